Background: an optimization exercise with open tools, aiming at a short achievable clock period and few clock cycles. Do not read the settings as production practice.
Only simulation tests tie the RTL to the original design; equivalence was not proved.
Order is by start time. A run may have started before the one above it ended, and the first run may already hold edits.
Not every run is shown, and edits may drop behaviour that the tests do not exercise.

## design/flow/run.sh

```bash
#!/bin/bash
# synth_recipe.tcl (not shown) runs the flow's synth.tcl, then flattens the netlist and writes it again
# the make line also repeats each setting of config.mk as NAME=value (left out here)
make -C /OpenROAD-flow-scripts/flow DESIGN_CONFIG=/design/flow/config.mk WORK_HOME=/design/flow/orfs CLKGATE_MAP_FILE= SYNTH_SCRIPT=/design/flow/synth_recipe.tcl finish
```

## design/flow/config.mk

```make
export PLATFORM = sky130hd
export DESIGN_NAME = mp4
export DESIGN_NICKNAME = mp4
export VERILOG_FILES = /design/flow/design.v
export SDC_FILE = /design/flow/constraint.sdc
export NUM_CORES = 4
export LEC_CHECK = 0
export CAP_MARGIN = 35
export CORE_MARGIN = 2
export CORE_UTILIZATION = 35
export SLEW_MARGIN = 20
```

## design/flow/constraint.sdc

```tcl
create_clock -name core_clock -period 12.0 [get_ports {clk}]
set_input_delay 2.4000 -clock core_clock [delete_from_list [all_inputs] [get_ports {clk}]]
set_output_delay 2.4000 -clock core_clock [all_outputs]
set_load 0.01 [all_outputs]
```

## design/flow/design.v

```verilog
package pcmux;
typedef enum bit [1:0] {
    pc_plus4  = 2'b00
    ,alu_out  = 2'b01
    ,alu_mod2 = 2'b10
    ,br       = 2'b11
} pcmux_sel_t;
endpackage
package marmux;
typedef enum bit {
    pc_out = 1'b0
    ,alu_out = 1'b1
} marmux_sel_t;
endpackage
package cmpmux;
typedef enum bit {
    rs2_out = 1'b0
    ,i_imm = 1'b1
} cmpmux_sel_t;
endpackage
package alumux;
typedef enum bit {
    rs1_out = 1'b0
    ,pc_out = 1'b1
} alumux1_sel_t;
typedef enum bit [2:0] {
    i_imm    = 3'b000
    ,u_imm   = 3'b001
    ,b_imm   = 3'b010
    ,s_imm   = 3'b011
    ,j_imm   = 3'b100
    ,rs2_out = 3'b101
} alumux2_sel_t;
endpackage
package regfilemux;
typedef enum bit [3:0] {
    alu_out   = 4'b0000
    ,br_en    = 4'b0001
    ,u_imm    = 4'b0010
    ,lw       = 4'b0011
    ,pc_plus4 = 4'b0100
    ,lb        = 4'b0101
    ,lbu       = 4'b0110   
    ,lh        = 4'b0111
    ,lhu       = 4'b1000   
} regfilemux_sel_t;
endpackage
package forwardmux;
typedef enum bit [2:0] {
    regfile_out    = 3'b000
    ,alu_out   = 3'b001
    ,cmp_out   = 3'b010
    ,idex_umm_out   = 3'b011
    ,idex_pc_out_plus4   = 3'b100
    ,exmem_regfilemux_out = 3'b101
    ,memwb_regmuxout_out = 3'b110
    ,m_out = 3'b111
} forwardmux_sel_t;
endpackage
package exemux;
typedef enum bit [1:0] {
    aluout      = 2'b00,
    mulout      = 2'b01,
    divout_q    = 2'b10,
    divout_r    = 2'b11
} exemux_sel_t;
endpackage
typedef logic [31:0] rv32i_word;
typedef logic [4:0] rv32i_reg;
typedef logic [3:0] rv32i_mem_wmask;
typedef enum bit [6:0] {
    op_lui   = 7'b0110111,  
    op_auipc = 7'b0010111,  
    op_jal   = 7'b1101111,  
    op_jalr  = 7'b1100111,  
    op_br    = 7'b1100011,  
    op_load  = 7'b0000011,  
    op_store = 7'b0100011,  
    op_imm   = 7'b0010011,  
    op_reg   = 7'b0110011,  
    op_csr   = 7'b1110011,   
    op_zeros = 7'b0000000
} rv32i_opcode;
typedef enum bit [2:0] {
    beq  = 3'b000,
    bne  = 3'b001,
    blt  = 3'b100,
    bge  = 3'b101,
    bltu = 3'b110,
    bgeu = 3'b111
} branch_funct3_t;
typedef enum bit [2:0] {
    lb  = 3'b000,
    lh  = 3'b001,
    lw  = 3'b010,
    lbu = 3'b100,
    lhu = 3'b101
} load_funct3_t;
typedef enum bit [2:0] {
    sb = 3'b000,
    sh = 3'b001,
    sw = 3'b010
} store_funct3_t;
typedef enum bit [2:0] {
    add  = 3'b000,  
    sll  = 3'b001,
    slt  = 3'b010,
    sltu = 3'b011,
    axor = 3'b100,
    sr   = 3'b101,  
    aor  = 3'b110,
    aand = 3'b111
} arith_funct3_t;
typedef enum bit [2:0] {
    mul     = 3'b000, 
    mulh    = 3'b001,
    mulhsu  = 3'b010,
    mulhu   = 3'b011,
    div     = 3'b100,
    divu    = 3'b101,
    rem     = 3'b110,
    remu    = 3'b111
} m_funct3_t;
typedef enum bit [2:0] {
    alu_add = 3'b000,
    alu_sll = 3'b001,
    alu_sra = 3'b010,
    alu_sub = 3'b011,
    alu_xor = 3'b100,
    alu_srl = 3'b101,
    alu_or  = 3'b110,
    alu_and = 3'b111
} alu_ops;
typedef struct packed {
    logic [1:0] pcmux_sel;
    logic alumux1_sel;
    logic [2:0] alumux2_sel;
    logic [3:0] regfilemux_sel;
    logic cmpmux_sel;
    alu_ops aluop;
    branch_funct3_t cmpop;
    logic [3:0] dmem_wmask;
    logic [4:0] rd;
    logic dmem_read;
    logic dmem_write;
    rv32i_opcode opcode;
    logic [4:0] rs1;
    logic [4:0] rs2;
    logic [1:0]  exemux_sel;
    logic         mul_en;
    logic         div_en;
    logic         div_signed_en;
    m_funct3_t    mul_funct3;
} control_word_t;
typedef enum logic [1:0] {
    sn,
    wn,
    wt,
    st
} state_t;
typedef struct packed {
    logic [1:0] bhrt_index;
    logic [1:0] bhr;
    state_t state;
} state_word_t;
module register
#(parameter REG_WIDTH=32)(clk, rst, load, reg_in, reg_out);
    input logic clk;
    input logic rst;
    input logic load;
    input logic [REG_WIDTH-1:0] reg_in;
    output logic [REG_WIDTH-1:0] reg_out;
    logic [REG_WIDTH-1:0] data;
    always_ff @(posedge clk) begin
        if (rst) begin 
            data <= '0;
        end
        else if (load) begin
            data <= reg_in;
        end
    end
    assign reg_out = data;
endmodule
module ir
(
    input clk,
    input rst,
    input load,
    input [31:0] in,
    output [2:0] funct3,
    output [6:0] funct7,
    output rv32i_opcode opcode,
    output [31:0] i_imm,
    output [31:0] s_imm,
    output [31:0] b_imm,
    output [31:0] u_imm,
    output [31:0] j_imm,
    output [4:0] rs1,
    output [4:0] rs2,
    output [4:0] rd
);
logic [31:0] data;
assign funct3 = data[14:12];
assign funct7 = data[31:25];
assign opcode = rv32i_opcode'(data[6:0]);
assign i_imm = {{21{data[31]}}, data[30:20]};
assign s_imm = {{21{data[31]}}, data[30:25], data[11:7]};
assign b_imm = {{20{data[31]}}, data[7], data[30:25], data[11:8], 1'b0};
assign u_imm = {data[31:12], 12'h000};
assign j_imm = {{12{data[31]}}, data[19:12], data[20], data[30:21], 1'b0};
assign rs1 = data[19:15];
assign rs2 = data[24:20];
assign rd = data[11:7];
always_ff @(posedge clk)
begin
    if (rst)
    begin
        data <= '0;
    end
    else if (load == 1)
    begin
        data <= in;
    end
    else
    begin
        data <= data;
    end
end
endmodule
module state_register
(
    input clk,
    input rst,
    input load,
    input state_word_t struct_in,
    output state_word_t struct_out
);
    state_word_t data;
    always_ff @(posedge clk) begin
        if (rst) begin 
            data.bhrt_index <= '0;
            data.bhr <= '0;
            data.state <= wn;
        end
        else if (load) begin
            data <= struct_in;
        end
    end
    assign struct_out = data;
endmodule
module control_register
(
    input clk,
    input rst,
    input load,
    input control_word_t struct_in,
    output control_word_t struct_out
);
    control_word_t data;
    always_ff @(posedge clk) begin
        if (rst) begin 
            data.pcmux_sel <= pcmux::pc_plus4;  
            data.cmpmux_sel <= cmpmux::rs2_out;
            data.alumux1_sel <= alumux::rs1_out;
            data.alumux2_sel <= alumux::i_imm;
            data.regfilemux_sel <= regfilemux::alu_out;
            data.aluop <= alu_add;
            data.cmpop <= beq;
            data.dmem_read <= 1'b0;
            data.dmem_write <= 1'b0;
            data.dmem_wmask <= 4'b0000;
            data.rd <= '0;
            data.opcode <= op_zeros;
            data.rs1 <= '0;
            data.rs2 <= '0;
            data.exemux_sel <= exemux::aluout;
            data.mul_en <= '0;
            data.div_en <= '0;
            data.div_signed_en <= '0;
            data.mul_funct3 <= m_funct3_t'(3'b000);
        end
        else if (load) begin
            data <= struct_in;
        end
    end
    assign struct_out = data;
endmodule
module full_adder (
    input logic A,
    input logic B,
    input logic Cin,
    output logic S,
    output logic Cout
);
assign S = A ^ B ^ Cin;
assign Cout = (A & B) | (B & Cin) | (A & Cin);
endmodule
module half_adder(
    input logic A,
    input logic B,
    output logic S,
    output logic Cout
);
assign S = A ^ B;      
assign Cout = A & B;     
endmodule
module alu
(
    input alu_ops aluop,
    input [31:0] a, b,
    output logic [31:0] f
);
always_comb
begin
    unique case (aluop)
        alu_add:  f = a + b;
        alu_sll:  f = a << b[4:0];
        alu_sra:  f = $unsigned($signed(a) >>> b[4:0]);
        alu_sub:  f = a - b;
        alu_xor:  f = a ^ b;
        alu_srl:  f = a >> b[4:0];
        alu_or:   f = a | b;
        alu_and:  f = a & b;
        default:;
    endcase
end
endmodule
module cmp
(
    input branch_funct3_t cmpop,
    input logic [31:0] rs1_out, cmpmux_out,
    output logic br_en
);
logic cmp_out;
always_comb
begin
    unique case(cmpop)
        beq: cmp_out = (rs1_out == cmpmux_out);
        bne: cmp_out = (rs1_out != cmpmux_out);
        blt: cmp_out = (signed'(rs1_out) < signed'(cmpmux_out));
        bge: cmp_out = (signed'(rs1_out) >= signed'(cmpmux_out));
        bltu: cmp_out = (rs1_out < cmpmux_out);
        bgeu: cmp_out = (rs1_out >= cmpmux_out);
        default: cmp_out = '0;
    endcase
end
assign br_en = cmp_out;
endmodule
module control_op
(
    input rv32i_opcode opcode,
    input logic [2:0] funct3,
    input logic [6:0] funct7,
    input logic [4:0] rd,  
    input logic [4:0] rs1,
    input logic [4:0] rs2,
    output control_word_t control_word,
    input [1:0] byte_pos
);
branch_funct3_t branch_funct3;
store_funct3_t store_funct3;
load_funct3_t load_funct3;
arith_funct3_t arith_funct3;
m_funct3_t mul_funct3;
assign arith_funct3 = arith_funct3_t'(funct3);
assign branch_funct3 = branch_funct3_t'(funct3);
assign load_funct3 = load_funct3_t'(funct3);
assign store_funct3 = store_funct3_t'(funct3);
assign mul_funct3 = m_funct3_t'(funct3);
function void set_defaults();    
    control_word.pcmux_sel = pcmux::pc_plus4;  
    control_word.cmpmux_sel = cmpmux::rs2_out;
    control_word.alumux1_sel = alumux::rs1_out;
    control_word.alumux2_sel = alumux::i_imm;
    control_word.regfilemux_sel = regfilemux::alu_out;
    control_word.aluop = alu_add;
    control_word.cmpop = beq;
    control_word.dmem_read = 1'b0;
    control_word.dmem_write = 1'b0;
    control_word.dmem_wmask = 4'b0000;  
    control_word.rd = '0;
    control_word.opcode = opcode;
    control_word.rs1 = '0;
    control_word.rs2 = '0;
    control_word.exemux_sel = exemux::aluout;
    control_word.mul_en = '0;
    control_word.div_en = '0;
    control_word.div_signed_en = '0;
    control_word.mul_funct3 = m_funct3_t'(3'b000);
endfunction
function void loadPC(logic [1:0] sel);
    control_word.pcmux_sel = sel;
endfunction
function void loadRegfile(logic [4:0] rd_val, logic [3:0] sel);
    control_word.regfilemux_sel = sel;
    control_word.rd = rd_val;
endfunction
function void setALU(logic sel1, logic [2:0] sel2, logic setop, alu_ops op);
    control_word.alumux1_sel = sel1;
    control_word.alumux2_sel = sel2;
    if (setop) control_word.aluop = op;  
    control_word.exemux_sel = exemux::aluout;
endfunction
function automatic void setCMP(logic sel, branch_funct3_t op);
    control_word.cmpop = op;
    control_word.cmpmux_sel = sel;
endfunction
function void setMUL();
    control_word.mul_en = 1'b1;
    control_word.exemux_sel = exemux::mulout;
    control_word.mul_funct3 = mul_funct3;
    control_word.alumux1_sel = alumux::rs1_out;
    control_word.alumux2_sel = alumux::rs2_out;
endfunction
function void setDIV(logic signed_en, logic [1:0] sel);
    control_word.div_en = 1'b1;
    control_word.div_signed_en = signed_en;
    control_word.exemux_sel = sel;
    control_word.alumux1_sel = alumux::rs1_out;
    control_word.alumux2_sel = alumux::rs2_out;
endfunction
always_comb begin : opcode_action
    set_defaults();
    case (opcode)
        op_lui: begin            
            loadRegfile(rd, regfilemux::u_imm);
        end
        op_auipc: begin
            setALU(alumux::pc_out, alumux::u_imm, 1'b1, alu_add);
            loadRegfile(rd, regfilemux::alu_out);
        end
        op_jal: begin 
            loadRegfile(rd, regfilemux::pc_plus4);
            setALU(alumux::pc_out, alumux::j_imm, 1'b1, alu_add);
            loadPC(pcmux::alu_out);
        end
        op_jalr: begin
            loadRegfile(rd, regfilemux::pc_plus4);
            setALU(alumux::rs1_out, alumux::i_imm, 1'b1, alu_add);
            loadPC(pcmux::alu_mod2);
            control_word.rs1 = rs1;       
        end
        op_br: begin
            setCMP(cmpmux::rs2_out, branch_funct3);
            setALU(alumux::pc_out, alumux::b_imm, 1'b1, alu_add);
            loadPC(pcmux::br);
            control_word.rs1 = rs1;
            control_word.rs2 = rs2;   
        end 
        op_load: begin
            setALU(alumux::rs1_out, alumux::i_imm, 1'b1, alu_add);
            control_word.dmem_read = 1'b1;           
            case(load_funct3)
                lw: loadRegfile(rd, regfilemux::lw);
                lb: loadRegfile(rd, regfilemux::lb);
                lbu: loadRegfile(rd, regfilemux::lbu);
                lh: loadRegfile(rd, regfilemux::lh);
                lhu: loadRegfile(rd, regfilemux::lhu);                                         
                default: loadRegfile(rd, regfilemux::lw);  
            endcase
            control_word.rs1 = rs1;
        end
        op_store: begin
            setALU(alumux::rs1_out, alumux::s_imm, 1'b1, alu_add);
            control_word.dmem_write = 1'b1;
            case (store_funct3)
                sw: control_word.dmem_wmask = 4'b1111;
                sh: control_word.dmem_wmask = 4'b0011 << byte_pos;   
                sb: control_word.dmem_wmask = 4'b0001 << byte_pos;   
                default: ;
            endcase
            control_word.rs1 = rs1;
            control_word.rs2 = rs2;       
        end
        op_imm: begin  
            case (arith_funct3)
                add:begin
                    setALU(alumux::rs1_out, alumux::i_imm, 1'b1, alu_add);
                    loadRegfile(rd, regfilemux::alu_out);
                    loadPC(pcmux::pc_plus4);
                end
                slt:begin  
                    setCMP(cmpmux::i_imm, blt);
                    loadRegfile(rd, regfilemux::br_en);
                    loadPC(pcmux::pc_plus4);
                end
                sltu:begin  
                    setCMP(cmpmux::i_imm, bltu);
                    loadRegfile(rd, regfilemux::br_en);
                    loadPC(pcmux::pc_plus4);
                end
                axor:begin
                    setALU(alumux::rs1_out, alumux::i_imm, 1'b1, alu_xor);
                    loadRegfile(rd, regfilemux::alu_out);
                    loadPC(pcmux::pc_plus4);
                end
                aor:begin
                    setALU(alumux::rs1_out, alumux::i_imm, 1'b1, alu_or);
                    loadRegfile(rd, regfilemux::alu_out);
                    loadPC(pcmux::pc_plus4);
                end
                aand:begin
                    setALU(alumux::rs1_out, alumux::i_imm, 1'b1, alu_and);
                    loadRegfile(rd, regfilemux::alu_out);
                    loadPC(pcmux::pc_plus4);
                end
                sll:begin
                    setALU(alumux::rs1_out, alumux::i_imm, 1'b1, alu_sll);
                    loadRegfile(rd, regfilemux::alu_out);
                    loadPC(pcmux::pc_plus4);
                end
                sr:begin  
                    if(funct7 == 7'b0100000) begin  
                        setALU(alumux::rs1_out, alumux::i_imm, 1'b1, alu_sra);
                    end
                    else begin   
                        setALU(alumux::rs1_out, alumux::i_imm, 1'b1, alu_srl);
                    end
                    loadRegfile(rd, regfilemux::alu_out);
                    loadPC(pcmux::pc_plus4);
                    end
                default: begin
                end
            endcase
            control_word.rs1 = rs1;
        end 
        op_reg: begin  
            if (!funct7[0]) begin    
                case (arith_funct3)
                    add:begin
                        if (funct7 == 7'b0100000) begin  
                            setALU(alumux::rs1_out, alumux::rs2_out, 1'b1, alu_sub);
                        end else begin  
                            setALU(alumux::rs1_out, alumux::rs2_out, 1'b1, alu_add);                    
                        end
                        loadRegfile(rd, regfilemux::alu_out);
                        loadPC(pcmux::pc_plus4);
                    end
                    slt:begin  
                        setCMP(cmpmux::rs2_out, blt);
                        loadRegfile(rd, regfilemux::br_en);
                        loadPC(pcmux::pc_plus4);
                    end
                    sltu:begin  
                        setCMP(cmpmux::rs2_out, bltu);
                        loadRegfile(rd, regfilemux::br_en);
                        loadPC(pcmux::pc_plus4);
                    end
                    axor:begin
                        setALU(alumux::rs1_out, alumux::rs2_out, 1'b1, alu_xor);
                        loadRegfile(rd, regfilemux::alu_out);
                        loadPC(pcmux::pc_plus4);
                    end
                    aor:begin
                        setALU(alumux::rs1_out, alumux::rs2_out, 1'b1, alu_or);
                        loadRegfile(rd, regfilemux::alu_out);
                        loadPC(pcmux::pc_plus4);
                    end
                    aand:begin
                        setALU(alumux::rs1_out, alumux::rs2_out, 1'b1, alu_and);
                        loadRegfile(rd, regfilemux::alu_out);
                        loadPC(pcmux::pc_plus4);
                    end
                    sll:begin
                        setALU(alumux::rs1_out, alumux::rs2_out, 1'b1, alu_sll);
                        loadRegfile(rd, regfilemux::alu_out);
                        loadPC(pcmux::pc_plus4);
                    end
                    sr:begin  
                        if(funct7 == 7'b0100000) begin  
                            setALU(alumux::rs1_out, alumux::rs2_out, 1'b1, alu_sra);
                        end
                        else begin   
                            setALU(alumux::rs1_out, alumux::rs2_out, 1'b1, alu_srl);
                        end
                        loadRegfile(rd, regfilemux::alu_out);
                        loadPC(pcmux::pc_plus4);
                    end
                    default: begin
                    end
                endcase
            end
            else begin       
                case (arith_funct3)
                    mul, mulh, mulhsu, mulhu: setMUL();
                    div: setDIV(1'b1, exemux::divout_q);
                    divu: setDIV(1'b0, exemux::divout_q);
                    rem: setDIV(1'b1, exemux::divout_r);
                    remu: setDIV(1'b0, exemux::divout_r);
                    default: ;
                endcase
                loadRegfile(rd, regfilemux::alu_out);
            end
            control_word.rs1 = rs1;
            control_word.rs2 = rs2;
        end 
        op_csr: begin
        end 
        op_zeros: begin
        end
        default: ;
    endcase
end
endmodule
module hdu
(
    input pc_brjl_load,
    input control_word_t ifid_control_out,
    input control_word_t idex_control_out,
    input control_word_t exmem_control_out,
    input control_word_t memwb_control_out,
    input logic all_ready,
    output logic ifid_flush,
    output logic idex_flush,
    output logic exmem_flush,
    output logic memwb_flush,
    output logic ifid_stall,
    output logic [2:0] forwardmux1_sel,
    output logic [2:0] forwardmux2_sel
);
always_comb begin
    ifid_flush = 1'b0;
    idex_flush = 1'b0; 
    exmem_flush = 1'b0;
    memwb_flush = 1'b0;
    ifid_stall = 1'b0;
    forwardmux1_sel = forwardmux::regfile_out;
    forwardmux2_sel = forwardmux::regfile_out;
    if (pc_brjl_load) begin
        if (all_ready) begin
            ifid_flush = 1'b1;
            idex_flush = 1'b1;
            exmem_flush = 1'b1;
        end
    end
    if (ifid_control_out.rs1) begin
        if (ifid_control_out.rs1 == idex_control_out.rd) begin
            unique case(idex_control_out.regfilemux_sel)
                regfilemux::alu_out:  begin
                    if(idex_control_out.mul_en || idex_control_out.div_en) begin
                        forwardmux1_sel = forwardmux::m_out;
                        if (all_ready) begin
                            ifid_stall = 1'b1;
                            idex_flush = 1'b1;
                        end
                    end
                    else 
                        forwardmux1_sel = forwardmux::alu_out;
                end
                regfilemux::br_en:  forwardmux1_sel = forwardmux::cmp_out;
                regfilemux::u_imm:  forwardmux1_sel = forwardmux::idex_umm_out;
                regfilemux::pc_plus4: forwardmux1_sel = forwardmux::idex_pc_out_plus4;
                regfilemux::lw, regfilemux::lb, regfilemux::lbu, regfilemux::lh,regfilemux::lhu: begin
                    if (all_ready) begin
                        ifid_stall = 1'b1;
                        idex_flush = 1'b1;
                    end
                end
                default: ;
            endcase     
        end
        else if (ifid_control_out.rs1 == exmem_control_out.rd) begin
            unique case(exmem_control_out.regfilemux_sel)
                regfilemux::lw, regfilemux::lb, regfilemux::lbu, regfilemux::lh,regfilemux::lhu: begin
                    if (all_ready) begin
                        ifid_stall = 1'b1;
                        idex_flush = 1'b1;
                    end
                end
                default: forwardmux1_sel = forwardmux::exmem_regfilemux_out;
            endcase     
        end
        else if (ifid_control_out.rs1 == memwb_control_out.rd) begin
            forwardmux1_sel = forwardmux::memwb_regmuxout_out;
        end
    end
    if (ifid_control_out.rs2) begin
        if (ifid_control_out.rs2 == idex_control_out.rd) begin
            unique case(idex_control_out.regfilemux_sel)
                regfilemux::alu_out:  begin
                    if(idex_control_out.mul_en || idex_control_out.div_en) begin
                        forwardmux2_sel = forwardmux::m_out;
                        if (all_ready) begin
                            ifid_stall = 1'b1;
                            idex_flush = 1'b1;
                        end
                    end
                    else 
                        forwardmux2_sel = forwardmux::alu_out;
                end
                regfilemux::br_en:  forwardmux2_sel = forwardmux::cmp_out;
                regfilemux::u_imm:  forwardmux2_sel = forwardmux::idex_umm_out;
                regfilemux::pc_plus4: forwardmux2_sel = forwardmux::idex_pc_out_plus4;
                regfilemux::lw, regfilemux::lb, regfilemux::lbu, regfilemux::lh,regfilemux::lhu: begin
                    if (all_ready) begin
                        ifid_stall = 1'b1;
                        idex_flush = 1'b1;
                    end
                end
                default: ;
            endcase     
        end
        else if (ifid_control_out.rs2 == exmem_control_out.rd) begin
            unique case(exmem_control_out.regfilemux_sel)
                regfilemux::lw, regfilemux::lb, regfilemux::lbu, regfilemux::lh,regfilemux::lhu: begin
                    if (all_ready) begin
                        ifid_stall = 1'b1;
                        idex_flush = 1'b1;
                    end
                end
                default: forwardmux2_sel = forwardmux::exmem_regfilemux_out;
            endcase
        end
        else if (ifid_control_out.rs2 == memwb_control_out.rd) begin
            forwardmux2_sel = forwardmux::memwb_regmuxout_out;
        end
    end
end
endmodule
module gbht
(   
    input clk,
    input rst,
    input update,
    input br_mem,
    input rv32i_word imem_address,
    input state_word_t ifid_state_out,
    input state_word_t idex_state_out,
    input state_word_t exmem_state_out,
    output state_word_t state_out,
    output logic mispredicted,
    output logic br_predicted 
);
state_t pht [16];
logic [1:0] ghr;
state_t updated_state;
logic [1:0] updated_ghr;
logic [3:0] pht_index;
assign br_predicted = (state_out.state == st || state_out.state == wt);
assign pht_index = {state_out.bhr, state_out.bhrt_index};
always_comb begin
    state_out.bhrt_index = imem_address[3:2];
    state_out.bhr = ghr;
    state_out.state = pht[pht_index];
end
always_comb begin
    updated_state = exmem_state_out.state;
    mispredicted = '0;
    if (update) begin
        unique case (exmem_state_out.state)
            sn: begin
                if (br_mem) begin
                    updated_state = wn;
                    mispredicted = '1;
                end
                else begin
                    updated_state = sn;
                end
            end
            wn: begin
                if (br_mem) begin
                    updated_state = wt;
                    mispredicted = '1;
                end
                else begin
                    updated_state = sn;
                end
            end
            wt: begin
                if (!br_mem) begin
                    updated_state = wn;
                    mispredicted = '1;
                end
                else begin
                    updated_state = st;
                end
            end
            st: begin
                if (!br_mem) begin
                    updated_state = wt;
                    mispredicted = '1;
                end
                else begin
                    updated_state = st;
                end
            end
            default: ;
        endcase
    end
end
always_ff @(posedge clk) begin
    if (rst) begin
        for (int i = 0; i < 16; i = i + 1) begin
            pht[i] <= wn;
        end
        ghr <= '0;
    end
    else if (update) begin
        ghr <= {ghr[0], br_mem};
        pht[{{exmem_state_out.bhr, exmem_state_out.bhrt_index}}] <= updated_state;
    end
end
endmodule
module pc_reg
(
    input clk,
    input rst,
    input load,
    input [31:0] pc_in,
    output logic [31:0] pc_out);
    logic [31:0] data;
    always_ff @(posedge clk) begin
        if (rst) begin 
            data <= 32'h40000000;
        end
        else if (load) begin
            data <= pc_in;
        end
    end
    assign pc_out = data;
endmodule
module regfile
(
    input clk,
    input rst,
    input load,
    input [31:0] in,
    input [4:0] src_a, src_b, dest,
    output logic [31:0] reg_a, reg_b
);
logic [31:0] data [32];
always_ff @(posedge clk)
begin
    if (rst)
    begin
        for (int i=0; i<32; i=i+1) begin
            data[i] <= '0;
        end
    end
    else if (load && dest)
    begin
        data[dest] <= in;
    end
end
always_comb
begin
    reg_a = src_a ? data[src_a] : 0;
    reg_b = src_b ? data[src_b] : 0;
end
endmodule
module IFID_latch
(
    input   clk,
    input   rst,
    input   load,
    input   rv32i_word pc_in,
    input   rv32i_word mem_rdata_i,
    output  [2:0] funct3,
    output  [6:0] funct7_,
    output  rv32i_opcode opcode,
    output  rv32i_word i_imm,
    output  rv32i_word s_imm,
    output  rv32i_word b_imm,
    output  rv32i_word u_imm,
    output  rv32i_word j_imm,
    output  [4:0] rs1,
    output  [4:0] rs2,
    output  [4:0] rd ,
    output  rv32i_word pc_id_out,
    input   state_word_t state_in,
    output  state_word_t state_out
);
    register IFID_PC_REG(
        .clk(clk),
        .rst(rst),
        .load(load),
        .reg_in(pc_in),
        .reg_out(pc_id_out)
    );
    ir IFID_INST_REG(
        .clk(clk),
        .rst(rst),
        .load(load),
        .in(mem_rdata_i),
        .funct3(funct3),
        .funct7(funct7_),
        .opcode(opcode),
        .i_imm(i_imm),
        .s_imm(s_imm),
        .b_imm(b_imm),
        .u_imm(u_imm),
        .j_imm(j_imm),
        .rs1(rs1),
        .rs2(rs2),
        .rd(rd)
    );
    state_register IFID_STATE_REG(
        .clk(clk),
        .rst(rst),
        .load(load),
        .struct_in(state_in),
        .struct_out(state_out)
    );
endmodule
module IDEX_latch
(
    input       clk,
    input       rst,
    input       load,
    input       rv32i_word pc_in,
    output      rv32i_word pc_out,
    input       rv32i_word u_imm_in,
    output      rv32i_word u_imm_out,
    input       rv32i_word rs2_in,
    output      rv32i_word rs2_out,
    input       rv32i_word alumux1_in,
    output      rv32i_word alumux1_out,
    input       rv32i_word alumux2_in,
    output      rv32i_word alumux2_out,
    input       rv32i_word cmp1_in,
    output      rv32i_word cmp1_out,
    input       rv32i_word cmp2_in,
    output      rv32i_word cmp2_out,
    input       control_word_t control_in,
    output      control_word_t control_out,
    input       logic [2:0] ifid_funct3_out,
    output      logic [2:0] idex_funct3_out,
    input       state_word_t state_in,
    output      state_word_t state_out
);
register IDEX_PC_REG(
    .clk(clk),
    .rst(rst),
    .load(load),
    .reg_in(pc_in),
    .reg_out(pc_out)
);
register #(3) IDEX_FUNCT3_REG(
    .clk(clk),
    .rst(rst),
    .load(load),
    .reg_in(ifid_funct3_out),
    .reg_out(idex_funct3_out)
);
register IDEX_UIMM_REG(
    .clk(clk),
    .rst(rst),
    .load(load),
    .reg_in(u_imm_in),
    .reg_out(u_imm_out)
);
register IDEX_RS2OUT_REG(
    .clk(clk),
    .rst(rst),
    .load(load),
    .reg_in(rs2_in),
    .reg_out(rs2_out)
);
register IDEX_ALU1_REG(
    .clk(clk),
    .rst(rst),
    .load(load),
    .reg_in(alumux1_in),
    .reg_out(alumux1_out)
);
register IDEX_ALU2_REG(
    .clk(clk),
    .rst(rst),
    .load(load),
    .reg_in(alumux2_in),
    .reg_out(alumux2_out)
);
register IDEX_CMP1_REG(
    .clk(clk),
    .rst(rst),
    .load(load),
    .reg_in(cmp1_in),
    .reg_out(cmp1_out)
);
register IDEX_CMP2_REG(
    .clk(clk),
    .rst(rst),
    .load(load),
    .reg_in(cmp2_in),
    .reg_out(cmp2_out)
);
control_register IDEX_CONTROL_REG(
    .clk(clk),
    .rst(rst),
    .load(load),
    .struct_in(control_in),
    .struct_out(control_out)
);
state_register IDEX_STATE_REG(
        .clk(clk),
        .rst(rst),
        .load(load),
        .struct_in(state_in),
        .struct_out(state_out)
    );
endmodule
module EXMEM_latch
(
    input       clk,
    input       rst,
    input       load,
    input       rv32i_word pc_in,
    output      rv32i_word pc_out,
    input       rv32i_word u_imm_in,
    output      rv32i_word u_imm_out,
    input       rv32i_word rs2_in,
    output      rv32i_word rs2_out,
    input       rv32i_word aluout_in,
    output      rv32i_word aluout_out,
    input       rv32i_word cmpout_in,
    output      rv32i_word cmpout_out,
    input       control_word_t control_in,
    output      control_word_t control_out,
    input       logic[1:0] byte_pos_in,
    output      logic[1:0] byte_pos_out,
    input       logic [2:0] idex_funct3_out,
    output      logic [2:0] exmem_funct3_out,
    input       state_word_t state_in,
    output      state_word_t state_out
);
register EXMEM_PC_REG(
    .clk(clk),
    .rst(rst),
    .load(load),
    .reg_in(pc_in),
    .reg_out(pc_out)
);
register EXMEM_UIMM_REG(
    .clk(clk),
    .rst(rst),
    .load(load),
    .reg_in(u_imm_in),
    .reg_out(u_imm_out)
);
register EXMEM_RS2OUT_REG(
    .clk(clk),
    .rst(rst),
    .load(load),
    .reg_in(rs2_in),
    .reg_out(rs2_out)
);
register EXMEM_ALUOUT_REG(
    .clk(clk),
    .rst(rst),
    .load(load),
    .reg_in(aluout_in),
    .reg_out(aluout_out)
);
register EXMEM_CMPOUT_REG(
    .clk(clk),
    .rst(rst),
    .load(load),
    .reg_in(cmpout_in),
    .reg_out(cmpout_out)
);
control_register EXEMEM_CONTROL_REG(
    .clk(clk),
    .rst(rst),
    .load(load),
    .struct_in(control_in),
    .struct_out(control_out)
);
register #(3) IDEX_FUNCT3_REG(
    .clk(clk),
    .rst(rst),
    .load(load),
    .reg_in(idex_funct3_out),
    .reg_out(exmem_funct3_out)
);
register #(2) EXMEM_BYTE_POS_REG(
    .clk(clk),
    .rst(rst),
    .load(load),
    .reg_in(byte_pos_in),
    .reg_out(byte_pos_out)
);
state_register EXMEM_STATE_REG(
    .clk(clk),
    .rst(rst),
    .load(load),
    .struct_in(state_in),
    .struct_out(state_out)
);
endmodule
module MEMWB_latch
(
    input   clk,
    input   rst,
    input   load,
    input   control_word_t control_in,
    output  control_word_t control_out,
    input   rv32i_word regmuxout_in,
    output  rv32i_word regmuxout_out
);
register MEMWB_REGMUXOUT_REG(
    .clk(clk),
    .rst(rst),
    .load(load),
    .reg_in(regmuxout_in),
    .reg_out(regmuxout_out)
);
control_register MEMWB_CONTROL_REG(
    .clk(clk),
    .rst(rst),
    .load(load),
    .struct_in(control_in),
    .struct_out(control_out)
);
endmodule
module Multiplier
(
    input clk,
    input rst,
    input logic mul_en,
    input logic [31:0] multiplier,
    input logic [31:0] multiplicand,
    input m_funct3_t mul_funct3,
    output logic [31:0] mul_out,
    output logic resp
);
logic [31:0] A, B;
logic [63:0] pre_result, pre_result_in;
logic [63:0] result;
logic sign, sign_in; 
enum int unsigned {IDLE, PREPARE, REDUCTION} state, next_state;
always_ff @(posedge clk) begin
    if(rst) begin
        state <= IDLE;
        pre_result <= '0;
        sign <= 1'b0;
    end
    else begin
        state <= next_state;
        pre_result <= pre_result_in;
        sign <= sign_in;
    end
end
always_comb begin
    next_state = state;
    unique case (state)
        IDLE: begin
            if(mul_en)
                next_state = PREPARE;
            else 
                next_state = IDLE;
        end
        PREPARE: next_state = REDUCTION;
        REDUCTION: next_state = IDLE;
        default:;
    endcase
end
always_comb begin
    mul_out = 32'd0;
    resp = 1'b0;
    mul_out = '0;
    result = '0;
    sign_in = 1'b0;
    A = '0;
    B = '0;
    unique case (state)
        IDLE: begin 
            sign_in = 1'b0;
        end
        PREPARE:begin
            case (mul_funct3)
                mul, mulh: begin
                    if (multiplier[31] && !multiplicand[31]) begin       
                        sign_in = 1'b1;
                        A = ~multiplier + 1;
                        B = multiplicand;
                    end
                    else if(!multiplier[31] && multiplicand[31]) begin   
                        sign_in = 1'b1;
                        A = multiplier;
                        B = ~multiplicand + 1;
                    end
                    else if (multiplier[31] && multiplicand[31])begin    
                        sign_in = 1'b0;
                        A = ~multiplier + 1;
                        B = ~multiplicand + 1;
                    end
                    else begin                                           
                        sign_in = 1'b0;
                        A = multiplier;
                        B = multiplicand;
                    end
                end
                mulhsu: begin
                    if (multiplier[31]) begin       
                        sign_in = 1'b1;
                        A = ~multiplier + 1;
                        B = multiplicand;
                    end
                    else begin
                        sign_in = 1'b0;
                        A = multiplier;
                        B = multiplicand;
                    end
                end
                mulhu: begin
                    sign_in = 1'b0;
                    A = multiplier;
                    B = multiplicand;
                end
                default: begin
                    sign_in = 1'b0;
                    A = multiplier;
                    B = multiplicand;
                end
            endcase
        end
        REDUCTION: begin
            case (sign) 
                1'b0: result = pre_result;
                1'b1: result = ~pre_result + 1;
                default: result = '0;
            endcase
            case (mul_funct3) 
                mul: begin
                    mul_out = result[31:0];
                end
                default: begin
                    mul_out = result[63:32];
                end
            endcase
            resp = 1'b1;
        end
        default: begin
            sign_in = 1'b0;
            resp = 1'b0;
            mul_out = '0;
            result = '0;
            A = '0;
            B = '0;
        end
    endcase
end
logic ps_00, ps_11, ps_10, ps_22, ps_21, ps_20, ps_33, ps_32, ps_31, ps_30, ps_44, ps_43, ps_42, ps_41, ps_40, ps_55, ps_54, ps_53, ps_52, ps_51, ps_50, ps_66, ps_65, ps_64, ps_63, ps_62, ps_61, ps_60, ps_77, ps_76, ps_75, ps_74, ps_73, ps_72, ps_71, ps_70, ps_88, ps_87, ps_86, ps_85, ps_84, ps_83, ps_82, ps_81, ps_80, ps_99, ps_98, ps_97, ps_96, ps_95, ps_94, ps_93, ps_92, ps_91, ps_90, ps_1010, ps_109, ps_108, ps_107, ps_106, ps_105, ps_104, ps_103, ps_102, ps_101, ps_100, ps_1111, ps_1110, ps_119, ps_118, ps_117, ps_116, ps_115, ps_114, ps_113, ps_112, ps_111, ps_110, ps_1212, ps_1211, ps_1210, ps_129, ps_128, ps_127, ps_126, ps_125, ps_124, ps_123, ps_122, ps_121, ps_120, ps_1313, ps_1312, ps_1311, ps_1310, ps_139, ps_138, ps_137, ps_136, ps_135, ps_134, ps_133, ps_132, ps_131, ps_130, ps_1414, ps_1413, ps_1412, ps_1411, ps_1410, ps_149, ps_148, ps_147, ps_146, ps_145, ps_144, ps_143, ps_142, ps_141, ps_140, ps_1515, ps_1514, ps_1513, ps_1512, ps_1511, ps_1510, ps_159, ps_158, ps_157, ps_156, ps_155, ps_154, ps_153, ps_152, ps_151, ps_150, ps_1616, ps_1615, ps_1614, ps_1613, ps_1612, ps_1611, ps_1610, ps_169, ps_168, ps_167, ps_166, ps_165, ps_164, ps_163, ps_162, ps_161, ps_160, ps_1717, ps_1716, ps_1715, ps_1714, ps_1713, ps_1712, ps_1711, ps_1710, ps_179, ps_178, ps_177, ps_176, ps_175, ps_174, ps_173, ps_172, ps_171, ps_170, ps_1818, ps_1817, ps_1816, ps_1815, ps_1814, ps_1813, ps_1812, ps_1811, ps_1810, ps_189, ps_188, ps_187, ps_186, ps_185, ps_184, ps_183, ps_182, ps_181, ps_180, ps_1919, ps_1918, ps_1917, ps_1916, ps_1915, ps_1914, ps_1913, ps_1912, ps_1911, ps_1910, ps_199, ps_198, ps_197, ps_196, ps_195, ps_194, ps_193, ps_192, ps_191, ps_190, ps_2020, ps_2019, ps_2018, ps_2017, ps_2016, ps_2015, ps_2014, ps_2013, ps_2012, ps_2011, ps_2010, ps_209, ps_208, ps_207, ps_206, ps_205, ps_204, ps_203, ps_202, ps_201, ps_200, ps_2121, ps_2120, ps_2119, ps_2118, ps_2117, ps_2116, ps_2115, ps_2114, ps_2113, ps_2112, ps_2111, ps_2110, ps_219, ps_218, ps_217, ps_216, ps_215, ps_214, ps_213, ps_212, ps_211, ps_210, ps_2222, ps_2221, ps_2220, ps_2219, ps_2218, ps_2217, ps_2216, ps_2215, ps_2214, ps_2213, ps_2212, ps_2211, ps_2210, ps_229, ps_228, ps_227, ps_226, ps_225, ps_224, ps_223, ps_222, ps_221, ps_220, ps_2323, ps_2322, ps_2321, ps_2320, ps_2319, ps_2318, ps_2317, ps_2316, ps_2315, ps_2314, ps_2313, ps_2312, ps_2311, ps_2310, ps_239, ps_238, ps_237, ps_236, ps_235, ps_234, ps_233, ps_232, ps_231, ps_230, ps_2424, ps_2423, ps_2422, ps_2421, ps_2420, ps_2419, ps_2418, ps_2417, ps_2416, ps_2415, ps_2414, ps_2413, ps_2412, ps_2411, ps_2410, ps_249, ps_248, ps_247, ps_246, ps_245, ps_244, ps_243, ps_242, ps_241, ps_240, ps_2525, ps_2524, ps_2523, ps_2522, ps_2521, ps_2520, ps_2519, ps_2518, ps_2517, ps_2516, ps_2515, ps_2514, ps_2513, ps_2512, ps_2511, ps_2510, ps_259, ps_258, ps_257, ps_256, ps_255, ps_254, ps_253, ps_252, ps_251, ps_250, ps_2626, ps_2625, ps_2624, ps_2623, ps_2622, ps_2621, ps_2620, ps_2619, ps_2618, ps_2617, ps_2616, ps_2615, ps_2614, ps_2613, ps_2612, ps_2611, ps_2610, ps_269, ps_268, ps_267, ps_266, ps_265, ps_264, ps_263, ps_262, ps_261, ps_260, ps_2727, ps_2726, ps_2725, ps_2724, ps_2723, ps_2722, ps_2721, ps_2720, ps_2719, ps_2718, ps_2717, ps_2716, ps_2715, ps_2714, ps_2713, ps_2712, ps_2711, ps_2710, ps_279, ps_278, ps_277, ps_276, ps_275, ps_274, ps_273, ps_272, ps_271, ps_270, ps_2828, ps_2827, ps_2826, ps_2825, ps_2824, ps_2823, ps_2822, ps_2821, ps_2820, ps_2819, ps_2818, ps_2817, ps_2816, ps_2815, ps_2814, ps_2813, ps_2812, ps_2811, ps_2810, ps_289, ps_288, ps_287, ps_286, ps_285, ps_284, ps_283, ps_282, ps_281, ps_280, ps_2929, ps_2928, ps_2927, ps_2926, ps_2925, ps_2924, ps_2923, ps_2922, ps_2921, ps_2920, ps_2919, ps_2918, ps_2917, ps_2916, ps_2915, ps_2914, ps_2913, ps_2912, ps_2911, ps_2910, ps_299, ps_298, ps_297, ps_296, ps_295, ps_294, ps_293, ps_292, ps_291, ps_290, ps_3030, ps_3029, ps_3028, ps_3027, ps_3026, ps_3025, ps_3024, ps_3023, ps_3022, ps_3021, ps_3020, ps_3019, ps_3018, ps_3017, ps_3016, ps_3015, ps_3014, ps_3013, ps_3012, ps_3011, ps_3010, ps_309, ps_308, ps_307, ps_306, ps_305, ps_304, ps_303, ps_302, ps_301, ps_300, ps_3131, ps_3130, ps_3129, ps_3128, ps_3127, ps_3126, ps_3125, ps_3124, ps_3123, ps_3122, ps_3121, ps_3120, ps_3119, ps_3118, ps_3117, ps_3116, ps_3115, ps_3114, ps_3113, ps_3112, ps_3111, ps_3110, ps_319, ps_318, ps_317, ps_316, ps_315, ps_314, ps_313, ps_312, ps_311, ps_310, ps_3231, ps_3230, ps_3229, ps_3228, ps_3227, ps_3226, ps_3225, ps_3224, ps_3223, ps_3222, ps_3221, ps_3220, ps_3219, ps_3218, ps_3217, ps_3216, ps_3215, ps_3214, ps_3213, ps_3212, ps_3211, ps_3210, ps_329, ps_328, ps_327, ps_326, ps_325, ps_324, ps_323, ps_322, ps_321, ps_3331, ps_3330, ps_3329, ps_3328, ps_3327, ps_3326, ps_3325, ps_3324, ps_3323, ps_3322, ps_3321, ps_3320, ps_3319, ps_3318, ps_3317, ps_3316, ps_3315, ps_3314, ps_3313, ps_3312, ps_3311, ps_3310, ps_339, ps_338, ps_337, ps_336, ps_335, ps_334, ps_333, ps_332, ps_3431, ps_3430, ps_3429, ps_3428, ps_3427, ps_3426, ps_3425, ps_3424, ps_3423, ps_3422, ps_3421, ps_3420, ps_3419, ps_3418, ps_3417, ps_3416, ps_3415, ps_3414, ps_3413, ps_3412, ps_3411, ps_3410, ps_349, ps_348, ps_347, ps_346, ps_345, ps_344, ps_343, ps_3531, ps_3530, ps_3529, ps_3528, ps_3527, ps_3526, ps_3525, ps_3524, ps_3523, ps_3522, ps_3521, ps_3520, ps_3519, ps_3518, ps_3517, ps_3516, ps_3515, ps_3514, ps_3513, ps_3512, ps_3511, ps_3510, ps_359, ps_358, ps_357, ps_356, ps_355, ps_354, ps_3631, ps_3630, ps_3629, ps_3628, ps_3627, ps_3626, ps_3625, ps_3624, ps_3623, ps_3622, ps_3621, ps_3620, ps_3619, ps_3618, ps_3617, ps_3616, ps_3615, ps_3614, ps_3613, ps_3612, ps_3611, ps_3610, ps_369, ps_368, ps_367, ps_366, ps_365, ps_3731, ps_3730, ps_3729, ps_3728, ps_3727, ps_3726, ps_3725, ps_3724, ps_3723, ps_3722, ps_3721, ps_3720, ps_3719, ps_3718, ps_3717, ps_3716, ps_3715, ps_3714, ps_3713, ps_3712, ps_3711, ps_3710, ps_379, ps_378, ps_377, ps_376, ps_3831, ps_3830, ps_3829, ps_3828, ps_3827, ps_3826, ps_3825, ps_3824, ps_3823, ps_3822, ps_3821, ps_3820, ps_3819, ps_3818, ps_3817, ps_3816, ps_3815, ps_3814, ps_3813, ps_3812, ps_3811, ps_3810, ps_389, ps_388, ps_387, ps_3931, ps_3930, ps_3929, ps_3928, ps_3927, ps_3926, ps_3925, ps_3924, ps_3923, ps_3922, ps_3921, ps_3920, ps_3919, ps_3918, ps_3917, ps_3916, ps_3915, ps_3914, ps_3913, ps_3912, ps_3911, ps_3910, ps_399, ps_398, ps_4031, ps_4030, ps_4029, ps_4028, ps_4027, ps_4026, ps_4025, ps_4024, ps_4023, ps_4022, ps_4021, ps_4020, ps_4019, ps_4018, ps_4017, ps_4016, ps_4015, ps_4014, ps_4013, ps_4012, ps_4011, ps_4010, ps_409, ps_4131, ps_4130, ps_4129, ps_4128, ps_4127, ps_4126, ps_4125, ps_4124, ps_4123, ps_4122, ps_4121, ps_4120, ps_4119, ps_4118, ps_4117, ps_4116, ps_4115, ps_4114, ps_4113, ps_4112, ps_4111, ps_4110, ps_4231, ps_4230, ps_4229, ps_4228, ps_4227, ps_4226, ps_4225, ps_4224, ps_4223, ps_4222, ps_4221, ps_4220, ps_4219, ps_4218, ps_4217, ps_4216, ps_4215, ps_4214, ps_4213, ps_4212, ps_4211, ps_4331, ps_4330, ps_4329, ps_4328, ps_4327, ps_4326, ps_4325, ps_4324, ps_4323, ps_4322, ps_4321, ps_4320, ps_4319, ps_4318, ps_4317, ps_4316, ps_4315, ps_4314, ps_4313, ps_4312, ps_4431, ps_4430, ps_4429, ps_4428, ps_4427, ps_4426, ps_4425, ps_4424, ps_4423, ps_4422, ps_4421, ps_4420, ps_4419, ps_4418, ps_4417, ps_4416, ps_4415, ps_4414, ps_4413, ps_4531, ps_4530, ps_4529, ps_4528, ps_4527, ps_4526, ps_4525, ps_4524, ps_4523, ps_4522, ps_4521, ps_4520, ps_4519, ps_4518, ps_4517, ps_4516, ps_4515, ps_4514, ps_4631, ps_4630, ps_4629, ps_4628, ps_4627, ps_4626, ps_4625, ps_4624, ps_4623, ps_4622, ps_4621, ps_4620, ps_4619, ps_4618, ps_4617, ps_4616, ps_4615, ps_4731, ps_4730, ps_4729, ps_4728, ps_4727, ps_4726, ps_4725, ps_4724, ps_4723, ps_4722, ps_4721, ps_4720, ps_4719, ps_4718, ps_4717, ps_4716, ps_4831, ps_4830, ps_4829, ps_4828, ps_4827, ps_4826, ps_4825, ps_4824, ps_4823, ps_4822, ps_4821, ps_4820, ps_4819, ps_4818, ps_4817, ps_4931, ps_4930, ps_4929, ps_4928, ps_4927, ps_4926, ps_4925, ps_4924, ps_4923, ps_4922, ps_4921, ps_4920, ps_4919, ps_4918, ps_5031, ps_5030, ps_5029, ps_5028, ps_5027, ps_5026, ps_5025, ps_5024, ps_5023, ps_5022, ps_5021, ps_5020, ps_5019, ps_5131, ps_5130, ps_5129, ps_5128, ps_5127, ps_5126, ps_5125, ps_5124, ps_5123, ps_5122, ps_5121, ps_5120, ps_5231, ps_5230, ps_5229, ps_5228, ps_5227, ps_5226, ps_5225, ps_5224, ps_5223, ps_5222, ps_5221, ps_5331, ps_5330, ps_5329, ps_5328, ps_5327, ps_5326, ps_5325, ps_5324, ps_5323, ps_5322, ps_5431, ps_5430, ps_5429, ps_5428, ps_5427, ps_5426, ps_5425, ps_5424, ps_5423, ps_5531, ps_5530, ps_5529, ps_5528, ps_5527, ps_5526, ps_5525, ps_5524, ps_5631, ps_5630, ps_5629, ps_5628, ps_5627, ps_5626, ps_5625, ps_5731, ps_5730, ps_5729, ps_5728, ps_5727, ps_5726, ps_5831, ps_5830, ps_5829, ps_5828, ps_5827, ps_5931, ps_5930, ps_5929, ps_5928, ps_6031, ps_6030, ps_6029, ps_6131, ps_6130, ps_6231;
assign ps_00 = A[0] & B[0]; 
assign ps_11 = A[1] & B[0]; 
assign ps_10 = A[0] & B[1]; 
assign ps_22 = A[2] & B[0]; 
assign ps_21 = A[1] & B[1]; 
assign ps_20 = A[0] & B[2]; 
assign ps_33 = A[3] & B[0]; 
assign ps_32 = A[2] & B[1]; 
assign ps_31 = A[1] & B[2]; 
assign ps_30 = A[0] & B[3]; 
assign ps_44 = A[4] & B[0]; 
assign ps_43 = A[3] & B[1]; 
assign ps_42 = A[2] & B[2]; 
assign ps_41 = A[1] & B[3]; 
assign ps_40 = A[0] & B[4]; 
assign ps_55 = A[5] & B[0]; 
assign ps_54 = A[4] & B[1]; 
assign ps_53 = A[3] & B[2]; 
assign ps_52 = A[2] & B[3]; 
assign ps_51 = A[1] & B[4]; 
assign ps_50 = A[0] & B[5]; 
assign ps_66 = A[6] & B[0]; 
assign ps_65 = A[5] & B[1]; 
assign ps_64 = A[4] & B[2]; 
assign ps_63 = A[3] & B[3]; 
assign ps_62 = A[2] & B[4]; 
assign ps_61 = A[1] & B[5]; 
assign ps_60 = A[0] & B[6]; 
assign ps_77 = A[7] & B[0]; 
assign ps_76 = A[6] & B[1]; 
assign ps_75 = A[5] & B[2]; 
assign ps_74 = A[4] & B[3]; 
assign ps_73 = A[3] & B[4]; 
assign ps_72 = A[2] & B[5]; 
assign ps_71 = A[1] & B[6]; 
assign ps_70 = A[0] & B[7]; 
assign ps_88 = A[8] & B[0]; 
assign ps_87 = A[7] & B[1]; 
assign ps_86 = A[6] & B[2]; 
assign ps_85 = A[5] & B[3]; 
assign ps_84 = A[4] & B[4]; 
assign ps_83 = A[3] & B[5]; 
assign ps_82 = A[2] & B[6]; 
assign ps_81 = A[1] & B[7]; 
assign ps_80 = A[0] & B[8]; 
assign ps_99 = A[9] & B[0]; 
assign ps_98 = A[8] & B[1]; 
assign ps_97 = A[7] & B[2]; 
assign ps_96 = A[6] & B[3]; 
assign ps_95 = A[5] & B[4]; 
assign ps_94 = A[4] & B[5]; 
assign ps_93 = A[3] & B[6]; 
assign ps_92 = A[2] & B[7]; 
assign ps_91 = A[1] & B[8]; 
assign ps_90 = A[0] & B[9]; 
assign ps_1010 = A[10] & B[0]; 
assign ps_109 = A[9] & B[1]; 
assign ps_108 = A[8] & B[2]; 
assign ps_107 = A[7] & B[3]; 
assign ps_106 = A[6] & B[4]; 
assign ps_105 = A[5] & B[5]; 
assign ps_104 = A[4] & B[6]; 
assign ps_103 = A[3] & B[7]; 
assign ps_102 = A[2] & B[8]; 
assign ps_101 = A[1] & B[9]; 
assign ps_100 = A[0] & B[10]; 
assign ps_1111 = A[11] & B[0]; 
assign ps_1110 = A[10] & B[1]; 
assign ps_119 = A[9] & B[2]; 
assign ps_118 = A[8] & B[3]; 
assign ps_117 = A[7] & B[4]; 
assign ps_116 = A[6] & B[5]; 
assign ps_115 = A[5] & B[6]; 
assign ps_114 = A[4] & B[7]; 
assign ps_113 = A[3] & B[8]; 
assign ps_112 = A[2] & B[9]; 
assign ps_111 = A[1] & B[10]; 
assign ps_110 = A[0] & B[11]; 
assign ps_1212 = A[12] & B[0]; 
assign ps_1211 = A[11] & B[1]; 
assign ps_1210 = A[10] & B[2]; 
assign ps_129 = A[9] & B[3]; 
assign ps_128 = A[8] & B[4]; 
assign ps_127 = A[7] & B[5]; 
assign ps_126 = A[6] & B[6]; 
assign ps_125 = A[5] & B[7]; 
assign ps_124 = A[4] & B[8]; 
assign ps_123 = A[3] & B[9]; 
assign ps_122 = A[2] & B[10]; 
assign ps_121 = A[1] & B[11]; 
assign ps_120 = A[0] & B[12]; 
assign ps_1313 = A[13] & B[0]; 
assign ps_1312 = A[12] & B[1]; 
assign ps_1311 = A[11] & B[2]; 
assign ps_1310 = A[10] & B[3]; 
assign ps_139 = A[9] & B[4]; 
assign ps_138 = A[8] & B[5]; 
assign ps_137 = A[7] & B[6]; 
assign ps_136 = A[6] & B[7]; 
assign ps_135 = A[5] & B[8]; 
assign ps_134 = A[4] & B[9]; 
assign ps_133 = A[3] & B[10]; 
assign ps_132 = A[2] & B[11]; 
assign ps_131 = A[1] & B[12]; 
assign ps_130 = A[0] & B[13]; 
assign ps_1414 = A[14] & B[0]; 
assign ps_1413 = A[13] & B[1]; 
assign ps_1412 = A[12] & B[2]; 
assign ps_1411 = A[11] & B[3]; 
assign ps_1410 = A[10] & B[4]; 
assign ps_149 = A[9] & B[5]; 
assign ps_148 = A[8] & B[6]; 
assign ps_147 = A[7] & B[7]; 
assign ps_146 = A[6] & B[8]; 
assign ps_145 = A[5] & B[9]; 
assign ps_144 = A[4] & B[10]; 
assign ps_143 = A[3] & B[11]; 
assign ps_142 = A[2] & B[12]; 
assign ps_141 = A[1] & B[13]; 
assign ps_140 = A[0] & B[14]; 
assign ps_1515 = A[15] & B[0]; 
assign ps_1514 = A[14] & B[1]; 
assign ps_1513 = A[13] & B[2]; 
assign ps_1512 = A[12] & B[3]; 
assign ps_1511 = A[11] & B[4]; 
assign ps_1510 = A[10] & B[5]; 
assign ps_159 = A[9] & B[6]; 
assign ps_158 = A[8] & B[7]; 
assign ps_157 = A[7] & B[8]; 
assign ps_156 = A[6] & B[9]; 
assign ps_155 = A[5] & B[10]; 
assign ps_154 = A[4] & B[11]; 
assign ps_153 = A[3] & B[12]; 
assign ps_152 = A[2] & B[13]; 
assign ps_151 = A[1] & B[14]; 
assign ps_150 = A[0] & B[15]; 
assign ps_1616 = A[16] & B[0]; 
assign ps_1615 = A[15] & B[1]; 
assign ps_1614 = A[14] & B[2]; 
assign ps_1613 = A[13] & B[3]; 
assign ps_1612 = A[12] & B[4]; 
assign ps_1611 = A[11] & B[5]; 
assign ps_1610 = A[10] & B[6]; 
assign ps_169 = A[9] & B[7]; 
assign ps_168 = A[8] & B[8]; 
assign ps_167 = A[7] & B[9]; 
assign ps_166 = A[6] & B[10]; 
assign ps_165 = A[5] & B[11]; 
assign ps_164 = A[4] & B[12]; 
assign ps_163 = A[3] & B[13]; 
assign ps_162 = A[2] & B[14]; 
assign ps_161 = A[1] & B[15]; 
assign ps_160 = A[0] & B[16]; 
assign ps_1717 = A[17] & B[0]; 
assign ps_1716 = A[16] & B[1]; 
assign ps_1715 = A[15] & B[2]; 
assign ps_1714 = A[14] & B[3]; 
assign ps_1713 = A[13] & B[4]; 
assign ps_1712 = A[12] & B[5]; 
assign ps_1711 = A[11] & B[6]; 
assign ps_1710 = A[10] & B[7]; 
assign ps_179 = A[9] & B[8]; 
assign ps_178 = A[8] & B[9]; 
assign ps_177 = A[7] & B[10]; 
assign ps_176 = A[6] & B[11]; 
assign ps_175 = A[5] & B[12]; 
assign ps_174 = A[4] & B[13]; 
assign ps_173 = A[3] & B[14]; 
assign ps_172 = A[2] & B[15]; 
assign ps_171 = A[1] & B[16]; 
assign ps_170 = A[0] & B[17]; 
assign ps_1818 = A[18] & B[0]; 
assign ps_1817 = A[17] & B[1]; 
assign ps_1816 = A[16] & B[2]; 
assign ps_1815 = A[15] & B[3]; 
assign ps_1814 = A[14] & B[4]; 
assign ps_1813 = A[13] & B[5]; 
assign ps_1812 = A[12] & B[6]; 
assign ps_1811 = A[11] & B[7]; 
assign ps_1810 = A[10] & B[8]; 
assign ps_189 = A[9] & B[9]; 
assign ps_188 = A[8] & B[10]; 
assign ps_187 = A[7] & B[11]; 
assign ps_186 = A[6] & B[12]; 
assign ps_185 = A[5] & B[13]; 
assign ps_184 = A[4] & B[14]; 
assign ps_183 = A[3] & B[15]; 
assign ps_182 = A[2] & B[16]; 
assign ps_181 = A[1] & B[17]; 
assign ps_180 = A[0] & B[18]; 
assign ps_1919 = A[19] & B[0]; 
assign ps_1918 = A[18] & B[1]; 
assign ps_1917 = A[17] & B[2]; 
assign ps_1916 = A[16] & B[3]; 
assign ps_1915 = A[15] & B[4]; 
assign ps_1914 = A[14] & B[5]; 
assign ps_1913 = A[13] & B[6]; 
assign ps_1912 = A[12] & B[7]; 
assign ps_1911 = A[11] & B[8]; 
assign ps_1910 = A[10] & B[9]; 
assign ps_199 = A[9] & B[10]; 
assign ps_198 = A[8] & B[11]; 
assign ps_197 = A[7] & B[12]; 
assign ps_196 = A[6] & B[13]; 
assign ps_195 = A[5] & B[14]; 
assign ps_194 = A[4] & B[15]; 
assign ps_193 = A[3] & B[16]; 
assign ps_192 = A[2] & B[17]; 
assign ps_191 = A[1] & B[18]; 
assign ps_190 = A[0] & B[19]; 
assign ps_2020 = A[20] & B[0]; 
assign ps_2019 = A[19] & B[1]; 
assign ps_2018 = A[18] & B[2]; 
assign ps_2017 = A[17] & B[3]; 
assign ps_2016 = A[16] & B[4]; 
assign ps_2015 = A[15] & B[5]; 
assign ps_2014 = A[14] & B[6]; 
assign ps_2013 = A[13] & B[7]; 
assign ps_2012 = A[12] & B[8]; 
assign ps_2011 = A[11] & B[9]; 
assign ps_2010 = A[10] & B[10]; 
assign ps_209 = A[9] & B[11]; 
assign ps_208 = A[8] & B[12]; 
assign ps_207 = A[7] & B[13]; 
assign ps_206 = A[6] & B[14]; 
assign ps_205 = A[5] & B[15]; 
assign ps_204 = A[4] & B[16]; 
assign ps_203 = A[3] & B[17]; 
assign ps_202 = A[2] & B[18]; 
assign ps_201 = A[1] & B[19]; 
assign ps_200 = A[0] & B[20]; 
assign ps_2121 = A[21] & B[0]; 
assign ps_2120 = A[20] & B[1]; 
assign ps_2119 = A[19] & B[2]; 
assign ps_2118 = A[18] & B[3]; 
assign ps_2117 = A[17] & B[4]; 
assign ps_2116 = A[16] & B[5]; 
assign ps_2115 = A[15] & B[6]; 
assign ps_2114 = A[14] & B[7]; 
assign ps_2113 = A[13] & B[8]; 
assign ps_2112 = A[12] & B[9]; 
assign ps_2111 = A[11] & B[10]; 
assign ps_2110 = A[10] & B[11]; 
assign ps_219 = A[9] & B[12]; 
assign ps_218 = A[8] & B[13]; 
assign ps_217 = A[7] & B[14]; 
assign ps_216 = A[6] & B[15]; 
assign ps_215 = A[5] & B[16]; 
assign ps_214 = A[4] & B[17]; 
assign ps_213 = A[3] & B[18]; 
assign ps_212 = A[2] & B[19]; 
assign ps_211 = A[1] & B[20]; 
assign ps_210 = A[0] & B[21]; 
assign ps_2222 = A[22] & B[0]; 
assign ps_2221 = A[21] & B[1]; 
assign ps_2220 = A[20] & B[2]; 
assign ps_2219 = A[19] & B[3]; 
assign ps_2218 = A[18] & B[4]; 
assign ps_2217 = A[17] & B[5]; 
assign ps_2216 = A[16] & B[6]; 
assign ps_2215 = A[15] & B[7]; 
assign ps_2214 = A[14] & B[8]; 
assign ps_2213 = A[13] & B[9]; 
assign ps_2212 = A[12] & B[10]; 
assign ps_2211 = A[11] & B[11]; 
assign ps_2210 = A[10] & B[12]; 
assign ps_229 = A[9] & B[13]; 
assign ps_228 = A[8] & B[14]; 
assign ps_227 = A[7] & B[15]; 
assign ps_226 = A[6] & B[16]; 
assign ps_225 = A[5] & B[17]; 
assign ps_224 = A[4] & B[18]; 
assign ps_223 = A[3] & B[19]; 
assign ps_222 = A[2] & B[20]; 
assign ps_221 = A[1] & B[21]; 
assign ps_220 = A[0] & B[22]; 
assign ps_2323 = A[23] & B[0]; 
assign ps_2322 = A[22] & B[1]; 
assign ps_2321 = A[21] & B[2]; 
assign ps_2320 = A[20] & B[3]; 
assign ps_2319 = A[19] & B[4]; 
assign ps_2318 = A[18] & B[5]; 
assign ps_2317 = A[17] & B[6]; 
assign ps_2316 = A[16] & B[7]; 
assign ps_2315 = A[15] & B[8]; 
assign ps_2314 = A[14] & B[9]; 
assign ps_2313 = A[13] & B[10]; 
assign ps_2312 = A[12] & B[11]; 
assign ps_2311 = A[11] & B[12]; 
assign ps_2310 = A[10] & B[13]; 
assign ps_239 = A[9] & B[14]; 
assign ps_238 = A[8] & B[15]; 
assign ps_237 = A[7] & B[16]; 
assign ps_236 = A[6] & B[17]; 
assign ps_235 = A[5] & B[18]; 
assign ps_234 = A[4] & B[19]; 
assign ps_233 = A[3] & B[20]; 
assign ps_232 = A[2] & B[21]; 
assign ps_231 = A[1] & B[22]; 
assign ps_230 = A[0] & B[23]; 
assign ps_2424 = A[24] & B[0]; 
assign ps_2423 = A[23] & B[1]; 
assign ps_2422 = A[22] & B[2]; 
assign ps_2421 = A[21] & B[3]; 
assign ps_2420 = A[20] & B[4]; 
assign ps_2419 = A[19] & B[5]; 
assign ps_2418 = A[18] & B[6]; 
assign ps_2417 = A[17] & B[7]; 
assign ps_2416 = A[16] & B[8]; 
assign ps_2415 = A[15] & B[9]; 
assign ps_2414 = A[14] & B[10]; 
assign ps_2413 = A[13] & B[11]; 
assign ps_2412 = A[12] & B[12]; 
assign ps_2411 = A[11] & B[13]; 
assign ps_2410 = A[10] & B[14]; 
assign ps_249 = A[9] & B[15]; 
assign ps_248 = A[8] & B[16]; 
assign ps_247 = A[7] & B[17]; 
assign ps_246 = A[6] & B[18]; 
assign ps_245 = A[5] & B[19]; 
assign ps_244 = A[4] & B[20]; 
assign ps_243 = A[3] & B[21]; 
assign ps_242 = A[2] & B[22]; 
assign ps_241 = A[1] & B[23]; 
assign ps_240 = A[0] & B[24]; 
assign ps_2525 = A[25] & B[0]; 
assign ps_2524 = A[24] & B[1]; 
assign ps_2523 = A[23] & B[2]; 
assign ps_2522 = A[22] & B[3]; 
assign ps_2521 = A[21] & B[4]; 
assign ps_2520 = A[20] & B[5]; 
assign ps_2519 = A[19] & B[6]; 
assign ps_2518 = A[18] & B[7]; 
assign ps_2517 = A[17] & B[8]; 
assign ps_2516 = A[16] & B[9]; 
assign ps_2515 = A[15] & B[10]; 
assign ps_2514 = A[14] & B[11]; 
assign ps_2513 = A[13] & B[12]; 
assign ps_2512 = A[12] & B[13]; 
assign ps_2511 = A[11] & B[14]; 
assign ps_2510 = A[10] & B[15]; 
assign ps_259 = A[9] & B[16]; 
assign ps_258 = A[8] & B[17]; 
assign ps_257 = A[7] & B[18]; 
assign ps_256 = A[6] & B[19]; 
assign ps_255 = A[5] & B[20]; 
assign ps_254 = A[4] & B[21]; 
assign ps_253 = A[3] & B[22]; 
assign ps_252 = A[2] & B[23]; 
assign ps_251 = A[1] & B[24]; 
assign ps_250 = A[0] & B[25]; 
assign ps_2626 = A[26] & B[0]; 
assign ps_2625 = A[25] & B[1]; 
assign ps_2624 = A[24] & B[2]; 
assign ps_2623 = A[23] & B[3]; 
assign ps_2622 = A[22] & B[4]; 
assign ps_2621 = A[21] & B[5]; 
assign ps_2620 = A[20] & B[6]; 
assign ps_2619 = A[19] & B[7]; 
assign ps_2618 = A[18] & B[8]; 
assign ps_2617 = A[17] & B[9]; 
assign ps_2616 = A[16] & B[10]; 
assign ps_2615 = A[15] & B[11]; 
assign ps_2614 = A[14] & B[12]; 
assign ps_2613 = A[13] & B[13]; 
assign ps_2612 = A[12] & B[14]; 
assign ps_2611 = A[11] & B[15]; 
assign ps_2610 = A[10] & B[16]; 
assign ps_269 = A[9] & B[17]; 
assign ps_268 = A[8] & B[18]; 
assign ps_267 = A[7] & B[19]; 
assign ps_266 = A[6] & B[20]; 
assign ps_265 = A[5] & B[21]; 
assign ps_264 = A[4] & B[22]; 
assign ps_263 = A[3] & B[23]; 
assign ps_262 = A[2] & B[24]; 
assign ps_261 = A[1] & B[25]; 
assign ps_260 = A[0] & B[26]; 
assign ps_2727 = A[27] & B[0]; 
assign ps_2726 = A[26] & B[1]; 
assign ps_2725 = A[25] & B[2]; 
assign ps_2724 = A[24] & B[3]; 
assign ps_2723 = A[23] & B[4]; 
assign ps_2722 = A[22] & B[5]; 
assign ps_2721 = A[21] & B[6]; 
assign ps_2720 = A[20] & B[7]; 
assign ps_2719 = A[19] & B[8]; 
assign ps_2718 = A[18] & B[9]; 
assign ps_2717 = A[17] & B[10]; 
assign ps_2716 = A[16] & B[11]; 
assign ps_2715 = A[15] & B[12]; 
assign ps_2714 = A[14] & B[13]; 
assign ps_2713 = A[13] & B[14]; 
assign ps_2712 = A[12] & B[15]; 
assign ps_2711 = A[11] & B[16]; 
assign ps_2710 = A[10] & B[17]; 
assign ps_279 = A[9] & B[18]; 
assign ps_278 = A[8] & B[19]; 
assign ps_277 = A[7] & B[20]; 
assign ps_276 = A[6] & B[21]; 
assign ps_275 = A[5] & B[22]; 
assign ps_274 = A[4] & B[23]; 
assign ps_273 = A[3] & B[24]; 
assign ps_272 = A[2] & B[25]; 
assign ps_271 = A[1] & B[26]; 
assign ps_270 = A[0] & B[27]; 
assign ps_2828 = A[28] & B[0]; 
assign ps_2827 = A[27] & B[1]; 
assign ps_2826 = A[26] & B[2]; 
assign ps_2825 = A[25] & B[3]; 
assign ps_2824 = A[24] & B[4]; 
assign ps_2823 = A[23] & B[5]; 
assign ps_2822 = A[22] & B[6]; 
assign ps_2821 = A[21] & B[7]; 
assign ps_2820 = A[20] & B[8]; 
assign ps_2819 = A[19] & B[9]; 
assign ps_2818 = A[18] & B[10]; 
assign ps_2817 = A[17] & B[11]; 
assign ps_2816 = A[16] & B[12]; 
assign ps_2815 = A[15] & B[13]; 
assign ps_2814 = A[14] & B[14]; 
assign ps_2813 = A[13] & B[15]; 
assign ps_2812 = A[12] & B[16]; 
assign ps_2811 = A[11] & B[17]; 
assign ps_2810 = A[10] & B[18]; 
assign ps_289 = A[9] & B[19]; 
assign ps_288 = A[8] & B[20]; 
assign ps_287 = A[7] & B[21]; 
assign ps_286 = A[6] & B[22]; 
assign ps_285 = A[5] & B[23]; 
assign ps_284 = A[4] & B[24]; 
assign ps_283 = A[3] & B[25]; 
assign ps_282 = A[2] & B[26]; 
assign ps_281 = A[1] & B[27]; 
assign ps_280 = A[0] & B[28]; 
assign ps_2929 = A[29] & B[0]; 
assign ps_2928 = A[28] & B[1]; 
assign ps_2927 = A[27] & B[2]; 
assign ps_2926 = A[26] & B[3]; 
assign ps_2925 = A[25] & B[4]; 
assign ps_2924 = A[24] & B[5]; 
assign ps_2923 = A[23] & B[6]; 
assign ps_2922 = A[22] & B[7]; 
assign ps_2921 = A[21] & B[8]; 
assign ps_2920 = A[20] & B[9]; 
assign ps_2919 = A[19] & B[10]; 
assign ps_2918 = A[18] & B[11]; 
assign ps_2917 = A[17] & B[12]; 
assign ps_2916 = A[16] & B[13]; 
assign ps_2915 = A[15] & B[14]; 
assign ps_2914 = A[14] & B[15]; 
assign ps_2913 = A[13] & B[16]; 
assign ps_2912 = A[12] & B[17]; 
assign ps_2911 = A[11] & B[18]; 
assign ps_2910 = A[10] & B[19]; 
assign ps_299 = A[9] & B[20]; 
assign ps_298 = A[8] & B[21]; 
assign ps_297 = A[7] & B[22]; 
assign ps_296 = A[6] & B[23]; 
assign ps_295 = A[5] & B[24]; 
assign ps_294 = A[4] & B[25]; 
assign ps_293 = A[3] & B[26]; 
assign ps_292 = A[2] & B[27]; 
assign ps_291 = A[1] & B[28]; 
assign ps_290 = A[0] & B[29]; 
assign ps_3030 = A[30] & B[0]; 
assign ps_3029 = A[29] & B[1]; 
assign ps_3028 = A[28] & B[2]; 
assign ps_3027 = A[27] & B[3]; 
assign ps_3026 = A[26] & B[4]; 
assign ps_3025 = A[25] & B[5]; 
assign ps_3024 = A[24] & B[6]; 
assign ps_3023 = A[23] & B[7]; 
assign ps_3022 = A[22] & B[8]; 
assign ps_3021 = A[21] & B[9]; 
assign ps_3020 = A[20] & B[10]; 
assign ps_3019 = A[19] & B[11]; 
assign ps_3018 = A[18] & B[12]; 
assign ps_3017 = A[17] & B[13]; 
assign ps_3016 = A[16] & B[14]; 
assign ps_3015 = A[15] & B[15]; 
assign ps_3014 = A[14] & B[16]; 
assign ps_3013 = A[13] & B[17]; 
assign ps_3012 = A[12] & B[18]; 
assign ps_3011 = A[11] & B[19]; 
assign ps_3010 = A[10] & B[20]; 
assign ps_309 = A[9] & B[21]; 
assign ps_308 = A[8] & B[22]; 
assign ps_307 = A[7] & B[23]; 
assign ps_306 = A[6] & B[24]; 
assign ps_305 = A[5] & B[25]; 
assign ps_304 = A[4] & B[26]; 
assign ps_303 = A[3] & B[27]; 
assign ps_302 = A[2] & B[28]; 
assign ps_301 = A[1] & B[29]; 
assign ps_300 = A[0] & B[30]; 
assign ps_3131 = A[31] & B[0]; 
assign ps_3130 = A[30] & B[1]; 
assign ps_3129 = A[29] & B[2]; 
assign ps_3128 = A[28] & B[3]; 
assign ps_3127 = A[27] & B[4]; 
assign ps_3126 = A[26] & B[5]; 
assign ps_3125 = A[25] & B[6]; 
assign ps_3124 = A[24] & B[7]; 
assign ps_3123 = A[23] & B[8]; 
assign ps_3122 = A[22] & B[9]; 
assign ps_3121 = A[21] & B[10]; 
assign ps_3120 = A[20] & B[11]; 
assign ps_3119 = A[19] & B[12]; 
assign ps_3118 = A[18] & B[13]; 
assign ps_3117 = A[17] & B[14]; 
assign ps_3116 = A[16] & B[15]; 
assign ps_3115 = A[15] & B[16]; 
assign ps_3114 = A[14] & B[17]; 
assign ps_3113 = A[13] & B[18]; 
assign ps_3112 = A[12] & B[19]; 
assign ps_3111 = A[11] & B[20]; 
assign ps_3110 = A[10] & B[21]; 
assign ps_319 = A[9] & B[22]; 
assign ps_318 = A[8] & B[23]; 
assign ps_317 = A[7] & B[24]; 
assign ps_316 = A[6] & B[25]; 
assign ps_315 = A[5] & B[26]; 
assign ps_314 = A[4] & B[27]; 
assign ps_313 = A[3] & B[28]; 
assign ps_312 = A[2] & B[29]; 
assign ps_311 = A[1] & B[30]; 
assign ps_310 = A[0] & B[31]; 
assign ps_3231 = A[31] & B[1]; 
assign ps_3230 = A[30] & B[2]; 
assign ps_3229 = A[29] & B[3]; 
assign ps_3228 = A[28] & B[4]; 
assign ps_3227 = A[27] & B[5]; 
assign ps_3226 = A[26] & B[6]; 
assign ps_3225 = A[25] & B[7]; 
assign ps_3224 = A[24] & B[8]; 
assign ps_3223 = A[23] & B[9]; 
assign ps_3222 = A[22] & B[10]; 
assign ps_3221 = A[21] & B[11]; 
assign ps_3220 = A[20] & B[12]; 
assign ps_3219 = A[19] & B[13]; 
assign ps_3218 = A[18] & B[14]; 
assign ps_3217 = A[17] & B[15]; 
assign ps_3216 = A[16] & B[16]; 
assign ps_3215 = A[15] & B[17]; 
assign ps_3214 = A[14] & B[18]; 
assign ps_3213 = A[13] & B[19]; 
assign ps_3212 = A[12] & B[20]; 
assign ps_3211 = A[11] & B[21]; 
assign ps_3210 = A[10] & B[22]; 
assign ps_329 = A[9] & B[23]; 
assign ps_328 = A[8] & B[24]; 
assign ps_327 = A[7] & B[25]; 
assign ps_326 = A[6] & B[26]; 
assign ps_325 = A[5] & B[27]; 
assign ps_324 = A[4] & B[28]; 
assign ps_323 = A[3] & B[29]; 
assign ps_322 = A[2] & B[30]; 
assign ps_321 = A[1] & B[31]; 
assign ps_3331 = A[31] & B[2]; 
assign ps_3330 = A[30] & B[3]; 
assign ps_3329 = A[29] & B[4]; 
assign ps_3328 = A[28] & B[5]; 
assign ps_3327 = A[27] & B[6]; 
assign ps_3326 = A[26] & B[7]; 
assign ps_3325 = A[25] & B[8]; 
assign ps_3324 = A[24] & B[9]; 
assign ps_3323 = A[23] & B[10]; 
assign ps_3322 = A[22] & B[11]; 
assign ps_3321 = A[21] & B[12]; 
assign ps_3320 = A[20] & B[13]; 
assign ps_3319 = A[19] & B[14]; 
assign ps_3318 = A[18] & B[15]; 
assign ps_3317 = A[17] & B[16]; 
assign ps_3316 = A[16] & B[17]; 
assign ps_3315 = A[15] & B[18]; 
assign ps_3314 = A[14] & B[19]; 
assign ps_3313 = A[13] & B[20]; 
assign ps_3312 = A[12] & B[21]; 
assign ps_3311 = A[11] & B[22]; 
assign ps_3310 = A[10] & B[23]; 
assign ps_339 = A[9] & B[24]; 
assign ps_338 = A[8] & B[25]; 
assign ps_337 = A[7] & B[26]; 
assign ps_336 = A[6] & B[27]; 
assign ps_335 = A[5] & B[28]; 
assign ps_334 = A[4] & B[29]; 
assign ps_333 = A[3] & B[30]; 
assign ps_332 = A[2] & B[31]; 
assign ps_3431 = A[31] & B[3]; 
assign ps_3430 = A[30] & B[4]; 
assign ps_3429 = A[29] & B[5]; 
assign ps_3428 = A[28] & B[6]; 
assign ps_3427 = A[27] & B[7]; 
assign ps_3426 = A[26] & B[8]; 
assign ps_3425 = A[25] & B[9]; 
assign ps_3424 = A[24] & B[10]; 
assign ps_3423 = A[23] & B[11]; 
assign ps_3422 = A[22] & B[12]; 
assign ps_3421 = A[21] & B[13]; 
assign ps_3420 = A[20] & B[14]; 
assign ps_3419 = A[19] & B[15]; 
assign ps_3418 = A[18] & B[16]; 
assign ps_3417 = A[17] & B[17]; 
assign ps_3416 = A[16] & B[18]; 
assign ps_3415 = A[15] & B[19]; 
assign ps_3414 = A[14] & B[20]; 
assign ps_3413 = A[13] & B[21]; 
assign ps_3412 = A[12] & B[22]; 
assign ps_3411 = A[11] & B[23]; 
assign ps_3410 = A[10] & B[24]; 
assign ps_349 = A[9] & B[25]; 
assign ps_348 = A[8] & B[26]; 
assign ps_347 = A[7] & B[27]; 
assign ps_346 = A[6] & B[28]; 
assign ps_345 = A[5] & B[29]; 
assign ps_344 = A[4] & B[30]; 
assign ps_343 = A[3] & B[31]; 
assign ps_3531 = A[31] & B[4]; 
assign ps_3530 = A[30] & B[5]; 
assign ps_3529 = A[29] & B[6]; 
assign ps_3528 = A[28] & B[7]; 
assign ps_3527 = A[27] & B[8]; 
assign ps_3526 = A[26] & B[9]; 
assign ps_3525 = A[25] & B[10]; 
assign ps_3524 = A[24] & B[11]; 
assign ps_3523 = A[23] & B[12]; 
assign ps_3522 = A[22] & B[13]; 
assign ps_3521 = A[21] & B[14]; 
assign ps_3520 = A[20] & B[15]; 
assign ps_3519 = A[19] & B[16]; 
assign ps_3518 = A[18] & B[17]; 
assign ps_3517 = A[17] & B[18]; 
assign ps_3516 = A[16] & B[19]; 
assign ps_3515 = A[15] & B[20]; 
assign ps_3514 = A[14] & B[21]; 
assign ps_3513 = A[13] & B[22]; 
assign ps_3512 = A[12] & B[23]; 
assign ps_3511 = A[11] & B[24]; 
assign ps_3510 = A[10] & B[25]; 
assign ps_359 = A[9] & B[26]; 
assign ps_358 = A[8] & B[27]; 
assign ps_357 = A[7] & B[28]; 
assign ps_356 = A[6] & B[29]; 
assign ps_355 = A[5] & B[30]; 
assign ps_354 = A[4] & B[31]; 
assign ps_3631 = A[31] & B[5]; 
assign ps_3630 = A[30] & B[6]; 
assign ps_3629 = A[29] & B[7]; 
assign ps_3628 = A[28] & B[8]; 
assign ps_3627 = A[27] & B[9]; 
assign ps_3626 = A[26] & B[10]; 
assign ps_3625 = A[25] & B[11]; 
assign ps_3624 = A[24] & B[12]; 
assign ps_3623 = A[23] & B[13]; 
assign ps_3622 = A[22] & B[14]; 
assign ps_3621 = A[21] & B[15]; 
assign ps_3620 = A[20] & B[16]; 
assign ps_3619 = A[19] & B[17]; 
assign ps_3618 = A[18] & B[18]; 
assign ps_3617 = A[17] & B[19]; 
assign ps_3616 = A[16] & B[20]; 
assign ps_3615 = A[15] & B[21]; 
assign ps_3614 = A[14] & B[22]; 
assign ps_3613 = A[13] & B[23]; 
assign ps_3612 = A[12] & B[24]; 
assign ps_3611 = A[11] & B[25]; 
assign ps_3610 = A[10] & B[26]; 
assign ps_369 = A[9] & B[27]; 
assign ps_368 = A[8] & B[28]; 
assign ps_367 = A[7] & B[29]; 
assign ps_366 = A[6] & B[30]; 
assign ps_365 = A[5] & B[31]; 
assign ps_3731 = A[31] & B[6]; 
assign ps_3730 = A[30] & B[7]; 
assign ps_3729 = A[29] & B[8]; 
assign ps_3728 = A[28] & B[9]; 
assign ps_3727 = A[27] & B[10]; 
assign ps_3726 = A[26] & B[11]; 
assign ps_3725 = A[25] & B[12]; 
assign ps_3724 = A[24] & B[13]; 
assign ps_3723 = A[23] & B[14]; 
assign ps_3722 = A[22] & B[15]; 
assign ps_3721 = A[21] & B[16]; 
assign ps_3720 = A[20] & B[17]; 
assign ps_3719 = A[19] & B[18]; 
assign ps_3718 = A[18] & B[19]; 
assign ps_3717 = A[17] & B[20]; 
assign ps_3716 = A[16] & B[21]; 
assign ps_3715 = A[15] & B[22]; 
assign ps_3714 = A[14] & B[23]; 
assign ps_3713 = A[13] & B[24]; 
assign ps_3712 = A[12] & B[25]; 
assign ps_3711 = A[11] & B[26]; 
assign ps_3710 = A[10] & B[27]; 
assign ps_379 = A[9] & B[28]; 
assign ps_378 = A[8] & B[29]; 
assign ps_377 = A[7] & B[30]; 
assign ps_376 = A[6] & B[31]; 
assign ps_3831 = A[31] & B[7]; 
assign ps_3830 = A[30] & B[8]; 
assign ps_3829 = A[29] & B[9]; 
assign ps_3828 = A[28] & B[10]; 
assign ps_3827 = A[27] & B[11]; 
assign ps_3826 = A[26] & B[12]; 
assign ps_3825 = A[25] & B[13]; 
assign ps_3824 = A[24] & B[14]; 
assign ps_3823 = A[23] & B[15]; 
assign ps_3822 = A[22] & B[16]; 
assign ps_3821 = A[21] & B[17]; 
assign ps_3820 = A[20] & B[18]; 
assign ps_3819 = A[19] & B[19]; 
assign ps_3818 = A[18] & B[20]; 
assign ps_3817 = A[17] & B[21]; 
assign ps_3816 = A[16] & B[22]; 
assign ps_3815 = A[15] & B[23]; 
assign ps_3814 = A[14] & B[24]; 
assign ps_3813 = A[13] & B[25]; 
assign ps_3812 = A[12] & B[26]; 
assign ps_3811 = A[11] & B[27]; 
assign ps_3810 = A[10] & B[28]; 
assign ps_389 = A[9] & B[29]; 
assign ps_388 = A[8] & B[30]; 
assign ps_387 = A[7] & B[31]; 
assign ps_3931 = A[31] & B[8]; 
assign ps_3930 = A[30] & B[9]; 
assign ps_3929 = A[29] & B[10]; 
assign ps_3928 = A[28] & B[11]; 
assign ps_3927 = A[27] & B[12]; 
assign ps_3926 = A[26] & B[13]; 
assign ps_3925 = A[25] & B[14]; 
assign ps_3924 = A[24] & B[15]; 
assign ps_3923 = A[23] & B[16]; 
assign ps_3922 = A[22] & B[17]; 
assign ps_3921 = A[21] & B[18]; 
assign ps_3920 = A[20] & B[19]; 
assign ps_3919 = A[19] & B[20]; 
assign ps_3918 = A[18] & B[21]; 
assign ps_3917 = A[17] & B[22]; 
assign ps_3916 = A[16] & B[23]; 
assign ps_3915 = A[15] & B[24]; 
assign ps_3914 = A[14] & B[25]; 
assign ps_3913 = A[13] & B[26]; 
assign ps_3912 = A[12] & B[27]; 
assign ps_3911 = A[11] & B[28]; 
assign ps_3910 = A[10] & B[29]; 
assign ps_399 = A[9] & B[30]; 
assign ps_398 = A[8] & B[31]; 
assign ps_4031 = A[31] & B[9]; 
assign ps_4030 = A[30] & B[10]; 
assign ps_4029 = A[29] & B[11]; 
assign ps_4028 = A[28] & B[12]; 
assign ps_4027 = A[27] & B[13]; 
assign ps_4026 = A[26] & B[14]; 
assign ps_4025 = A[25] & B[15]; 
assign ps_4024 = A[24] & B[16]; 
assign ps_4023 = A[23] & B[17]; 
assign ps_4022 = A[22] & B[18]; 
assign ps_4021 = A[21] & B[19]; 
assign ps_4020 = A[20] & B[20]; 
assign ps_4019 = A[19] & B[21]; 
assign ps_4018 = A[18] & B[22]; 
assign ps_4017 = A[17] & B[23]; 
assign ps_4016 = A[16] & B[24]; 
assign ps_4015 = A[15] & B[25]; 
assign ps_4014 = A[14] & B[26]; 
assign ps_4013 = A[13] & B[27]; 
assign ps_4012 = A[12] & B[28]; 
assign ps_4011 = A[11] & B[29]; 
assign ps_4010 = A[10] & B[30]; 
assign ps_409 = A[9] & B[31]; 
assign ps_4131 = A[31] & B[10]; 
assign ps_4130 = A[30] & B[11]; 
assign ps_4129 = A[29] & B[12]; 
assign ps_4128 = A[28] & B[13]; 
assign ps_4127 = A[27] & B[14]; 
assign ps_4126 = A[26] & B[15]; 
assign ps_4125 = A[25] & B[16]; 
assign ps_4124 = A[24] & B[17]; 
assign ps_4123 = A[23] & B[18]; 
assign ps_4122 = A[22] & B[19]; 
assign ps_4121 = A[21] & B[20]; 
assign ps_4120 = A[20] & B[21]; 
assign ps_4119 = A[19] & B[22]; 
assign ps_4118 = A[18] & B[23]; 
assign ps_4117 = A[17] & B[24]; 
assign ps_4116 = A[16] & B[25]; 
assign ps_4115 = A[15] & B[26]; 
assign ps_4114 = A[14] & B[27]; 
assign ps_4113 = A[13] & B[28]; 
assign ps_4112 = A[12] & B[29]; 
assign ps_4111 = A[11] & B[30]; 
assign ps_4110 = A[10] & B[31]; 
assign ps_4231 = A[31] & B[11]; 
assign ps_4230 = A[30] & B[12]; 
assign ps_4229 = A[29] & B[13]; 
assign ps_4228 = A[28] & B[14]; 
assign ps_4227 = A[27] & B[15]; 
assign ps_4226 = A[26] & B[16]; 
assign ps_4225 = A[25] & B[17]; 
assign ps_4224 = A[24] & B[18]; 
assign ps_4223 = A[23] & B[19]; 
assign ps_4222 = A[22] & B[20]; 
assign ps_4221 = A[21] & B[21]; 
assign ps_4220 = A[20] & B[22]; 
assign ps_4219 = A[19] & B[23]; 
assign ps_4218 = A[18] & B[24]; 
assign ps_4217 = A[17] & B[25]; 
assign ps_4216 = A[16] & B[26]; 
assign ps_4215 = A[15] & B[27]; 
assign ps_4214 = A[14] & B[28]; 
assign ps_4213 = A[13] & B[29]; 
assign ps_4212 = A[12] & B[30]; 
assign ps_4211 = A[11] & B[31]; 
assign ps_4331 = A[31] & B[12]; 
assign ps_4330 = A[30] & B[13]; 
assign ps_4329 = A[29] & B[14]; 
assign ps_4328 = A[28] & B[15]; 
assign ps_4327 = A[27] & B[16]; 
assign ps_4326 = A[26] & B[17]; 
assign ps_4325 = A[25] & B[18]; 
assign ps_4324 = A[24] & B[19]; 
assign ps_4323 = A[23] & B[20]; 
assign ps_4322 = A[22] & B[21]; 
assign ps_4321 = A[21] & B[22]; 
assign ps_4320 = A[20] & B[23]; 
assign ps_4319 = A[19] & B[24]; 
assign ps_4318 = A[18] & B[25]; 
assign ps_4317 = A[17] & B[26]; 
assign ps_4316 = A[16] & B[27]; 
assign ps_4315 = A[15] & B[28]; 
assign ps_4314 = A[14] & B[29]; 
assign ps_4313 = A[13] & B[30]; 
assign ps_4312 = A[12] & B[31]; 
assign ps_4431 = A[31] & B[13]; 
assign ps_4430 = A[30] & B[14]; 
assign ps_4429 = A[29] & B[15]; 
assign ps_4428 = A[28] & B[16]; 
assign ps_4427 = A[27] & B[17]; 
assign ps_4426 = A[26] & B[18]; 
assign ps_4425 = A[25] & B[19]; 
assign ps_4424 = A[24] & B[20]; 
assign ps_4423 = A[23] & B[21]; 
assign ps_4422 = A[22] & B[22]; 
assign ps_4421 = A[21] & B[23]; 
assign ps_4420 = A[20] & B[24]; 
assign ps_4419 = A[19] & B[25]; 
assign ps_4418 = A[18] & B[26]; 
assign ps_4417 = A[17] & B[27]; 
assign ps_4416 = A[16] & B[28]; 
assign ps_4415 = A[15] & B[29]; 
assign ps_4414 = A[14] & B[30]; 
assign ps_4413 = A[13] & B[31]; 
assign ps_4531 = A[31] & B[14]; 
assign ps_4530 = A[30] & B[15]; 
assign ps_4529 = A[29] & B[16]; 
assign ps_4528 = A[28] & B[17]; 
assign ps_4527 = A[27] & B[18]; 
assign ps_4526 = A[26] & B[19]; 
assign ps_4525 = A[25] & B[20]; 
assign ps_4524 = A[24] & B[21]; 
assign ps_4523 = A[23] & B[22]; 
assign ps_4522 = A[22] & B[23]; 
assign ps_4521 = A[21] & B[24]; 
assign ps_4520 = A[20] & B[25]; 
assign ps_4519 = A[19] & B[26]; 
assign ps_4518 = A[18] & B[27]; 
assign ps_4517 = A[17] & B[28]; 
assign ps_4516 = A[16] & B[29]; 
assign ps_4515 = A[15] & B[30]; 
assign ps_4514 = A[14] & B[31]; 
assign ps_4631 = A[31] & B[15]; 
assign ps_4630 = A[30] & B[16]; 
assign ps_4629 = A[29] & B[17]; 
assign ps_4628 = A[28] & B[18]; 
assign ps_4627 = A[27] & B[19]; 
assign ps_4626 = A[26] & B[20]; 
assign ps_4625 = A[25] & B[21]; 
assign ps_4624 = A[24] & B[22]; 
assign ps_4623 = A[23] & B[23]; 
assign ps_4622 = A[22] & B[24]; 
assign ps_4621 = A[21] & B[25]; 
assign ps_4620 = A[20] & B[26]; 
assign ps_4619 = A[19] & B[27]; 
assign ps_4618 = A[18] & B[28]; 
assign ps_4617 = A[17] & B[29]; 
assign ps_4616 = A[16] & B[30]; 
assign ps_4615 = A[15] & B[31]; 
assign ps_4731 = A[31] & B[16]; 
assign ps_4730 = A[30] & B[17]; 
assign ps_4729 = A[29] & B[18]; 
assign ps_4728 = A[28] & B[19]; 
assign ps_4727 = A[27] & B[20]; 
assign ps_4726 = A[26] & B[21]; 
assign ps_4725 = A[25] & B[22]; 
assign ps_4724 = A[24] & B[23]; 
assign ps_4723 = A[23] & B[24]; 
assign ps_4722 = A[22] & B[25]; 
assign ps_4721 = A[21] & B[26]; 
assign ps_4720 = A[20] & B[27]; 
assign ps_4719 = A[19] & B[28]; 
assign ps_4718 = A[18] & B[29]; 
assign ps_4717 = A[17] & B[30]; 
assign ps_4716 = A[16] & B[31]; 
assign ps_4831 = A[31] & B[17]; 
assign ps_4830 = A[30] & B[18]; 
assign ps_4829 = A[29] & B[19]; 
assign ps_4828 = A[28] & B[20]; 
assign ps_4827 = A[27] & B[21]; 
assign ps_4826 = A[26] & B[22]; 
assign ps_4825 = A[25] & B[23]; 
assign ps_4824 = A[24] & B[24]; 
assign ps_4823 = A[23] & B[25]; 
assign ps_4822 = A[22] & B[26]; 
assign ps_4821 = A[21] & B[27]; 
assign ps_4820 = A[20] & B[28]; 
assign ps_4819 = A[19] & B[29]; 
assign ps_4818 = A[18] & B[30]; 
assign ps_4817 = A[17] & B[31]; 
assign ps_4931 = A[31] & B[18]; 
assign ps_4930 = A[30] & B[19]; 
assign ps_4929 = A[29] & B[20]; 
assign ps_4928 = A[28] & B[21]; 
assign ps_4927 = A[27] & B[22]; 
assign ps_4926 = A[26] & B[23]; 
assign ps_4925 = A[25] & B[24]; 
assign ps_4924 = A[24] & B[25]; 
assign ps_4923 = A[23] & B[26]; 
assign ps_4922 = A[22] & B[27]; 
assign ps_4921 = A[21] & B[28]; 
assign ps_4920 = A[20] & B[29]; 
assign ps_4919 = A[19] & B[30]; 
assign ps_4918 = A[18] & B[31]; 
assign ps_5031 = A[31] & B[19]; 
assign ps_5030 = A[30] & B[20]; 
assign ps_5029 = A[29] & B[21]; 
assign ps_5028 = A[28] & B[22]; 
assign ps_5027 = A[27] & B[23]; 
assign ps_5026 = A[26] & B[24]; 
assign ps_5025 = A[25] & B[25]; 
assign ps_5024 = A[24] & B[26]; 
assign ps_5023 = A[23] & B[27]; 
assign ps_5022 = A[22] & B[28]; 
assign ps_5021 = A[21] & B[29]; 
assign ps_5020 = A[20] & B[30]; 
assign ps_5019 = A[19] & B[31]; 
assign ps_5131 = A[31] & B[20]; 
assign ps_5130 = A[30] & B[21]; 
assign ps_5129 = A[29] & B[22]; 
assign ps_5128 = A[28] & B[23]; 
assign ps_5127 = A[27] & B[24]; 
assign ps_5126 = A[26] & B[25]; 
assign ps_5125 = A[25] & B[26]; 
assign ps_5124 = A[24] & B[27]; 
assign ps_5123 = A[23] & B[28]; 
assign ps_5122 = A[22] & B[29]; 
assign ps_5121 = A[21] & B[30]; 
assign ps_5120 = A[20] & B[31]; 
assign ps_5231 = A[31] & B[21]; 
assign ps_5230 = A[30] & B[22]; 
assign ps_5229 = A[29] & B[23]; 
assign ps_5228 = A[28] & B[24]; 
assign ps_5227 = A[27] & B[25]; 
assign ps_5226 = A[26] & B[26]; 
assign ps_5225 = A[25] & B[27]; 
assign ps_5224 = A[24] & B[28]; 
assign ps_5223 = A[23] & B[29]; 
assign ps_5222 = A[22] & B[30]; 
assign ps_5221 = A[21] & B[31]; 
assign ps_5331 = A[31] & B[22]; 
assign ps_5330 = A[30] & B[23]; 
assign ps_5329 = A[29] & B[24]; 
assign ps_5328 = A[28] & B[25]; 
assign ps_5327 = A[27] & B[26]; 
assign ps_5326 = A[26] & B[27]; 
assign ps_5325 = A[25] & B[28]; 
assign ps_5324 = A[24] & B[29]; 
assign ps_5323 = A[23] & B[30]; 
assign ps_5322 = A[22] & B[31]; 
assign ps_5431 = A[31] & B[23]; 
assign ps_5430 = A[30] & B[24]; 
assign ps_5429 = A[29] & B[25]; 
assign ps_5428 = A[28] & B[26]; 
assign ps_5427 = A[27] & B[27]; 
assign ps_5426 = A[26] & B[28]; 
assign ps_5425 = A[25] & B[29]; 
assign ps_5424 = A[24] & B[30]; 
assign ps_5423 = A[23] & B[31]; 
assign ps_5531 = A[31] & B[24]; 
assign ps_5530 = A[30] & B[25]; 
assign ps_5529 = A[29] & B[26]; 
assign ps_5528 = A[28] & B[27]; 
assign ps_5527 = A[27] & B[28]; 
assign ps_5526 = A[26] & B[29]; 
assign ps_5525 = A[25] & B[30]; 
assign ps_5524 = A[24] & B[31]; 
assign ps_5631 = A[31] & B[25]; 
assign ps_5630 = A[30] & B[26]; 
assign ps_5629 = A[29] & B[27]; 
assign ps_5628 = A[28] & B[28]; 
assign ps_5627 = A[27] & B[29]; 
assign ps_5626 = A[26] & B[30]; 
assign ps_5625 = A[25] & B[31]; 
assign ps_5731 = A[31] & B[26]; 
assign ps_5730 = A[30] & B[27]; 
assign ps_5729 = A[29] & B[28]; 
assign ps_5728 = A[28] & B[29]; 
assign ps_5727 = A[27] & B[30]; 
assign ps_5726 = A[26] & B[31]; 
assign ps_5831 = A[31] & B[27]; 
assign ps_5830 = A[30] & B[28]; 
assign ps_5829 = A[29] & B[29]; 
assign ps_5828 = A[28] & B[30]; 
assign ps_5827 = A[27] & B[31]; 
assign ps_5931 = A[31] & B[28]; 
assign ps_5930 = A[30] & B[29]; 
assign ps_5929 = A[29] & B[30]; 
assign ps_5928 = A[28] & B[31]; 
assign ps_6031 = A[31] & B[29]; 
assign ps_6030 = A[30] & B[30]; 
assign ps_6029 = A[29] & B[31]; 
assign ps_6131 = A[31] & B[30]; 
assign ps_6130 = A[30] & B[31]; 
assign ps_6231 = A[31] & B[31]; 
logic s1_280_hacout, s1_280_has, s1_290_facout, s1_290_fas, s1_290_hacout, s1_290_has, s1_300_facout, s1_300_fas, s1_301_facout, s1_301_fas, s1_300_hacout, s1_300_has, s1_310_facout, s1_310_fas, s1_311_facout, s1_311_fas, s1_312_facout, s1_312_fas, s1_310_hacout, s1_310_has, s1_320_facout, s1_320_fas, s1_321_facout, s1_321_fas, s1_322_facout, s1_322_fas, s1_320_hacout, s1_320_has, s1_330_facout, s1_330_fas, s1_331_facout, s1_331_fas, s1_332_facout, s1_332_fas, s1_340_facout, s1_340_fas, s1_341_facout, s1_341_fas, s1_350_facout, s1_350_fas;
half_adder s1_28ha0 ( .A(ps_2828), .B(ps_2827), .S(s1_280_has), .Cout(s1_280_hacout));
full_adder s1_29fa0 ( .A(ps_2929), .B(ps_2928), .Cin(ps_2927), .S(s1_290_fas), .Cout(s1_290_facout));
half_adder s1_29ha0 ( .A(ps_2926), .B(ps_2925), .S(s1_290_has), .Cout(s1_290_hacout));
full_adder s1_30fa0 ( .A(ps_3030), .B(ps_3029), .Cin(ps_3028), .S(s1_300_fas), .Cout(s1_300_facout));
full_adder s1_30fa1 ( .A(ps_3027), .B(ps_3026), .Cin(ps_3025), .S(s1_301_fas), .Cout(s1_301_facout));
half_adder s1_30ha0 ( .A(ps_3024), .B(ps_3023), .S(s1_300_has), .Cout(s1_300_hacout));
full_adder s1_31fa0 ( .A(ps_3131), .B(ps_3130), .Cin(ps_3129), .S(s1_310_fas), .Cout(s1_310_facout));
full_adder s1_31fa1 ( .A(ps_3128), .B(ps_3127), .Cin(ps_3126), .S(s1_311_fas), .Cout(s1_311_facout));
full_adder s1_31fa2 ( .A(ps_3125), .B(ps_3124), .Cin(ps_3123), .S(s1_312_fas), .Cout(s1_312_facout));
half_adder s1_31ha0 ( .A(ps_3122), .B(ps_3121), .S(s1_310_has), .Cout(s1_310_hacout));
full_adder s1_32fa0 ( .A(ps_3231), .B(ps_3230), .Cin(ps_3229), .S(s1_320_fas), .Cout(s1_320_facout));
full_adder s1_32fa1 ( .A(ps_3228), .B(ps_3227), .Cin(ps_3226), .S(s1_321_fas), .Cout(s1_321_facout));
full_adder s1_32fa2 ( .A(ps_3225), .B(ps_3224), .Cin(ps_3223), .S(s1_322_fas), .Cout(s1_322_facout));
half_adder s1_32ha0 ( .A(ps_3222), .B(ps_3221), .S(s1_320_has), .Cout(s1_320_hacout));
full_adder s1_33fa0 ( .A(ps_3331), .B(ps_3330), .Cin(ps_3329), .S(s1_330_fas), .Cout(s1_330_facout));
full_adder s1_33fa1 ( .A(ps_3328), .B(ps_3327), .Cin(ps_3326), .S(s1_331_fas), .Cout(s1_331_facout));
full_adder s1_33fa2 ( .A(ps_3325), .B(ps_3324), .Cin(ps_3323), .S(s1_332_fas), .Cout(s1_332_facout));
full_adder s1_34fa0 ( .A(ps_3431), .B(ps_3430), .Cin(ps_3429), .S(s1_340_fas), .Cout(s1_340_facout));
full_adder s1_34fa1 ( .A(ps_3428), .B(ps_3427), .Cin(ps_3426), .S(s1_341_fas), .Cout(s1_341_facout));
full_adder s1_35fa0 ( .A(ps_3531), .B(ps_3530), .Cin(ps_3529), .S(s1_350_fas), .Cout(s1_350_facout));
logic s2_190_hacout, s2_190_has, s2_200_facout, s2_200_fas, s2_200_hacout, s2_200_has, s2_210_facout, s2_210_fas, s2_211_facout, s2_211_fas, s2_210_hacout, s2_210_has, s2_220_facout, s2_220_fas, s2_221_facout, s2_221_fas, s2_222_facout, s2_222_fas, s2_220_hacout, s2_220_has, s2_230_facout, s2_230_fas, s2_231_facout, s2_231_fas, s2_232_facout, s2_232_fas, s2_233_facout, s2_233_fas, s2_230_hacout, s2_230_has, s2_240_facout, s2_240_fas, s2_241_facout, s2_241_fas, s2_242_facout, s2_242_fas, s2_243_facout, s2_243_fas, s2_244_facout, s2_244_fas, s2_240_hacout, s2_240_has, s2_250_facout, s2_250_fas, s2_251_facout, s2_251_fas, s2_252_facout, s2_252_fas, s2_253_facout, s2_253_fas, s2_254_facout, s2_254_fas, s2_255_facout, s2_255_fas, s2_250_hacout, s2_250_has, s2_260_facout, s2_260_fas, s2_261_facout, s2_261_fas, s2_262_facout, s2_262_fas, s2_263_facout, s2_263_fas, s2_264_facout, s2_264_fas, s2_265_facout, s2_265_fas, s2_266_facout, s2_266_fas, s2_260_hacout, s2_260_has, s2_270_facout, s2_270_fas, s2_271_facout, s2_271_fas, s2_272_facout, s2_272_fas, s2_273_facout, s2_273_fas, s2_274_facout, s2_274_fas, s2_275_facout, s2_275_fas, s2_276_facout, s2_276_fas, s2_277_facout, s2_277_fas, s2_270_hacout, s2_270_has, s2_280_facout, s2_280_fas, s2_281_facout, s2_281_fas, s2_282_facout, s2_282_fas, s2_283_facout, s2_283_fas, s2_284_facout, s2_284_fas, s2_285_facout, s2_285_fas, s2_286_facout, s2_286_fas, s2_287_facout, s2_287_fas, s2_288_facout, s2_288_fas, s2_290_facout, s2_290_fas, s2_291_facout, s2_291_fas, s2_292_facout, s2_292_fas, s2_293_facout, s2_293_fas, s2_294_facout, s2_294_fas, s2_295_facout, s2_295_fas, s2_296_facout, s2_296_fas, s2_297_facout, s2_297_fas, s2_298_facout, s2_298_fas, s2_300_facout, s2_300_fas, s2_301_facout, s2_301_fas, s2_302_facout, s2_302_fas, s2_303_facout, s2_303_fas, s2_304_facout, s2_304_fas, s2_305_facout, s2_305_fas, s2_306_facout, s2_306_fas, s2_307_facout, s2_307_fas, s2_308_facout, s2_308_fas, s2_310_facout, s2_310_fas, s2_311_facout, s2_311_fas, s2_312_facout, s2_312_fas, s2_313_facout, s2_313_fas, s2_314_facout, s2_314_fas, s2_315_facout, s2_315_fas, s2_316_facout, s2_316_fas, s2_317_facout, s2_317_fas, s2_318_facout, s2_318_fas, s2_320_facout, s2_320_fas, s2_321_facout, s2_321_fas, s2_322_facout, s2_322_fas, s2_323_facout, s2_323_fas, s2_324_facout, s2_324_fas, s2_325_facout, s2_325_fas, s2_326_facout, s2_326_fas, s2_327_facout, s2_327_fas, s2_328_facout, s2_328_fas, s2_330_facout, s2_330_fas, s2_331_facout, s2_331_fas, s2_332_facout, s2_332_fas, s2_333_facout, s2_333_fas, s2_334_facout, s2_334_fas, s2_335_facout, s2_335_fas, s2_336_facout, s2_336_fas, s2_337_facout, s2_337_fas, s2_338_facout, s2_338_fas, s2_340_facout, s2_340_fas, s2_341_facout, s2_341_fas, s2_342_facout, s2_342_fas, s2_343_facout, s2_343_fas, s2_344_facout, s2_344_fas, s2_345_facout, s2_345_fas, s2_346_facout, s2_346_fas, s2_347_facout, s2_347_fas, s2_348_facout, s2_348_fas, s2_350_facout, s2_350_fas, s2_351_facout, s2_351_fas, s2_352_facout, s2_352_fas, s2_353_facout, s2_353_fas, s2_354_facout, s2_354_fas, s2_355_facout, s2_355_fas, s2_356_facout, s2_356_fas, s2_357_facout, s2_357_fas, s2_358_facout, s2_358_fas, s2_360_facout, s2_360_fas, s2_361_facout, s2_361_fas, s2_362_facout, s2_362_fas, s2_363_facout, s2_363_fas, s2_364_facout, s2_364_fas, s2_365_facout, s2_365_fas, s2_366_facout, s2_366_fas, s2_367_facout, s2_367_fas, s2_368_facout, s2_368_fas, s2_370_facout, s2_370_fas, s2_371_facout, s2_371_fas, s2_372_facout, s2_372_fas, s2_373_facout, s2_373_fas, s2_374_facout, s2_374_fas, s2_375_facout, s2_375_fas, s2_376_facout, s2_376_fas, s2_377_facout, s2_377_fas, s2_380_facout, s2_380_fas, s2_381_facout, s2_381_fas, s2_382_facout, s2_382_fas, s2_383_facout, s2_383_fas, s2_384_facout, s2_384_fas, s2_385_facout, s2_385_fas, s2_386_facout, s2_386_fas, s2_390_facout, s2_390_fas, s2_391_facout, s2_391_fas, s2_392_facout, s2_392_fas, s2_393_facout, s2_393_fas, s2_394_facout, s2_394_fas, s2_395_facout, s2_395_fas, s2_400_facout, s2_400_fas, s2_401_facout, s2_401_fas, s2_402_facout, s2_402_fas, s2_403_facout, s2_403_fas, s2_404_facout, s2_404_fas, s2_410_facout, s2_410_fas, s2_411_facout, s2_411_fas, s2_412_facout, s2_412_fas, s2_413_facout, s2_413_fas, s2_420_facout, s2_420_fas, s2_421_facout, s2_421_fas, s2_422_facout, s2_422_fas, s2_430_facout, s2_430_fas, s2_431_facout, s2_431_fas, s2_440_facout, s2_440_fas;
half_adder s2_19ha0 ( .A(ps_1919), .B(ps_1918), .S(s2_190_has), .Cout(s2_190_hacout));
full_adder s2_20fa0 ( .A(ps_2020), .B(ps_2019), .Cin(ps_2018), .S(s2_200_fas), .Cout(s2_200_facout));
half_adder s2_20ha0 ( .A(ps_2017), .B(ps_2016), .S(s2_200_has), .Cout(s2_200_hacout));
full_adder s2_21fa0 ( .A(ps_2121), .B(ps_2120), .Cin(ps_2119), .S(s2_210_fas), .Cout(s2_210_facout));
full_adder s2_21fa1 ( .A(ps_2118), .B(ps_2117), .Cin(ps_2116), .S(s2_211_fas), .Cout(s2_211_facout));
half_adder s2_21ha0 ( .A(ps_2115), .B(ps_2114), .S(s2_210_has), .Cout(s2_210_hacout));
full_adder s2_22fa0 ( .A(ps_2222), .B(ps_2221), .Cin(ps_2220), .S(s2_220_fas), .Cout(s2_220_facout));
full_adder s2_22fa1 ( .A(ps_2219), .B(ps_2218), .Cin(ps_2217), .S(s2_221_fas), .Cout(s2_221_facout));
full_adder s2_22fa2 ( .A(ps_2216), .B(ps_2215), .Cin(ps_2214), .S(s2_222_fas), .Cout(s2_222_facout));
half_adder s2_22ha0 ( .A(ps_2213), .B(ps_2212), .S(s2_220_has), .Cout(s2_220_hacout));
full_adder s2_23fa0 ( .A(ps_2323), .B(ps_2322), .Cin(ps_2321), .S(s2_230_fas), .Cout(s2_230_facout));
full_adder s2_23fa1 ( .A(ps_2320), .B(ps_2319), .Cin(ps_2318), .S(s2_231_fas), .Cout(s2_231_facout));
full_adder s2_23fa2 ( .A(ps_2317), .B(ps_2316), .Cin(ps_2315), .S(s2_232_fas), .Cout(s2_232_facout));
full_adder s2_23fa3 ( .A(ps_2314), .B(ps_2313), .Cin(ps_2312), .S(s2_233_fas), .Cout(s2_233_facout));
half_adder s2_23ha0 ( .A(ps_2311), .B(ps_2310), .S(s2_230_has), .Cout(s2_230_hacout));
full_adder s2_24fa0 ( .A(ps_2424), .B(ps_2423), .Cin(ps_2422), .S(s2_240_fas), .Cout(s2_240_facout));
full_adder s2_24fa1 ( .A(ps_2421), .B(ps_2420), .Cin(ps_2419), .S(s2_241_fas), .Cout(s2_241_facout));
full_adder s2_24fa2 ( .A(ps_2418), .B(ps_2417), .Cin(ps_2416), .S(s2_242_fas), .Cout(s2_242_facout));
full_adder s2_24fa3 ( .A(ps_2415), .B(ps_2414), .Cin(ps_2413), .S(s2_243_fas), .Cout(s2_243_facout));
full_adder s2_24fa4 ( .A(ps_2412), .B(ps_2411), .Cin(ps_2410), .S(s2_244_fas), .Cout(s2_244_facout));
half_adder s2_24ha0 ( .A(ps_249), .B(ps_248), .S(s2_240_has), .Cout(s2_240_hacout));
full_adder s2_25fa0 ( .A(ps_2525), .B(ps_2524), .Cin(ps_2523), .S(s2_250_fas), .Cout(s2_250_facout));
full_adder s2_25fa1 ( .A(ps_2522), .B(ps_2521), .Cin(ps_2520), .S(s2_251_fas), .Cout(s2_251_facout));
full_adder s2_25fa2 ( .A(ps_2519), .B(ps_2518), .Cin(ps_2517), .S(s2_252_fas), .Cout(s2_252_facout));
full_adder s2_25fa3 ( .A(ps_2516), .B(ps_2515), .Cin(ps_2514), .S(s2_253_fas), .Cout(s2_253_facout));
full_adder s2_25fa4 ( .A(ps_2513), .B(ps_2512), .Cin(ps_2511), .S(s2_254_fas), .Cout(s2_254_facout));
full_adder s2_25fa5 ( .A(ps_2510), .B(ps_259), .Cin(ps_258), .S(s2_255_fas), .Cout(s2_255_facout));
half_adder s2_25ha0 ( .A(ps_257), .B(ps_256), .S(s2_250_has), .Cout(s2_250_hacout));
full_adder s2_26fa0 ( .A(ps_2626), .B(ps_2625), .Cin(ps_2624), .S(s2_260_fas), .Cout(s2_260_facout));
full_adder s2_26fa1 ( .A(ps_2623), .B(ps_2622), .Cin(ps_2621), .S(s2_261_fas), .Cout(s2_261_facout));
full_adder s2_26fa2 ( .A(ps_2620), .B(ps_2619), .Cin(ps_2618), .S(s2_262_fas), .Cout(s2_262_facout));
full_adder s2_26fa3 ( .A(ps_2617), .B(ps_2616), .Cin(ps_2615), .S(s2_263_fas), .Cout(s2_263_facout));
full_adder s2_26fa4 ( .A(ps_2614), .B(ps_2613), .Cin(ps_2612), .S(s2_264_fas), .Cout(s2_264_facout));
full_adder s2_26fa5 ( .A(ps_2611), .B(ps_2610), .Cin(ps_269), .S(s2_265_fas), .Cout(s2_265_facout));
full_adder s2_26fa6 ( .A(ps_268), .B(ps_267), .Cin(ps_266), .S(s2_266_fas), .Cout(s2_266_facout));
half_adder s2_26ha0 ( .A(ps_265), .B(ps_264), .S(s2_260_has), .Cout(s2_260_hacout));
full_adder s2_27fa0 ( .A(ps_2727), .B(ps_2726), .Cin(ps_2725), .S(s2_270_fas), .Cout(s2_270_facout));
full_adder s2_27fa1 ( .A(ps_2724), .B(ps_2723), .Cin(ps_2722), .S(s2_271_fas), .Cout(s2_271_facout));
full_adder s2_27fa2 ( .A(ps_2721), .B(ps_2720), .Cin(ps_2719), .S(s2_272_fas), .Cout(s2_272_facout));
full_adder s2_27fa3 ( .A(ps_2718), .B(ps_2717), .Cin(ps_2716), .S(s2_273_fas), .Cout(s2_273_facout));
full_adder s2_27fa4 ( .A(ps_2715), .B(ps_2714), .Cin(ps_2713), .S(s2_274_fas), .Cout(s2_274_facout));
full_adder s2_27fa5 ( .A(ps_2712), .B(ps_2711), .Cin(ps_2710), .S(s2_275_fas), .Cout(s2_275_facout));
full_adder s2_27fa6 ( .A(ps_279), .B(ps_278), .Cin(ps_277), .S(s2_276_fas), .Cout(s2_276_facout));
full_adder s2_27fa7 ( .A(ps_276), .B(ps_275), .Cin(ps_274), .S(s2_277_fas), .Cout(s2_277_facout));
half_adder s2_27ha0 ( .A(ps_273), .B(ps_272), .S(s2_270_has), .Cout(s2_270_hacout));
full_adder s2_28fa0 ( .A(ps_2826), .B(ps_2825), .Cin(ps_2824), .S(s2_280_fas), .Cout(s2_280_facout));
full_adder s2_28fa1 ( .A(ps_2823), .B(ps_2822), .Cin(ps_2821), .S(s2_281_fas), .Cout(s2_281_facout));
full_adder s2_28fa2 ( .A(ps_2820), .B(ps_2819), .Cin(ps_2818), .S(s2_282_fas), .Cout(s2_282_facout));
full_adder s2_28fa3 ( .A(ps_2817), .B(ps_2816), .Cin(ps_2815), .S(s2_283_fas), .Cout(s2_283_facout));
full_adder s2_28fa4 ( .A(ps_2814), .B(ps_2813), .Cin(ps_2812), .S(s2_284_fas), .Cout(s2_284_facout));
full_adder s2_28fa5 ( .A(ps_2811), .B(ps_2810), .Cin(ps_289), .S(s2_285_fas), .Cout(s2_285_facout));
full_adder s2_28fa6 ( .A(ps_288), .B(ps_287), .Cin(ps_286), .S(s2_286_fas), .Cout(s2_286_facout));
full_adder s2_28fa7 ( .A(ps_285), .B(ps_284), .Cin(ps_283), .S(s2_287_fas), .Cout(s2_287_facout));
full_adder s2_28fa8 ( .A(ps_282), .B(ps_281), .Cin(ps_280), .S(s2_288_fas), .Cout(s2_288_facout));
full_adder s2_29fa0 ( .A(ps_2924), .B(ps_2923), .Cin(ps_2922), .S(s2_290_fas), .Cout(s2_290_facout));
full_adder s2_29fa1 ( .A(ps_2921), .B(ps_2920), .Cin(ps_2919), .S(s2_291_fas), .Cout(s2_291_facout));
full_adder s2_29fa2 ( .A(ps_2918), .B(ps_2917), .Cin(ps_2916), .S(s2_292_fas), .Cout(s2_292_facout));
full_adder s2_29fa3 ( .A(ps_2915), .B(ps_2914), .Cin(ps_2913), .S(s2_293_fas), .Cout(s2_293_facout));
full_adder s2_29fa4 ( .A(ps_2912), .B(ps_2911), .Cin(ps_2910), .S(s2_294_fas), .Cout(s2_294_facout));
full_adder s2_29fa5 ( .A(ps_299), .B(ps_298), .Cin(ps_297), .S(s2_295_fas), .Cout(s2_295_facout));
full_adder s2_29fa6 ( .A(ps_296), .B(ps_295), .Cin(ps_294), .S(s2_296_fas), .Cout(s2_296_facout));
full_adder s2_29fa7 ( .A(ps_293), .B(ps_292), .Cin(ps_291), .S(s2_297_fas), .Cout(s2_297_facout));
full_adder s2_29fa8 ( .A(ps_290), .B(s1_280_hacout), .Cin(s1_290_fas), .S(s2_298_fas), .Cout(s2_298_facout));
full_adder s2_30fa0 ( .A(ps_3022), .B(ps_3021), .Cin(ps_3020), .S(s2_300_fas), .Cout(s2_300_facout));
full_adder s2_30fa1 ( .A(ps_3019), .B(ps_3018), .Cin(ps_3017), .S(s2_301_fas), .Cout(s2_301_facout));
full_adder s2_30fa2 ( .A(ps_3016), .B(ps_3015), .Cin(ps_3014), .S(s2_302_fas), .Cout(s2_302_facout));
full_adder s2_30fa3 ( .A(ps_3013), .B(ps_3012), .Cin(ps_3011), .S(s2_303_fas), .Cout(s2_303_facout));
full_adder s2_30fa4 ( .A(ps_3010), .B(ps_309), .Cin(ps_308), .S(s2_304_fas), .Cout(s2_304_facout));
full_adder s2_30fa5 ( .A(ps_307), .B(ps_306), .Cin(ps_305), .S(s2_305_fas), .Cout(s2_305_facout));
full_adder s2_30fa6 ( .A(ps_304), .B(ps_303), .Cin(ps_302), .S(s2_306_fas), .Cout(s2_306_facout));
full_adder s2_30fa7 ( .A(ps_301), .B(ps_300), .Cin(s1_290_facout), .S(s2_307_fas), .Cout(s2_307_facout));
full_adder s2_30fa8 ( .A(s1_290_hacout), .B(s1_300_fas), .Cin(s1_301_fas), .S(s2_308_fas), .Cout(s2_308_facout));
full_adder s2_31fa0 ( .A(ps_3120), .B(ps_3119), .Cin(ps_3118), .S(s2_310_fas), .Cout(s2_310_facout));
full_adder s2_31fa1 ( .A(ps_3117), .B(ps_3116), .Cin(ps_3115), .S(s2_311_fas), .Cout(s2_311_facout));
full_adder s2_31fa2 ( .A(ps_3114), .B(ps_3113), .Cin(ps_3112), .S(s2_312_fas), .Cout(s2_312_facout));
full_adder s2_31fa3 ( .A(ps_3111), .B(ps_3110), .Cin(ps_319), .S(s2_313_fas), .Cout(s2_313_facout));
full_adder s2_31fa4 ( .A(ps_318), .B(ps_317), .Cin(ps_316), .S(s2_314_fas), .Cout(s2_314_facout));
full_adder s2_31fa5 ( .A(ps_315), .B(ps_314), .Cin(ps_313), .S(s2_315_fas), .Cout(s2_315_facout));
full_adder s2_31fa6 ( .A(ps_312), .B(ps_311), .Cin(ps_310), .S(s2_316_fas), .Cout(s2_316_facout));
full_adder s2_31fa7 ( .A(s1_300_facout), .B(s1_301_facout), .Cin(s1_300_hacout), .S(s2_317_fas), .Cout(s2_317_facout));
full_adder s2_31fa8 ( .A(s1_310_fas), .B(s1_311_fas), .Cin(s1_312_fas), .S(s2_318_fas), .Cout(s2_318_facout));
full_adder s2_32fa0 ( .A(ps_3220), .B(ps_3219), .Cin(ps_3218), .S(s2_320_fas), .Cout(s2_320_facout));
full_adder s2_32fa1 ( .A(ps_3217), .B(ps_3216), .Cin(ps_3215), .S(s2_321_fas), .Cout(s2_321_facout));
full_adder s2_32fa2 ( .A(ps_3214), .B(ps_3213), .Cin(ps_3212), .S(s2_322_fas), .Cout(s2_322_facout));
full_adder s2_32fa3 ( .A(ps_3211), .B(ps_3210), .Cin(ps_329), .S(s2_323_fas), .Cout(s2_323_facout));
full_adder s2_32fa4 ( .A(ps_328), .B(ps_327), .Cin(ps_326), .S(s2_324_fas), .Cout(s2_324_facout));
full_adder s2_32fa5 ( .A(ps_325), .B(ps_324), .Cin(ps_323), .S(s2_325_fas), .Cout(s2_325_facout));
full_adder s2_32fa6 ( .A(ps_322), .B(ps_321), .Cin(s1_310_facout), .S(s2_326_fas), .Cout(s2_326_facout));
full_adder s2_32fa7 ( .A(s1_311_facout), .B(s1_312_facout), .Cin(s1_310_hacout), .S(s2_327_fas), .Cout(s2_327_facout));
full_adder s2_32fa8 ( .A(s1_320_fas), .B(s1_321_fas), .Cin(s1_322_fas), .S(s2_328_fas), .Cout(s2_328_facout));
full_adder s2_33fa0 ( .A(ps_3322), .B(ps_3321), .Cin(ps_3320), .S(s2_330_fas), .Cout(s2_330_facout));
full_adder s2_33fa1 ( .A(ps_3319), .B(ps_3318), .Cin(ps_3317), .S(s2_331_fas), .Cout(s2_331_facout));
full_adder s2_33fa2 ( .A(ps_3316), .B(ps_3315), .Cin(ps_3314), .S(s2_332_fas), .Cout(s2_332_facout));
full_adder s2_33fa3 ( .A(ps_3313), .B(ps_3312), .Cin(ps_3311), .S(s2_333_fas), .Cout(s2_333_facout));
full_adder s2_33fa4 ( .A(ps_3310), .B(ps_339), .Cin(ps_338), .S(s2_334_fas), .Cout(s2_334_facout));
full_adder s2_33fa5 ( .A(ps_337), .B(ps_336), .Cin(ps_335), .S(s2_335_fas), .Cout(s2_335_facout));
full_adder s2_33fa6 ( .A(ps_334), .B(ps_333), .Cin(ps_332), .S(s2_336_fas), .Cout(s2_336_facout));
full_adder s2_33fa7 ( .A(s1_320_facout), .B(s1_321_facout), .Cin(s1_322_facout), .S(s2_337_fas), .Cout(s2_337_facout));
full_adder s2_33fa8 ( .A(s1_320_hacout), .B(s1_330_fas), .Cin(s1_331_fas), .S(s2_338_fas), .Cout(s2_338_facout));
full_adder s2_34fa0 ( .A(ps_3425), .B(ps_3424), .Cin(ps_3423), .S(s2_340_fas), .Cout(s2_340_facout));
full_adder s2_34fa1 ( .A(ps_3422), .B(ps_3421), .Cin(ps_3420), .S(s2_341_fas), .Cout(s2_341_facout));
full_adder s2_34fa2 ( .A(ps_3419), .B(ps_3418), .Cin(ps_3417), .S(s2_342_fas), .Cout(s2_342_facout));
full_adder s2_34fa3 ( .A(ps_3416), .B(ps_3415), .Cin(ps_3414), .S(s2_343_fas), .Cout(s2_343_facout));
full_adder s2_34fa4 ( .A(ps_3413), .B(ps_3412), .Cin(ps_3411), .S(s2_344_fas), .Cout(s2_344_facout));
full_adder s2_34fa5 ( .A(ps_3410), .B(ps_349), .Cin(ps_348), .S(s2_345_fas), .Cout(s2_345_facout));
full_adder s2_34fa6 ( .A(ps_347), .B(ps_346), .Cin(ps_345), .S(s2_346_fas), .Cout(s2_346_facout));
full_adder s2_34fa7 ( .A(ps_344), .B(ps_343), .Cin(s1_330_facout), .S(s2_347_fas), .Cout(s2_347_facout));
full_adder s2_34fa8 ( .A(s1_331_facout), .B(s1_332_facout), .Cin(s1_340_fas), .S(s2_348_fas), .Cout(s2_348_facout));
full_adder s2_35fa0 ( .A(ps_3528), .B(ps_3527), .Cin(ps_3526), .S(s2_350_fas), .Cout(s2_350_facout));
full_adder s2_35fa1 ( .A(ps_3525), .B(ps_3524), .Cin(ps_3523), .S(s2_351_fas), .Cout(s2_351_facout));
full_adder s2_35fa2 ( .A(ps_3522), .B(ps_3521), .Cin(ps_3520), .S(s2_352_fas), .Cout(s2_352_facout));
full_adder s2_35fa3 ( .A(ps_3519), .B(ps_3518), .Cin(ps_3517), .S(s2_353_fas), .Cout(s2_353_facout));
full_adder s2_35fa4 ( .A(ps_3516), .B(ps_3515), .Cin(ps_3514), .S(s2_354_fas), .Cout(s2_354_facout));
full_adder s2_35fa5 ( .A(ps_3513), .B(ps_3512), .Cin(ps_3511), .S(s2_355_fas), .Cout(s2_355_facout));
full_adder s2_35fa6 ( .A(ps_3510), .B(ps_359), .Cin(ps_358), .S(s2_356_fas), .Cout(s2_356_facout));
full_adder s2_35fa7 ( .A(ps_357), .B(ps_356), .Cin(ps_355), .S(s2_357_fas), .Cout(s2_357_facout));
full_adder s2_35fa8 ( .A(ps_354), .B(s1_340_facout), .Cin(s1_341_facout), .S(s2_358_fas), .Cout(s2_358_facout));
full_adder s2_36fa0 ( .A(ps_3631), .B(ps_3630), .Cin(ps_3629), .S(s2_360_fas), .Cout(s2_360_facout));
full_adder s2_36fa1 ( .A(ps_3628), .B(ps_3627), .Cin(ps_3626), .S(s2_361_fas), .Cout(s2_361_facout));
full_adder s2_36fa2 ( .A(ps_3625), .B(ps_3624), .Cin(ps_3623), .S(s2_362_fas), .Cout(s2_362_facout));
full_adder s2_36fa3 ( .A(ps_3622), .B(ps_3621), .Cin(ps_3620), .S(s2_363_fas), .Cout(s2_363_facout));
full_adder s2_36fa4 ( .A(ps_3619), .B(ps_3618), .Cin(ps_3617), .S(s2_364_fas), .Cout(s2_364_facout));
full_adder s2_36fa5 ( .A(ps_3616), .B(ps_3615), .Cin(ps_3614), .S(s2_365_fas), .Cout(s2_365_facout));
full_adder s2_36fa6 ( .A(ps_3613), .B(ps_3612), .Cin(ps_3611), .S(s2_366_fas), .Cout(s2_366_facout));
full_adder s2_36fa7 ( .A(ps_3610), .B(ps_369), .Cin(ps_368), .S(s2_367_fas), .Cout(s2_367_facout));
full_adder s2_36fa8 ( .A(ps_367), .B(ps_366), .Cin(ps_365), .S(s2_368_fas), .Cout(s2_368_facout));
full_adder s2_37fa0 ( .A(ps_3731), .B(ps_3730), .Cin(ps_3729), .S(s2_370_fas), .Cout(s2_370_facout));
full_adder s2_37fa1 ( .A(ps_3728), .B(ps_3727), .Cin(ps_3726), .S(s2_371_fas), .Cout(s2_371_facout));
full_adder s2_37fa2 ( .A(ps_3725), .B(ps_3724), .Cin(ps_3723), .S(s2_372_fas), .Cout(s2_372_facout));
full_adder s2_37fa3 ( .A(ps_3722), .B(ps_3721), .Cin(ps_3720), .S(s2_373_fas), .Cout(s2_373_facout));
full_adder s2_37fa4 ( .A(ps_3719), .B(ps_3718), .Cin(ps_3717), .S(s2_374_fas), .Cout(s2_374_facout));
full_adder s2_37fa5 ( .A(ps_3716), .B(ps_3715), .Cin(ps_3714), .S(s2_375_fas), .Cout(s2_375_facout));
full_adder s2_37fa6 ( .A(ps_3713), .B(ps_3712), .Cin(ps_3711), .S(s2_376_fas), .Cout(s2_376_facout));
full_adder s2_37fa7 ( .A(ps_3710), .B(ps_379), .Cin(ps_378), .S(s2_377_fas), .Cout(s2_377_facout));
full_adder s2_38fa0 ( .A(ps_3831), .B(ps_3830), .Cin(ps_3829), .S(s2_380_fas), .Cout(s2_380_facout));
full_adder s2_38fa1 ( .A(ps_3828), .B(ps_3827), .Cin(ps_3826), .S(s2_381_fas), .Cout(s2_381_facout));
full_adder s2_38fa2 ( .A(ps_3825), .B(ps_3824), .Cin(ps_3823), .S(s2_382_fas), .Cout(s2_382_facout));
full_adder s2_38fa3 ( .A(ps_3822), .B(ps_3821), .Cin(ps_3820), .S(s2_383_fas), .Cout(s2_383_facout));
full_adder s2_38fa4 ( .A(ps_3819), .B(ps_3818), .Cin(ps_3817), .S(s2_384_fas), .Cout(s2_384_facout));
full_adder s2_38fa5 ( .A(ps_3816), .B(ps_3815), .Cin(ps_3814), .S(s2_385_fas), .Cout(s2_385_facout));
full_adder s2_38fa6 ( .A(ps_3813), .B(ps_3812), .Cin(ps_3811), .S(s2_386_fas), .Cout(s2_386_facout));
full_adder s2_39fa0 ( .A(ps_3931), .B(ps_3930), .Cin(ps_3929), .S(s2_390_fas), .Cout(s2_390_facout));
full_adder s2_39fa1 ( .A(ps_3928), .B(ps_3927), .Cin(ps_3926), .S(s2_391_fas), .Cout(s2_391_facout));
full_adder s2_39fa2 ( .A(ps_3925), .B(ps_3924), .Cin(ps_3923), .S(s2_392_fas), .Cout(s2_392_facout));
full_adder s2_39fa3 ( .A(ps_3922), .B(ps_3921), .Cin(ps_3920), .S(s2_393_fas), .Cout(s2_393_facout));
full_adder s2_39fa4 ( .A(ps_3919), .B(ps_3918), .Cin(ps_3917), .S(s2_394_fas), .Cout(s2_394_facout));
full_adder s2_39fa5 ( .A(ps_3916), .B(ps_3915), .Cin(ps_3914), .S(s2_395_fas), .Cout(s2_395_facout));
full_adder s2_40fa0 ( .A(ps_4031), .B(ps_4030), .Cin(ps_4029), .S(s2_400_fas), .Cout(s2_400_facout));
full_adder s2_40fa1 ( .A(ps_4028), .B(ps_4027), .Cin(ps_4026), .S(s2_401_fas), .Cout(s2_401_facout));
full_adder s2_40fa2 ( .A(ps_4025), .B(ps_4024), .Cin(ps_4023), .S(s2_402_fas), .Cout(s2_402_facout));
full_adder s2_40fa3 ( .A(ps_4022), .B(ps_4021), .Cin(ps_4020), .S(s2_403_fas), .Cout(s2_403_facout));
full_adder s2_40fa4 ( .A(ps_4019), .B(ps_4018), .Cin(ps_4017), .S(s2_404_fas), .Cout(s2_404_facout));
full_adder s2_41fa0 ( .A(ps_4131), .B(ps_4130), .Cin(ps_4129), .S(s2_410_fas), .Cout(s2_410_facout));
full_adder s2_41fa1 ( .A(ps_4128), .B(ps_4127), .Cin(ps_4126), .S(s2_411_fas), .Cout(s2_411_facout));
full_adder s2_41fa2 ( .A(ps_4125), .B(ps_4124), .Cin(ps_4123), .S(s2_412_fas), .Cout(s2_412_facout));
full_adder s2_41fa3 ( .A(ps_4122), .B(ps_4121), .Cin(ps_4120), .S(s2_413_fas), .Cout(s2_413_facout));
full_adder s2_42fa0 ( .A(ps_4231), .B(ps_4230), .Cin(ps_4229), .S(s2_420_fas), .Cout(s2_420_facout));
full_adder s2_42fa1 ( .A(ps_4228), .B(ps_4227), .Cin(ps_4226), .S(s2_421_fas), .Cout(s2_421_facout));
full_adder s2_42fa2 ( .A(ps_4225), .B(ps_4224), .Cin(ps_4223), .S(s2_422_fas), .Cout(s2_422_facout));
full_adder s2_43fa0 ( .A(ps_4331), .B(ps_4330), .Cin(ps_4329), .S(s2_430_fas), .Cout(s2_430_facout));
full_adder s2_43fa1 ( .A(ps_4328), .B(ps_4327), .Cin(ps_4326), .S(s2_431_fas), .Cout(s2_431_facout));
full_adder s2_44fa0 ( .A(ps_4431), .B(ps_4430), .Cin(ps_4429), .S(s2_440_fas), .Cout(s2_440_facout));
logic s3_130_hacout, s3_130_has, s3_140_facout, s3_140_fas, s3_140_hacout, s3_140_has, s3_150_facout, s3_150_fas, s3_151_facout, s3_151_fas, s3_150_hacout, s3_150_has, s3_160_facout, s3_160_fas, s3_161_facout, s3_161_fas, s3_162_facout, s3_162_fas, s3_160_hacout, s3_160_has, s3_170_facout, s3_170_fas, s3_171_facout, s3_171_fas, s3_172_facout, s3_172_fas, s3_173_facout, s3_173_fas, s3_170_hacout, s3_170_has, s3_180_facout, s3_180_fas, s3_181_facout, s3_181_fas, s3_182_facout, s3_182_fas, s3_183_facout, s3_183_fas, s3_184_facout, s3_184_fas, s3_180_hacout, s3_180_has, s3_190_facout, s3_190_fas, s3_191_facout, s3_191_fas, s3_192_facout, s3_192_fas, s3_193_facout, s3_193_fas, s3_194_facout, s3_194_fas, s3_195_facout, s3_195_fas, s3_200_facout, s3_200_fas, s3_201_facout, s3_201_fas, s3_202_facout, s3_202_fas, s3_203_facout, s3_203_fas, s3_204_facout, s3_204_fas, s3_205_facout, s3_205_fas, s3_210_facout, s3_210_fas, s3_211_facout, s3_211_fas, s3_212_facout, s3_212_fas, s3_213_facout, s3_213_fas, s3_214_facout, s3_214_fas, s3_215_facout, s3_215_fas, s3_220_facout, s3_220_fas, s3_221_facout, s3_221_fas, s3_222_facout, s3_222_fas, s3_223_facout, s3_223_fas, s3_224_facout, s3_224_fas, s3_225_facout, s3_225_fas, s3_230_facout, s3_230_fas, s3_231_facout, s3_231_fas, s3_232_facout, s3_232_fas, s3_233_facout, s3_233_fas, s3_234_facout, s3_234_fas, s3_235_facout, s3_235_fas, s3_240_facout, s3_240_fas, s3_241_facout, s3_241_fas, s3_242_facout, s3_242_fas, s3_243_facout, s3_243_fas, s3_244_facout, s3_244_fas, s3_245_facout, s3_245_fas, s3_250_facout, s3_250_fas, s3_251_facout, s3_251_fas, s3_252_facout, s3_252_fas, s3_253_facout, s3_253_fas, s3_254_facout, s3_254_fas, s3_255_facout, s3_255_fas, s3_260_facout, s3_260_fas, s3_261_facout, s3_261_fas, s3_262_facout, s3_262_fas, s3_263_facout, s3_263_fas, s3_264_facout, s3_264_fas, s3_265_facout, s3_265_fas, s3_270_facout, s3_270_fas, s3_271_facout, s3_271_fas, s3_272_facout, s3_272_fas, s3_273_facout, s3_273_fas, s3_274_facout, s3_274_fas, s3_275_facout, s3_275_fas, s3_280_facout, s3_280_fas, s3_281_facout, s3_281_fas, s3_282_facout, s3_282_fas, s3_283_facout, s3_283_fas, s3_284_facout, s3_284_fas, s3_285_facout, s3_285_fas, s3_290_facout, s3_290_fas, s3_291_facout, s3_291_fas, s3_292_facout, s3_292_fas, s3_293_facout, s3_293_fas, s3_294_facout, s3_294_fas, s3_295_facout, s3_295_fas, s3_300_facout, s3_300_fas, s3_301_facout, s3_301_fas, s3_302_facout, s3_302_fas, s3_303_facout, s3_303_fas, s3_304_facout, s3_304_fas, s3_305_facout, s3_305_fas, s3_310_facout, s3_310_fas, s3_311_facout, s3_311_fas, s3_312_facout, s3_312_fas, s3_313_facout, s3_313_fas, s3_314_facout, s3_314_fas, s3_315_facout, s3_315_fas, s3_320_facout, s3_320_fas, s3_321_facout, s3_321_fas, s3_322_facout, s3_322_fas, s3_323_facout, s3_323_fas, s3_324_facout, s3_324_fas, s3_325_facout, s3_325_fas, s3_330_facout, s3_330_fas, s3_331_facout, s3_331_fas, s3_332_facout, s3_332_fas, s3_333_facout, s3_333_fas, s3_334_facout, s3_334_fas, s3_335_facout, s3_335_fas, s3_340_facout, s3_340_fas, s3_341_facout, s3_341_fas, s3_342_facout, s3_342_fas, s3_343_facout, s3_343_fas, s3_344_facout, s3_344_fas, s3_345_facout, s3_345_fas, s3_350_facout, s3_350_fas, s3_351_facout, s3_351_fas, s3_352_facout, s3_352_fas, s3_353_facout, s3_353_fas, s3_354_facout, s3_354_fas, s3_355_facout, s3_355_fas, s3_360_facout, s3_360_fas, s3_361_facout, s3_361_fas, s3_362_facout, s3_362_fas, s3_363_facout, s3_363_fas, s3_364_facout, s3_364_fas, s3_365_facout, s3_365_fas, s3_370_facout, s3_370_fas, s3_371_facout, s3_371_fas, s3_372_facout, s3_372_fas, s3_373_facout, s3_373_fas, s3_374_facout, s3_374_fas, s3_375_facout, s3_375_fas, s3_380_facout, s3_380_fas, s3_381_facout, s3_381_fas, s3_382_facout, s3_382_fas, s3_383_facout, s3_383_fas, s3_384_facout, s3_384_fas, s3_385_facout, s3_385_fas, s3_390_facout, s3_390_fas, s3_391_facout, s3_391_fas, s3_392_facout, s3_392_fas, s3_393_facout, s3_393_fas, s3_394_facout, s3_394_fas, s3_395_facout, s3_395_fas, s3_400_facout, s3_400_fas, s3_401_facout, s3_401_fas, s3_402_facout, s3_402_fas, s3_403_facout, s3_403_fas, s3_404_facout, s3_404_fas, s3_405_facout, s3_405_fas, s3_410_facout, s3_410_fas, s3_411_facout, s3_411_fas, s3_412_facout, s3_412_fas, s3_413_facout, s3_413_fas, s3_414_facout, s3_414_fas, s3_415_facout, s3_415_fas, s3_420_facout, s3_420_fas, s3_421_facout, s3_421_fas, s3_422_facout, s3_422_fas, s3_423_facout, s3_423_fas, s3_424_facout, s3_424_fas, s3_425_facout, s3_425_fas, s3_430_facout, s3_430_fas, s3_431_facout, s3_431_fas, s3_432_facout, s3_432_fas, s3_433_facout, s3_433_fas, s3_434_facout, s3_434_fas, s3_435_facout, s3_435_fas, s3_440_facout, s3_440_fas, s3_441_facout, s3_441_fas, s3_442_facout, s3_442_fas, s3_443_facout, s3_443_fas, s3_444_facout, s3_444_fas, s3_445_facout, s3_445_fas, s3_450_facout, s3_450_fas, s3_451_facout, s3_451_fas, s3_452_facout, s3_452_fas, s3_453_facout, s3_453_fas, s3_454_facout, s3_454_fas, s3_455_facout, s3_455_fas, s3_460_facout, s3_460_fas, s3_461_facout, s3_461_fas, s3_462_facout, s3_462_fas, s3_463_facout, s3_463_fas, s3_464_facout, s3_464_fas, s3_470_facout, s3_470_fas, s3_471_facout, s3_471_fas, s3_472_facout, s3_472_fas, s3_473_facout, s3_473_fas, s3_480_facout, s3_480_fas, s3_481_facout, s3_481_fas, s3_482_facout, s3_482_fas, s3_490_facout, s3_490_fas, s3_491_facout, s3_491_fas, s3_500_facout, s3_500_fas;
half_adder s3_13ha0 ( .A(ps_1313), .B(ps_1312), .S(s3_130_has), .Cout(s3_130_hacout));
full_adder s3_14fa0 ( .A(ps_1414), .B(ps_1413), .Cin(ps_1412), .S(s3_140_fas), .Cout(s3_140_facout));
half_adder s3_14ha0 ( .A(ps_1411), .B(ps_1410), .S(s3_140_has), .Cout(s3_140_hacout));
full_adder s3_15fa0 ( .A(ps_1515), .B(ps_1514), .Cin(ps_1513), .S(s3_150_fas), .Cout(s3_150_facout));
full_adder s3_15fa1 ( .A(ps_1512), .B(ps_1511), .Cin(ps_1510), .S(s3_151_fas), .Cout(s3_151_facout));
half_adder s3_15ha0 ( .A(ps_159), .B(ps_158), .S(s3_150_has), .Cout(s3_150_hacout));
full_adder s3_16fa0 ( .A(ps_1616), .B(ps_1615), .Cin(ps_1614), .S(s3_160_fas), .Cout(s3_160_facout));
full_adder s3_16fa1 ( .A(ps_1613), .B(ps_1612), .Cin(ps_1611), .S(s3_161_fas), .Cout(s3_161_facout));
full_adder s3_16fa2 ( .A(ps_1610), .B(ps_169), .Cin(ps_168), .S(s3_162_fas), .Cout(s3_162_facout));
half_adder s3_16ha0 ( .A(ps_167), .B(ps_166), .S(s3_160_has), .Cout(s3_160_hacout));
full_adder s3_17fa0 ( .A(ps_1717), .B(ps_1716), .Cin(ps_1715), .S(s3_170_fas), .Cout(s3_170_facout));
full_adder s3_17fa1 ( .A(ps_1714), .B(ps_1713), .Cin(ps_1712), .S(s3_171_fas), .Cout(s3_171_facout));
full_adder s3_17fa2 ( .A(ps_1711), .B(ps_1710), .Cin(ps_179), .S(s3_172_fas), .Cout(s3_172_facout));
full_adder s3_17fa3 ( .A(ps_178), .B(ps_177), .Cin(ps_176), .S(s3_173_fas), .Cout(s3_173_facout));
half_adder s3_17ha0 ( .A(ps_175), .B(ps_174), .S(s3_170_has), .Cout(s3_170_hacout));
full_adder s3_18fa0 ( .A(ps_1818), .B(ps_1817), .Cin(ps_1816), .S(s3_180_fas), .Cout(s3_180_facout));
full_adder s3_18fa1 ( .A(ps_1815), .B(ps_1814), .Cin(ps_1813), .S(s3_181_fas), .Cout(s3_181_facout));
full_adder s3_18fa2 ( .A(ps_1812), .B(ps_1811), .Cin(ps_1810), .S(s3_182_fas), .Cout(s3_182_facout));
full_adder s3_18fa3 ( .A(ps_189), .B(ps_188), .Cin(ps_187), .S(s3_183_fas), .Cout(s3_183_facout));
full_adder s3_18fa4 ( .A(ps_186), .B(ps_185), .Cin(ps_184), .S(s3_184_fas), .Cout(s3_184_facout));
half_adder s3_18ha0 ( .A(ps_183), .B(ps_182), .S(s3_180_has), .Cout(s3_180_hacout));
full_adder s3_19fa0 ( .A(ps_1917), .B(ps_1916), .Cin(ps_1915), .S(s3_190_fas), .Cout(s3_190_facout));
full_adder s3_19fa1 ( .A(ps_1914), .B(ps_1913), .Cin(ps_1912), .S(s3_191_fas), .Cout(s3_191_facout));
full_adder s3_19fa2 ( .A(ps_1911), .B(ps_1910), .Cin(ps_199), .S(s3_192_fas), .Cout(s3_192_facout));
full_adder s3_19fa3 ( .A(ps_198), .B(ps_197), .Cin(ps_196), .S(s3_193_fas), .Cout(s3_193_facout));
full_adder s3_19fa4 ( .A(ps_195), .B(ps_194), .Cin(ps_193), .S(s3_194_fas), .Cout(s3_194_facout));
full_adder s3_19fa5 ( .A(ps_192), .B(ps_191), .Cin(ps_190), .S(s3_195_fas), .Cout(s3_195_facout));
full_adder s3_20fa0 ( .A(ps_2015), .B(ps_2014), .Cin(ps_2013), .S(s3_200_fas), .Cout(s3_200_facout));
full_adder s3_20fa1 ( .A(ps_2012), .B(ps_2011), .Cin(ps_2010), .S(s3_201_fas), .Cout(s3_201_facout));
full_adder s3_20fa2 ( .A(ps_209), .B(ps_208), .Cin(ps_207), .S(s3_202_fas), .Cout(s3_202_facout));
full_adder s3_20fa3 ( .A(ps_206), .B(ps_205), .Cin(ps_204), .S(s3_203_fas), .Cout(s3_203_facout));
full_adder s3_20fa4 ( .A(ps_203), .B(ps_202), .Cin(ps_201), .S(s3_204_fas), .Cout(s3_204_facout));
full_adder s3_20fa5 ( .A(ps_200), .B(s2_190_hacout), .Cin(s2_200_fas), .S(s3_205_fas), .Cout(s3_205_facout));
full_adder s3_21fa0 ( .A(ps_2113), .B(ps_2112), .Cin(ps_2111), .S(s3_210_fas), .Cout(s3_210_facout));
full_adder s3_21fa1 ( .A(ps_2110), .B(ps_219), .Cin(ps_218), .S(s3_211_fas), .Cout(s3_211_facout));
full_adder s3_21fa2 ( .A(ps_217), .B(ps_216), .Cin(ps_215), .S(s3_212_fas), .Cout(s3_212_facout));
full_adder s3_21fa3 ( .A(ps_214), .B(ps_213), .Cin(ps_212), .S(s3_213_fas), .Cout(s3_213_facout));
full_adder s3_21fa4 ( .A(ps_211), .B(ps_210), .Cin(s2_200_facout), .S(s3_214_fas), .Cout(s3_214_facout));
full_adder s3_21fa5 ( .A(s2_200_hacout), .B(s2_210_fas), .Cin(s2_211_fas), .S(s3_215_fas), .Cout(s3_215_facout));
full_adder s3_22fa0 ( .A(ps_2211), .B(ps_2210), .Cin(ps_229), .S(s3_220_fas), .Cout(s3_220_facout));
full_adder s3_22fa1 ( .A(ps_228), .B(ps_227), .Cin(ps_226), .S(s3_221_fas), .Cout(s3_221_facout));
full_adder s3_22fa2 ( .A(ps_225), .B(ps_224), .Cin(ps_223), .S(s3_222_fas), .Cout(s3_222_facout));
full_adder s3_22fa3 ( .A(ps_222), .B(ps_221), .Cin(ps_220), .S(s3_223_fas), .Cout(s3_223_facout));
full_adder s3_22fa4 ( .A(s2_210_facout), .B(s2_211_facout), .Cin(s2_210_hacout), .S(s3_224_fas), .Cout(s3_224_facout));
full_adder s3_22fa5 ( .A(s2_220_fas), .B(s2_221_fas), .Cin(s2_222_fas), .S(s3_225_fas), .Cout(s3_225_facout));
full_adder s3_23fa0 ( .A(ps_239), .B(ps_238), .Cin(ps_237), .S(s3_230_fas), .Cout(s3_230_facout));
full_adder s3_23fa1 ( .A(ps_236), .B(ps_235), .Cin(ps_234), .S(s3_231_fas), .Cout(s3_231_facout));
full_adder s3_23fa2 ( .A(ps_233), .B(ps_232), .Cin(ps_231), .S(s3_232_fas), .Cout(s3_232_facout));
full_adder s3_23fa3 ( .A(ps_230), .B(s2_220_facout), .Cin(s2_221_facout), .S(s3_233_fas), .Cout(s3_233_facout));
full_adder s3_23fa4 ( .A(s2_222_facout), .B(s2_220_hacout), .Cin(s2_230_fas), .S(s3_234_fas), .Cout(s3_234_facout));
full_adder s3_23fa5 ( .A(s2_231_fas), .B(s2_232_fas), .Cin(s2_233_fas), .S(s3_235_fas), .Cout(s3_235_facout));
full_adder s3_24fa0 ( .A(ps_247), .B(ps_246), .Cin(ps_245), .S(s3_240_fas), .Cout(s3_240_facout));
full_adder s3_24fa1 ( .A(ps_244), .B(ps_243), .Cin(ps_242), .S(s3_241_fas), .Cout(s3_241_facout));
full_adder s3_24fa2 ( .A(ps_241), .B(ps_240), .Cin(s2_230_facout), .S(s3_242_fas), .Cout(s3_242_facout));
full_adder s3_24fa3 ( .A(s2_231_facout), .B(s2_232_facout), .Cin(s2_233_facout), .S(s3_243_fas), .Cout(s3_243_facout));
full_adder s3_24fa4 ( .A(s2_230_hacout), .B(s2_240_fas), .Cin(s2_241_fas), .S(s3_244_fas), .Cout(s3_244_facout));
full_adder s3_24fa5 ( .A(s2_242_fas), .B(s2_243_fas), .Cin(s2_244_fas), .S(s3_245_fas), .Cout(s3_245_facout));
full_adder s3_25fa0 ( .A(ps_255), .B(ps_254), .Cin(ps_253), .S(s3_250_fas), .Cout(s3_250_facout));
full_adder s3_25fa1 ( .A(ps_252), .B(ps_251), .Cin(ps_250), .S(s3_251_fas), .Cout(s3_251_facout));
full_adder s3_25fa2 ( .A(s2_240_facout), .B(s2_241_facout), .Cin(s2_242_facout), .S(s3_252_fas), .Cout(s3_252_facout));
full_adder s3_25fa3 ( .A(s2_243_facout), .B(s2_244_facout), .Cin(s2_240_hacout), .S(s3_253_fas), .Cout(s3_253_facout));
full_adder s3_25fa4 ( .A(s2_250_fas), .B(s2_251_fas), .Cin(s2_252_fas), .S(s3_254_fas), .Cout(s3_254_facout));
full_adder s3_25fa5 ( .A(s2_253_fas), .B(s2_254_fas), .Cin(s2_255_fas), .S(s3_255_fas), .Cout(s3_255_facout));
full_adder s3_26fa0 ( .A(ps_263), .B(ps_262), .Cin(ps_261), .S(s3_260_fas), .Cout(s3_260_facout));
full_adder s3_26fa1 ( .A(ps_260), .B(s2_250_facout), .Cin(s2_251_facout), .S(s3_261_fas), .Cout(s3_261_facout));
full_adder s3_26fa2 ( .A(s2_252_facout), .B(s2_253_facout), .Cin(s2_254_facout), .S(s3_262_fas), .Cout(s3_262_facout));
full_adder s3_26fa3 ( .A(s2_255_facout), .B(s2_250_hacout), .Cin(s2_260_fas), .S(s3_263_fas), .Cout(s3_263_facout));
full_adder s3_26fa4 ( .A(s2_261_fas), .B(s2_262_fas), .Cin(s2_263_fas), .S(s3_264_fas), .Cout(s3_264_facout));
full_adder s3_26fa5 ( .A(s2_264_fas), .B(s2_265_fas), .Cin(s2_266_fas), .S(s3_265_fas), .Cout(s3_265_facout));
full_adder s3_27fa0 ( .A(ps_271), .B(ps_270), .Cin(s2_260_facout), .S(s3_270_fas), .Cout(s3_270_facout));
full_adder s3_27fa1 ( .A(s2_261_facout), .B(s2_262_facout), .Cin(s2_263_facout), .S(s3_271_fas), .Cout(s3_271_facout));
full_adder s3_27fa2 ( .A(s2_264_facout), .B(s2_265_facout), .Cin(s2_266_facout), .S(s3_272_fas), .Cout(s3_272_facout));
full_adder s3_27fa3 ( .A(s2_260_hacout), .B(s2_270_fas), .Cin(s2_271_fas), .S(s3_273_fas), .Cout(s3_273_facout));
full_adder s3_27fa4 ( .A(s2_272_fas), .B(s2_273_fas), .Cin(s2_274_fas), .S(s3_274_fas), .Cout(s3_274_facout));
full_adder s3_27fa5 ( .A(s2_275_fas), .B(s2_276_fas), .Cin(s2_277_fas), .S(s3_275_fas), .Cout(s3_275_facout));
full_adder s3_28fa0 ( .A(s1_280_has), .B(s2_270_facout), .Cin(s2_271_facout), .S(s3_280_fas), .Cout(s3_280_facout));
full_adder s3_28fa1 ( .A(s2_272_facout), .B(s2_273_facout), .Cin(s2_274_facout), .S(s3_281_fas), .Cout(s3_281_facout));
full_adder s3_28fa2 ( .A(s2_275_facout), .B(s2_276_facout), .Cin(s2_277_facout), .S(s3_282_fas), .Cout(s3_282_facout));
full_adder s3_28fa3 ( .A(s2_270_hacout), .B(s2_280_fas), .Cin(s2_281_fas), .S(s3_283_fas), .Cout(s3_283_facout));
full_adder s3_28fa4 ( .A(s2_282_fas), .B(s2_283_fas), .Cin(s2_284_fas), .S(s3_284_fas), .Cout(s3_284_facout));
full_adder s3_28fa5 ( .A(s2_285_fas), .B(s2_286_fas), .Cin(s2_287_fas), .S(s3_285_fas), .Cout(s3_285_facout));
full_adder s3_29fa0 ( .A(s1_290_has), .B(s2_280_facout), .Cin(s2_281_facout), .S(s3_290_fas), .Cout(s3_290_facout));
full_adder s3_29fa1 ( .A(s2_282_facout), .B(s2_283_facout), .Cin(s2_284_facout), .S(s3_291_fas), .Cout(s3_291_facout));
full_adder s3_29fa2 ( .A(s2_285_facout), .B(s2_286_facout), .Cin(s2_287_facout), .S(s3_292_fas), .Cout(s3_292_facout));
full_adder s3_29fa3 ( .A(s2_288_facout), .B(s2_290_fas), .Cin(s2_291_fas), .S(s3_293_fas), .Cout(s3_293_facout));
full_adder s3_29fa4 ( .A(s2_292_fas), .B(s2_293_fas), .Cin(s2_294_fas), .S(s3_294_fas), .Cout(s3_294_facout));
full_adder s3_29fa5 ( .A(s2_295_fas), .B(s2_296_fas), .Cin(s2_297_fas), .S(s3_295_fas), .Cout(s3_295_facout));
full_adder s3_30fa0 ( .A(s1_300_has), .B(s2_290_facout), .Cin(s2_291_facout), .S(s3_300_fas), .Cout(s3_300_facout));
full_adder s3_30fa1 ( .A(s2_292_facout), .B(s2_293_facout), .Cin(s2_294_facout), .S(s3_301_fas), .Cout(s3_301_facout));
full_adder s3_30fa2 ( .A(s2_295_facout), .B(s2_296_facout), .Cin(s2_297_facout), .S(s3_302_fas), .Cout(s3_302_facout));
full_adder s3_30fa3 ( .A(s2_298_facout), .B(s2_300_fas), .Cin(s2_301_fas), .S(s3_303_fas), .Cout(s3_303_facout));
full_adder s3_30fa4 ( .A(s2_302_fas), .B(s2_303_fas), .Cin(s2_304_fas), .S(s3_304_fas), .Cout(s3_304_facout));
full_adder s3_30fa5 ( .A(s2_305_fas), .B(s2_306_fas), .Cin(s2_307_fas), .S(s3_305_fas), .Cout(s3_305_facout));
full_adder s3_31fa0 ( .A(s1_310_has), .B(s2_300_facout), .Cin(s2_301_facout), .S(s3_310_fas), .Cout(s3_310_facout));
full_adder s3_31fa1 ( .A(s2_302_facout), .B(s2_303_facout), .Cin(s2_304_facout), .S(s3_311_fas), .Cout(s3_311_facout));
full_adder s3_31fa2 ( .A(s2_305_facout), .B(s2_306_facout), .Cin(s2_307_facout), .S(s3_312_fas), .Cout(s3_312_facout));
full_adder s3_31fa3 ( .A(s2_308_facout), .B(s2_310_fas), .Cin(s2_311_fas), .S(s3_313_fas), .Cout(s3_313_facout));
full_adder s3_31fa4 ( .A(s2_312_fas), .B(s2_313_fas), .Cin(s2_314_fas), .S(s3_314_fas), .Cout(s3_314_facout));
full_adder s3_31fa5 ( .A(s2_315_fas), .B(s2_316_fas), .Cin(s2_317_fas), .S(s3_315_fas), .Cout(s3_315_facout));
full_adder s3_32fa0 ( .A(s1_320_has), .B(s2_310_facout), .Cin(s2_311_facout), .S(s3_320_fas), .Cout(s3_320_facout));
full_adder s3_32fa1 ( .A(s2_312_facout), .B(s2_313_facout), .Cin(s2_314_facout), .S(s3_321_fas), .Cout(s3_321_facout));
full_adder s3_32fa2 ( .A(s2_315_facout), .B(s2_316_facout), .Cin(s2_317_facout), .S(s3_322_fas), .Cout(s3_322_facout));
full_adder s3_32fa3 ( .A(s2_318_facout), .B(s2_320_fas), .Cin(s2_321_fas), .S(s3_323_fas), .Cout(s3_323_facout));
full_adder s3_32fa4 ( .A(s2_322_fas), .B(s2_323_fas), .Cin(s2_324_fas), .S(s3_324_fas), .Cout(s3_324_facout));
full_adder s3_32fa5 ( .A(s2_325_fas), .B(s2_326_fas), .Cin(s2_327_fas), .S(s3_325_fas), .Cout(s3_325_facout));
full_adder s3_33fa0 ( .A(s1_332_fas), .B(s2_320_facout), .Cin(s2_321_facout), .S(s3_330_fas), .Cout(s3_330_facout));
full_adder s3_33fa1 ( .A(s2_322_facout), .B(s2_323_facout), .Cin(s2_324_facout), .S(s3_331_fas), .Cout(s3_331_facout));
full_adder s3_33fa2 ( .A(s2_325_facout), .B(s2_326_facout), .Cin(s2_327_facout), .S(s3_332_fas), .Cout(s3_332_facout));
full_adder s3_33fa3 ( .A(s2_328_facout), .B(s2_330_fas), .Cin(s2_331_fas), .S(s3_333_fas), .Cout(s3_333_facout));
full_adder s3_33fa4 ( .A(s2_332_fas), .B(s2_333_fas), .Cin(s2_334_fas), .S(s3_334_fas), .Cout(s3_334_facout));
full_adder s3_33fa5 ( .A(s2_335_fas), .B(s2_336_fas), .Cin(s2_337_fas), .S(s3_335_fas), .Cout(s3_335_facout));
full_adder s3_34fa0 ( .A(s1_341_fas), .B(s2_330_facout), .Cin(s2_331_facout), .S(s3_340_fas), .Cout(s3_340_facout));
full_adder s3_34fa1 ( .A(s2_332_facout), .B(s2_333_facout), .Cin(s2_334_facout), .S(s3_341_fas), .Cout(s3_341_facout));
full_adder s3_34fa2 ( .A(s2_335_facout), .B(s2_336_facout), .Cin(s2_337_facout), .S(s3_342_fas), .Cout(s3_342_facout));
full_adder s3_34fa3 ( .A(s2_338_facout), .B(s2_340_fas), .Cin(s2_341_fas), .S(s3_343_fas), .Cout(s3_343_facout));
full_adder s3_34fa4 ( .A(s2_342_fas), .B(s2_343_fas), .Cin(s2_344_fas), .S(s3_344_fas), .Cout(s3_344_facout));
full_adder s3_34fa5 ( .A(s2_345_fas), .B(s2_346_fas), .Cin(s2_347_fas), .S(s3_345_fas), .Cout(s3_345_facout));
full_adder s3_35fa0 ( .A(s1_350_fas), .B(s2_340_facout), .Cin(s2_341_facout), .S(s3_350_fas), .Cout(s3_350_facout));
full_adder s3_35fa1 ( .A(s2_342_facout), .B(s2_343_facout), .Cin(s2_344_facout), .S(s3_351_fas), .Cout(s3_351_facout));
full_adder s3_35fa2 ( .A(s2_345_facout), .B(s2_346_facout), .Cin(s2_347_facout), .S(s3_352_fas), .Cout(s3_352_facout));
full_adder s3_35fa3 ( .A(s2_348_facout), .B(s2_350_fas), .Cin(s2_351_fas), .S(s3_353_fas), .Cout(s3_353_facout));
full_adder s3_35fa4 ( .A(s2_352_fas), .B(s2_353_fas), .Cin(s2_354_fas), .S(s3_354_fas), .Cout(s3_354_facout));
full_adder s3_35fa5 ( .A(s2_355_fas), .B(s2_356_fas), .Cin(s2_357_fas), .S(s3_355_fas), .Cout(s3_355_facout));
full_adder s3_36fa0 ( .A(s1_350_facout), .B(s2_350_facout), .Cin(s2_351_facout), .S(s3_360_fas), .Cout(s3_360_facout));
full_adder s3_36fa1 ( .A(s2_352_facout), .B(s2_353_facout), .Cin(s2_354_facout), .S(s3_361_fas), .Cout(s3_361_facout));
full_adder s3_36fa2 ( .A(s2_355_facout), .B(s2_356_facout), .Cin(s2_357_facout), .S(s3_362_fas), .Cout(s3_362_facout));
full_adder s3_36fa3 ( .A(s2_358_facout), .B(s2_360_fas), .Cin(s2_361_fas), .S(s3_363_fas), .Cout(s3_363_facout));
full_adder s3_36fa4 ( .A(s2_362_fas), .B(s2_363_fas), .Cin(s2_364_fas), .S(s3_364_fas), .Cout(s3_364_facout));
full_adder s3_36fa5 ( .A(s2_365_fas), .B(s2_366_fas), .Cin(s2_367_fas), .S(s3_365_fas), .Cout(s3_365_facout));
full_adder s3_37fa0 ( .A(ps_377), .B(ps_376), .Cin(s2_360_facout), .S(s3_370_fas), .Cout(s3_370_facout));
full_adder s3_37fa1 ( .A(s2_361_facout), .B(s2_362_facout), .Cin(s2_363_facout), .S(s3_371_fas), .Cout(s3_371_facout));
full_adder s3_37fa2 ( .A(s2_364_facout), .B(s2_365_facout), .Cin(s2_366_facout), .S(s3_372_fas), .Cout(s3_372_facout));
full_adder s3_37fa3 ( .A(s2_367_facout), .B(s2_368_facout), .Cin(s2_370_fas), .S(s3_373_fas), .Cout(s3_373_facout));
full_adder s3_37fa4 ( .A(s2_371_fas), .B(s2_372_fas), .Cin(s2_373_fas), .S(s3_374_fas), .Cout(s3_374_facout));
full_adder s3_37fa5 ( .A(s2_374_fas), .B(s2_375_fas), .Cin(s2_376_fas), .S(s3_375_fas), .Cout(s3_375_facout));
full_adder s3_38fa0 ( .A(ps_3810), .B(ps_389), .Cin(ps_388), .S(s3_380_fas), .Cout(s3_380_facout));
full_adder s3_38fa1 ( .A(ps_387), .B(s2_370_facout), .Cin(s2_371_facout), .S(s3_381_fas), .Cout(s3_381_facout));
full_adder s3_38fa2 ( .A(s2_372_facout), .B(s2_373_facout), .Cin(s2_374_facout), .S(s3_382_fas), .Cout(s3_382_facout));
full_adder s3_38fa3 ( .A(s2_375_facout), .B(s2_376_facout), .Cin(s2_377_facout), .S(s3_383_fas), .Cout(s3_383_facout));
full_adder s3_38fa4 ( .A(s2_380_fas), .B(s2_381_fas), .Cin(s2_382_fas), .S(s3_384_fas), .Cout(s3_384_facout));
full_adder s3_38fa5 ( .A(s2_383_fas), .B(s2_384_fas), .Cin(s2_385_fas), .S(s3_385_fas), .Cout(s3_385_facout));
full_adder s3_39fa0 ( .A(ps_3913), .B(ps_3912), .Cin(ps_3911), .S(s3_390_fas), .Cout(s3_390_facout));
full_adder s3_39fa1 ( .A(ps_3910), .B(ps_399), .Cin(ps_398), .S(s3_391_fas), .Cout(s3_391_facout));
full_adder s3_39fa2 ( .A(s2_380_facout), .B(s2_381_facout), .Cin(s2_382_facout), .S(s3_392_fas), .Cout(s3_392_facout));
full_adder s3_39fa3 ( .A(s2_383_facout), .B(s2_384_facout), .Cin(s2_385_facout), .S(s3_393_fas), .Cout(s3_393_facout));
full_adder s3_39fa4 ( .A(s2_386_facout), .B(s2_390_fas), .Cin(s2_391_fas), .S(s3_394_fas), .Cout(s3_394_facout));
full_adder s3_39fa5 ( .A(s2_392_fas), .B(s2_393_fas), .Cin(s2_394_fas), .S(s3_395_fas), .Cout(s3_395_facout));
full_adder s3_40fa0 ( .A(ps_4016), .B(ps_4015), .Cin(ps_4014), .S(s3_400_fas), .Cout(s3_400_facout));
full_adder s3_40fa1 ( .A(ps_4013), .B(ps_4012), .Cin(ps_4011), .S(s3_401_fas), .Cout(s3_401_facout));
full_adder s3_40fa2 ( .A(ps_4010), .B(ps_409), .Cin(s2_390_facout), .S(s3_402_fas), .Cout(s3_402_facout));
full_adder s3_40fa3 ( .A(s2_391_facout), .B(s2_392_facout), .Cin(s2_393_facout), .S(s3_403_fas), .Cout(s3_403_facout));
full_adder s3_40fa4 ( .A(s2_394_facout), .B(s2_395_facout), .Cin(s2_400_fas), .S(s3_404_fas), .Cout(s3_404_facout));
full_adder s3_40fa5 ( .A(s2_401_fas), .B(s2_402_fas), .Cin(s2_403_fas), .S(s3_405_fas), .Cout(s3_405_facout));
full_adder s3_41fa0 ( .A(ps_4119), .B(ps_4118), .Cin(ps_4117), .S(s3_410_fas), .Cout(s3_410_facout));
full_adder s3_41fa1 ( .A(ps_4116), .B(ps_4115), .Cin(ps_4114), .S(s3_411_fas), .Cout(s3_411_facout));
full_adder s3_41fa2 ( .A(ps_4113), .B(ps_4112), .Cin(ps_4111), .S(s3_412_fas), .Cout(s3_412_facout));
full_adder s3_41fa3 ( .A(ps_4110), .B(s2_400_facout), .Cin(s2_401_facout), .S(s3_413_fas), .Cout(s3_413_facout));
full_adder s3_41fa4 ( .A(s2_402_facout), .B(s2_403_facout), .Cin(s2_404_facout), .S(s3_414_fas), .Cout(s3_414_facout));
full_adder s3_41fa5 ( .A(s2_410_fas), .B(s2_411_fas), .Cin(s2_412_fas), .S(s3_415_fas), .Cout(s3_415_facout));
full_adder s3_42fa0 ( .A(ps_4222), .B(ps_4221), .Cin(ps_4220), .S(s3_420_fas), .Cout(s3_420_facout));
full_adder s3_42fa1 ( .A(ps_4219), .B(ps_4218), .Cin(ps_4217), .S(s3_421_fas), .Cout(s3_421_facout));
full_adder s3_42fa2 ( .A(ps_4216), .B(ps_4215), .Cin(ps_4214), .S(s3_422_fas), .Cout(s3_422_facout));
full_adder s3_42fa3 ( .A(ps_4213), .B(ps_4212), .Cin(ps_4211), .S(s3_423_fas), .Cout(s3_423_facout));
full_adder s3_42fa4 ( .A(s2_410_facout), .B(s2_411_facout), .Cin(s2_412_facout), .S(s3_424_fas), .Cout(s3_424_facout));
full_adder s3_42fa5 ( .A(s2_413_facout), .B(s2_420_fas), .Cin(s2_421_fas), .S(s3_425_fas), .Cout(s3_425_facout));
full_adder s3_43fa0 ( .A(ps_4325), .B(ps_4324), .Cin(ps_4323), .S(s3_430_fas), .Cout(s3_430_facout));
full_adder s3_43fa1 ( .A(ps_4322), .B(ps_4321), .Cin(ps_4320), .S(s3_431_fas), .Cout(s3_431_facout));
full_adder s3_43fa2 ( .A(ps_4319), .B(ps_4318), .Cin(ps_4317), .S(s3_432_fas), .Cout(s3_432_facout));
full_adder s3_43fa3 ( .A(ps_4316), .B(ps_4315), .Cin(ps_4314), .S(s3_433_fas), .Cout(s3_433_facout));
full_adder s3_43fa4 ( .A(ps_4313), .B(ps_4312), .Cin(s2_420_facout), .S(s3_434_fas), .Cout(s3_434_facout));
full_adder s3_43fa5 ( .A(s2_421_facout), .B(s2_422_facout), .Cin(s2_430_fas), .S(s3_435_fas), .Cout(s3_435_facout));
full_adder s3_44fa0 ( .A(ps_4428), .B(ps_4427), .Cin(ps_4426), .S(s3_440_fas), .Cout(s3_440_facout));
full_adder s3_44fa1 ( .A(ps_4425), .B(ps_4424), .Cin(ps_4423), .S(s3_441_fas), .Cout(s3_441_facout));
full_adder s3_44fa2 ( .A(ps_4422), .B(ps_4421), .Cin(ps_4420), .S(s3_442_fas), .Cout(s3_442_facout));
full_adder s3_44fa3 ( .A(ps_4419), .B(ps_4418), .Cin(ps_4417), .S(s3_443_fas), .Cout(s3_443_facout));
full_adder s3_44fa4 ( .A(ps_4416), .B(ps_4415), .Cin(ps_4414), .S(s3_444_fas), .Cout(s3_444_facout));
full_adder s3_44fa5 ( .A(ps_4413), .B(s2_430_facout), .Cin(s2_431_facout), .S(s3_445_fas), .Cout(s3_445_facout));
full_adder s3_45fa0 ( .A(ps_4531), .B(ps_4530), .Cin(ps_4529), .S(s3_450_fas), .Cout(s3_450_facout));
full_adder s3_45fa1 ( .A(ps_4528), .B(ps_4527), .Cin(ps_4526), .S(s3_451_fas), .Cout(s3_451_facout));
full_adder s3_45fa2 ( .A(ps_4525), .B(ps_4524), .Cin(ps_4523), .S(s3_452_fas), .Cout(s3_452_facout));
full_adder s3_45fa3 ( .A(ps_4522), .B(ps_4521), .Cin(ps_4520), .S(s3_453_fas), .Cout(s3_453_facout));
full_adder s3_45fa4 ( .A(ps_4519), .B(ps_4518), .Cin(ps_4517), .S(s3_454_fas), .Cout(s3_454_facout));
full_adder s3_45fa5 ( .A(ps_4516), .B(ps_4515), .Cin(ps_4514), .S(s3_455_fas), .Cout(s3_455_facout));
full_adder s3_46fa0 ( .A(ps_4631), .B(ps_4630), .Cin(ps_4629), .S(s3_460_fas), .Cout(s3_460_facout));
full_adder s3_46fa1 ( .A(ps_4628), .B(ps_4627), .Cin(ps_4626), .S(s3_461_fas), .Cout(s3_461_facout));
full_adder s3_46fa2 ( .A(ps_4625), .B(ps_4624), .Cin(ps_4623), .S(s3_462_fas), .Cout(s3_462_facout));
full_adder s3_46fa3 ( .A(ps_4622), .B(ps_4621), .Cin(ps_4620), .S(s3_463_fas), .Cout(s3_463_facout));
full_adder s3_46fa4 ( .A(ps_4619), .B(ps_4618), .Cin(ps_4617), .S(s3_464_fas), .Cout(s3_464_facout));
full_adder s3_47fa0 ( .A(ps_4731), .B(ps_4730), .Cin(ps_4729), .S(s3_470_fas), .Cout(s3_470_facout));
full_adder s3_47fa1 ( .A(ps_4728), .B(ps_4727), .Cin(ps_4726), .S(s3_471_fas), .Cout(s3_471_facout));
full_adder s3_47fa2 ( .A(ps_4725), .B(ps_4724), .Cin(ps_4723), .S(s3_472_fas), .Cout(s3_472_facout));
full_adder s3_47fa3 ( .A(ps_4722), .B(ps_4721), .Cin(ps_4720), .S(s3_473_fas), .Cout(s3_473_facout));
full_adder s3_48fa0 ( .A(ps_4831), .B(ps_4830), .Cin(ps_4829), .S(s3_480_fas), .Cout(s3_480_facout));
full_adder s3_48fa1 ( .A(ps_4828), .B(ps_4827), .Cin(ps_4826), .S(s3_481_fas), .Cout(s3_481_facout));
full_adder s3_48fa2 ( .A(ps_4825), .B(ps_4824), .Cin(ps_4823), .S(s3_482_fas), .Cout(s3_482_facout));
full_adder s3_49fa0 ( .A(ps_4931), .B(ps_4930), .Cin(ps_4929), .S(s3_490_fas), .Cout(s3_490_facout));
full_adder s3_49fa1 ( .A(ps_4928), .B(ps_4927), .Cin(ps_4926), .S(s3_491_fas), .Cout(s3_491_facout));
full_adder s3_50fa0 ( .A(ps_5031), .B(ps_5030), .Cin(ps_5029), .S(s3_500_fas), .Cout(s3_500_facout));
logic s4_90_hacout, s4_90_has, s4_100_facout, s4_100_fas, s4_100_hacout, s4_100_has, s4_110_facout, s4_110_fas, s4_111_facout, s4_111_fas, s4_110_hacout, s4_110_has, s4_120_facout, s4_120_fas, s4_121_facout, s4_121_fas, s4_122_facout, s4_122_fas, s4_120_hacout, s4_120_has, s4_130_facout, s4_130_fas, s4_131_facout, s4_131_fas, s4_132_facout, s4_132_fas, s4_133_facout, s4_133_fas, s4_140_facout, s4_140_fas, s4_141_facout, s4_141_fas, s4_142_facout, s4_142_fas, s4_143_facout, s4_143_fas, s4_150_facout, s4_150_fas, s4_151_facout, s4_151_fas, s4_152_facout, s4_152_fas, s4_153_facout, s4_153_fas, s4_160_facout, s4_160_fas, s4_161_facout, s4_161_fas, s4_162_facout, s4_162_fas, s4_163_facout, s4_163_fas, s4_170_facout, s4_170_fas, s4_171_facout, s4_171_fas, s4_172_facout, s4_172_fas, s4_173_facout, s4_173_fas, s4_180_facout, s4_180_fas, s4_181_facout, s4_181_fas, s4_182_facout, s4_182_fas, s4_183_facout, s4_183_fas, s4_190_facout, s4_190_fas, s4_191_facout, s4_191_fas, s4_192_facout, s4_192_fas, s4_193_facout, s4_193_fas, s4_200_facout, s4_200_fas, s4_201_facout, s4_201_fas, s4_202_facout, s4_202_fas, s4_203_facout, s4_203_fas, s4_210_facout, s4_210_fas, s4_211_facout, s4_211_fas, s4_212_facout, s4_212_fas, s4_213_facout, s4_213_fas, s4_220_facout, s4_220_fas, s4_221_facout, s4_221_fas, s4_222_facout, s4_222_fas, s4_223_facout, s4_223_fas, s4_230_facout, s4_230_fas, s4_231_facout, s4_231_fas, s4_232_facout, s4_232_fas, s4_233_facout, s4_233_fas, s4_240_facout, s4_240_fas, s4_241_facout, s4_241_fas, s4_242_facout, s4_242_fas, s4_243_facout, s4_243_fas, s4_250_facout, s4_250_fas, s4_251_facout, s4_251_fas, s4_252_facout, s4_252_fas, s4_253_facout, s4_253_fas, s4_260_facout, s4_260_fas, s4_261_facout, s4_261_fas, s4_262_facout, s4_262_fas, s4_263_facout, s4_263_fas, s4_270_facout, s4_270_fas, s4_271_facout, s4_271_fas, s4_272_facout, s4_272_fas, s4_273_facout, s4_273_fas, s4_280_facout, s4_280_fas, s4_281_facout, s4_281_fas, s4_282_facout, s4_282_fas, s4_283_facout, s4_283_fas, s4_290_facout, s4_290_fas, s4_291_facout, s4_291_fas, s4_292_facout, s4_292_fas, s4_293_facout, s4_293_fas, s4_300_facout, s4_300_fas, s4_301_facout, s4_301_fas, s4_302_facout, s4_302_fas, s4_303_facout, s4_303_fas, s4_310_facout, s4_310_fas, s4_311_facout, s4_311_fas, s4_312_facout, s4_312_fas, s4_313_facout, s4_313_fas, s4_320_facout, s4_320_fas, s4_321_facout, s4_321_fas, s4_322_facout, s4_322_fas, s4_323_facout, s4_323_fas, s4_330_facout, s4_330_fas, s4_331_facout, s4_331_fas, s4_332_facout, s4_332_fas, s4_333_facout, s4_333_fas, s4_340_facout, s4_340_fas, s4_341_facout, s4_341_fas, s4_342_facout, s4_342_fas, s4_343_facout, s4_343_fas, s4_350_facout, s4_350_fas, s4_351_facout, s4_351_fas, s4_352_facout, s4_352_fas, s4_353_facout, s4_353_fas, s4_360_facout, s4_360_fas, s4_361_facout, s4_361_fas, s4_362_facout, s4_362_fas, s4_363_facout, s4_363_fas, s4_370_facout, s4_370_fas, s4_371_facout, s4_371_fas, s4_372_facout, s4_372_fas, s4_373_facout, s4_373_fas, s4_380_facout, s4_380_fas, s4_381_facout, s4_381_fas, s4_382_facout, s4_382_fas, s4_383_facout, s4_383_fas, s4_390_facout, s4_390_fas, s4_391_facout, s4_391_fas, s4_392_facout, s4_392_fas, s4_393_facout, s4_393_fas, s4_400_facout, s4_400_fas, s4_401_facout, s4_401_fas, s4_402_facout, s4_402_fas, s4_403_facout, s4_403_fas, s4_410_facout, s4_410_fas, s4_411_facout, s4_411_fas, s4_412_facout, s4_412_fas, s4_413_facout, s4_413_fas, s4_420_facout, s4_420_fas, s4_421_facout, s4_421_fas, s4_422_facout, s4_422_fas, s4_423_facout, s4_423_fas, s4_430_facout, s4_430_fas, s4_431_facout, s4_431_fas, s4_432_facout, s4_432_fas, s4_433_facout, s4_433_fas, s4_440_facout, s4_440_fas, s4_441_facout, s4_441_fas, s4_442_facout, s4_442_fas, s4_443_facout, s4_443_fas, s4_450_facout, s4_450_fas, s4_451_facout, s4_451_fas, s4_452_facout, s4_452_fas, s4_453_facout, s4_453_fas, s4_460_facout, s4_460_fas, s4_461_facout, s4_461_fas, s4_462_facout, s4_462_fas, s4_463_facout, s4_463_fas, s4_470_facout, s4_470_fas, s4_471_facout, s4_471_fas, s4_472_facout, s4_472_fas, s4_473_facout, s4_473_fas, s4_480_facout, s4_480_fas, s4_481_facout, s4_481_fas, s4_482_facout, s4_482_fas, s4_483_facout, s4_483_fas, s4_490_facout, s4_490_fas, s4_491_facout, s4_491_fas, s4_492_facout, s4_492_fas, s4_493_facout, s4_493_fas, s4_500_facout, s4_500_fas, s4_501_facout, s4_501_fas, s4_502_facout, s4_502_fas, s4_503_facout, s4_503_fas, s4_510_facout, s4_510_fas, s4_511_facout, s4_511_fas, s4_512_facout, s4_512_fas, s4_513_facout, s4_513_fas, s4_520_facout, s4_520_fas, s4_521_facout, s4_521_fas, s4_522_facout, s4_522_fas, s4_530_facout, s4_530_fas, s4_531_facout, s4_531_fas, s4_540_facout, s4_540_fas;
half_adder s4_9ha0 ( .A(ps_99), .B(ps_98), .S(s4_90_has), .Cout(s4_90_hacout));
full_adder s4_10fa0 ( .A(ps_1010), .B(ps_109), .Cin(ps_108), .S(s4_100_fas), .Cout(s4_100_facout));
half_adder s4_10ha0 ( .A(ps_107), .B(ps_106), .S(s4_100_has), .Cout(s4_100_hacout));
full_adder s4_11fa0 ( .A(ps_1111), .B(ps_1110), .Cin(ps_119), .S(s4_110_fas), .Cout(s4_110_facout));
full_adder s4_11fa1 ( .A(ps_118), .B(ps_117), .Cin(ps_116), .S(s4_111_fas), .Cout(s4_111_facout));
half_adder s4_11ha0 ( .A(ps_115), .B(ps_114), .S(s4_110_has), .Cout(s4_110_hacout));
full_adder s4_12fa0 ( .A(ps_1212), .B(ps_1211), .Cin(ps_1210), .S(s4_120_fas), .Cout(s4_120_facout));
full_adder s4_12fa1 ( .A(ps_129), .B(ps_128), .Cin(ps_127), .S(s4_121_fas), .Cout(s4_121_facout));
full_adder s4_12fa2 ( .A(ps_126), .B(ps_125), .Cin(ps_124), .S(s4_122_fas), .Cout(s4_122_facout));
half_adder s4_12ha0 ( .A(ps_123), .B(ps_122), .S(s4_120_has), .Cout(s4_120_hacout));
full_adder s4_13fa0 ( .A(ps_1311), .B(ps_1310), .Cin(ps_139), .S(s4_130_fas), .Cout(s4_130_facout));
full_adder s4_13fa1 ( .A(ps_138), .B(ps_137), .Cin(ps_136), .S(s4_131_fas), .Cout(s4_131_facout));
full_adder s4_13fa2 ( .A(ps_135), .B(ps_134), .Cin(ps_133), .S(s4_132_fas), .Cout(s4_132_facout));
full_adder s4_13fa3 ( .A(ps_132), .B(ps_131), .Cin(ps_130), .S(s4_133_fas), .Cout(s4_133_facout));
full_adder s4_14fa0 ( .A(ps_149), .B(ps_148), .Cin(ps_147), .S(s4_140_fas), .Cout(s4_140_facout));
full_adder s4_14fa1 ( .A(ps_146), .B(ps_145), .Cin(ps_144), .S(s4_141_fas), .Cout(s4_141_facout));
full_adder s4_14fa2 ( .A(ps_143), .B(ps_142), .Cin(ps_141), .S(s4_142_fas), .Cout(s4_142_facout));
full_adder s4_14fa3 ( .A(ps_140), .B(s3_130_hacout), .Cin(s3_140_fas), .S(s4_143_fas), .Cout(s4_143_facout));
full_adder s4_15fa0 ( .A(ps_157), .B(ps_156), .Cin(ps_155), .S(s4_150_fas), .Cout(s4_150_facout));
full_adder s4_15fa1 ( .A(ps_154), .B(ps_153), .Cin(ps_152), .S(s4_151_fas), .Cout(s4_151_facout));
full_adder s4_15fa2 ( .A(ps_151), .B(ps_150), .Cin(s3_140_facout), .S(s4_152_fas), .Cout(s4_152_facout));
full_adder s4_15fa3 ( .A(s3_140_hacout), .B(s3_150_fas), .Cin(s3_151_fas), .S(s4_153_fas), .Cout(s4_153_facout));
full_adder s4_16fa0 ( .A(ps_165), .B(ps_164), .Cin(ps_163), .S(s4_160_fas), .Cout(s4_160_facout));
full_adder s4_16fa1 ( .A(ps_162), .B(ps_161), .Cin(ps_160), .S(s4_161_fas), .Cout(s4_161_facout));
full_adder s4_16fa2 ( .A(s3_150_facout), .B(s3_151_facout), .Cin(s3_150_hacout), .S(s4_162_fas), .Cout(s4_162_facout));
full_adder s4_16fa3 ( .A(s3_160_fas), .B(s3_161_fas), .Cin(s3_162_fas), .S(s4_163_fas), .Cout(s4_163_facout));
full_adder s4_17fa0 ( .A(ps_173), .B(ps_172), .Cin(ps_171), .S(s4_170_fas), .Cout(s4_170_facout));
full_adder s4_17fa1 ( .A(ps_170), .B(s3_160_facout), .Cin(s3_161_facout), .S(s4_171_fas), .Cout(s4_171_facout));
full_adder s4_17fa2 ( .A(s3_162_facout), .B(s3_160_hacout), .Cin(s3_170_fas), .S(s4_172_fas), .Cout(s4_172_facout));
full_adder s4_17fa3 ( .A(s3_171_fas), .B(s3_172_fas), .Cin(s3_173_fas), .S(s4_173_fas), .Cout(s4_173_facout));
full_adder s4_18fa0 ( .A(ps_181), .B(ps_180), .Cin(s3_170_facout), .S(s4_180_fas), .Cout(s4_180_facout));
full_adder s4_18fa1 ( .A(s3_171_facout), .B(s3_172_facout), .Cin(s3_173_facout), .S(s4_181_fas), .Cout(s4_181_facout));
full_adder s4_18fa2 ( .A(s3_170_hacout), .B(s3_180_fas), .Cin(s3_181_fas), .S(s4_182_fas), .Cout(s4_182_facout));
full_adder s4_18fa3 ( .A(s3_182_fas), .B(s3_183_fas), .Cin(s3_184_fas), .S(s4_183_fas), .Cout(s4_183_facout));
full_adder s4_19fa0 ( .A(s2_190_has), .B(s3_180_facout), .Cin(s3_181_facout), .S(s4_190_fas), .Cout(s4_190_facout));
full_adder s4_19fa1 ( .A(s3_182_facout), .B(s3_183_facout), .Cin(s3_184_facout), .S(s4_191_fas), .Cout(s4_191_facout));
full_adder s4_19fa2 ( .A(s3_180_hacout), .B(s3_190_fas), .Cin(s3_191_fas), .S(s4_192_fas), .Cout(s4_192_facout));
full_adder s4_19fa3 ( .A(s3_192_fas), .B(s3_193_fas), .Cin(s3_194_fas), .S(s4_193_fas), .Cout(s4_193_facout));
full_adder s4_20fa0 ( .A(s2_200_has), .B(s3_190_facout), .Cin(s3_191_facout), .S(s4_200_fas), .Cout(s4_200_facout));
full_adder s4_20fa1 ( .A(s3_192_facout), .B(s3_193_facout), .Cin(s3_194_facout), .S(s4_201_fas), .Cout(s4_201_facout));
full_adder s4_20fa2 ( .A(s3_195_facout), .B(s3_200_fas), .Cin(s3_201_fas), .S(s4_202_fas), .Cout(s4_202_facout));
full_adder s4_20fa3 ( .A(s3_202_fas), .B(s3_203_fas), .Cin(s3_204_fas), .S(s4_203_fas), .Cout(s4_203_facout));
full_adder s4_21fa0 ( .A(s2_210_has), .B(s3_200_facout), .Cin(s3_201_facout), .S(s4_210_fas), .Cout(s4_210_facout));
full_adder s4_21fa1 ( .A(s3_202_facout), .B(s3_203_facout), .Cin(s3_204_facout), .S(s4_211_fas), .Cout(s4_211_facout));
full_adder s4_21fa2 ( .A(s3_205_facout), .B(s3_210_fas), .Cin(s3_211_fas), .S(s4_212_fas), .Cout(s4_212_facout));
full_adder s4_21fa3 ( .A(s3_212_fas), .B(s3_213_fas), .Cin(s3_214_fas), .S(s4_213_fas), .Cout(s4_213_facout));
full_adder s4_22fa0 ( .A(s2_220_has), .B(s3_210_facout), .Cin(s3_211_facout), .S(s4_220_fas), .Cout(s4_220_facout));
full_adder s4_22fa1 ( .A(s3_212_facout), .B(s3_213_facout), .Cin(s3_214_facout), .S(s4_221_fas), .Cout(s4_221_facout));
full_adder s4_22fa2 ( .A(s3_215_facout), .B(s3_220_fas), .Cin(s3_221_fas), .S(s4_222_fas), .Cout(s4_222_facout));
full_adder s4_22fa3 ( .A(s3_222_fas), .B(s3_223_fas), .Cin(s3_224_fas), .S(s4_223_fas), .Cout(s4_223_facout));
full_adder s4_23fa0 ( .A(s2_230_has), .B(s3_220_facout), .Cin(s3_221_facout), .S(s4_230_fas), .Cout(s4_230_facout));
full_adder s4_23fa1 ( .A(s3_222_facout), .B(s3_223_facout), .Cin(s3_224_facout), .S(s4_231_fas), .Cout(s4_231_facout));
full_adder s4_23fa2 ( .A(s3_225_facout), .B(s3_230_fas), .Cin(s3_231_fas), .S(s4_232_fas), .Cout(s4_232_facout));
full_adder s4_23fa3 ( .A(s3_232_fas), .B(s3_233_fas), .Cin(s3_234_fas), .S(s4_233_fas), .Cout(s4_233_facout));
full_adder s4_24fa0 ( .A(s2_240_has), .B(s3_230_facout), .Cin(s3_231_facout), .S(s4_240_fas), .Cout(s4_240_facout));
full_adder s4_24fa1 ( .A(s3_232_facout), .B(s3_233_facout), .Cin(s3_234_facout), .S(s4_241_fas), .Cout(s4_241_facout));
full_adder s4_24fa2 ( .A(s3_235_facout), .B(s3_240_fas), .Cin(s3_241_fas), .S(s4_242_fas), .Cout(s4_242_facout));
full_adder s4_24fa3 ( .A(s3_242_fas), .B(s3_243_fas), .Cin(s3_244_fas), .S(s4_243_fas), .Cout(s4_243_facout));
full_adder s4_25fa0 ( .A(s2_250_has), .B(s3_240_facout), .Cin(s3_241_facout), .S(s4_250_fas), .Cout(s4_250_facout));
full_adder s4_25fa1 ( .A(s3_242_facout), .B(s3_243_facout), .Cin(s3_244_facout), .S(s4_251_fas), .Cout(s4_251_facout));
full_adder s4_25fa2 ( .A(s3_245_facout), .B(s3_250_fas), .Cin(s3_251_fas), .S(s4_252_fas), .Cout(s4_252_facout));
full_adder s4_25fa3 ( .A(s3_252_fas), .B(s3_253_fas), .Cin(s3_254_fas), .S(s4_253_fas), .Cout(s4_253_facout));
full_adder s4_26fa0 ( .A(s2_260_has), .B(s3_250_facout), .Cin(s3_251_facout), .S(s4_260_fas), .Cout(s4_260_facout));
full_adder s4_26fa1 ( .A(s3_252_facout), .B(s3_253_facout), .Cin(s3_254_facout), .S(s4_261_fas), .Cout(s4_261_facout));
full_adder s4_26fa2 ( .A(s3_255_facout), .B(s3_260_fas), .Cin(s3_261_fas), .S(s4_262_fas), .Cout(s4_262_facout));
full_adder s4_26fa3 ( .A(s3_262_fas), .B(s3_263_fas), .Cin(s3_264_fas), .S(s4_263_fas), .Cout(s4_263_facout));
full_adder s4_27fa0 ( .A(s2_270_has), .B(s3_260_facout), .Cin(s3_261_facout), .S(s4_270_fas), .Cout(s4_270_facout));
full_adder s4_27fa1 ( .A(s3_262_facout), .B(s3_263_facout), .Cin(s3_264_facout), .S(s4_271_fas), .Cout(s4_271_facout));
full_adder s4_27fa2 ( .A(s3_265_facout), .B(s3_270_fas), .Cin(s3_271_fas), .S(s4_272_fas), .Cout(s4_272_facout));
full_adder s4_27fa3 ( .A(s3_272_fas), .B(s3_273_fas), .Cin(s3_274_fas), .S(s4_273_fas), .Cout(s4_273_facout));
full_adder s4_28fa0 ( .A(s2_288_fas), .B(s3_270_facout), .Cin(s3_271_facout), .S(s4_280_fas), .Cout(s4_280_facout));
full_adder s4_28fa1 ( .A(s3_272_facout), .B(s3_273_facout), .Cin(s3_274_facout), .S(s4_281_fas), .Cout(s4_281_facout));
full_adder s4_28fa2 ( .A(s3_275_facout), .B(s3_280_fas), .Cin(s3_281_fas), .S(s4_282_fas), .Cout(s4_282_facout));
full_adder s4_28fa3 ( .A(s3_282_fas), .B(s3_283_fas), .Cin(s3_284_fas), .S(s4_283_fas), .Cout(s4_283_facout));
full_adder s4_29fa0 ( .A(s2_298_fas), .B(s3_280_facout), .Cin(s3_281_facout), .S(s4_290_fas), .Cout(s4_290_facout));
full_adder s4_29fa1 ( .A(s3_282_facout), .B(s3_283_facout), .Cin(s3_284_facout), .S(s4_291_fas), .Cout(s4_291_facout));
full_adder s4_29fa2 ( .A(s3_285_facout), .B(s3_290_fas), .Cin(s3_291_fas), .S(s4_292_fas), .Cout(s4_292_facout));
full_adder s4_29fa3 ( .A(s3_292_fas), .B(s3_293_fas), .Cin(s3_294_fas), .S(s4_293_fas), .Cout(s4_293_facout));
full_adder s4_30fa0 ( .A(s2_308_fas), .B(s3_290_facout), .Cin(s3_291_facout), .S(s4_300_fas), .Cout(s4_300_facout));
full_adder s4_30fa1 ( .A(s3_292_facout), .B(s3_293_facout), .Cin(s3_294_facout), .S(s4_301_fas), .Cout(s4_301_facout));
full_adder s4_30fa2 ( .A(s3_295_facout), .B(s3_300_fas), .Cin(s3_301_fas), .S(s4_302_fas), .Cout(s4_302_facout));
full_adder s4_30fa3 ( .A(s3_302_fas), .B(s3_303_fas), .Cin(s3_304_fas), .S(s4_303_fas), .Cout(s4_303_facout));
full_adder s4_31fa0 ( .A(s2_318_fas), .B(s3_300_facout), .Cin(s3_301_facout), .S(s4_310_fas), .Cout(s4_310_facout));
full_adder s4_31fa1 ( .A(s3_302_facout), .B(s3_303_facout), .Cin(s3_304_facout), .S(s4_311_fas), .Cout(s4_311_facout));
full_adder s4_31fa2 ( .A(s3_305_facout), .B(s3_310_fas), .Cin(s3_311_fas), .S(s4_312_fas), .Cout(s4_312_facout));
full_adder s4_31fa3 ( .A(s3_312_fas), .B(s3_313_fas), .Cin(s3_314_fas), .S(s4_313_fas), .Cout(s4_313_facout));
full_adder s4_32fa0 ( .A(s2_328_fas), .B(s3_310_facout), .Cin(s3_311_facout), .S(s4_320_fas), .Cout(s4_320_facout));
full_adder s4_32fa1 ( .A(s3_312_facout), .B(s3_313_facout), .Cin(s3_314_facout), .S(s4_321_fas), .Cout(s4_321_facout));
full_adder s4_32fa2 ( .A(s3_315_facout), .B(s3_320_fas), .Cin(s3_321_fas), .S(s4_322_fas), .Cout(s4_322_facout));
full_adder s4_32fa3 ( .A(s3_322_fas), .B(s3_323_fas), .Cin(s3_324_fas), .S(s4_323_fas), .Cout(s4_323_facout));
full_adder s4_33fa0 ( .A(s2_338_fas), .B(s3_320_facout), .Cin(s3_321_facout), .S(s4_330_fas), .Cout(s4_330_facout));
full_adder s4_33fa1 ( .A(s3_322_facout), .B(s3_323_facout), .Cin(s3_324_facout), .S(s4_331_fas), .Cout(s4_331_facout));
full_adder s4_33fa2 ( .A(s3_325_facout), .B(s3_330_fas), .Cin(s3_331_fas), .S(s4_332_fas), .Cout(s4_332_facout));
full_adder s4_33fa3 ( .A(s3_332_fas), .B(s3_333_fas), .Cin(s3_334_fas), .S(s4_333_fas), .Cout(s4_333_facout));
full_adder s4_34fa0 ( .A(s2_348_fas), .B(s3_330_facout), .Cin(s3_331_facout), .S(s4_340_fas), .Cout(s4_340_facout));
full_adder s4_34fa1 ( .A(s3_332_facout), .B(s3_333_facout), .Cin(s3_334_facout), .S(s4_341_fas), .Cout(s4_341_facout));
full_adder s4_34fa2 ( .A(s3_335_facout), .B(s3_340_fas), .Cin(s3_341_fas), .S(s4_342_fas), .Cout(s4_342_facout));
full_adder s4_34fa3 ( .A(s3_342_fas), .B(s3_343_fas), .Cin(s3_344_fas), .S(s4_343_fas), .Cout(s4_343_facout));
full_adder s4_35fa0 ( .A(s2_358_fas), .B(s3_340_facout), .Cin(s3_341_facout), .S(s4_350_fas), .Cout(s4_350_facout));
full_adder s4_35fa1 ( .A(s3_342_facout), .B(s3_343_facout), .Cin(s3_344_facout), .S(s4_351_fas), .Cout(s4_351_facout));
full_adder s4_35fa2 ( .A(s3_345_facout), .B(s3_350_fas), .Cin(s3_351_fas), .S(s4_352_fas), .Cout(s4_352_facout));
full_adder s4_35fa3 ( .A(s3_352_fas), .B(s3_353_fas), .Cin(s3_354_fas), .S(s4_353_fas), .Cout(s4_353_facout));
full_adder s4_36fa0 ( .A(s2_368_fas), .B(s3_350_facout), .Cin(s3_351_facout), .S(s4_360_fas), .Cout(s4_360_facout));
full_adder s4_36fa1 ( .A(s3_352_facout), .B(s3_353_facout), .Cin(s3_354_facout), .S(s4_361_fas), .Cout(s4_361_facout));
full_adder s4_36fa2 ( .A(s3_355_facout), .B(s3_360_fas), .Cin(s3_361_fas), .S(s4_362_fas), .Cout(s4_362_facout));
full_adder s4_36fa3 ( .A(s3_362_fas), .B(s3_363_fas), .Cin(s3_364_fas), .S(s4_363_fas), .Cout(s4_363_facout));
full_adder s4_37fa0 ( .A(s2_377_fas), .B(s3_360_facout), .Cin(s3_361_facout), .S(s4_370_fas), .Cout(s4_370_facout));
full_adder s4_37fa1 ( .A(s3_362_facout), .B(s3_363_facout), .Cin(s3_364_facout), .S(s4_371_fas), .Cout(s4_371_facout));
full_adder s4_37fa2 ( .A(s3_365_facout), .B(s3_370_fas), .Cin(s3_371_fas), .S(s4_372_fas), .Cout(s4_372_facout));
full_adder s4_37fa3 ( .A(s3_372_fas), .B(s3_373_fas), .Cin(s3_374_fas), .S(s4_373_fas), .Cout(s4_373_facout));
full_adder s4_38fa0 ( .A(s2_386_fas), .B(s3_370_facout), .Cin(s3_371_facout), .S(s4_380_fas), .Cout(s4_380_facout));
full_adder s4_38fa1 ( .A(s3_372_facout), .B(s3_373_facout), .Cin(s3_374_facout), .S(s4_381_fas), .Cout(s4_381_facout));
full_adder s4_38fa2 ( .A(s3_375_facout), .B(s3_380_fas), .Cin(s3_381_fas), .S(s4_382_fas), .Cout(s4_382_facout));
full_adder s4_38fa3 ( .A(s3_382_fas), .B(s3_383_fas), .Cin(s3_384_fas), .S(s4_383_fas), .Cout(s4_383_facout));
full_adder s4_39fa0 ( .A(s2_395_fas), .B(s3_380_facout), .Cin(s3_381_facout), .S(s4_390_fas), .Cout(s4_390_facout));
full_adder s4_39fa1 ( .A(s3_382_facout), .B(s3_383_facout), .Cin(s3_384_facout), .S(s4_391_fas), .Cout(s4_391_facout));
full_adder s4_39fa2 ( .A(s3_385_facout), .B(s3_390_fas), .Cin(s3_391_fas), .S(s4_392_fas), .Cout(s4_392_facout));
full_adder s4_39fa3 ( .A(s3_392_fas), .B(s3_393_fas), .Cin(s3_394_fas), .S(s4_393_fas), .Cout(s4_393_facout));
full_adder s4_40fa0 ( .A(s2_404_fas), .B(s3_390_facout), .Cin(s3_391_facout), .S(s4_400_fas), .Cout(s4_400_facout));
full_adder s4_40fa1 ( .A(s3_392_facout), .B(s3_393_facout), .Cin(s3_394_facout), .S(s4_401_fas), .Cout(s4_401_facout));
full_adder s4_40fa2 ( .A(s3_395_facout), .B(s3_400_fas), .Cin(s3_401_fas), .S(s4_402_fas), .Cout(s4_402_facout));
full_adder s4_40fa3 ( .A(s3_402_fas), .B(s3_403_fas), .Cin(s3_404_fas), .S(s4_403_fas), .Cout(s4_403_facout));
full_adder s4_41fa0 ( .A(s2_413_fas), .B(s3_400_facout), .Cin(s3_401_facout), .S(s4_410_fas), .Cout(s4_410_facout));
full_adder s4_41fa1 ( .A(s3_402_facout), .B(s3_403_facout), .Cin(s3_404_facout), .S(s4_411_fas), .Cout(s4_411_facout));
full_adder s4_41fa2 ( .A(s3_405_facout), .B(s3_410_fas), .Cin(s3_411_fas), .S(s4_412_fas), .Cout(s4_412_facout));
full_adder s4_41fa3 ( .A(s3_412_fas), .B(s3_413_fas), .Cin(s3_414_fas), .S(s4_413_fas), .Cout(s4_413_facout));
full_adder s4_42fa0 ( .A(s2_422_fas), .B(s3_410_facout), .Cin(s3_411_facout), .S(s4_420_fas), .Cout(s4_420_facout));
full_adder s4_42fa1 ( .A(s3_412_facout), .B(s3_413_facout), .Cin(s3_414_facout), .S(s4_421_fas), .Cout(s4_421_facout));
full_adder s4_42fa2 ( .A(s3_415_facout), .B(s3_420_fas), .Cin(s3_421_fas), .S(s4_422_fas), .Cout(s4_422_facout));
full_adder s4_42fa3 ( .A(s3_422_fas), .B(s3_423_fas), .Cin(s3_424_fas), .S(s4_423_fas), .Cout(s4_423_facout));
full_adder s4_43fa0 ( .A(s2_431_fas), .B(s3_420_facout), .Cin(s3_421_facout), .S(s4_430_fas), .Cout(s4_430_facout));
full_adder s4_43fa1 ( .A(s3_422_facout), .B(s3_423_facout), .Cin(s3_424_facout), .S(s4_431_fas), .Cout(s4_431_facout));
full_adder s4_43fa2 ( .A(s3_425_facout), .B(s3_430_fas), .Cin(s3_431_fas), .S(s4_432_fas), .Cout(s4_432_facout));
full_adder s4_43fa3 ( .A(s3_432_fas), .B(s3_433_fas), .Cin(s3_434_fas), .S(s4_433_fas), .Cout(s4_433_facout));
full_adder s4_44fa0 ( .A(s2_440_fas), .B(s3_430_facout), .Cin(s3_431_facout), .S(s4_440_fas), .Cout(s4_440_facout));
full_adder s4_44fa1 ( .A(s3_432_facout), .B(s3_433_facout), .Cin(s3_434_facout), .S(s4_441_fas), .Cout(s4_441_facout));
full_adder s4_44fa2 ( .A(s3_435_facout), .B(s3_440_fas), .Cin(s3_441_fas), .S(s4_442_fas), .Cout(s4_442_facout));
full_adder s4_44fa3 ( .A(s3_442_fas), .B(s3_443_fas), .Cin(s3_444_fas), .S(s4_443_fas), .Cout(s4_443_facout));
full_adder s4_45fa0 ( .A(s2_440_facout), .B(s3_440_facout), .Cin(s3_441_facout), .S(s4_450_fas), .Cout(s4_450_facout));
full_adder s4_45fa1 ( .A(s3_442_facout), .B(s3_443_facout), .Cin(s3_444_facout), .S(s4_451_fas), .Cout(s4_451_facout));
full_adder s4_45fa2 ( .A(s3_445_facout), .B(s3_450_fas), .Cin(s3_451_fas), .S(s4_452_fas), .Cout(s4_452_facout));
full_adder s4_45fa3 ( .A(s3_452_fas), .B(s3_453_fas), .Cin(s3_454_fas), .S(s4_453_fas), .Cout(s4_453_facout));
full_adder s4_46fa0 ( .A(ps_4616), .B(ps_4615), .Cin(s3_450_facout), .S(s4_460_fas), .Cout(s4_460_facout));
full_adder s4_46fa1 ( .A(s3_451_facout), .B(s3_452_facout), .Cin(s3_453_facout), .S(s4_461_fas), .Cout(s4_461_facout));
full_adder s4_46fa2 ( .A(s3_454_facout), .B(s3_455_facout), .Cin(s3_460_fas), .S(s4_462_fas), .Cout(s4_462_facout));
full_adder s4_46fa3 ( .A(s3_461_fas), .B(s3_462_fas), .Cin(s3_463_fas), .S(s4_463_fas), .Cout(s4_463_facout));
full_adder s4_47fa0 ( .A(ps_4719), .B(ps_4718), .Cin(ps_4717), .S(s4_470_fas), .Cout(s4_470_facout));
full_adder s4_47fa1 ( .A(ps_4716), .B(s3_460_facout), .Cin(s3_461_facout), .S(s4_471_fas), .Cout(s4_471_facout));
full_adder s4_47fa2 ( .A(s3_462_facout), .B(s3_463_facout), .Cin(s3_464_facout), .S(s4_472_fas), .Cout(s4_472_facout));
full_adder s4_47fa3 ( .A(s3_470_fas), .B(s3_471_fas), .Cin(s3_472_fas), .S(s4_473_fas), .Cout(s4_473_facout));
full_adder s4_48fa0 ( .A(ps_4822), .B(ps_4821), .Cin(ps_4820), .S(s4_480_fas), .Cout(s4_480_facout));
full_adder s4_48fa1 ( .A(ps_4819), .B(ps_4818), .Cin(ps_4817), .S(s4_481_fas), .Cout(s4_481_facout));
full_adder s4_48fa2 ( .A(s3_470_facout), .B(s3_471_facout), .Cin(s3_472_facout), .S(s4_482_fas), .Cout(s4_482_facout));
full_adder s4_48fa3 ( .A(s3_473_facout), .B(s3_480_fas), .Cin(s3_481_fas), .S(s4_483_fas), .Cout(s4_483_facout));
full_adder s4_49fa0 ( .A(ps_4925), .B(ps_4924), .Cin(ps_4923), .S(s4_490_fas), .Cout(s4_490_facout));
full_adder s4_49fa1 ( .A(ps_4922), .B(ps_4921), .Cin(ps_4920), .S(s4_491_fas), .Cout(s4_491_facout));
full_adder s4_49fa2 ( .A(ps_4919), .B(ps_4918), .Cin(s3_480_facout), .S(s4_492_fas), .Cout(s4_492_facout));
full_adder s4_49fa3 ( .A(s3_481_facout), .B(s3_482_facout), .Cin(s3_490_fas), .S(s4_493_fas), .Cout(s4_493_facout));
full_adder s4_50fa0 ( .A(ps_5028), .B(ps_5027), .Cin(ps_5026), .S(s4_500_fas), .Cout(s4_500_facout));
full_adder s4_50fa1 ( .A(ps_5025), .B(ps_5024), .Cin(ps_5023), .S(s4_501_fas), .Cout(s4_501_facout));
full_adder s4_50fa2 ( .A(ps_5022), .B(ps_5021), .Cin(ps_5020), .S(s4_502_fas), .Cout(s4_502_facout));
full_adder s4_50fa3 ( .A(ps_5019), .B(s3_490_facout), .Cin(s3_491_facout), .S(s4_503_fas), .Cout(s4_503_facout));
full_adder s4_51fa0 ( .A(ps_5131), .B(ps_5130), .Cin(ps_5129), .S(s4_510_fas), .Cout(s4_510_facout));
full_adder s4_51fa1 ( .A(ps_5128), .B(ps_5127), .Cin(ps_5126), .S(s4_511_fas), .Cout(s4_511_facout));
full_adder s4_51fa2 ( .A(ps_5125), .B(ps_5124), .Cin(ps_5123), .S(s4_512_fas), .Cout(s4_512_facout));
full_adder s4_51fa3 ( .A(ps_5122), .B(ps_5121), .Cin(ps_5120), .S(s4_513_fas), .Cout(s4_513_facout));
full_adder s4_52fa0 ( .A(ps_5231), .B(ps_5230), .Cin(ps_5229), .S(s4_520_fas), .Cout(s4_520_facout));
full_adder s4_52fa1 ( .A(ps_5228), .B(ps_5227), .Cin(ps_5226), .S(s4_521_fas), .Cout(s4_521_facout));
full_adder s4_52fa2 ( .A(ps_5225), .B(ps_5224), .Cin(ps_5223), .S(s4_522_fas), .Cout(s4_522_facout));
full_adder s4_53fa0 ( .A(ps_5331), .B(ps_5330), .Cin(ps_5329), .S(s4_530_fas), .Cout(s4_530_facout));
full_adder s4_53fa1 ( .A(ps_5328), .B(ps_5327), .Cin(ps_5326), .S(s4_531_fas), .Cout(s4_531_facout));
full_adder s4_54fa0 ( .A(ps_5431), .B(ps_5430), .Cin(ps_5429), .S(s4_540_fas), .Cout(s4_540_facout));
logic s5_60_hacout, s5_60_has, s5_70_facout, s5_70_fas, s5_70_hacout, s5_70_has, s5_80_facout, s5_80_fas, s5_81_facout, s5_81_fas, s5_80_hacout, s5_80_has, s5_90_facout, s5_90_fas, s5_91_facout, s5_91_fas, s5_92_facout, s5_92_fas, s5_100_facout, s5_100_fas, s5_101_facout, s5_101_fas, s5_102_facout, s5_102_fas, s5_110_facout, s5_110_fas, s5_111_facout, s5_111_fas, s5_112_facout, s5_112_fas, s5_120_facout, s5_120_fas, s5_121_facout, s5_121_fas, s5_122_facout, s5_122_fas, s5_130_facout, s5_130_fas, s5_131_facout, s5_131_fas, s5_132_facout, s5_132_fas, s5_140_facout, s5_140_fas, s5_141_facout, s5_141_fas, s5_142_facout, s5_142_fas, s5_150_facout, s5_150_fas, s5_151_facout, s5_151_fas, s5_152_facout, s5_152_fas, s5_160_facout, s5_160_fas, s5_161_facout, s5_161_fas, s5_162_facout, s5_162_fas, s5_170_facout, s5_170_fas, s5_171_facout, s5_171_fas, s5_172_facout, s5_172_fas, s5_180_facout, s5_180_fas, s5_181_facout, s5_181_fas, s5_182_facout, s5_182_fas, s5_190_facout, s5_190_fas, s5_191_facout, s5_191_fas, s5_192_facout, s5_192_fas, s5_200_facout, s5_200_fas, s5_201_facout, s5_201_fas, s5_202_facout, s5_202_fas, s5_210_facout, s5_210_fas, s5_211_facout, s5_211_fas, s5_212_facout, s5_212_fas, s5_220_facout, s5_220_fas, s5_221_facout, s5_221_fas, s5_222_facout, s5_222_fas, s5_230_facout, s5_230_fas, s5_231_facout, s5_231_fas, s5_232_facout, s5_232_fas, s5_240_facout, s5_240_fas, s5_241_facout, s5_241_fas, s5_242_facout, s5_242_fas, s5_250_facout, s5_250_fas, s5_251_facout, s5_251_fas, s5_252_facout, s5_252_fas, s5_260_facout, s5_260_fas, s5_261_facout, s5_261_fas, s5_262_facout, s5_262_fas, s5_270_facout, s5_270_fas, s5_271_facout, s5_271_fas, s5_272_facout, s5_272_fas, s5_280_facout, s5_280_fas, s5_281_facout, s5_281_fas, s5_282_facout, s5_282_fas, s5_290_facout, s5_290_fas, s5_291_facout, s5_291_fas, s5_292_facout, s5_292_fas, s5_300_facout, s5_300_fas, s5_301_facout, s5_301_fas, s5_302_facout, s5_302_fas, s5_310_facout, s5_310_fas, s5_311_facout, s5_311_fas, s5_312_facout, s5_312_fas, s5_320_facout, s5_320_fas, s5_321_facout, s5_321_fas, s5_322_facout, s5_322_fas, s5_330_facout, s5_330_fas, s5_331_facout, s5_331_fas, s5_332_facout, s5_332_fas, s5_340_facout, s5_340_fas, s5_341_facout, s5_341_fas, s5_342_facout, s5_342_fas, s5_350_facout, s5_350_fas, s5_351_facout, s5_351_fas, s5_352_facout, s5_352_fas, s5_360_facout, s5_360_fas, s5_361_facout, s5_361_fas, s5_362_facout, s5_362_fas, s5_370_facout, s5_370_fas, s5_371_facout, s5_371_fas, s5_372_facout, s5_372_fas, s5_380_facout, s5_380_fas, s5_381_facout, s5_381_fas, s5_382_facout, s5_382_fas, s5_390_facout, s5_390_fas, s5_391_facout, s5_391_fas, s5_392_facout, s5_392_fas, s5_400_facout, s5_400_fas, s5_401_facout, s5_401_fas, s5_402_facout, s5_402_fas, s5_410_facout, s5_410_fas, s5_411_facout, s5_411_fas, s5_412_facout, s5_412_fas, s5_420_facout, s5_420_fas, s5_421_facout, s5_421_fas, s5_422_facout, s5_422_fas, s5_430_facout, s5_430_fas, s5_431_facout, s5_431_fas, s5_432_facout, s5_432_fas, s5_440_facout, s5_440_fas, s5_441_facout, s5_441_fas, s5_442_facout, s5_442_fas, s5_450_facout, s5_450_fas, s5_451_facout, s5_451_fas, s5_452_facout, s5_452_fas, s5_460_facout, s5_460_fas, s5_461_facout, s5_461_fas, s5_462_facout, s5_462_fas, s5_470_facout, s5_470_fas, s5_471_facout, s5_471_fas, s5_472_facout, s5_472_fas, s5_480_facout, s5_480_fas, s5_481_facout, s5_481_fas, s5_482_facout, s5_482_fas, s5_490_facout, s5_490_fas, s5_491_facout, s5_491_fas, s5_492_facout, s5_492_fas, s5_500_facout, s5_500_fas, s5_501_facout, s5_501_fas, s5_502_facout, s5_502_fas, s5_510_facout, s5_510_fas, s5_511_facout, s5_511_fas, s5_512_facout, s5_512_fas, s5_520_facout, s5_520_fas, s5_521_facout, s5_521_fas, s5_522_facout, s5_522_fas, s5_530_facout, s5_530_fas, s5_531_facout, s5_531_fas, s5_532_facout, s5_532_fas, s5_540_facout, s5_540_fas, s5_541_facout, s5_541_fas, s5_542_facout, s5_542_fas, s5_550_facout, s5_550_fas, s5_551_facout, s5_551_fas, s5_552_facout, s5_552_fas, s5_560_facout, s5_560_fas, s5_561_facout, s5_561_fas, s5_570_facout, s5_570_fas;
half_adder s5_6ha0 ( .A(ps_66), .B(ps_65), .S(s5_60_has), .Cout(s5_60_hacout));
full_adder s5_7fa0 ( .A(ps_77), .B(ps_76), .Cin(ps_75), .S(s5_70_fas), .Cout(s5_70_facout));
half_adder s5_7ha0 ( .A(ps_74), .B(ps_73), .S(s5_70_has), .Cout(s5_70_hacout));
full_adder s5_8fa0 ( .A(ps_88), .B(ps_87), .Cin(ps_86), .S(s5_80_fas), .Cout(s5_80_facout));
full_adder s5_8fa1 ( .A(ps_85), .B(ps_84), .Cin(ps_83), .S(s5_81_fas), .Cout(s5_81_facout));
half_adder s5_8ha0 ( .A(ps_82), .B(ps_81), .S(s5_80_has), .Cout(s5_80_hacout));
full_adder s5_9fa0 ( .A(ps_97), .B(ps_96), .Cin(ps_95), .S(s5_90_fas), .Cout(s5_90_facout));
full_adder s5_9fa1 ( .A(ps_94), .B(ps_93), .Cin(ps_92), .S(s5_91_fas), .Cout(s5_91_facout));
full_adder s5_9fa2 ( .A(ps_91), .B(ps_90), .Cin(s4_90_has), .S(s5_92_fas), .Cout(s5_92_facout));
full_adder s5_10fa0 ( .A(ps_105), .B(ps_104), .Cin(ps_103), .S(s5_100_fas), .Cout(s5_100_facout));
full_adder s5_10fa1 ( .A(ps_102), .B(ps_101), .Cin(ps_100), .S(s5_101_fas), .Cout(s5_101_facout));
full_adder s5_10fa2 ( .A(s4_90_hacout), .B(s4_100_fas), .Cin(s4_100_has), .S(s5_102_fas), .Cout(s5_102_facout));
full_adder s5_11fa0 ( .A(ps_113), .B(ps_112), .Cin(ps_111), .S(s5_110_fas), .Cout(s5_110_facout));
full_adder s5_11fa1 ( .A(ps_110), .B(s4_100_facout), .Cin(s4_100_hacout), .S(s5_111_fas), .Cout(s5_111_facout));
full_adder s5_11fa2 ( .A(s4_110_fas), .B(s4_111_fas), .Cin(s4_110_has), .S(s5_112_fas), .Cout(s5_112_facout));
full_adder s5_12fa0 ( .A(ps_121), .B(ps_120), .Cin(s4_110_facout), .S(s5_120_fas), .Cout(s5_120_facout));
full_adder s5_12fa1 ( .A(s4_111_facout), .B(s4_110_hacout), .Cin(s4_120_fas), .S(s5_121_fas), .Cout(s5_121_facout));
full_adder s5_12fa2 ( .A(s4_121_fas), .B(s4_122_fas), .Cin(s4_120_has), .S(s5_122_fas), .Cout(s5_122_facout));
full_adder s5_13fa0 ( .A(s3_130_has), .B(s4_120_facout), .Cin(s4_121_facout), .S(s5_130_fas), .Cout(s5_130_facout));
full_adder s5_13fa1 ( .A(s4_122_facout), .B(s4_120_hacout), .Cin(s4_130_fas), .S(s5_131_fas), .Cout(s5_131_facout));
full_adder s5_13fa2 ( .A(s4_131_fas), .B(s4_132_fas), .Cin(s4_133_fas), .S(s5_132_fas), .Cout(s5_132_facout));
full_adder s5_14fa0 ( .A(s3_140_has), .B(s4_130_facout), .Cin(s4_131_facout), .S(s5_140_fas), .Cout(s5_140_facout));
full_adder s5_14fa1 ( .A(s4_132_facout), .B(s4_133_facout), .Cin(s4_140_fas), .S(s5_141_fas), .Cout(s5_141_facout));
full_adder s5_14fa2 ( .A(s4_141_fas), .B(s4_142_fas), .Cin(s4_143_fas), .S(s5_142_fas), .Cout(s5_142_facout));
full_adder s5_15fa0 ( .A(s3_150_has), .B(s4_140_facout), .Cin(s4_141_facout), .S(s5_150_fas), .Cout(s5_150_facout));
full_adder s5_15fa1 ( .A(s4_142_facout), .B(s4_143_facout), .Cin(s4_150_fas), .S(s5_151_fas), .Cout(s5_151_facout));
full_adder s5_15fa2 ( .A(s4_151_fas), .B(s4_152_fas), .Cin(s4_153_fas), .S(s5_152_fas), .Cout(s5_152_facout));
full_adder s5_16fa0 ( .A(s3_160_has), .B(s4_150_facout), .Cin(s4_151_facout), .S(s5_160_fas), .Cout(s5_160_facout));
full_adder s5_16fa1 ( .A(s4_152_facout), .B(s4_153_facout), .Cin(s4_160_fas), .S(s5_161_fas), .Cout(s5_161_facout));
full_adder s5_16fa2 ( .A(s4_161_fas), .B(s4_162_fas), .Cin(s4_163_fas), .S(s5_162_fas), .Cout(s5_162_facout));
full_adder s5_17fa0 ( .A(s3_170_has), .B(s4_160_facout), .Cin(s4_161_facout), .S(s5_170_fas), .Cout(s5_170_facout));
full_adder s5_17fa1 ( .A(s4_162_facout), .B(s4_163_facout), .Cin(s4_170_fas), .S(s5_171_fas), .Cout(s5_171_facout));
full_adder s5_17fa2 ( .A(s4_171_fas), .B(s4_172_fas), .Cin(s4_173_fas), .S(s5_172_fas), .Cout(s5_172_facout));
full_adder s5_18fa0 ( .A(s3_180_has), .B(s4_170_facout), .Cin(s4_171_facout), .S(s5_180_fas), .Cout(s5_180_facout));
full_adder s5_18fa1 ( .A(s4_172_facout), .B(s4_173_facout), .Cin(s4_180_fas), .S(s5_181_fas), .Cout(s5_181_facout));
full_adder s5_18fa2 ( .A(s4_181_fas), .B(s4_182_fas), .Cin(s4_183_fas), .S(s5_182_fas), .Cout(s5_182_facout));
full_adder s5_19fa0 ( .A(s3_195_fas), .B(s4_180_facout), .Cin(s4_181_facout), .S(s5_190_fas), .Cout(s5_190_facout));
full_adder s5_19fa1 ( .A(s4_182_facout), .B(s4_183_facout), .Cin(s4_190_fas), .S(s5_191_fas), .Cout(s5_191_facout));
full_adder s5_19fa2 ( .A(s4_191_fas), .B(s4_192_fas), .Cin(s4_193_fas), .S(s5_192_fas), .Cout(s5_192_facout));
full_adder s5_20fa0 ( .A(s3_205_fas), .B(s4_190_facout), .Cin(s4_191_facout), .S(s5_200_fas), .Cout(s5_200_facout));
full_adder s5_20fa1 ( .A(s4_192_facout), .B(s4_193_facout), .Cin(s4_200_fas), .S(s5_201_fas), .Cout(s5_201_facout));
full_adder s5_20fa2 ( .A(s4_201_fas), .B(s4_202_fas), .Cin(s4_203_fas), .S(s5_202_fas), .Cout(s5_202_facout));
full_adder s5_21fa0 ( .A(s3_215_fas), .B(s4_200_facout), .Cin(s4_201_facout), .S(s5_210_fas), .Cout(s5_210_facout));
full_adder s5_21fa1 ( .A(s4_202_facout), .B(s4_203_facout), .Cin(s4_210_fas), .S(s5_211_fas), .Cout(s5_211_facout));
full_adder s5_21fa2 ( .A(s4_211_fas), .B(s4_212_fas), .Cin(s4_213_fas), .S(s5_212_fas), .Cout(s5_212_facout));
full_adder s5_22fa0 ( .A(s3_225_fas), .B(s4_210_facout), .Cin(s4_211_facout), .S(s5_220_fas), .Cout(s5_220_facout));
full_adder s5_22fa1 ( .A(s4_212_facout), .B(s4_213_facout), .Cin(s4_220_fas), .S(s5_221_fas), .Cout(s5_221_facout));
full_adder s5_22fa2 ( .A(s4_221_fas), .B(s4_222_fas), .Cin(s4_223_fas), .S(s5_222_fas), .Cout(s5_222_facout));
full_adder s5_23fa0 ( .A(s3_235_fas), .B(s4_220_facout), .Cin(s4_221_facout), .S(s5_230_fas), .Cout(s5_230_facout));
full_adder s5_23fa1 ( .A(s4_222_facout), .B(s4_223_facout), .Cin(s4_230_fas), .S(s5_231_fas), .Cout(s5_231_facout));
full_adder s5_23fa2 ( .A(s4_231_fas), .B(s4_232_fas), .Cin(s4_233_fas), .S(s5_232_fas), .Cout(s5_232_facout));
full_adder s5_24fa0 ( .A(s3_245_fas), .B(s4_230_facout), .Cin(s4_231_facout), .S(s5_240_fas), .Cout(s5_240_facout));
full_adder s5_24fa1 ( .A(s4_232_facout), .B(s4_233_facout), .Cin(s4_240_fas), .S(s5_241_fas), .Cout(s5_241_facout));
full_adder s5_24fa2 ( .A(s4_241_fas), .B(s4_242_fas), .Cin(s4_243_fas), .S(s5_242_fas), .Cout(s5_242_facout));
full_adder s5_25fa0 ( .A(s3_255_fas), .B(s4_240_facout), .Cin(s4_241_facout), .S(s5_250_fas), .Cout(s5_250_facout));
full_adder s5_25fa1 ( .A(s4_242_facout), .B(s4_243_facout), .Cin(s4_250_fas), .S(s5_251_fas), .Cout(s5_251_facout));
full_adder s5_25fa2 ( .A(s4_251_fas), .B(s4_252_fas), .Cin(s4_253_fas), .S(s5_252_fas), .Cout(s5_252_facout));
full_adder s5_26fa0 ( .A(s3_265_fas), .B(s4_250_facout), .Cin(s4_251_facout), .S(s5_260_fas), .Cout(s5_260_facout));
full_adder s5_26fa1 ( .A(s4_252_facout), .B(s4_253_facout), .Cin(s4_260_fas), .S(s5_261_fas), .Cout(s5_261_facout));
full_adder s5_26fa2 ( .A(s4_261_fas), .B(s4_262_fas), .Cin(s4_263_fas), .S(s5_262_fas), .Cout(s5_262_facout));
full_adder s5_27fa0 ( .A(s3_275_fas), .B(s4_260_facout), .Cin(s4_261_facout), .S(s5_270_fas), .Cout(s5_270_facout));
full_adder s5_27fa1 ( .A(s4_262_facout), .B(s4_263_facout), .Cin(s4_270_fas), .S(s5_271_fas), .Cout(s5_271_facout));
full_adder s5_27fa2 ( .A(s4_271_fas), .B(s4_272_fas), .Cin(s4_273_fas), .S(s5_272_fas), .Cout(s5_272_facout));
full_adder s5_28fa0 ( .A(s3_285_fas), .B(s4_270_facout), .Cin(s4_271_facout), .S(s5_280_fas), .Cout(s5_280_facout));
full_adder s5_28fa1 ( .A(s4_272_facout), .B(s4_273_facout), .Cin(s4_280_fas), .S(s5_281_fas), .Cout(s5_281_facout));
full_adder s5_28fa2 ( .A(s4_281_fas), .B(s4_282_fas), .Cin(s4_283_fas), .S(s5_282_fas), .Cout(s5_282_facout));
full_adder s5_29fa0 ( .A(s3_295_fas), .B(s4_280_facout), .Cin(s4_281_facout), .S(s5_290_fas), .Cout(s5_290_facout));
full_adder s5_29fa1 ( .A(s4_282_facout), .B(s4_283_facout), .Cin(s4_290_fas), .S(s5_291_fas), .Cout(s5_291_facout));
full_adder s5_29fa2 ( .A(s4_291_fas), .B(s4_292_fas), .Cin(s4_293_fas), .S(s5_292_fas), .Cout(s5_292_facout));
full_adder s5_30fa0 ( .A(s3_305_fas), .B(s4_290_facout), .Cin(s4_291_facout), .S(s5_300_fas), .Cout(s5_300_facout));
full_adder s5_30fa1 ( .A(s4_292_facout), .B(s4_293_facout), .Cin(s4_300_fas), .S(s5_301_fas), .Cout(s5_301_facout));
full_adder s5_30fa2 ( .A(s4_301_fas), .B(s4_302_fas), .Cin(s4_303_fas), .S(s5_302_fas), .Cout(s5_302_facout));
full_adder s5_31fa0 ( .A(s3_315_fas), .B(s4_300_facout), .Cin(s4_301_facout), .S(s5_310_fas), .Cout(s5_310_facout));
full_adder s5_31fa1 ( .A(s4_302_facout), .B(s4_303_facout), .Cin(s4_310_fas), .S(s5_311_fas), .Cout(s5_311_facout));
full_adder s5_31fa2 ( .A(s4_311_fas), .B(s4_312_fas), .Cin(s4_313_fas), .S(s5_312_fas), .Cout(s5_312_facout));
full_adder s5_32fa0 ( .A(s3_325_fas), .B(s4_310_facout), .Cin(s4_311_facout), .S(s5_320_fas), .Cout(s5_320_facout));
full_adder s5_32fa1 ( .A(s4_312_facout), .B(s4_313_facout), .Cin(s4_320_fas), .S(s5_321_fas), .Cout(s5_321_facout));
full_adder s5_32fa2 ( .A(s4_321_fas), .B(s4_322_fas), .Cin(s4_323_fas), .S(s5_322_fas), .Cout(s5_322_facout));
full_adder s5_33fa0 ( .A(s3_335_fas), .B(s4_320_facout), .Cin(s4_321_facout), .S(s5_330_fas), .Cout(s5_330_facout));
full_adder s5_33fa1 ( .A(s4_322_facout), .B(s4_323_facout), .Cin(s4_330_fas), .S(s5_331_fas), .Cout(s5_331_facout));
full_adder s5_33fa2 ( .A(s4_331_fas), .B(s4_332_fas), .Cin(s4_333_fas), .S(s5_332_fas), .Cout(s5_332_facout));
full_adder s5_34fa0 ( .A(s3_345_fas), .B(s4_330_facout), .Cin(s4_331_facout), .S(s5_340_fas), .Cout(s5_340_facout));
full_adder s5_34fa1 ( .A(s4_332_facout), .B(s4_333_facout), .Cin(s4_340_fas), .S(s5_341_fas), .Cout(s5_341_facout));
full_adder s5_34fa2 ( .A(s4_341_fas), .B(s4_342_fas), .Cin(s4_343_fas), .S(s5_342_fas), .Cout(s5_342_facout));
full_adder s5_35fa0 ( .A(s3_355_fas), .B(s4_340_facout), .Cin(s4_341_facout), .S(s5_350_fas), .Cout(s5_350_facout));
full_adder s5_35fa1 ( .A(s4_342_facout), .B(s4_343_facout), .Cin(s4_350_fas), .S(s5_351_fas), .Cout(s5_351_facout));
full_adder s5_35fa2 ( .A(s4_351_fas), .B(s4_352_fas), .Cin(s4_353_fas), .S(s5_352_fas), .Cout(s5_352_facout));
full_adder s5_36fa0 ( .A(s3_365_fas), .B(s4_350_facout), .Cin(s4_351_facout), .S(s5_360_fas), .Cout(s5_360_facout));
full_adder s5_36fa1 ( .A(s4_352_facout), .B(s4_353_facout), .Cin(s4_360_fas), .S(s5_361_fas), .Cout(s5_361_facout));
full_adder s5_36fa2 ( .A(s4_361_fas), .B(s4_362_fas), .Cin(s4_363_fas), .S(s5_362_fas), .Cout(s5_362_facout));
full_adder s5_37fa0 ( .A(s3_375_fas), .B(s4_360_facout), .Cin(s4_361_facout), .S(s5_370_fas), .Cout(s5_370_facout));
full_adder s5_37fa1 ( .A(s4_362_facout), .B(s4_363_facout), .Cin(s4_370_fas), .S(s5_371_fas), .Cout(s5_371_facout));
full_adder s5_37fa2 ( .A(s4_371_fas), .B(s4_372_fas), .Cin(s4_373_fas), .S(s5_372_fas), .Cout(s5_372_facout));
full_adder s5_38fa0 ( .A(s3_385_fas), .B(s4_370_facout), .Cin(s4_371_facout), .S(s5_380_fas), .Cout(s5_380_facout));
full_adder s5_38fa1 ( .A(s4_372_facout), .B(s4_373_facout), .Cin(s4_380_fas), .S(s5_381_fas), .Cout(s5_381_facout));
full_adder s5_38fa2 ( .A(s4_381_fas), .B(s4_382_fas), .Cin(s4_383_fas), .S(s5_382_fas), .Cout(s5_382_facout));
full_adder s5_39fa0 ( .A(s3_395_fas), .B(s4_380_facout), .Cin(s4_381_facout), .S(s5_390_fas), .Cout(s5_390_facout));
full_adder s5_39fa1 ( .A(s4_382_facout), .B(s4_383_facout), .Cin(s4_390_fas), .S(s5_391_fas), .Cout(s5_391_facout));
full_adder s5_39fa2 ( .A(s4_391_fas), .B(s4_392_fas), .Cin(s4_393_fas), .S(s5_392_fas), .Cout(s5_392_facout));
full_adder s5_40fa0 ( .A(s3_405_fas), .B(s4_390_facout), .Cin(s4_391_facout), .S(s5_400_fas), .Cout(s5_400_facout));
full_adder s5_40fa1 ( .A(s4_392_facout), .B(s4_393_facout), .Cin(s4_400_fas), .S(s5_401_fas), .Cout(s5_401_facout));
full_adder s5_40fa2 ( .A(s4_401_fas), .B(s4_402_fas), .Cin(s4_403_fas), .S(s5_402_fas), .Cout(s5_402_facout));
full_adder s5_41fa0 ( .A(s3_415_fas), .B(s4_400_facout), .Cin(s4_401_facout), .S(s5_410_fas), .Cout(s5_410_facout));
full_adder s5_41fa1 ( .A(s4_402_facout), .B(s4_403_facout), .Cin(s4_410_fas), .S(s5_411_fas), .Cout(s5_411_facout));
full_adder s5_41fa2 ( .A(s4_411_fas), .B(s4_412_fas), .Cin(s4_413_fas), .S(s5_412_fas), .Cout(s5_412_facout));
full_adder s5_42fa0 ( .A(s3_425_fas), .B(s4_410_facout), .Cin(s4_411_facout), .S(s5_420_fas), .Cout(s5_420_facout));
full_adder s5_42fa1 ( .A(s4_412_facout), .B(s4_413_facout), .Cin(s4_420_fas), .S(s5_421_fas), .Cout(s5_421_facout));
full_adder s5_42fa2 ( .A(s4_421_fas), .B(s4_422_fas), .Cin(s4_423_fas), .S(s5_422_fas), .Cout(s5_422_facout));
full_adder s5_43fa0 ( .A(s3_435_fas), .B(s4_420_facout), .Cin(s4_421_facout), .S(s5_430_fas), .Cout(s5_430_facout));
full_adder s5_43fa1 ( .A(s4_422_facout), .B(s4_423_facout), .Cin(s4_430_fas), .S(s5_431_fas), .Cout(s5_431_facout));
full_adder s5_43fa2 ( .A(s4_431_fas), .B(s4_432_fas), .Cin(s4_433_fas), .S(s5_432_fas), .Cout(s5_432_facout));
full_adder s5_44fa0 ( .A(s3_445_fas), .B(s4_430_facout), .Cin(s4_431_facout), .S(s5_440_fas), .Cout(s5_440_facout));
full_adder s5_44fa1 ( .A(s4_432_facout), .B(s4_433_facout), .Cin(s4_440_fas), .S(s5_441_fas), .Cout(s5_441_facout));
full_adder s5_44fa2 ( .A(s4_441_fas), .B(s4_442_fas), .Cin(s4_443_fas), .S(s5_442_fas), .Cout(s5_442_facout));
full_adder s5_45fa0 ( .A(s3_455_fas), .B(s4_440_facout), .Cin(s4_441_facout), .S(s5_450_fas), .Cout(s5_450_facout));
full_adder s5_45fa1 ( .A(s4_442_facout), .B(s4_443_facout), .Cin(s4_450_fas), .S(s5_451_fas), .Cout(s5_451_facout));
full_adder s5_45fa2 ( .A(s4_451_fas), .B(s4_452_fas), .Cin(s4_453_fas), .S(s5_452_fas), .Cout(s5_452_facout));
full_adder s5_46fa0 ( .A(s3_464_fas), .B(s4_450_facout), .Cin(s4_451_facout), .S(s5_460_fas), .Cout(s5_460_facout));
full_adder s5_46fa1 ( .A(s4_452_facout), .B(s4_453_facout), .Cin(s4_460_fas), .S(s5_461_fas), .Cout(s5_461_facout));
full_adder s5_46fa2 ( .A(s4_461_fas), .B(s4_462_fas), .Cin(s4_463_fas), .S(s5_462_fas), .Cout(s5_462_facout));
full_adder s5_47fa0 ( .A(s3_473_fas), .B(s4_460_facout), .Cin(s4_461_facout), .S(s5_470_fas), .Cout(s5_470_facout));
full_adder s5_47fa1 ( .A(s4_462_facout), .B(s4_463_facout), .Cin(s4_470_fas), .S(s5_471_fas), .Cout(s5_471_facout));
full_adder s5_47fa2 ( .A(s4_471_fas), .B(s4_472_fas), .Cin(s4_473_fas), .S(s5_472_fas), .Cout(s5_472_facout));
full_adder s5_48fa0 ( .A(s3_482_fas), .B(s4_470_facout), .Cin(s4_471_facout), .S(s5_480_fas), .Cout(s5_480_facout));
full_adder s5_48fa1 ( .A(s4_472_facout), .B(s4_473_facout), .Cin(s4_480_fas), .S(s5_481_fas), .Cout(s5_481_facout));
full_adder s5_48fa2 ( .A(s4_481_fas), .B(s4_482_fas), .Cin(s4_483_fas), .S(s5_482_fas), .Cout(s5_482_facout));
full_adder s5_49fa0 ( .A(s3_491_fas), .B(s4_480_facout), .Cin(s4_481_facout), .S(s5_490_fas), .Cout(s5_490_facout));
full_adder s5_49fa1 ( .A(s4_482_facout), .B(s4_483_facout), .Cin(s4_490_fas), .S(s5_491_fas), .Cout(s5_491_facout));
full_adder s5_49fa2 ( .A(s4_491_fas), .B(s4_492_fas), .Cin(s4_493_fas), .S(s5_492_fas), .Cout(s5_492_facout));
full_adder s5_50fa0 ( .A(s3_500_fas), .B(s4_490_facout), .Cin(s4_491_facout), .S(s5_500_fas), .Cout(s5_500_facout));
full_adder s5_50fa1 ( .A(s4_492_facout), .B(s4_493_facout), .Cin(s4_500_fas), .S(s5_501_fas), .Cout(s5_501_facout));
full_adder s5_50fa2 ( .A(s4_501_fas), .B(s4_502_fas), .Cin(s4_503_fas), .S(s5_502_fas), .Cout(s5_502_facout));
full_adder s5_51fa0 ( .A(s3_500_facout), .B(s4_500_facout), .Cin(s4_501_facout), .S(s5_510_fas), .Cout(s5_510_facout));
full_adder s5_51fa1 ( .A(s4_502_facout), .B(s4_503_facout), .Cin(s4_510_fas), .S(s5_511_fas), .Cout(s5_511_facout));
full_adder s5_51fa2 ( .A(s4_511_fas), .B(s4_512_fas), .Cin(s4_513_fas), .S(s5_512_fas), .Cout(s5_512_facout));
full_adder s5_52fa0 ( .A(ps_5222), .B(ps_5221), .Cin(s4_510_facout), .S(s5_520_fas), .Cout(s5_520_facout));
full_adder s5_52fa1 ( .A(s4_511_facout), .B(s4_512_facout), .Cin(s4_513_facout), .S(s5_521_fas), .Cout(s5_521_facout));
full_adder s5_52fa2 ( .A(s4_520_fas), .B(s4_521_fas), .Cin(s4_522_fas), .S(s5_522_fas), .Cout(s5_522_facout));
full_adder s5_53fa0 ( .A(ps_5325), .B(ps_5324), .Cin(ps_5323), .S(s5_530_fas), .Cout(s5_530_facout));
full_adder s5_53fa1 ( .A(ps_5322), .B(s4_520_facout), .Cin(s4_521_facout), .S(s5_531_fas), .Cout(s5_531_facout));
full_adder s5_53fa2 ( .A(s4_522_facout), .B(s4_530_fas), .Cin(s4_531_fas), .S(s5_532_fas), .Cout(s5_532_facout));
full_adder s5_54fa0 ( .A(ps_5428), .B(ps_5427), .Cin(ps_5426), .S(s5_540_fas), .Cout(s5_540_facout));
full_adder s5_54fa1 ( .A(ps_5425), .B(ps_5424), .Cin(ps_5423), .S(s5_541_fas), .Cout(s5_541_facout));
full_adder s5_54fa2 ( .A(s4_530_facout), .B(s4_531_facout), .Cin(s4_540_fas), .S(s5_542_fas), .Cout(s5_542_facout));
full_adder s5_55fa0 ( .A(ps_5531), .B(ps_5530), .Cin(ps_5529), .S(s5_550_fas), .Cout(s5_550_facout));
full_adder s5_55fa1 ( .A(ps_5528), .B(ps_5527), .Cin(ps_5526), .S(s5_551_fas), .Cout(s5_551_facout));
full_adder s5_55fa2 ( .A(ps_5525), .B(ps_5524), .Cin(s4_540_facout), .S(s5_552_fas), .Cout(s5_552_facout));
full_adder s5_56fa0 ( .A(ps_5631), .B(ps_5630), .Cin(ps_5629), .S(s5_560_fas), .Cout(s5_560_facout));
full_adder s5_56fa1 ( .A(ps_5628), .B(ps_5627), .Cin(ps_5626), .S(s5_561_fas), .Cout(s5_561_facout));
full_adder s5_57fa0 ( .A(ps_5731), .B(ps_5730), .Cin(ps_5729), .S(s5_570_fas), .Cout(s5_570_facout));
logic s6_40_hacout, s6_40_has, s6_50_facout, s6_50_fas, s6_50_hacout, s6_50_has, s6_60_facout, s6_60_fas, s6_61_facout, s6_61_fas, s6_70_facout, s6_70_fas, s6_71_facout, s6_71_fas, s6_80_facout, s6_80_fas, s6_81_facout, s6_81_fas, s6_90_facout, s6_90_fas, s6_91_facout, s6_91_fas, s6_100_facout, s6_100_fas, s6_101_facout, s6_101_fas, s6_110_facout, s6_110_fas, s6_111_facout, s6_111_fas, s6_120_facout, s6_120_fas, s6_121_facout, s6_121_fas, s6_130_facout, s6_130_fas, s6_131_facout, s6_131_fas, s6_140_facout, s6_140_fas, s6_141_facout, s6_141_fas, s6_150_facout, s6_150_fas, s6_151_facout, s6_151_fas, s6_160_facout, s6_160_fas, s6_161_facout, s6_161_fas, s6_170_facout, s6_170_fas, s6_171_facout, s6_171_fas, s6_180_facout, s6_180_fas, s6_181_facout, s6_181_fas, s6_190_facout, s6_190_fas, s6_191_facout, s6_191_fas, s6_200_facout, s6_200_fas, s6_201_facout, s6_201_fas, s6_210_facout, s6_210_fas, s6_211_facout, s6_211_fas, s6_220_facout, s6_220_fas, s6_221_facout, s6_221_fas, s6_230_facout, s6_230_fas, s6_231_facout, s6_231_fas, s6_240_facout, s6_240_fas, s6_241_facout, s6_241_fas, s6_250_facout, s6_250_fas, s6_251_facout, s6_251_fas, s6_260_facout, s6_260_fas, s6_261_facout, s6_261_fas, s6_270_facout, s6_270_fas, s6_271_facout, s6_271_fas, s6_280_facout, s6_280_fas, s6_281_facout, s6_281_fas, s6_290_facout, s6_290_fas, s6_291_facout, s6_291_fas, s6_300_facout, s6_300_fas, s6_301_facout, s6_301_fas, s6_310_facout, s6_310_fas, s6_311_facout, s6_311_fas, s6_320_facout, s6_320_fas, s6_321_facout, s6_321_fas, s6_330_facout, s6_330_fas, s6_331_facout, s6_331_fas, s6_340_facout, s6_340_fas, s6_341_facout, s6_341_fas, s6_350_facout, s6_350_fas, s6_351_facout, s6_351_fas, s6_360_facout, s6_360_fas, s6_361_facout, s6_361_fas, s6_370_facout, s6_370_fas, s6_371_facout, s6_371_fas, s6_380_facout, s6_380_fas, s6_381_facout, s6_381_fas, s6_390_facout, s6_390_fas, s6_391_facout, s6_391_fas, s6_400_facout, s6_400_fas, s6_401_facout, s6_401_fas, s6_410_facout, s6_410_fas, s6_411_facout, s6_411_fas, s6_420_facout, s6_420_fas, s6_421_facout, s6_421_fas, s6_430_facout, s6_430_fas, s6_431_facout, s6_431_fas, s6_440_facout, s6_440_fas, s6_441_facout, s6_441_fas, s6_450_facout, s6_450_fas, s6_451_facout, s6_451_fas, s6_460_facout, s6_460_fas, s6_461_facout, s6_461_fas, s6_470_facout, s6_470_fas, s6_471_facout, s6_471_fas, s6_480_facout, s6_480_fas, s6_481_facout, s6_481_fas, s6_490_facout, s6_490_fas, s6_491_facout, s6_491_fas, s6_500_facout, s6_500_fas, s6_501_facout, s6_501_fas, s6_510_facout, s6_510_fas, s6_511_facout, s6_511_fas, s6_520_facout, s6_520_fas, s6_521_facout, s6_521_fas, s6_530_facout, s6_530_fas, s6_531_facout, s6_531_fas, s6_540_facout, s6_540_fas, s6_541_facout, s6_541_fas, s6_550_facout, s6_550_fas, s6_551_facout, s6_551_fas, s6_560_facout, s6_560_fas, s6_561_facout, s6_561_fas, s6_570_facout, s6_570_fas, s6_571_facout, s6_571_fas, s6_580_facout, s6_580_fas, s6_581_facout, s6_581_fas, s6_590_facout, s6_590_fas;
half_adder s6_4ha0 ( .A(ps_44), .B(ps_43), .S(s6_40_has), .Cout(s6_40_hacout));
full_adder s6_5fa0 ( .A(ps_55), .B(ps_54), .Cin(ps_53), .S(s6_50_fas), .Cout(s6_50_facout));
half_adder s6_5ha0 ( .A(ps_52), .B(ps_51), .S(s6_50_has), .Cout(s6_50_hacout));
full_adder s6_6fa0 ( .A(ps_64), .B(ps_63), .Cin(ps_62), .S(s6_60_fas), .Cout(s6_60_facout));
full_adder s6_6fa1 ( .A(ps_61), .B(ps_60), .Cin(s5_60_has), .S(s6_61_fas), .Cout(s6_61_facout));
full_adder s6_7fa0 ( .A(ps_72), .B(ps_71), .Cin(ps_70), .S(s6_70_fas), .Cout(s6_70_facout));
full_adder s6_7fa1 ( .A(s5_60_hacout), .B(s5_70_fas), .Cin(s5_70_has), .S(s6_71_fas), .Cout(s6_71_facout));
full_adder s6_8fa0 ( .A(ps_80), .B(s5_70_facout), .Cin(s5_70_hacout), .S(s6_80_fas), .Cout(s6_80_facout));
full_adder s6_8fa1 ( .A(s5_80_fas), .B(s5_81_fas), .Cin(s5_80_has), .S(s6_81_fas), .Cout(s6_81_facout));
full_adder s6_9fa0 ( .A(s5_80_facout), .B(s5_81_facout), .Cin(s5_80_hacout), .S(s6_90_fas), .Cout(s6_90_facout));
full_adder s6_9fa1 ( .A(s5_90_fas), .B(s5_91_fas), .Cin(s5_92_fas), .S(s6_91_fas), .Cout(s6_91_facout));
full_adder s6_10fa0 ( .A(s5_90_facout), .B(s5_91_facout), .Cin(s5_92_facout), .S(s6_100_fas), .Cout(s6_100_facout));
full_adder s6_10fa1 ( .A(s5_100_fas), .B(s5_101_fas), .Cin(s5_102_fas), .S(s6_101_fas), .Cout(s6_101_facout));
full_adder s6_11fa0 ( .A(s5_100_facout), .B(s5_101_facout), .Cin(s5_102_facout), .S(s6_110_fas), .Cout(s6_110_facout));
full_adder s6_11fa1 ( .A(s5_110_fas), .B(s5_111_fas), .Cin(s5_112_fas), .S(s6_111_fas), .Cout(s6_111_facout));
full_adder s6_12fa0 ( .A(s5_110_facout), .B(s5_111_facout), .Cin(s5_112_facout), .S(s6_120_fas), .Cout(s6_120_facout));
full_adder s6_12fa1 ( .A(s5_120_fas), .B(s5_121_fas), .Cin(s5_122_fas), .S(s6_121_fas), .Cout(s6_121_facout));
full_adder s6_13fa0 ( .A(s5_120_facout), .B(s5_121_facout), .Cin(s5_122_facout), .S(s6_130_fas), .Cout(s6_130_facout));
full_adder s6_13fa1 ( .A(s5_130_fas), .B(s5_131_fas), .Cin(s5_132_fas), .S(s6_131_fas), .Cout(s6_131_facout));
full_adder s6_14fa0 ( .A(s5_130_facout), .B(s5_131_facout), .Cin(s5_132_facout), .S(s6_140_fas), .Cout(s6_140_facout));
full_adder s6_14fa1 ( .A(s5_140_fas), .B(s5_141_fas), .Cin(s5_142_fas), .S(s6_141_fas), .Cout(s6_141_facout));
full_adder s6_15fa0 ( .A(s5_140_facout), .B(s5_141_facout), .Cin(s5_142_facout), .S(s6_150_fas), .Cout(s6_150_facout));
full_adder s6_15fa1 ( .A(s5_150_fas), .B(s5_151_fas), .Cin(s5_152_fas), .S(s6_151_fas), .Cout(s6_151_facout));
full_adder s6_16fa0 ( .A(s5_150_facout), .B(s5_151_facout), .Cin(s5_152_facout), .S(s6_160_fas), .Cout(s6_160_facout));
full_adder s6_16fa1 ( .A(s5_160_fas), .B(s5_161_fas), .Cin(s5_162_fas), .S(s6_161_fas), .Cout(s6_161_facout));
full_adder s6_17fa0 ( .A(s5_160_facout), .B(s5_161_facout), .Cin(s5_162_facout), .S(s6_170_fas), .Cout(s6_170_facout));
full_adder s6_17fa1 ( .A(s5_170_fas), .B(s5_171_fas), .Cin(s5_172_fas), .S(s6_171_fas), .Cout(s6_171_facout));
full_adder s6_18fa0 ( .A(s5_170_facout), .B(s5_171_facout), .Cin(s5_172_facout), .S(s6_180_fas), .Cout(s6_180_facout));
full_adder s6_18fa1 ( .A(s5_180_fas), .B(s5_181_fas), .Cin(s5_182_fas), .S(s6_181_fas), .Cout(s6_181_facout));
full_adder s6_19fa0 ( .A(s5_180_facout), .B(s5_181_facout), .Cin(s5_182_facout), .S(s6_190_fas), .Cout(s6_190_facout));
full_adder s6_19fa1 ( .A(s5_190_fas), .B(s5_191_fas), .Cin(s5_192_fas), .S(s6_191_fas), .Cout(s6_191_facout));
full_adder s6_20fa0 ( .A(s5_190_facout), .B(s5_191_facout), .Cin(s5_192_facout), .S(s6_200_fas), .Cout(s6_200_facout));
full_adder s6_20fa1 ( .A(s5_200_fas), .B(s5_201_fas), .Cin(s5_202_fas), .S(s6_201_fas), .Cout(s6_201_facout));
full_adder s6_21fa0 ( .A(s5_200_facout), .B(s5_201_facout), .Cin(s5_202_facout), .S(s6_210_fas), .Cout(s6_210_facout));
full_adder s6_21fa1 ( .A(s5_210_fas), .B(s5_211_fas), .Cin(s5_212_fas), .S(s6_211_fas), .Cout(s6_211_facout));
full_adder s6_22fa0 ( .A(s5_210_facout), .B(s5_211_facout), .Cin(s5_212_facout), .S(s6_220_fas), .Cout(s6_220_facout));
full_adder s6_22fa1 ( .A(s5_220_fas), .B(s5_221_fas), .Cin(s5_222_fas), .S(s6_221_fas), .Cout(s6_221_facout));
full_adder s6_23fa0 ( .A(s5_220_facout), .B(s5_221_facout), .Cin(s5_222_facout), .S(s6_230_fas), .Cout(s6_230_facout));
full_adder s6_23fa1 ( .A(s5_230_fas), .B(s5_231_fas), .Cin(s5_232_fas), .S(s6_231_fas), .Cout(s6_231_facout));
full_adder s6_24fa0 ( .A(s5_230_facout), .B(s5_231_facout), .Cin(s5_232_facout), .S(s6_240_fas), .Cout(s6_240_facout));
full_adder s6_24fa1 ( .A(s5_240_fas), .B(s5_241_fas), .Cin(s5_242_fas), .S(s6_241_fas), .Cout(s6_241_facout));
full_adder s6_25fa0 ( .A(s5_240_facout), .B(s5_241_facout), .Cin(s5_242_facout), .S(s6_250_fas), .Cout(s6_250_facout));
full_adder s6_25fa1 ( .A(s5_250_fas), .B(s5_251_fas), .Cin(s5_252_fas), .S(s6_251_fas), .Cout(s6_251_facout));
full_adder s6_26fa0 ( .A(s5_250_facout), .B(s5_251_facout), .Cin(s5_252_facout), .S(s6_260_fas), .Cout(s6_260_facout));
full_adder s6_26fa1 ( .A(s5_260_fas), .B(s5_261_fas), .Cin(s5_262_fas), .S(s6_261_fas), .Cout(s6_261_facout));
full_adder s6_27fa0 ( .A(s5_260_facout), .B(s5_261_facout), .Cin(s5_262_facout), .S(s6_270_fas), .Cout(s6_270_facout));
full_adder s6_27fa1 ( .A(s5_270_fas), .B(s5_271_fas), .Cin(s5_272_fas), .S(s6_271_fas), .Cout(s6_271_facout));
full_adder s6_28fa0 ( .A(s5_270_facout), .B(s5_271_facout), .Cin(s5_272_facout), .S(s6_280_fas), .Cout(s6_280_facout));
full_adder s6_28fa1 ( .A(s5_280_fas), .B(s5_281_fas), .Cin(s5_282_fas), .S(s6_281_fas), .Cout(s6_281_facout));
full_adder s6_29fa0 ( .A(s5_280_facout), .B(s5_281_facout), .Cin(s5_282_facout), .S(s6_290_fas), .Cout(s6_290_facout));
full_adder s6_29fa1 ( .A(s5_290_fas), .B(s5_291_fas), .Cin(s5_292_fas), .S(s6_291_fas), .Cout(s6_291_facout));
full_adder s6_30fa0 ( .A(s5_290_facout), .B(s5_291_facout), .Cin(s5_292_facout), .S(s6_300_fas), .Cout(s6_300_facout));
full_adder s6_30fa1 ( .A(s5_300_fas), .B(s5_301_fas), .Cin(s5_302_fas), .S(s6_301_fas), .Cout(s6_301_facout));
full_adder s6_31fa0 ( .A(s5_300_facout), .B(s5_301_facout), .Cin(s5_302_facout), .S(s6_310_fas), .Cout(s6_310_facout));
full_adder s6_31fa1 ( .A(s5_310_fas), .B(s5_311_fas), .Cin(s5_312_fas), .S(s6_311_fas), .Cout(s6_311_facout));
full_adder s6_32fa0 ( .A(s5_310_facout), .B(s5_311_facout), .Cin(s5_312_facout), .S(s6_320_fas), .Cout(s6_320_facout));
full_adder s6_32fa1 ( .A(s5_320_fas), .B(s5_321_fas), .Cin(s5_322_fas), .S(s6_321_fas), .Cout(s6_321_facout));
full_adder s6_33fa0 ( .A(s5_320_facout), .B(s5_321_facout), .Cin(s5_322_facout), .S(s6_330_fas), .Cout(s6_330_facout));
full_adder s6_33fa1 ( .A(s5_330_fas), .B(s5_331_fas), .Cin(s5_332_fas), .S(s6_331_fas), .Cout(s6_331_facout));
full_adder s6_34fa0 ( .A(s5_330_facout), .B(s5_331_facout), .Cin(s5_332_facout), .S(s6_340_fas), .Cout(s6_340_facout));
full_adder s6_34fa1 ( .A(s5_340_fas), .B(s5_341_fas), .Cin(s5_342_fas), .S(s6_341_fas), .Cout(s6_341_facout));
full_adder s6_35fa0 ( .A(s5_340_facout), .B(s5_341_facout), .Cin(s5_342_facout), .S(s6_350_fas), .Cout(s6_350_facout));
full_adder s6_35fa1 ( .A(s5_350_fas), .B(s5_351_fas), .Cin(s5_352_fas), .S(s6_351_fas), .Cout(s6_351_facout));
full_adder s6_36fa0 ( .A(s5_350_facout), .B(s5_351_facout), .Cin(s5_352_facout), .S(s6_360_fas), .Cout(s6_360_facout));
full_adder s6_36fa1 ( .A(s5_360_fas), .B(s5_361_fas), .Cin(s5_362_fas), .S(s6_361_fas), .Cout(s6_361_facout));
full_adder s6_37fa0 ( .A(s5_360_facout), .B(s5_361_facout), .Cin(s5_362_facout), .S(s6_370_fas), .Cout(s6_370_facout));
full_adder s6_37fa1 ( .A(s5_370_fas), .B(s5_371_fas), .Cin(s5_372_fas), .S(s6_371_fas), .Cout(s6_371_facout));
full_adder s6_38fa0 ( .A(s5_370_facout), .B(s5_371_facout), .Cin(s5_372_facout), .S(s6_380_fas), .Cout(s6_380_facout));
full_adder s6_38fa1 ( .A(s5_380_fas), .B(s5_381_fas), .Cin(s5_382_fas), .S(s6_381_fas), .Cout(s6_381_facout));
full_adder s6_39fa0 ( .A(s5_380_facout), .B(s5_381_facout), .Cin(s5_382_facout), .S(s6_390_fas), .Cout(s6_390_facout));
full_adder s6_39fa1 ( .A(s5_390_fas), .B(s5_391_fas), .Cin(s5_392_fas), .S(s6_391_fas), .Cout(s6_391_facout));
full_adder s6_40fa0 ( .A(s5_390_facout), .B(s5_391_facout), .Cin(s5_392_facout), .S(s6_400_fas), .Cout(s6_400_facout));
full_adder s6_40fa1 ( .A(s5_400_fas), .B(s5_401_fas), .Cin(s5_402_fas), .S(s6_401_fas), .Cout(s6_401_facout));
full_adder s6_41fa0 ( .A(s5_400_facout), .B(s5_401_facout), .Cin(s5_402_facout), .S(s6_410_fas), .Cout(s6_410_facout));
full_adder s6_41fa1 ( .A(s5_410_fas), .B(s5_411_fas), .Cin(s5_412_fas), .S(s6_411_fas), .Cout(s6_411_facout));
full_adder s6_42fa0 ( .A(s5_410_facout), .B(s5_411_facout), .Cin(s5_412_facout), .S(s6_420_fas), .Cout(s6_420_facout));
full_adder s6_42fa1 ( .A(s5_420_fas), .B(s5_421_fas), .Cin(s5_422_fas), .S(s6_421_fas), .Cout(s6_421_facout));
full_adder s6_43fa0 ( .A(s5_420_facout), .B(s5_421_facout), .Cin(s5_422_facout), .S(s6_430_fas), .Cout(s6_430_facout));
full_adder s6_43fa1 ( .A(s5_430_fas), .B(s5_431_fas), .Cin(s5_432_fas), .S(s6_431_fas), .Cout(s6_431_facout));
full_adder s6_44fa0 ( .A(s5_430_facout), .B(s5_431_facout), .Cin(s5_432_facout), .S(s6_440_fas), .Cout(s6_440_facout));
full_adder s6_44fa1 ( .A(s5_440_fas), .B(s5_441_fas), .Cin(s5_442_fas), .S(s6_441_fas), .Cout(s6_441_facout));
full_adder s6_45fa0 ( .A(s5_440_facout), .B(s5_441_facout), .Cin(s5_442_facout), .S(s6_450_fas), .Cout(s6_450_facout));
full_adder s6_45fa1 ( .A(s5_450_fas), .B(s5_451_fas), .Cin(s5_452_fas), .S(s6_451_fas), .Cout(s6_451_facout));
full_adder s6_46fa0 ( .A(s5_450_facout), .B(s5_451_facout), .Cin(s5_452_facout), .S(s6_460_fas), .Cout(s6_460_facout));
full_adder s6_46fa1 ( .A(s5_460_fas), .B(s5_461_fas), .Cin(s5_462_fas), .S(s6_461_fas), .Cout(s6_461_facout));
full_adder s6_47fa0 ( .A(s5_460_facout), .B(s5_461_facout), .Cin(s5_462_facout), .S(s6_470_fas), .Cout(s6_470_facout));
full_adder s6_47fa1 ( .A(s5_470_fas), .B(s5_471_fas), .Cin(s5_472_fas), .S(s6_471_fas), .Cout(s6_471_facout));
full_adder s6_48fa0 ( .A(s5_470_facout), .B(s5_471_facout), .Cin(s5_472_facout), .S(s6_480_fas), .Cout(s6_480_facout));
full_adder s6_48fa1 ( .A(s5_480_fas), .B(s5_481_fas), .Cin(s5_482_fas), .S(s6_481_fas), .Cout(s6_481_facout));
full_adder s6_49fa0 ( .A(s5_480_facout), .B(s5_481_facout), .Cin(s5_482_facout), .S(s6_490_fas), .Cout(s6_490_facout));
full_adder s6_49fa1 ( .A(s5_490_fas), .B(s5_491_fas), .Cin(s5_492_fas), .S(s6_491_fas), .Cout(s6_491_facout));
full_adder s6_50fa0 ( .A(s5_490_facout), .B(s5_491_facout), .Cin(s5_492_facout), .S(s6_500_fas), .Cout(s6_500_facout));
full_adder s6_50fa1 ( .A(s5_500_fas), .B(s5_501_fas), .Cin(s5_502_fas), .S(s6_501_fas), .Cout(s6_501_facout));
full_adder s6_51fa0 ( .A(s5_500_facout), .B(s5_501_facout), .Cin(s5_502_facout), .S(s6_510_fas), .Cout(s6_510_facout));
full_adder s6_51fa1 ( .A(s5_510_fas), .B(s5_511_fas), .Cin(s5_512_fas), .S(s6_511_fas), .Cout(s6_511_facout));
full_adder s6_52fa0 ( .A(s5_510_facout), .B(s5_511_facout), .Cin(s5_512_facout), .S(s6_520_fas), .Cout(s6_520_facout));
full_adder s6_52fa1 ( .A(s5_520_fas), .B(s5_521_fas), .Cin(s5_522_fas), .S(s6_521_fas), .Cout(s6_521_facout));
full_adder s6_53fa0 ( .A(s5_520_facout), .B(s5_521_facout), .Cin(s5_522_facout), .S(s6_530_fas), .Cout(s6_530_facout));
full_adder s6_53fa1 ( .A(s5_530_fas), .B(s5_531_fas), .Cin(s5_532_fas), .S(s6_531_fas), .Cout(s6_531_facout));
full_adder s6_54fa0 ( .A(s5_530_facout), .B(s5_531_facout), .Cin(s5_532_facout), .S(s6_540_fas), .Cout(s6_540_facout));
full_adder s6_54fa1 ( .A(s5_540_fas), .B(s5_541_fas), .Cin(s5_542_fas), .S(s6_541_fas), .Cout(s6_541_facout));
full_adder s6_55fa0 ( .A(s5_540_facout), .B(s5_541_facout), .Cin(s5_542_facout), .S(s6_550_fas), .Cout(s6_550_facout));
full_adder s6_55fa1 ( .A(s5_550_fas), .B(s5_551_fas), .Cin(s5_552_fas), .S(s6_551_fas), .Cout(s6_551_facout));
full_adder s6_56fa0 ( .A(ps_5625), .B(s5_550_facout), .Cin(s5_551_facout), .S(s6_560_fas), .Cout(s6_560_facout));
full_adder s6_56fa1 ( .A(s5_552_facout), .B(s5_560_fas), .Cin(s5_561_fas), .S(s6_561_fas), .Cout(s6_561_facout));
full_adder s6_57fa0 ( .A(ps_5728), .B(ps_5727), .Cin(ps_5726), .S(s6_570_fas), .Cout(s6_570_facout));
full_adder s6_57fa1 ( .A(s5_560_facout), .B(s5_561_facout), .Cin(s5_570_fas), .S(s6_571_fas), .Cout(s6_571_facout));
full_adder s6_58fa0 ( .A(ps_5831), .B(ps_5830), .Cin(ps_5829), .S(s6_580_fas), .Cout(s6_580_facout));
full_adder s6_58fa1 ( .A(ps_5828), .B(ps_5827), .Cin(s5_570_facout), .S(s6_581_fas), .Cout(s6_581_facout));
full_adder s6_59fa0 ( .A(ps_5931), .B(ps_5930), .Cin(ps_5929), .S(s6_590_fas), .Cout(s6_590_facout));
logic s7_30_hacout, s7_30_has, s7_40_facout, s7_40_fas, s7_50_facout, s7_50_fas, s7_60_facout, s7_60_fas, s7_70_facout, s7_70_fas, s7_80_facout, s7_80_fas, s7_90_facout, s7_90_fas, s7_100_facout, s7_100_fas, s7_110_facout, s7_110_fas, s7_120_facout, s7_120_fas, s7_130_facout, s7_130_fas, s7_140_facout, s7_140_fas, s7_150_facout, s7_150_fas, s7_160_facout, s7_160_fas, s7_170_facout, s7_170_fas, s7_180_facout, s7_180_fas, s7_190_facout, s7_190_fas, s7_200_facout, s7_200_fas, s7_210_facout, s7_210_fas, s7_220_facout, s7_220_fas, s7_230_facout, s7_230_fas, s7_240_facout, s7_240_fas, s7_250_facout, s7_250_fas, s7_260_facout, s7_260_fas, s7_270_facout, s7_270_fas, s7_280_facout, s7_280_fas, s7_290_facout, s7_290_fas, s7_300_facout, s7_300_fas, s7_310_facout, s7_310_fas, s7_320_facout, s7_320_fas, s7_330_facout, s7_330_fas, s7_340_facout, s7_340_fas, s7_350_facout, s7_350_fas, s7_360_facout, s7_360_fas, s7_370_facout, s7_370_fas, s7_380_facout, s7_380_fas, s7_390_facout, s7_390_fas, s7_400_facout, s7_400_fas, s7_410_facout, s7_410_fas, s7_420_facout, s7_420_fas, s7_430_facout, s7_430_fas, s7_440_facout, s7_440_fas, s7_450_facout, s7_450_fas, s7_460_facout, s7_460_fas, s7_470_facout, s7_470_fas, s7_480_facout, s7_480_fas, s7_490_facout, s7_490_fas, s7_500_facout, s7_500_fas, s7_510_facout, s7_510_fas, s7_520_facout, s7_520_fas, s7_530_facout, s7_530_fas, s7_540_facout, s7_540_fas, s7_550_facout, s7_550_fas, s7_560_facout, s7_560_fas, s7_570_facout, s7_570_fas, s7_580_facout, s7_580_fas, s7_590_facout, s7_590_fas, s7_600_facout, s7_600_fas;
half_adder s7_3ha0 ( .A(ps_33), .B(ps_32), .S(s7_30_has), .Cout(s7_30_hacout));
full_adder s7_4fa0 ( .A(ps_42), .B(ps_41), .Cin(ps_40), .S(s7_40_fas), .Cout(s7_40_facout));
full_adder s7_5fa0 ( .A(ps_50), .B(s6_40_hacout), .Cin(s6_50_fas), .S(s7_50_fas), .Cout(s7_50_facout));
full_adder s7_6fa0 ( .A(s6_50_facout), .B(s6_50_hacout), .Cin(s6_60_fas), .S(s7_60_fas), .Cout(s7_60_facout));
full_adder s7_7fa0 ( .A(s6_60_facout), .B(s6_61_facout), .Cin(s6_70_fas), .S(s7_70_fas), .Cout(s7_70_facout));
full_adder s7_8fa0 ( .A(s6_70_facout), .B(s6_71_facout), .Cin(s6_80_fas), .S(s7_80_fas), .Cout(s7_80_facout));
full_adder s7_9fa0 ( .A(s6_80_facout), .B(s6_81_facout), .Cin(s6_90_fas), .S(s7_90_fas), .Cout(s7_90_facout));
full_adder s7_10fa0 ( .A(s6_90_facout), .B(s6_91_facout), .Cin(s6_100_fas), .S(s7_100_fas), .Cout(s7_100_facout));
full_adder s7_11fa0 ( .A(s6_100_facout), .B(s6_101_facout), .Cin(s6_110_fas), .S(s7_110_fas), .Cout(s7_110_facout));
full_adder s7_12fa0 ( .A(s6_110_facout), .B(s6_111_facout), .Cin(s6_120_fas), .S(s7_120_fas), .Cout(s7_120_facout));
full_adder s7_13fa0 ( .A(s6_120_facout), .B(s6_121_facout), .Cin(s6_130_fas), .S(s7_130_fas), .Cout(s7_130_facout));
full_adder s7_14fa0 ( .A(s6_130_facout), .B(s6_131_facout), .Cin(s6_140_fas), .S(s7_140_fas), .Cout(s7_140_facout));
full_adder s7_15fa0 ( .A(s6_140_facout), .B(s6_141_facout), .Cin(s6_150_fas), .S(s7_150_fas), .Cout(s7_150_facout));
full_adder s7_16fa0 ( .A(s6_150_facout), .B(s6_151_facout), .Cin(s6_160_fas), .S(s7_160_fas), .Cout(s7_160_facout));
full_adder s7_17fa0 ( .A(s6_160_facout), .B(s6_161_facout), .Cin(s6_170_fas), .S(s7_170_fas), .Cout(s7_170_facout));
full_adder s7_18fa0 ( .A(s6_170_facout), .B(s6_171_facout), .Cin(s6_180_fas), .S(s7_180_fas), .Cout(s7_180_facout));
full_adder s7_19fa0 ( .A(s6_180_facout), .B(s6_181_facout), .Cin(s6_190_fas), .S(s7_190_fas), .Cout(s7_190_facout));
full_adder s7_20fa0 ( .A(s6_190_facout), .B(s6_191_facout), .Cin(s6_200_fas), .S(s7_200_fas), .Cout(s7_200_facout));
full_adder s7_21fa0 ( .A(s6_200_facout), .B(s6_201_facout), .Cin(s6_210_fas), .S(s7_210_fas), .Cout(s7_210_facout));
full_adder s7_22fa0 ( .A(s6_210_facout), .B(s6_211_facout), .Cin(s6_220_fas), .S(s7_220_fas), .Cout(s7_220_facout));
full_adder s7_23fa0 ( .A(s6_220_facout), .B(s6_221_facout), .Cin(s6_230_fas), .S(s7_230_fas), .Cout(s7_230_facout));
full_adder s7_24fa0 ( .A(s6_230_facout), .B(s6_231_facout), .Cin(s6_240_fas), .S(s7_240_fas), .Cout(s7_240_facout));
full_adder s7_25fa0 ( .A(s6_240_facout), .B(s6_241_facout), .Cin(s6_250_fas), .S(s7_250_fas), .Cout(s7_250_facout));
full_adder s7_26fa0 ( .A(s6_250_facout), .B(s6_251_facout), .Cin(s6_260_fas), .S(s7_260_fas), .Cout(s7_260_facout));
full_adder s7_27fa0 ( .A(s6_260_facout), .B(s6_261_facout), .Cin(s6_270_fas), .S(s7_270_fas), .Cout(s7_270_facout));
full_adder s7_28fa0 ( .A(s6_270_facout), .B(s6_271_facout), .Cin(s6_280_fas), .S(s7_280_fas), .Cout(s7_280_facout));
full_adder s7_29fa0 ( .A(s6_280_facout), .B(s6_281_facout), .Cin(s6_290_fas), .S(s7_290_fas), .Cout(s7_290_facout));
full_adder s7_30fa0 ( .A(s6_290_facout), .B(s6_291_facout), .Cin(s6_300_fas), .S(s7_300_fas), .Cout(s7_300_facout));
full_adder s7_31fa0 ( .A(s6_300_facout), .B(s6_301_facout), .Cin(s6_310_fas), .S(s7_310_fas), .Cout(s7_310_facout));
full_adder s7_32fa0 ( .A(s6_310_facout), .B(s6_311_facout), .Cin(s6_320_fas), .S(s7_320_fas), .Cout(s7_320_facout));
full_adder s7_33fa0 ( .A(s6_320_facout), .B(s6_321_facout), .Cin(s6_330_fas), .S(s7_330_fas), .Cout(s7_330_facout));
full_adder s7_34fa0 ( .A(s6_330_facout), .B(s6_331_facout), .Cin(s6_340_fas), .S(s7_340_fas), .Cout(s7_340_facout));
full_adder s7_35fa0 ( .A(s6_340_facout), .B(s6_341_facout), .Cin(s6_350_fas), .S(s7_350_fas), .Cout(s7_350_facout));
full_adder s7_36fa0 ( .A(s6_350_facout), .B(s6_351_facout), .Cin(s6_360_fas), .S(s7_360_fas), .Cout(s7_360_facout));
full_adder s7_37fa0 ( .A(s6_360_facout), .B(s6_361_facout), .Cin(s6_370_fas), .S(s7_370_fas), .Cout(s7_370_facout));
full_adder s7_38fa0 ( .A(s6_370_facout), .B(s6_371_facout), .Cin(s6_380_fas), .S(s7_380_fas), .Cout(s7_380_facout));
full_adder s7_39fa0 ( .A(s6_380_facout), .B(s6_381_facout), .Cin(s6_390_fas), .S(s7_390_fas), .Cout(s7_390_facout));
full_adder s7_40fa0 ( .A(s6_390_facout), .B(s6_391_facout), .Cin(s6_400_fas), .S(s7_400_fas), .Cout(s7_400_facout));
full_adder s7_41fa0 ( .A(s6_400_facout), .B(s6_401_facout), .Cin(s6_410_fas), .S(s7_410_fas), .Cout(s7_410_facout));
full_adder s7_42fa0 ( .A(s6_410_facout), .B(s6_411_facout), .Cin(s6_420_fas), .S(s7_420_fas), .Cout(s7_420_facout));
full_adder s7_43fa0 ( .A(s6_420_facout), .B(s6_421_facout), .Cin(s6_430_fas), .S(s7_430_fas), .Cout(s7_430_facout));
full_adder s7_44fa0 ( .A(s6_430_facout), .B(s6_431_facout), .Cin(s6_440_fas), .S(s7_440_fas), .Cout(s7_440_facout));
full_adder s7_45fa0 ( .A(s6_440_facout), .B(s6_441_facout), .Cin(s6_450_fas), .S(s7_450_fas), .Cout(s7_450_facout));
full_adder s7_46fa0 ( .A(s6_450_facout), .B(s6_451_facout), .Cin(s6_460_fas), .S(s7_460_fas), .Cout(s7_460_facout));
full_adder s7_47fa0 ( .A(s6_460_facout), .B(s6_461_facout), .Cin(s6_470_fas), .S(s7_470_fas), .Cout(s7_470_facout));
full_adder s7_48fa0 ( .A(s6_470_facout), .B(s6_471_facout), .Cin(s6_480_fas), .S(s7_480_fas), .Cout(s7_480_facout));
full_adder s7_49fa0 ( .A(s6_480_facout), .B(s6_481_facout), .Cin(s6_490_fas), .S(s7_490_fas), .Cout(s7_490_facout));
full_adder s7_50fa0 ( .A(s6_490_facout), .B(s6_491_facout), .Cin(s6_500_fas), .S(s7_500_fas), .Cout(s7_500_facout));
full_adder s7_51fa0 ( .A(s6_500_facout), .B(s6_501_facout), .Cin(s6_510_fas), .S(s7_510_fas), .Cout(s7_510_facout));
full_adder s7_52fa0 ( .A(s6_510_facout), .B(s6_511_facout), .Cin(s6_520_fas), .S(s7_520_fas), .Cout(s7_520_facout));
full_adder s7_53fa0 ( .A(s6_520_facout), .B(s6_521_facout), .Cin(s6_530_fas), .S(s7_530_fas), .Cout(s7_530_facout));
full_adder s7_54fa0 ( .A(s6_530_facout), .B(s6_531_facout), .Cin(s6_540_fas), .S(s7_540_fas), .Cout(s7_540_facout));
full_adder s7_55fa0 ( .A(s6_540_facout), .B(s6_541_facout), .Cin(s6_550_fas), .S(s7_550_fas), .Cout(s7_550_facout));
full_adder s7_56fa0 ( .A(s6_550_facout), .B(s6_551_facout), .Cin(s6_560_fas), .S(s7_560_fas), .Cout(s7_560_facout));
full_adder s7_57fa0 ( .A(s6_560_facout), .B(s6_561_facout), .Cin(s6_570_fas), .S(s7_570_fas), .Cout(s7_570_facout));
full_adder s7_58fa0 ( .A(s6_570_facout), .B(s6_571_facout), .Cin(s6_580_fas), .S(s7_580_fas), .Cout(s7_580_facout));
full_adder s7_59fa0 ( .A(ps_5928), .B(s6_580_facout), .Cin(s6_581_facout), .S(s7_590_fas), .Cout(s7_590_facout));
full_adder s7_60fa0 ( .A(ps_6031), .B(ps_6030), .Cin(ps_6029), .S(s7_600_fas), .Cout(s7_600_facout));
logic s8_20_hacout, s8_20_has, s8_30_facout, s8_30_fas, s8_40_facout, s8_40_fas, s8_50_facout, s8_50_fas, s8_60_facout, s8_60_fas, s8_70_facout, s8_70_fas, s8_80_facout, s8_80_fas, s8_90_facout, s8_90_fas, s8_100_facout, s8_100_fas, s8_110_facout, s8_110_fas, s8_120_facout, s8_120_fas, s8_130_facout, s8_130_fas, s8_140_facout, s8_140_fas, s8_150_facout, s8_150_fas, s8_160_facout, s8_160_fas, s8_170_facout, s8_170_fas, s8_180_facout, s8_180_fas, s8_190_facout, s8_190_fas, s8_200_facout, s8_200_fas, s8_210_facout, s8_210_fas, s8_220_facout, s8_220_fas, s8_230_facout, s8_230_fas, s8_240_facout, s8_240_fas, s8_250_facout, s8_250_fas, s8_260_facout, s8_260_fas, s8_270_facout, s8_270_fas, s8_280_facout, s8_280_fas, s8_290_facout, s8_290_fas, s8_300_facout, s8_300_fas, s8_310_facout, s8_310_fas, s8_320_facout, s8_320_fas, s8_330_facout, s8_330_fas, s8_340_facout, s8_340_fas, s8_350_facout, s8_350_fas, s8_360_facout, s8_360_fas, s8_370_facout, s8_370_fas, s8_380_facout, s8_380_fas, s8_390_facout, s8_390_fas, s8_400_facout, s8_400_fas, s8_410_facout, s8_410_fas, s8_420_facout, s8_420_fas, s8_430_facout, s8_430_fas, s8_440_facout, s8_440_fas, s8_450_facout, s8_450_fas, s8_460_facout, s8_460_fas, s8_470_facout, s8_470_fas, s8_480_facout, s8_480_fas, s8_490_facout, s8_490_fas, s8_500_facout, s8_500_fas, s8_510_facout, s8_510_fas, s8_520_facout, s8_520_fas, s8_530_facout, s8_530_fas, s8_540_facout, s8_540_fas, s8_550_facout, s8_550_fas, s8_560_facout, s8_560_fas, s8_570_facout, s8_570_fas, s8_580_facout, s8_580_fas, s8_590_facout, s8_590_fas, s8_600_facout, s8_600_fas, s8_610_facout, s8_610_fas;
half_adder s8_2ha0 ( .A(ps_22), .B(ps_21), .S(s8_20_has), .Cout(s8_20_hacout));
full_adder s8_3fa0 ( .A(ps_31), .B(ps_30), .Cin(s7_30_has), .S(s8_30_fas), .Cout(s8_30_facout));
full_adder s8_4fa0 ( .A(s6_40_has), .B(s7_30_hacout), .Cin(s7_40_fas), .S(s8_40_fas), .Cout(s8_40_facout));
full_adder s8_5fa0 ( .A(s6_50_has), .B(s7_40_facout), .Cin(s7_50_fas), .S(s8_50_fas), .Cout(s8_50_facout));
full_adder s8_6fa0 ( .A(s6_61_fas), .B(s7_50_facout), .Cin(s7_60_fas), .S(s8_60_fas), .Cout(s8_60_facout));
full_adder s8_7fa0 ( .A(s6_71_fas), .B(s7_60_facout), .Cin(s7_70_fas), .S(s8_70_fas), .Cout(s8_70_facout));
full_adder s8_8fa0 ( .A(s6_81_fas), .B(s7_70_facout), .Cin(s7_80_fas), .S(s8_80_fas), .Cout(s8_80_facout));
full_adder s8_9fa0 ( .A(s6_91_fas), .B(s7_80_facout), .Cin(s7_90_fas), .S(s8_90_fas), .Cout(s8_90_facout));
full_adder s8_10fa0 ( .A(s6_101_fas), .B(s7_90_facout), .Cin(s7_100_fas), .S(s8_100_fas), .Cout(s8_100_facout));
full_adder s8_11fa0 ( .A(s6_111_fas), .B(s7_100_facout), .Cin(s7_110_fas), .S(s8_110_fas), .Cout(s8_110_facout));
full_adder s8_12fa0 ( .A(s6_121_fas), .B(s7_110_facout), .Cin(s7_120_fas), .S(s8_120_fas), .Cout(s8_120_facout));
full_adder s8_13fa0 ( .A(s6_131_fas), .B(s7_120_facout), .Cin(s7_130_fas), .S(s8_130_fas), .Cout(s8_130_facout));
full_adder s8_14fa0 ( .A(s6_141_fas), .B(s7_130_facout), .Cin(s7_140_fas), .S(s8_140_fas), .Cout(s8_140_facout));
full_adder s8_15fa0 ( .A(s6_151_fas), .B(s7_140_facout), .Cin(s7_150_fas), .S(s8_150_fas), .Cout(s8_150_facout));
full_adder s8_16fa0 ( .A(s6_161_fas), .B(s7_150_facout), .Cin(s7_160_fas), .S(s8_160_fas), .Cout(s8_160_facout));
full_adder s8_17fa0 ( .A(s6_171_fas), .B(s7_160_facout), .Cin(s7_170_fas), .S(s8_170_fas), .Cout(s8_170_facout));
full_adder s8_18fa0 ( .A(s6_181_fas), .B(s7_170_facout), .Cin(s7_180_fas), .S(s8_180_fas), .Cout(s8_180_facout));
full_adder s8_19fa0 ( .A(s6_191_fas), .B(s7_180_facout), .Cin(s7_190_fas), .S(s8_190_fas), .Cout(s8_190_facout));
full_adder s8_20fa0 ( .A(s6_201_fas), .B(s7_190_facout), .Cin(s7_200_fas), .S(s8_200_fas), .Cout(s8_200_facout));
full_adder s8_21fa0 ( .A(s6_211_fas), .B(s7_200_facout), .Cin(s7_210_fas), .S(s8_210_fas), .Cout(s8_210_facout));
full_adder s8_22fa0 ( .A(s6_221_fas), .B(s7_210_facout), .Cin(s7_220_fas), .S(s8_220_fas), .Cout(s8_220_facout));
full_adder s8_23fa0 ( .A(s6_231_fas), .B(s7_220_facout), .Cin(s7_230_fas), .S(s8_230_fas), .Cout(s8_230_facout));
full_adder s8_24fa0 ( .A(s6_241_fas), .B(s7_230_facout), .Cin(s7_240_fas), .S(s8_240_fas), .Cout(s8_240_facout));
full_adder s8_25fa0 ( .A(s6_251_fas), .B(s7_240_facout), .Cin(s7_250_fas), .S(s8_250_fas), .Cout(s8_250_facout));
full_adder s8_26fa0 ( .A(s6_261_fas), .B(s7_250_facout), .Cin(s7_260_fas), .S(s8_260_fas), .Cout(s8_260_facout));
full_adder s8_27fa0 ( .A(s6_271_fas), .B(s7_260_facout), .Cin(s7_270_fas), .S(s8_270_fas), .Cout(s8_270_facout));
full_adder s8_28fa0 ( .A(s6_281_fas), .B(s7_270_facout), .Cin(s7_280_fas), .S(s8_280_fas), .Cout(s8_280_facout));
full_adder s8_29fa0 ( .A(s6_291_fas), .B(s7_280_facout), .Cin(s7_290_fas), .S(s8_290_fas), .Cout(s8_290_facout));
full_adder s8_30fa0 ( .A(s6_301_fas), .B(s7_290_facout), .Cin(s7_300_fas), .S(s8_300_fas), .Cout(s8_300_facout));
full_adder s8_31fa0 ( .A(s6_311_fas), .B(s7_300_facout), .Cin(s7_310_fas), .S(s8_310_fas), .Cout(s8_310_facout));
full_adder s8_32fa0 ( .A(s6_321_fas), .B(s7_310_facout), .Cin(s7_320_fas), .S(s8_320_fas), .Cout(s8_320_facout));
full_adder s8_33fa0 ( .A(s6_331_fas), .B(s7_320_facout), .Cin(s7_330_fas), .S(s8_330_fas), .Cout(s8_330_facout));
full_adder s8_34fa0 ( .A(s6_341_fas), .B(s7_330_facout), .Cin(s7_340_fas), .S(s8_340_fas), .Cout(s8_340_facout));
full_adder s8_35fa0 ( .A(s6_351_fas), .B(s7_340_facout), .Cin(s7_350_fas), .S(s8_350_fas), .Cout(s8_350_facout));
full_adder s8_36fa0 ( .A(s6_361_fas), .B(s7_350_facout), .Cin(s7_360_fas), .S(s8_360_fas), .Cout(s8_360_facout));
full_adder s8_37fa0 ( .A(s6_371_fas), .B(s7_360_facout), .Cin(s7_370_fas), .S(s8_370_fas), .Cout(s8_370_facout));
full_adder s8_38fa0 ( .A(s6_381_fas), .B(s7_370_facout), .Cin(s7_380_fas), .S(s8_380_fas), .Cout(s8_380_facout));
full_adder s8_39fa0 ( .A(s6_391_fas), .B(s7_380_facout), .Cin(s7_390_fas), .S(s8_390_fas), .Cout(s8_390_facout));
full_adder s8_40fa0 ( .A(s6_401_fas), .B(s7_390_facout), .Cin(s7_400_fas), .S(s8_400_fas), .Cout(s8_400_facout));
full_adder s8_41fa0 ( .A(s6_411_fas), .B(s7_400_facout), .Cin(s7_410_fas), .S(s8_410_fas), .Cout(s8_410_facout));
full_adder s8_42fa0 ( .A(s6_421_fas), .B(s7_410_facout), .Cin(s7_420_fas), .S(s8_420_fas), .Cout(s8_420_facout));
full_adder s8_43fa0 ( .A(s6_431_fas), .B(s7_420_facout), .Cin(s7_430_fas), .S(s8_430_fas), .Cout(s8_430_facout));
full_adder s8_44fa0 ( .A(s6_441_fas), .B(s7_430_facout), .Cin(s7_440_fas), .S(s8_440_fas), .Cout(s8_440_facout));
full_adder s8_45fa0 ( .A(s6_451_fas), .B(s7_440_facout), .Cin(s7_450_fas), .S(s8_450_fas), .Cout(s8_450_facout));
full_adder s8_46fa0 ( .A(s6_461_fas), .B(s7_450_facout), .Cin(s7_460_fas), .S(s8_460_fas), .Cout(s8_460_facout));
full_adder s8_47fa0 ( .A(s6_471_fas), .B(s7_460_facout), .Cin(s7_470_fas), .S(s8_470_fas), .Cout(s8_470_facout));
full_adder s8_48fa0 ( .A(s6_481_fas), .B(s7_470_facout), .Cin(s7_480_fas), .S(s8_480_fas), .Cout(s8_480_facout));
full_adder s8_49fa0 ( .A(s6_491_fas), .B(s7_480_facout), .Cin(s7_490_fas), .S(s8_490_fas), .Cout(s8_490_facout));
full_adder s8_50fa0 ( .A(s6_501_fas), .B(s7_490_facout), .Cin(s7_500_fas), .S(s8_500_fas), .Cout(s8_500_facout));
full_adder s8_51fa0 ( .A(s6_511_fas), .B(s7_500_facout), .Cin(s7_510_fas), .S(s8_510_fas), .Cout(s8_510_facout));
full_adder s8_52fa0 ( .A(s6_521_fas), .B(s7_510_facout), .Cin(s7_520_fas), .S(s8_520_fas), .Cout(s8_520_facout));
full_adder s8_53fa0 ( .A(s6_531_fas), .B(s7_520_facout), .Cin(s7_530_fas), .S(s8_530_fas), .Cout(s8_530_facout));
full_adder s8_54fa0 ( .A(s6_541_fas), .B(s7_530_facout), .Cin(s7_540_fas), .S(s8_540_fas), .Cout(s8_540_facout));
full_adder s8_55fa0 ( .A(s6_551_fas), .B(s7_540_facout), .Cin(s7_550_fas), .S(s8_550_fas), .Cout(s8_550_facout));
full_adder s8_56fa0 ( .A(s6_561_fas), .B(s7_550_facout), .Cin(s7_560_fas), .S(s8_560_fas), .Cout(s8_560_facout));
full_adder s8_57fa0 ( .A(s6_571_fas), .B(s7_560_facout), .Cin(s7_570_fas), .S(s8_570_fas), .Cout(s8_570_facout));
full_adder s8_58fa0 ( .A(s6_581_fas), .B(s7_570_facout), .Cin(s7_580_fas), .S(s8_580_fas), .Cout(s8_580_facout));
full_adder s8_59fa0 ( .A(s6_590_fas), .B(s7_580_facout), .Cin(s7_590_fas), .S(s8_590_fas), .Cout(s8_590_facout));
full_adder s8_60fa0 ( .A(s6_590_facout), .B(s7_590_facout), .Cin(s7_600_fas), .S(s8_600_fas), .Cout(s8_600_facout));
full_adder s8_61fa0 ( .A(ps_6131), .B(ps_6130), .Cin(s7_600_facout), .S(s8_610_fas), .Cout(s8_610_facout));
logic [63:0] op1, op2;
assign op1[0] = ps_00;
assign op2[0] = '0;
assign op1[1] = ps_11;
assign op2[1] = ps_10;
assign op1[2] = ps_20;
assign op2[2] = s8_20_has;
assign op1[3] = s8_20_hacout;
assign op2[3] = s8_30_fas;
assign op1[4] = s8_30_facout;
assign op2[4] = s8_40_fas;
assign op1[5] = s8_40_facout;
assign op2[5] = s8_50_fas;
assign op1[6] = s8_50_facout;
assign op2[6] = s8_60_fas;
assign op1[7] = s8_60_facout;
assign op2[7] = s8_70_fas;
assign op1[8] = s8_70_facout;
assign op2[8] = s8_80_fas;
assign op1[9] = s8_80_facout;
assign op2[9] = s8_90_fas;
assign op1[10] = s8_90_facout;
assign op2[10] = s8_100_fas;
assign op1[11] = s8_100_facout;
assign op2[11] = s8_110_fas;
assign op1[12] = s8_110_facout;
assign op2[12] = s8_120_fas;
assign op1[13] = s8_120_facout;
assign op2[13] = s8_130_fas;
assign op1[14] = s8_130_facout;
assign op2[14] = s8_140_fas;
assign op1[15] = s8_140_facout;
assign op2[15] = s8_150_fas;
assign op1[16] = s8_150_facout;
assign op2[16] = s8_160_fas;
assign op1[17] = s8_160_facout;
assign op2[17] = s8_170_fas;
assign op1[18] = s8_170_facout;
assign op2[18] = s8_180_fas;
assign op1[19] = s8_180_facout;
assign op2[19] = s8_190_fas;
assign op1[20] = s8_190_facout;
assign op2[20] = s8_200_fas;
assign op1[21] = s8_200_facout;
assign op2[21] = s8_210_fas;
assign op1[22] = s8_210_facout;
assign op2[22] = s8_220_fas;
assign op1[23] = s8_220_facout;
assign op2[23] = s8_230_fas;
assign op1[24] = s8_230_facout;
assign op2[24] = s8_240_fas;
assign op1[25] = s8_240_facout;
assign op2[25] = s8_250_fas;
assign op1[26] = s8_250_facout;
assign op2[26] = s8_260_fas;
assign op1[27] = s8_260_facout;
assign op2[27] = s8_270_fas;
assign op1[28] = s8_270_facout;
assign op2[28] = s8_280_fas;
assign op1[29] = s8_280_facout;
assign op2[29] = s8_290_fas;
assign op1[30] = s8_290_facout;
assign op2[30] = s8_300_fas;
assign op1[31] = s8_300_facout;
assign op2[31] = s8_310_fas;
assign op1[32] = s8_310_facout;
assign op2[32] = s8_320_fas;
assign op1[33] = s8_320_facout;
assign op2[33] = s8_330_fas;
assign op1[34] = s8_330_facout;
assign op2[34] = s8_340_fas;
assign op1[35] = s8_340_facout;
assign op2[35] = s8_350_fas;
assign op1[36] = s8_350_facout;
assign op2[36] = s8_360_fas;
assign op1[37] = s8_360_facout;
assign op2[37] = s8_370_fas;
assign op1[38] = s8_370_facout;
assign op2[38] = s8_380_fas;
assign op1[39] = s8_380_facout;
assign op2[39] = s8_390_fas;
assign op1[40] = s8_390_facout;
assign op2[40] = s8_400_fas;
assign op1[41] = s8_400_facout;
assign op2[41] = s8_410_fas;
assign op1[42] = s8_410_facout;
assign op2[42] = s8_420_fas;
assign op1[43] = s8_420_facout;
assign op2[43] = s8_430_fas;
assign op1[44] = s8_430_facout;
assign op2[44] = s8_440_fas;
assign op1[45] = s8_440_facout;
assign op2[45] = s8_450_fas;
assign op1[46] = s8_450_facout;
assign op2[46] = s8_460_fas;
assign op1[47] = s8_460_facout;
assign op2[47] = s8_470_fas;
assign op1[48] = s8_470_facout;
assign op2[48] = s8_480_fas;
assign op1[49] = s8_480_facout;
assign op2[49] = s8_490_fas;
assign op1[50] = s8_490_facout;
assign op2[50] = s8_500_fas;
assign op1[51] = s8_500_facout;
assign op2[51] = s8_510_fas;
assign op1[52] = s8_510_facout;
assign op2[52] = s8_520_fas;
assign op1[53] = s8_520_facout;
assign op2[53] = s8_530_fas;
assign op1[54] = s8_530_facout;
assign op2[54] = s8_540_fas;
assign op1[55] = s8_540_facout;
assign op2[55] = s8_550_fas;
assign op1[56] = s8_550_facout;
assign op2[56] = s8_560_fas;
assign op1[57] = s8_560_facout;
assign op2[57] = s8_570_fas;
assign op1[58] = s8_570_facout;
assign op2[58] = s8_580_fas;
assign op1[59] = s8_580_facout;
assign op2[59] = s8_590_fas;
assign op1[60] = s8_590_facout;
assign op2[60] = s8_600_fas;
assign op1[61] = s8_600_facout;
assign op2[61] = s8_610_fas;
assign op1[62] = ps_6231;
assign op2[62] = s8_610_facout;
assign op1[63] = '0;
assign op2[63] = '0;
assign pre_result_in = op1 + op2;
endmodule
module Divider
(
  input clk,
  input rst,
  input logic div_en,
  input logic [31:0] dividend,
  input logic [31:0] divisor,
  input logic signed_en,
  output logic [31:0] quotient,
  output logic [31:0] remainder,
  output logic resp
);
    enum logic [1:0] {IDLE, PREPARE, DIV, DONE} state;
    logic [31:0] divisor_temp, quotient_temp;
    logic [32:0] remainder_temp;
    logic [4:0]  count;
    logic [32:0] trial;
    assign trial = {remainder_temp[31:0], quotient_temp[31]} - {1'b0, divisor_temp};
    always_ff @(posedge clk) begin
        if (rst) begin
            state <= IDLE;
            divisor_temp <= '0;
            quotient_temp <= '0;
            remainder_temp <= '0;
            count <= '0;
        end
        else begin
            unique case (state)
                IDLE: begin
                    if (div_en) begin
                        state <= PREPARE;
                        quotient_temp <= (dividend[31] & signed_en) ? ~dividend + 1 : dividend;
                        divisor_temp <= (divisor[31] & signed_en) ? ~divisor + 1 : divisor;
                        remainder_temp <= '0;
                        count <= '0;
                    end
                end
                PREPARE: state <= DIV;
                DIV: begin
                    if (trial[32]) begin
                        remainder_temp <= {remainder_temp[31:0], quotient_temp[31]};
                        quotient_temp <= {quotient_temp[30:0], 1'b0};
                    end
                    else begin
                        remainder_temp <= trial;
                        quotient_temp <= {quotient_temp[30:0], 1'b1};
                    end
                    count <= count + 5'd1;
                    if (count == 5'd31) state <= DONE;
                end
                DONE: state <= IDLE;
                default: state <= IDLE;
            endcase
        end
    end
    always_comb begin
        resp = '0;
        quotient = '0;
        remainder = '0;
        if (state == DONE) begin
            resp = '1;
            if (divisor == 32'd0) begin
                quotient = 32'hffffffff;
                remainder = dividend;
            end
            else begin
                quotient = ((dividend[31] ^ divisor[31]) & signed_en) ? ~quotient_temp + 1 : quotient_temp;
                remainder = (dividend[31] & signed_en) ? ~remainder_temp[31:0] + 1 : remainder_temp[31:0];
            end
        end
    end
endmodule
module datapath
(
    input    logic                           clk,
    input    logic                           rst,
    output   logic                           imem_read,
    output   logic [31:0]                    imem_address,
    input    logic [31:0]                    imem_rdata,
    output   logic                           dmem_read,
    output   logic                           dmem_write,
    output   logic [3:0]                     dmem_wmask,
    output   logic [31:0]                    dmem_address,
    input    logic [31:0]                    dmem_rdata,
    output   logic [31:0]                    dmem_wdata,
    input    control_word_t                  control,
    output   rv32i_opcode                    opcode,
    output   logic [2:0]                     funct3,
    output   logic [6:0]                     funct7,
    output   logic [4:0]                     rd,
    output   logic [4:0]                     rs1,
    output   logic [4:0]                     rs2,
    input    logic                           imem_resp,
    input    logic                           dmem_resp,
    output   logic [1:0]                     byte_pos,
    output   logic                           pc_brjl_load,
    output   control_word_t                  ifid_control_out,
    output   control_word_t                  idex_control_out,
    output   control_word_t                  exmem_control_out,
    output   control_word_t                  memwb_control_out,
    input    logic                           ifid_flush,
    input    logic                           idex_flush,
    input    logic                           exmem_flush,
    input    logic                           memwb_flush,
    input    logic                           ifid_stall,
    input    logic [2:0]    forwardmux1_sel,
    input    logic [2:0]    forwardmux2_sel,
    output   logic                           all_ready,
    input    logic                           br_predicted,
    input    logic                           mispredicted,
    input    state_word_t                    state_out,
    output   state_word_t                    ifid_state_out,
    output   state_word_t                    idex_state_out,
    output   state_word_t                    exmem_state_out,
    output   logic                           br_mem,
    output   logic                           update
);
rv32i_word pcmux_out;
rv32i_word pc_in;
rv32i_word alumux1_out;
rv32i_word alumux2_out;
rv32i_word regfilemux_out;
rv32i_word cmpmux_out;
logic [4:0] ifid_rs1_out, rs1_addr;
logic [4:0] ifid_rs2_out, rs2_addr;
assign rs1_addr = ifid_rs1_out;
assign rs2_addr = ifid_rs2_out;
logic [4:0] ifid_rd_out;
logic [2:0] ifid_funct3_out;
logic [6:0] ifid_funct7_out;
logic [2:0] idex_funct3_out;
logic [2:0] exmem_funct3_out;
rv32i_opcode ifid_opcode_out;
rv32i_word ifid_i_imm_out, ifid_s_imm_out, ifid_b_imm_out, ifid_u_imm_out, ifid_j_imm_out, ifid_pc_out;
rv32i_word idex_pc_out, idex_umm_out, idex_alumux1_out, idex_alumux2_out, idex_cmp1_out, idex_cmp2_out;
rv32i_word idex_rs2_out;
logic load_ifid, load_idex, load_exmem, load_memwb;
rv32i_word exmem_pc_out, exmem_umm_out, exmem_rs2_out, exmem_aluout, exmem_cmpout;
rv32i_word memwb_regmuxout_out; 
logic load_pc;
logic [31:0] pc_out, pc_prev;
logic [31:0] i_imm, s_imm, b_imm, u_imm, j_imm;
logic [31:0] rs1_out, rs2_out, updated_rs1_out, updated_rs2_out;
logic br_en;
logic [31:0] alu_out, mul_out, div_q_out, div_r_out, exe_out;
logic [31:0] cmp_out;
logic [4:0] ready_mask;
logic [31:0] shifted_val;
logic [3:0] dmem_rmask;
logic [1:0] byte_pos_out;
logic mul_resp, div_resp;
logic br_if;
rv32i_word target_predicted;
assign update = (exmem_control_out.pcmux_sel == pcmux::br && all_ready);
assign br_mem = (exmem_cmpout == 32'b1);
assign br_if = imem_rdata[6:0] == op_br;
assign target_predicted = pc_out + {{20{imem_rdata[31]}}, imem_rdata[7], imem_rdata[30:25], imem_rdata[11:8], 1'b0};
assign pc_brjl_load = ((exmem_control_out.pcmux_sel == pcmux::br && mispredicted) || (exmem_control_out.pcmux_sel == pcmux::alu_out) || (exmem_control_out.pcmux_sel == pcmux::alu_mod2)) && all_ready;
assign ifid_control_out = control;
assign cmp_out = {31'd0, br_en};
assign rs1 = ifid_rs1_out;
assign rs2 = ifid_rs2_out;
assign ready_mask = {(!imem_read || imem_resp), 1'b1, 
(!idex_control_out.mul_en || (idex_control_out.mul_en && mul_resp)) && (!idex_control_out.div_en || (idex_control_out.div_en && div_resp)), 
((!exmem_control_out.dmem_read && !exmem_control_out.dmem_write) || dmem_resp), 1'b1};
assign all_ready = (ready_mask == 5'b11111);
assign load_ifid = all_ready && (~ifid_stall);
assign load_idex = all_ready;
assign load_exmem = all_ready;
assign load_memwb = all_ready;
assign load_pc = load_ifid|| pc_brjl_load;
assign imem_address = pc_out;
assign imem_read = '1;
assign dmem_read = exmem_control_out.dmem_read;
assign dmem_write = exmem_control_out.dmem_write;
assign opcode = ifid_opcode_out;
assign funct3 = ifid_funct3_out;
assign funct7 = ifid_funct7_out;
assign rd = ifid_rd_out;
pc_reg PC_REG(
    .clk(clk),
    .rst(rst),
    .load(load_pc),
    .pc_in(pcmux_out),
    .pc_out(pc_out)
);
IFID_latch ifid_latch(
    .clk(clk),
    .rst(rst || ifid_flush),
    .load(load_ifid),
    .pc_in(pc_out),
    .mem_rdata_i(imem_rdata),
    .funct3(ifid_funct3_out),
    .funct7_(ifid_funct7_out),
    .opcode(ifid_opcode_out),
    .i_imm(ifid_i_imm_out),
    .s_imm(ifid_s_imm_out),
    .b_imm(ifid_b_imm_out),
    .u_imm(ifid_u_imm_out),
    .j_imm(ifid_j_imm_out),
    .rs1(ifid_rs1_out),
    .rs2(ifid_rs2_out),
    .rd (ifid_rd_out),
    .pc_id_out(ifid_pc_out),
    .state_in(state_out),
    .state_out(ifid_state_out)
);
regfile regfile(
    .clk(clk),
    .rst(rst),
    .load(load_memwb),
    .in(memwb_regmuxout_out),
    .src_a(ifid_rs1_out),
    .src_b(ifid_rs2_out),
    .dest(memwb_control_out.rd),
    .reg_a(rs1_out),
    .reg_b(rs2_out)
);
IDEX_latch idex_latch(
    .clk(clk),
    .rst(rst || idex_flush),
    .load(load_idex),
    .pc_in(ifid_pc_out),
    .pc_out(idex_pc_out),
    .u_imm_in(ifid_u_imm_out),
    .u_imm_out(idex_umm_out),
    .rs2_in(updated_rs2_out),
    .rs2_out(idex_rs2_out),
    .alumux1_in(alumux1_out),
    .alumux1_out(idex_alumux1_out),
    .alumux2_in(alumux2_out),
    .alumux2_out(idex_alumux2_out),
    .cmp1_in(updated_rs1_out),
    .cmp1_out(idex_cmp1_out),
    .cmp2_in(cmpmux_out),
    .cmp2_out(idex_cmp2_out),
    .control_in(control),
    .control_out(idex_control_out),
    .ifid_funct3_out(ifid_funct3_out),
    .idex_funct3_out(idex_funct3_out),
    .state_in(ifid_state_out),
    .state_out(idex_state_out)
);
alu ALU(
    .aluop(idex_control_out.aluop), 
    .a(idex_alumux1_out), 
    .b(idex_alumux2_out), 
    .f(alu_out)
);
Multiplier multuplier(
    .clk(clk),
    .rst(rst),
    .mul_en(idex_control_out.mul_en),
    .multiplier(idex_alumux1_out),
    .multiplicand(idex_alumux2_out),
    .mul_funct3(idex_control_out.mul_funct3),
    .mul_out(mul_out),
    .resp(mul_resp)
);
Divider divider(
    .clk(clk),
    .rst(rst),
    .div_en(idex_control_out.div_en),
    .dividend(idex_alumux1_out),
    .divisor(idex_alumux2_out),
    .signed_en(idex_control_out.div_signed_en),
    .quotient(div_q_out),
    .remainder(div_r_out),
    .resp(div_resp)
);
cmp CMP(
    .cmpop(idex_control_out.cmpop),
    .rs1_out(idex_cmp1_out),
    .cmpmux_out(idex_cmp2_out),
    .br_en(br_en)
);
EXMEM_latch exmem_latch(
    .clk(clk),
    .rst(rst || exmem_flush),
    .load(load_exmem),
    .pc_in(idex_pc_out),
    .pc_out(exmem_pc_out),
    .u_imm_in(idex_umm_out),
    .u_imm_out(exmem_umm_out),
    .rs2_in(idex_rs2_out),
    .rs2_out(exmem_rs2_out),
    .aluout_in(exe_out),
    .aluout_out(exmem_aluout),
    .cmpout_in(cmp_out),
    .cmpout_out(exmem_cmpout),
    .control_in(idex_control_out),
    .control_out(exmem_control_out),
    .byte_pos_in(byte_pos),
    .byte_pos_out(byte_pos_out),
    .idex_funct3_out(idex_funct3_out),
    .exmem_funct3_out(exmem_funct3_out),
    .state_in(idex_state_out),
    .state_out(exmem_state_out)
);
assign dmem_address = {exmem_aluout[31:2], 2'b00};
assign byte_pos = exmem_aluout[1:0];
MEMWB_latch memwb_latch(
    .clk(clk),
    .rst(rst || memwb_flush),
    .load(load_memwb),
    .regmuxout_in(regfilemux_out),
    .regmuxout_out(memwb_regmuxout_out),
    .control_in(exmem_control_out),
    .control_out(memwb_control_out)
);
always_comb begin : assign_mask
    if(dmem_write) begin
        case (exmem_funct3_out)
            sw: begin 
                dmem_wdata = exmem_rs2_out;
                dmem_wmask = 4'b1111;
            end
            sh: begin 
                dmem_wdata = exmem_rs2_out  << (8 * byte_pos);
                dmem_wmask = 4'b0011 << byte_pos;   
            end
            sb: begin
                dmem_wdata = exmem_rs2_out  << (8 * byte_pos);
                dmem_wmask = 4'b0001 << byte_pos;   
            end
            default: begin
                dmem_wmask = 4'b0000;
                dmem_wdata = '0;
            end
        endcase
    end
    else begin 
        dmem_wmask = 4'b0000;
        dmem_wdata = '0;
    end
end
always_comb begin : MUXES
    shifted_val = '0;
    unique case (exmem_control_out.regfilemux_sel)
        regfilemux::alu_out:   begin 
            regfilemux_out = exmem_aluout;
            dmem_rmask = '0;
        end
        regfilemux::br_en:     begin 
            regfilemux_out = exmem_cmpout;
            dmem_rmask = '0;
        end
        regfilemux::u_imm:     begin 
            regfilemux_out = exmem_umm_out;
            dmem_rmask = '0;
        end
        regfilemux::pc_plus4:  begin 
            regfilemux_out = exmem_pc_out + 4;
            dmem_rmask = '0;
        end
        regfilemux::lw: begin
            regfilemux_out = dmem_rdata;
            dmem_rmask = 4'b1111;
        end
        regfilemux::lb: begin
            shifted_val = (dmem_rdata >> (8 * byte_pos));
            regfilemux_out = {{24{shifted_val[7]}}, shifted_val[7:0]};
            dmem_rmask = 4'b0001 << byte_pos;
        end
        regfilemux::lbu: begin
            shifted_val = (dmem_rdata >> (8 * byte_pos));
            regfilemux_out = {24'b0, shifted_val[7:0]};
            dmem_rmask = 4'b0001 << byte_pos;
        end
        regfilemux::lh: begin
            shifted_val = (dmem_rdata >> (8 * byte_pos));
            regfilemux_out = {{16{shifted_val[15]}}, shifted_val[15:0]};
            dmem_rmask = 4'b0011 << byte_pos;
        end
        regfilemux::lhu: begin
            shifted_val = (dmem_rdata >> (8 * byte_pos));
            regfilemux_out = {16'b0, shifted_val[15:0]};
            dmem_rmask = 4'b0011 << byte_pos;
        end
        default: begin
            shifted_val = '0;
            regfilemux_out = '0;
            dmem_rmask = '0;
        end
    endcase
    unique case (exmem_control_out.pcmux_sel)
        pcmux::pc_plus4: pcmux_out = (br_if && br_predicted) ? target_predicted : pc_out + 4;
        pcmux::alu_out: pcmux_out = exmem_aluout;
        pcmux::alu_mod2: pcmux_out = {exmem_aluout[31:1], 1'b0};
        pcmux::br: pcmux_out = mispredicted ? ((exmem_cmpout == 32'b1) ? exmem_aluout : exmem_pc_out + 4) : ((br_if && br_predicted) ? target_predicted : pc_out + 4);
    endcase
    unique case (forwardmux1_sel)
        forwardmux::regfile_out: updated_rs1_out = rs1_out;
        forwardmux::alu_out: updated_rs1_out = alu_out;
        forwardmux::cmp_out: updated_rs1_out = cmp_out;
        forwardmux::idex_umm_out: updated_rs1_out = idex_umm_out;
        forwardmux::idex_pc_out_plus4: updated_rs1_out = idex_pc_out + 4;
        forwardmux::exmem_regfilemux_out: updated_rs1_out = regfilemux_out;
        forwardmux::memwb_regmuxout_out: updated_rs1_out = memwb_regmuxout_out;
        forwardmux::m_out: updated_rs1_out = exmem_aluout;
        default: updated_rs1_out = '0;
    endcase
    unique case (forwardmux2_sel)
        forwardmux::regfile_out: updated_rs2_out = rs2_out;
        forwardmux::alu_out: updated_rs2_out = alu_out;
        forwardmux::cmp_out: updated_rs2_out = cmp_out;
        forwardmux::idex_umm_out: updated_rs2_out = idex_umm_out;
        forwardmux::idex_pc_out_plus4: updated_rs2_out = idex_pc_out + 4;
        forwardmux::exmem_regfilemux_out: updated_rs2_out = regfilemux_out;
        forwardmux::memwb_regmuxout_out: updated_rs2_out = memwb_regmuxout_out;
        forwardmux::m_out: updated_rs2_out = exmem_aluout;
        default: updated_rs2_out = '0;
    endcase
    unique case (control.alumux1_sel)
        alumux::rs1_out: alumux1_out = updated_rs1_out;
        alumux::pc_out: alumux1_out = ifid_pc_out;
    endcase
    unique case (control.alumux2_sel)
        alumux::i_imm: alumux2_out = ifid_i_imm_out;
        alumux::u_imm: alumux2_out = ifid_u_imm_out;
        alumux::b_imm: alumux2_out = ifid_b_imm_out;
        alumux::s_imm: alumux2_out = ifid_s_imm_out;
        alumux::j_imm: alumux2_out = ifid_j_imm_out;
        alumux::rs2_out: alumux2_out = updated_rs2_out;
        default: alumux2_out = '0;
    endcase
    unique case (control.cmpmux_sel)
        cmpmux::rs2_out: cmpmux_out = updated_rs2_out;
        cmpmux::i_imm: cmpmux_out = ifid_i_imm_out;
    endcase
    unique case (idex_control_out.exemux_sel) 
        exemux::aluout:     exe_out = alu_out;
        exemux::mulout:     exe_out = mul_out;
        exemux::divout_q:   exe_out = div_q_out;
        exemux::divout_r:   exe_out = div_r_out;
        default: exe_out = alu_out;
    endcase
end
endmodule
module mp4
(
    input   logic           clk,
    input   logic           rst,
    output  logic   [31:0]  imem_address,
    output  logic           imem_read,
    input   logic   [31:0]  imem_rdata,
    input   logic           imem_resp,
    output  logic   [31:0]  dmem_address,
    output  logic           dmem_read,
    output  logic           dmem_write,
    output  logic   [3:0]   dmem_wmask,
    input   logic   [31:0]  dmem_rdata,
    output  logic   [31:0]  dmem_wdata,
    input   logic           dmem_resp
);
    rv32i_opcode opcode;
    logic [2:0] funct3;
    logic [6:0] funct7;
    logic [4:0] rd;
    logic [4:0] rs1;
    logic [4:0] rs2;
    logic [4:0] rs1_addr;
    logic [4:0] rs2_addr;
    control_word_t control_word;
    logic [1:0] byte_pos;
    logic pc_brjl_load;
    control_word_t ifid_control_out;
    control_word_t idex_control_out;
    control_word_t exmem_control_out;
    control_word_t memwb_control_out;
    logic ifid_flush;
    logic idex_flush;
    logic exmem_flush;
    logic memwb_flush;
    logic ifid_stall;
    logic [2:0] forwardmux1_sel;
    logic [2:0] forwardmux2_sel;
    logic all_ready;
    state_word_t state_out;
    state_word_t ifid_state_out;
    state_word_t idex_state_out;
    state_word_t exmem_state_out;
    logic        br_mem;
    logic mispredicted;
    logic br_predicted; 
    logic update;
    control_op control_op(
        .opcode(opcode),
        .funct3(funct3),
        .funct7(funct7),
        .rd(rd),
        .control_word(control_word),
        .byte_pos(byte_pos),
        .rs1(rs1),
        .rs2(rs2)
    );
    hdu hazard_detection_unit(
        .pc_brjl_load(pc_brjl_load),
        .ifid_control_out(ifid_control_out),
        .idex_control_out(idex_control_out),
        .exmem_control_out(exmem_control_out),
        .memwb_control_out(memwb_control_out),
        .ifid_flush(ifid_flush),
        .idex_flush(idex_flush),
        .exmem_flush(exmem_flush),
        .memwb_flush(memwb_flush),
        .ifid_stall(ifid_stall),
        .forwardmux1_sel(forwardmux1_sel),
        .forwardmux2_sel(forwardmux2_sel),
        .all_ready(all_ready)
    );
    gbht global_branch_history_table(
        .clk(clk),
        .rst(rst),
        .br_mem(br_mem),
        .imem_address(imem_address),
        .ifid_state_out(ifid_state_out),
        .idex_state_out(idex_state_out),
        .exmem_state_out(exmem_state_out),
        .state_out(state_out),
        .mispredicted(mispredicted),
        .br_predicted(br_predicted),
        .update(update)
    );
    datapath datapath(
        .clk(clk),
        .rst(rst),
        .imem_read(imem_read),
        .imem_address(imem_address),
        .imem_rdata(imem_rdata),
        .dmem_read(dmem_read),
        .dmem_write(dmem_write),
        .dmem_wmask(dmem_wmask),
        .dmem_address(dmem_address),
        .dmem_rdata(dmem_rdata),
        .dmem_wdata(dmem_wdata),
        .control(control_word),
        .opcode(opcode),
        .funct3(funct3),
        .funct7(funct7),
        .rd(rd),
        .imem_resp(imem_resp),
        .dmem_resp(dmem_resp),
        .byte_pos(byte_pos),
        .pc_brjl_load(pc_brjl_load),
        .ifid_control_out(ifid_control_out),
        .idex_control_out(idex_control_out),
        .exmem_control_out(exmem_control_out),
        .memwb_control_out(memwb_control_out),
        .ifid_flush(ifid_flush),
        .idex_flush(idex_flush),
        .exmem_flush(exmem_flush),
        .memwb_flush(memwb_flush),
        .ifid_stall(ifid_stall),
        .forwardmux1_sel(forwardmux1_sel),
        .forwardmux2_sel(forwardmux2_sel),
        .rs1(rs1),
        .rs2(rs2),
        .all_ready(all_ready),
        .br_mem(br_mem),
        .ifid_state_out(ifid_state_out),
        .idex_state_out(idex_state_out),
        .exmem_state_out(exmem_state_out),
        .state_out(state_out),
        .mispredicted(mispredicted),
        .br_predicted(br_predicted),
        .update(update)
    );
endmodule
```

==> results of run 1 <==
==> worst min path at each step <==
stage                                                            start                                              to  slack [ns]
after floorplan           datapath.idex_latch.IDEX_RS2OUT_REG.data[16]  datapath.exmem_latch.EXMEM_RS2OUT_REG.data[16]        0.43
after global placement      datapath.ifid_latch.IFID_STATE_REG.data[1]      datapath.idex_latch.IDEX_STATE_REG.data[1]        0.44
after detailed placement  datapath.idex_latch.IDEX_RS2OUT_REG.data[26]  datapath.exmem_latch.EXMEM_RS2OUT_REG.data[26]        0.44
after CTS                  datapath.idex_latch.IDEX_RS2OUT_REG.data[9]   datapath.exmem_latch.EXMEM_RS2OUT_REG.data[9]        0.41
after global routing       datapath.idex_latch.IDEX_RS2OUT_REG.data[9]   datapath.exmem_latch.EXMEM_RS2OUT_REG.data[9]        0.43
final                      datapath.idex_latch.IDEX_RS2OUT_REG.data[9]   datapath.exmem_latch.EXMEM_RS2OUT_REG.data[9]        0.40
==> layout make-up <==
type | count | area (sq um) | share of cell area [%]
diodes | 43 | 108 | 0.0692
clock buffers | 239 | 5240 | 3.37
clock inverters | 97 | 1150 | 0.740
inverters | 1209 | 4540 | 2.92
multi-input cells | 10200 | 85400 | 55.0
flip-flops and latches | 1751 | 45700 | 29.4
well taps | 5242 | 6560 | 4.22
repair buffers | 794 | 6770 | 4.35
==> cell families (layout without fill, tap and decap cells) <==
kind of cell,after synthesis,after routing,synth area share (%)
compound gates,2502,2502,11.5
xor+xnor,464,464,2.92
fa+ha+maj,1218,1218,15.8
buf+inv,2393,2339,6.66
flops,1751,1751,32.8
mux,935,935,13.2
other cells,2,78,0.00540
simple gates,5079,5079,17.0
==> cells in the final DEF, fill, tap and decap left out, types with 166 or more instances in the layout <==
master,count
buf_4,555
nor2_1,1233
xnor2_1,285
inv_1,1189
fa_1,903
and2_1,1054
mux4_2,716
edfxtp_1,1056
nand2_1,1902
clkdlybuf4s50_1,166
clkbuf_16,196
ha_1,312
a211oi_1,189
dfxtp_1,675
a21oi_1,795
o21ai_0,576
==> metal layers <==
layer  up-vias  share of wire, %  track usage (%)
li1      49100                 -                -
met1     59800                38             41.2
met2      8425                41             44.7
met3      1916                14             10.9
met4        48               7.0             19.0
met5         -             0.060                0
==> stage by stage <==
step           hold slack [ns]  util, %  cell area (sq um)  worst slack, ns
2_1_floorplan            0.429        -             139000             1.59
3_3_place_gp             0.438     37.4             148000            0.830
3_5_place_dp             0.443     37.5             149000            0.911
4_1_cts                  0.407     39.2             155000            0.879
5_1_grt                  0.434     39.3             155000            0.216
6_report                 0.401     39.3             155000            0.555
==> worst max-delay path: cells and delay by family (launching register included) <==
kind,cells,cell delay [ns]
AO/OA/AOI/OAI,5,1.12
XOR/XNOR,1,0.19
adder cells (fa/ha/maj),9,4.35
buffers and inverters,5,1.21
flip-flops,1,0.49
AND/OR/NAND/NOR,12,3.93
==> metrics.cfg, run 1 <==
[layout]
nets=15500
fill_cells=38900
area_growth_pct=11.8
drive_gt1_share_pct=13.6
largest_reg_flops=1024
top_register=datapath.regfile.data
instances_no_fill=19600
reg_top3=datapath.regfile.data: 1024 flops, datapath.multuplier.pre_result: 64 flops

[clocking]
root_buffer=clkbuf_16
cts_sinks=1751
numCtsBuffers=192
h-tree-depth=4
cts_hold_buf=0
cts_setup_buffers=0
cts_buffer_depth=4
cts.reportedPaths.clkPinSlew_ns=0.06
post_cts_resized=0
clock_latency_ns=0.93
cts_tree=yes

[min_path]
min_path_type=reg2reg
hold_depth=2

[detailed_routing]
routedWlPerCell_um=33.1
vias=119000
dr.pass1.iters=7
antenna_left=0
wirelength_um=650000
drc=0
drt_iter0_markers=18200
vias_per_cell=6.08

[global_route]
grt_max_degree=187
overflow=0
grt_pass1_vias=113000
grtUsageTotal_pct=31.5
antenna_found_initial=71
grt_pass1_wl_um=894000

[setup_path]
endpoint_kind=flop
crit_type=reg2reg
crit_end=datapath.multuplier.pre_result[63]
critPathRequiredTime_ns=12.73
cp_max_fo=33
rrSetupSlack_ns=0.56
startpoint=datapath.idex_latch.IDEX_ALU2_REG.data[1]
r2r-end=datapath.multuplier.pre_result[63]
rr_startpoint=datapath.idex_latch.IDEX_ALU2_REG.data[1]
cpPeakStageDelay_ns=0.68
slowest_stage=nor3_1
r2r_cells=32
arrival_ns=12.17
critPathMostFrequentCell=fa_1
cp-start-kind=flop

[yosys]
ys_seq_elements=1751
async_reset_ff_share_pct=0
avgSynthCellArea_sq_um=9.69
synth_top_area_cell=edfxtp_1
yosys-top-cells-area=edfxtp_1, fa_1, mux4_2
yosys_warnings=16
synth_edf_count=1056
synth_cell_types=120
synth-seq-area-share_pct=32.8
syn_area_sq_mm=0.139
syn_inst=14300
synth.most_common_cell=nand2_1
synth_common_cells=nand2_1, nor2_1, inv_1
netlist.area_leader.share_pct=22.8
synth_flop_cell=edfxtp_1

[sta]
fmax_mhz=87.4
relSlewSlack_pct=19.6
period_needed_ns=11.44
rsz0062_at_grt=false
finalSetupViolations=0
post-route-period-util_pct=95.4
finalHoldViolations=0
worst_clock_skew_ns=0.116
drv_slew=0
fin_setup_tns_ns=0
max_slew.worst_pin.slew_ns=1.21

[die]
die_w_um=634
core_sq_mm=0.396
die_y_um=634
start_util_pct=35.1
rows=231
dieArea_sq_mm=0.402
io-pin-count=171

[flow_run]
drv_cap=0

[placed_design]
placed_cells=19200
gp_congestion=1.06
port_buffers=167
dpl.hpwl_um=464000

[outcome]
outcome=timing/DRC/antenna clean

Testbench counts, summed over its fixed seeds: cycles 951,074.
Power of run 1 is not shown: the default activity estimate is doubtful for this run.
## Run 2: large edit since run 1, in outline
design/flow/design.v: 3905 -> 3686 lines; modules unchanged: 0
  mul_tree: new, 3203 lines, shown in part
  muldiv: new, 108 lines
  mp4: edited, 130 -> 375 lines
  removed: register, ir, state_register, control_register, full_adder, half_adder, alu, cmp, control_op, hdu, gbht, pc_reg, regfile, IFID_latch, IDEX_latch, EXMEM_latch, MEMWB_latch, Multiplier, Divider, datapath
  code outside the modules changed too, not shown
==> module mul_tree as of run 2, first 57 of 3203 lines <==
module mul_tree (input logic [32:0] a, input logic [32:0] b, output logic [63:0] s, output logic [63:0] c);
    wire t0 = (a[0] & b[0]);
    wire t1 = (a[0] & b[1]);
    wire t2 = (a[1] & b[0]);
    wire t3 = (a[0] & b[2]);
    wire t4 = (a[1] & b[1]);
    wire t5 = (a[2] & b[0]);
    wire t6 = (a[0] & b[3]);
    wire t7 = (a[1] & b[2]);
    wire t8 = (a[2] & b[1]);
    wire t9 = (a[3] & b[0]);
    wire t10 = (a[0] & b[4]);
    wire t11 = (a[1] & b[3]);
    wire t12 = (a[2] & b[2]);
    wire t13 = (a[3] & b[1]);
    wire t14 = (a[4] & b[0]);
    wire t15 = (a[0] & b[5]);
    wire t16 = (a[1] & b[4]);
    wire t17 = (a[2] & b[3]);
    wire t18 = (a[3] & b[2]);
    wire t19 = (a[4] & b[1]);
    wire t20 = (a[5] & b[0]);
    wire t21 = (a[0] & b[6]);
    wire t22 = (a[1] & b[5]);
    wire t23 = (a[2] & b[4]);
    wire t24 = (a[3] & b[3]);
    wire t25 = (a[4] & b[2]);
    wire t26 = (a[5] & b[1]);
    wire t27 = (a[6] & b[0]);
    wire t28 = (a[0] & b[7]);
    wire t29 = (a[1] & b[6]);
    wire t30 = (a[2] & b[5]);
    wire t31 = (a[3] & b[4]);
    wire t32 = (a[4] & b[3]);
    wire t33 = (a[5] & b[2]);
    wire t34 = (a[6] & b[1]);
    wire t35 = (a[7] & b[0]);
    wire t36 = (a[0] & b[8]);
    wire t37 = (a[1] & b[7]);
    wire t38 = (a[2] & b[6]);
    wire t39 = (a[3] & b[5]);
    wire t40 = (a[4] & b[4]);
    wire t41 = (a[5] & b[3]);
    wire t42 = (a[6] & b[2]);
    wire t43 = (a[7] & b[1]);
    wire t44 = (a[8] & b[0]);
    wire t45 = (a[0] & b[9]);
    wire t46 = (a[1] & b[8]);
    wire t47 = (a[2] & b[7]);
    wire t48 = (a[3] & b[6]);
    wire t49 = (a[4] & b[5]);
    wire t50 = (a[5] & b[4]);
    wire t51 = (a[6] & b[3]);
    wire t52 = (a[7] & b[2]);
    wire t53 = (a[8] & b[1]);
    wire t54 = (a[9] & b[0]);
    wire t55 = (a[0] & b[10]);
==> module muldiv as of run 2 <==
module muldiv
(
    input  logic        clk,
    input  logic        rst,
    input  logic        start_mul,
    input  logic        start_div,
    input  logic [2:0]  f3,
    input  logic [31:0] a,
    input  logic [31:0] b,
    input  logic        adv,
    output logic        done,
    output logic [31:0] res
);
    typedef enum logic [2:0] {S_IDLE, S_M1, S_M2, S_DNORM, S_DITER, S_DDONE} st_t;
    st_t state;
    logic [32:0] ma, mb;
    logic        mhi;
    logic [63:0] ts, tc, ms, mc, mprod;
    mul_tree u_tree (.a(ma), .b(mb), .s(ts), .c(tc));
    assign mprod = ms + mc;
    logic [31:0] n_abs, d_abs, a_raw, dq, dr, dd;
    logic        neg_q, neg_r, dz, drem;
    logic [4:0]  cnt;
    logic [5:0]  cn, cd;
    logic [32:0] diff;
    function automatic logic [5:0] clz32(input logic [31:0] v);
        logic [5:0] r;
        r = 6'd32;
        for (int i = 0; i < 32; i++) if (v[i]) r = 31 - i;
        clz32 = r;
    endfunction
    logic [5:0] kdiff;
    assign cn   = clz32(n_abs);
    assign kdiff = cd - cn;
    assign cd   = clz32(d_abs);
    assign diff = {1'b0, dr} - {1'b0, dd};
    always_ff @(posedge clk) begin
        if (rst) begin
            state <= S_IDLE;
        end else begin
            case (state)
                S_IDLE: begin
                    if (start_mul) state <= S_M1;
                    else if (start_div) state <= S_DNORM;
                end
                S_M1: state <= S_M2;
                S_M2: if (adv) state <= S_IDLE;
                S_DNORM: begin
                    if (dz || cd < cn) state <= S_DDONE;
                    else state <= S_DITER;
                end
                S_DITER: if (cnt == 5'd0) state <= S_DDONE;
                S_DDONE: if (adv) state <= S_IDLE;
                default: state <= S_IDLE;
            endcase
        end
    end
    always_ff @(posedge clk) begin
        case (state)
            S_IDLE: begin
                ma    <= {(f3[1:0] == 2'd1 || f3[1:0] == 2'd2) & a[31], a};
                mb    <= {(f3[1:0] == 2'd1) & b[31], b};
                mhi   <= (f3[1:0] != 2'd0);
                n_abs <= (!f3[0] && a[31]) ? (32'd0 - a) : a;
                d_abs <= (!f3[0] && b[31]) ? (32'd0 - b) : b;
                a_raw <= a;
                neg_q <= !f3[0] && (a[31] ^ b[31]);
                neg_r <= !f3[0] && a[31];
                dz    <= (b == 32'd0);
                drem  <= f3[1];
            end
            S_M1: begin
                ms <= ts;
                mc <= tc;
            end
            S_DNORM: begin
                dq  <= 32'd0;
                dr  <= n_abs;
                dd  <= d_abs << kdiff[4:0];
                cnt <= kdiff[4:0];
            end
            S_DITER: begin
                if (!diff[32]) begin
                    dr <= diff[31:0];
                    dq <= {dq[30:0], 1'b1};
                end else begin
                    dq <= {dq[30:0], 1'b0};
                end
                dd  <= dd >> 1;
                cnt <= cnt - 5'd1;
            end
            default: ;
        endcase
    end
    always_comb begin
        done = 1'b0;
        res  = 32'd0;
        if (state == S_M2) begin
            done = 1'b1;
            res  = mhi ? mprod[63:32] : mprod[31:0];
        end else if (state == S_DDONE) begin
            done = 1'b1;
            if (dz)        res = drem ? a_raw : 32'hffffffff;
            else if (drem) res = neg_r ? (32'd0 - dr) : dr;
            else           res = neg_q ? (32'd0 - dq) : dq;
        end
    end
endmodule
==> module mp4 as of run 2 <==
module mp4
(
    input   logic           clk,
    input   logic           rst,
    output  logic   [31:0]  imem_address,
    output  logic           imem_read,
    input   logic   [31:0]  imem_rdata,
    input   logic           imem_resp,
    output  logic   [31:0]  dmem_address,
    output  logic           dmem_read,
    output  logic           dmem_write,
    output  logic   [3:0]   dmem_wmask,
    input   logic   [31:0]  dmem_rdata,
    output  logic   [31:0]  dmem_wdata,
    input   logic           dmem_resp
);
    logic stall_m, stall_x, load_use, hold_d, redirect;
    logic [31:0] redirect_pc;
    logic [31:0] pc_f;
    logic        btb_v   [16];
    logic [9:0]  btb_tag [16];
    logic [31:0] btb_tgt [16];
    logic        btb_j   [16];
    logic [1:0]  pht [256];
    logic [7:0]  ghr;
    logic [3:0]  btb_idx_f;
    logic        btb_hit_f, pred_taken_f;
    logic [7:0]  pht_idx_f;
    logic [31:0] pred_tgt_f;
    assign btb_idx_f    = pc_f[5:2];
    assign btb_hit_f    = btb_v[btb_idx_f] && (btb_tag[btb_idx_f] == pc_f[15:6]);
    assign pht_idx_f    = pc_f[9:2] ^ ghr;
    assign pred_taken_f = btb_hit_f && (btb_j[btb_idx_f] || pht[pht_idx_f][1]);
    assign pred_tgt_f   = btb_tgt[btb_idx_f];
    assign imem_address = pc_f;
    assign imem_read    = 1'b1;
    logic        valid_d;
    logic [31:0] instr_d, pc_d, pred_tgt_d;
    logic        pred_taken_d;
    logic [7:0]  pht_idx_d;
    always_ff @(posedge clk) begin
        if (rst) begin
            pc_f <= 32'h40000000;
        end else if (redirect) begin
            pc_f <= redirect_pc;
        end else if (!hold_d && imem_resp) begin
            pc_f <= pred_taken_f ? pred_tgt_f : pc_f + 32'd4;
        end
    end
    always_ff @(posedge clk) begin
        if (rst || redirect) valid_d <= 1'b0;
        else if (!hold_d)    valid_d <= imem_resp;
    end
    always_ff @(posedge clk) begin
        if (!hold_d) begin
            instr_d      <= imem_rdata;
            pc_d         <= pc_f;
            pred_taken_d <= pred_taken_f;
            pred_tgt_d   <= pred_tgt_f;
            pht_idx_d    <= pht_idx_f;
        end
    end
    logic [6:0] opc_d;
    logic [4:0] rd_d, rs1_d, rs2_d;
    logic [2:0] f3_d;
    logic [6:0] f7_d;
    assign opc_d = instr_d[6:0];
    assign rd_d  = instr_d[11:7];
    assign f3_d  = instr_d[14:12];
    assign rs1_d = instr_d[19:15];
    assign rs2_d = instr_d[24:20];
    assign f7_d  = instr_d[31:25];
    logic is_lui_d, is_auipc_d, is_jal_d, is_jalr_d, is_br_d, is_load_d, is_store_d, is_opimm_d, is_op_d;
    logic is_md_d, is_mul_d, is_div_d;
    assign is_lui_d   = opc_d == 7'b0110111;
    assign is_auipc_d = opc_d == 7'b0010111;
    assign is_jal_d   = opc_d == 7'b1101111;
    assign is_jalr_d  = opc_d == 7'b1100111;
    assign is_br_d    = opc_d == 7'b1100011;
    assign is_load_d  = opc_d == 7'b0000011;
    assign is_store_d = opc_d == 7'b0100011;
    assign is_opimm_d = opc_d == 7'b0010011;
    assign is_op_d    = opc_d == 7'b0110011;
    assign is_md_d    = is_op_d && (f7_d == 7'b0000001);
    assign is_mul_d   = is_md_d && !f3_d[2];
    assign is_div_d   = is_md_d &&  f3_d[2];
    logic uses_rs1_d, uses_rs2_d, wen_d;
    assign uses_rs1_d = (is_jalr_d || is_br_d || is_load_d || is_store_d || is_opimm_d || is_op_d) && (rs1_d != 5'd0);
    assign uses_rs2_d = (is_br_d || is_store_d || is_op_d) && (rs2_d != 5'd0);
    assign wen_d      = (is_lui_d || is_auipc_d || is_jal_d || is_jalr_d || is_load_d || is_opimm_d || is_op_d) && (rd_d != 5'd0);
    logic [31:0] imm_i_d, imm_s_d, imm_b_d, imm_u_d, imm_j_d;
    assign imm_i_d = {{20{instr_d[31]}}, instr_d[31:20]};
    assign imm_s_d = {{20{instr_d[31]}}, instr_d[31:25], instr_d[11:7]};
    assign imm_b_d = {{19{instr_d[31]}}, instr_d[31], instr_d[7], instr_d[30:25], instr_d[11:8], 1'b0};
    assign imm_u_d = {instr_d[31:12], 12'b0};
    assign imm_j_d = {{11{instr_d[31]}}, instr_d[31], instr_d[19:12], instr_d[20], instr_d[30:21], 1'b0};
    logic [31:0] rf [1:31];
    logic        wen_w;
    logic [4:0]  rd_w;
    logic [31:0] wdata_w;
    logic [31:0] rs1_val_d, rs2_val_d;
    always_comb begin
        if (rs1_d == 5'd0)                    rs1_val_d = 32'd0;
        else if (wen_w && rd_w == rs1_d)      rs1_val_d = wdata_w;
        else                                  rs1_val_d = rf[rs1_d];
        if (rs2_d == 5'd0)                    rs2_val_d = 32'd0;
        else if (wen_w && rd_w == rs2_d)      rs2_val_d = wdata_w;
        else                                  rs2_val_d = rf[rs2_d];
    end
    logic [31:0] op1_d, op2_d;
    logic        op2_is_rs2_d;
    assign op2_is_rs2_d = is_op_d || is_br_d;
    always_comb begin
        if (is_auipc_d)    op1_d = pc_d;
        else if (is_lui_d) op1_d = 32'd0;
        else               op1_d = rs1_val_d;
        if (op2_is_rs2_d)                   op2_d = rs2_val_d;
        else if (is_store_d)                op2_d = imm_s_d;
        else if (is_lui_d || is_auipc_d)    op2_d = imm_u_d;
        else                                op2_d = imm_i_d;
    end
    logic [9:0] aluop_d;
    always_comb begin
        aluop_d = 10'b1;
        if ((is_op_d && !is_md_d) || is_opimm_d) begin
            case (f3_d)
                3'd0: aluop_d = (is_op_d && f7_d[5]) ? 10'd2 : 10'd1;
                3'd1: aluop_d = 10'd4;
                3'd2: aluop_d = 10'd8;
                3'd3: aluop_d = 10'd16;
                3'd4: aluop_d = 10'd32;
                3'd5: aluop_d = f7_d[5] ? 10'd128 : 10'd64;
                3'd6: aluop_d = 10'd256;
                3'd7: aluop_d = 10'd512;
            endcase
        end
    end
    logic [31:0] target_d, pc4_d;
    assign target_d = pc_d + (is_jal_d ? imm_j_d : imm_b_d);
    assign pc4_d    = pc_d + 32'd4;
    logic        valid_x;
    logic [31:0] pc_x, pc4_x, target_x, pred_tgt_x, op1_x, op2_x, rs2v_x;
    logic        pred_taken_x;
    logic [7:0]  pht_idx_x;
    logic [4:0]  rd_x;
    logic        wen_x;
    logic [2:0]  f3_x;
    logic [9:0]  aluop_x;
    logic        is_jal_x, is_jalr_x, is_br_x, is_load_x, is_store_x, is_mul_x, is_div_x, is_link_x;
    logic        f1m_x, f1w_x, f2m_x, f2w_x, fsm_x, fsw_x;
    logic        f1m_d, f1w_d, f2m_d, f2w_d, fsm_d, fsw_d;
    logic [4:0]  rd_m;
    logic        wen_m, valid_m;
    assign f1m_d = uses_rs1_d && valid_x && wen_x && (rd_x == rs1_d);
    assign f1w_d = uses_rs1_d && valid_m && wen_m && (rd_m == rs1_d);
    assign fsm_d = uses_rs2_d && valid_x && wen_x && (rd_x == rs2_d);
    assign fsw_d = uses_rs2_d && valid_m && wen_m && (rd_m == rs2_d);
    assign f2m_d = op2_is_rs2_d && fsm_d;
    assign f2w_d = op2_is_rs2_d && fsw_d;
    assign load_use = valid_d && valid_x && is_load_x && wen_x &&
                      ((uses_rs1_d && rd_x == rs1_d) || (uses_rs2_d && rd_x == rs2_d));
    assign hold_d   = stall_m || stall_x || load_use;
    always_ff @(posedge clk) begin
        if (rst || redirect)            valid_x <= 1'b0;
        else if (stall_m || stall_x)    valid_x <= valid_x;
        else if (load_use)              valid_x <= 1'b0;
        else                            valid_x <= valid_d;
    end
    always_ff @(posedge clk) begin
        if (!(stall_m || stall_x)) begin
            pc_x         <= pc_d;
            pc4_x        <= pc4_d;
            target_x     <= target_d;
            pred_tgt_x   <= pred_tgt_d;
            pred_taken_x <= pred_taken_d;
            pht_idx_x    <= pht_idx_d;
            op1_x        <= op1_d;
            op2_x        <= op2_d;
            rs2v_x       <= rs2_val_d;
            rd_x         <= rd_d;
            wen_x        <= wen_d;
            f3_x         <= f3_d;
            aluop_x      <= aluop_d;
            is_jal_x     <= is_jal_d;
            is_jalr_x    <= is_jalr_d;
            is_br_x      <= is_br_d;
            is_load_x    <= is_load_d;
            is_store_x   <= is_store_d;
            is_mul_x     <= is_mul_d;
            is_div_x     <= is_div_d;
            is_link_x    <= is_jal_d || is_jalr_d;
            f1m_x        <= f1m_d;
            f1w_x        <= f1w_d;
            f2m_x        <= f2m_d;
            f2w_x        <= f2w_d;
            fsm_x        <= fsm_d;
            fsw_x        <= fsw_d;
        end
    end
    logic [31:0] res_m;
    logic [31:0] a_x, b_x, sd_x;
    assign a_x  = f1m_x ? res_m : (f1w_x ? wdata_w : op1_x);
    assign b_x  = f2m_x ? res_m : (f2w_x ? wdata_w : op2_x);
    assign sd_x = fsm_x ? res_m : (fsw_x ? wdata_w : rs2v_x);
    logic eq_x, lt_x, ltu_x;
    assign eq_x  = (a_x == b_x);
    assign lt_x  = ($signed(a_x) < $signed(b_x));
    assign ltu_x = (a_x < b_x);
    logic [31:0] sum_x, alu_x;
    assign sum_x = aluop_x[1] ? (a_x - b_x) : (a_x + b_x);
    always_comb begin
        alu_x = 32'd0;
        case (1'b1)
            aluop_x[0]: alu_x = sum_x;
            aluop_x[1]: alu_x = sum_x;
            aluop_x[2]: alu_x = a_x << b_x[4:0];
            aluop_x[3]: alu_x = {31'd0, lt_x};
            aluop_x[4]: alu_x = {31'd0, ltu_x};
            aluop_x[5]: alu_x = a_x ^ b_x;
            aluop_x[6]: alu_x = a_x >> b_x[4:0];
            aluop_x[7]: alu_x = $unsigned($signed(a_x) >>> b_x[4:0]);
            aluop_x[8]: alu_x = a_x | b_x;
            aluop_x[9]: alu_x = a_x & b_x;
            default:    alu_x = sum_x;
        endcase
    end
    logic br_cond_x, taken_x, mispred_x;
    always_comb begin
        case (f3_x)
            3'd0: br_cond_x = eq_x;
            3'd1: br_cond_x = !eq_x;
            3'd4: br_cond_x = lt_x;
            3'd5: br_cond_x = !lt_x;
            3'd6: br_cond_x = ltu_x;
            3'd7: br_cond_x = !ltu_x;
            default: br_cond_x = 1'b0;
        endcase
    end
    assign taken_x   = is_jal_x || (is_br_x && br_cond_x);
    assign mispred_x = is_jalr_x || (taken_x != pred_taken_x) || (taken_x && (target_x != pred_tgt_x));
    assign redirect  = valid_x && mispred_x && !stall_m && !stall_x;
    always_comb begin
        if (is_jalr_x)    redirect_pc = {sum_x[31:1], 1'b0};
        else if (taken_x) redirect_pc = target_x;
        else              redirect_pc = pc4_x;
    end
    logic        md_done;
    logic [31:0] md_res;
    logic        x_adv;
    assign x_adv = !stall_m;
    muldiv u_md (
        .clk(clk), .rst(rst),
        .start_mul(valid_x && is_mul_x), .start_div(valid_x && is_div_x),
        .f3(f3_x), .a(a_x), .b(b_x), .adv(x_adv),
        .done(md_done), .res(md_res)
    );
    assign stall_x = valid_x && (is_mul_x || is_div_x) && !md_done;
    logic [31:0] res_x;
    assign res_x = is_link_x ? pc4_x : ((is_mul_x || is_div_x) ? md_res : alu_x);
    logic [31:0] wdata_x;
    logic [3:0]  wmask_x;
    always_comb begin
        case (f3_x[1:0])
            2'd0: begin wdata_x = {4{sd_x[7:0]}};  wmask_x = 4'b0001 << sum_x[1:0]; end
            2'd1: begin wdata_x = {2{sd_x[15:0]}}; wmask_x = sum_x[1] ? 4'b1100 : 4'b0011; end
            default: begin wdata_x = sd_x;         wmask_x = 4'b1111; end
        endcase
    end
    logic        upd_br, upd_taken, upd_set, upd_clr, upd_j;
    logic [7:0]  upd_pidx;
    logic [3:0]  upd_bidx;
    logic [9:0]  upd_tag;
    logic [31:0] upd_tgt;
    always_ff @(posedge clk) begin
        if (rst) begin
            upd_br  <= 1'b0;
            upd_set <= 1'b0;
            upd_clr <= 1'b0;
        end else begin
            upd_br  <= valid_x && !stall_m && !stall_x && is_br_x;
            upd_set <= valid_x && !stall_m && !stall_x && taken_x;
            upd_clr <= valid_x && !stall_m && !stall_x && !taken_x && pred_taken_x && !is_br_x;
        end
    end
    always_ff @(posedge clk) begin
        upd_taken <= br_cond_x;
        upd_pidx  <= pht_idx_x;
        upd_bidx  <= pc_x[5:2];
        upd_tag   <= pc_x[15:6];
        upd_tgt   <= target_x;
        upd_j     <= is_jal_x;
    end
    always_ff @(posedge clk) begin
        if (rst) begin
            ghr <= 8'd0;
            for (int i = 0; i < 256; i++) pht[i] <= 2'b01;
            for (int i = 0; i < 16; i++) btb_v[i] <= 1'b0;
        end else begin
            if (upd_br) begin
                ghr <= {ghr[6:0], upd_taken};
                if (upd_taken) pht[upd_pidx] <= (pht[upd_pidx] == 2'b11) ? 2'b11 : pht[upd_pidx] + 2'b01;
                else           pht[upd_pidx] <= (pht[upd_pidx] == 2'b00) ? 2'b00 : pht[upd_pidx] - 2'b01;
            end
            if (upd_set)      btb_v[upd_bidx] <= 1'b1;
            else if (upd_clr) btb_v[upd_bidx] <= 1'b0;
        end
    end
    always_ff @(posedge clk) begin
        if (upd_set) begin
            btb_tag[upd_bidx] <= upd_tag;
            btb_tgt[upd_bidx] <= upd_tgt;
            btb_j[upd_bidx]   <= upd_j;
        end
    end
    logic        is_load_m, is_store_m;
    logic [2:0]  f3_m;
    logic [31:0] wdata_m;
    logic [3:0]  wmask_m;
    always_ff @(posedge clk) begin
        if (rst)            valid_m <= 1'b0;
        else if (stall_m)   valid_m <= valid_m;
        else if (stall_x)   valid_m <= 1'b0;
        else                valid_m <= valid_x;
    end
    always_ff @(posedge clk) begin
        if (!stall_m) begin
            res_m      <= res_x;
            rd_m       <= rd_x;
            wen_m      <= wen_x;
            is_load_m  <= is_load_x;
            is_store_m <= is_store_x;
            f3_m       <= f3_x;
            wdata_m    <= wdata_x;
            wmask_m    <= wmask_x;
        end
    end
    assign dmem_address = {res_m[31:2], 2'b00};
    assign dmem_read    = valid_m && is_load_m;
    assign dmem_write   = valid_m && is_store_m;
    assign dmem_wdata   = wdata_m;
    assign dmem_wmask   = wmask_m;
    assign stall_m      = valid_m && (is_load_m || is_store_m) && !dmem_resp;
    logic [31:0] ld_m, wb_m;
    logic [15:0] ld_h;
    logic [7:0]  ld_b;
    always_comb begin
        ld_h = res_m[1] ? dmem_rdata[31:16] : dmem_rdata[15:0];
        ld_b = res_m[0] ? ld_h[15:8] : ld_h[7:0];
        case (f3_m)
            3'd0: ld_m = {{24{ld_b[7]}}, ld_b};
            3'd1: ld_m = {{16{ld_h[15]}}, ld_h};
            3'd4: ld_m = {24'd0, ld_b};
            3'd5: ld_m = {16'd0, ld_h};
            default: ld_m = dmem_rdata;
        endcase
    end
    assign wb_m = is_load_m ? ld_m : res_m;
    always_ff @(posedge clk) begin
        if (rst)            wen_w <= 1'b0;
        else if (!stall_m)  wen_w <= valid_m && wen_m;
    end
    always_ff @(posedge clk) begin
        if (!stall_m) begin
            rd_w    <= rd_m;
            wdata_w <= wb_m;
        end
    end
    always_ff @(posedge clk) begin
        if (rst) begin
            for (int i = 1; i < 32; i++) rf[i] <= 32'd0;
        end else if (wen_w) begin
            rf[rd_w] <= wdata_w;
        end
    end
endmodule
--- a/design/flow/config.mk
+++ b/design/flow/config.mk
@@ -7,2 +7,3 @@
 export LEC_CHECK = 0
+export ABC_CLOCK_PERIOD_IN_PS = 4000
 export CAP_MARGIN = 35
@@ -10,2 +11,3 @@
 export CORE_UTILIZATION = 35
+export SETUP_SLACK_MARGIN = 5
 export SLEW_MARGIN = 20
==> run 2 against run 1 <==
Net effect:
- still clean
- register-to-register slack better by 4.7 ns
- clock skew up 0.041 ns
- flip-flop and latch count up 1438
- first-iteration DRC count up 0.19%
- cell area up 42%
- worst hold slack worse by 0.13 ns
- fmax up 70%
- setup slack better by 4.7 ns
- area after synthesis up 43%
- highest routed layer unchanged
==> metrics.cfg, run 2 <==
[outcome]
outcome=timing/DRC/antenna clean  ; unchanged

[detailed_routing]
dr_wl_met3_um=76500  ; was 88500 um
vias=137000  ; was 119000
drt_iter0_markers=18300  ; was 18200
wirelength_um=733000  ; was 650000 um
antenna_left=0  ; unchanged
drc=0  ; unchanged
vias_per_cell=5.87  ; was 6.08
routedWlPerCell_um=31.4  ; was 33.1 um
dr_wl_met2_um=333000  ; was 269000 um
dr.pass1.iters=8  ; was 7
detail_route.wirelength.met1_um=279000  ; was 247000 um
highest_layer=met5  ; unchanged

[die]
start_util_pct=35.1  ; about the same
rows=276  ; was 231
core_sq_mm=0.565  ; was 0.396 sq mm
dieArea_sq_mm=0.573  ; was 0.402 sq mm
die_w_um=757  ; was 634 um
io-pin-count=171  ; unchanged
die_y_um=757  ; was 634 um

[setup_path]
crit_type=reg2reg  ; unchanged
endpoint_kind=flop  ; unchanged
critPathBufInv=5  ; unchanged
path_depth=19  ; was 32
cp_max_fo=48  ; was 33
worst_path_dominant_cell_family=compound AO/OA/AOI/OAI gates  ; was adder cells
rr_startpoint=f2w_x  ; was datapath.idex_latch.IDEX_ALU2_REG.data[1]
slowest_stage=a2111oi_0  ; was nor3_1
cp-start-kind=flop  ; unchanged
crit_chain=buf_6 -> mux2i_1 -> o21a_2 -> buf_4 -> buf_6 -> inv_1 -> buf_4 -> ha_1 -> a2111oi_0 -> o21ai_0 -> a311o_1 -> a311o_1 -> o21ai_0 -> o311ai_0 -> a21oi_1 -> xnor2_1 -> o221ai_1 -> a32o_1 -> nand3_1
r2r-end=res_m[24]  ; was datapath.multuplier.pre_result[63]
cpPeakStageDelay_ns=0.57  ; was 0.68 ns
arrival_ns=7.53  ; was 12.17 ns
critPathRequiredTime_ns=12.78  ; was 12.73 ns
startpoint=f2w_x  ; was datapath.idex_latch.IDEX_ALU2_REG.data[1]
rrSetupSlack_ns=5.26  ; was 0.56 ns
r2r_cells=19  ; was 32
crit_end=res_m[24]  ; was datapath.multuplier.pre_result[63]

[layout]
final_cell_mix=edfxtp_1, and2_1, inv_1  ; was nand2_1, nor2_1, inv_1
reg_top3=rf: 1024 flops, btb_tgt: 512 flops, pht: 512 flops  ; was datapath.regfile.data: 1024 flops, datapath.multuplier.pre_result: 64 flops
area_growth_pct=11.5  ; was 11.8%
largest_reg_flops=1024  ; unchanged
nets=16800  ; was 15500
drive_gt1_share_pct=15.2  ; was 13.6%
top_register=rf  ; was datapath.regfile.data
layout_commonest_cell=edfxtp_1  ; was nand2_1

[clocking]
cts_tree=yes  ; unchanged
numCtsBuffers=347  ; was 192
cts_sinks=3189  ; was 1751
cts.reportedPaths.clkPinSlew_ns=0.07  ; was 0.06 ns
root_buffer=clkbuf_16  ; unchanged
clock_latency_ns=1.06  ; was 0.93 ns
h-tree-depth=5  ; was 4
cts_buffer_depth=4  ; unchanged

[yosys]
synth_edf_count=3069  ; was 1056
synth_common_cells=edfxtp_1, and2_1, inv_1  ; was nand2_1, nor2_1, inv_1
async_reset_ff_share_pct=0  ; unchanged
avgSynthCellArea_sq_um=12.5  ; was 9.69 sq um
syn_area_sq_mm=0.198  ; was 0.139 sq mm
netlist.area_leader.share_pct=46.5  ; was 22.8%
synth_cell_types=97  ; was 120
ys_seq_elements=3189  ; was 1751
yosys-top-cells-area=edfxtp_1, mux4_2, fa_1  ; was edfxtp_1, fa_1, mux4_2
synth.most_common_cell=edfxtp_1  ; was nand2_1
synth_top_area_cell=edfxtp_1  ; unchanged
synth-seq-area-share_pct=47.7  ; was 32.8%
synth_flop_cell=edfxtp_1  ; unchanged
syn_inst=15900  ; was 14300
yosys_warnings=2  ; was 16

[placed_design]
port_buffers=167  ; unchanged
gp_congestion=1.09  ; was 1.06
dpl.hpwl_um=486000  ; was 464000 um

[global_route]
grtUsageTotal_pct=25.1  ; was 31.5%
grt_pass1_vias=136000  ; was 113000
overflow=0  ; unchanged
antenna_found_initial=73  ; was 71
grt_pass1_wl_um=1030000  ; was 894000 um
grt_max_degree=191  ; was 187

[sta]
fin_setup_tns_ns=0  ; unchanged
rsz0062_at_grt=false  ; unchanged
post-route-period-util_pct=56.2  ; was 95.4%
max_slew.worst_pin.slew_ns=1.20  ; was 1.21 ns
finalSetupViolations=0  ; unchanged
relSlewSlack_pct=20.3  ; was 19.6%
worst_clock_skew_ns=0.157  ; was 0.116 ns
finalHoldViolations=0  ; unchanged
period_needed_ns=6.74  ; was 11.44 ns
fmax_mhz=148  ; was 87.4 MHz
drv_slew=0  ; unchanged

[min_path]
min_path_type=reg2reg  ; unchanged

[flow_run]
drv_cap=0  ; unchanged

-- run 2: cell types whose count changed in the layout (fill, tap and decap cells not counted), moves of 73 or more --
cell and delta:
edfxtp_1 +2013, a21oi_1 -286, mux4_2 +383, inv_1 +164, a211oi_1 -73, dfxtp_1 -573, buf_4 -147, nand2_1 -888
and2_1 +786, nor3_1 +179, clkbuf_16 +153, nand3_1 +238, mux2i_1 +292, nor2_1 -644
-- run 2: layer usage --
layer | vias to the layer above | track usage [%]
met5 | - | 0
met4 | 22 | 12.8
met3 | 1747 | 5.89
met2 | 8045 | 39.1
met1 | 71100 | 32.7
li1 | 56300 | -
-- run 2: cell type report --
class	count	area [sq um]
tap	7506	9390
sequential	3189	94600
timing repair buffer	669	6130
antenna	29	72.6
clock buffer	437	9180
inverter	1367	5150
clock inverter	207	2250
fill	53100	344000
multi-input combinational	9970	94300
-- run 2: repair_timing --
action | 4_1_cts | 5_1_grt
resized for setup | 1 | 8
pin swaps | 1 | 0
hold buffers | 0 | 0
endpoints found under the setup margin | 24 | 37
buffers inserted | 2 | 0
-- run 2: worst register-to-register path, delay by kind of cell, from the launching register on --
family | cells | cell delay [ns]
adders and majority gates | 1 | 0.33
xor gates and xnor gates | 1 | 0.27
DFF | 1 | 0.34
and+or+nand+nor | 1 | 0.07
buffers and inverters | 5 | 1.50
AOI/OAI and AO/OA | 10 | 3.67
muxes | 1 | 0.32
-- run 2: how the worst min path moves through the flow --
stage | startpoint | endpoint | slack [ns] | cells past startpoint
6_report | pred_tgt_d[13] | pred_tgt_x[13] | 0.27 | 0
2_1_floorplan | pc_x[2] | upd_bidx[0] | 0.32 | 0
3_5_place_dp | pc_x[8] | upd_tag[2] | 0.33 | 0
3_3_place_gp | pc_x[10] | upd_tag[4] | 0.32 | 0
4_1_cts | pc_x[10] | upd_tag[4] | 0.26 | 0
5_1_grt | pc_x[10] | upd_tag[4] | 0.28 | 0
-- run 2: stage by stage --
step	hold slack, ns	utilization, %	worst slack [ns]	instances	instance area (sq um)
after floorplan	0.323	-	4.84	15900	198000
after global placement	0.325	36.9	4.75	22600	208000
after detailed placement	0.329	37.0	4.85	22700	209000
after CTS	0.263	39.1	5.15	23300	221000
after global routing	0.281	39.1	5.01	23300	221000
final	0.273	39.2	5.26	23400	221000
-- run 2: kinds of logic (layout without fill, tap and decap cells) --
family	Yosys count	count (layout)	synth area share (%)
simple gates	4667	4667	12.2
other cells	2	32	0.00379
xor+xnor	365	365	1.62
compound gates	2078	2078	6.55
buf+inv	2697	2680	5.33
mux	1619	1619	15.1
flops	3189	3189	47.7
fa+ha+maj	1238	1238	11.5
Testbench counts for the RTL of run 2, summed over its fixed seeds: cycles 799,748.
Power of run 2 is not shown: the default activity estimate is doubtful for this run.
## Run 3: large edit since run 2, in outline
design/flow/design.v: 3686 -> 4122 lines; modules unchanged: 0
  mul_tree1: new, 2987 lines, shown in part
  mul_tree2: new, 640 lines, not shown
  muldiv: edited, 108 -> 117 lines
  mp4: edited, 375 -> 378 lines
  removed: mul_tree
==> module mul_tree1 as of run 3, first 54 of 2987 lines <==
module mul_tree1 (input logic [32:0] a, input logic [32:0] b, output logic [63:0] r0, output logic [63:0] r1, output logic [63:0] r2, output logic [63:0] r3, output logic [63:0] r4, output logic [63:0] r5);
    wire t0 = (a[0] & b[0]);
    wire t1 = (a[0] & b[1]);
    wire t2 = (a[1] & b[0]);
    wire t3 = (a[0] & b[2]);
    wire t4 = (a[1] & b[1]);
    wire t5 = (a[2] & b[0]);
    wire t6 = (a[0] & b[3]);
    wire t7 = (a[1] & b[2]);
    wire t8 = (a[2] & b[1]);
    wire t9 = (a[3] & b[0]);
    wire t10 = (a[0] & b[4]);
    wire t11 = (a[1] & b[3]);
    wire t12 = (a[2] & b[2]);
    wire t13 = (a[3] & b[1]);
    wire t14 = (a[4] & b[0]);
    wire t15 = (a[0] & b[5]);
    wire t16 = (a[1] & b[4]);
    wire t17 = (a[2] & b[3]);
    wire t18 = (a[3] & b[2]);
    wire t19 = (a[4] & b[1]);
    wire t20 = (a[5] & b[0]);
    wire t21 = (a[0] & b[6]);
    wire t22 = (a[1] & b[5]);
    wire t23 = (a[2] & b[4]);
    wire t24 = (a[3] & b[3]);
    wire t25 = (a[4] & b[2]);
    wire t26 = (a[5] & b[1]);
    wire t27 = (a[6] & b[0]);
    wire t28 = (a[0] & b[7]);
    wire t29 = (a[1] & b[6]);
    wire t30 = (a[2] & b[5]);
    wire t31 = (a[3] & b[4]);
    wire t32 = (a[4] & b[3]);
    wire t33 = (a[5] & b[2]);
    wire t34 = (a[6] & b[1]);
    wire t35 = (a[7] & b[0]);
    wire t36 = (a[0] & b[8]);
    wire t37 = (a[1] & b[7]);
    wire t38 = (a[2] & b[6]);
    wire t39 = (a[3] & b[5]);
    wire t40 = (a[4] & b[4]);
    wire t41 = (a[5] & b[3]);
    wire t42 = (a[6] & b[2]);
    wire t43 = (a[7] & b[1]);
    wire t44 = (a[8] & b[0]);
    wire t45 = (a[0] & b[9]);
    wire t46 = (a[1] & b[8]);
    wire t47 = (a[2] & b[7]);
    wire t48 = (a[3] & b[6]);
    wire t49 = (a[4] & b[5]);
    wire t50 = (a[5] & b[4]);
    wire t51 = (a[6] & b[3]);
    wire t52 = (a[7] & b[2]);
==> module muldiv, changes in run 3 <==
@@ -17,6 +17,10 @@
     logic        mhi;
-    logic [63:0] ts, tc, ms, mc, mprod;
-    mul_tree u_tree (.a(ma), .b(mb), .s(ts), .c(tc));
+    logic [63:0] q0, q1, q2, q3, q4, q5, r0, r1, r2, r3, r4, r5, ms, mc, mprod;
+    mul_tree1 u_tree1 (.a(ma), .b(mb), .r0(q0), .r1(q1), .r2(q2), .r3(q3), .r4(q4), .r5(q5));
+    mul_tree2 u_tree2 (.r0(r0), .r1(r1), .r2(r2), .r3(r3), .r4(r4), .r5(r5), .s(ms), .c(mc));
     assign mprod = ms + mc;
     logic [31:0] n_abs, d_abs, a_raw, dq, dr, dd;
+    logic [34:0] t1, t2, t3;
+    logic [33:0] d3, dd3;
+    logic [1:0]  qd;
     logic        neg_q, neg_r, dz, drem;
@@ -24,3 +28,2 @@
     logic [5:0]  cn, cd;
-    logic [32:0] diff;
     function automatic logic [5:0] clz32(input logic [31:0] v);
@@ -35,3 +38,7 @@
     assign cd   = clz32(d_abs);
-    assign diff = {1'b0, dr} - {1'b0, dd};
+    assign t1 = {3'b0, dr} - {3'b0, dd};
+    assign t2 = {3'b0, dr} - {2'b0, dd, 1'b0};
+    assign t3 = {3'b0, dr} - {1'b0, dd3};
+    assign d3 = {2'b0, d_abs} + {1'b0, d_abs, 1'b0};
+    assign qd = !t3[34] ? 2'd3 : !t2[34] ? 2'd2 : !t1[34] ? 2'd1 : 2'd0;
     always_ff @(posedge clk) begin
@@ -72,4 +79,3 @@
             S_M1: begin
-                ms <= ts;
-                mc <= tc;
+                r0 <= q0; r1 <= q1; r2 <= q2; r3 <= q3; r4 <= q4; r5 <= q5;
             end
@@ -78,13 +84,16 @@
                 dr  <= n_abs;
-                dd  <= d_abs << kdiff[4:0];
-                cnt <= kdiff[4:0];
+                dd  <= d_abs << {kdiff[4:1], 1'b0};
+                dd3 <= d3 << {kdiff[4:1], 1'b0};
+                cnt <= {1'b0, kdiff[4:1]};
             end
             S_DITER: begin
-                if (!diff[32]) begin
-                    dr <= diff[31:0];
-                    dq <= {dq[30:0], 1'b1};
-                end else begin
-                    dq <= {dq[30:0], 1'b0};
-                end
-                dd  <= dd >> 1;
+                case (qd)
+                    2'd3: dr <= t3[31:0];
+                    2'd2: dr <= t2[31:0];
+                    2'd1: dr <= t1[31:0];
+                    default: ;
+                endcase
+                dq  <= {dq[29:0], qd};
+                dd  <= dd >> 2;
+                dd3 <= dd3 >> 2;
                 cnt <= cnt - 5'd1;
==> module mp4, changes in run 3 <==
@@ -16,4 +16,4 @@
 );
-    logic stall_m, stall_x, load_use, hold_d, redirect;
-    logic [31:0] redirect_pc;
+    logic stall_m, stall_x, load_use, hold_d, mis_x, redir_q;
+    logic [31:0] redirect_pc, redir_pc_q;
     logic [31:0] pc_f;
@@ -43,4 +43,4 @@
             pc_f <= 32'h40000000;
-        end else if (redirect) begin
-            pc_f <= redirect_pc;
+        end else if (redir_q) begin
+            pc_f <= redir_pc_q;
         end else if (!hold_d && imem_resp) begin
@@ -50,3 +50,3 @@
     always_ff @(posedge clk) begin
-        if (rst || redirect) valid_d <= 1'b0;
+        if (rst || redir_q)  valid_d <= 1'b0;
         else if (!hold_d)    valid_d <= imem_resp;
@@ -100,10 +100,15 @@
     logic [31:0] wdata_w;
+    logic [4:0]  rd_m;
+    logic        wen_m, valid_m;
+    logic [31:0] wb_m;
     logic [31:0] rs1_val_d, rs2_val_d;
     always_comb begin
-        if (rs1_d == 5'd0)                    rs1_val_d = 32'd0;
-        else if (wen_w && rd_w == rs1_d)      rs1_val_d = wdata_w;
-        else                                  rs1_val_d = rf[rs1_d];
-        if (rs2_d == 5'd0)                    rs2_val_d = 32'd0;
-        else if (wen_w && rd_w == rs2_d)      rs2_val_d = wdata_w;
-        else                                  rs2_val_d = rf[rs2_d];
+        if (rs1_d == 5'd0)                          rs1_val_d = 32'd0;
+        else if (valid_m && wen_m && rd_m == rs1_d) rs1_val_d = wb_m;
+        else if (wen_w && rd_w == rs1_d)            rs1_val_d = wdata_w;
+        else                                        rs1_val_d = rf[rs1_d];
+        if (rs2_d == 5'd0)                          rs2_val_d = 32'd0;
+        else if (valid_m && wen_m && rd_m == rs2_d) rs2_val_d = wb_m;
+        else if (wen_w && rd_w == rs2_d)            rs2_val_d = wdata_w;
+        else                                        rs2_val_d = rf[rs2_d];
     end
@@ -140,3 +145,4 @@
     assign pc4_d    = pc_d + 32'd4;
-    logic        valid_x;
+    logic        valid_x, valid_xr;
+    assign valid_x = valid_xr && !redir_q;
     logic [31:0] pc_x, pc4_x, target_x, pred_tgt_x, op1_x, op2_x, rs2v_x;
@@ -149,12 +155,7 @@
     logic        is_jal_x, is_jalr_x, is_br_x, is_load_x, is_store_x, is_mul_x, is_div_x, is_link_x;
-    logic        f1m_x, f1w_x, f2m_x, f2w_x, fsm_x, fsw_x;
-    logic        f1m_d, f1w_d, f2m_d, f2w_d, fsm_d, fsw_d;
-    logic [4:0]  rd_m;
-    logic        wen_m, valid_m;
+    logic        f1m_x, f2m_x, fsm_x;
+    logic        f1m_d, f2m_d, fsm_d;
     assign f1m_d = uses_rs1_d && valid_x && wen_x && (rd_x == rs1_d);
-    assign f1w_d = uses_rs1_d && valid_m && wen_m && (rd_m == rs1_d);
     assign fsm_d = uses_rs2_d && valid_x && wen_x && (rd_x == rs2_d);
-    assign fsw_d = uses_rs2_d && valid_m && wen_m && (rd_m == rs2_d);
     assign f2m_d = op2_is_rs2_d && fsm_d;
-    assign f2w_d = op2_is_rs2_d && fsw_d;
     assign load_use = valid_d && valid_x && is_load_x && wen_x &&
@@ -163,6 +164,6 @@
     always_ff @(posedge clk) begin
-        if (rst || redirect)            valid_x <= 1'b0;
-        else if (stall_m || stall_x)    valid_x <= valid_x;
-        else if (load_use)              valid_x <= 1'b0;
-        else                            valid_x <= valid_d;
+        if (rst || redir_q)             valid_xr <= 1'b0;
+        else if (stall_m || stall_x)    valid_xr <= valid_xr;
+        else if (load_use)              valid_xr <= 1'b0;
+        else                            valid_xr <= valid_d;
     end
@@ -192,7 +193,4 @@
             f1m_x        <= f1m_d;
-            f1w_x        <= f1w_d;
             f2m_x        <= f2m_d;
-            f2w_x        <= f2w_d;
             fsm_x        <= fsm_d;
-            fsw_x        <= fsw_d;
         end
@@ -201,5 +199,5 @@
     logic [31:0] a_x, b_x, sd_x;
-    assign a_x  = f1m_x ? res_m : (f1w_x ? wdata_w : op1_x);
-    assign b_x  = f2m_x ? res_m : (f2w_x ? wdata_w : op2_x);
-    assign sd_x = fsm_x ? res_m : (fsw_x ? wdata_w : rs2v_x);
+    assign a_x  = f1m_x ? res_m : op1_x;
+    assign b_x  = f2m_x ? res_m : op2_x;
+    assign sd_x = fsm_x ? res_m : rs2v_x;
     logic eq_x, lt_x, ltu_x;
@@ -240,3 +238,8 @@
     assign mispred_x = is_jalr_x || (taken_x != pred_taken_x) || (taken_x && (target_x != pred_tgt_x));
-    assign redirect  = valid_x && mispred_x && !stall_m && !stall_x;
+    assign mis_x     = valid_x && mispred_x && !stall_m && !stall_x;
+    always_ff @(posedge clk) begin
+        if (rst) redir_q <= 1'b0;
+        else     redir_q <= mis_x;
+        redir_pc_q <= redirect_pc;
+    end
     always_comb begin
@@ -342,3 +345,3 @@
     assign stall_m      = valid_m && (is_load_m || is_store_m) && !dmem_resp;
-    logic [31:0] ld_m, wb_m;
+    logic [31:0] ld_m;
     logic [15:0] ld_h;
removed: design/flow/run.sh
==> design/flow/flow/run.sh (new file) <==
#!/bin/bash
set -euo pipefail
MARGIN=$(cat flow/margin.txt)
bash standard.sh SETUP_SLACK_MARGIN=$MARGIN finish > standard_flow.log 2>&1
==> design/flow/flow/margin.txt (new file) <==
7
==> design/flow/standard.sh (new file) <==
#!/bin/bash
# synth_recipe.tcl (not shown) runs the flow's synth.tcl, then flattens the netlist and writes it again
# the make line also repeats each setting of config.mk as NAME=value (left out here)
make -C /OpenROAD-flow-scripts/flow DESIGN_CONFIG=/design/flow/config.mk WORK_HOME=/design/flow/orfs CLKGATE_MAP_FILE= SYNTH_SCRIPT=/design/flow/synth_recipe.tcl "${@:-finish}"
--- a/design/flow/config.mk
+++ b/design/flow/config.mk
@@ -11,3 +11,2 @@
 export CORE_UTILIZATION = 35
-export SETUP_SLACK_MARGIN = 5
 export SLEW_MARGIN = 20
==> run 3 against run 2 <==
Net effect:
- still clean on timing, DRC and antenna
- register-to-register slack better by 1.4 ns
- setup slack better by 1.4 ns
- via count increased by 8.7%
- flip-flop and latch count grew 297
- fmax rose by 27%
- count of clock-buffer cells in the layout rose by 86
- first-iteration DRC count rose by 12%
- critical path type unchanged
- critical endpoint is now res_m[22]
==> metrics.cfg, run 3 <==
[sta]
finalSetupViolations=0  ; unchanged
max_slew.worst_pin.slew_ns=1.03  ; was 1.20 ns
rsz0062_at_grt=true  ; was false
fmax_mhz=188  ; was 148 MHz
post-route-period-util_pct=44.3  ; was 56.2%
finalHoldViolations=0  ; unchanged
relSlewSlack_pct=30.5  ; was 20.3%
fin_setup_tns_ns=0  ; unchanged
drv_slew=0  ; unchanged
period_needed_ns=5.31  ; was 6.74 ns
worst_clock_skew_ns=0.138  ; was 0.157 ns

[yosys]
synth_common_cells=edfxtp_1, and2_1, inv_1  ; unchanged
ys_seq_elements=3486  ; was 3189
synth.most_common_cell=edfxtp_1  ; unchanged
async_reset_ff_share_pct=0  ; unchanged
yosys_warnings=2  ; unchanged
synth_cell_types=105  ; was 97
syn_area_sq_mm=0.212  ; was 0.198 sq mm
synth-seq-area-share_pct=48.6  ; was 47.7%
synth_top_area_cell=edfxtp_1  ; unchanged
synth_edf_count=3333  ; was 3069
netlist.area_leader.share_pct=47.1  ; was 46.5%
synth_flop_cell=edfxtp_1  ; unchanged
avgSynthCellArea_sq_um=12.6  ; was 12.5 sq um
syn_inst=16800  ; was 15900
yosys-top-cells-area=edfxtp_1, mux4_2, fa_1  ; unchanged

[detailed_routing]
detail_route.wirelength.met1_um=298000  ; was 279000 um
vias_per_cell=5.92  ; was 5.87
wirelength_um=798000  ; was 733000 um
dr.pass1.iters=9  ; was 8
drt_iter0_markers=20500  ; was 18300
vias=149000  ; was 137000
antenna_left=0  ; unchanged
dr_wl_met2_um=358000  ; was 333000 um
dr_wl_met3_um=88200  ; was 76500 um
drc=0  ; unchanged
routedWlPerCell_um=31.7  ; was 31.4 um
highest_layer=met5  ; unchanged

[layout]
multi_input_area_sq_mm=0.102  ; was 0.0943 sq mm
top_register=rf  ; unchanged
nets=18200  ; was 16800
largest_reg_flops=1024  ; unchanged
utilization_pct=39.9  ; was 39.2%
layout_commonest_cell=edfxtp_1  ; unchanged
drive_gt1_share_pct=17.3  ; was 15.2%
area_growth_pct=13.8  ; was 11.5%
fill_cells=56500  ; was 53100
instances_no_fill=25200  ; was 23400
postLayoutCellArea_sq_mm=0.242  ; was 0.221 sq mm
final_cell_mix=edfxtp_1, and2_1, inv_1  ; unchanged
reg_top3=rf: 1024 flops, btb_tgt: 512 flops, pht: 512 flops  ; unchanged
regArea_sq_mm=0.103  ; was 0.0946 sq mm

[setup_path]
worst_path_dominant_cell_family=compound AO/OA/AOI/OAI gates  ; unchanged
arrival_ns=5.99  ; was 7.53 ns
crit_chain=fa_1 -> ha_1 -> fa_1 -> ha_4 -> inv_2 -> fa_2 -> nor2b_4 -> o31a_1 -> o2111ai_4 -> buf_4 -> a21oi_4 -> o21ba_4 -> o21ai_2 -> a211oi_2 -> mux2i_2 -> a221oi_4 -> o211ai_1  ; was buf_6 -> mux2i_1 -> o21a_2 -> buf_4 -> buf_6 -> inv_1 -> buf_4 -> ha_1 -> a2111oi_0 -> o21ai_0 -> a311o_1 -> a311o_1 -> o21ai_0 -> o311ai_0 -> a21oi_1 -> xnor2_1 -> o221ai_1 -> a32o_1 -> nand3_1
cp_max_fo=4  ; was 48
endpoint_kind=flop  ; unchanged
cp-start-kind=flop  ; unchanged
critPathBufInv=2  ; was 5
critPathMostFrequentCell=fa_1
critPathRequiredTime_ns=12.68  ; was 12.78 ns
cpPeakStageDelay_ns=0.56  ; was 0.57 ns
crit_type=reg2reg  ; unchanged
slowest_stage=o211ai_1  ; was a2111oi_0

[die]
io-pin-count=171  ; unchanged
start_util_pct=35.1  ; about the same
rows=286  ; was 276
core_sq_mm=0.605  ; was 0.565 sq mm
die_w_um=783  ; was 757 um
dieArea_sq_mm=0.613  ; was 0.573 sq mm
die_y_um=783  ; was 757 um

[clocking]
root_buffer=clkbuf_16  ; unchanged
cts_buffer_depth=4  ; unchanged
h-tree-depth=5  ; unchanged
numCtsBuffers=388  ; was 347
cts_hold_buf=0  ; unchanged
cts.reportedPaths.clkPinSlew_ns=0.06  ; was 0.07 ns
cts_tree=yes  ; unchanged
clock_latency_ns=1.06  ; about the same
cts_sinks=3486  ; was 3189

[min_path]
min_path_type=reg2reg  ; unchanged

[placed_design]
dpl_cell_area_sq_mm=0.225  ; was 0.209 sq mm
port_buffers=167  ; unchanged
dpl.hpwl_um=525000  ; was 486000 um
placed_cells=24200  ; was 22700
gp_congestion=1.04  ; was 1.09

[global_route]
grt_pass1_vias=146000  ; was 136000
antenna_found_initial=76  ; was 73
grt_pass1_wl_um=1120000  ; was 1030000 um
grt_max_degree=156  ; was 191
grtUsageTotal_pct=25.3  ; was 25.1%
overflow=0  ; unchanged

[flow_run]
drv_cap=0  ; unchanged

[outcome]
outcome=timing/DRC/antenna clean  ; unchanged

run 3: cell type report:
type	count	area share, %
clock inverter	194	0.850
sequential	3486	42.7
multi-input combinational	10700	42.2
timing repair buffer	884	3.71
antenna	36	0.0373
tap	8064	4.18
inverter	1259	1.98
timing repair inverter	2	0.00414
clock buffer	523	4.35
run 3: per-layer routing:
layer,vias up,global-route usage (%)
met5,-,0
met2,9479,39.2
li1,61000,-
met1,76600,33.0
met3,1998,5.64
met4,18,14.1
run 3: cells by family after synthesis:
family,after synthesis,share of synthesized area [%]
compound gates,2470,7.38
xor+xnor,435,1.80
buf+inv,2573,4.86
simple gates,4861,11.9
other cells,2,0.00354
mux,1624,14.2
flops,3486,48.6
fa+ha+maj,1340,11.3
run 3: path summary, 6_finish.rpt:
| kind | end | from | slack, ns | cells past startpoint |
|---|---|---|---|---|
| worst max-delay path | res_m[22] | u_md.r0[4] | 6.69 | 17 |
| worst min-delay path | upd_pidx[1] | pht_idx_x[1] | 0.26 | 0 |
| worst min register to register | upd_pidx[1] | pht_idx_x[1] | 0.26 | 0 |
| worst max register to register | res_m[22] | u_md.r0[4] | 6.69 | 17 |
run 3: worst register-to-register path: stages, from the launching register on:
cell and delay (ns):
edfxtp_1 0.41, fa_1 0.50, ha_1 0.32, fa_1 0.52, ha_4 0.15, inv_2 0.04, fa_2 0.41, nor2b_4 0.13
o31a_1 0.27, o2111ai_4 0.23, buf_4 0.21, a21oi_4 0.17, o21ba_4 0.19, o21ai_2 0.08, a211oi_2 0.32, mux2i_2 0.37
a221oi_4 0.14, o211ai_1 0.57
run 3: metrics by stage:
stage,hold WS (ns),setup WS (ns)
after CTS,0.247,6.87
after detailed placement,0.328,5.02
final,0.259,6.69
after floorplan,0.323,1.95
after global routing,0.266,6.75
after global placement,0.327,5.07
run 3: repair_timing:
action / 4_1_cts / 5_1_grt
endpoints found under the setup margin: 981 / 458
gates cloned: 10 / 8
buffers inserted: 75 / 68
gates resized for setup: 285 / 215
pin swaps: 60 / 87
Testbench counts for the RTL of run 3, summed over its fixed seeds: cycles 795,538.
Power of run 3 is not shown: the default activity estimate is doubtful for this run.
==> run 4: too many edits to list; what changed since run 3 <==
design/flow/design.v: 4122 -> 3939 lines; modules unchanged: 0
  mul_tree1: edited, 2987 -> 3143 lines, shown in part
  mul_tree2: edited, 640 -> 258 lines
  muldiv: edited, 117 -> 131 lines
  mp4: edited, 378 -> 407 lines
==> module mul_tree1, changes in run 4, first 32 of 921 lines <==
@@ -1,2 +1,2 @@
-module mul_tree1 (input logic [32:0] a, input logic [32:0] b, output logic [63:0] r0, output logic [63:0] r1, output logic [63:0] r2, output logic [63:0] r3, output logic [63:0] r4, output logic [63:0] r5);
+module mul_tree1 (input logic [32:0] a, input logic [32:0] b, output logic [63:0] r0, output logic [63:0] r1, output logic [63:0] r2);
     wire t0 = (a[0] & b[0]);
@@ -2602,2 +2602,350 @@
     wire t2600 = (t1069 & t1070) | (t1069 & t1071) | (t1070 & t1071);
+    wire t2601 = t10 ^ t11;
+    wire t2602 = t10 & t11;
+    wire t2603 = t15 ^ t16 ^ t17;
+    wire t2604 = (t15 & t16) | (t15 & t17) | (t16 & t17);
+    wire t2605 = t18 ^ t19;
+    wire t2606 = t18 & t19;
+    wire t2607 = t2289 ^ t23 ^ t24;
+    wire t2608 = (t2289 & t23) | (t2289 & t24) | (t23 & t24);
+    wire t2609 = t25 ^ t26 ^ t27;
+    wire t2610 = (t25 & t26) | (t25 & t27) | (t26 & t27);
+    wire t2611 = t2290 ^ t2291 ^ t2293;
+    wire t2612 = (t2290 & t2291) | (t2290 & t2293) | (t2291 & t2293);
+    wire t2613 = t33 ^ t34 ^ t35;
+    wire t2614 = (t33 & t34) | (t33 & t35) | (t34 & t35);
+    wire t2615 = t2292 ^ t2294 ^ t2295;
+    wire t2616 = (t2292 & t2294) | (t2292 & t2295) | (t2294 & t2295);
+    wire t2617 = t2297 ^ t2299 ^ t44;
+    wire t2618 = (t2297 & t2299) | (t2297 & t44) | (t2299 & t44);
+    wire t2619 = t2296 ^ t2298 ^ t2300;
+    wire t2620 = (t2296 & t2298) | (t2296 & t2300) | (t2298 & t2300);
+    wire t2621 = t2301 ^ t2303 ^ t2305;
+    wire t2622 = (t2301 & t2303) | (t2301 & t2305) | (t2303 & t2305);
+    wire t2623 = t2302 ^ t2304 ^ t2306;
+    wire t2624 = (t2302 & t2304) | (t2302 & t2306) | (t2304 & t2306);
+    wire t2625 = t2307 ^ t2309 ^ t2311;
+    wire t2626 = (t2307 & t2309) | (t2307 & t2311) | (t2309 & t2311);
==> module mul_tree2 as of run 4 <==
module mul_tree2 (input logic [63:0] r0, input logic [63:0] r1, input logic [63:0] r2, output logic [63:0] s, output logic [63:0] c);
    wire t2949 = r0[0] ^ r1[0];
    wire t2950 = r0[0] & r1[0];
    wire t2951 = r0[1] ^ r1[1] ^ r2[1];
    wire t2952 = (r0[1] & r1[1]) | (r0[1] & r2[1]) | (r1[1] & r2[1]);
    wire t2953 = r0[2] ^ r1[2] ^ r2[2];
    wire t2954 = (r0[2] & r1[2]) | (r0[2] & r2[2]) | (r1[2] & r2[2]);
    wire t2955 = r0[3] ^ r1[3] ^ r2[3];
    wire t2956 = (r0[3] & r1[3]) | (r0[3] & r2[3]) | (r1[3] & r2[3]);
    wire t2957 = r0[4] ^ r1[4] ^ r2[4];
    wire t2958 = (r0[4] & r1[4]) | (r0[4] & r2[4]) | (r1[4] & r2[4]);
    wire t2959 = r0[5] ^ r1[5] ^ r2[5];
    wire t2960 = (r0[5] & r1[5]) | (r0[5] & r2[5]) | (r1[5] & r2[5]);
    wire t2961 = r0[6] ^ r1[6] ^ r2[6];
    wire t2962 = (r0[6] & r1[6]) | (r0[6] & r2[6]) | (r1[6] & r2[6]);
    wire t2963 = r0[7] ^ r1[7] ^ r2[7];
    wire t2964 = (r0[7] & r1[7]) | (r0[7] & r2[7]) | (r1[7] & r2[7]);
    wire t2965 = r0[8] ^ r1[8] ^ r2[8];
    wire t2966 = (r0[8] & r1[8]) | (r0[8] & r2[8]) | (r1[8] & r2[8]);
    wire t2967 = r0[9] ^ r1[9] ^ r2[9];
    wire t2968 = (r0[9] & r1[9]) | (r0[9] & r2[9]) | (r1[9] & r2[9]);
    wire t2969 = r0[10] ^ r1[10] ^ r2[10];
    wire t2970 = (r0[10] & r1[10]) | (r0[10] & r2[10]) | (r1[10] & r2[10]);
    wire t2971 = r0[11] ^ r1[11] ^ r2[11];
    wire t2972 = (r0[11] & r1[11]) | (r0[11] & r2[11]) | (r1[11] & r2[11]);
    wire t2973 = r0[12] ^ r1[12] ^ r2[12];
    wire t2974 = (r0[12] & r1[12]) | (r0[12] & r2[12]) | (r1[12] & r2[12]);
    wire t2975 = r0[13] ^ r1[13] ^ r2[13];
    wire t2976 = (r0[13] & r1[13]) | (r0[13] & r2[13]) | (r1[13] & r2[13]);
    wire t2977 = r0[14] ^ r1[14] ^ r2[14];
    wire t2978 = (r0[14] & r1[14]) | (r0[14] & r2[14]) | (r1[14] & r2[14]);
    wire t2979 = r0[15] ^ r1[15] ^ r2[15];
    wire t2980 = (r0[15] & r1[15]) | (r0[15] & r2[15]) | (r1[15] & r2[15]);
    wire t2981 = r0[16] ^ r1[16] ^ r2[16];
    wire t2982 = (r0[16] & r1[16]) | (r0[16] & r2[16]) | (r1[16] & r2[16]);
    wire t2983 = r0[17] ^ r1[17] ^ r2[17];
    wire t2984 = (r0[17] & r1[17]) | (r0[17] & r2[17]) | (r1[17] & r2[17]);
    wire t2985 = r0[18] ^ r1[18] ^ r2[18];
    wire t2986 = (r0[18] & r1[18]) | (r0[18] & r2[18]) | (r1[18] & r2[18]);
    wire t2987 = r0[19] ^ r1[19] ^ r2[19];
    wire t2988 = (r0[19] & r1[19]) | (r0[19] & r2[19]) | (r1[19] & r2[19]);
    wire t2989 = r0[20] ^ r1[20] ^ r2[20];
    wire t2990 = (r0[20] & r1[20]) | (r0[20] & r2[20]) | (r1[20] & r2[20]);
    wire t2991 = r0[21] ^ r1[21] ^ r2[21];
    wire t2992 = (r0[21] & r1[21]) | (r0[21] & r2[21]) | (r1[21] & r2[21]);
    wire t2993 = r0[22] ^ r1[22] ^ r2[22];
    wire t2994 = (r0[22] & r1[22]) | (r0[22] & r2[22]) | (r1[22] & r2[22]);
    wire t2995 = r0[23] ^ r1[23] ^ r2[23];
    wire t2996 = (r0[23] & r1[23]) | (r0[23] & r2[23]) | (r1[23] & r2[23]);
    wire t2997 = r0[24] ^ r1[24] ^ r2[24];
    wire t2998 = (r0[24] & r1[24]) | (r0[24] & r2[24]) | (r1[24] & r2[24]);
    wire t2999 = r0[25] ^ r1[25] ^ r2[25];
    wire t3000 = (r0[25] & r1[25]) | (r0[25] & r2[25]) | (r1[25] & r2[25]);
    wire t3001 = r0[26] ^ r1[26] ^ r2[26];
    wire t3002 = (r0[26] & r1[26]) | (r0[26] & r2[26]) | (r1[26] & r2[26]);
    wire t3003 = r0[27] ^ r1[27] ^ r2[27];
    wire t3004 = (r0[27] & r1[27]) | (r0[27] & r2[27]) | (r1[27] & r2[27]);
    wire t3005 = r0[28] ^ r1[28] ^ r2[28];
    wire t3006 = (r0[28] & r1[28]) | (r0[28] & r2[28]) | (r1[28] & r2[28]);
    wire t3007 = r0[29] ^ r1[29] ^ r2[29];
    wire t3008 = (r0[29] & r1[29]) | (r0[29] & r2[29]) | (r1[29] & r2[29]);
    wire t3009 = r0[30] ^ r1[30] ^ r2[30];
    wire t3010 = (r0[30] & r1[30]) | (r0[30] & r2[30]) | (r1[30] & r2[30]);
    wire t3011 = r0[31] ^ r1[31] ^ r2[31];
    wire t3012 = (r0[31] & r1[31]) | (r0[31] & r2[31]) | (r1[31] & r2[31]);
    wire t3013 = r0[32] ^ r1[32] ^ r2[32];
    wire t3014 = (r0[32] & r1[32]) | (r0[32] & r2[32]) | (r1[32] & r2[32]);
    wire t3015 = r0[33] ^ r1[33] ^ r2[33];
    wire t3016 = (r0[33] & r1[33]) | (r0[33] & r2[33]) | (r1[33] & r2[33]);
    wire t3017 = r0[34] ^ r1[34] ^ r2[34];
    wire t3018 = (r0[34] & r1[34]) | (r0[34] & r2[34]) | (r1[34] & r2[34]);
    wire t3019 = r0[35] ^ r1[35] ^ r2[35];
    wire t3020 = (r0[35] & r1[35]) | (r0[35] & r2[35]) | (r1[35] & r2[35]);
    wire t3021 = r0[36] ^ r1[36] ^ r2[36];
    wire t3022 = (r0[36] & r1[36]) | (r0[36] & r2[36]) | (r1[36] & r2[36]);
    wire t3023 = r0[37] ^ r1[37] ^ r2[37];
    wire t3024 = (r0[37] & r1[37]) | (r0[37] & r2[37]) | (r1[37] & r2[37]);
    wire t3025 = r0[38] ^ r1[38] ^ r2[38];
    wire t3026 = (r0[38] & r1[38]) | (r0[38] & r2[38]) | (r1[38] & r2[38]);
    wire t3027 = r0[39] ^ r1[39] ^ r2[39];
    wire t3028 = (r0[39] & r1[39]) | (r0[39] & r2[39]) | (r1[39] & r2[39]);
    wire t3029 = r0[40] ^ r1[40] ^ r2[40];
    wire t3030 = (r0[40] & r1[40]) | (r0[40] & r2[40]) | (r1[40] & r2[40]);
    wire t3031 = r0[41] ^ r1[41] ^ r2[41];
    wire t3032 = (r0[41] & r1[41]) | (r0[41] & r2[41]) | (r1[41] & r2[41]);
    wire t3033 = r0[42] ^ r1[42] ^ r2[42];
    wire t3034 = (r0[42] & r1[42]) | (r0[42] & r2[42]) | (r1[42] & r2[42]);
    wire t3035 = r0[43] ^ r1[43] ^ r2[43];
    wire t3036 = (r0[43] & r1[43]) | (r0[43] & r2[43]) | (r1[43] & r2[43]);
    wire t3037 = r0[44] ^ r1[44] ^ r2[44];
    wire t3038 = (r0[44] & r1[44]) | (r0[44] & r2[44]) | (r1[44] & r2[44]);
    wire t3039 = r0[45] ^ r1[45] ^ r2[45];
    wire t3040 = (r0[45] & r1[45]) | (r0[45] & r2[45]) | (r1[45] & r2[45]);
    wire t3041 = r0[46] ^ r1[46] ^ r2[46];
    wire t3042 = (r0[46] & r1[46]) | (r0[46] & r2[46]) | (r1[46] & r2[46]);
    wire t3043 = r0[47] ^ r1[47] ^ r2[47];
    wire t3044 = (r0[47] & r1[47]) | (r0[47] & r2[47]) | (r1[47] & r2[47]);
    wire t3045 = r0[48] ^ r1[48] ^ r2[48];
    wire t3046 = (r0[48] & r1[48]) | (r0[48] & r2[48]) | (r1[48] & r2[48]);
    wire t3047 = r0[49] ^ r1[49] ^ r2[49];
    wire t3048 = (r0[49] & r1[49]) | (r0[49] & r2[49]) | (r1[49] & r2[49]);
    wire t3049 = r0[50] ^ r1[50] ^ r2[50];
    wire t3050 = (r0[50] & r1[50]) | (r0[50] & r2[50]) | (r1[50] & r2[50]);
    wire t3051 = r0[51] ^ r1[51] ^ r2[51];
    wire t3052 = (r0[51] & r1[51]) | (r0[51] & r2[51]) | (r1[51] & r2[51]);
    wire t3053 = r0[52] ^ r1[52] ^ r2[52];
    wire t3054 = (r0[52] & r1[52]) | (r0[52] & r2[52]) | (r1[52] & r2[52]);
    wire t3055 = r0[53] ^ r1[53] ^ r2[53];
    wire t3056 = (r0[53] & r1[53]) | (r0[53] & r2[53]) | (r1[53] & r2[53]);
    wire t3057 = r0[54] ^ r1[54] ^ r2[54];
    wire t3058 = (r0[54] & r1[54]) | (r0[54] & r2[54]) | (r1[54] & r2[54]);
    wire t3059 = r0[55] ^ r1[55] ^ r2[55];
    wire t3060 = (r0[55] & r1[55]) | (r0[55] & r2[55]) | (r1[55] & r2[55]);
    wire t3061 = r0[56] ^ r1[56] ^ r2[56];
    wire t3062 = (r0[56] & r1[56]) | (r0[56] & r2[56]) | (r1[56] & r2[56]);
    wire t3063 = r0[57] ^ r1[57] ^ r2[57];
    wire t3064 = (r0[57] & r1[57]) | (r0[57] & r2[57]) | (r1[57] & r2[57]);
    wire t3065 = r0[58] ^ r1[58] ^ r2[58];
    wire t3066 = (r0[58] & r1[58]) | (r0[58] & r2[58]) | (r1[58] & r2[58]);
    wire t3067 = r0[59] ^ r1[59] ^ r2[59];
    wire t3068 = (r0[59] & r1[59]) | (r0[59] & r2[59]) | (r1[59] & r2[59]);
    wire t3069 = r0[60] ^ r1[60] ^ r2[60];
    wire t3070 = (r0[60] & r1[60]) | (r0[60] & r2[60]) | (r1[60] & r2[60]);
    wire t3071 = r0[61] ^ r1[61] ^ r2[61];
    wire t3072 = (r0[61] & r1[61]) | (r0[61] & r2[61]) | (r1[61] & r2[61]);
    wire t3073 = r0[62] ^ r1[62] ^ r2[62];
    wire t3074 = (r0[62] & r1[62]) | (r0[62] & r2[62]) | (r1[62] & r2[62]);
    wire t3075 = r0[63] ^ r1[63] ^ r2[63];
    wire t3076 = (r0[63] & r1[63]) | (r0[63] & r2[63]) | (r1[63] & r2[63]);
    assign s[0] = t2949;
    assign c[0] = r2[0];
    assign s[1] = t2950;
    assign c[1] = t2951;
    assign s[2] = t2952;
    assign c[2] = t2953;
    assign s[3] = t2954;
    assign c[3] = t2955;
    assign s[4] = t2956;
    assign c[4] = t2957;
    assign s[5] = t2958;
    assign c[5] = t2959;
    assign s[6] = t2960;
    assign c[6] = t2961;
    assign s[7] = t2962;
    assign c[7] = t2963;
    assign s[8] = t2964;
    assign c[8] = t2965;
    assign s[9] = t2966;
    assign c[9] = t2967;
    assign s[10] = t2968;
    assign c[10] = t2969;
    assign s[11] = t2970;
    assign c[11] = t2971;
    assign s[12] = t2972;
    assign c[12] = t2973;
    assign s[13] = t2974;
    assign c[13] = t2975;
    assign s[14] = t2976;
    assign c[14] = t2977;
    assign s[15] = t2978;
    assign c[15] = t2979;
    assign s[16] = t2980;
    assign c[16] = t2981;
    assign s[17] = t2982;
    assign c[17] = t2983;
    assign s[18] = t2984;
    assign c[18] = t2985;
    assign s[19] = t2986;
    assign c[19] = t2987;
    assign s[20] = t2988;
    assign c[20] = t2989;
    assign s[21] = t2990;
    assign c[21] = t2991;
    assign s[22] = t2992;
    assign c[22] = t2993;
    assign s[23] = t2994;
    assign c[23] = t2995;
    assign s[24] = t2996;
    assign c[24] = t2997;
    assign s[25] = t2998;
    assign c[25] = t2999;
    assign s[26] = t3000;
    assign c[26] = t3001;
    assign s[27] = t3002;
    assign c[27] = t3003;
    assign s[28] = t3004;
    assign c[28] = t3005;
    assign s[29] = t3006;
    assign c[29] = t3007;
    assign s[30] = t3008;
    assign c[30] = t3009;
    assign s[31] = t3010;
    assign c[31] = t3011;
    assign s[32] = t3012;
    assign c[32] = t3013;
    assign s[33] = t3014;
    assign c[33] = t3015;
    assign s[34] = t3016;
    assign c[34] = t3017;
    assign s[35] = t3018;
    assign c[35] = t3019;
    assign s[36] = t3020;
    assign c[36] = t3021;
    assign s[37] = t3022;
    assign c[37] = t3023;
    assign s[38] = t3024;
    assign c[38] = t3025;
    assign s[39] = t3026;
    assign c[39] = t3027;
    assign s[40] = t3028;
    assign c[40] = t3029;
    assign s[41] = t3030;
    assign c[41] = t3031;
    assign s[42] = t3032;
    assign c[42] = t3033;
    assign s[43] = t3034;
    assign c[43] = t3035;
    assign s[44] = t3036;
    assign c[44] = t3037;
    assign s[45] = t3038;
    assign c[45] = t3039;
    assign s[46] = t3040;
    assign c[46] = t3041;
    assign s[47] = t3042;
    assign c[47] = t3043;
    assign s[48] = t3044;
    assign c[48] = t3045;
    assign s[49] = t3046;
    assign c[49] = t3047;
    assign s[50] = t3048;
    assign c[50] = t3049;
    assign s[51] = t3050;
    assign c[51] = t3051;
    assign s[52] = t3052;
    assign c[52] = t3053;
    assign s[53] = t3054;
    assign c[53] = t3055;
    assign s[54] = t3056;
    assign c[54] = t3057;
    assign s[55] = t3058;
    assign c[55] = t3059;
    assign s[56] = t3060;
    assign c[56] = t3061;
    assign s[57] = t3062;
    assign c[57] = t3063;
    assign s[58] = t3064;
    assign c[58] = t3065;
    assign s[59] = t3066;
    assign c[59] = t3067;
    assign s[60] = t3068;
    assign c[60] = t3069;
    assign s[61] = t3070;
    assign c[61] = t3071;
    assign s[62] = t3072;
    assign c[62] = t3073;
    assign s[63] = t3074;
    assign c[63] = t3075;
endmodule
==> module muldiv, changes in run 4 <==
@@ -17,5 +17,5 @@
     logic        mhi;
-    logic [63:0] q0, q1, q2, q3, q4, q5, r0, r1, r2, r3, r4, r5, ms, mc, mprod;
-    mul_tree1 u_tree1 (.a(ma), .b(mb), .r0(q0), .r1(q1), .r2(q2), .r3(q3), .r4(q4), .r5(q5));
-    mul_tree2 u_tree2 (.r0(r0), .r1(r1), .r2(r2), .r3(r3), .r4(r4), .r5(r5), .s(ms), .c(mc));
+    logic [63:0] q0, q1, q2, r0, r1, r2, ms, mc, mprod;
+    mul_tree1 u_tree1 (.a(ma), .b(mb), .r0(q0), .r1(q1), .r2(q2));
+    mul_tree2 u_tree2 (.r0(r0), .r1(r1), .r2(r2), .s(ms), .c(mc));
     assign mprod = ms + mc;
@@ -28,7 +28,21 @@
     logic [5:0]  cn, cd;
+    function automatic logic [2:0] clz8(input logic [7:0] v);
+        logic [2:0] r;
+        r = 3'd7;
+        for (int i = 0; i < 8; i++) if (v[i]) r = 7 - i;
+        clz8 = r;
+    endfunction
     function automatic logic [5:0] clz32(input logic [31:0] v);
-        logic [5:0] r;
-        r = 6'd32;
-        for (int i = 0; i < 32; i++) if (v[i]) r = 31 - i;
-        clz32 = r;
+        logic [3:0] nz;
+        logic [2:0] c3, c2, c1, c0;
+        nz = {|v[31:24], |v[23:16], |v[15:8], |v[7:0]};
+        c3 = clz8(v[31:24]);
+        c2 = clz8(v[23:16]);
+        c1 = clz8(v[15:8]);
+        c0 = clz8(v[7:0]);
+        if (nz[3])      clz32 = {3'd0, c3};
+        else if (nz[2]) clz32 = {3'd1, c2};
+        else if (nz[1]) clz32 = {3'd2, c1};
+        else if (nz[0]) clz32 = {3'd3, c0};
+        else            clz32 = 6'd32;
     endfunction
@@ -79,3 +93,3 @@
             S_M1: begin
-                r0 <= q0; r1 <= q1; r2 <= q2; r3 <= q3; r4 <= q4; r5 <= q5;
+                r0 <= q0; r1 <= q1; r2 <= q2;
             end
==> module mp4, changes in run 4 <==
@@ -28,3 +28,4 @@
     logic [7:0]  pht_idx_f;
-    logic [31:0] pred_tgt_f;
+    logic [31:0] pred_tgt_f, pc4_f, target_f;
+    logic [1:0]  pht_val_f;
     assign btb_idx_f    = pc_f[5:2];
@@ -32,4 +33,11 @@
     assign pht_idx_f    = pc_f[9:2] ^ ghr;
-    assign pred_taken_f = btb_hit_f && (btb_j[btb_idx_f] || pht[pht_idx_f][1]);
+    assign pred_taken_f = btb_hit_f && (btb_j[btb_idx_f] || pht_val_f[1]);
     assign pred_tgt_f   = btb_tgt[btb_idx_f];
+    logic        rst_q;
+    always_ff @(posedge clk) rst_q <= rst;
+    assign pht_val_f    = rst_q ? 2'b01 : pht[pht_idx_f];
+    assign pc4_f        = pc_f + 32'd4;
+    assign target_f     = pc_f + ((imem_rdata[6:0] == 7'b1101111) ?
+                          {{11{imem_rdata[31]}}, imem_rdata[31], imem_rdata[19:12], imem_rdata[20], imem_rdata[30:21], 1'b0} :
+                          {{19{imem_rdata[31]}}, imem_rdata[31], imem_rdata[7], imem_rdata[30:25], imem_rdata[11:8], 1'b0});
     assign imem_address = pc_f;
@@ -37,3 +45,4 @@
     logic        valid_d;
-    logic [31:0] instr_d, pc_d, pred_tgt_d;
+    logic [31:0] instr_d, pc_d, pred_tgt_d, target_d, pc4_d;
+    logic [1:0]  pht_val_d;
     logic        pred_taken_d;
@@ -46,3 +55,3 @@
         end else if (!hold_d && imem_resp) begin
-            pc_f <= pred_taken_f ? pred_tgt_f : pc_f + 32'd4;
+            pc_f <= pred_taken_f ? pred_tgt_f : pc4_f;
         end
@@ -60,2 +69,5 @@
             pht_idx_d    <= pht_idx_f;
+            pht_val_d    <= pht_val_f;
+            target_d     <= target_f;
+            pc4_d        <= pc4_f;
         end
@@ -142,5 +154,2 @@
     end
-    logic [31:0] target_d, pc4_d;
-    assign target_d = pc_d + (is_jal_d ? imm_j_d : imm_b_d);
-    assign pc4_d    = pc_d + 32'd4;
     logic        valid_x, valid_xr;
@@ -148,2 +157,3 @@
     logic [31:0] pc_x, pc4_x, target_x, pred_tgt_x, op1_x, op2_x, rs2v_x;
+    logic [1:0]  pht_val_x;
     logic        pred_taken_x;
@@ -175,2 +185,3 @@
             pred_tgt_x   <= pred_tgt_d;
+            pht_val_x    <= pht_val_d;
             pred_taken_x <= pred_taken_d;
@@ -273,2 +284,3 @@
     logic [7:0]  upd_pidx;
+    logic [1:0]  upd_pval;
     logic [3:0]  upd_bidx;
@@ -290,2 +302,3 @@
         upd_pidx  <= pht_idx_x;
+        upd_pval  <= pht_val_x;
         upd_bidx  <= pc_x[5:2];
@@ -296,5 +309,12 @@
     always_ff @(posedge clk) begin
+        if (rst_q) begin
+            for (int i = 0; i < 256; i++) pht[i] <= 2'b01;
+        end else if (upd_br) begin
+            if (upd_taken) pht[upd_pidx] <= (upd_pval == 2'b11) ? 2'b11 : upd_pval + 2'b01;
+            else           pht[upd_pidx] <= (upd_pval == 2'b00) ? 2'b00 : upd_pval - 2'b01;
+        end
+    end
+    always_ff @(posedge clk) begin
         if (rst) begin
             ghr <= 8'd0;
-            for (int i = 0; i < 256; i++) pht[i] <= 2'b01;
             for (int i = 0; i < 16; i++) btb_v[i] <= 1'b0;
@@ -303,4 +323,2 @@
                 ghr <= {ghr[6:0], upd_taken};
-                if (upd_taken) pht[upd_pidx] <= (pht[upd_pidx] == 2'b11) ? 2'b11 : pht[upd_pidx] + 2'b01;
-                else           pht[upd_pidx] <= (pht[upd_pidx] == 2'b00) ? 2'b00 : pht[upd_pidx] - 2'b01;
             end
@@ -317,3 +335,3 @@
     end
-    logic        is_load_m, is_store_m;
+    logic        is_load_m, is_store_m, rdreq_m, wrreq_m;
     logic [2:0]  f3_m;
@@ -322,6 +340,19 @@
     always_ff @(posedge clk) begin
-        if (rst)            valid_m <= 1'b0;
-        else if (stall_m)   valid_m <= valid_m;
-        else if (stall_x)   valid_m <= 1'b0;
-        else                valid_m <= valid_x;
+        if (rst) begin
+            valid_m <= 1'b0;
+            rdreq_m <= 1'b0;
+            wrreq_m <= 1'b0;
+        end else if (stall_m) begin
+            valid_m <= valid_m;
+            rdreq_m <= rdreq_m;
+            wrreq_m <= wrreq_m;
+        end else if (stall_x) begin
+            valid_m <= 1'b0;
+            rdreq_m <= 1'b0;
+            wrreq_m <= 1'b0;
+        end else begin
+            valid_m <= valid_x;
+            rdreq_m <= valid_x && is_load_x;
+            wrreq_m <= valid_x && is_store_x;
+        end
     end
@@ -340,7 +371,7 @@
     assign dmem_address = {res_m[31:2], 2'b00};
-    assign dmem_read    = valid_m && is_load_m;
-    assign dmem_write   = valid_m && is_store_m;
+    assign dmem_read    = rdreq_m;
+    assign dmem_write   = wrreq_m;
     assign dmem_wdata   = wdata_m;
     assign dmem_wmask   = wmask_m;
-    assign stall_m      = valid_m && (is_load_m || is_store_m) && !dmem_resp;
+    assign stall_m      = (rdreq_m || wrreq_m) && !dmem_resp;
     logic [31:0] ld_m;
@@ -361,13 +392,11 @@
     always_ff @(posedge clk) begin
-        if (rst)            wen_w <= 1'b0;
-        else if (!stall_m)  wen_w <= valid_m && wen_m;
+        if (rst) wen_w <= 1'b0;
+        else     wen_w <= valid_m && wen_m && !stall_m;
     end
     always_ff @(posedge clk) begin
-        if (!stall_m) begin
-            rd_w    <= rd_m;
-            wdata_w <= wb_m;
-        end
+        rd_w    <= rd_m;
+        wdata_w <= wb_m;
     end
     always_ff @(posedge clk) begin
-        if (rst) begin
+        if (rst_q) begin
             for (int i = 1; i < 32; i++) rf[i] <= 32'd0;
==> design/flow/flow/margin.txt (replaced) <==
7.5
--- a/design/flow/config.mk
+++ b/design/flow/config.mk
@@ -10,3 +10,3 @@
 export CORE_MARGIN = 2
-export CORE_UTILIZATION = 35
+export CORE_UTILIZATION = 45
 export SLEW_MARGIN = 20
==> run 4 against run 3 <==
Net effect:
- still clean
- via count fell by 0.56%
- synthesized cell count fell by 1.6%
- non-clock buffer count rose by 277
- cell area fell by 1.1%
- final cell count fell by 7.8%
- wire length rose by 0.68%
- clock skew fell by 0.040 ns
- fmax rose by 7.0%
- die area fell by 24%
- largest cell class is now multi-input gates
==> metrics.cfg, run 4 <==
[sta]
finalHoldViolations=0  ; unchanged
fmax_mhz=201  ; was 188 MHz
fin_setup_tns_ns=0  ; unchanged
rsz0062_at_grt=true  ; unchanged
finalSetupViolations=0  ; unchanged
period_needed_ns=4.96  ; was 5.31 ns
relSlewSlack_pct=3.75  ; was 30.5%
fin_ws_ns=7.04  ; was 6.69 ns
worst_clock_skew_ns=0.0976  ; was 0.138 ns
hold_ws_ns=0.340  ; was 0.259 ns
max_slew.worst_pin.slew_ns=1.44  ; was 1.03 ns
post-route-period-util_pct=41.4  ; was 44.3%
drv_slew=0  ; unchanged

[layout]
drive_gt1_share_pct=20.9  ; was 17.3%
final_cell_mix=edfxtp_1, and2_1, inv_1  ; unchanged
area_growth_pct=15.5  ; was 13.8%
nets=18200  ; about the same
layout_commonest_cell=edfxtp_1  ; unchanged
top_register=rf  ; unchanged
largest_reg_flops=1024  ; unchanged
reg_top3=rf: 1024 flops, btb_tgt: 512 flops, pht: 512 flops  ; unchanged

[placed_design]
port_buffers=167  ; unchanged
dpl.hpwl_um=509000  ; was 525000 um
pre_cts_slack_ns=4.49  ; was 5.02 ns
gp_congestion=1.03  ; was 1.04

[clocking]
clock_latency_ns=1.03  ; was 1.06 ns
cts.reportedPaths.clkPinSlew_ns=0.07  ; was 0.06 ns
cts_buffer_depth=4  ; unchanged
cts_sinks=3384  ; was 3486
root_buffer=clkbuf_16  ; unchanged
numCtsBuffers=370  ; was 388
cts_tree=yes  ; unchanged
h-tree-depth=5  ; unchanged

[die]
die_y_um=682  ; was 783 um
die_w_um=682  ; was 783 um
start_util_pct=45.3  ; was 35.1%
core_sq_mm=0.457  ; was 0.605 sq mm
dieArea_sq_mm=0.465  ; was 0.613 sq mm
io-pin-count=171  ; unchanged
rows=248  ; was 286

[yosys]
synth_cell_types=95  ; was 105
synth_edf_count=3189  ; was 3333
netlist.area_leader.share_pct=46.3  ; was 47.1%
synth_flop_cell=edfxtp_1  ; unchanged
synth.most_common_cell=edfxtp_1  ; unchanged
synth_top_area_cell=edfxtp_1  ; unchanged
syn_inst=16500  ; was 16800
yosys-top-cells-area=edfxtp_1, mux4_2, fa_1  ; unchanged
synth_common_cells=edfxtp_1, and2_1, inv_1  ; unchanged
async_reset_ff_share_pct=0  ; unchanged
avgSynthCellArea_sq_um=12.5  ; was 12.6 sq um
synth-seq-area-share_pct=48.2  ; was 48.6%
syn_area_sq_mm=0.207  ; was 0.212 sq mm
ys_seq_elements=3384  ; was 3486
yosys_warnings=2  ; unchanged

[flow_run]
drv_cap=0  ; unchanged

[setup_path]
crit_chain=buf_6 -> nand4_1 -> nor3_4 -> buf_6 -> mux2_4 -> ha_4 -> a21o_1 -> a21oi_2 -> o21ai_2 -> a21o_1 -> a2111oi_4 -> nor3_2 -> o31a_1 -> o211ai_1 -> buf_4 -> a21boi_2 -> a31oi_1 -> xnor2_1  ; was fa_1 -> ha_1 -> fa_1 -> ha_4 -> inv_2 -> fa_2 -> nor2b_4 -> o31a_1 -> o2111ai_4 -> buf_4 -> a21oi_4 -> o21ba_4 -> o21ai_2 -> a211oi_2 -> mux2i_2 -> a221oi_4 -> o211ai_1
slowest_stage=a2111oi_4  ; was o211ai_1
cp-start-kind=input pin  ; was flop
critPathBufInv=3  ; was 2
rr_startpoint=u_md.dr[0]  ; was u_md.r0[4]
arrival_ns=5.75  ; was 5.99 ns
crit_type=in2reg  ; was reg2reg
critPathRequiredTime_ns=12.78  ; was 12.68 ns
endpoint_kind=flop  ; unchanged
rrSetupSlack_ns=7.24  ; was 6.69 ns
worst_path_dominant_cell_family=compound AO/OA/AOI/OAI gates  ; unchanged
cp_max_fo=4  ; unchanged
r2r_cells=19  ; was 17
r2r-end=u_md.dr[28]  ; was res_m[22]
cpPeakStageDelay_ns=0.38  ; was 0.56 ns

[detailed_routing]
routedWlPerCell_um=34.6  ; was 31.7 um
drt_iter0_markers=21300  ; was 20500
dr.pass1.iters=9  ; unchanged
vias_per_cell=6.39  ; was 5.92
drc=0  ; unchanged
wirelength_um=804000  ; was 798000 um
vias=148000  ; was 149000
antenna_left=0  ; unchanged

[outcome]
outcome=timing/DRC/antenna clean  ; unchanged

[min_path]
holdPathEnd=upd_pval[0]  ; was upd_pidx[1]
min_path_type=reg2reg  ; unchanged
worstHoldStart=pht_val_x[0]  ; was pht_idx_x[1]
hold_depth=0  ; unchanged

[global_route]
grt_pass1_wl_um=1110000  ; was 1120000 um
grtUsageTotal_pct=33.8  ; was 25.3%
antenna_found_initial=83  ; was 76
grt_max_degree=154  ; was 156
overflow=0  ; unchanged
grt_pass1_vias=144000  ; was 146000

[run 4: logic make-up (layout without fill, tap and decap cells)]
logic type      Yosys count  in the layout  share of synthesized area, %
compound gates         2506           2506                          7.99
buf+inv                2552           3088                          4.75
xor+xnor                437            437                          1.86
mux                    1459           1459                          13.2
flops                  3384           3384                          48.2
other cells               2             35                       0.00363
fa+ha+maj              1365           1365                          11.8
simple gates           4820           4820                          12.2
[run 4: per-layer routing]
metal	up-vias	part of all wire, %	global-route usage (%)
met3	2118	12	8.56
li1	60500	-	-
met5	-	0.017	0
met2	9560	44	50.5
met4	24	7.5	20.4
met1	76100	37	44.6
[run 4: how the worst max path moves through the flow]
stage	depth (start not counted)	endpoint	from	slack (ns)
5_1_grt	18	target_d[30]	imem_rdata[0]	6.90
4_1_cts	18	target_d[30]	imem_rdata[2]	7.01
6_report	18	target_d[30]	imem_rdata[0]	7.04
3_5_place_dp	17	target_d[31]	imem_rdata[0]	4.49
3_3_place_gp	17	target_d[31]	imem_rdata[2]	4.43
2_1_floorplan	4	aluop_x[0]	dmem_resp	3.95
[run 4: layout make-up]
type,instances,area [sq um]
fillers,38800,218000
multi-input cells,10600,102000
flip-flops and latches,3384,99800
repair buffers,1161,12600
clock buffers,476,9990
well taps,6125,7660
inverters,1251,4850
clock inverters,197,1960
diodes,32,80.1
repair inverters,3,27.5
[run 4: repair_timing]
item,in CTS,in global routing
hold buffers,0,0
pin swaps,157,271
endpoints found under the setup margin,590,300
gates resized for setup,850,567
cloned,34,29
buffers inserted,228,171
[run 4: per-stage QoR]
step	cell area (sq um)	utilization, %	cells
2_1_floorplan	207000	-	16500
3_3_place_gp	216000	47.2	22000
3_5_place_dp	216000	47.4	22000
4_1_cts	234000	51.2	23000
5_1_grt	239000	52.3	23200
6_report	239000	52.3	23200
Testbench counts for the RTL of run 4, summed over its fixed seeds: cycles 795,538.
Power of run 4 is not shown: the default activity estimate is doubtful for this run.
## Run 5: large edit since run 4, in outline
design/flow/design.v: 3939 -> 2621 lines; modules unchanged: 0
  mul_tree1: edited, 3143 -> 1829 lines, shown in part
  mul_tree2: edited, 258 -> 258 lines
  muldiv: edited, 131 -> 122 lines
  mp4: edited, 407 -> 412 lines
==> module mul_tree1 as of run 5, first 43 of 1829 lines <==
module mul_tree1 (input logic [32:0] a, input logic [32:0] b, output logic [63:0] r0, output logic [63:0] r1, output logic [63:0] r2);
    wire t0 = b[0] ^ 1'b0;
    wire t1 = (b[1] & ~b[0] & ~1'b0) | (~b[1] & b[0] & 1'b0);
    wire t2 = b[1];
    wire t3 = b[2] ^ b[1];
    wire t4 = (b[3] & ~b[2] & ~b[1]) | (~b[3] & b[2] & b[1]);
    wire t5 = b[3];
    wire t6 = b[4] ^ b[3];
    wire t7 = (b[5] & ~b[4] & ~b[3]) | (~b[5] & b[4] & b[3]);
    wire t8 = b[5];
    wire t9 = b[6] ^ b[5];
    wire t10 = (b[7] & ~b[6] & ~b[5]) | (~b[7] & b[6] & b[5]);
    wire t11 = b[7];
    wire t12 = b[8] ^ b[7];
    wire t13 = (b[9] & ~b[8] & ~b[7]) | (~b[9] & b[8] & b[7]);
    wire t14 = b[9];
    wire t15 = b[10] ^ b[9];
    wire t16 = (b[11] & ~b[10] & ~b[9]) | (~b[11] & b[10] & b[9]);
    wire t17 = b[11];
    wire t18 = b[12] ^ b[11];
    wire t19 = (b[13] & ~b[12] & ~b[11]) | (~b[13] & b[12] & b[11]);
    wire t20 = b[13];
    wire t21 = b[14] ^ b[13];
    wire t22 = (b[15] & ~b[14] & ~b[13]) | (~b[15] & b[14] & b[13]);
    wire t23 = b[15];
    wire t24 = b[16] ^ b[15];
    wire t25 = (b[17] & ~b[16] & ~b[15]) | (~b[17] & b[16] & b[15]);
    wire t26 = b[17];
    wire t27 = b[18] ^ b[17];
    wire t28 = (b[19] & ~b[18] & ~b[17]) | (~b[19] & b[18] & b[17]);
    wire t29 = b[19];
    wire t30 = b[20] ^ b[19];
    wire t31 = (b[21] & ~b[20] & ~b[19]) | (~b[21] & b[20] & b[19]);
    wire t32 = b[21];
    wire t33 = b[22] ^ b[21];
    wire t34 = (b[23] & ~b[22] & ~b[21]) | (~b[23] & b[22] & b[21]);
    wire t35 = b[23];
    wire t36 = b[24] ^ b[23];
    wire t37 = (b[25] & ~b[24] & ~b[23]) | (~b[25] & b[24] & b[23]);
    wire t38 = b[25];
    wire t39 = b[26] ^ b[25];
    wire t40 = (b[27] & ~b[26] & ~b[25]) | (~b[27] & b[26] & b[25]);
    wire t41 = b[27];
==> module mul_tree2 as of run 5 <==
module mul_tree2 (input logic [63:0] r0, input logic [63:0] r1, input logic [63:0] r2, output logic [63:0] s, output logic [63:0] c);
    wire t1635 = r0[0] ^ r1[0];
    wire t1636 = r0[0] & r1[0];
    wire t1637 = r0[1] ^ r1[1] ^ r2[1];
    wire t1638 = (r0[1] & r1[1]) | (r0[1] & r2[1]) | (r1[1] & r2[1]);
    wire t1639 = r0[2] ^ r1[2] ^ r2[2];
    wire t1640 = (r0[2] & r1[2]) | (r0[2] & r2[2]) | (r1[2] & r2[2]);
    wire t1641 = r0[3] ^ r1[3] ^ r2[3];
    wire t1642 = (r0[3] & r1[3]) | (r0[3] & r2[3]) | (r1[3] & r2[3]);
    wire t1643 = r0[4] ^ r1[4] ^ r2[4];
    wire t1644 = (r0[4] & r1[4]) | (r0[4] & r2[4]) | (r1[4] & r2[4]);
    wire t1645 = r0[5] ^ r1[5] ^ r2[5];
    wire t1646 = (r0[5] & r1[5]) | (r0[5] & r2[5]) | (r1[5] & r2[5]);
    wire t1647 = r0[6] ^ r1[6] ^ r2[6];
    wire t1648 = (r0[6] & r1[6]) | (r0[6] & r2[6]) | (r1[6] & r2[6]);
    wire t1649 = r0[7] ^ r1[7] ^ r2[7];
    wire t1650 = (r0[7] & r1[7]) | (r0[7] & r2[7]) | (r1[7] & r2[7]);
    wire t1651 = r0[8] ^ r1[8] ^ r2[8];
    wire t1652 = (r0[8] & r1[8]) | (r0[8] & r2[8]) | (r1[8] & r2[8]);
    wire t1653 = r0[9] ^ r1[9] ^ r2[9];
    wire t1654 = (r0[9] & r1[9]) | (r0[9] & r2[9]) | (r1[9] & r2[9]);
    wire t1655 = r0[10] ^ r1[10] ^ r2[10];
    wire t1656 = (r0[10] & r1[10]) | (r0[10] & r2[10]) | (r1[10] & r2[10]);
    wire t1657 = r0[11] ^ r1[11] ^ r2[11];
    wire t1658 = (r0[11] & r1[11]) | (r0[11] & r2[11]) | (r1[11] & r2[11]);
    wire t1659 = r0[12] ^ r1[12] ^ r2[12];
    wire t1660 = (r0[12] & r1[12]) | (r0[12] & r2[12]) | (r1[12] & r2[12]);
    wire t1661 = r0[13] ^ r1[13] ^ r2[13];
    wire t1662 = (r0[13] & r1[13]) | (r0[13] & r2[13]) | (r1[13] & r2[13]);
    wire t1663 = r0[14] ^ r1[14] ^ r2[14];
    wire t1664 = (r0[14] & r1[14]) | (r0[14] & r2[14]) | (r1[14] & r2[14]);
    wire t1665 = r0[15] ^ r1[15] ^ r2[15];
    wire t1666 = (r0[15] & r1[15]) | (r0[15] & r2[15]) | (r1[15] & r2[15]);
    wire t1667 = r0[16] ^ r1[16] ^ r2[16];
    wire t1668 = (r0[16] & r1[16]) | (r0[16] & r2[16]) | (r1[16] & r2[16]);
    wire t1669 = r0[17] ^ r1[17] ^ r2[17];
    wire t1670 = (r0[17] & r1[17]) | (r0[17] & r2[17]) | (r1[17] & r2[17]);
    wire t1671 = r0[18] ^ r1[18] ^ r2[18];
    wire t1672 = (r0[18] & r1[18]) | (r0[18] & r2[18]) | (r1[18] & r2[18]);
    wire t1673 = r0[19] ^ r1[19] ^ r2[19];
    wire t1674 = (r0[19] & r1[19]) | (r0[19] & r2[19]) | (r1[19] & r2[19]);
    wire t1675 = r0[20] ^ r1[20] ^ r2[20];
    wire t1676 = (r0[20] & r1[20]) | (r0[20] & r2[20]) | (r1[20] & r2[20]);
    wire t1677 = r0[21] ^ r1[21] ^ r2[21];
    wire t1678 = (r0[21] & r1[21]) | (r0[21] & r2[21]) | (r1[21] & r2[21]);
    wire t1679 = r0[22] ^ r1[22] ^ r2[22];
    wire t1680 = (r0[22] & r1[22]) | (r0[22] & r2[22]) | (r1[22] & r2[22]);
    wire t1681 = r0[23] ^ r1[23] ^ r2[23];
    wire t1682 = (r0[23] & r1[23]) | (r0[23] & r2[23]) | (r1[23] & r2[23]);
    wire t1683 = r0[24] ^ r1[24] ^ r2[24];
    wire t1684 = (r0[24] & r1[24]) | (r0[24] & r2[24]) | (r1[24] & r2[24]);
    wire t1685 = r0[25] ^ r1[25] ^ r2[25];
    wire t1686 = (r0[25] & r1[25]) | (r0[25] & r2[25]) | (r1[25] & r2[25]);
    wire t1687 = r0[26] ^ r1[26] ^ r2[26];
    wire t1688 = (r0[26] & r1[26]) | (r0[26] & r2[26]) | (r1[26] & r2[26]);
    wire t1689 = r0[27] ^ r1[27] ^ r2[27];
    wire t1690 = (r0[27] & r1[27]) | (r0[27] & r2[27]) | (r1[27] & r2[27]);
    wire t1691 = r0[28] ^ r1[28] ^ r2[28];
    wire t1692 = (r0[28] & r1[28]) | (r0[28] & r2[28]) | (r1[28] & r2[28]);
    wire t1693 = r0[29] ^ r1[29] ^ r2[29];
    wire t1694 = (r0[29] & r1[29]) | (r0[29] & r2[29]) | (r1[29] & r2[29]);
    wire t1695 = r0[30] ^ r1[30] ^ r2[30];
    wire t1696 = (r0[30] & r1[30]) | (r0[30] & r2[30]) | (r1[30] & r2[30]);
    wire t1697 = r0[31] ^ r1[31] ^ r2[31];
    wire t1698 = (r0[31] & r1[31]) | (r0[31] & r2[31]) | (r1[31] & r2[31]);
    wire t1699 = r0[32] ^ r1[32] ^ r2[32];
    wire t1700 = (r0[32] & r1[32]) | (r0[32] & r2[32]) | (r1[32] & r2[32]);
    wire t1701 = r0[33] ^ r1[33] ^ r2[33];
    wire t1702 = (r0[33] & r1[33]) | (r0[33] & r2[33]) | (r1[33] & r2[33]);
    wire t1703 = r0[34] ^ r1[34] ^ r2[34];
    wire t1704 = (r0[34] & r1[34]) | (r0[34] & r2[34]) | (r1[34] & r2[34]);
    wire t1705 = r0[35] ^ r1[35] ^ r2[35];
    wire t1706 = (r0[35] & r1[35]) | (r0[35] & r2[35]) | (r1[35] & r2[35]);
    wire t1707 = r0[36] ^ r1[36] ^ r2[36];
    wire t1708 = (r0[36] & r1[36]) | (r0[36] & r2[36]) | (r1[36] & r2[36]);
    wire t1709 = r0[37] ^ r1[37] ^ r2[37];
    wire t1710 = (r0[37] & r1[37]) | (r0[37] & r2[37]) | (r1[37] & r2[37]);
    wire t1711 = r0[38] ^ r1[38] ^ r2[38];
    wire t1712 = (r0[38] & r1[38]) | (r0[38] & r2[38]) | (r1[38] & r2[38]);
    wire t1713 = r0[39] ^ r1[39] ^ r2[39];
    wire t1714 = (r0[39] & r1[39]) | (r0[39] & r2[39]) | (r1[39] & r2[39]);
    wire t1715 = r0[40] ^ r1[40] ^ r2[40];
    wire t1716 = (r0[40] & r1[40]) | (r0[40] & r2[40]) | (r1[40] & r2[40]);
    wire t1717 = r0[41] ^ r1[41] ^ r2[41];
    wire t1718 = (r0[41] & r1[41]) | (r0[41] & r2[41]) | (r1[41] & r2[41]);
    wire t1719 = r0[42] ^ r1[42] ^ r2[42];
    wire t1720 = (r0[42] & r1[42]) | (r0[42] & r2[42]) | (r1[42] & r2[42]);
    wire t1721 = r0[43] ^ r1[43] ^ r2[43];
    wire t1722 = (r0[43] & r1[43]) | (r0[43] & r2[43]) | (r1[43] & r2[43]);
    wire t1723 = r0[44] ^ r1[44] ^ r2[44];
    wire t1724 = (r0[44] & r1[44]) | (r0[44] & r2[44]) | (r1[44] & r2[44]);
    wire t1725 = r0[45] ^ r1[45] ^ r2[45];
    wire t1726 = (r0[45] & r1[45]) | (r0[45] & r2[45]) | (r1[45] & r2[45]);
    wire t1727 = r0[46] ^ r1[46] ^ r2[46];
    wire t1728 = (r0[46] & r1[46]) | (r0[46] & r2[46]) | (r1[46] & r2[46]);
    wire t1729 = r0[47] ^ r1[47] ^ r2[47];
    wire t1730 = (r0[47] & r1[47]) | (r0[47] & r2[47]) | (r1[47] & r2[47]);
    wire t1731 = r0[48] ^ r1[48] ^ r2[48];
    wire t1732 = (r0[48] & r1[48]) | (r0[48] & r2[48]) | (r1[48] & r2[48]);
    wire t1733 = r0[49] ^ r1[49] ^ r2[49];
    wire t1734 = (r0[49] & r1[49]) | (r0[49] & r2[49]) | (r1[49] & r2[49]);
    wire t1735 = r0[50] ^ r1[50] ^ r2[50];
    wire t1736 = (r0[50] & r1[50]) | (r0[50] & r2[50]) | (r1[50] & r2[50]);
    wire t1737 = r0[51] ^ r1[51] ^ r2[51];
    wire t1738 = (r0[51] & r1[51]) | (r0[51] & r2[51]) | (r1[51] & r2[51]);
    wire t1739 = r0[52] ^ r1[52] ^ r2[52];
    wire t1740 = (r0[52] & r1[52]) | (r0[52] & r2[52]) | (r1[52] & r2[52]);
    wire t1741 = r0[53] ^ r1[53] ^ r2[53];
    wire t1742 = (r0[53] & r1[53]) | (r0[53] & r2[53]) | (r1[53] & r2[53]);
    wire t1743 = r0[54] ^ r1[54] ^ r2[54];
    wire t1744 = (r0[54] & r1[54]) | (r0[54] & r2[54]) | (r1[54] & r2[54]);
    wire t1745 = r0[55] ^ r1[55] ^ r2[55];
    wire t1746 = (r0[55] & r1[55]) | (r0[55] & r2[55]) | (r1[55] & r2[55]);
    wire t1747 = r0[56] ^ r1[56] ^ r2[56];
    wire t1748 = (r0[56] & r1[56]) | (r0[56] & r2[56]) | (r1[56] & r2[56]);
    wire t1749 = r0[57] ^ r1[57] ^ r2[57];
    wire t1750 = (r0[57] & r1[57]) | (r0[57] & r2[57]) | (r1[57] & r2[57]);
    wire t1751 = r0[58] ^ r1[58] ^ r2[58];
    wire t1752 = (r0[58] & r1[58]) | (r0[58] & r2[58]) | (r1[58] & r2[58]);
    wire t1753 = r0[59] ^ r1[59] ^ r2[59];
    wire t1754 = (r0[59] & r1[59]) | (r0[59] & r2[59]) | (r1[59] & r2[59]);
    wire t1755 = r0[60] ^ r1[60] ^ r2[60];
    wire t1756 = (r0[60] & r1[60]) | (r0[60] & r2[60]) | (r1[60] & r2[60]);
    wire t1757 = r0[61] ^ r1[61] ^ r2[61];
    wire t1758 = (r0[61] & r1[61]) | (r0[61] & r2[61]) | (r1[61] & r2[61]);
    wire t1759 = r0[62] ^ r1[62] ^ r2[62];
    wire t1760 = (r0[62] & r1[62]) | (r0[62] & r2[62]) | (r1[62] & r2[62]);
    wire t1761 = r0[63] ^ r1[63] ^ r2[63];
    wire t1762 = (r0[63] & r1[63]) | (r0[63] & r2[63]) | (r1[63] & r2[63]);
    assign s[0] = t1635;
    assign c[0] = r2[0];
    assign s[1] = t1636;
    assign c[1] = t1637;
    assign s[2] = t1638;
    assign c[2] = t1639;
    assign s[3] = t1640;
    assign c[3] = t1641;
    assign s[4] = t1642;
    assign c[4] = t1643;
    assign s[5] = t1644;
    assign c[5] = t1645;
    assign s[6] = t1646;
    assign c[6] = t1647;
    assign s[7] = t1648;
    assign c[7] = t1649;
    assign s[8] = t1650;
    assign c[8] = t1651;
    assign s[9] = t1652;
    assign c[9] = t1653;
    assign s[10] = t1654;
    assign c[10] = t1655;
    assign s[11] = t1656;
    assign c[11] = t1657;
    assign s[12] = t1658;
    assign c[12] = t1659;
    assign s[13] = t1660;
    assign c[13] = t1661;
    assign s[14] = t1662;
    assign c[14] = t1663;
    assign s[15] = t1664;
    assign c[15] = t1665;
    assign s[16] = t1666;
    assign c[16] = t1667;
    assign s[17] = t1668;
    assign c[17] = t1669;
    assign s[18] = t1670;
    assign c[18] = t1671;
    assign s[19] = t1672;
    assign c[19] = t1673;
    assign s[20] = t1674;
    assign c[20] = t1675;
    assign s[21] = t1676;
    assign c[21] = t1677;
    assign s[22] = t1678;
    assign c[22] = t1679;
    assign s[23] = t1680;
    assign c[23] = t1681;
    assign s[24] = t1682;
    assign c[24] = t1683;
    assign s[25] = t1684;
    assign c[25] = t1685;
    assign s[26] = t1686;
    assign c[26] = t1687;
    assign s[27] = t1688;
    assign c[27] = t1689;
    assign s[28] = t1690;
    assign c[28] = t1691;
    assign s[29] = t1692;
    assign c[29] = t1693;
    assign s[30] = t1694;
    assign c[30] = t1695;
    assign s[31] = t1696;
    assign c[31] = t1697;
    assign s[32] = t1698;
    assign c[32] = t1699;
    assign s[33] = t1700;
    assign c[33] = t1701;
    assign s[34] = t1702;
    assign c[34] = t1703;
    assign s[35] = t1704;
    assign c[35] = t1705;
    assign s[36] = t1706;
    assign c[36] = t1707;
    assign s[37] = t1708;
    assign c[37] = t1709;
    assign s[38] = t1710;
    assign c[38] = t1711;
    assign s[39] = t1712;
    assign c[39] = t1713;
    assign s[40] = t1714;
    assign c[40] = t1715;
    assign s[41] = t1716;
    assign c[41] = t1717;
    assign s[42] = t1718;
    assign c[42] = t1719;
    assign s[43] = t1720;
    assign c[43] = t1721;
    assign s[44] = t1722;
    assign c[44] = t1723;
    assign s[45] = t1724;
    assign c[45] = t1725;
    assign s[46] = t1726;
    assign c[46] = t1727;
    assign s[47] = t1728;
    assign c[47] = t1729;
    assign s[48] = t1730;
    assign c[48] = t1731;
    assign s[49] = t1732;
    assign c[49] = t1733;
    assign s[50] = t1734;
    assign c[50] = t1735;
    assign s[51] = t1736;
    assign c[51] = t1737;
    assign s[52] = t1738;
    assign c[52] = t1739;
    assign s[53] = t1740;
    assign c[53] = t1741;
    assign s[54] = t1742;
    assign c[54] = t1743;
    assign s[55] = t1744;
    assign c[55] = t1745;
    assign s[56] = t1746;
    assign c[56] = t1747;
    assign s[57] = t1748;
    assign c[57] = t1749;
    assign s[58] = t1750;
    assign c[58] = t1751;
    assign s[59] = t1752;
    assign c[59] = t1753;
    assign s[60] = t1754;
    assign c[60] = t1755;
    assign s[61] = t1756;
    assign c[61] = t1757;
    assign s[62] = t1758;
    assign c[62] = t1759;
    assign s[63] = t1760;
    assign c[63] = t1761;
endmodule
==> module muldiv, changes in run 5 <==
@@ -22,5 +22,3 @@
     logic [31:0] n_abs, d_abs, a_raw, dq, dr, dd;
-    logic [34:0] t1, t2, t3;
-    logic [33:0] d3, dd3;
-    logic [1:0]  qd;
+    logic [32:0] diff;
     logic        neg_q, neg_r, dz, drem;
@@ -52,7 +50,3 @@
     assign cd   = clz32(d_abs);
-    assign t1 = {3'b0, dr} - {3'b0, dd};
-    assign t2 = {3'b0, dr} - {2'b0, dd, 1'b0};
-    assign t3 = {3'b0, dr} - {1'b0, dd3};
-    assign d3 = {2'b0, d_abs} + {1'b0, d_abs, 1'b0};
-    assign qd = !t3[34] ? 2'd3 : !t2[34] ? 2'd2 : !t1[34] ? 2'd1 : 2'd0;
+    assign diff = {1'b0, dr} - {1'b0, dd};
     always_ff @(posedge clk) begin
@@ -98,16 +92,13 @@
                 dr  <= n_abs;
-                dd  <= d_abs << {kdiff[4:1], 1'b0};
-                dd3 <= d3 << {kdiff[4:1], 1'b0};
-                cnt <= {1'b0, kdiff[4:1]};
+                dd  <= d_abs << kdiff[4:0];
+                cnt <= kdiff[4:0];
             end
             S_DITER: begin
-                case (qd)
-                    2'd3: dr <= t3[31:0];
-                    2'd2: dr <= t2[31:0];
-                    2'd1: dr <= t1[31:0];
-                    default: ;
-                endcase
-                dq  <= {dq[29:0], qd};
-                dd  <= dd >> 2;
-                dd3 <= dd3 >> 2;
+                if (!diff[32]) begin
+                    dr <= diff[31:0];
+                    dq <= {dq[30:0], 1'b1};
+                end else begin
+                    dq <= {dq[30:0], 1'b0};
+                end
+                dd  <= dd >> 1;
                 cnt <= cnt - 5'd1;
==> module mp4, changes in run 5 <==
@@ -17,3 +17,4 @@
     logic stall_m, stall_x, load_use, hold_d, mis_x, redir_q;
-    logic [31:0] redirect_pc, redir_pc_q;
+    logic [31:0] redirect_pc, redir_jt_q, redir_bt_q, redir_p4_q;
+    logic        redir_j_q, redir_t_q;
     logic [31:0] pc_f;
@@ -28,3 +29,3 @@
     logic [7:0]  pht_idx_f;
-    logic [31:0] pred_tgt_f, pc4_f, target_f;
+    logic [31:0] pred_tgt_f, pc4_f, target_bf, target_jf;
     logic [1:0]  pht_val_f;
@@ -39,5 +40,4 @@
     assign pc4_f        = pc_f + 32'd4;
-    assign target_f     = pc_f + ((imem_rdata[6:0] == 7'b1101111) ?
-                          {{11{imem_rdata[31]}}, imem_rdata[31], imem_rdata[19:12], imem_rdata[20], imem_rdata[30:21], 1'b0} :
-                          {{19{imem_rdata[31]}}, imem_rdata[31], imem_rdata[7], imem_rdata[30:25], imem_rdata[11:8], 1'b0});
+    assign target_jf    = pc_f + {{11{imem_rdata[31]}}, imem_rdata[31], imem_rdata[19:12], imem_rdata[20], imem_rdata[30:21], 1'b0};
+    assign target_bf    = pc_f + {{19{imem_rdata[31]}}, imem_rdata[31], imem_rdata[7], imem_rdata[30:25], imem_rdata[11:8], 1'b0};
     assign imem_address = pc_f;
@@ -45,3 +45,3 @@
     logic        valid_d;
-    logic [31:0] instr_d, pc_d, pred_tgt_d, target_d, pc4_d;
+    logic [31:0] instr_d, pc_d, pred_tgt_d, target_bd, target_jd, pc4_d;
     logic [1:0]  pht_val_d;
@@ -53,3 +53,3 @@
         end else if (redir_q) begin
-            pc_f <= redir_pc_q;
+            pc_f <= redirect_pc;
         end else if (!hold_d && imem_resp) begin
@@ -70,3 +70,4 @@
             pht_val_d    <= pht_val_f;
-            target_d     <= target_f;
+            target_bd    <= target_bf;
+            target_jd    <= target_jf;
             pc4_d        <= pc4_f;
@@ -183,3 +184,3 @@
             pc4_x        <= pc4_d;
-            target_x     <= target_d;
+            target_x     <= is_jal_d ? target_jd : target_bd;
             pred_tgt_x   <= pred_tgt_d;
@@ -253,8 +254,12 @@
         else     redir_q <= mis_x;
-        redir_pc_q <= redirect_pc;
+        redir_j_q  <= is_jalr_x;
+        redir_t_q  <= taken_x;
+        redir_jt_q <= {sum_x[31:1], 1'b0};
+        redir_bt_q <= target_x;
+        redir_p4_q <= pc4_x;
     end
     always_comb begin
-        if (is_jalr_x)    redirect_pc = {sum_x[31:1], 1'b0};
-        else if (taken_x) redirect_pc = target_x;
-        else              redirect_pc = pc4_x;
+        if (redir_j_q)      redirect_pc = redir_jt_q;
+        else if (redir_t_q) redirect_pc = redir_bt_q;
+        else                redirect_pc = redir_p4_q;
     end
==> run 5 against run 4 <==
Net effect:
- worst hold slack worse by 0.031 ns
- first-iteration DRC count up 0.63%
- critical path type is now reg2reg
- global-route usage up 0.55 points
- critical endpoint is now u_md.dd[20]
- final cell count down 1.8%
==> metrics.cfg, run 5 <==
[yosys]
yosys_warnings=2  ; unchanged
ys_seq_elements=3412  ; was 3384
netlist.area_leader.share_pct=47.9  ; was 46.3%
synth.most_common_cell=edfxtp_1  ; unchanged
syn_inst=16600  ; was 16500
yosys-top-cells-area=edfxtp_1, mux4_2, fa_1  ; unchanged
synth_edf_count=3184  ; was 3189
synth_common_cells=edfxtp_1, nor2_1, clkbuf_1  ; was edfxtp_1, and2_1, inv_1
syn_area_sq_mm=0.200  ; was 0.207 sq mm
async_reset_ff_share_pct=0  ; unchanged
synth_flop_cell=edfxtp_1  ; unchanged
avgSynthCellArea_sq_um=12.0  ; was 12.5 sq um
synth_top_area_cell=edfxtp_1  ; unchanged
synth_cell_types=101  ; was 95
synth-seq-area-share_pct=50.2  ; was 48.2%

[sta]
finalSetupViolations=0  ; unchanged
finalHoldViolations=0  ; unchanged
rsz0062_at_grt=true  ; unchanged
max_slew.worst_pin.slew_ns=1.14  ; was 1.44 ns
relSlewSlack_pct=23.2  ; was 3.75%
drv_slew=0  ; unchanged
period_needed_ns=4.91  ; was 4.96 ns
fin_setup_tns_ns=0  ; unchanged
fmax_mhz=204  ; was 201 MHz
post-route-period-util_pct=40.9  ; was 41.4%
worst_clock_skew_ns=0.120  ; was 0.0976 ns

[die]
io-pin-count=171  ; unchanged
dieArea_sq_mm=0.449  ; was 0.465 sq mm
die_y_um=670  ; was 682 um
start_util_pct=45.2  ; was 45.3%
rows=244  ; was 248
core_sq_mm=0.441  ; was 0.457 sq mm
die_w_um=670  ; was 682 um

[min_path]
worstHoldStart=pht_idx_x[5]  ; was pht_val_x[0]
min_path_type=reg2reg  ; unchanged
hold_depth=0  ; unchanged

[global_route]
antenna_found_initial=73  ; was 83
grt_pass1_wl_um=1100000  ; was 1110000 um
grtUsageTotal_pct=34.4  ; was 33.8%
grt_max_degree=109  ; was 154
overflow=0  ; unchanged
grt_pass1_vias=143000  ; was 144000

[detailed_routing]
drt_iter0_markers=21400  ; was 21300
wirelength_um=799000  ; was 804000 um
dr.pass1.iters=9  ; unchanged
antenna_left=0  ; unchanged
vias=150000  ; was 148000
routedWlPerCell_um=35.0  ; was 34.6 um
drc=0  ; unchanged
vias_per_cell=6.58  ; was 6.39

[placed_design]
gp_congestion=1.05  ; was 1.03
dpl.hpwl_um=521000  ; was 509000 um
port_buffers=167  ; unchanged

[clocking]
cts_tree=yes  ; unchanged
cts_buffer_depth=4  ; unchanged
h-tree-depth=5  ; unchanged
clock_latency_ns=1.05  ; was 1.03 ns
root_buffer=clkbuf_16  ; unchanged
cts_sinks=3412  ; was 3384
numCtsBuffers=380  ; was 370
cts_hold_buf=0  ; unchanged
cts.reportedPaths.clkPinSlew_ns=0.06  ; was 0.07 ns

[layout]
drive_gt1_share_pct=19.9  ; was 20.9%
top_register=rf  ; unchanged
regArea_sq_mm=0.100  ; was 0.0998 sq mm
final_cell_mix=edfxtp_1, nor2_1, and2_1  ; was edfxtp_1, and2_1, inv_1
multi_input_area_sq_mm=0.0942  ; was 0.102 sq mm
nets=17400  ; was 18200
fill_cells=37700  ; was 38800
layout_commonest_cell=edfxtp_1  ; unchanged
largest_reg_flops=1024  ; unchanged
reg_top3=rf: 1024 flops, btb_tgt: 512 flops, pht: 512 flops  ; unchanged
area_growth_pct=15.5  ; about the same

[setup_path]
crit_type=reg2reg  ; was in2reg
endpoint_kind=flop  ; unchanged
arrival_ns=5.57  ; was 5.75 ns
cp-start-kind=flop  ; was input pin
rr_startpoint=u_md.n_abs[6]  ; was u_md.dr[0]
startpoint=u_md.n_abs[6]  ; was imem_rdata[0]
r2r-end=u_md.dd[20]  ; was u_md.dr[28]
crit_end=u_md.dd[20]  ; was target_d[30]
rrSetupSlack_ns=7.09  ; was 7.24 ns
critPathRequiredTime_ns=12.66  ; was 12.78 ns
r2r_cells=18  ; was 19
cp_max_fo=5  ; was 4

[flow_run]
drv_cap=0  ; unchanged

[outcome]
outcome=timing/DRC/antenna clean  ; unchanged

-- run 5: changes by cell type in the layout (fill, tap and decap cells not counted), sizes merged, moves of 82 or more --
cell / before / now
a211oi: 89 / 482
a21o: 409 / 65
a221oi: 73 / 228
a22oi: 69 / 325
and2: 1821 / 1053
fa: 969 / 478
ha: 395 / 313
inv: 1243 / 640
nand2: 897 / 1047
nor2: 711 / 1368
nor3: 491 / 333
o21ai: 446 / 1015
-- run 5: critical path, cell delays in order, from the launching register on --
cell and delay (ns):
edfxtp_1 0.39, or4_4 0.57, nor4b_4 0.32, nor2_2 0.09, a2111oi_4 0.30, o31ai_2 0.11
a211oi_2 0.21, nor3_1 0.08, o31ai_2 0.22, buf_4 0.16, fa_4 0.65, buf_12 0.17
buf_12 0.12, buf_16 0.13, mux4_2 0.36, mux2i_2 0.25, mux2i_2 0.13, a221oi_2 0.29
a21oi_1 0.07
-- run 5: logic make-up after synthesis --
kind of cell | synth area share [%]
buf+inv | 4.45
xor+xnor | 2.08
compound gates | 11.0
other cells | 0.00376
mux | 14.1
fa+ha+maj | 6.92
simple gates | 11.2
flops | 50.2
-- run 5: through the flow --
| stage | area [sq um] | hold WS (ns) | worst slack [ns] | util [%] | cells |
|---|---|---|---|---|---|
| global route | 230000 | 0.314 | 6.89 | 52.2 | 22800 |
| floorplan | 200000 | 0.323 | 3.42 | - | 16600 |
| finish | 230000 | 0.308 | 7.09 | 52.2 | 22800 |
| CTS | 226000 | 0.308 | 7.07 | 51.2 | 22500 |
| global placement | 208000 | 0.324 | 5.54 | 47.0 | 21600 |
| detailed placement | 209000 | 0.329 | 5.59 | 47.4 | 21700 |
-- run 5: final cells by class --
class,count,area share [%]
Tap cell,5904,3.21
Multi-Input combinational cell,10900,40.9
Sequential cell,3412,43.5
Clock inverter,196,0.917
Timing Repair Buffer,1176,5.74
Inverter,665,1.14
Antenna cell,40,0.0435
Clock buffer,500,4.53
-- run 5: metal layers --
layer | global-route usage (%) | vias to the layer above | part of all wire, % | wire length [um]
met5 | 0 | - | 0.052 | 416
met4 | 24.4 | 58 | 9.3 | 73900
met3 | 8.59 | 2907 | 11 | 85900
met2 | 53.4 | 9985 | 45 | 359000
met1 | 42.1 | 75300 | 35 | 280000
li1 | - | 61900 | - | -
-- run 5: worst min-delay path by stage --
| stage | end |
|---|---|
| global placement | upd_pidx[6] |
| finish | upd_pidx[5] |
| global route | upd_pidx[5] |
| detailed placement | upd_bidx[0] |
| CTS | upd_pidx[5] |
| floorplan | upd_bidx[0] |
-- run 5: timing repair --
action	4_1_cts	5_1_grt
gates cloned	28	30
setup endpoints to repair	420	189
setup buffers	153	169
gates resized for setup	632	425
pin swaps	68	113
Testbench counts for the RTL of run 5, summed over its fixed seeds: cycles 803,146.
Power of run 5 is not shown: the default activity estimate is doubtful for this run.

[port drivers added, routing unchanged]
No port has a modelled driver above. Below, the same layouts with a new extraction and two added sets of constraints. Step 1 (the two cells are an assumption about what drives the block):
set clk [get_ports {clk}]
set_driving_cell -lib_cell sky130_fd_sc_hd__clkbuf_16 $clk
set_driving_cell -lib_cell sky130_fd_sc_hd__buf_2 [delete_from_list [all_inputs] $clk]
Step 2 also shifts input and output timing later by t, the mid clock arrival at the registers, as if the neighbouring blocks saw the same clock. Slacks: ideal / step 1 / step 2; pairs: ideal / step 1.
| run | t (ns) | setup slack, ns | hold slack, ns | worst register clock-pin slew, ns |
|---|---|---|---|---|
| run 1 | 0.958 | 0.555 / 0.555 / 0.555 | 0.401 / 0.401 / 0.401 | 0.09 / 0.09 |
| run 2 | 1.125 | 5.256 / 5.256 / 5.256 | 0.273 / 0.273 / 0.273 | 0.07 / 0.07 |
| run 3 | 1.123 | 6.689 / 6.689 / 5.893 | 0.259 / 0.259 / 0.259 | 0.07 / 0.07 |
| run 4 | 1.101 | 7.036 / 7.107 / 6.006 | 0.340 / 0.340 / 0.340 | 0.08 / 0.08 |
| run 5 | 1.128 | 7.094 / 7.094 / 6.407 | 0.308 / 0.308 / 0.308 | 0.08 / 0.08 |
After both steps every run listed still meets setup and hold. For run 4, which loses most, drivers alone change the setup slack by +0.071 ns; drivers and shift together by -1.030 ns.
